What follows belongs to an exercise in optimizing a design on an open flow for small area, a short achievable clock period and few clock cycles per item; a production flow would make more cautious choices.
RTL that was checked went through simulation tests only; none was proved equivalent to the original.
The runs stand in the order in which they began. Some may have run side by side, so a run need not build on the results above it, and the first need not be the original design.
Not every run is shown, and edits may drop behaviour that the tests do not exercise.
Function not checked in runs 10 to 16, 20, 23, 29, 30, 32, 36, 37 and 40: the RTL went through the layout flow alone.
No activity file was given, so power comes from the tool's default toggle rates.

<file path="design/flow/constraint.sdc">
create_clock -name core_clock -period 10.0 [get_ports {CLK}]
set_input_delay 2.0000 -clock core_clock [delete_from_list [all_inputs] [get_ports {CLK}]]
set_output_delay 2.0000 -clock core_clock [all_outputs]
set_load 0.01 [all_outputs]
</file>
<file path="design/flow/design.v">
module matvecmult(
    CLK,
    RST,
    vector_x,
    vector_b,
    vector_y,
    Q,
    A,
    finish
);
input               CLK;
input               RST;
input       [127:0]	vector_x;
input       [127:0]	vector_b;
output  reg [127:0]	vector_y;
input       [127:0]	Q;
output  reg [3:0]   A;
output  reg         finish;
integer i;
integer j;
reg [7:0] vector_x_w[0:15],vector_x_r[0:15];
reg [7:0] vector_b_w[0:15],vector_b_r[0:15];
reg [7:0] vector_y_w[0:15],vector_y_r[0:15];
reg [7:0] part_matrix_a_w[0:15],part_matrix_a_r[0:15];
reg       finish_w,finish_r;
reg [3:0] counter_w,counter_r;
reg [7:0] temp;
always @(*) begin
    vector_x_w[0] = vector_x[7:0];
    vector_x_w[1] = vector_x[15:8];
    vector_x_w[2] = vector_x[23:16];
    vector_x_w[3] = vector_x[31:24];
    vector_x_w[4] = vector_x[39:32];
    vector_x_w[5] = vector_x[47:40];
    vector_x_w[6] = vector_x[55:48];
    vector_x_w[7] = vector_x[63:56];
    vector_x_w[8] = vector_x[71:64];
    vector_x_w[9] = vector_x[79:72];
    vector_x_w[10] = vector_x[87:80];
    vector_x_w[11] = vector_x[95:88];
    vector_x_w[12] = vector_x[103:96];
    vector_x_w[13] = vector_x[111:104];
    vector_x_w[14] = vector_x[119:112];
    vector_x_w[15] = vector_x[127:120];
    vector_b_w[0] = vector_b[7:0];
    vector_b_w[1] = vector_b[15:8];
    vector_b_w[2] = vector_b[23:16];
    vector_b_w[3] = vector_b[31:24];
    vector_b_w[4] = vector_b[39:32];
    vector_b_w[5] = vector_b[47:40];
    vector_b_w[6] = vector_b[55:48];
    vector_b_w[7] = vector_b[63:56];
    vector_b_w[8] = vector_b[71:64];
    vector_b_w[9] = vector_b[79:72];
    vector_b_w[10] = vector_b[87:80];
    vector_b_w[11] = vector_b[95:88];
    vector_b_w[12] = vector_b[103:96];
    vector_b_w[13] = vector_b[111:104];
    vector_b_w[14] = vector_b[119:112];
    vector_b_w[15] = vector_b[127:120];
    part_matrix_a_w[0] = Q[7:0];
    part_matrix_a_w[1] = Q[15:8];
    part_matrix_a_w[2] = Q[23:16];
    part_matrix_a_w[3] = Q[31:24];
    part_matrix_a_w[4] = Q[39:32];
    part_matrix_a_w[5] = Q[47:40];
    part_matrix_a_w[6] = Q[55:48];
    part_matrix_a_w[7] = Q[63:56];
    part_matrix_a_w[8] = Q[71:64];
    part_matrix_a_w[9] = Q[79:72];
    part_matrix_a_w[10] = Q[87:80];
    part_matrix_a_w[11] = Q[95:88];
    part_matrix_a_w[12] = Q[103:96];
    part_matrix_a_w[13] = Q[111:104];
    part_matrix_a_w[14] = Q[119:112];
    part_matrix_a_w[15] = Q[127:120];
    for(i=0;i<=15;i=i+1) begin
        vector_y_w[i] = vector_y_r[i];
    end
    temp =  2*part_matrix_a_w[15]*vector_x_w[0]+
            2*part_matrix_a_w[14]*vector_x_w[1]+
            2*part_matrix_a_w[13]*vector_x_w[2]+
            2*part_matrix_a_w[12]*vector_x_w[3]+
            2*part_matrix_a_w[11]*vector_x_w[4]+
            2*part_matrix_a_w[10]*vector_x_w[5]+
            2*part_matrix_a_w[9]*vector_x_w[6]+
            2*part_matrix_a_w[8]*vector_x_w[7]+
            2*part_matrix_a_w[7]*vector_x_w[8]+
            2*part_matrix_a_w[6]*vector_x_w[9]+
            2*part_matrix_a_w[5]*vector_x_w[10]+
            2*part_matrix_a_w[4]*vector_x_w[11]+
            2*part_matrix_a_w[3]*vector_x_w[12]+
            2*part_matrix_a_w[2]*vector_x_w[13]+
            2*part_matrix_a_w[1]*vector_x_w[14]+
            2*part_matrix_a_w[0]*vector_x_w[15];
    finish_w = 1'b0;
    counter_w = counter_r;
    if(RST)
        counter_w = 1'b0;
    else if(counter_r<4'b1111) begin
        i = counter_r;
        vector_y_w[i] = vector_y_r[i]+temp+vector_b_w[i];
        counter_w = counter_r+1'b1;
    end
    else begin
        finish_w = 1'b1;
        if(finish_r==1'b0)
            vector_y_w[15] = vector_y_r[15]+temp+vector_b_w[15];
        else
            vector_y_w[15] = vector_y_r[15];
    end
    finish = finish_r;
    A = counter_w;
    vector_y = {vector_y_r[15],vector_y_r[14],vector_y_r[13],vector_y_r[12],vector_y_r[11],vector_y_r[10],vector_y_r[9],vector_y_r[8],vector_y_r[7],vector_y_r[6],vector_y_r[5],vector_y_r[4],vector_y_r[3],vector_y_r[2],vector_y_r[1],vector_y_r[0]};
end
always @(posedge CLK or posedge RST) begin
    if (RST) begin
        counter_r <= 1'b0;
        finish_r <= 1'b0;
        for(i=0;i<=15;i=i+1) begin
            part_matrix_a_r[i]<=1'b0;
            vector_y_r[i]<=1'b0;
        end
    end
    else begin
        counter_r <= counter_w;
        finish_r <= finish_w;
        for(i=0;i<=15;i=i+1) begin
            part_matrix_a_r[i]<=part_matrix_a_w[i];
            vector_y_r[i]<=vector_y_w[i];
        end
    end
end
endmodule
</file>
<file path="design/flow/run.sh">
#!/bin/bash
# synth_recipe.tcl (not shown) runs the flow's synth.tcl, then flattens the netlist and writes it again
# the make line also repeats each setting of config.mk as NAME=value (left out here)
make -C /OpenROAD-flow-scripts/flow DESIGN_CONFIG=/design/flow/config.mk WORK_HOME=/design/flow/orfs CLKGATE_MAP_FILE= SYNTH_SCRIPT=/design/flow/synth_recipe.tcl finish
</file>
<file path="design/flow/config.mk">
export PLATFORM = sky130hd
export DESIGN_NAME = matvecmult
export DESIGN_NICKNAME = matvecmult
export VERILOG_FILES = /design/flow/design.v
export SDC_FILE = /design/flow/constraint.sdc
export NUM_CORES = 4
export LEC_CHECK = 0
export CAP_MARGIN = 20
export CORE_MARGIN = 2
export CORE_UTILIZATION = 40
export SLEW_MARGIN = 20
</file>
==> out/results.tsv, run 1 <==
stage	metric	value	unit
run	max-capacitance violation count	0	
synthesis	Synth area leaders	fa_1 (20%), dfrtp_1 (17%), ha_1 (15%)	
drt	Avg Vias per Cell	5.29	
critical_path	WP data required	10.31	ns
sta	Worst Tran Pin Value	1.14	ns
synthesis	sequential fraction of the synthesis area	16.7	%
clocking	Clk Latency, worst-skew pair	0.42	ns
sta	Setup-failing EPs final	0	
hold_path	hold crit path type	flop to flop	
global_route	initial antenna violation count	2	
synthesis	synthesized area	0.0199	mm2
drt	DRT Pass-1 Iters	7	
synthesis	top-count cell post-synth	and2_1	
drt	via count	18400	
critical_path	max incr delay on CP	0.55	ns
floorplan	starting density of the core	40.6	%
critical_path	Critical Path AT	10.13	ns
critical_path	critical path's slowest cell	fa_1	
global_route	first-pass GRT wire length	118000	um
synthesis	cell taking the most area after synthesis	fa_1	
place	port bufs	486	
drt	drt drc	0	
critical_path	R2R Setup Slk	4.32	ns
critical_path	critical path peak fanout	7	
clocking	H-tree levels	4	
drt	post-route antenna net violation count	0	
floorplan	io pins	519	
cells_and_area	P&R area growth vs syn	46.5	%
drt	drt initial violations	1506	
clocking	clock root buffer	clkbuf_16	
cells_and_area	filler cell count	4312	
global_route	largest net degree at the start of global routing	83	
drt	Avg WL per Cell	23.9	um
sta	Min Clock Period, post-route	9.82	ns
floorplan	core region area	0.0491	mm2
sta	Tcrit/Tclk final	98.2	%
cells_and_area	Storage cell area	0.00333	mm2
clocking	Sink Count	133	
clocking	CTS tree	built	
synthesis	Cells after Synth	2124	
floorplan	row cnt	81	
outcome	outcome	timing/DRC/antenna clean	
floorplan	Die Span X	227	um
global_route	total track usage	31.4	%
critical_path	critical path's top delay family	adder cells	
floorplan	Die ar.	0.0516	mm2
synthesis	ys flop type	dfrtp_1	
critical_path	WS Path Type	primary input to flop	
clocking	CTS Hold Bufs	0	
synthesis	Yosys cell types	48	
sta	fmax	102	MHz
critical_path	Critical Path Most Common Cell	fa_1	
sta	Final Hold Viols	0	
cells_and_area	post-layout util	59.5	%
sta	Max-slew headroom	23.7	%
place	gpl congestion	0.973	
clocking	Clock Path Buffers	2	
drt	DRT Wirelength	83300	um
floorplan	Die H	227	um
synthesis	Post-synth ARST share	100	%
cells_and_area	area of the multi-input gates	0.0168	mm2
synthesis	synth cell count leaders	and2_1 (257), inv_1 (251), ha_1 (238), nand2_1 (232), fa_1 (199)	
clocking	CTS Buf Count	17	
sta	skew final	0.0122	ns
cells_and_area	fin nets	3627	
critical_path	CP endpoint kind	flop	
global_route	GR Overflow Total	0	
global_route	vias in the first global route	18700	
synthesis	Ys Warns	7	
clocking	clock-pin slew on the worst setup and hold paths	0.06	ns
critical_path	Startpoint Class	primary input	
cells_and_area	fraction of layout cells with a size suffix above 1	20.5	%
synthesis	number of synthesized flops with an enable pin	0	
sta	final max-slew violation count	0	
synthesis	post-synth top area share	20.0	%
critical_path	WP buf/inv	8	
place	DP Wirelength	70400	um
synthesis	Syn Area/Cell	9.38	um2
synthesis	Synth Register Bits	133	
sta	RSZ-0062 raised after global routing	no	
## flip-flops by register name, summed over array words and instances (netlist names)
signal	count
counter_r	4
vector_y_r	128
finish_r	1
## area by class of cell
class | count | share of cell area [%]
Multi-Input combinational cell | 1680 | 57.5
Timing Repair Buffer | 721 | 23.1
Sequential cell | 133 | 11.4
Inverter | 251 | 3.24
Tap cell | 664 | 2.85
Clock buffer | 19 | 1.55
Clock inverter | 12 | 0.360
Antenna cell | 2 | 0.0171
## cells by family (layout without fill, tap and decap cells)
family	count (synthesis)	in the layout	share of synthesized area, %
adders and majority gates	437	437	35.0
other	0	2	0
DFF	133	133	16.7
buffers and inverters	311	1003	5.91
xor gates and xnor gates	267	267	12.3
muxes	96	96	5.43
AOI/OAI and AO/OA	263	263	8.94
and+or+nand+nor	617	617	15.7
## path summary, 6_finish.rpt
| path | cells past startpoint | endpoint | from |
|---|---|---|---|
| worst min register to register | 2 | vector_y_r[1][3] | vector_y_r[1][3] |
| worst max register to register | 21 | vector_y_r[14][7] | counter_r[3] |
| min in group asynchronous | 2 | finish_r | RST |
| max in group asynchronous | 3 | vector_y_r[14][3] | RST |
| worst max-delay path | 30 | vector_y_r[14][7] | Q[60] |
| worst min-delay path | 2 | vector_y_r[1][3] | vector_y_r[1][3] |
## placed cells by master, fill, tap and decap left out, types with 7 or more instances in the layout
cell type / instances
ha_1: 173
a22o_1: 14
xnor2_2: 10
buf_4: 231
fa_2: 12
nand2b_1: 7
nand2_1: 221
xnor2_1: 185
a22oi_1: 67
mux2_2: 93
a222oi_1: 15
clkbuf_16: 18
and2_1: 231
nand3_1: 25
dfrtp_1: 133
inv_2: 17
a21oi_1: 60
nor2_1: 52
a221oi_1: 11
a21o_1: 38
clkdlybuf4s50_1: 349
dlymetal6s2s_1: 95
ha_4: 65
xor2_4: 8
o21ai_0: 33
xor2_1: 48
nand4_1: 9
and2_4: 26
inv_1: 233
clkbuf_2: 34
fa_1: 187
nand2_2: 11
## timing repair
| item | CTS | global route |
|---|---|---|
| gates cloned | 0 | 1 |
| pin swaps | 51 | 99 |
| gates resized for setup | 95 | 310 |
| buffers inserted | 2 | 0 |
| endpoints found under the setup margin | 48 | 44 |
## metal layers
| metal | vias up | GRT usage [%] | share of wire (%) | wire length (um) |
|---|---|---|---|---|
| li1 | 8312 | - | - | - |
| met1 | 9241 | 46.2 | 45 | 37800 |
| met2 | 743 | 49.8 | 46 | 38000 |
| met3 | 137 | 3.78 | 6.3 | 5220 |
| met4 | 2 | 6.51 | 2.8 | 2330 |
| met5 | - | 0 | 0.016 | 13 |
## stage by stage
| step | setup slack, ns | cell area (um2) | hold WS [ns] | TNS [ns] | instances |
|---|---|---|---|---|---|
| after floorplan | 0.0912 | 19900 | 0.533 | 0 | 2124 |
| after global placement | -1.06 | 27200 | 0.489 | -38.01 | 3449 |
| after detailed placement | -1.12 | 27200 | 0.501 | -41.28 | 3449 |
| after CTS | -0.130 | 28200 | 0.515 | -1.87 | 3482 |
| after global routing | 0.00233 | 29200 | 0.540 | 0 | 3481 |
| final | 0.180 | 29200 | 0.513 | 0 | 3482 |
## worst reg2reg max path, delay by kind of cell (launching register included)
| kind | cells | cell delay, ns |
|---|---|---|
| and+or+nand+nor | 4 | 1.09 |
| DFF | 1 | 0.98 |
| muxes | 1 | 0.26 |
| xor gates and xnor gates | 3 | 0.51 |
| buffers and inverters | 4 | 0.64 |
| adders and majority gates | 3 | 1.25 |
| AOI/OAI and AO/OA | 6 | 0.85 |
Testbench counts, summed over its fixed seeds: cycles 40,800, items 2,400.
Power of run 1 is left out: the tool's default activity adds up to more than one toggle a clock period on the data nets, which glitch-free logic cannot reach.
==> run 2: changes to the inputs <==
==> design/flow/design.v (replaced) <==
module matvecmult(
    CLK,
    RST,
    vector_x,
    vector_b,
    vector_y,
    Q,
    A,
    finish
);
input               CLK;
input               RST;
input       [127:0] vector_x;
input       [127:0] vector_b;
output      [127:0] vector_y;
input       [127:0] Q;
output      [3:0]   A;
output              finish;
reg  [4:0] cnt;
reg        rs;
reg        slow;
reg  [3:0] tag1;      
reg  [3:0] tag2;      
reg        done1;
reg        fin;
reg  [7:0] y_r [0:15];
reg  [7:0] bsel;
integer    i;
wire [3:0] a_w = {cnt[3:1], cnt[0] | rs};
wire       fetched = cnt[4] & (cnt[0] == slow);    
assign A = a_w;
assign finish = fin;
always @(posedge CLK) begin
    rs   <= RST;
    if (RST)
        slow <= rs;
    tag1 <= a_w;
    tag2 <= tag1;
end
always @(posedge CLK or posedge RST) begin
    if (RST) begin
        cnt   <= 5'd0;
        done1 <= 1'b0;
        fin   <= 1'b0;
    end else begin
        if (!fetched)
            cnt <= cnt + (rs ? 5'd2 : 5'd1);
        done1 <= fetched;
        fin   <= fetched;
    end
end
always @(*) begin
    bsel = 8'd0;
    for (i = 0; i < 16; i = i + 1)
        if (tag1 == i)
            bsel = vector_b[8*i +: 8];
end
wire p1;
wire p2;
wire p3;
wire p4;
wire p5;
wire p6;
wire p7;
wire p8;
wire p9;
wire p10;
wire p11;
wire p12;
wire p13;
wire p14;
wire p15;
wire p16;
wire p17;
wire p18;
wire p19;
wire p20;
wire p21;
wire p22;
wire p23;
wire p24;
wire p25;
wire p26;
wire p27;
wire p28;
wire p29;
wire p30;
wire p31;
wire p32;
wire p33;
wire p34;
wire p35;
wire p36;
wire p37;
wire p38;
wire p39;
wire p40;
wire p41;
wire p42;
wire p43;
wire p44;
wire p45;
wire p46;
wire p47;
wire p48;
wire p49;
wire p50;
wire p51;
wire p52;
wire p53;
wire p54;
wire p55;
wire p56;
wire p57;
wire p58;
wire p59;
wire p60;
wire p61;
wire p62;
wire p63;
wire p64;
wire p65;
wire p66;
wire p67;
wire p68;
wire p69;
wire p70;
wire p71;
wire p72;
wire p73;
wire p74;
wire p75;
wire p76;
wire p77;
wire p78;
wire p79;
wire p80;
wire p81;
wire p82;
wire p83;
wire p84;
wire p85;
wire p86;
wire p87;
wire p88;
wire p89;
wire p90;
wire p91;
wire p92;
wire p93;
wire p94;
wire p95;
wire p96;
wire p97;
wire p98;
wire p99;
wire p100;
wire p101;
wire p102;
wire p103;
wire p104;
wire p105;
wire p106;
wire p107;
wire p108;
wire p109;
wire p110;
wire p111;
wire p112;
wire p113;
wire p114;
wire p115;
wire p116;
wire p117;
wire p118;
wire p119;
wire p120;
wire p121;
wire p122;
wire p123;
wire p124;
wire p125;
wire p126;
wire p127;
wire p128;
wire p129;
wire p130;
wire p131;
wire p132;
wire p133;
wire p134;
wire p135;
wire p136;
wire p137;
wire p138;
wire p139;
wire p140;
wire p141;
wire p142;
wire p143;
wire p144;
wire p145;
wire p146;
wire p147;
wire p148;
wire p149;
wire p150;
wire p151;
wire p152;
wire p153;
wire p154;
wire p155;
wire p156;
wire p157;
wire p158;
wire p159;
wire p160;
wire p161;
wire p162;
wire p163;
wire p164;
wire p165;
wire p166;
wire p167;
wire p168;
wire p169;
wire p170;
wire p171;
wire p172;
wire p173;
wire p174;
wire p175;
wire p176;
wire p177;
wire p178;
wire p179;
wire p180;
wire p181;
wire p182;
wire p183;
wire p184;
wire p185;
wire p186;
wire p187;
wire p188;
wire p189;
wire p190;
wire p191;
wire p192;
wire p193;
wire p194;
wire p195;
wire p196;
wire p197;
wire p198;
wire p199;
wire p200;
wire p201;
wire p202;
wire p203;
wire p204;
wire p205;
wire p206;
wire p207;
wire p208;
wire p209;
wire p210;
wire p211;
wire p212;
wire p213;
wire p214;
wire p215;
wire p216;
wire p217;
wire p218;
wire p219;
wire p220;
wire p221;
wire p222;
wire p223;
wire p224;
wire p225;
wire p226;
wire p227;
wire p228;
wire p229;
wire p230;
wire p231;
wire p232;
wire p233;
wire p234;
wire p235;
wire p236;
wire p237;
wire p238;
wire p239;
wire p240;
wire p241;
wire p242;
wire p243;
wire p244;
wire p245;
wire p246;
wire p247;
wire p248;
wire p249;
wire p250;
wire p251;
wire p252;
wire p253;
wire p254;
wire p255;
wire p256;
wire p257;
wire p258;
wire p259;
wire p260;
wire p261;
wire p262;
wire p263;
wire p264;
wire p265;
wire p266;
wire p267;
wire p268;
wire p269;
wire p270;
wire p271;
wire p272;
wire p273;
wire p274;
wire p275;
wire p276;
wire p277;
wire p278;
wire p279;
wire p280;
wire p281;
wire p282;
wire p283;
wire p284;
wire p285;
wire p286;
wire p287;
wire p288;
wire p289;
wire p290;
wire p291;
wire p292;
wire p293;
wire p294;
wire p295;
wire p296;
wire p297;
wire p298;
wire p299;
wire p300;
wire p301;
wire p302;
wire p303;
wire p304;
wire p305;
wire p306;
wire p307;
wire p308;
wire p309;
wire p310;
wire p311;
wire p312;
wire p313;
wire p314;
wire p315;
wire p316;
wire p317;
wire p318;
wire p319;
wire p320;
wire p321;
wire p322;
wire p323;
wire p324;
wire p325;
wire p326;
wire p327;
wire p328;
wire p329;
wire p330;
wire p331;
wire p332;
wire p333;
wire p334;
wire p335;
wire p336;
wire p337;
wire p338;
wire p339;
wire p340;
wire p341;
wire p342;
wire p343;
wire p344;
wire p345;
wire p346;
wire p347;
wire p348;
wire p349;
wire p350;
wire p351;
wire p352;
wire p353;
wire p354;
wire p355;
wire p356;
wire p357;
wire p358;
wire p359;
wire p360;
wire p361;
wire p362;
wire p363;
wire p364;
wire p365;
wire p366;
wire p367;
wire p368;
wire p369;
wire p370;
wire p371;
wire p372;
wire p373;
wire p374;
wire p375;
wire p376;
wire p377;
wire p378;
wire p379;
wire p380;
wire p381;
wire p382;
wire p383;
wire p384;
wire p385;
wire p386;
wire p387;
wire p388;
wire p389;
wire p390;
wire p391;
wire p392;
wire p393;
wire p394;
wire p395;
wire p396;
wire p397;
wire p398;
wire p399;
wire p400;
wire p401;
wire p402;
wire p403;
wire p404;
wire p405;
wire p406;
wire p407;
wire p408;
wire p409;
wire p410;
wire p411;
wire p412;
wire p413;
wire p414;
wire p415;
wire p416;
wire p417;
wire p418;
wire p419;
wire p420;
wire p421;
wire p422;
wire p423;
wire p424;
wire p425;
wire p426;
wire p427;
wire p428;
wire p429;
wire p430;
wire p431;
wire p432;
wire p433;
wire p434;
wire p435;
wire p436;
wire p437;
wire p438;
wire p439;
wire p440;
wire p441;
wire p442;
wire p443;
wire p444;
wire p445;
wire p446;
wire p447;
wire p448;
wire bb449;
wire bb450;
wire bb451;
wire bb452;
wire bb453;
wire bb454;
wire bb455;
wire s456;
wire c457;
wire s458;
wire c459;
wire s460;
wire c461;
wire s462;
wire c463;
wire s464;
wire c465;
wire s466;
wire c467;
wire s468;
wire c469;
wire s470;
wire c471;
wire s472;
wire c473;
wire s474;
wire c475;
wire s476;
wire c477;
wire s478;
wire c479;
wire s480;
wire c481;
wire s482;
wire c483;
wire s484;
wire c485;
wire s486;
wire c487;
wire s488;
wire c489;
wire s490;
wire c491;
wire s492;
wire c493;
wire s494;
wire c495;
wire s496;
wire c497;
wire s498;
wire c499;
wire s500;
wire c501;
wire s502;
wire c503;
wire s504;
wire c505;
wire s506;
wire c507;
wire s508;
wire c509;
wire s510;
wire c511;
wire s512;
wire c513;
wire s514;
wire c515;
wire s516;
wire c517;
wire s518;
wire c519;
wire s520;
wire c521;
wire s522;
wire c523;
wire s524;
wire c525;
wire s526;
wire c527;
wire s528;
wire c529;
wire s530;
wire c531;
wire s532;
wire c533;
wire s534;
wire c535;
wire s536;
wire c537;
wire s538;
wire c539;
wire s540;
wire c541;
wire s542;
wire c543;
wire s544;
wire c545;
wire s546;
wire c547;
wire s548;
wire c549;
wire s550;
wire c551;
wire s552;
wire c553;
wire s554;
wire c555;
wire s556;
wire c557;
wire s558;
wire c559;
wire s560;
wire c561;
wire s562;
wire c563;
wire s564;
wire c565;
wire s566;
wire c567;
wire s568;
wire c569;
wire s570;
wire c571;
wire s572;
wire c573;
wire s574;
wire c575;
wire s576;
wire c577;
wire s578;
wire c579;
wire s580;
wire c581;
wire s582;
wire c583;
wire s584;
wire c585;
wire s586;
wire c587;
wire s588;
wire c589;
wire s590;
wire c591;
wire s592;
wire c593;
wire s594;
wire c595;
wire s596;
wire c597;
wire s598;
wire c599;
wire s600;
wire c601;
wire s602;
wire c603;
wire s604;
wire c605;
wire s606;
wire c607;
wire s608;
wire c609;
wire s610;
wire c611;
wire s612;
wire c613;
wire s614;
wire c615;
wire s616;
wire c617;
wire s618;
wire c619;
wire s620;
wire c621;
wire s622;
wire c623;
wire s624;
wire c625;
wire s626;
wire c627;
wire s628;
wire c629;
wire s630;
wire c631;
wire s632;
wire c633;
wire s634;
wire c635;
wire s636;
wire c637;
wire s638;
wire c639;
wire s640;
wire c641;
wire s642;
wire c643;
wire s644;
wire c645;
wire s646;
wire c647;
wire s648;
wire c649;
wire s650;
wire c651;
wire s652;
wire c653;
wire s654;
wire c655;
wire s656;
wire c657;
wire s658;
wire c659;
wire s660;
wire c661;
wire s662;
wire c663;
wire s664;
wire c665;
wire s666;
wire c667;
wire s668;
wire c669;
wire s670;
wire c671;
wire s672;
wire c673;
wire s674;
wire c675;
wire s676;
wire c677;
wire s678;
wire c679;
wire s680;
wire c681;
wire s682;
wire c683;
wire s684;
wire c685;
wire s686;
wire c687;
wire s688;
wire c689;
wire s690;
wire c691;
wire s692;
wire c693;
wire s694;
wire c695;
wire s696;
wire c697;
wire s698;
wire c699;
wire s700;
wire c701;
wire s702;
wire c703;
wire s704;
wire c705;
wire s706;
wire c707;
wire s708;
wire c709;
wire s710;
wire c711;
wire s712;
wire c713;
wire s714;
wire c715;
wire s716;
wire c717;
wire s718;
wire c719;
wire s720;
wire c721;
wire s722;
wire c723;
wire s724;
wire c725;
wire s726;
wire c727;
wire s728;
wire c729;
wire s730;
wire c731;
wire s732;
wire c733;
wire s734;
wire c735;
wire s736;
wire c737;
wire s738;
wire c739;
wire s740;
wire c741;
wire s742;
wire c743;
wire s744;
wire c745;
wire s746;
wire c747;
wire s748;
wire c749;
wire s750;
wire c751;
wire s752;
wire c753;
wire s754;
wire c755;
wire s756;
wire c757;
wire s758;
wire c759;
wire s760;
wire c761;
wire s762;
wire c763;
wire s764;
wire c765;
wire s766;
wire c767;
wire s768;
wire c769;
wire s770;
wire c771;
wire s772;
wire c773;
wire s774;
wire c775;
wire s776;
wire c777;
wire s778;
wire c779;
wire s780;
wire c781;
wire s782;
wire c783;
wire s784;
wire c785;
wire s786;
wire c787;
wire s788;
wire c789;
wire s790;
wire c791;
wire s792;
wire c793;
wire s794;
wire c795;
wire s796;
wire c797;
wire s798;
wire c799;
wire s800;
wire c801;
wire s802;
wire c803;
wire s804;
wire c805;
wire s806;
wire c807;
wire s808;
wire c809;
wire s810;
wire c811;
wire s812;
wire c813;
wire s814;
wire c815;
wire s816;
wire c817;
wire s818;
wire c819;
wire s820;
wire c821;
wire s822;
wire c823;
wire s824;
wire c825;
wire s826;
wire c827;
wire s828;
wire c829;
wire s830;
wire c831;
wire s832;
wire c833;
wire s834;
wire c835;
wire s836;
wire c837;
wire s838;
wire c839;
wire s840;
wire c841;
wire s842;
wire c843;
wire s844;
wire c845;
wire s846;
wire c847;
wire s848;
wire c849;
wire s850;
wire c851;
wire s852;
wire c853;
wire s854;
wire c855;
wire s856;
wire c857;
wire s858;
wire c859;
wire s860;
wire c861;
wire s862;
wire c863;
wire s864;
wire c865;
wire s866;
wire c867;
wire s868;
wire c869;
wire s870;
wire c871;
wire s872;
wire c873;
wire s874;
wire c875;
wire s876;
wire c877;
wire s878;
wire c879;
wire s880;
wire c881;
wire s882;
wire c883;
wire s884;
wire c885;
wire s886;
wire c887;
wire s888;
wire c889;
wire s890;
wire c891;
wire s892;
wire c893;
wire s894;
wire c895;
wire s896;
wire c897;
wire s898;
wire c899;
wire s900;
wire c901;
wire s902;
wire c903;
wire s904;
wire c905;
wire s906;
wire c907;
wire s908;
wire c909;
wire s910;
wire c911;
wire s912;
wire c913;
wire s914;
wire c915;
wire s916;
wire c917;
wire s918;
wire c919;
wire s920;
wire c921;
wire s922;
wire c923;
wire s924;
wire c925;
wire s926;
wire c927;
wire s928;
wire c929;
wire s930;
wire c931;
wire s932;
wire c933;
wire s934;
wire c935;
wire s936;
wire c937;
wire s938;
wire c939;
wire s940;
wire c941;
wire s942;
wire c943;
wire s944;
wire c945;
wire s946;
wire c947;
wire s948;
wire c949;
wire s950;
wire c951;
wire s952;
wire c953;
wire s954;
wire c955;
wire s956;
wire c957;
wire s958;
wire c959;
wire s960;
wire c961;
wire s962;
wire c963;
wire s964;
wire c965;
wire s966;
wire c967;
wire s968;
wire c969;
wire s970;
wire s971;
wire s972;
wire s973;
wire s974;
wire s975;
wire s976;
wire s977;
wire s978;
wire s979;
wire s980;
wire s981;
wire s982;
wire s983;
wire s984;
wire s985;
wire s986;
wire s987;
wire s988;
wire s989;
wire s990;
wire s991;
wire s992;
wire s993;
wire s994;
wire s995;
wire s996;
wire s997;
wire s998;
wire s999;
wire s1000;
wire s1001;
wire s1002;
wire s1003;
wire s1004;
wire s1005;
wire s1006;
wire s1007;
wire s1008;
wire s1009;
wire s1010;
wire s1011;
wire s1012;
wire s1013;
wire s1014;
wire s1015;
wire s1016;
wire s1017;
wire s1018;
wire s1019;
wire s1020;
wire s1021;
wire s1022;
wire s1023;
wire s1024;
wire s1025;
wire s1026;
wire s1027;
wire s1028;
wire s1029;
wire s1030;
wire s1031;
wire s1032;
wire s1033;
wire s1034;
wire s1035;
wire s1036;
wire s1037;
wire s1038;
wire s1039;
wire s1040;
wire s1041;
wire s1042;
wire s1043;
wire s1044;
wire s1045;
wire s1046;
wire s1047;
wire s1048;
wire s1049;
wire s1050;
wire s1051;
wire s1052;
wire s1053;
wire s1054;
wire s1055;
wire s1056;
wire s1057;
wire s1058;
wire s1059;
wire s1060;
wire s1061;
wire s1062;
wire s1063;
wire s1064;
wire s1065;
wire s1066;
assign p1 = Q[0] & vector_x[120];
assign p2 = Q[0] & vector_x[121];
assign p3 = Q[0] & vector_x[122];
assign p4 = Q[0] & vector_x[123];
assign p5 = Q[0] & vector_x[124];
assign p6 = Q[0] & vector_x[125];
assign p7 = Q[0] & vector_x[126];
assign p8 = Q[1] & vector_x[120];
assign p9 = Q[1] & vector_x[121];
assign p10 = Q[1] & vector_x[122];
assign p11 = Q[1] & vector_x[123];
assign p12 = Q[1] & vector_x[124];
assign p13 = Q[1] & vector_x[125];
assign p14 = Q[2] & vector_x[120];
assign p15 = Q[2] & vector_x[121];
assign p16 = Q[2] & vector_x[122];
assign p17 = Q[2] & vector_x[123];
assign p18 = Q[2] & vector_x[124];
assign p19 = Q[3] & vector_x[120];
assign p20 = Q[3] & vector_x[121];
assign p21 = Q[3] & vector_x[122];
assign p22 = Q[3] & vector_x[123];
assign p23 = Q[4] & vector_x[120];
assign p24 = Q[4] & vector_x[121];
assign p25 = Q[4] & vector_x[122];
assign p26 = Q[5] & vector_x[120];
assign p27 = Q[5] & vector_x[121];
assign p28 = Q[6] & vector_x[120];
assign p29 = Q[8] & vector_x[112];
assign p30 = Q[8] & vector_x[113];
assign p31 = Q[8] & vector_x[114];
assign p32 = Q[8] & vector_x[115];
assign p33 = Q[8] & vector_x[116];
assign p34 = Q[8] & vector_x[117];
assign p35 = Q[8] & vector_x[118];
assign p36 = Q[9] & vector_x[112];
assign p37 = Q[9] & vector_x[113];
assign p38 = Q[9] & vector_x[114];
assign p39 = Q[9] & vector_x[115];
assign p40 = Q[9] & vector_x[116];
assign p41 = Q[9] & vector_x[117];
assign p42 = Q[10] & vector_x[112];
assign p43 = Q[10] & vector_x[113];
assign p44 = Q[10] & vector_x[114];
assign p45 = Q[10] & vector_x[115];
assign p46 = Q[10] & vector_x[116];
assign p47 = Q[11] & vector_x[112];
assign p48 = Q[11] & vector_x[113];
assign p49 = Q[11] & vector_x[114];
assign p50 = Q[11] & vector_x[115];
assign p51 = Q[12] & vector_x[112];
assign p52 = Q[12] & vector_x[113];
assign p53 = Q[12] & vector_x[114];
assign p54 = Q[13] & vector_x[112];
assign p55 = Q[13] & vector_x[113];
assign p56 = Q[14] & vector_x[112];
assign p57 = Q[16] & vector_x[104];
assign p58 = Q[16] & vector_x[105];
assign p59 = Q[16] & vector_x[106];
assign p60 = Q[16] & vector_x[107];
assign p61 = Q[16] & vector_x[108];
assign p62 = Q[16] & vector_x[109];
assign p63 = Q[16] & vector_x[110];
assign p64 = Q[17] & vector_x[104];
assign p65 = Q[17] & vector_x[105];
assign p66 = Q[17] & vector_x[106];
assign p67 = Q[17] & vector_x[107];
assign p68 = Q[17] & vector_x[108];
assign p69 = Q[17] & vector_x[109];
assign p70 = Q[18] & vector_x[104];
assign p71 = Q[18] & vector_x[105];
assign p72 = Q[18] & vector_x[106];
assign p73 = Q[18] & vector_x[107];
assign p74 = Q[18] & vector_x[108];
assign p75 = Q[19] & vector_x[104];
assign p76 = Q[19] & vector_x[105];
assign p77 = Q[19] & vector_x[106];
assign p78 = Q[19] & vector_x[107];
assign p79 = Q[20] & vector_x[104];
assign p80 = Q[20] & vector_x[105];
assign p81 = Q[20] & vector_x[106];
assign p82 = Q[21] & vector_x[104];
assign p83 = Q[21] & vector_x[105];
assign p84 = Q[22] & vector_x[104];
assign p85 = Q[24] & vector_x[96];
assign p86 = Q[24] & vector_x[97];
assign p87 = Q[24] & vector_x[98];
assign p88 = Q[24] & vector_x[99];
assign p89 = Q[24] & vector_x[100];
assign p90 = Q[24] & vector_x[101];
assign p91 = Q[24] & vector_x[102];
assign p92 = Q[25] & vector_x[96];
assign p93 = Q[25] & vector_x[97];
assign p94 = Q[25] & vector_x[98];
assign p95 = Q[25] & vector_x[99];
assign p96 = Q[25] & vector_x[100];
assign p97 = Q[25] & vector_x[101];
assign p98 = Q[26] & vector_x[96];
assign p99 = Q[26] & vector_x[97];
assign p100 = Q[26] & vector_x[98];
assign p101 = Q[26] & vector_x[99];
assign p102 = Q[26] & vector_x[100];
assign p103 = Q[27] & vector_x[96];
assign p104 = Q[27] & vector_x[97];
assign p105 = Q[27] & vector_x[98];
assign p106 = Q[27] & vector_x[99];
assign p107 = Q[28] & vector_x[96];
assign p108 = Q[28] & vector_x[97];
assign p109 = Q[28] & vector_x[98];
assign p110 = Q[29] & vector_x[96];
assign p111 = Q[29] & vector_x[97];
assign p112 = Q[30] & vector_x[96];
assign p113 = Q[32] & vector_x[88];
assign p114 = Q[32] & vector_x[89];
assign p115 = Q[32] & vector_x[90];
assign p116 = Q[32] & vector_x[91];
assign p117 = Q[32] & vector_x[92];
assign p118 = Q[32] & vector_x[93];
assign p119 = Q[32] & vector_x[94];
assign p120 = Q[33] & vector_x[88];
assign p121 = Q[33] & vector_x[89];
assign p122 = Q[33] & vector_x[90];
assign p123 = Q[33] & vector_x[91];
assign p124 = Q[33] & vector_x[92];
assign p125 = Q[33] & vector_x[93];
assign p126 = Q[34] & vector_x[88];
assign p127 = Q[34] & vector_x[89];
assign p128 = Q[34] & vector_x[90];
assign p129 = Q[34] & vector_x[91];
assign p130 = Q[34] & vector_x[92];
assign p131 = Q[35] & vector_x[88];
assign p132 = Q[35] & vector_x[89];
assign p133 = Q[35] & vector_x[90];
assign p134 = Q[35] & vector_x[91];
assign p135 = Q[36] & vector_x[88];
assign p136 = Q[36] & vector_x[89];
assign p137 = Q[36] & vector_x[90];
assign p138 = Q[37] & vector_x[88];
assign p139 = Q[37] & vector_x[89];
assign p140 = Q[38] & vector_x[88];
assign p141 = Q[40] & vector_x[80];
assign p142 = Q[40] & vector_x[81];
assign p143 = Q[40] & vector_x[82];
assign p144 = Q[40] & vector_x[83];
assign p145 = Q[40] & vector_x[84];
assign p146 = Q[40] & vector_x[85];
assign p147 = Q[40] & vector_x[86];
assign p148 = Q[41] & vector_x[80];
assign p149 = Q[41] & vector_x[81];
assign p150 = Q[41] & vector_x[82];
assign p151 = Q[41] & vector_x[83];
assign p152 = Q[41] & vector_x[84];
assign p153 = Q[41] & vector_x[85];
assign p154 = Q[42] & vector_x[80];
assign p155 = Q[42] & vector_x[81];
assign p156 = Q[42] & vector_x[82];
assign p157 = Q[42] & vector_x[83];
assign p158 = Q[42] & vector_x[84];
assign p159 = Q[43] & vector_x[80];
assign p160 = Q[43] & vector_x[81];
assign p161 = Q[43] & vector_x[82];
assign p162 = Q[43] & vector_x[83];
assign p163 = Q[44] & vector_x[80];
assign p164 = Q[44] & vector_x[81];
assign p165 = Q[44] & vector_x[82];
assign p166 = Q[45] & vector_x[80];
assign p167 = Q[45] & vector_x[81];
assign p168 = Q[46] & vector_x[80];
assign p169 = Q[48] & vector_x[72];
assign p170 = Q[48] & vector_x[73];
assign p171 = Q[48] & vector_x[74];
assign p172 = Q[48] & vector_x[75];
assign p173 = Q[48] & vector_x[76];
assign p174 = Q[48] & vector_x[77];
assign p175 = Q[48] & vector_x[78];
assign p176 = Q[49] & vector_x[72];
assign p177 = Q[49] & vector_x[73];
assign p178 = Q[49] & vector_x[74];
assign p179 = Q[49] & vector_x[75];
assign p180 = Q[49] & vector_x[76];
assign p181 = Q[49] & vector_x[77];
assign p182 = Q[50] & vector_x[72];
assign p183 = Q[50] & vector_x[73];
assign p184 = Q[50] & vector_x[74];
assign p185 = Q[50] & vector_x[75];
assign p186 = Q[50] & vector_x[76];
assign p187 = Q[51] & vector_x[72];
assign p188 = Q[51] & vector_x[73];
assign p189 = Q[51] & vector_x[74];
assign p190 = Q[51] & vector_x[75];
assign p191 = Q[52] & vector_x[72];
assign p192 = Q[52] & vector_x[73];
assign p193 = Q[52] & vector_x[74];
assign p194 = Q[53] & vector_x[72];
assign p195 = Q[53] & vector_x[73];
assign p196 = Q[54] & vector_x[72];
assign p197 = Q[56] & vector_x[64];
assign p198 = Q[56] & vector_x[65];
assign p199 = Q[56] & vector_x[66];
assign p200 = Q[56] & vector_x[67];
assign p201 = Q[56] & vector_x[68];
assign p202 = Q[56] & vector_x[69];
assign p203 = Q[56] & vector_x[70];
assign p204 = Q[57] & vector_x[64];
assign p205 = Q[57] & vector_x[65];
assign p206 = Q[57] & vector_x[66];
assign p207 = Q[57] & vector_x[67];
assign p208 = Q[57] & vector_x[68];
assign p209 = Q[57] & vector_x[69];
assign p210 = Q[58] & vector_x[64];
assign p211 = Q[58] & vector_x[65];
assign p212 = Q[58] & vector_x[66];
assign p213 = Q[58] & vector_x[67];
assign p214 = Q[58] & vector_x[68];
assign p215 = Q[59] & vector_x[64];
assign p216 = Q[59] & vector_x[65];
assign p217 = Q[59] & vector_x[66];
assign p218 = Q[59] & vector_x[67];
assign p219 = Q[60] & vector_x[64];
assign p220 = Q[60] & vector_x[65];
assign p221 = Q[60] & vector_x[66];
assign p222 = Q[61] & vector_x[64];
assign p223 = Q[61] & vector_x[65];
assign p224 = Q[62] & vector_x[64];
assign p225 = Q[64] & vector_x[56];
assign p226 = Q[64] & vector_x[57];
assign p227 = Q[64] & vector_x[58];
assign p228 = Q[64] & vector_x[59];
assign p229 = Q[64] & vector_x[60];
assign p230 = Q[64] & vector_x[61];
assign p231 = Q[64] & vector_x[62];
assign p232 = Q[65] & vector_x[56];
assign p233 = Q[65] & vector_x[57];
assign p234 = Q[65] & vector_x[58];
assign p235 = Q[65] & vector_x[59];
assign p236 = Q[65] & vector_x[60];
assign p237 = Q[65] & vector_x[61];
assign p238 = Q[66] & vector_x[56];
assign p239 = Q[66] & vector_x[57];
assign p240 = Q[66] & vector_x[58];
assign p241 = Q[66] & vector_x[59];
assign p242 = Q[66] & vector_x[60];
assign p243 = Q[67] & vector_x[56];
assign p244 = Q[67] & vector_x[57];
assign p245 = Q[67] & vector_x[58];
assign p246 = Q[67] & vector_x[59];
assign p247 = Q[68] & vector_x[56];
assign p248 = Q[68] & vector_x[57];
assign p249 = Q[68] & vector_x[58];
assign p250 = Q[69] & vector_x[56];
assign p251 = Q[69] & vector_x[57];
assign p252 = Q[70] & vector_x[56];
assign p253 = Q[72] & vector_x[48];
assign p254 = Q[72] & vector_x[49];
assign p255 = Q[72] & vector_x[50];
assign p256 = Q[72] & vector_x[51];
assign p257 = Q[72] & vector_x[52];
assign p258 = Q[72] & vector_x[53];
assign p259 = Q[72] & vector_x[54];
assign p260 = Q[73] & vector_x[48];
assign p261 = Q[73] & vector_x[49];
assign p262 = Q[73] & vector_x[50];
assign p263 = Q[73] & vector_x[51];
assign p264 = Q[73] & vector_x[52];
assign p265 = Q[73] & vector_x[53];
assign p266 = Q[74] & vector_x[48];
assign p267 = Q[74] & vector_x[49];
assign p268 = Q[74] & vector_x[50];
assign p269 = Q[74] & vector_x[51];
assign p270 = Q[74] & vector_x[52];
assign p271 = Q[75] & vector_x[48];
assign p272 = Q[75] & vector_x[49];
assign p273 = Q[75] & vector_x[50];
assign p274 = Q[75] & vector_x[51];
assign p275 = Q[76] & vector_x[48];
assign p276 = Q[76] & vector_x[49];
assign p277 = Q[76] & vector_x[50];
assign p278 = Q[77] & vector_x[48];
assign p279 = Q[77] & vector_x[49];
assign p280 = Q[78] & vector_x[48];
assign p281 = Q[80] & vector_x[40];
assign p282 = Q[80] & vector_x[41];
assign p283 = Q[80] & vector_x[42];
assign p284 = Q[80] & vector_x[43];
assign p285 = Q[80] & vector_x[44];
assign p286 = Q[80] & vector_x[45];
assign p287 = Q[80] & vector_x[46];
assign p288 = Q[81] & vector_x[40];
assign p289 = Q[81] & vector_x[41];
assign p290 = Q[81] & vector_x[42];
assign p291 = Q[81] & vector_x[43];
assign p292 = Q[81] & vector_x[44];
assign p293 = Q[81] & vector_x[45];
assign p294 = Q[82] & vector_x[40];
assign p295 = Q[82] & vector_x[41];
assign p296 = Q[82] & vector_x[42];
assign p297 = Q[82] & vector_x[43];
assign p298 = Q[82] & vector_x[44];
assign p299 = Q[83] & vector_x[40];
assign p300 = Q[83] & vector_x[41];
assign p301 = Q[83] & vector_x[42];
assign p302 = Q[83] & vector_x[43];
assign p303 = Q[84] & vector_x[40];
assign p304 = Q[84] & vector_x[41];
assign p305 = Q[84] & vector_x[42];
assign p306 = Q[85] & vector_x[40];
assign p307 = Q[85] & vector_x[41];
assign p308 = Q[86] & vector_x[40];
assign p309 = Q[88] & vector_x[32];
assign p310 = Q[88] & vector_x[33];
assign p311 = Q[88] & vector_x[34];
assign p312 = Q[88] & vector_x[35];
assign p313 = Q[88] & vector_x[36];
assign p314 = Q[88] & vector_x[37];
assign p315 = Q[88] & vector_x[38];
assign p316 = Q[89] & vector_x[32];
assign p317 = Q[89] & vector_x[33];
assign p318 = Q[89] & vector_x[34];
assign p319 = Q[89] & vector_x[35];
assign p320 = Q[89] & vector_x[36];
assign p321 = Q[89] & vector_x[37];
assign p322 = Q[90] & vector_x[32];
assign p323 = Q[90] & vector_x[33];
assign p324 = Q[90] & vector_x[34];
assign p325 = Q[90] & vector_x[35];
assign p326 = Q[90] & vector_x[36];
assign p327 = Q[91] & vector_x[32];
assign p328 = Q[91] & vector_x[33];
assign p329 = Q[91] & vector_x[34];
assign p330 = Q[91] & vector_x[35];
assign p331 = Q[92] & vector_x[32];
assign p332 = Q[92] & vector_x[33];
assign p333 = Q[92] & vector_x[34];
assign p334 = Q[93] & vector_x[32];
assign p335 = Q[93] & vector_x[33];
assign p336 = Q[94] & vector_x[32];
assign p337 = Q[96] & vector_x[24];
assign p338 = Q[96] & vector_x[25];
assign p339 = Q[96] & vector_x[26];
assign p340 = Q[96] & vector_x[27];
assign p341 = Q[96] & vector_x[28];
assign p342 = Q[96] & vector_x[29];
assign p343 = Q[96] & vector_x[30];
assign p344 = Q[97] & vector_x[24];
assign p345 = Q[97] & vector_x[25];
assign p346 = Q[97] & vector_x[26];
assign p347 = Q[97] & vector_x[27];
assign p348 = Q[97] & vector_x[28];
assign p349 = Q[97] & vector_x[29];
assign p350 = Q[98] & vector_x[24];
assign p351 = Q[98] & vector_x[25];
assign p352 = Q[98] & vector_x[26];
assign p353 = Q[98] & vector_x[27];
assign p354 = Q[98] & vector_x[28];
assign p355 = Q[99] & vector_x[24];
assign p356 = Q[99] & vector_x[25];
assign p357 = Q[99] & vector_x[26];
assign p358 = Q[99] & vector_x[27];
assign p359 = Q[100] & vector_x[24];
assign p360 = Q[100] & vector_x[25];
assign p361 = Q[100] & vector_x[26];
assign p362 = Q[101] & vector_x[24];
assign p363 = Q[101] & vector_x[25];
assign p364 = Q[102] & vector_x[24];
assign p365 = Q[104] & vector_x[16];
assign p366 = Q[104] & vector_x[17];
assign p367 = Q[104] & vector_x[18];
assign p368 = Q[104] & vector_x[19];
assign p369 = Q[104] & vector_x[20];
assign p370 = Q[104] & vector_x[21];
assign p371 = Q[104] & vector_x[22];
assign p372 = Q[105] & vector_x[16];
assign p373 = Q[105] & vector_x[17];
assign p374 = Q[105] & vector_x[18];
assign p375 = Q[105] & vector_x[19];
assign p376 = Q[105] & vector_x[20];
assign p377 = Q[105] & vector_x[21];
assign p378 = Q[106] & vector_x[16];
assign p379 = Q[106] & vector_x[17];
assign p380 = Q[106] & vector_x[18];
assign p381 = Q[106] & vector_x[19];
assign p382 = Q[106] & vector_x[20];
assign p383 = Q[107] & vector_x[16];
assign p384 = Q[107] & vector_x[17];
assign p385 = Q[107] & vector_x[18];
assign p386 = Q[107] & vector_x[19];
assign p387 = Q[108] & vector_x[16];
assign p388 = Q[108] & vector_x[17];
assign p389 = Q[108] & vector_x[18];
assign p390 = Q[109] & vector_x[16];
assign p391 = Q[109] & vector_x[17];
assign p392 = Q[110] & vector_x[16];
assign p393 = Q[112] & vector_x[8];
assign p394 = Q[112] & vector_x[9];
assign p395 = Q[112] & vector_x[10];
assign p396 = Q[112] & vector_x[11];
assign p397 = Q[112] & vector_x[12];
assign p398 = Q[112] & vector_x[13];
assign p399 = Q[112] & vector_x[14];
assign p400 = Q[113] & vector_x[8];
assign p401 = Q[113] & vector_x[9];
assign p402 = Q[113] & vector_x[10];
assign p403 = Q[113] & vector_x[11];
assign p404 = Q[113] & vector_x[12];
assign p405 = Q[113] & vector_x[13];
assign p406 = Q[114] & vector_x[8];
assign p407 = Q[114] & vector_x[9];
assign p408 = Q[114] & vector_x[10];
assign p409 = Q[114] & vector_x[11];
assign p410 = Q[114] & vector_x[12];
assign p411 = Q[115] & vector_x[8];
assign p412 = Q[115] & vector_x[9];
assign p413 = Q[115] & vector_x[10];
assign p414 = Q[115] & vector_x[11];
assign p415 = Q[116] & vector_x[8];
assign p416 = Q[116] & vector_x[9];
assign p417 = Q[116] & vector_x[10];
assign p418 = Q[117] & vector_x[8];
assign p419 = Q[117] & vector_x[9];
assign p420 = Q[118] & vector_x[8];
assign p421 = Q[120] & vector_x[0];
assign p422 = Q[120] & vector_x[1];
assign p423 = Q[120] & vector_x[2];
assign p424 = Q[120] & vector_x[3];
assign p425 = Q[120] & vector_x[4];
assign p426 = Q[120] & vector_x[5];
assign p427 = Q[120] & vector_x[6];
assign p428 = Q[121] & vector_x[0];
assign p429 = Q[121] & vector_x[1];
assign p430 = Q[121] & vector_x[2];
assign p431 = Q[121] & vector_x[3];
assign p432 = Q[121] & vector_x[4];
assign p433 = Q[121] & vector_x[5];
assign p434 = Q[122] & vector_x[0];
assign p435 = Q[122] & vector_x[1];
assign p436 = Q[122] & vector_x[2];
assign p437 = Q[122] & vector_x[3];
assign p438 = Q[122] & vector_x[4];
assign p439 = Q[123] & vector_x[0];
assign p440 = Q[123] & vector_x[1];
assign p441 = Q[123] & vector_x[2];
assign p442 = Q[123] & vector_x[3];
assign p443 = Q[124] & vector_x[0];
assign p444 = Q[124] & vector_x[1];
assign p445 = Q[124] & vector_x[2];
assign p446 = Q[125] & vector_x[0];
assign p447 = Q[125] & vector_x[1];
assign p448 = Q[126] & vector_x[0];
assign bb449 = bsel[1];
assign bb450 = bsel[2];
assign bb451 = bsel[3];
assign bb452 = bsel[4];
assign bb453 = bsel[5];
assign bb454 = bsel[6];
assign bb455 = bsel[7];
assign s456 = p1 ^ p113 ^ p141;
assign c457 = (p1 & p113) | (p1 & p141) | (p113 & p141);
assign s458 = p169 ^ p197 ^ p225;
assign c459 = (p169 & p197) | (p169 & p225) | (p197 & p225);
assign s460 = p253 ^ p281 ^ p29;
assign c461 = (p253 & p281) | (p253 & p29) | (p281 & p29);
assign s462 = p309 ^ p337 ^ p365;
assign c463 = (p309 & p337) | (p309 & p365) | (p337 & p365);
assign s464 = p393 ^ p421 ^ p57;
assign c465 = (p393 & p421) | (p393 & p57) | (p421 & p57);
assign s466 = p85 ^ bb449 ^ s456;
assign c467 = (p85 & bb449) | (p85 & s456) | (bb449 & s456);
assign s468 = s458 ^ s460 ^ s462;
assign c469 = (s458 & s460) | (s458 & s462) | (s460 & s462);
assign s470 = s464 ^ s466 ^ s468;
assign c471 = (s464 & s466) | (s464 & s468) | (s466 & s468);
assign s472 = p114 ^ p120 ^ p142;
assign c473 = (p114 & p120) | (p114 & p142) | (p120 & p142);
assign s474 = p148 ^ p170 ^ p176;
assign c475 = (p148 & p170) | (p148 & p176) | (p170 & p176);
assign s476 = p198 ^ p2 ^ p204;
assign c477 = (p198 & p2) | (p198 & p204) | (p2 & p204);
assign s478 = p226 ^ p232 ^ p254;
assign c479 = (p226 & p232) | (p226 & p254) | (p232 & p254);
assign s480 = p260 ^ p282 ^ p288;
assign c481 = (p260 & p282) | (p260 & p288) | (p282 & p288);
assign s482 = p30 ^ p310 ^ p316;
assign c483 = (p30 & p310) | (p30 & p316) | (p310 & p316);
assign s484 = p338 ^ p344 ^ p36;
assign c485 = (p338 & p344) | (p338 & p36) | (p344 & p36);
assign s486 = p366 ^ p372 ^ p394;
assign c487 = (p366 & p372) | (p366 & p394) | (p372 & p394);
assign s488 = p400 ^ p422 ^ p428;
assign c489 = (p400 & p422) | (p400 & p428) | (p422 & p428);
assign s490 = p58 ^ p64 ^ p8;
assign c491 = (p58 & p64) | (p58 & p8) | (p64 & p8);
assign s492 = p86 ^ p92 ^ c457;
assign c493 = (p86 & p92) | (p86 & c457) | (p92 & c457);
assign s494 = c459 ^ c461 ^ c463;
assign c495 = (c459 & c461) | (c459 & c463) | (c461 & c463);
assign s496 = c465 ^ bb450 ^ s472;
assign c497 = (c465 & bb450) | (c465 & s472) | (bb450 & s472);
assign s498 = s474 ^ s476 ^ s478;
assign c499 = (s474 & s476) | (s474 & s478) | (s476 & s478);
assign s500 = s480 ^ s482 ^ s484;
assign c501 = (s480 & s482) | (s480 & s484) | (s482 & s484);
assign s502 = s486 ^ s488 ^ s490;
assign c503 = (s486 & s488) | (s486 & s490) | (s488 & s490);
assign s504 = c467 ^ c469 ^ s492;
assign c505 = (c467 & c469) | (c467 & s492) | (c469 & s492);
assign s506 = s494 ^ s496 ^ s498;
assign c507 = (s494 & s496) | (s494 & s498) | (s496 & s498);
assign s508 = s500 ^ s502 ^ s504;
assign c509 = (s500 & s502) | (s500 & s504) | (s502 & s504);
assign s510 = c471 ^ s506 ^ s508;
assign c511 = (c471 & s506) | (c471 & s508) | (s506 & s508);
assign s512 = p115 ^ p121 ^ p126;
assign c513 = (p115 & p121) | (p115 & p126) | (p121 & p126);
assign s514 = p14 ^ p143 ^ p149;
assign c515 = (p14 & p143) | (p14 & p149) | (p143 & p149);
assign s516 = p154 ^ p171 ^ p177;
assign c517 = (p154 & p171) | (p154 & p177) | (p171 & p177);
assign s518 = p182 ^ p199 ^ p205;
assign c519 = (p182 & p199) | (p182 & p205) | (p199 & p205);
assign s520 = p210 ^ p227 ^ p233;
assign c521 = (p210 & p227) | (p210 & p233) | (p227 & p233);
assign s522 = p238 ^ p255 ^ p261;
assign c523 = (p238 & p255) | (p238 & p261) | (p255 & p261);
assign s524 = p266 ^ p283 ^ p289;
assign c525 = (p266 & p283) | (p266 & p289) | (p283 & p289);
assign s526 = p294 ^ p3 ^ p31;
assign c527 = (p294 & p3) | (p294 & p31) | (p3 & p31);
assign s528 = p311 ^ p317 ^ p322;
assign c529 = (p311 & p317) | (p311 & p322) | (p317 & p322);
assign s530 = p339 ^ p345 ^ p350;
assign c531 = (p339 & p345) | (p339 & p350) | (p345 & p350);
assign s532 = p367 ^ p37 ^ p373;
assign c533 = (p367 & p37) | (p367 & p373) | (p37 & p373);
assign s534 = p378 ^ p395 ^ p401;
assign c535 = (p378 & p395) | (p378 & p401) | (p395 & p401);
assign s536 = p406 ^ p42 ^ p423;
assign c537 = (p406 & p42) | (p406 & p423) | (p42 & p423);
assign s538 = p429 ^ p434 ^ p59;
assign c539 = (p429 & p434) | (p429 & p59) | (p434 & p59);
assign s540 = p65 ^ p70 ^ p87;
assign c541 = (p65 & p70) | (p65 & p87) | (p70 & p87);
assign s542 = p9 ^ p93 ^ p98;
assign c543 = (p9 & p93) | (p9 & p98) | (p93 & p98);
assign s544 = c473 ^ c475 ^ c477;
assign c545 = (c473 & c475) | (c473 & c477) | (c475 & c477);
assign s546 = c479 ^ c481 ^ c483;
assign c547 = (c479 & c481) | (c479 & c483) | (c481 & c483);
assign s548 = c485 ^ c487 ^ c489;
assign c549 = (c485 & c487) | (c485 & c489) | (c487 & c489);
assign s550 = c491 ^ bb451 ^ s512;
assign c551 = (c491 & bb451) | (c491 & s512) | (bb451 & s512);
assign s552 = s514 ^ s516 ^ s518;
assign c553 = (s514 & s516) | (s514 & s518) | (s516 & s518);
assign s554 = s520 ^ s522 ^ s524;
assign c555 = (s520 & s522) | (s520 & s524) | (s522 & s524);
assign s556 = s526 ^ s528 ^ s530;
assign c557 = (s526 & s528) | (s526 & s530) | (s528 & s530);
assign s558 = s532 ^ s534 ^ s536;
assign c559 = (s532 & s534) | (s532 & s536) | (s534 & s536);
assign s560 = s538 ^ s540 ^ s542;
assign c561 = (s538 & s540) | (s538 & s542) | (s540 & s542);
assign s562 = c493 ^ c495 ^ c497;
assign c563 = (c493 & c495) | (c493 & c497) | (c495 & c497);
assign s564 = c499 ^ c501 ^ c503;
assign c565 = (c499 & c501) | (c499 & c503) | (c501 & c503);
assign s566 = s544 ^ s546 ^ s548;
assign c567 = (s544 & s546) | (s544 & s548) | (s546 & s548);
assign s568 = s550 ^ s552 ^ s554;
assign c569 = (s550 & s552) | (s550 & s554) | (s552 & s554);
assign s570 = s556 ^ s558 ^ s560;
assign c571 = (s556 & s558) | (s556 & s560) | (s558 & s560);
assign s572 = c505 ^ s562 ^ s564;
assign c573 = (c505 & s562) | (c505 & s564) | (s562 & s564);
assign s574 = s566 ^ c507 ^ s568;
assign c575 = (s566 & c507) | (s566 & s568) | (c507 & s568);
assign s576 = s570 ^ c509 ^ s572;
assign c577 = (s570 & c509) | (s570 & s572) | (c509 & s572);
assign s578 = s574 ^ c511 ^ s576;
assign c579 = (s574 & c511) | (s574 & s576) | (c511 & s576);
assign s580 = p10 ^ p103 ^ p116;
assign c581 = (p10 & p103) | (p10 & p116) | (p103 & p116);
assign s582 = p122 ^ p127 ^ p131;
assign c583 = (p122 & p127) | (p122 & p131) | (p127 & p131);
assign s584 = p144 ^ p15 ^ p150;
assign c585 = (p144 & p15) | (p144 & p150) | (p15 & p150);
assign s586 = p155 ^ p159 ^ p172;
assign c587 = (p155 & p159) | (p155 & p172) | (p159 & p172);
assign s588 = p178 ^ p183 ^ p187;
assign c589 = (p178 & p183) | (p178 & p187) | (p183 & p187);
assign s590 = p19 ^ p200 ^ p206;
assign c591 = (p19 & p200) | (p19 & p206) | (p200 & p206);
assign s592 = p211 ^ p215 ^ p228;
assign c593 = (p211 & p215) | (p211 & p228) | (p215 & p228);
assign s594 = p234 ^ p239 ^ p243;
assign c595 = (p234 & p239) | (p234 & p243) | (p239 & p243);
assign s596 = p256 ^ p262 ^ p267;
assign c597 = (p256 & p262) | (p256 & p267) | (p262 & p267);
assign s598 = p271 ^ p284 ^ p290;
assign c599 = (p271 & p284) | (p271 & p290) | (p284 & p290);
assign s600 = p295 ^ p299 ^ p312;
assign c601 = (p295 & p299) | (p295 & p312) | (p299 & p312);
assign s602 = p318 ^ p32 ^ p323;
assign c603 = (p318 & p32) | (p318 & p323) | (p32 & p323);
assign s604 = p327 ^ p340 ^ p346;
assign c605 = (p327 & p340) | (p327 & p346) | (p340 & p346);
assign s606 = p351 ^ p355 ^ p368;
assign c607 = (p351 & p355) | (p351 & p368) | (p355 & p368);
assign s608 = p374 ^ p379 ^ p38;
assign c609 = (p374 & p379) | (p374 & p38) | (p379 & p38);
assign s610 = p383 ^ p396 ^ p4;
assign c611 = (p383 & p396) | (p383 & p4) | (p396 & p4);
assign s612 = p402 ^ p407 ^ p411;
assign c613 = (p402 & p407) | (p402 & p411) | (p407 & p411);
assign s614 = p424 ^ p43 ^ p430;
assign c615 = (p424 & p43) | (p424 & p430) | (p43 & p430);
assign s616 = p435 ^ p439 ^ p47;
assign c617 = (p435 & p439) | (p435 & p47) | (p439 & p47);
assign s618 = p60 ^ p66 ^ p71;
assign c619 = (p60 & p66) | (p60 & p71) | (p66 & p71);
assign s620 = p75 ^ p88 ^ p94;
assign c621 = (p75 & p88) | (p75 & p94) | (p88 & p94);
assign s622 = p99 ^ c513 ^ c515;
assign c623 = (p99 & c513) | (p99 & c515) | (c513 & c515);
assign s624 = c517 ^ c519 ^ c521;
assign c625 = (c517 & c519) | (c517 & c521) | (c519 & c521);
assign s626 = c523 ^ c525 ^ c527;
assign c627 = (c523 & c525) | (c523 & c527) | (c525 & c527);
assign s628 = c529 ^ c531 ^ c533;
assign c629 = (c529 & c531) | (c529 & c533) | (c531 & c533);
assign s630 = c535 ^ c537 ^ c539;
assign c631 = (c535 & c537) | (c535 & c539) | (c537 & c539);
assign s632 = c541 ^ c543 ^ bb452;
assign c633 = (c541 & c543) | (c541 & bb452) | (c543 & bb452);
assign s634 = s580 ^ s582 ^ s584;
assign c635 = (s580 & s582) | (s580 & s584) | (s582 & s584);
assign s636 = s586 ^ s588 ^ s590;
assign c637 = (s586 & s588) | (s586 & s590) | (s588 & s590);
assign s638 = s592 ^ s594 ^ s596;
assign c639 = (s592 & s594) | (s592 & s596) | (s594 & s596);
assign s640 = s598 ^ s600 ^ s602;
assign c641 = (s598 & s600) | (s598 & s602) | (s600 & s602);
assign s642 = s604 ^ s606 ^ s608;
assign c643 = (s604 & s606) | (s604 & s608) | (s606 & s608);
assign s644 = s610 ^ s612 ^ s614;
assign c645 = (s610 & s612) | (s610 & s614) | (s612 & s614);
assign s646 = s616 ^ s618 ^ s620;
assign c647 = (s616 & s618) | (s616 & s620) | (s618 & s620);
assign s648 = c545 ^ c547 ^ c549;
assign c649 = (c545 & c547) | (c545 & c549) | (c547 & c549);
assign s650 = c551 ^ c553 ^ c555;
assign c651 = (c551 & c553) | (c551 & c555) | (c553 & c555);
assign s652 = c557 ^ c559 ^ c561;
assign c653 = (c557 & c559) | (c557 & c561) | (c559 & c561);
assign s654 = s622 ^ s624 ^ s626;
assign c655 = (s622 & s624) | (s622 & s626) | (s624 & s626);
assign s656 = s628 ^ s630 ^ s632;
assign c657 = (s628 & s630) | (s628 & s632) | (s630 & s632);
assign s658 = s634 ^ s636 ^ s638;
assign c659 = (s634 & s636) | (s634 & s638) | (s636 & s638);
assign s660 = s640 ^ s642 ^ s644;
assign c661 = (s640 & s642) | (s640 & s644) | (s642 & s644);
assign s662 = s646 ^ c563 ^ c565;
assign c663 = (s646 & c563) | (s646 & c565) | (c563 & c565);
assign s664 = c567 ^ s648 ^ s650;
assign c665 = (c567 & s648) | (c567 & s650) | (s648 & s650);
assign s666 = s652 ^ s654 ^ c569;
assign c667 = (s652 & s654) | (s652 & c569) | (s654 & c569);
assign s668 = c571 ^ s656 ^ s658;
assign c669 = (c571 & s656) | (c571 & s658) | (s656 & s658);
assign s670 = s660 ^ s662 ^ c573;
assign c671 = (s660 & s662) | (s660 & c573) | (s662 & c573);
assign s672 = c575 ^ s664 ^ s666;
assign c673 = (c575 & s664) | (c575 & s666) | (s664 & s666);
assign s674 = s668 ^ c577 ^ s670;
assign c675 = (s668 & c577) | (s668 & s670) | (c577 & s670);
assign s676 = s672 ^ c579 ^ s674;
assign c677 = (s672 & c579) | (s672 & s674) | (c579 & s674);
assign s678 = p100 ^ p104 ^ p107;
assign c679 = (p100 & p104) | (p100 & p107) | (p104 & p107);
assign s680 = p11 ^ p117 ^ p123;
assign c681 = (p11 & p117) | (p11 & p123) | (p117 & p123);
assign s682 = p128 ^ p132 ^ p135;
assign c683 = (p128 & p132) | (p128 & p135) | (p132 & p135);
assign s684 = p145 ^ p151 ^ p156;
assign c685 = (p145 & p151) | (p145 & p156) | (p151 & p156);
assign s686 = p16 ^ p160 ^ p163;
assign c687 = (p16 & p160) | (p16 & p163) | (p160 & p163);
assign s688 = p173 ^ p179 ^ p184;
assign c689 = (p173 & p179) | (p173 & p184) | (p179 & p184);
assign s690 = p188 ^ p191 ^ p20;
assign c691 = (p188 & p191) | (p188 & p20) | (p191 & p20);
assign s692 = p201 ^ p207 ^ p212;
assign c693 = (p201 & p207) | (p201 & p212) | (p207 & p212);
assign s694 = p216 ^ p219 ^ p229;
assign c695 = (p216 & p219) | (p216 & p229) | (p219 & p229);
assign s696 = p23 ^ p235 ^ p240;
assign c697 = (p23 & p235) | (p23 & p240) | (p235 & p240);
assign s698 = p244 ^ p247 ^ p257;
assign c699 = (p244 & p247) | (p244 & p257) | (p247 & p257);
assign s700 = p263 ^ p268 ^ p272;
assign c701 = (p263 & p268) | (p263 & p272) | (p268 & p272);
assign s702 = p275 ^ p285 ^ p291;
assign c703 = (p275 & p285) | (p275 & p291) | (p285 & p291);
assign s704 = p296 ^ p300 ^ p303;
assign c705 = (p296 & p300) | (p296 & p303) | (p300 & p303);
assign s706 = p313 ^ p319 ^ p324;
assign c707 = (p313 & p319) | (p313 & p324) | (p319 & p324);
assign s708 = p328 ^ p33 ^ p331;
assign c709 = (p328 & p33) | (p328 & p331) | (p33 & p331);
assign s710 = p341 ^ p347 ^ p352;
assign c711 = (p341 & p347) | (p341 & p352) | (p347 & p352);
assign s712 = p356 ^ p359 ^ p369;
assign c713 = (p356 & p359) | (p356 & p369) | (p359 & p369);
assign s714 = p375 ^ p380 ^ p384;
assign c715 = (p375 & p380) | (p375 & p384) | (p380 & p384);
assign s716 = p387 ^ p39 ^ p397;
assign c717 = (p387 & p39) | (p387 & p397) | (p39 & p397);
assign s718 = p403 ^ p408 ^ p412;
assign c719 = (p403 & p408) | (p403 & p412) | (p408 & p412);
assign s720 = p415 ^ p425 ^ p431;
assign c721 = (p415 & p425) | (p415 & p431) | (p425 & p431);
assign s722 = p436 ^ p44 ^ p440;
assign c723 = (p436 & p44) | (p436 & p440) | (p44 & p440);
assign s724 = p443 ^ p48 ^ p5;
assign c725 = (p443 & p48) | (p443 & p5) | (p48 & p5);
assign s726 = p51 ^ p61 ^ p67;
assign c727 = (p51 & p61) | (p51 & p67) | (p61 & p67);
assign s728 = p72 ^ p76 ^ p79;
assign c729 = (p72 & p76) | (p72 & p79) | (p76 & p79);
assign s730 = p89 ^ p95 ^ c581;
assign c731 = (p89 & p95) | (p89 & c581) | (p95 & c581);
assign s732 = c583 ^ c585 ^ c587;
assign c733 = (c583 & c585) | (c583 & c587) | (c585 & c587);
assign s734 = c589 ^ c591 ^ c593;
assign c735 = (c589 & c591) | (c589 & c593) | (c591 & c593);
assign s736 = c595 ^ c597 ^ c599;
assign c737 = (c595 & c597) | (c595 & c599) | (c597 & c599);
assign s738 = c601 ^ c603 ^ c605;
assign c739 = (c601 & c603) | (c601 & c605) | (c603 & c605);
assign s740 = c607 ^ c609 ^ c611;
assign c741 = (c607 & c609) | (c607 & c611) | (c609 & c611);
assign s742 = c613 ^ c615 ^ c617;
assign c743 = (c613 & c615) | (c613 & c617) | (c615 & c617);
assign s744 = c619 ^ c621 ^ bb453;
assign c745 = (c619 & c621) | (c619 & bb453) | (c621 & bb453);
assign s746 = s678 ^ s680 ^ s682;
assign c747 = (s678 & s680) | (s678 & s682) | (s680 & s682);
assign s748 = s684 ^ s686 ^ s688;
assign c749 = (s684 & s686) | (s684 & s688) | (s686 & s688);
assign s750 = s690 ^ s692 ^ s694;
assign c751 = (s690 & s692) | (s690 & s694) | (s692 & s694);
assign s752 = s696 ^ s698 ^ s700;
assign c753 = (s696 & s698) | (s696 & s700) | (s698 & s700);
assign s754 = s702 ^ s704 ^ s706;
assign c755 = (s702 & s704) | (s702 & s706) | (s704 & s706);
assign s756 = s708 ^ s710 ^ s712;
assign c757 = (s708 & s710) | (s708 & s712) | (s710 & s712);
assign s758 = s714 ^ s716 ^ s718;
assign c759 = (s714 & s716) | (s714 & s718) | (s716 & s718);
assign s760 = s720 ^ s722 ^ s724;
assign c761 = (s720 & s722) | (s720 & s724) | (s722 & s724);
assign s762 = s726 ^ s728 ^ c623;
assign c763 = (s726 & s728) | (s726 & c623) | (s728 & c623);
assign s764 = c625 ^ c627 ^ c629;
assign c765 = (c625 & c627) | (c625 & c629) | (c627 & c629);
assign s766 = c631 ^ c633 ^ c635;
assign c767 = (c631 & c633) | (c631 & c635) | (c633 & c635);
assign s768 = c637 ^ c639 ^ c641;
assign c769 = (c637 & c639) | (c637 & c641) | (c639 & c641);
assign s770 = c643 ^ c645 ^ c647;
assign c771 = (c643 & c645) | (c643 & c647) | (c645 & c647);
assign s772 = s730 ^ s732 ^ s734;
assign c773 = (s730 & s732) | (s730 & s734) | (s732 & s734);
assign s774 = s736 ^ s738 ^ s740;
assign c775 = (s736 & s738) | (s736 & s740) | (s738 & s740);
assign s776 = s742 ^ s744 ^ s746;
assign c777 = (s742 & s744) | (s742 & s746) | (s744 & s746);
assign s778 = s748 ^ s750 ^ s752;
assign c779 = (s748 & s750) | (s748 & s752) | (s750 & s752);
assign s780 = s754 ^ s756 ^ s758;
assign c781 = (s754 & s756) | (s754 & s758) | (s756 & s758);
assign s782 = s760 ^ c649 ^ c651;
assign c783 = (s760 & c649) | (s760 & c651) | (c649 & c651);
assign s784 = c653 ^ c655 ^ s762;
assign c785 = (c653 & c655) | (c653 & s762) | (c655 & s762);
assign s786 = s764 ^ s766 ^ s768;
assign c787 = (s764 & s766) | (s764 & s768) | (s766 & s768);
assign s788 = s770 ^ s772 ^ s774;
assign c789 = (s770 & s772) | (s770 & s774) | (s772 & s774);
assign s790 = c657 ^ c659 ^ c661;
assign c791 = (c657 & c659) | (c657 & c661) | (c659 & c661);
assign s792 = s776 ^ s778 ^ s780;
assign c793 = (s776 & s778) | (s776 & s780) | (s778 & s780);
assign s794 = c663 ^ s782 ^ c665;
assign c795 = (c663 & s782) | (c663 & c665) | (s782 & c665);
assign s796 = c667 ^ s784 ^ c669;
assign c797 = (c667 & s784) | (c667 & c669) | (s784 & c669);
assign s798 = s786 ^ s788 ^ s790;
assign c799 = (s786 & s788) | (s786 & s790) | (s788 & s790);
assign s800 = s792 ^ c671 ^ c673;
assign c801 = (s792 & c671) | (s792 & c673) | (c671 & c673);
assign s802 = s794 ^ s796 ^ s798;
assign c803 = (s794 & s796) | (s794 & s798) | (s796 & s798);
assign s804 = c675 ^ s800 ^ s802;
assign c805 = (c675 & s800) | (c675 & s802) | (s800 & s802);
assign s806 = c677 ^ s804;
assign c807 = c677 & s804;
assign s808 = p101 ^ p105 ^ p108;
assign c809 = (p101 & p105) | (p101 & p108) | (p105 & p108);
assign s810 = p110 ^ p118 ^ p12;
assign c811 = (p110 & p118) | (p110 & p12) | (p118 & p12);
assign s812 = p124 ^ p129 ^ p133;
assign c813 = (p124 & p129) | (p124 & p133) | (p129 & p133);
assign s814 = p136 ^ p138 ^ p146;
assign c815 = (p136 & p138) | (p136 & p146) | (p138 & p146);
assign s816 = p152 ^ p157 ^ p161;
assign c817 = (p152 & p157) | (p152 & p161) | (p157 & p161);
assign s818 = p164 ^ p166 ^ p17;
assign c819 = (p164 & p166) | (p164 & p17) | (p166 & p17);
assign s820 = p174 ^ p180 ^ p185;
assign c821 = (p174 & p180) | (p174 & p185) | (p180 & p185);
assign s822 = p189 ^ p192 ^ p194;
assign c823 = (p189 & p192) | (p189 & p194) | (p192 & p194);
assign s824 = p202 ^ p208 ^ p21;
assign c825 = (p202 & p208) | (p202 & p21) | (p208 & p21);
assign s826 = p213 ^ p217 ^ p220;
assign c827 = (p213 & p217) | (p213 & p220) | (p217 & p220);
assign s828 = p222 ^ p230 ^ p236;
assign c829 = (p222 & p230) | (p222 & p236) | (p230 & p236);
assign s830 = p24 ^ p241 ^ p245;
assign c831 = (p24 & p241) | (p24 & p245) | (p241 & p245);
assign s832 = p248 ^ p250 ^ p258;
assign c833 = (p248 & p250) | (p248 & p258) | (p250 & p258);
assign s834 = p26 ^ p264 ^ p269;
assign c835 = (p26 & p264) | (p26 & p269) | (p264 & p269);
assign s836 = p273 ^ p276 ^ p278;
assign c837 = (p273 & p276) | (p273 & p278) | (p276 & p278);
assign s838 = p286 ^ p292 ^ p297;
assign c839 = (p286 & p292) | (p286 & p297) | (p292 & p297);
assign s840 = p301 ^ p304 ^ p306;
assign c841 = (p301 & p304) | (p301 & p306) | (p304 & p306);
assign s842 = p314 ^ p320 ^ p325;
assign c843 = (p314 & p320) | (p314 & p325) | (p320 & p325);
assign s844 = p329 ^ p332 ^ p334;
assign c845 = (p329 & p332) | (p329 & p334) | (p332 & p334);
assign s846 = p34 ^ p342 ^ p348;
assign c847 = (p34 & p342) | (p34 & p348) | (p342 & p348);
assign s848 = p353 ^ p357 ^ p360;
assign c849 = (p353 & p357) | (p353 & p360) | (p357 & p360);
assign s850 = p362 ^ p370 ^ p376;
assign c851 = (p362 & p370) | (p362 & p376) | (p370 & p376);
assign s852 = p381 ^ p385 ^ p388;
assign c853 = (p381 & p385) | (p381 & p388) | (p385 & p388);
assign s854 = p390 ^ p398 ^ p40;
assign c855 = (p390 & p398) | (p390 & p40) | (p398 & p40);
assign s856 = p404 ^ p409 ^ p413;
assign c857 = (p404 & p409) | (p404 & p413) | (p409 & p413);
assign s858 = p416 ^ p418 ^ p426;
assign c859 = (p416 & p418) | (p416 & p426) | (p418 & p426);
assign s860 = p432 ^ p437 ^ p441;
assign c861 = (p432 & p437) | (p432 & p441) | (p437 & p441);
assign s862 = p444 ^ p446 ^ p45;
assign c863 = (p444 & p446) | (p444 & p45) | (p446 & p45);
assign s864 = p49 ^ p52 ^ p54;
assign c865 = (p49 & p52) | (p49 & p54) | (p52 & p54);
assign s866 = p6 ^ p62 ^ p68;
assign c867 = (p6 & p62) | (p6 & p68) | (p62 & p68);
assign s868 = p73 ^ p77 ^ p80;
assign c869 = (p73 & p77) | (p73 & p80) | (p77 & p80);
assign s870 = p82 ^ p90 ^ p96;
assign c871 = (p82 & p90) | (p82 & p96) | (p90 & p96);
assign s872 = c679 ^ c681 ^ c683;
assign c873 = (c679 & c681) | (c679 & c683) | (c681 & c683);
assign s874 = c685 ^ c687 ^ c689;
assign c875 = (c685 & c687) | (c685 & c689) | (c687 & c689);
assign s876 = c691 ^ c693 ^ c695;
assign c877 = (c691 & c693) | (c691 & c695) | (c693 & c695);
assign s878 = c697 ^ c699 ^ c701;
assign c879 = (c697 & c699) | (c697 & c701) | (c699 & c701);
assign s880 = c703 ^ c705 ^ c707;
assign c881 = (c703 & c705) | (c703 & c707) | (c705 & c707);
assign s882 = c709 ^ c711 ^ c713;
assign c883 = (c709 & c711) | (c709 & c713) | (c711 & c713);
assign s884 = c715 ^ c717 ^ c719;
assign c885 = (c715 & c717) | (c715 & c719) | (c717 & c719);
assign s886 = c721 ^ c723 ^ c725;
assign c887 = (c721 & c723) | (c721 & c725) | (c723 & c725);
assign s888 = c727 ^ c729 ^ bb454;
assign c889 = (c727 & c729) | (c727 & bb454) | (c729 & bb454);
assign s890 = s808 ^ s810 ^ s812;
assign c891 = (s808 & s810) | (s808 & s812) | (s810 & s812);
assign s892 = s814 ^ s816 ^ s818;
assign c893 = (s814 & s816) | (s814 & s818) | (s816 & s818);
assign s894 = s820 ^ s822 ^ s824;
assign c895 = (s820 & s822) | (s820 & s824) | (s822 & s824);
assign s896 = s826 ^ s828 ^ s830;
assign c897 = (s826 & s828) | (s826 & s830) | (s828 & s830);
assign s898 = s832 ^ s834 ^ s836;
assign c899 = (s832 & s834) | (s832 & s836) | (s834 & s836);
assign s900 = s838 ^ s840 ^ s842;
assign c901 = (s838 & s840) | (s838 & s842) | (s840 & s842);
assign s902 = s844 ^ s846 ^ s848;
assign c903 = (s844 & s846) | (s844 & s848) | (s846 & s848);
assign s904 = s850 ^ s852 ^ s854;
assign c905 = (s850 & s852) | (s850 & s854) | (s852 & s854);
assign s906 = s856 ^ s858 ^ s860;
assign c907 = (s856 & s858) | (s856 & s860) | (s858 & s860);
assign s908 = s862 ^ s864 ^ s866;
assign c909 = (s862 & s864) | (s862 & s866) | (s864 & s866);
assign s910 = s868 ^ s870 ^ c731;
assign c911 = (s868 & s870) | (s868 & c731) | (s870 & c731);
assign s912 = c733 ^ c735 ^ c737;
assign c913 = (c733 & c735) | (c733 & c737) | (c735 & c737);
assign s914 = c739 ^ c741 ^ c743;
assign c915 = (c739 & c741) | (c739 & c743) | (c741 & c743);
assign s916 = c745 ^ c747 ^ c749;
assign c917 = (c745 & c747) | (c745 & c749) | (c747 & c749);
assign s918 = c751 ^ c753 ^ c755;
assign c919 = (c751 & c753) | (c751 & c755) | (c753 & c755);
assign s920 = c757 ^ c759 ^ c761;
assign c921 = (c757 & c759) | (c757 & c761) | (c759 & c761);
assign s922 = s872 ^ s874 ^ s876;
assign c923 = (s872 & s874) | (s872 & s876) | (s874 & s876);
assign s924 = s878 ^ s880 ^ s882;
assign c925 = (s878 & s880) | (s878 & s882) | (s880 & s882);
assign s926 = s884 ^ s886 ^ s888;
assign c927 = (s884 & s886) | (s884 & s888) | (s886 & s888);
assign s928 = s890 ^ s892 ^ s894;
assign c929 = (s890 & s892) | (s890 & s894) | (s892 & s894);
assign s930 = s896 ^ s898 ^ s900;
assign c931 = (s896 & s898) | (s896 & s900) | (s898 & s900);
assign s932 = s902 ^ s904 ^ s906;
assign c933 = (s902 & s904) | (s902 & s906) | (s904 & s906);
assign s934 = s908 ^ c763 ^ c765;
assign c935 = (s908 & c763) | (s908 & c765) | (c763 & c765);
assign s936 = c767 ^ c769 ^ c771;
assign c937 = (c767 & c769) | (c767 & c771) | (c769 & c771);
assign s938 = c773 ^ c775 ^ s910;
assign c939 = (c773 & c775) | (c773 & s910) | (c775 & s910);
assign s940 = s912 ^ s914 ^ s916;
assign c941 = (s912 & s914) | (s912 & s916) | (s914 & s916);
assign s942 = s918 ^ s920 ^ s922;
assign c943 = (s918 & s920) | (s918 & s922) | (s920 & s922);
assign s944 = s924 ^ c777 ^ c779;
assign c945 = (s924 & c777) | (s924 & c779) | (c777 & c779);
assign s946 = c781 ^ s926 ^ s928;
assign c947 = (c781 & s926) | (c781 & s928) | (s926 & s928);
assign s948 = s930 ^ s932 ^ c783;
assign c949 = (s930 & s932) | (s930 & c783) | (s932 & c783);
assign s950 = s934 ^ c785 ^ s936;
assign c951 = (s934 & c785) | (s934 & s936) | (c785 & s936);
assign s952 = c787 ^ c789 ^ c791;
assign c953 = (c787 & c789) | (c787 & c791) | (c789 & c791);
assign s954 = s938 ^ c793 ^ s940;
assign c955 = (s938 & c793) | (s938 & s940) | (c793 & s940);
assign s956 = s942 ^ s944 ^ s946;
assign c957 = (s942 & s944) | (s942 & s946) | (s944 & s946);
assign s958 = c795 ^ s948 ^ c797;
assign c959 = (c795 & s948) | (c795 & c797) | (s948 & c797);
assign s960 = s950 ^ c799 ^ s952;
assign c961 = (s950 & c799) | (s950 & s952) | (c799 & s952);
assign s962 = s954 ^ s956 ^ c801;
assign c963 = (s954 & s956) | (s954 & c801) | (s956 & c801);
assign s964 = c803 ^ s958 ^ s960;
assign c965 = (c803 & s958) | (c803 & s960) | (s958 & s960);
assign s966 = s962 ^ c805 ^ s964;
assign c967 = (s962 & c805) | (s962 & s964) | (c805 & s964);
assign s968 = c807 ^ s966;
assign c969 = c807 & s966;
assign s970 = p102 ^ p106 ^ p109;
assign s971 = p111 ^ p112 ^ p119;
assign s972 = p125 ^ p13 ^ p130;
assign s973 = p134 ^ p137 ^ p139;
assign s974 = p140 ^ p147 ^ p153;
assign s975 = p158 ^ p162 ^ p165;
assign s976 = p167 ^ p168 ^ p175;
assign s977 = p18 ^ p181 ^ p186;
assign s978 = p190 ^ p193 ^ p195;
assign s979 = p196 ^ p203 ^ p209;
assign s980 = p214 ^ p218 ^ p22;
assign s981 = p221 ^ p223 ^ p224;
assign s982 = p231 ^ p237 ^ p242;
assign s983 = p246 ^ p249 ^ p25;
assign s984 = p251 ^ p252 ^ p259;
assign s985 = p265 ^ p27 ^ p270;
assign s986 = p274 ^ p277 ^ p279;
assign s987 = p28 ^ p280 ^ p287;
assign s988 = p293 ^ p298 ^ p302;
assign s989 = p305 ^ p307 ^ p308;
assign s990 = p315 ^ p321 ^ p326;
assign s991 = p330 ^ p333 ^ p335;
assign s992 = p336 ^ p343 ^ p349;
assign s993 = p35 ^ p354 ^ p358;
assign s994 = p361 ^ p363 ^ p364;
assign s995 = p371 ^ p377 ^ p382;
assign s996 = p386 ^ p389 ^ p391;
assign s997 = p392 ^ p399 ^ p405;
assign s998 = p41 ^ p410 ^ p414;
assign s999 = p417 ^ p419 ^ p420;
assign s1000 = p427 ^ p433 ^ p438;
assign s1001 = p442 ^ p445 ^ p447;
assign s1002 = p448 ^ p46 ^ p50;
assign s1003 = p53 ^ p55 ^ p56;
assign s1004 = p63 ^ p69 ^ p7;
assign s1005 = p74 ^ p78 ^ p81;
assign s1006 = p83 ^ p84 ^ p91;
assign s1007 = p97 ^ c809 ^ c811;
assign s1008 = c813 ^ c815 ^ c817;
assign s1009 = c819 ^ c821 ^ c823;
assign s1010 = c825 ^ c827 ^ c829;
assign s1011 = c831 ^ c833 ^ c835;
assign s1012 = c837 ^ c839 ^ c841;
assign s1013 = c843 ^ c845 ^ c847;
assign s1014 = c849 ^ c851 ^ c853;
assign s1015 = c855 ^ c857 ^ c859;
assign s1016 = c861 ^ c863 ^ c865;
assign s1017 = c867 ^ c869 ^ c871;
assign s1018 = bb455 ^ s1000 ^ s1001;
assign s1019 = s1002 ^ s1003 ^ s1004;
assign s1020 = s1005 ^ s1006 ^ s970;
assign s1021 = s971 ^ s972 ^ s973;
assign s1022 = s974 ^ s975 ^ s976;
assign s1023 = s977 ^ s978 ^ s979;
assign s1024 = s980 ^ s981 ^ s982;
assign s1025 = s983 ^ s984 ^ s985;
assign s1026 = s986 ^ s987 ^ s988;
assign s1027 = s989 ^ s990 ^ s991;
assign s1028 = s992 ^ s993 ^ s994;
assign s1029 = s995 ^ s996 ^ s997;
assign s1030 = s998 ^ s999 ^ c873;
assign s1031 = c875 ^ c877 ^ c879;
assign s1032 = c881 ^ c883 ^ c885;
assign s1033 = c887 ^ c889 ^ c891;
assign s1034 = c893 ^ c895 ^ c897;
assign s1035 = c899 ^ c901 ^ c903;
assign s1036 = c905 ^ c907 ^ c909;
assign s1037 = s1007 ^ s1008 ^ s1009;
assign s1038 = s1010 ^ s1011 ^ s1012;
assign s1039 = s1013 ^ s1014 ^ s1015;
assign s1040 = s1016 ^ s1017 ^ s1018;
assign s1041 = s1019 ^ s1020 ^ s1021;
assign s1042 = s1022 ^ s1023 ^ s1024;
assign s1043 = s1025 ^ s1026 ^ s1027;
assign s1044 = s1028 ^ s1029 ^ c911;
assign s1045 = c913 ^ c915 ^ c917;
assign s1046 = c919 ^ c921 ^ c923;
assign s1047 = c925 ^ s1030 ^ s1031;
assign s1048 = s1032 ^ s1033 ^ s1034;
assign s1049 = s1035 ^ s1036 ^ s1037;
assign s1050 = s1038 ^ s1039 ^ c927;
assign s1051 = c929 ^ c931 ^ c933;
assign s1052 = s1040 ^ s1041 ^ s1042;
assign s1053 = s1043 ^ c935 ^ c937;
assign s1054 = s1044 ^ c939 ^ s1045;
assign s1055 = s1046 ^ c941 ^ c943;
assign s1056 = c945 ^ s1047 ^ c947;
assign s1057 = s1048 ^ s1049 ^ s1050;
assign s1058 = s1051 ^ s1052 ^ c949;
assign s1059 = c951 ^ c953 ^ s1053;
assign s1060 = c955 ^ s1054 ^ s1055;
assign s1061 = c957 ^ s1056 ^ s1057;
assign s1062 = s1058 ^ c959 ^ c961;
assign s1063 = s1059 ^ s1060 ^ s1061;
assign s1064 = c963 ^ c965 ^ s1062;
assign s1065 = s1063 ^ c967 ^ s1064;
assign s1066 = c969 ^ s1065;
wire [6:0] sum = {s1066, s968, s806, s676, s578, s510, s470};
always @(posedge CLK) begin
    for (i = 0; i < 16; i = i + 1)
        if (tag1 == i)
            y_r[i] <= {sum, bsel[0]};
end
genvar g;
generate for (g = 0; g < 16; g = g + 1) begin : gy
    assign vector_y[8*g +: 8] = y_r[g];
end endgenerate
endmodule
==> run 2 against run 1 <==
  * Still clean on timing, DRC and antenna
  * Design area down 25%
  * Final cell count shrank 28%
  * Sequential share of layout area up 7.4 points
  * Clock-buffer cell count increased by 1
  * Core utilization decreased by 3.0 points
  * Hold slack worse by 0.070 ns
  * Via count decreased by 32%
  * Critical path type unchanged
  * Critical endpoint is now y_r[1][7]
  * Highest routed layer is now met4
==> out/results.tsv, run 2 <==
stage	metric	value	unit	change
outcome	outcome	timing/DRC/antenna clean		
critical_path	critical path's slowest cell	fa_1		
cells_and_area	commonest non-fill, non-tap cell in the layout	clkdlybuf4s50_1		
sta	Max-slew headroom	36.2	%	+13 points
synthesis	synth cell count leaders	and2_1 (305), fa_1 (256), inv_1 (229), nand2_1 (164), xnor2_1 (142)		
clocking	CTS Buf Count	17		unchanged
hold_path	Hold Crit Start	cnt[3]		
global_route	GR Overflow Total	0		unchanged
critical_path	Reg2Reg Capture Point	y_r[1][7]		
critical_path	R2R Path Start	tag1[2]		
cells_and_area	max reg flops	128		unchanged
synthesis	sequential fraction of the synthesis area	26.1	%	+9.4 points
critical_path	WS Path Type	primary input to flop		
drt	drt drc	0		unchanged
synthesis	Yosys cell types	52		+8.3%
synthesis	ys flop type	edfxtp_1		
place	DP Wirelength	56400	um	-20%
critical_path	max incr delay on CP	0.55	ns	about the same
global_route	vias in the first global route	13500		-28%
synthesis	post-synth top area share	32.5	%	+12 points
synthesis	Syn Area/Cell	10.6	um2	+13%
critical_path	Critical Path AT	9.44	ns	-0.69 ns
cells_and_area	P&R area growth vs syn	39.0	%	
clocking	Sink Count	140		+5.3%
critical_path	WP buf/inv	5		-3
clocking	Clk Latency, worst-skew pair	0.41	ns	about the same
sta	RSZ-0062 raised after global routing	no		
sta	Worst Tran Pin Value	0.956	ns	-0.184 ns
critical_path	CP endpoint kind	flop		
sta	Min Clock Period, post-route	9.32	ns	-0.502 ns
cells_and_area	most frequent cells in the layout	clkdlybuf4s50_1 (486), and2_1 (305), fa_1 (256), inv_1 (229), nand2_1 (164)		
hold_path	hold depth	0		-2
synthesis	cell taking the most area after synthesis	fa_1		
floorplan	row cnt	72		-11%
floorplan	Die Span X	203	um	-11%
place	port bufs	486		unchanged
drt	Avg WL per Cell	25.5	um	+6.4%
drt	Avg Vias per Cell	4.99		-5.7%
sta	Tcrit/Tclk final	93.2	%	-5.0 points
clocking	CTS Hold Bufs	0		unchanged
clocking	Clock Path Buffers	2		unchanged
sta	skew final	0.00965	ns	-0.00257 ns
global_route	total track usage	31.5	%	+0.075 points
floorplan	core region area	0.0388	mm2	-21%
global_route	largest net degree at the start of global routing	32		-61%
clocking	H-tree levels	4		unchanged
place	gpl congestion	0.967		-0.64%
sta	Setup-failing EPs final	0		unchanged
clocking	CTS tree	built		
clocking	post-cts resize count	0		-100%
sta	final max-slew violation count	0		unchanged
clocking	Post-CTS Setup Inserts	0		-2
drt	DRT Wirelength	64100	um	-23%
synthesis	Synth area leaders	fa_1 (32%), edfxtp_1 (25%), and2_1 (12%)		
synthesis	Cells after Synth	1488		-30%
cells_and_area	fraction of layout cells with a size suffix above 1	3.40	%	-17 points
clocking	clock root buffer	clkbuf_16		
cells_and_area	fin nets	2633		-27%
synthesis	Ys Warns	2		-5
critical_path	Startpoint Class	primary input		
floorplan	Die H	203	um	-11%
critical_path	critical path's top delay family	adder cells		
cells_and_area	Largest Register	y_r		
floorplan	Die ar.	0.0410	mm2	-20%
critical_path	critical path peak fanout	16		+9
critical_path	WP data required	10.12	ns	-0.19 ns
run	max-capacitance violation count	0		unchanged
cells_and_area	diode count	0		-2
synthesis	number of synthesized flops with an enable pin	129		+129
clocking	clock-pin slew on the worst setup and hold paths	0.06	ns	about the same
synthesis	Synth Register Bits	140		+5.3%
synthesis	synthesized area	0.0158	mm2	-21%
hold_path	hold crit path type	flop to flop		
global_route	first-pass GRT wire length	92400	um	-22%
place	placed insts	2485		-28%
synthesis	Post-synth ARST share	4.29	%	-96 points
critical_path	R2R Setup Slk	1.35	ns	-2.97 ns
critical_path	R2R depth	27		+29%
cells_and_area	final non-filler cell total	2517		-28%
critical_path	Critical Path Most Common Cell	fa_1		
drt	post-route antenna net violation count	0		unchanged
sta	Setup TNS	0	ns	unchanged
drt	DRT Pass-1 Iters	5		-2
cells_and_area	Top Registers	y_r (128), cnt (5), tag1 (4)		
hold_path	WHS Endpoint	tag1[3]		
sta	fmax	107	MHz	+5.4%
sta	Final Hold Viols	0		unchanged
global_route	initial antenna violation count	0		-2
floorplan	io pins	519		unchanged
synthesis	top-count cell post-synth	and2_1		
floorplan	starting density of the core	40.6	%	about the same
drt	via count	12600		-32%
drt	drt initial violations	791		-47%
==> run 2: changes by cell type in the layout (fill, tap and decap cells not counted), sizes merged, moves of 36 or more <==
cell,previous run,this run
a21o,38,2
a21oi,70,23
a22oi,67,6
and2,261,305
buf,238,15
clkdlybuf4s50,349,486
dfrtp,133,6
dlymetal6s2s,95,0
edfxtp,0,129
fa,199,256
ha,238,5
mux2,94,6
nand2,232,164
xnor2,200,144
==> run 2: cell type report <==
class | count | area [um2]
clock buffer | 20 | 437
clock inverter | 12 | 163
fill | 3501 | 16900
inverter | 232 | 871
multi-input combinational | 1094 | 10700
sequential | 140 | 4130
tap | 518 | 648
timing repair buffer | 501 | 4980
==> run 2: worst max path at each step <==
stage,start,slack [ns],endpoint,cells past startpoint
2_1_floorplan,vector_b[19],1.62,y_r[0][7],25
3_3_place_gp,vector_b[19],0.43,y_r[7][7],27
3_5_place_dp,vector_b[19],0.37,y_r[2][7],27
4_1_cts,vector_b[19],0.74,y_r[1][7],27
5_1_grt,vector_b[19],0.39,y_r[1][7],27
6_report,vector_b[19],0.68,y_r[1][7],27
==> run 2: through the flow <==
step	setup slack [ns]	util, %	instance area (um2)	hold WS [ns]
floorplan	1.62	-	15800	0.407
global placement	0.432	54.9	21300	0.429
detailed placement	0.373	54.9	21300	0.429
CTS	0.744	56.4	21900	0.446
global route	0.386	56.5	21900	0.461
finish	0.681	56.5	21900	0.443
==> run 2: layer usage <==
metal  routed length, um  GRT usage (%)
met1               25100           39.0
met2               33600           57.6
met3                3640           4.04
met4                1780           8.86
met5                   0              0
==> run 2: kinds of logic after synthesis <==
| family | after synthesis | synth area share [%] |
|---|---|---|
| buf+inv | 254 | 6.15 |
| fa+ha+maj | 261 | 32.9 |
| compound gates | 97 | 4.06 |
| xor+xnor | 187 | 11.3 |
| flops | 140 | 26.1 |
| simple gates | 530 | 17.9 |
| mux | 19 | 1.57 |
Testbench counts for the RTL of run 2, summed over its fixed seeds: cycles 40,800, items 2,400.
Power of run 2 is not shown: the default activity estimate is doubtful for this run.
## Run 3: large edit since run 2, in outline
design/flow/design.v: 2200 -> 2298 lines; modules unchanged: 0
  matvecmult: edited, 2200 -> 2298 lines, shown in part
==> module matvecmult, changes in run 3, first 82 of 1496 lines <==
@@ -46,7 +46,7 @@
         if (!fetched)
             cnt <= cnt + (rs ? 5'd2 : 5'd1);
         done1 <= fetched;
-        fin   <= fetched;
+        fin   <= done1;
     end
 end
 always @(*) begin
@@ -937,168 +937,168 @@
 wire s880;
 wire c881;
 wire s882;
-wire c883;
+wire s883;
 wire s884;
-wire c885;
+wire s885;
 wire s886;
-wire c887;
+wire s887;
 wire s888;
-wire c889;
+wire s889;
 wire s890;
-wire c891;
+wire s891;
 wire s892;
-wire c893;
+wire s893;
 wire s894;
-wire c895;
+wire s895;
 wire s896;
-wire c897;
+wire s897;
 wire s898;
-wire c899;
+wire s899;
 wire s900;
-wire c901;
+wire s901;
 wire s902;
-wire c903;
+wire s903;
 wire s904;
-wire c905;
+wire s905;
 wire s906;
-wire c907;
+wire s907;
 wire s908;
-wire c909;
+wire s909;
 wire s910;
-wire c911;
+wire s911;
 wire s912;
-wire c913;
+wire s913;
 wire s914;
-wire c915;
+wire s915;
 wire s916;
-wire c917;
+wire s917;
 wire s918;
-wire c919;
+wire s919;
 wire s920;
-wire c921;
+wire s921;
 wire s922;
-wire c923;
+wire s923;
 wire s924;
-wire c925;
+wire s925;
 wire s926;
-wire c927;
+wire s927;
 wire s928;
==> run 3 against run 2 <==
  * Design area up 9.6%
  * Critical endpoint is now cut[91]
  * Sequential cell count rose by 98
  * Register-to-register slack better by 3.9 ns
  * Sequential share of layout area up 6.5 points
  * Synthesized cell count grew 5.9%
  * Non-clock buffer count is 8 lower
  * Critical path type unchanged
  * Clock-buffer cell count grew 13
  * Via count is 2.4% higher
  * Die area grew 12%
  * Hold slack worse by 0.098 ns
==> out/results.tsv, run 3 <==
stage	metric	value	unit	change
synthesis	Synth Register Bits	238		+70%
sta	RSZ-0062 raised after global routing	no		
sta	Setup-failing EPs final	0		unchanged
drt	Met2 Wirelength	29200	um	-13%
sta	Worst Tran Pin Value	1.06	ns	+0.106 ns
critical_path	WS Path Type	primary input to flop		
sta	skew final	0.00969	ns	+0.0000342 ns
drt	Avg WL per Cell	21.7	um	-15%
synthesis	sequential fraction of the synthesis area	34.4	%	+8.3 points
synthesis	Synth Area in Simple Gates	16.1	%	-1.8 points
cells_and_area	fin nets	2719		+3.3%
global_route	initial antenna violation count	6		+6
clocking	clock-pin slew on the worst setup and hold paths	0.07	ns	about the same
critical_path	CP endpoint kind	flop		
critical_path	critical path's slowest cell	clkdlybuf4s50_1		
critical_path	WP buf/inv	1		-4
critical_path	critical path's top delay family	adder cells		
synthesis	Syn Area/Cell	11.2	um2	+5.8%
clocking	Sink Count	238		+70%
critical_path	R2R depth	15		-44%
critical_path	R2R Setup Slk	5.29	ns	+3.94 ns
floorplan	io pins	519		unchanged
synthesis	ys flop type	edfxtp_1		
clocking	Clk Latency, worst-skew pair	0.51	ns	+0.10 ns
drt	via count	12900		+2.4%
synthesis	post-synth top area share	29.0	%	-3.5 points
drt	DRT Pass-1 Iters	5		unchanged
synthesis	main combinational cell family by area after synthesis	adder cells		
clocking	clock root buffer	clkbuf_16		
floorplan	core region area	0.0439	mm2	+13%
cells_and_area	Largest Register	y_r		
critical_path	critical path cell sequence	clkdlybuf4s50_1 -> and2_1 -> fa_1 -> fa_1 -> fa_1 -> xor2_1 -> xnor2_1 -> xnor2_1 -> xnor2_1 -> xnor2_1		
critical_path	max incr delay on CP	0.60	ns	+0.05 ns
synthesis	synth cell count leaders	and2_1 (284), fa_1 (256), inv_1 (191), nand2_1 (182), xnor2_1 (155)		
floorplan	Die ar.	0.0459	mm2	+12%
clocking	CTS Buf Count	24		+7
critical_path	WP depth	10		-63%
sta	Min Clock Period, post-route	4.83	ns	-4.48 ns
sta	Final Hold Viols	0		unchanged
critical_path	Critical Path Most Common Cell	xnor2_1		
clocking	CTS Hold Bufs	0		unchanged
critical_path	Startpoint Class	primary input		
synthesis	Cells after Synth	1576		+5.9%
drt	Top Metal Used	met5		
synthesis	top-count cell post-synth	and2_1		
floorplan	row cnt	77		+6.9%
synthesis	synthesized area	0.0177	mm2	+12%
hold_path	hold crit path type	flop to flop		
critical_path	Setup crit end	cut[91]		
floorplan	starting density of the core	40.3	%	-0.38 points
clocking	CTS tree	built		
drt	drt drc	0		unchanged
floorplan	Die Span X	214	um	+5.8%
synthesis	Yosys cell types	55		+5.8%
clocking	Post-CTS Setup Inserts	0		unchanged
floorplan	Die H	214	um	+5.8%
critical_path	WP data required	10.43	ns	+0.31 ns
clocking	post-cts resize count	0		unchanged
drt	met3 routed WL	3100	um	-15%
synthesis	Ys Warns	2		unchanged
global_route	total track usage	25.2	%	-6.3 points
synthesis	cell taking the most area after synthesis	fa_1		
synthesis	number of synthesized flops with an enable pin	129		unchanged
drt	DRT Wirelength	58200	um	-9.2%
place	port bufs	486		unchanged
drt	wire length on met1	24700	um	-1.7%
drt	Avg Vias per Cell	4.79		-4.1%
sta	Tcrit/Tclk final	48.3	%	-45 points
sta	final max-slew violation count	0		unchanged
synthesis	Post-synth ARST share	2.94	%	-1.3 points
sta	Setup TNS	0	ns	unchanged
run	max-capacitance violation count	0		unchanged
critical_path	critical path peak fanout	7		-9
global_route	GR Overflow Total	0		unchanged
global_route	largest net degree at the start of global routing	54		+69%
cells_and_area	max reg flops	128		unchanged
critical_path	crit path from	vector_x[96]		
cells_and_area	commonest non-fill, non-tap cell in the layout	clkdlybuf4s50_1		
clocking	Clock Path Buffers	3		+1
global_route	vias in the first global route	13900		+3.3%
cells_and_area	Top Registers	y_r (128), cut (92), cnt (5)		
outcome	outcome	timing/DRC/antenna clean		
place	gpl congestion	0.883		-8.7%
cells_and_area	fraction of layout cells with a size suffix above 1	2.87	%	-0.53 points
cells_and_area	filler cell count	3932		+12%
critical_path	Critical Path AT	5.27	ns	-4.17 ns
synthesis	Synth Area in Compound Gates	3.28	%	-0.78 points
cells_and_area	most frequent cells in the layout	clkdlybuf4s50_1 (486), and2_1 (284), fa_1 (256), inv_1 (191), nand2_1 (182)		
synthesis	post-synthesis adder-cell area fraction	29.3	%	-3.5 points
place	DP Wirelength	49800	um	-12%
synthesis	Synth area leaders	fa_1 (29%), edfxtp_1 (22%), dfxtp_1 (12%)		
synthesis	mux cell area share after synthesis	2.19	%	+0.62 points
sta	Max-slew headroom	28.7	%	-7.6 points
critical_path	Reg2Reg Capture Point	y_r[10][7]		
clocking	H-tree levels	1		-3
drt	post-route antenna net violation count	0		unchanged
synthesis	Synth Area in XOR/XNOR	9.71	%	-1.6 points
critical_path	R2R Path Start	cut[32]		
sta	fmax	207	MHz	+93%
cells_and_area	P&R area growth vs syn	35.9	%	
drt	drt initial violations	617		-22%
global_route	first-pass GRT wire length	86600	um	-6.2%
==> run 3: changes by cell type in the layout (fill, tap and decap cells not counted), sizes merged, moves of 6 or more <==
cell	before	now
o21ai	23	17
buf	15	7
nand2	164	182
clkbuf	20	33
inv	235	193
nor2	30	44
and2	305	284
xor2	34	41
xnor2	144	155
dfxtp	5	102
xnor3	9	0
==> run 3: area by class of cell <==
type	instances	area [um2]	area share [%]
inverter	193	724	3.01
tap	592	741	3.08
antenna	5	12.5	0.0521
clock buffer	33	687	2.86
clock inverter	11	119	0.495
sequential	238	6090	25.4
timing repair buffer	493	4920	20.5
multi-input combinational	1122	10700	44.7
==> run 3: how the worst min path moves through the flow <==
stage,startpoint,endpoint,slack [ns],cells after the start
3_5_place_dp,done1,fin,0.34,0
3_3_place_gp,done1,fin,0.33,0
6_report,done1,fin,0.34,0
5_1_grt,done1,fin,0.36,0
2_1_floorplan,tag1[3],tag2[3],0.33,0
4_1_cts,tag1[0],tag2[0],0.36,0
==> run 3: per-layer routing <==
metal	up-vias	track usage, %
met5	-	0
met1	6461	33.0
li1	5903	-
met4	2	5.88
met3	63	3.76
met2	442	44.1
==> run 3: logic make-up (layout without fill, tap and decap cells) <==
kind of cell / after synthesis / after routing
simple gates: 549 / 549
buf+inv: 216 / 730
mux: 26 / 26
xor+xnor: 196 / 196
compound gates: 90 / 90
fa+ha+maj: 261 / 261
flops: 238 / 238
other cells: 0 / 5
==> run 3: through the flow <==
step	instance area (um2)	hold slack (ns)	std cells	setup slack (ns)	util, %
6_report	24000	0.345	2687	5.17	54.7
5_1_grt	24000	0.359	2687	5.08	54.7
4_1_cts	24000	0.364	2682	5.20	54.6
3_5_place_dp	23200	0.336	2638	4.70	52.8
3_3_place_gp	23200	0.333	2638	4.72	52.8
2_1_floorplan	17700	0.329	1576	5.47	-
Testbench counts for the RTL of run 3, summed over its fixed seeds: cycles 43,200, items 2,400.
Power of run 3 is not shown: the default activity estimate is doubtful for this run.
==> run 4: changes to the inputs <==
--- a/design/flow/config.mk
+++ b/design/flow/config.mk
@@ -5,6 +5,7 @@
 export SDC_FILE = /design/flow/constraint.sdc
 export NUM_CORES = 4
 export LEC_CHECK = 0
+export ABC_CLOCK_PERIOD_IN_PS = 3000
 export CAP_MARGIN = 20
 export CORE_MARGIN = 2
 export CORE_UTILIZATION = 40
==> run 4 against run 3 <==
  * Critical endpoint unchanged
  * Die area unchanged
  * Clock-buffer cell count unchanged
  * Clock skew stayed put
==> out/results.tsv, run 4 <==
stage	metric	value	unit	change
global_route	total track usage	25.2	%	unchanged
critical_path	critical path cell sequence	clkdlybuf4s50_1 -> and2_1 -> fa_1 -> fa_1 -> fa_1 -> xor2_1 -> xnor2_1 -> xnor2_1 -> xnor2_1 -> xnor2_1		
floorplan	starting density of the core	40.3	%	unchanged
cells_and_area	Largest Register	y_r		
sta	Min Clock Period, post-route	4.83	ns	unchanged
drt	via count	12900		unchanged
drt	DRT Pass-1 Iters	5		unchanged
sta	fmax	207	MHz	unchanged
sta	Setup TNS	0	ns	unchanged
drt	post-route antenna net violation count	0		unchanged
cells_and_area	most frequent cells in the layout	clkdlybuf4s50_1 (486), and2_1 (284), fa_1 (256), inv_1 (191), nand2_1 (182)		
place	cell area after placement	0.0232	mm2	unchanged
clocking	CTS tree	built		
drt	drt drc	0		unchanged
drt	Avg Vias per Cell	4.79		unchanged
cells_and_area	filler cell count	3932		unchanged
clocking	Clock Path Buffers	3		unchanged
clocking	Post-CTS Setup Inserts	0		unchanged
cells_and_area	max reg flops	128		unchanged
sta	Tcrit/Tclk final	48.3	%	unchanged
drt	drt initial violations	617		unchanged
cells_and_area	area of the multi-input gates	0.0107	mm2	unchanged
place	gpl congestion	0.883		unchanged
floorplan	io pins	519		unchanged
synthesis	cell taking the most area after synthesis	fa_1		
critical_path	critical path's slowest cell	clkdlybuf4s50_1		
clocking	clock-pin slew on the worst setup and hold paths	0.07	ns	about the same
synthesis	Post-synth ARST share	2.94	%	unchanged
synthesis	Synth area leaders	fa_1 (29%), edfxtp_1 (22%), dfxtp_1 (12%)		
synthesis	Ys Warns	2		unchanged
drt	Avg WL per Cell	21.7	um	unchanged
critical_path	CP endpoint kind	flop		
clocking	Sink Count	238		unchanged
sta	Setup-failing EPs final	0		unchanged
sta	RSZ-0062 raised after global routing	no		
cells_and_area	commonest non-fill, non-tap cell in the layout	clkdlybuf4s50_1		
critical_path	WP data required	10.43	ns	about the same
synthesis	synth cell count leaders	and2_1 (284), fa_1 (256), inv_1 (191), nand2_1 (182), xnor2_1 (155)		
floorplan	core region area	0.0439	mm2	unchanged
synthesis	number of synthesized flops with an enable pin	129		unchanged
critical_path	max incr delay on CP	0.60	ns	about the same
synthesis	Synth Register Bits	238		unchanged
hold_path	hold crit path type	flop to flop		
floorplan	Die ar.	0.0459	mm2	unchanged
clocking	post-cts resize count	0		unchanged
critical_path	Startpoint Class	primary input		
critical_path	Critical Path AT	5.27	ns	about the same
cells_and_area	fraction of layout cells with a size suffix above 1	2.87	%	unchanged
sta	worst hold slack	0.345	ns	unchanged
place	DP Wirelength	49800	um	unchanged
place	placed insts	2638		unchanged
global_route	largest net degree at the start of global routing	54		unchanged
cells_and_area	fin nets	2719		unchanged
run	max-capacitance violation count	0		unchanged
global_route	GR Overflow Total	0		unchanged
clocking	CTS Buf Count	24		unchanged
synthesis	ys flop type	edfxtp_1		
critical_path	critical path peak fanout	7		unchanged
cells_and_area	fin area	0.0240	mm2	unchanged
critical_path	Critical Path Most Common Cell	xnor2_1		
sta	Worst Tran Pin Value	1.06	ns	unchanged
outcome	outcome	timing/DRC/antenna clean		
synthesis	Yosys cell types	55		unchanged
place	port bufs	486		unchanged
floorplan	Die H	214	um	unchanged
critical_path	WS Path Type	primary input to flop		
synthesis	Syn Area/Cell	11.2	um2	unchanged
critical_path	R2R Setup Slk	5.29	ns	about the same
clocking	H-tree levels	1		unchanged
synthesis	synthesized area	0.0177	mm2	unchanged
cells_and_area	final non-filler cell total	2687		unchanged
synthesis	top-count cell post-synth	and2_1		
global_route	initial antenna violation count	6		unchanged
clocking	CTS Hold Bufs	0		unchanged
global_route	first-pass GRT wire length	86600	um	unchanged
sta	Final Hold Viols	0		unchanged
sta	skew final	0.00969	ns	unchanged
clocking	clock root buffer	clkbuf_16		
global_route	vias in the first global route	13900		unchanged
floorplan	Die Span X	214	um	unchanged
synthesis	post-synth top area share	29.0	%	unchanged
drt	DRT Wirelength	58200	um	unchanged
cells_and_area	Storage cell area	0.00609	mm2	unchanged
synthesis	Cells after Synth	1576		unchanged
sta	Max-slew headroom	28.7	%	unchanged
cells_and_area	Top Registers	y_r (128), cut (92), cnt (5)		
floorplan	row cnt	77		unchanged
sta	final max-slew violation count	0		unchanged
cells_and_area	P&R area growth vs syn	35.9	%	unchanged
clocking	Clk Latency, worst-skew pair	0.51	ns	about the same
synthesis	sequential fraction of the synthesis area	34.4	%	unchanged
## run 4: cell counts in the layout (fill, tap and decap cells not counted)
Identical to the previous run, type by type.
## run 4: final cells by class
class	instances	area share, %
antenna	5	0.0521
clock buffer	33	2.86
clock inverter	11	0.495
inverter	193	3.01
multi-input combinational	1122	44.7
sequential	238	25.4
tap	592	3.08
timing repair buffer	493	20.5
## run 4: worst paths after layout
check | from | endpoint | depth (start not counted)
max | vector_x[96] | cut[91] | 10
min | done1 | fin | 0
max reg2reg | cut[32] | y_r[10][7] | 15
min reg2reg | done1 | fin | 0
max in group asynchronous | RST | cnt[2] | 2
min in group asynchronous | RST | cnt[1] | 2
## run 4: stage by stage
step / utilization [%] / setup WS [ns]
3_3_place_gp: 52.8 / 4.72
2_1_floorplan: - / 5.47
5_1_grt: 54.7 / 5.08
3_5_place_dp: 52.8 / 4.70
6_report: 54.7 / 5.17
4_1_cts: 54.6 / 5.20
## run 4: kinds of logic (layout without fill, tap and decap cells)
group,after synthesis,in the layout,synth area share [%]
flops,238,238,34.4
xor+xnor,196,196,9.71
buf+inv,216,730,4.96
compound gates,90,90,3.28
other cells,0,5,0
mux,26,26,2.19
simple gates,549,549,16.1
fa+ha+maj,261,261,29.3
## run 4: critical path: cells and delay by family
family | cells | cell delay [ns]
XOR/XNOR | 5 | 0.86
adder cells (fa/ha/maj) | 3 | 1.50
buffers and inverters | 1 | 0.60
AND/OR/NAND/NOR | 1 | 0.28
## run 4: routing by layer
layer / part of all wire (%) / track usage, % / vias to the layer above
met4: 2.0 / 5.88 / 2
met1: 42 / 33.0 / 6461
met5: 0.021 / 0 / -
met2: 50 / 44.1 / 442
met3: 5.3 / 3.76 / 63
li1: - / - / 5903
Power of run 4 is not shown: the default activity estimate is doubtful for this run.
==> run 5: changes to the inputs <==
==> design/flow/flow/run.sh (new file) <==
#!/bin/bash
set -euo pipefail
export BUFFER_PORTS_ARGS="-buffer_cell sky130_fd_sc_hd__buf_1"
bash standard.sh > standard_make.log 2>&1
==> design/flow/standard.sh (new file) <==
#!/bin/bash
# synth_recipe.tcl (not shown) runs the flow's synth.tcl, then flattens the netlist and writes it again
# the make line also repeats each setting of config.mk as NAME=value (left out here)
make -C /OpenROAD-flow-scripts/flow DESIGN_CONFIG=/design/flow/config.mk WORK_HOME=/design/flow/orfs CLKGATE_MAP_FILE= SYNTH_SCRIPT=/design/flow/synth_recipe.tcl "${@:-finish}"
removed: design/flow/run.sh
==> run 5 against run 4 <==
  * Still clean
  * Design area decreased by 12%
  * Sequential cell count is the same
  * Core utilization down 6.8 points
  * Hold slack improved by 0.012 ns
  * Via count is 0.17% lower
  * Clock skew increased by 0.0032 ns
  * Setup slack improved by 0.21 ns
  * Synthesized area is the same
  * Critical endpoint is now y_r[13][7]
  * Highest routed layer unchanged
==> out/results.tsv, run 5 <==
stage	metric	value	unit	change
cells_and_area	fin area	0.0211	mm2	-12%
outcome	outcome	timing/DRC/antenna clean		
synthesis	ys flop type	edfxtp_1		
synthesis	Post-synth ARST share	2.94	%	unchanged
clocking	Clock Path Buffers	3		unchanged
place	DP Wirelength	47700	um	-4.3%
cells_and_area	Top Registers	y_r (128), cut (92), cnt (5)		
hold_path	hold depth	0		unchanged
floorplan	Die Span X	214	um	unchanged
global_route	initial antenna violation count	12		+6
critical_path	CP endpoint kind	flop		
floorplan	core region area	0.0439	mm2	unchanged
synthesis	Yosys cell types	55		unchanged
place	port bufs	486		unchanged
sta	Tcrit/Tclk final	46.2	%	-2.1 points
cells_and_area	max reg flops	128		unchanged
sta	skew final	0.0129	ns	+0.00322 ns
global_route	largest net degree at the start of global routing	32		-41%
floorplan	starting density of the core	40.3	%	unchanged
synthesis	synthesized area	0.0177	mm2	unchanged
sta	fmax	216	MHz	+4.6%
clocking	post-cts resize count	0		unchanged
floorplan	Die ar.	0.0459	mm2	unchanged
run	max-capacitance violation count	0		unchanged
clocking	CTS Buf Count	25		+4.2%
sta	Setup TNS	0	ns	unchanged
synthesis	sequential fraction of the synthesis area	34.4	%	unchanged
critical_path	Critical Path AT	4.97	ns	-0.30 ns
cells_and_area	area of the multi-input gates	0.0107	mm2	about the same
critical_path	R2R Setup Slk	5.38	ns	+0.09 ns
sta	Worst Tran Pin Value	0.983	ns	-0.0790 ns
clocking	CTS tree	built		
clocking	clock root buffer	clkbuf_16		
global_route	first-pass GRT wire length	83500	um	-3.7%
synthesis	top-count cell post-synth	and2_1		
drt	DRT Pass-1 Iters	5		unchanged
sta	Max-slew headroom	34.2	%	+5.6 points
floorplan	row cnt	77		unchanged
synthesis	cell taking the most area after synthesis	fa_1		
critical_path	Startpoint Class	flop		
clocking	Clk Latency, worst-skew pair	0.54	ns	+0.03 ns
drt	post-route antenna net violation count	0		unchanged
critical_path	WS Path Type	flop to flop		
synthesis	Syn Area/Cell	11.2	um2	unchanged
clocking	clock-pin slew on the worst setup and hold paths	0.07	ns	about the same
place	cell area after placement	0.0202	mm2	-13%
clocking	Sink Count	238		unchanged
sta	Setup-failing EPs final	0		unchanged
cells_and_area	fraction of layout cells with a size suffix above 1	3.30	%	+0.43 points
drt	drt drc	0		unchanged
global_route	total track usage	24.2	%	-0.95 points
synthesis	post-synth top area share	29.0	%	unchanged
cells_and_area	most frequent cells in the layout	buf_1 (486), and2_1 (284), fa_1 (256), inv_1 (191), nand2_1 (182)		
critical_path	R2R Path Start	cut[32]		
drt	drt initial violations	602		-2.4%
place	Place WS	5.11	ns	+0.411 ns
hold_path	WHS Endpoint	fin		
cells_and_area	filler cell count	4169		+6.0%
cells_and_area	Largest Register	y_r		
critical_path	Reg2Reg Capture Point	y_r[13][7]		
floorplan	Die H	214	um	unchanged
sta	final max-slew violation count	0		unchanged
cells_and_area	Storage cell area	0.00609	mm2	unchanged
clocking	Post-CTS Setup Inserts	0		unchanged
global_route	GR Overflow Total	0		unchanged
clocking	H-tree levels	1		unchanged
drt	via count	12800		-0.17%
synthesis	Ys Warns	2		unchanged
synthesis	Synth Register Bits	238		unchanged
critical_path	WP data required	10.35	ns	-0.08 ns
cells_and_area	P&R area growth vs syn	19.1	%	
critical_path	critical path peak fanout	16		+9
drt	Avg Vias per Cell	4.77		-0.36%
drt	DRT Wirelength	55100	um	-5.3%
sta	RSZ-0062 raised after global routing	no		
global_route	vias in the first global route	13600		-1.9%
hold_path	hold crit path type	flop to flop		
sta	Final Hold Viols	0		unchanged
cells_and_area	post-layout util	47.9	%	-6.8 points
synthesis	number of synthesized flops with an enable pin	129		unchanged
cells_and_area	commonest non-fill, non-tap cell in the layout	buf_1		
sta	final setup margin	5.38	ns	+0.214 ns
synthesis	Synth area leaders	fa_1 (29%), edfxtp_1 (22%), dfxtp_1 (12%)		
hold_path	Hold Crit Start	done1		
sta	Min Clock Period, post-route	4.62	ns	-0.214 ns
synthesis	synth cell count leaders	and2_1 (284), fa_1 (256), inv_1 (191), nand2_1 (182), xnor2_1 (155)		
drt	Avg WL per Cell	20.5	um	-5.5%
clocking	CTS Hold Bufs	0		unchanged
synthesis	Cells after Synth	1576		unchanged
cells_and_area	fin nets	2720		+0.037%
floorplan	io pins	519		unchanged
critical_path	R2R depth	15		unchanged
place	gpl congestion	0.893		+1.1%
run 5: cell types whose count changed in the layout (fill, tap and decap cells not counted), moves of 3 or more:
cell	previous run	this run
inv_6	1	4
buf_1	0	486
clkbuf_1	6	0
clkinvlp_4	2	5
clkdlybuf4s50_1	486	0
diode_2	5	8
run 5: worst max-delay path by stage:
| stage | start | to | slack (ns) |
|---|---|---|---|
| final | cut[32] | y_r[13][7] | 5.38 |
| after global routing | cut[32] | y_r[15][7] | 5.14 |
| after CTS | cut[32] | y_r[13][7] | 5.34 |
| after detailed placement | vector_x[96] | cut[91] | 5.11 |
| after global placement | vector_x[96] | cut[91] | 5.10 |
| after floorplan | cut[32] | y_r[0][7] | 5.47 |
run 5: final cells by class:
type	instances	share of cell area, %
Inverter	193	3.44
Timing Repair Buffer	493	8.91
Clock buffer	25	2.97
Tap cell	592	3.52
Multi-Input combinational cell	1122	51.0
Sequential cell	238	28.9
Antenna cell	8	0.0951
Clock inverter	21	1.13
run 5: per-layer routing:
| metal | part of all wire [%] | up-vias | global-route usage, % |
|---|---|---|---|
| met5 | 0.083 | - | 0 |
| met4 | 3.3 | 8 | 8.15 |
| met3 | 6.9 | 93 | 5.01 |
| met2 | 49 | 498 | 41.2 |
| met1 | 41 | 6338 | 30.9 |
| li1 | - | 5912 | - |
run 5: logic make-up (layout without fill, tap and decap cells):
group / Yosys count / count (layout) / synth area share, %
fa+ha+maj: 261 / 261 / 29.3
flops: 238 / 238 / 34.4
mux: 26 / 26 / 2.19
compound gates: 90 / 90 / 3.28
simple gates: 549 / 549 / 16.1
xor+xnor: 196 / 196 / 9.71
other cells: 0 / 8 / 0
buf+inv: 216 / 732 / 4.96
run 5: critical path, stage by stage (launching register included):
cell	delay, ns
dfxtp_1	0.33
fa_1	0.55
inv_1	0.06
fa_1	0.45
fa_1	0.58
fa_1	0.44
fa_1	0.50
inv_1	0.04
ha_1	0.21
xnor2_1	0.15
xnor2_1	0.22
xnor2_1	0.17
xnor2_1	0.16
xnor2_1	0.15
xnor2_1	0.14
buf_4	0.28
run 5: per-stage QoR:
stage          instances  hold WS (ns)
2_1_floorplan       1576         0.329
3_3_place_gp        2638         0.336
3_5_place_dp        2638         0.340
4_1_cts             2684         0.363
5_1_grt             2686         0.374
6_report            2692         0.356
Power of run 5 is not shown: the default activity estimate is doubtful for this run.
## Run 6: large edit since run 5, in outline
design/flow/design.v: 2298 -> 2233 lines; modules unchanged: 0
  matvecmult: edited, 2298 -> 2220 lines, shown in part
  mv_fa: new, 4 lines, not shown
  mv_xor3: new, 3 lines
  mv_xor2: new, 3 lines
  mv_xnor2: new, 3 lines
==> module matvecmult, changes in run 6, first 25 of 2271 lines <==
@@ -1012,1182 +1012,1119 @@
 wire s955;
 wire s956;
 wire s957;
-wire c958;
+wire s958;
 wire s959;
-wire c960;
+wire s960;
 wire s961;
-wire c962;
+wire s962;
 wire s963;
-wire c964;
+wire s964;
 wire s965;
-wire c966;
+wire s966;
 wire s967;
-wire c968;
+wire s968;
 wire s969;
-wire c970;
+wire s970;
 wire s971;
==> module mv_xor3 as of run 6 <==
module mv_xor3(input a, input b, input c, output s);
assign s = a ^ b ^ c;
endmodule
==> module mv_xor2 as of run 6 <==
module mv_xor2(input a, input b, output s);
assign s = a ^ b;
endmodule
==> module mv_xnor2 as of run 6 <==
module mv_xnor2(input a, input b, output s);
assign s = ~(a ^ b);
endmodule
--- a/design/flow/config.mk
+++ b/design/flow/config.mk
@@ -5,8 +5,9 @@
 export SDC_FILE = /design/flow/constraint.sdc
 export NUM_CORES = 4
 export LEC_CHECK = 0
-export ABC_CLOCK_PERIOD_IN_PS = 3000
 export CAP_MARGIN = 20
 export CORE_MARGIN = 2
 export CORE_UTILIZATION = 40
 export SLEW_MARGIN = 20
+export SYNTH_HIERARCHICAL = 1
+export SYNTH_MINIMUM_KEEP_SIZE = 0
==> run 6 against run 5 <==
  * Design area is 8.5% lower
  * Maximum frequency is 14% higher
  * Via count shrank 5.8%
  * Routed wire length shrank 7.7%
  * Synthesized area down 8.9%
  * Critical path type unchanged
  * Largest cell class unchanged
==> out/results.tsv, run 6 <==
stage	metric	value	unit	change
outcome	outcome	timing/DRC/antenna clean		
drt	Avg WL per Cell	20.9	um	+2.3%
critical_path	critical path's top delay family	adder cells		
synthesis	post-synth top area share	31.8	%	+2.8 points
cells_and_area	P&R area growth vs syn	19.6	%	
global_route	first-pass GRT wire length	75400	um	-9.6%
cells_and_area	most frequent cells in the layout	buf_1 (486), nand2_1 (468), fa_1 (256), xnor2_1 (197), edfxtp_1 (129)		
cells_and_area	Top Registers	y_r (128), cut (77), cnt (5)		
cells_and_area	post-layout util	48.5	%	+0.55 points
cells_and_area	fin nets	2531		-6.9%
drt	post-route antenna net violation count	0		unchanged
clocking	Sink Count	223		-6.3%
sta	fmax	246	MHz	+14%
cells_and_area	Storage cell area	0.00579	mm2	-4.9%
hold_path	hold crit path type	flop to flop		
global_route	GR Overflow Total	0		unchanged
cells_and_area	max reg flops	128		unchanged
synthesis	synth cell count leaders	nand2_1 (468), fa_1 (256), xnor2_1 (197), edfxtp_1 (129), dfxtp_1 (87)		
drt	drt initial violations	615		+2.2%
place	Place WS	5.48	ns	+0.371 ns
clocking	H-tree levels	1		unchanged
critical_path	CP endpoint kind	flop		
global_route	initial antenna violation count	5		-7
place	port bufs	486		unchanged
critical_path	WP data required	10.21	ns	-0.14 ns
cells_and_area	filler cell count	3713		-11%
critical_path	critical path cell sequence	fa_1 -> fa_1 -> fa_1 -> fa_1 -> fa_1 -> or3_1 -> xnor2_1 -> inv_1		
sta	Final Hold Viols	0		unchanged
clocking	clock-pin slew on the worst setup and hold paths	0.07	ns	about the same
place	gpl congestion	0.942		+5.5%
clocking	post-cts resize count	0		unchanged
hold_path	WHS Endpoint	fin		
drt	drt drc	0		unchanged
sta	Worst Tran Pin Value	0.899	ns	-0.0843 ns
critical_path	max incr delay on CP	0.58	ns	about the same
floorplan	Die H	205	um	-4.5%
floorplan	starting density of the core	40.5	%	+0.29 points
global_route	largest net degree at the start of global routing	49		+53%
synthesis	number of synthesized flops with an enable pin	129		unchanged
critical_path	Reg2Reg Capture Point	y_r[0][7]		
critical_path	Startpoint Class	flop		
synthesis	ys flop type	edfxtp_1		
clocking	CTS Buf Count	23		-8.0%
clocking	Clock Path Buffers	3		unchanged
sta	final setup margin	5.94	ns	+0.557 ns
sta	Min Clock Period, post-route	4.06	ns	-0.557 ns
global_route	vias in the first global route	12500		-8.3%
critical_path	WP buf/inv	1		-2
drt	DRT Pass-1 Iters	5		unchanged
critical_path	R2R Path Start	cut[26]		
run	max-capacitance violation count	0		unchanged
floorplan	Die Span X	205	um	-4.5%
clocking	clock root buffer	clkbuf_16		
synthesis	synthesized area	0.0161	mm2	-8.9%
cells_and_area	area of the multi-input gates	0.0101	mm2	-6.1%
sta	final max-slew violation count	0		unchanged
sta	skew final	0.0110	ns	-0.00194 ns
synthesis	Yosys cell types	62		+13%
global_route	total track usage	24.3	%	+0.068 points
synthesis	Syn Area/Cell	11.6	um2	+3.2%
synthesis	Post-synth ARST share	3.14	%	+0.20 points
cells_and_area	Largest Register	y_r		
cells_and_area	commonest non-fill, non-tap cell in the layout	buf_1		
drt	DRT Wirelength	50900	um	-7.7%
critical_path	critical path peak fanout	16		unchanged
synthesis	Ys Warns	8		+6
drt	Avg Vias per Cell	4.98		+4.4%
critical_path	R2R depth	8		-7
clocking	CTS tree	built		
floorplan	io pins	519		unchanged
synthesis	Cells after Synth	1391		-12%
clocking	CTS Hold Bufs	0		unchanged
synthesis	sequential fraction of the synthesis area	35.9	%	+1.5 points
sta	Setup-failing EPs final	0		unchanged
place	DP Wirelength	43900	um	-7.9%
sta	Setup TNS	0	ns	unchanged
sta	Max-slew headroom	39.9	%	+5.6 points
floorplan	Die ar.	0.0419	mm2	-8.7%
critical_path	Critical Path AT	4.27	ns	-0.70 ns
critical_path	WS Path Type	flop to flop		
synthesis	Synth Register Bits	223		-6.3%
synthesis	top-count cell post-synth	nand2_1		
critical_path	Critical Path Most Common Cell	fa_1		
hold_path	Hold Crit Start	done1		
floorplan	row cnt	73		-5.2%
clocking	Clk Latency, worst-skew pair	0.50	ns	-0.04 ns
clocking	Post-CTS Setup Inserts	0		unchanged
synthesis	cell taking the most area after synthesis	fa_1		
critical_path	R2R Setup Slk	5.94	ns	+0.56 ns
hold_path	hold depth	0		unchanged
critical_path	critical path's slowest cell	fa_1		
cells_and_area	fraction of layout cells with a size suffix above 1	3.73	%	+0.44 points
drt	via count	12100		-5.8%
sta	RSZ-0062 raised after global routing	no		
synthesis	Synth area leaders	fa_1 (32%), edfxtp_1 (24%), nand2_1 (11%)		
sta	Tcrit/Tclk final	40.6	%	-5.6 points
floorplan	core region area	0.0397	mm2	-9.6%
-- run 6: changes by cell type after synthesis, moves of 5 or more --
cell,previous run,this run
xnor2_1,155,197
o21ai_0,15,22
buf_4,5,13
o22ai_1,11,4
nand2_1,182,468
and2_1,284,1
nand2b_1,7,12
a21oi_1,27,21
nor2_1,44,26
dfxtp_1,102,87
xor2_1,41,1
inv_1,191,18
-- run 6: through the flow --
stage / instances / hold WS (ns) / area [um2]
2_1_floorplan: 1391 / 0.331 / 16100
3_3_place_gp: 2385 / 0.337 / 18500
3_5_place_dp: 2386 / 0.336 / 18500
4_1_cts: 2426 / 0.358 / 19200
5_1_grt: 2429 / 0.361 / 19300
6_report: 2429 / 0.355 / 19300
-- run 6: cell families (layout without fill, tap and decap cells) --
kind of cell,Yosys count,after routing,share of synthesized area [%]
AOI/OAI and AO/OA,92,92,3.78
xor gates and xnor gates,198,198,10.8
adders and majority gates,259,259,32.0
buffers and inverters,43,553,1.55
DFF,223,223,35.9
muxes,29,29,2.35
other,0,3,0
and+or+nand+nor,547,547,13.5
-- run 6: worst max-delay path by stage --
| stage | startpoint | end | slack (ns) | depth (start not counted) |
|---|---|---|---|---|
| floorplan | vector_b[27] | cut[11] | 6.03 | 6 |
| global placement | vector_x[120] | cut[64] | 5.53 | 6 |
| detailed placement | vector_x[120] | cut[64] | 5.48 | 6 |
| CTS | cut[26] | y_r[11][7] | 5.90 | 8 |
| global route | cut[26] | y_r[4][7] | 5.75 | 8 |
| finish | cut[26] | y_r[0][7] | 5.94 | 8 |
-- run 6: cell type report --
| cell class | count | share of cell area, % |
|---|---|---|
| clock buffer | 24 | 3.01 |
| clock inverter | 16 | 1.00 |
| antenna | 3 | 0.0390 |
| inverter | 20 | 0.390 |
| multi-input combinational | 1125 | 52.4 |
| sequential | 223 | 30.1 |
| timing repair buffer | 493 | 9.73 |
| tap | 525 | 3.41 |
-- run 6: routing by layer --
metal  up-vias  global-route usage (%)  routed length [um]
met5         -                       0                  26
met4         4                    7.51                1750
met3        88                    3.04                2770
met2       480                    42.4               25500
met1      6013                    31.5               20900
li1       5520                       -                   -
-- run 6: Yosys stat by module, one instance, submodules excluded --
module	flops+latches	cell area (um2)	cells inside
mv_xnor2	0	8.76	1
matvecmult	223	9300	941
mv_fa	0	20.0	1
Testbench counts for the RTL of run 6, summed over its fixed seeds: cycles 43,200, items 2,400.
Power of run 6 is not shown: the default activity estimate is doubtful for this run.
==> run 7: changes to the inputs <==
==> design/flow/run.sh (new file) <==
#!/bin/bash
# synth_recipe.tcl (not shown) runs the flow's synth.tcl, then flattens the netlist and writes it again
# the make line also repeats each setting of config.mk as NAME=value (left out here)
make -C /OpenROAD-flow-scripts/flow DESIGN_CONFIG=/design/flow/config.mk WORK_HOME=/design/flow/orfs CLKGATE_MAP_FILE= SYNTH_SCRIPT=/design/flow/synth_recipe.tcl finish
removed: design/flow/flow/run.sh
removed: design/flow/standard.sh
==> run 7 against run 6 <==
  * Critical path depth fell by 2
  * Critical path type is now primary input to flop
  * Largest cell class unchanged
  * Critical endpoint is now cut[64]
  * Via count is 0.31% higher
  * Register-to-register slack got worse by 0.04 ns
==> out/results.tsv, run 7 <==
stage	metric	value	unit	change
clocking	Clock Path Buffers	3		unchanged
drt	post-route antenna net violation count	0		unchanged
outcome	outcome	timing/DRC/antenna clean		
hold_path	hold crit path type	flop to flop		
critical_path	WP depth	6		-2
critical_path	Critical Path AT	4.75	ns	+0.48 ns
clocking	H-tree levels	1		unchanged
drt	via count	12100		+0.31%
sta	Worst Tran Pin Value	0.959	ns	+0.0606 ns
critical_path	WP data required	10.38	ns	+0.17 ns
global_route	vias in the first global route	12900		+3.1%
floorplan	core region area	0.0397	mm2	unchanged
clocking	CTS tree	built		
floorplan	Die ar.	0.0419	mm2	unchanged
critical_path	R2R Path Start	cut[26]		
floorplan	row cnt	73		unchanged
critical_path	R2R Setup Slk	5.90	ns	-0.04 ns
place	DP Wirelength	46600	um	+6.1%
hold_path	WHS Endpoint	fin		
synthesis	Synth area leaders	fa_1 (32%), edfxtp_1 (24%), nand2_1 (11%)		
cells_and_area	fin nets	2531		unchanged
drt	DRT Wirelength	53900	um	+5.9%
cells_and_area	diode count	0		-3
cells_and_area	fin area	0.0223	mm2	+16%
drt	Avg WL per Cell	22.2	um	+6.1%
critical_path	critical path's slowest cell	clkdlybuf4s50_1		
synthesis	post-synth top area share	31.8	%	unchanged
cells_and_area	Largest Register	y_r		
clocking	post-cts resize count	0		unchanged
clocking	clock-pin slew on the worst setup and hold paths	0.06	ns	about the same
drt	Avg Vias per Cell	5.00		+0.43%
sta	fmax	229	MHz	-6.9%
clocking	CTS Buf Count	22		-4.3%
synthesis	number of synthesized flops with an enable pin	129		unchanged
critical_path	R2R depth	8		unchanged
synthesis	synthesized area	0.0161	mm2	unchanged
critical_path	Startpoint Class	primary input		
sta	Tcrit/Tclk final	43.7	%	+3.0 points
critical_path	CP endpoint kind	flop		
global_route	initial antenna violation count	1		-4
clocking	Clk Latency, worst-skew pair	0.51	ns	about the same
clocking	Sink Count	223		unchanged
run	max-capacitance violation count	0		unchanged
sta	Setup TNS	0	ns	unchanged
drt	drt drc	0		unchanged
cells_and_area	Top Registers	y_r (128), cut (77), cnt (5)		
synthesis	cell taking the most area after synthesis	fa_1		
synthesis	Post-synth ARST share	3.14	%	unchanged
cells_and_area	max reg flops	128		unchanged
sta	Max-slew headroom	35.8	%	-4.1 points
sta	final setup margin	5.63	ns	-0.301 ns
synthesis	synth cell count leaders	nand2_1 (468), fa_1 (256), xnor2_1 (197), edfxtp_1 (129), dfxtp_1 (87)		
drt	DRT Pass-1 Iters	7		+2
cells_and_area	fraction of layout cells with a size suffix above 1	3.52	%	-0.21 points
clocking	clock root buffer	clkbuf_16		
global_route	GR Overflow Total	0		unchanged
sta	final max-slew violation count	0		unchanged
critical_path	critical path peak fanout	7		-9
drt	drt initial violations	701		+14%
floorplan	Die Span X	205	um	unchanged
synthesis	Cells after Synth	1391		unchanged
floorplan	Die H	205	um	unchanged
cells_and_area	commonest non-fill, non-tap cell in the layout	clkdlybuf4s50_1		
hold_path	Hold Crit Start	done1		
global_route	total track usage	25.7	%	+1.4 points
critical_path	max incr delay on CP	0.72	ns	+0.14 ns
critical_path	critical path cell sequence	clkdlybuf4s50_1 -> nand2_1 -> fa_1 -> fa_1 -> fa_1 -> fa_1		
synthesis	Synth Register Bits	223		unchanged
clocking	CTS Hold Bufs	0		unchanged
cells_and_area	P&R area growth vs syn	38.2	%	
synthesis	ys flop type	edfxtp_1		
cells_and_area	filler cell count	3487		-6.1%
place	cell area after placement	0.0215	mm2	+16%
critical_path	WS Path Type	primary input to flop		
synthesis	top-count cell post-synth	nand2_1		
sta	Final Hold Viols	0		unchanged
hold_path	hold depth	0		unchanged
critical_path	critical path's top delay family	adder cells		
floorplan	io pins	519		unchanged
place	gpl congestion	0.935		-0.75%
sta	Setup-failing EPs final	0		unchanged
synthesis	sequential fraction of the synthesis area	35.9	%	unchanged
synthesis	Syn Area/Cell	11.6	um2	unchanged
sta	skew final	0.0215	ns	+0.0105 ns
sta	Min Clock Period, post-route	4.37	ns	+0.301 ns
global_route	largest net degree at the start of global routing	48		-2.0%
critical_path	Critical Path Most Common Cell	fa_1		
sta	RSZ-0062 raised after global routing	no		
critical_path	WP buf/inv	1		unchanged
place	Place WS	5.14	ns	-0.338 ns
cells_and_area	most frequent cells in the layout	clkdlybuf4s50_1 (486), nand2_1 (468), fa_1 (256), xnor2_1 (197), edfxtp_1 (129)		
global_route	first-pass GRT wire length	79700	um	+5.7%
synthesis	Ys Warns	8		unchanged
place	port bufs	486		unchanged
critical_path	Reg2Reg Capture Point	y_r[12][7]		
clocking	Post-CTS Setup Inserts	0		unchanged
synthesis	Yosys cell types	62		unchanged
floorplan	starting density of the core	40.5	%	unchanged
==> run 7: modules after synthesis (local to each module, per instance) <==
module	area, um2	cells	flops+latches	times used
matvecmult	9300	941	223	1
mv_fa	20.0	1	0	255
mv_xnor2	8.76	1	0	195
==> run 7: worst max-delay path by stage <==
stage / from / end / slack [ns]
floorplan: vector_b[27] / cut[11] / 6.03
global placement: vector_x[120] / cut[64] / 5.16
detailed placement: vector_x[120] / cut[64] / 5.14
CTS: vector_x[120] / cut[64] / 5.68
global route: vector_x[120] / cut[64] / 5.62
finish: vector_x[120] / cut[64] / 5.63
==> run 7: worst reg2reg max path: stages, from the launching register on <==
cell and delay [ns]:
dfxtp_1 0.35, fa_1 0.46, fa_1 0.57, fa_1 0.44, fa_1 0.55, fa_1 0.46, or3_1 0.34, xnor2_1 0.13
inv_1 0.48
==> run 7: per-stage QoR <==
| step | util, % | hold WS (ns) | cells |
|---|---|---|---|
| after global placement | 54.2 | 0.336 | 2387 |
| final | 56.0 | 0.348 | 2426 |
| after floorplan | - | 0.331 | 1391 |
| after detailed placement | 54.2 | 0.335 | 2387 |
| after CTS | 56.0 | 0.349 | 2426 |
| after global routing | 56.0 | 0.370 | 2426 |
==> run 7: cells by family after synthesis <==
kind of cell               after synthesis  synth area share (%)
and+or+nand+nor                        547                  13.5
adders and majority gates              259                  32.0
muxes                                   29                  2.35
AOI/OAI and AO/OA                       92                  3.78
DFF                                    223                  35.9
xor gates and xnor gates               198                  10.8
buffers and inverters                   43                  1.55
==> run 7: per-layer routing <==
metal | GRT usage, % | wire length [um]
met2 | 46.6 | 28000
met1 | 34.0 | 22600
met4 | 3.70 | 612
met5 | 0 | 11
met3 | 2.48 | 2730
==> run 7: area by class of cell <==
type | count | area (um2) | share of cell area, %
multi-input combinational | 1125 | 10100 | 45.3
tap | 525 | 657 | 2.95
clock buffer | 29 | 619 | 2.78
sequential | 223 | 5790 | 26.0
timing repair buffer | 494 | 4920 | 22.1
clock inverter | 10 | 115 | 0.517
inverter | 20 | 75.1 | 0.337
Power of run 7 is not shown: the default activity estimate is doubtful for this run.
==> run 8: changes to the inputs <==
==> design/flow/flow/run.sh (new file) <==
#!/bin/bash
set -euo pipefail
export BUFFER_PORTS_ARGS="-buffer_cell sky130_fd_sc_hd__buf_1"
export SETUP_SLACK_MARGIN=6.5
bash standard.sh > standard_make.log 2>&1
==> design/flow/standard.sh (new file) <==
#!/bin/bash
# synth_recipe.tcl (not shown) runs the flow's synth.tcl, then flattens the netlist and writes it again
# the make line also repeats each setting of config.mk as NAME=value (left out here)
make -C /OpenROAD-flow-scripts/flow DESIGN_CONFIG=/design/flow/config.mk WORK_HOME=/design/flow/orfs CLKGATE_MAP_FILE= SYNTH_SCRIPT=/design/flow/synth_recipe.tcl "${@:-finish}"
removed: design/flow/run.sh
==> run 8 against run 7 <==
  * Critical endpoint is now y_r[6][7]
  * Critical path type is now flop to flop
  * Non-clock buffer count up 1
  * Hold slack worse by 0.0011 ns
  * Setup slack improved by 0.47 ns
  * Sequential cell count stayed put
==> out/results.tsv, run 8 <==
stage	metric	value	unit	change
outcome	outcome	timing/DRC/antenna clean		
synthesis	ys flop type	edfxtp_1		
critical_path	R2R Path Start	cut[26]		
run	max-capacitance violation count	0		unchanged
critical_path	WS Path Type	flop to flop		
cells_and_area	P&R area growth vs syn	30.0	%	
cells_and_area	Storage cell area	0.00580	mm2	about the same
cells_and_area	final non-filler cell total	2435		+0.37%
sta	Tcrit/Tclk final	38.9	%	-4.7 points
floorplan	Die H	205	um	unchanged
floorplan	Die Span X	205	um	unchanged
sta	final max-slew violation count	0		unchanged
critical_path	Reg2Reg Capture Point	y_r[6][7]		
cells_and_area	Largest Register	y_r		
clocking	clock root buffer	clkbuf_16		
global_route	total track usage	25.4	%	-0.30 points
synthesis	post-synth top area share	31.8	%	unchanged
sta	Setup TNS	0	ns	unchanged
drt	Avg Vias per Cell	5.06		+1.0%
drt	DRT Wirelength	53700	um	-0.43%
synthesis	Cells after Synth	1391		unchanged
floorplan	Die ar.	0.0419	mm2	unchanged
cells_and_area	fraction of layout cells with a size suffix above 1	23.8	%	+20 points
hold_path	hold crit path type	flop to flop		
place	gpl congestion	0.887		-5.1%
sta	Final Hold Viols	0		unchanged
floorplan	row cnt	73		unchanged
clocking	Clk Latency, worst-skew pair	0.51	ns	about the same
hold_path	WHS Endpoint	fin		
cells_and_area	area of the multi-input gates	0.0111	mm2	+11%
clocking	CTS Buf Count	24		+9.1%
sta	skew final	0.00820	ns	-0.0133 ns
critical_path	R2R Setup Slk	6.11	ns	+0.21 ns
place	cell area after placement	0.0193	mm2	-10%
cells_and_area	Top Registers	y_r (128), cut (77), cnt (5)		
drt	drt drc	0		unchanged
synthesis	Syn Area/Cell	11.6	um2	unchanged
sta	Min Clock Period, post-route	3.89	ns	-0.470 ns
cells_and_area	fin area	0.0209	mm2	-5.9%
synthesis	Post-synth ARST share	3.14	%	unchanged
cells_and_area	commonest non-fill, non-tap cell in the layout	nand2_1		
sta	RSZ-0062 raised after global routing	yes		
floorplan	io pins	519		unchanged
critical_path	WP data required	10.21	ns	-0.17 ns
drt	post-route antenna net violation count	0		unchanged
critical_path	CP endpoint kind	flop		
drt	DRT Pass-1 Iters	5		-2
drt	Avg WL per Cell	22.0	um	-0.79%
place	port bufs	486		unchanged
global_route	first-pass GRT wire length	78800	um	-1.2%
cells_and_area	filler cell count	3512		+0.72%
synthesis	Ys Warns	8		unchanged
cells_and_area	most frequent cells in the layout	nand2_1 (377), buf_1 (357), xnor2_1 (188), fa_2 (129), edfxtp_1 (129)		
clocking	Clock Path Buffers	3		unchanged
hold_path	Hold Crit Start	done1		
critical_path	critical path peak fanout	8		+1
synthesis	top-count cell post-synth	nand2_1		
place	DP Wirelength	45700	um	-1.8%
place	placed insts	2385		-0.084%
sta	fmax	257	MHz	+12%
sta	Setup-failing EPs final	0		unchanged
critical_path	Critical Path AT	4.10	ns	-0.65 ns
clocking	clock-pin slew on the worst setup and hold paths	0.06	ns	about the same
global_route	initial antenna violation count	5		+4
cells_and_area	fin nets	2535		+0.16%
critical_path	Startpoint Class	flop		
synthesis	Yosys cell types	62		unchanged
drt	drt initial violations	588		-16%
synthesis	Synth Register Bits	223		unchanged
clocking	Sink Count	223		unchanged
synthesis	number of synthesized flops with an enable pin	129		unchanged
global_route	vias in the first global route	12900		+0.22%
hold_path	hold depth	0		unchanged
global_route	largest net degree at the start of global routing	51		+6.3%
synthesis	cell taking the most area after synthesis	fa_1		
synthesis	synth cell count leaders	nand2_1 (468), fa_1 (256), xnor2_1 (197), edfxtp_1 (129), dfxtp_1 (87)		
synthesis	Synth area leaders	fa_1 (32%), edfxtp_1 (24%), nand2_1 (11%)		
floorplan	core region area	0.0397	mm2	unchanged
synthesis	sequential fraction of the synthesis area	35.9	%	unchanged
clocking	H-tree levels	1		unchanged
cells_and_area	max reg flops	128		unchanged
critical_path	R2R depth	8		unchanged
floorplan	starting density of the core	40.5	%	unchanged
sta	Max-slew headroom	48.1	%	+12 points
global_route	GR Overflow Total	0		unchanged
clocking	CTS tree	built		
drt	via count	12300		+1.4%
sta	Worst Tran Pin Value	0.776	ns	-0.183 ns
synthesis	synthesized area	0.0161	mm2	unchanged
clocking	CTS Hold Bufs	0		unchanged
run 8: cell counts after synthesis:
No cell type changed its count.
run 8: cell type report:
cell class	count	share of cell area, %
Clock inverter	16	1.03
Clock buffer	28	3.04
Sequential cell	223	27.7
Multi-Input combinational cell	1125	53.2
Inverter	20	0.376
Tap cell	525	3.14
Antenna cell	2	0.0239
Timing Repair Buffer	495	11.5
Timing Repair inverter	1	0.0358
run 8: cell families (layout without fill, tap and decap cells):
logic type / after synthesis / in the layout / share of synthesized area, %
multiplexers: 29 / 29 / 2.35
flip-flops: 223 / 223 / 35.9
XOR/XNOR: 198 / 198 / 10.8
AND/OR/NAND/NOR: 547 / 547 / 13.5
adder cells (fa/ha/maj): 259 / 259 / 32.0
other: 0 / 2 / 0
AO/OA/AOI/OAI: 92 / 92 / 3.78
buffers and inverters: 43 / 560 / 1.55
run 8: how the worst max path moves through the flow:
stage                  from         end  slack (ns)
2_1_floorplan  vector_b[27]     cut[11]        6.11
3_3_place_gp           Q[0]     cut[64]        5.42
3_5_place_dp   vector_x[49]     cut[64]        5.41
4_1_cts             cut[26]  y_r[12][7]        6.06
5_1_grt             cut[26]   y_r[6][7]        6.02
6_report            cut[26]   y_r[6][7]        6.11
run 8: critical path: stages (launching register included):
cell        delay (ns)
dfxtp_2           0.34
fa_2              0.58
fa_2              0.45
fa_2              0.38
fa_1              0.54
fa_1              0.44
or3_4             0.37
xnor2_4           0.25
clkinvlp_4        0.24
run 8: modules after synthesis (local to each module, per instance):
module / cell area, um2 / flops+latches
matvecmult: 9300 / 223
mv_xnor2: 8.76 / 0
mv_fa: 20.0 / 0
run 8: layer usage:
metal	part of all wire, %	vias to the layer above	GRT usage (%)
li1	-	5537	-
met1	42	6281	34.0
met2	51	425	44.9
met3	5.0	61	2.47
met4	1.8	6	5.15
met5	0.078	-	0
run 8: what timing repair did:
action / 4_1_cts / 5_1_grt
endpoints found under the setup margin: 106 / 56
setup buffers: 2 / 1
resized for setup: 148 / 201
pin swaps: 12 / 31
cloned: 1 / 0
run 8: stage by stage:
| stage | hold WS [ns] | util [%] | worst slack [ns] |
|---|---|---|---|
| 3_3_place_gp | 0.334 | 48.6 | 5.42 |
| 4_1_cts | 0.347 | 51.5 | 6.06 |
| 5_1_grt | 0.358 | 52.7 | 6.02 |
| 3_5_place_dp | 0.339 | 48.6 | 5.41 |
| 6_report | 0.347 | 52.7 | 6.11 |
| 2_1_floorplan | 0.331 | - | 6.11 |
Power of run 8 is left out: the tool's default activity adds up to more than one toggle a clock period on the data nets, which glitch-free logic cannot reach.
==> run 9: changes to the inputs <==
==> design/flow/flow/run.sh (replaced) <==
#!/bin/bash
set -euo pipefail
export BUFFER_PORTS_ARGS="-buffer_cell sky130_fd_sc_hd__buf_1"
export SETUP_SLACK_MARGIN=7.0
bash standard.sh > standard_make.log 2>&1
--- a/design/flow/config.mk
+++ b/design/flow/config.mk
@@ -7,7 +7,7 @@
 export LEC_CHECK = 0
 export CAP_MARGIN = 20
 export CORE_MARGIN = 2
-export CORE_UTILIZATION = 40
+export CORE_UTILIZATION = 55
 export SLEW_MARGIN = 20
 export SYNTH_HIERARCHICAL = 1
 export SYNTH_MINIMUM_KEEP_SIZE = 0
==> run 9 against run 8 <==
  * Clock-buffer cell count is 1 higher
  * Critical path depth is 1 higher
  * Final cell count shrank 3.4%
  * Synthesized cell count unchanged
  * Sequential cell count unchanged
  * Still clean on timing, DRC and antenna
  * Hold slack better by 0.019 ns
  * Setup slack gained 0.16 ns
  * Design area increased by 16%
  * First-iteration DRC count is 86% higher
  * Clock skew rose by 0.0052 ns
  * Routed wire length grew 9.3%
  * Synthesized area unchanged
==> out/results.tsv, run 9 <==
stage	metric	value	unit	change
drt	post-route antenna net violation count	0		unchanged
sta	Tcrit/Tclk final	37.4	%	-1.6 points
sta	final setup margin	6.26	ns	+0.156 ns
cells_and_area	most frequent cells in the layout	nand2_1 (217), fa_2 (197), buf_1 (186), nand2_2 (147), xnor2_1 (141)		
synthesis	cell taking the most area after synthesis	fa_1		
critical_path	WS Path Type	flop to flop		
floorplan	starting density of the core	56.0	%	+15 points
hold_path	hold depth	0		unchanged
critical_path	critical path peak fanout	8		unchanged
cells_and_area	fin nets	2591		+2.2%
synthesis	Synth Register Bits	223		unchanged
clocking	clock-pin slew on the worst setup and hold paths	0.06	ns	about the same
synthesis	number of synthesized flops with an enable pin	129		unchanged
hold_path	WHS Endpoint	fin		
outcome	outcome	timing/DRC/antenna clean		
drt	DRT Pass-1 Iters	5		unchanged
critical_path	WP data required	10.22	ns	about the same
clocking	Sink Count	223		unchanged
hold_path	hold crit path type	flop to flop		
global_route	vias in the first global route	13600		+5.2%
sta	RSZ-0062 raised after global routing	yes		
hold_path	Hold Crit Start	done1		
cells_and_area	Largest Register	y_r		
critical_path	WP buf/inv	3		+2
global_route	first-pass GRT wire length	80800	um	+2.6%
drt	Avg Vias per Cell	5.69		+12%
critical_path	critical path's slowest cell	fa_1		
floorplan	Die Span X	175	um	-14%
synthesis	Cells after Synth	1391		unchanged
sta	Setup TNS	0	ns	unchanged
sta	Setup-failing EPs final	0		unchanged
place	gpl congestion	0.932		+5.0%
run	max-capacitance violation count	0		unchanged
drt	drt initial violations	1095		+86%
critical_path	CP endpoint kind	flop		
synthesis	ys flop type	edfxtp_1		
place	port bufs	486		unchanged
clocking	CTS Hold Bufs	0		unchanged
clocking	CTS Buf Count	23		-4.2%
synthesis	Ys Warns	8		unchanged
synthesis	sequential fraction of the synthesis area	35.9	%	unchanged
synthesis	synth cell count leaders	nand2_1 (468), fa_1 (256), xnor2_1 (197), edfxtp_1 (129), dfxtp_1 (87)		
critical_path	critical path's top delay family	adder cells		
floorplan	Die H	175	um	-14%
global_route	GR Overflow Total	0		unchanged
sta	Max-slew headroom	32.1	%	-16 points
critical_path	Startpoint Class	flop		
global_route	total track usage	35.6	%	+10 points
drt	Avg WL per Cell	24.9	um	+13%
clocking	Clock Path Buffers	3		unchanged
clocking	Clk Latency, worst-skew pair	0.52	ns	about the same
synthesis	Yosys cell types	62		unchanged
sta	skew final	0.0134	ns	+0.00516 ns
floorplan	io pins	519		unchanged
sta	Min Clock Period, post-route	3.74	ns	-0.156 ns
sta	worst hold slack	0.366	ns	+0.0190 ns
synthesis	Synth area leaders	fa_1 (32%), edfxtp_1 (24%), nand2_1 (11%)		
critical_path	Critical Path AT	3.96	ns	-0.14 ns
critical_path	critical path cell sequence	fa_2 -> fa_1 -> fa_1 -> fa_1 -> fa_2 -> buf_6 -> buf_6 -> xnor2_4 -> clkinvlp_4		
clocking	clock root buffer	clkbuf_16		
sta	fmax	267	MHz	+4.2%
place	DP Wirelength	42200	um	-7.7%
clocking	H-tree levels	1		unchanged
cells_and_area	post-layout util	84.2	%	+31 points
drt	DRT Wirelength	58600	um	+9.3%
critical_path	R2R Path Start	cut[30]		
floorplan	core region area	0.0288	mm2	-28%
cells_and_area	fraction of layout cells with a size suffix above 1	49.7	%	+26 points
cells_and_area	Top Registers	y_r (128), cut (77), cnt (5)		
cells_and_area	commonest non-fill, non-tap cell in the layout	nand2_1		
floorplan	row cnt	62		-15%
place	Place WS	5.39	ns	-0.0127 ns
sta	Final Hold Viols	0		unchanged
global_route	initial antenna violation count	4		-1
drt	via count	13400		+8.6%
clocking	CTS tree	built		
cells_and_area	P&R area growth vs syn	50.5	%	
sta	final max-slew violation count	0		unchanged
floorplan	Die ar.	0.0307	mm2	-27%
critical_path	R2R Setup Slk	6.26	ns	+0.16 ns
synthesis	Syn Area/Cell	11.6	um2	unchanged
synthesis	Post-synth ARST share	3.14	%	unchanged
critical_path	R2R depth	9		+1
sta	Worst Tran Pin Value	1.01	ns	+0.234 ns
critical_path	Critical Path Most Common Cell	fa_1		
cells_and_area	max reg flops	128		unchanged
drt	drt drc	0		unchanged
synthesis	post-synth top area share	31.8	%	unchanged
critical_path	Reg2Reg Capture Point	y_r[13][6]		
synthesis	top-count cell post-synth	nand2_1		
synthesis	synthesized area	0.0161	mm2	unchanged
critical_path	max incr delay on CP	0.52	ns	-0.06 ns
global_route	largest net degree at the start of global routing	36		-29%
run 9: worst reg2reg max path, cell delays in order (launching register included):
cell	delay (ns)
dfxtp_2	0.33
fa_2	0.41
fa_1	0.51
fa_1	0.52
fa_1	0.51
fa_2	0.46
buf_6	0.13
buf_6	0.11
xnor2_4	0.21
clkinvlp_4	0.24
run 9: metrics by stage:
| step | instance area (um2) | instances |
|---|---|---|
| 2_1_floorplan | 17500 | 1391 |
| 3_3_place_gp | 19600 | 2244 |
| 3_5_place_dp | 19600 | 2244 |
| 4_1_cts | 23100 | 2324 |
| 5_1_grt | 24200 | 2351 |
| 6_report | 24200 | 2351 |
run 9: final cells by class:
class	count	area, um2
inverters	20	83.8
multi-input cells	1125	12700
repair buffers	551	4380
fillers	1521	4540
well taps	384	480
clock buffers	29	639
flip-flops and latches	223	5810
diodes	4	10.0
repair inverters	2	15.0
clock inverters	13	154
run 9: how the worst max path moves through the flow:
stage                 startpoint  cells after the start         end  slack [ns]
global route             cut[30]                      8   y_r[1][7]        6.18
floorplan           vector_b[27]                      6     cut[11]        6.11
detailed placement  vector_x[49]                      5     cut[62]        5.39
finish                   cut[30]                      9  y_r[13][6]        6.26
CTS                      cut[32]                      8   y_r[1][7]        6.20
global placement            Q[0]                      8     cut[76]        5.41
run 9: layer usage:
metal,GRT usage [%],share of wire (%)
met3,4.35,6.5
met1,46.4,36
met2,61.6,52
met5,0,0
met4,13.1,5.1
run 9: logic make-up (layout without fill, tap and decap cells):
| family | after synthesis | after routing | share of synthesized area, % |
|---|---|---|---|
| XOR/XNOR | 198 | 198 | 10.8 |
| flip-flops | 223 | 223 | 35.9 |
| multiplexers | 29 | 29 | 2.35 |
| adder cells (fa/ha/maj) | 259 | 259 | 32.0 |
| buffers and inverters | 43 | 615 | 1.55 |
| AND/OR/NAND/NOR | 547 | 547 | 13.5 |
| other | 0 | 4 | 0 |
| AO/OA/AOI/OAI | 92 | 92 | 3.78 |
run 9: per-module statistics from Yosys (local to each module, per instance):
module      cell area, um2  flops+latches  cells  times used
mv_fa                 20.0              0      1         255
matvecmult            9300            223    941           1
mv_xnor2              8.76              0      1         195
run 9: what timing repair did:
item,4_1_cts,5_1_grt
setup endpoints to repair,274,254
buffers inserted,36,21
gates cloned,2,0
pin swaps,204,147
resized for setup,799,280
Power of run 9 is left out for the same reason.
--- run 10: outline of the changes from run 9 ---
design/flow/design.v: 2233 -> 2230 lines; modules unchanged: 2
  matvecmult: edited, 2220 -> 2223 lines, shown in part
  removed: mv_xor3, mv_xor2
==> module matvecmult, changes in run 10, first 25 of 1000 lines <==
@@ -19,34 +19,35 @@
 reg  [4:0] cnt;
 reg        rs;
 reg        slow;
-reg  [3:0] tag1;      
-reg  [3:0] tag2;      
-reg        done1;
+reg  [3:0] tag1;            
+reg  [2:1] val;          
+reg  [2:1] done;         
 reg        fin;
 reg  [7:0] y_r [0:15];
 reg  [7:0] bsel;
 integer    i;
-wire [3:0] a_w = {cnt[3:1], cnt[0] | rs};
-wire       fetched = cnt[4] & (cnt[0] == slow);    
+wire       skip = rs & ~slow;           
+wire [3:0] a_w = {cnt[3:1], cnt[0] | skip};
+wire       fetched = cnt[4];            
 assign A = a_w;
 assign finish = fin;
 always @(posedge CLK) begin
-    rs   <= RST;
+    rs <= RST;
     if (RST)
==> design/flow/flow/run.sh (replaced) <==
#!/bin/bash
set -euo pipefail
export BUFFER_PORTS_ARGS="-buffer_cell sky130_fd_sc_hd__buf_1"
bash standard.sh > standard_make.log 2>&1
--- a/design/flow/config.mk
+++ b/design/flow/config.mk
@@ -7,7 +7,7 @@
 export LEC_CHECK = 0
 export CAP_MARGIN = 20
 export CORE_MARGIN = 2
-export CORE_UTILIZATION = 55
+export CORE_UTILIZATION = 40
 export SLEW_MARGIN = 20
 export SYNTH_HIERARCHICAL = 1
 export SYNTH_MINIMUM_KEEP_SIZE = 0
==> run 10 against run 9 <==
  * Largest cell class unchanged
  * Critical path depth rose by 1
  * Sequential share of layout area rose by 6.2 points
  * Clock skew fell by 0.0038 ns
  * Sequential cell count fell by 2
==> out/results.tsv, run 10 <==
stage	metric	value	unit	change
outcome	outcome	timing/DRC/antenna clean		
drt	drt initial violations	712		-35%
drt	Avg WL per Cell	20.6	um	-17%
sta	Max-slew headroom	35.6	%	+3.5 points
power_and_ir_drop	P_int	0.00415	W	
synthesis	Syn Area/Cell	11.7	um2	+1.2%
synthesis	sequential fraction of the synthesis area	36.1	%	+0.12 points
floorplan	io pins	519		unchanged
cells_and_area	max reg flops	128		unchanged
clocking	Sink Count	221		-0.90%
drt	via count	12000		-10%
critical_path	WS Path Type	primary input to flop		
clocking	post-cts resize count	0		-100%
cells_and_area	post-layout util	48.3	%	-36 points
clocking	H-tree levels	1		unchanged
sta	skew final	0.00958	ns	-0.00378 ns
place	DP Wirelength	42500	um	+0.57%
clocking	CTS tree	built		
global_route	initial antenna violation count	1		-3
drt	Avg Vias per Cell	4.99		-12%
synthesis	synthesized area	0.0159	mm2	-1.0%
synthesis	post-synth top area share	32.1	%	+0.33 points
sta	Setup TNS	0	ns	unchanged
clocking	CTS Hold Bufs	0		unchanged
drt	post-route antenna net violation count	0		unchanged
drt	wire length on met1	19900	um	-6.9%
place	cell area after placement	0.0183	mm2	-6.7%
critical_path	Startpoint Class	primary input		
sta	Final Hold Viols	0		unchanged
floorplan	Die H	204	um	+16%
drt	drt drc	0		unchanged
synthesis	Synth area leaders	fa_1 (32%), edfxtp_1 (24%), nand2_1 (11%)		
sta	final max-slew violation count	0		unchanged
critical_path	CP endpoint kind	flop		
synthesis	Ys Warns	8		unchanged
synthesis	synth cell count leaders	nand2_1 (475), fa_1 (256), xnor2_1 (195), edfxtp_1 (129), dfxtp_1 (85)		
clocking	Post-CTS Setup Inserts	0		-100%
synthesis	Synth Register Bits	221		-0.90%
power_and_ir_drop	Comb power frac	63.2	%	
floorplan	starting density of the core	40.3	%	-16 points
clocking	Clock Path Buffers	3		unchanged
critical_path	R2R Setup Slk	6.40	ns	+0.14 ns
floorplan	row cnt	73		+18%
critical_path	critical path peak fanout	6		-2
place	port bufs	486		unchanged
synthesis	top-count cell post-synth	nand2_1		
cells_and_area	commonest non-fill, non-tap cell in the layout	buf_1		
sta	RSZ-0062 raised after global routing	no		
power_and_ir_drop	Reg power frac	24.5	%	
sta	Worst Tran Pin Value	0.959	ns	-0.0515 ns
cells_and_area	Top Registers	y_r (128), cut1 (77), cnt (5)		
floorplan	Die ar.	0.0415	mm2	+35%
power_and_ir_drop	PD cells	365	mW/mm2	
synthesis	Yosys cell types	60		-3.2%
cells_and_area	diode count	0		-4
sta	Tcrit/Tclk final	43.8	%	+6.4 points
global_route	vias in the first global route	12600		-7.3%
power_and_ir_drop	Pleak	6.49	nW	
cells_and_area	fin area	0.0191	mm2	-21%
cells_and_area	most frequent cells in the layout	buf_1 (486), nand2_1 (475), fa_1 (256), xnor2_1 (195), edfxtp_1 (129)		
critical_path	WP data required	10.43	ns	+0.21 ns
run	max-capacitance violation count	0		unchanged
drt	Met2 Wirelength	24600	um	-19%
place	gpl congestion	0.947		+1.6%
drt	met3 routed WL	3300	um	-14%
sta	Min Clock Period, post-route	4.38	ns	+0.640 ns
cells_and_area	fin nets	2499		-3.6%
cells_and_area	fraction of layout cells with a size suffix above 1	3.31	%	-46 points
clocking	Clk Latency, worst-skew pair	0.50	ns	-0.02 ns
sta	fmax	228	MHz	-15%
power_and_ir_drop	P_sw	0.00283	W	
global_route	total track usage	23.8	%	-12 points
drt	Top Metal Used	met5		
power_and_ir_drop	sw frac	40.5	%	
synthesis	Post-synth ARST share	3.17	%	+0.028 points
synthesis	number of synthesized flops with an enable pin	129		unchanged
power_and_ir_drop	Max IR drop VDD	1010	uV	
floorplan	Die Span X	204	um	+16%
global_route	first-pass GRT wire length	74100	um	-8.3%
power_and_ir_drop	clock power share	12.4	%	
cells_and_area	filler cell count	3724		+140%
drt	DRT Wirelength	49400	um	-16%
global_route	largest net degree at the start of global routing	94		+160%
sta	Setup-failing EPs final	0		unchanged
hold_path	hold crit path type	flop to flop		
clocking	clock root buffer	clkbuf_16		
floorplan	core region area	0.0395	mm2	+37%
global_route	GR Overflow Total	0		unchanged
clocking	clock-pin slew on the worst setup and hold paths	0.06	ns	about the same
cells_and_area	Largest Register	y_r		
cells_and_area	P&R area growth vs syn	19.8	%	
clocking	CTS Buf Count	24		+4.3%
critical_path	Critical Path AT	4.81	ns	+0.85 ns
drt	DRT Pass-1 Iters	5		unchanged
synthesis	Cells after Synth	1361		-2.2%
synthesis	cell taking the most area after synthesis	fa_1		
synthesis	ys flop type	edfxtp_1		
[run 10: final cells by class]
class	count	area (um2)	share of cell area, %
clock buffer	26	629	3.29
clock inverter	18	155	0.812
inverter	20	75.1	0.393
multi-input combinational	1096	9960	52.2
sequential	221	5760	30.1
tap	525	657	3.44
timing repair buffer	491	1870	9.77
[run 10: Yosys stat by module (local to each module, per instance)]
module	area, um2	cells	flip-flops and latches	copies in the design
matvecmult	9130	911	221	1
mv_fa	20.0	1	0	255
mv_xnor2	8.76	1	0	195
[run 10: path summary, 6_finish.rpt]
kind / startpoint / to / cells past startpoint
max in group asynchronous: RST / done / 2
min in group asynchronous: RST / cnt[3] / 2
worst min register to register: val[1] / val[2] / 0
worst max register to register: cut1[26] / y_r[15][7] / 8
worst max-delay path: Q[17] / cut1[72] / 10
worst min-delay path: val[1] / val[2] / 0
[run 10: cell families (layout without fill, tap and decap cells)]
logic type,Yosys count,in the layout,share of synthesized area [%]
simple gates,525,525,13.0
fa+ha+maj,259,259,32.4
mux,30,30,2.57
flops,221,221,36.1
buf+inv,44,555,1.44
compound gates,85,85,3.72
xor+xnor,197,197,10.8
[run 10: through the flow]
step           power, W  std cells  worst slack (ns)  hold slack (ns)
2_1_floorplan   0.00511       1361              6.01            0.310
3_3_place_gp    0.00609       2353              5.27            0.310
3_5_place_dp    0.00618       2353              5.24            0.314
4_1_cts         0.00706       2397              5.75            0.327
5_1_grt         0.00763       2397              5.63            0.329
6_report        0.00698       2397              5.62            0.325
[run 10: power by group through the flow]
stage | sequential [W] | clock [W] | combinational [W]
2_1_floorplan | 0.00177 | 0 | 0.00334
3_3_place_gp | 0.00173 | 0 | 0.00436
3_5_place_dp | 0.00174 | 0 | 0.00445
4_1_cts | 0.00172 | 0.000889 | 0.00445
5_1_grt | 0.00174 | 0.000925 | 0.00496
6_report | 0.00171 | 0.000863 | 0.00441
[run 10: routing by layer]
layer  up-vias  track usage, %
li1       5415               -
met4         2            7.61
met3        80            3.69
met1      5976            30.7
met5         -               0
met2       497            41.3
[run 10: critical path: stages]
cell and delay (ns):
buf_1 0.36, nand2_1 0.12, xnor2_1 0.78, xnor2_1 0.19, xnor2_1 0.18, xnor2_1 0.40
xnor2_1 0.15, xnor2_1 0.31, xnor2_1 0.17, xnor2_1 0.13
==> run 11: too many edits to list; what changed since run 10 <==
design/flow/design.v: 2230 -> 2311 lines; modules unchanged: 2
  matvecmult: edited, 2223 -> 2304 lines, shown in part
==> module matvecmult, changes in run 11, first 63 of 1377 lines <==
@@ -20,8 +20,8 @@
 reg        rs;
 reg        slow;
 reg  [3:0] tag1;            
-reg  [2:1] val;          
-reg  [2:1] done;         
+reg  [3:1] val;          
+reg  [3:1] done;         
 reg        fin;
 reg  [7:0] y_r [0:15];
 reg  [7:0] bsel;
@@ -41,13 +41,13 @@
 always @(posedge CLK or posedge RST) begin
     if (RST) begin
         cnt  <= 5'd0;
-        done <= {2{1'b0}};
+        done <= {3{1'b0}};
         fin  <= 1'b0;
     end else begin
         if (!fetched)
             cnt <= cnt + (skip ? 5'd2 : 5'd1);
         done <= {done, fetched};
-        fin  <= done[1];
+        fin  <= done[2];
     end
 end
 always @(*) begin
@@ -862,79 +862,79 @@
 wire s804;
 wire c805;
 wire s806;
-wire c807;
+wire s807;
 wire s808;
-wire c809;
+wire s809;
 wire s810;
-wire c811;
+wire s811;
 wire s812;
-wire c813;
+wire s813;
 wire s814;
-wire c815;
+wire s815;
 wire s816;
-wire c817;
+wire s817;
 wire s818;
-wire c819;
+wire s819;
 wire s820;
-wire c821;
+wire s821;
 wire s822;
-wire c823;
+wire s823;
 wire s824;
-wire c825;
+wire s825;
 wire s826;
-wire c827;
+wire s827;
==> run 11 against run 10 <==
  * Via count up 3.2%
  * Critical path depth down 6
  * Design area up 9.6%
  * Critical path type is now flop to primary output
  * Clock power up 27%
  * Clock skew up 0.011 ns
  * Synthesized area up 10%
  * Critical endpoint is now A[0]
  * Largest cell class unchanged
==> out/results.tsv, run 11 <==
stage	metric	value	unit	change
sta	Setup TNS	0	ns	unchanged
global_route	GR met1 Demand/Resource	30.7	%	about the same
sta	Tcrit/Tclk final	36.0	%	-7.8 points
synthesis	synthesized area	0.0175	mm2	+10%
sta	Max-slew headroom	36.0	%	+0.40 points
floorplan	core region area	0.0432	mm2	+9.2%
drt	via count	12400		+3.2%
critical_path	critical path peak fanout	4		-2
synthesis	number of synthesized flops with an enable pin	129		unchanged
power_and_ir_drop	Reg power frac	32.8	%	+8.3 points
synthesis	Ys Warns	8		unchanged
synthesis	Syn Area/Cell	12.2	um2	+3.9%
critical_path	Critical Path AT	1.60	ns	-3.21 ns
clocking	CTS Buf Count	31		+29%
sta	final max-slew violation count	0		unchanged
clocking	clock-pin slew on the worst setup and hold paths	0.06	ns	about the same
synthesis	Post-synth ARST share	2.68	%	-0.49 points
clocking	clock root buffer	clkbuf_16		
cells_and_area	Largest Register	cut1		
floorplan	Die Span X	213	um	+4.8%
floorplan	Die ar.	0.0455	mm2	+9.8%
cells_and_area	final non-filler cell total	2547		+6.3%
critical_path	R2R depth	8		unchanged
power_and_ir_drop	clock power share	17.8	%	+5.4 points
power_and_ir_drop	Pleak	7.24	nW	+11%
cells_and_area	P&R area growth vs syn	19.4	%	
place	gpl congestion	0.874		-7.7%
synthesis	Cells after Synth	1441		+5.9%
synthesis	ys flop type	dfxtp_1		
cells_and_area	Top Registers	cut1 (134), y_r (128), cut2 (18)		
sta	Final Hold Viols	0		unchanged
floorplan	Die H	213	um	+4.8%
cells_and_area	commonest non-fill, non-tap cell in the layout	buf_1		
power_and_ir_drop	sw frac	38.3	%	-2.3 points
cells_and_area	fin area	0.0209	mm2	+9.6%
power_and_ir_drop	P_sw	0.00237	W	-16%
sta	Setup-failing EPs final	0		unchanged
clocking	H-tree levels	1		unchanged
clocking	post-cts resize count	0		unchanged
global_route	first-pass GRT wire length	75300	um	+1.6%
sta	Worst Tran Pin Value	0.960	ns	+0.000825 ns
synthesis	post-synth top area share	29.2	%	-2.9 points
clocking	Clock Path Buffers	3		unchanged
synthesis	Synth Area in Compound Gates	3.94	%	+0.22 points
drt	drt drc	0		unchanged
synthesis	Synth Register Bits	299		+35%
place	placed insts	2489		+5.8%
floorplan	io pins	519		unchanged
global_route	initial antenna violation count	6		+5
synthesis	sequential fraction of the synthesis area	41.7	%	+5.7 points
cells_and_area	fin nets	2582		+3.3%
global_route	grt peak-use layer	met2		
sta	fmax	278	MHz	+22%
critical_path	WS Path Type	flop to primary output		
critical_path	R2R Setup Slk	6.98	ns	+0.58 ns
global_route	largest net degree at the start of global routing	81		-14%
synthesis	mux cell area share after synthesis	2.02	%	-0.55 points
synthesis	Yosys cell types	57		-5.0%
place	port bufs	486		unchanged
drt	Avg WL per Cell	20.2	um	-2.1%
synthesis	cell taking the most area after synthesis	fa_1		
power_and_ir_drop	total power	0.00619	W	-11%
clocking	Clk Latency, worst-skew pair	0.57	ns	+0.07 ns
global_route	vias in the first global route	13000		+3.0%
clocking	CTS Hold Bufs	0		unchanged
power_and_ir_drop	Comb power frac	49.4	%	-14 points
drt	post-route antenna net violation count	0		unchanged
synthesis	main combinational cell family by area after synthesis	adder cells		
synthesis	top-count cell post-synth	nand2_1		
synthesis	Synth Area in XOR/XNOR	9.84	%	-0.98 points
sta	Min Clock Period, post-route	3.60	ns	-0.779 ns
drt	DRT Pass-1 Iters	5		unchanged
cells_and_area	filler cell count	4031		+8.2%
power_and_ir_drop	PD cells	296	mW/mm2	-19%
clocking	CTS tree	built		
synthesis	synth cell count leaders	nand2_1 (458), fa_1 (256), xnor2_1 (195), dfxtp_1 (162), edfxtp_1 (129)		
place	cell area after placement	0.0199	mm2	+8.9%
global_route	total track usage	22.3	%	-1.5 points
critical_path	WP data required	8.00	ns	-2.43 ns
outcome	outcome	timing/DRC/antenna clean		
hold_path	hold depth	0		unchanged
critical_path	Startpoint Class	flop		
sta	skew final	0.0211	ns	+0.0115 ns
power_and_ir_drop	P_int	0.00382	W	-7.9%
synthesis	Synth area leaders	fa_1 (29%), edfxtp_1 (22%), dfxtp_1 (18%)		
clocking	Sink Count	299		+35%
hold_path	hold crit path type	flop to flop		
cells_and_area	most frequent cells in the layout	buf_1 (486), nand2_1 (458), fa_1 (256), xnor2_1 (195), dfxtp_1 (160)		
power_and_ir_drop	Max IR drop VDD	242	uV	-76%
global_route	M3 GR Usage	4.96	%	+1.3 points
floorplan	starting density of the core	40.6	%	+0.30 points
global_route	GR Overflow Total	0		unchanged
place	DP Wirelength	43600	um	+2.6%
clocking	Post-CTS Setup Inserts	0		unchanged
synthesis	Synth Area in Simple Gates	11.6	%	-1.4 points
cells_and_area	fraction of layout cells with a size suffix above 1	3.58	%	+0.26 points
global_route	met2 track demand over resource	36.1	%	-5.2 points
run	max-capacitance violation count	0		unchanged
floorplan	row cnt	76		+4.1%
sta	RSZ-0062 raised after global routing	no		
critical_path	CP endpoint kind	primary output		
drt	Avg Vias per Cell	4.85		-2.9%
cells_and_area	max reg flops	134		+4.7%
synthesis	post-synthesis adder-cell area fraction	29.4	%	-2.9 points
drt	DRT Wirelength	51400	um	+4.1%
drt	drt initial violations	743		+4.4%
## run 11: changes by cell type after synthesis, sizes merged, moves of 5 or more
cell    delta
mux2       +5
nand2     -17
mux4       -6
a31oi      +6
nand2b     -7
nor2       +6
dfxtp     +77
## run 11: worst paths after layout
| kind | from | to |
|---|---|---|
| min | val[1] | val[2] |
| max | slow | A[0] |
| min reg2reg | val[1] | val[2] |
| min in group asynchronous | RST | cnt[3] |
| max in group asynchronous | RST | cnt[1] |
| max reg2reg | tag1[1] | cut1[125] |
## run 11: metrics by stage
step / setup WS, ns / util [%] / hold WS (ns)
2_1_floorplan: 6.43 / - / 0.310
4_1_cts: 6.34 / 48.5 / 0.327
3_5_place_dp: 6.07 / 46.2 / 0.315
3_3_place_gp: 6.07 / 46.2 / 0.311
6_report: 6.40 / 48.5 / 0.326
5_1_grt: 6.28 / 48.5 / 0.334
## run 11: kinds of logic (layout without fill, tap and decap cells)
group | Yosys count | count (layout)
adders and majority gates | 259 | 259
AOI/OAI and AO/OA | 98 | 98
muxes | 32 | 32
other | 0 | 4
buffers and inverters | 45 | 562
and+or+nand+nor | 511 | 511
xor gates and xnor gates | 197 | 197
DFF | 299 | 299
## run 11: critical path: stages (launching register included)
cell      delay [ns]
edfxtp_1        0.36
nand2b_1        0.24
ha_1            0.23
inv_1           0.07
buf_1           0.16
## run 11: layout make-up
cell class	instances	area (um2)	share of cell area [%]
multi-input combinational	1097	9970	47.6
tap	585	732	3.50
timing repair buffer	491	1860	8.90
sequential	299	7320	35.0
antenna	4	10.0	0.0478
inverter	17	63.8	0.305
clock buffer	44	906	4.33
clock inverter	10	65.1	0.311
## run 11: power by group through the flow
stage | Clock, W | Combinational, W | Sequential, W
2_1_floorplan | 0 | 0.00213 | 0.00205
3_3_place_gp | 0 | 0.00308 | 0.00205
3_5_place_dp | 0 | 0.00311 | 0.00206
4_1_cts | 0.00113 | 0.00312 | 0.00204
5_1_grt | 0.00118 | 0.00345 | 0.00207
6_report | 0.00110 | 0.00306 | 0.00203
## run 11: metal layers
layer	routed length (um)	vias to the layer above
li1	-	5686
met1	22600	6125
met2	24100	475
met3	3740	62
met4	892	4
met5	31	-
## run 11: Yosys stat by module, one instance, submodules excluded
module,cells inside,times used,flip-flops and latches,area [um2]
mv_xnor2,1,195,0,8.76
mv_fa,1,255,0,20.0
matvecmult,991,1,299,10700
## Run 12: large edit since run 11, in outline
design/flow/design.v: 2311 -> 2239 lines; modules unchanged: 2
  matvecmult: edited, 2304 -> 2232 lines, shown in part
==> module matvecmult, changes in run 12, first 44 of 1478 lines <==
@@ -18,36 +18,34 @@
 output              finish;
 reg  [4:0] cnt;
 reg        rs;
-reg        slow;
 reg  [3:0] tag1;            
-reg  [3:1] val;          
-reg  [3:1] done;         
+reg  [2:1] val;          
+reg  [2:1] done;         
 reg        fin;
 reg  [7:0] y_r [0:15];
 reg  [7:0] bsel;
 integer    i;
-wire       skip = rs & ~slow;           
+reg        skip;                        
 wire [3:0] a_w = {cnt[3:1], cnt[0] | skip};
 wire       fetched = cnt[4];            
 assign A = a_w;
 assign finish = fin;
 always @(posedge CLK) begin
-    rs <= RST;
-    if (RST)
-        slow <= rs;
+    rs   <= RST;
+    skip <= RST & ~rs;
     tag1 <= a_w;
     val  <= {val, RST ? ~rs : ~fetched};
 end
 always @(posedge CLK or posedge RST) begin
     if (RST) begin
         cnt  <= 5'd0;
-        done <= {3{1'b0}};
+        done <= {2{1'b0}};
         fin  <= 1'b0;
     end else begin
         if (!fetched)
             cnt <= cnt + (skip ? 5'd2 : 5'd1);
         done <= {done, fetched};
-        fin  <= done[2];
+        fin  <= done[1];
     end
 end
 always @(*) begin
==> run 12 against run 11 <==
  * Design area fell by 8.4%
  * Still clean on timing, DRC and antenna
  * Sequential share of layout area shrank 3.9 points
  * Synthesized cell count shrank 6.9%
  * Critical path depth is 4 higher
  * Register-to-register slack lost 0.57 ns
  * Via count fell by 4.2%
  * Hold slack better by 0.0018 ns
  * Clock-buffer cell count decreased by 10
  * Die area down 8.7%
  * Final cell count is 6.5% lower
  * Critical path type is now primary input to flop
==> out/results.tsv, run 12 <==
stage	metric	value	unit	change
outcome	outcome	timing/DRC/antenna clean		
clocking	CTS tree	built		
hold_path	hold crit path type	flop to flop		
power_and_ir_drop	Comb power frac	61.2	%	+12 points
synthesis	post-synthesis adder-cell area fraction	32.3	%	+2.9 points
global_route	initial antenna violation count	1		-5
power_and_ir_drop	P_sw	0.00277	W	+17%
cells_and_area	P&R area growth vs syn	19.9	%	
power_and_ir_drop	PD cells	364	mW/mm2	+23%
floorplan	Die Span X	204	um	-4.4%
synthesis	cell taking the most area after synthesis	fa_1		
critical_path	crit path from	vector_b[36]		
floorplan	row cnt	73		-3.9%
global_route	largest net degree at the start of global routing	89		+9.9%
drt	Avg WL per Cell	20.2	um	-0.13%
floorplan	io pins	519		unchanged
global_route	GR Overflow Total	0		unchanged
run	max-capacitance violation count	0		unchanged
clocking	clock root buffer	clkbuf_16		
synthesis	Synth area leaders	fa_1 (32%), edfxtp_1 (24%), dfxtp_1 (12%)		
clocking	Sink Count	232		-22%
sta	Setup TNS	0	ns	unchanged
sta	final max-slew violation count	0		unchanged
clocking	Clk Latency, worst-skew pair	0.52	ns	-0.05 ns
global_route	vias in the first global route	12500		-3.9%
sta	Final Hold Viols	0		unchanged
floorplan	Die H	204	um	-4.4%
sta	Setup-failing EPs final	0		unchanged
place	Place WS	5.48	ns	-0.595 ns
synthesis	Yosys cell types	55		-3.5%
place	gpl congestion	0.982		+12%
clocking	clock-pin slew on the worst setup and hold paths	0.06	ns	about the same
critical_path	Startpoint Class	primary input		
drt	Avg Vias per Cell	4.97		+2.5%
power_and_ir_drop	sw frac	39.7	%	+1.5 points
synthesis	Synth Area in XOR/XNOR	10.8	%	+0.95 points
clocking	Clock Path Buffers	3		unchanged
global_route	first-pass GRT wire length	72000	um	-4.4%
power_and_ir_drop	Pleak	6.56	nW	-9.3%
sta	RSZ-0062 raised after global routing	no		
floorplan	starting density of the core	40.4	%	-0.20 points
synthesis	Cells after Synth	1341		-6.9%
global_route	total track usage	23.0	%	+0.75 points
critical_path	WP data required	10.39	ns	+2.39 ns
synthesis	Synth Area in Simple Gates	12.4	%	+0.76 points
synthesis	sequential fraction of the synthesis area	37.3	%	-4.4 points
power_and_ir_drop	P_int	0.00420	W	+10%
sta	Tcrit/Tclk final	40.3	%	+4.3 points
synthesis	number of synthesized flops with an enable pin	128		-0.78%
place	port bufs	486		unchanged
synthesis	Post-synth ARST share	3.02	%	+0.34 points
synthesis	synthesized area	0.0160	mm2	-8.8%
sta	Min Clock Period, post-route	4.03	ns	+0.431 ns
sta	final setup margin	5.97	ns	-0.431 ns
sta	Worst Tran Pin Value	1.06	ns	+0.104 ns
synthesis	main combinational cell family by area after synthesis	adder cells		
clocking	CTS Hold Bufs	0		unchanged
cells_and_area	most frequent cells in the layout	buf_1 (486), nand2_1 (462), fa_1 (256), xnor2_1 (195), edfxtp_1 (128)		
critical_path	critical path peak fanout	2		-2
synthesis	Synth Register Bits	232		-22%
floorplan	core region area	0.0395	mm2	-8.4%
synthesis	mux cell area share after synthesis	2.73	%	+0.71 points
synthesis	synth cell count leaders	nand2_1 (462), fa_1 (256), xnor2_1 (195), edfxtp_1 (128), dfxtp_1 (97)		
drt	post-route antenna net violation count	0		unchanged
power_and_ir_drop	total power	0.00698	W	+13%
drt	drt drc	0		unchanged
synthesis	Synth Area in Compound Gates	3.09	%	-0.85 points
synthesis	Ys Warns	8		unchanged
critical_path	R2R Path Start	tag1[0]		
sta	fmax	248	MHz	-11%
critical_path	CP endpoint kind	flop		
power_and_ir_drop	clock power share	12.9	%	-4.9 points
global_route	GR met1 Demand/Resource	29.5	%	-1.2 points
drt	DRT Pass-1 Iters	5		unchanged
hold_path	Hold Crit Start	val[1]		
cells_and_area	Largest Register	y_r		
drt	DRT Wirelength	48000	um	-6.6%
cells_and_area	Top Registers	y_r (128), cut1 (88), cnt (5)		
power_and_ir_drop	Max IR drop VDD	816	uV	+240%
drt	drt initial violations	666		-10%
synthesis	post-synth top area share	32.1	%	+2.8 points
cells_and_area	max reg flops	128		-4.5%
place	DP Wirelength	41100	um	-5.7%
critical_path	Critical Path AT	4.42	ns	+2.82 ns
clocking	CTS Buf Count	26		-16%
cells_and_area	fin nets	2481		-3.9%
global_route	M3 GR Usage	3.00	%	-2.0 points
synthesis	Syn Area/Cell	11.9	um2	-2.0%
floorplan	Die ar.	0.0416	mm2	-8.7%
sta	skew final	0.0100	ns	-0.0110 ns
cells_and_area	commonest non-fill, non-tap cell in the layout	buf_1		
global_route	met2 track demand over resource	40.5	%	+4.4 points
clocking	Post-CTS Setup Inserts	0		unchanged
drt	via count	11800		-4.2%
power_and_ir_drop	Reg power frac	25.9	%	-6.9 points
synthesis	top-count cell post-synth	nand2_1		
clocking	H-tree levels	1		unchanged
clocking	post-cts resize count	0		unchanged
critical_path	WS Path Type	primary input to flop		
sta	Max-slew headroom	29.1	%	-7.0 points
synthesis	ys flop type	edfxtp_1		
global_route	grt peak-use layer	met2		
cells_and_area	fraction of layout cells with a size suffix above 1	2.64	%	-0.93 points
[run 12: logic make-up (layout without fill, tap and decap cells)]
family          after synthesis  count (layout)
simple gates                504             504
fa+ha+maj                   259             259
flops                       232             232
xor+xnor                    197             197
compound gates               76              76
buf+inv                      44             558
mux                          29              29
other cells                   0               1
[run 12: path summary, 6_finish.rpt]
kind                            end  slack (ns)  depth (start not counted)
min in group asynchronous       fin        1.47                          2
min reg2reg                  val[2]        0.33                          0
max in group asynchronous      done        8.30                          2
max reg2reg                cut1[61]        6.41                          8
min                          val[2]        0.33                          0
max                        cut1[22]        5.97                          8
[run 12: metrics by stage]
step	instance area [um2]	util, %	hold slack (ns)	std cells
final	19200	48.5	0.328	2381
after global routing	19200	48.5	0.343	2380
after CTS	19200	48.5	0.332	2380
after detailed placement	18400	46.4	0.322	2333
after global placement	18400	46.4	0.312	2333
after floorplan	16000	-	0.310	1341
[run 12: final cells by class]
| type | count | area (um2) |
|---|---|---|
| clock inverters | 13 | 114 |
| repair buffers | 490 | 1850 |
| multi-input cells | 1065 | 9800 |
| inverters | 21 | 78.8 |
| clock buffers | 34 | 702 |
| well taps | 525 | 657 |
| diodes | 1 | 2.50 |
| flip-flops and latches | 232 | 5970 |
| fillers | 3705 | 20400 |
[run 12: metal layers]
metal / share of wire [%] / wire [um]
met2: 50 / 24000
met4: 3.3 / 1600
met3: 6.3 / 3020
met1: 40 / 19400
met5: 0 / 0
[run 12: worst max-delay path, cell delays in order]
cell	delay [ns]
buf_1	0.07
or3b_1	0.15
a21oi_1	0.07
a311oi_1	0.66
nor3b_1	0.26
o22a_1	0.22
fa_1	0.49
fa_1	0.49
[run 12: power groups by stage]
stage	sequential, W	clock [W]	combinational (W)
floorplan	0.00184	0	0.00327
global placement	0.00182	0	0.00420
detailed placement	0.00183	0	0.00429
CTS	0.00182	0.000928	0.00431
global route	0.00184	0.000966	0.00474
finish	0.00180	0.000903	0.00427
[run 12: Yosys stat by module (local to each module, per instance)]
module      cells  flip-flops and latches  cell area [um2]  times used
matvecmult    891                     232             9170           1
mv_fa           1                       0             20.0         255
mv_xnor2        1                       0             8.76         195
--- run 13: outline of the changes from run 12 ---
design/flow/design.v: 2239 -> 2326 lines; modules unchanged: 2
  matvecmult: edited, 2232 -> 2319 lines, shown in part
==> module matvecmult, changes in run 13, first 63 of 1494 lines <==
@@ -19,8 +19,8 @@
 reg  [4:0] cnt;
 reg        rs;
 reg  [3:0] tag1;            
-reg  [2:1] val;          
-reg  [2:1] done;         
+reg  [3:1] val;          
+reg  [3:1] done;         
 reg        fin;
 reg  [7:0] y_r [0:15];
 reg  [7:0] bsel;
@@ -39,13 +39,13 @@
 always @(posedge CLK or posedge RST) begin
     if (RST) begin
         cnt  <= 5'd0;
-        done <= {2{1'b0}};
+        done <= {3{1'b0}};
         fin  <= 1'b0;
     end else begin
         if (!fetched)
             cnt <= cnt + (skip ? 5'd2 : 5'd1);
         done <= {done, fetched};
-        fin  <= done[1];
+        fin  <= done[2];
     end
 end
 always @(*) begin
@@ -860,79 +860,79 @@
 wire s804;
 wire c805;
 wire s806;
-wire c807;
+wire s807;
 wire s808;
-wire c809;
+wire s809;
 wire s810;
-wire c811;
+wire s811;
 wire s812;
-wire c813;
+wire s813;
 wire s814;
-wire c815;
+wire s815;
 wire s816;
-wire c817;
+wire s817;
 wire s818;
-wire c819;
+wire s819;
 wire s820;
-wire c821;
+wire s821;
 wire s822;
-wire c823;
+wire s823;
 wire s824;
-wire c825;
+wire s825;
 wire s826;
-wire c827;
+wire s827;
==> run 13 against run 12 <==
  * First-iteration DRC count shrank 5.0%
  * Critical path depth shrank 4
  * Critical path type is now flop to primary output
  * Clock-buffer cell count grew 16
  * Setup slack gained 0.62 ns
  * Still clean on timing, DRC and antenna
==> out/results.tsv, run 13 <==
stage	metric	value	unit	change
critical_path	R2R Path Start	cut1[51]		
floorplan	Die Span X	214	um	+5.1%
critical_path	WS Path Type	flop to primary output		
sta	RSZ-0062 raised after global routing	no		
critical_path	critical path peak fanout	3		+1
cells_and_area	max reg flops	158		+23%
cells_and_area	fin nets	2573		+3.7%
critical_path	R2R Setup Slk	7.00	ns	+0.59 ns
clocking	Sink Count	316		+36%
drt	drt drc	0		unchanged
synthesis	Synth Register Bits	316		+36%
drt	drt initial violations	633		-5.0%
synthesis	number of synthesized flops with an enable pin	128		unchanged
cells_and_area	fraction of layout cells with a size suffix above 1	4.15	%	+1.5 points
power_and_ir_drop	PD cells	329	mW/mm2	-9.5%
cells_and_area	most frequent cells in the layout	buf_1 (486), nand2_1 (459), fa_1 (256), xnor2_1 (195), dfxtp_1 (178)		
place	port bufs	486		unchanged
clocking	clock-pin slew on the worst setup and hold paths	0.05	ns	about the same
cells_and_area	P&R area growth vs syn	20.6	%	
critical_path	critical path's slowest cell	dfxtp_1		
critical_path	critical path's top delay family	buffers and inverters		
global_route	largest net degree at the start of global routing	86		-3.4%
global_route	GR Overflow Total	0		unchanged
critical_path	critical path cell sequence	inv_1 -> ha_1 -> inv_1 -> buf_1		
clocking	Clock Path Buffers	3		unchanged
sta	skew final	0.0140	ns	+0.00393 ns
power_and_ir_drop	Pleak	7.44	nW	+13%
critical_path	Critical Path Most Common Cell	inv_1		
sta	Setup TNS	0	ns	unchanged
clocking	clock root buffer	clkbuf_16		
synthesis	sequential fraction of the synthesis area	43.2	%	+5.9 points
floorplan	Die ar.	0.0459	mm2	+10%
place	DP Wirelength	45400	um	+10%
power_and_ir_drop	Max IR drop VDD	314	uV	-62%
cells_and_area	commonest non-fill, non-tap cell in the layout	buf_1		
synthesis	synth cell count leaders	nand2_1 (459), fa_1 (256), xnor2_1 (195), dfxtp_1 (180), edfxtp_1 (128)		
clocking	Post-CTS Setup Inserts	0		unchanged
synthesis	Cells after Synth	1420		+5.9%
synthesis	post-synth top area share	29.0	%	-3.1 points
global_route	vias in the first global route	13100		+4.9%
sta	Worst Tran Pin Value	1.04	ns	-0.0230 ns
sta	Min Clock Period, post-route	3.41	ns	-0.619 ns
critical_path	Critical Path AT	1.41	ns	-3.01 ns
cells_and_area	Top Registers	cut1 (158), y_r (128), cut2 (11)		
critical_path	Setup crit end	A[0]		
global_route	initial antenna violation count	4		+3
run	max-capacitance violation count	0		unchanged
synthesis	ys flop type	dfxtp_1		
cells_and_area	Largest Register	cut1		
hold_path	hold crit path type	flop to flop		
floorplan	core region area	0.0439	mm2	+11%
floorplan	io pins	519		unchanged
clocking	Clk Latency, worst-skew pair	0.54	ns	+0.02 ns
critical_path	CP endpoint kind	primary output		
synthesis	synthesized area	0.0177	mm2	+11%
floorplan	Die H	214	um	+5.1%
sta	Final Hold Viols	0		unchanged
critical_path	WP depth	4		-4
drt	Avg WL per Cell	21.1	um	+4.7%
sta	Max-slew headroom	30.6	%	+1.5 points
synthesis	Syn Area/Cell	12.5	um2	+4.5%
global_route	first-pass GRT wire length	80000	um	+11%
sta	Tcrit/Tclk final	34.1	%	-6.2 points
clocking	CTS Hold Bufs	0		unchanged
synthesis	Yosys cell types	62		+13%
critical_path	Reg2Reg Capture Point	cut2[10]		
critical_path	WP data required	8.00	ns	-2.39 ns
synthesis	Post-synth ARST share	2.53	%	-0.49 points
outcome	outcome	timing/DRC/antenna clean		
synthesis	Synth area leaders	fa_1 (29%), edfxtp_1 (22%), dfxtp_1 (20%)		
drt	via count	12400		+4.8%
drt	post-route antenna net violation count	0		unchanged
drt	DRT Pass-1 Iters	5		unchanged
synthesis	Ys Warns	8		unchanged
critical_path	crit path from	skip		
synthesis	cell taking the most area after synthesis	fa_1		
floorplan	starting density of the core	40.3	%	-0.14 points
critical_path	WP buf/inv	3		+2
cells_and_area	filler cell count	4045		+9.2%
sta	fmax	293	MHz	+18%
critical_path	Startpoint Class	flop		
sta	final max-slew violation count	0		unchanged
clocking	CTS tree	built		
clocking	H-tree levels	2		+1
clocking	post-cts resize count	0		unchanged
sta	worst hold slack	0.326	ns	-0.00170 ns
clocking	CTS Buf Count	37		+42%
synthesis	top-count cell post-synth	nand2_1		
floorplan	row cnt	77		+5.5%
critical_path	R2R depth	6		-2
global_route	total track usage	23.5	%	+0.42 points
drt	DRT Wirelength	53900	um	+12%
place	gpl congestion	0.924		-5.9%
sta	Setup-failing EPs final	0		unchanged
critical_path	max incr delay on CP	0.33	ns	-0.33 ns
drt	Avg Vias per Cell	4.86		-2.2%
## run 13: modules after synthesis (local to each module, per instance)
| module | area, um2 | flip-flops and latches | times used |
|---|---|---|---|
| mv_xnor2 | 8.76 | 0 | 195 |
| matvecmult | 10900 | 316 | 1 |
| mv_fa | 20.0 | 0 | 255 |
## run 13: layer usage
metal	track usage, %	routed length [um]
met3	4.62	3530
met2	37.6	25400
met4	6.30	1210
met1	32.7	23700
met5	0	0
## run 13: area by class of cell
| type | count | area [um2] | share of cell area [%] |
|---|---|---|---|
| Antenna cell | 4 | 10.0 | 0.0469 |
| Timing Repair Buffer | 491 | 1860 | 8.72 |
| Clock buffer | 50 | 1020 | 4.80 |
| Multi-Input combinational cell | 1064 | 9860 | 46.2 |
| Sequential cell | 316 | 7650 | 35.9 |
| Tap cell | 592 | 741 | 3.47 |
| Clock inverter | 15 | 124 | 0.580 |
| Inverter | 18 | 67.6 | 0.317 |
## run 13: worst min-delay path by stage
| stage | startpoint | to | slack (ns) | depth (start not counted) |
|---|---|---|---|---|
| after floorplan | b0_1 | b0_2 | 0.31 | 0 |
| after global placement | b0_1 | b0_2 | 0.31 | 0 |
| after detailed placement | val[2] | val[3] | 0.31 | 0 |
| after CTS | val[2] | val[3] | 0.33 | 0 |
| after global routing | val[2] | val[3] | 0.34 | 0 |
| final | val[2] | val[3] | 0.33 | 0 |
## run 13: through the flow
step / total power [W] / instances / setup WS [ns] / instance area [um2] / util (%)
floorplan: 0.00465 / 1420 / 6.37 / 17700 / -
global placement: 0.00578 / 2481 / 6.10 / 20200 / 45.9
detailed placement: 0.00582 / 2481 / 6.08 / 20200 / 45.9
CTS: 0.00712 / 2546 / 6.54 / 21300 / 48.6
global route: 0.00758 / 2550 / 6.52 / 21300 / 48.6
finish: 0.00703 / 2550 / 6.59 / 21300 / 48.6
## run 13: logic make-up after synthesis
kind of cell             synth area share (%)
buffers and inverters                    1.07
AO/OA/AOI/OAI                            2.68
AND/OR/NAND/NOR                          11.2
multiplexers                             2.89
XOR/XNOR                                 9.75
adder cells (fa/ha/maj)                  29.2
flip-flops                               43.2
## run 13: power breakdown
part           total, W  leakage (nW)  internal, W  switching (W)
registers       0.00209          2.81      0.00185       0.000243
logic           0.00366          4.07      0.00173        0.00193
clock network   0.00128         0.566     0.000747       0.000532
total           0.00703          7.44      0.00432        0.00271
## Run 14: large edit since run 13, in outline
design/flow/design.v: 2326 -> 2326 lines; modules unchanged: 2
  matvecmult: edited, 2319 -> 2316 lines, shown in part
  mv_or2: new, 3 lines
==> module matvecmult, changes in run 14, first 39 of 922 lines <==
@@ -18,7 +18,6 @@
 output              finish;
 reg  [4:0] cnt;
 reg        rs;
-reg  [3:0] tag1;            
 reg  [3:1] val;          
 reg  [3:1] done;         
 reg        fin;
@@ -26,14 +25,15 @@
 reg  [7:0] bsel;
 integer    i;
 reg        skip;                        
-wire [3:0] a_w = {cnt[3:1], cnt[0] | skip};
+wire [3:0] a_w;
+mv_or2 ua0 (.a(cnt[0]), .b(skip), .y(a_w[0]));
+assign a_w[3:1] = cnt[3:1];
 wire       fetched = cnt[4];            
 assign A = a_w;
 assign finish = fin;
 always @(posedge CLK) begin
     rs   <= RST;
     skip <= RST & ~rs;
-    tag1 <= a_w;
     val  <= {val, RST ? ~rs : ~fetched};
 end
 always @(posedge CLK or posedge RST) begin
@@ -48,11 +48,10 @@
         fin  <= done[2];
     end
 end
-always @(*) begin
-    bsel = 8'd0;
+always @(posedge CLK) begin
     for (i = 0; i < 16; i = i + 1)
-        if (tag1 == i)
-            bsel = vector_b[8*i +: 8];
+        if (a_w == i)
+            bsel <= vector_b[8*i +: 8];
 end
==> module mv_or2 as of run 14 <==
module mv_or2(input a, input b, output y);
assign y = a | b;
endmodule
==> run 14 against run 13 <==
  * First-iteration DRC count rose by 22%
  * Clock-buffer cell count rose by 4
  * Routed wire length fell by 1.0%
  * Clock skew rose by 0.013 ns
  * Final cell count rose by 3.5%
  * Die area rose by 3.1%
  * Highest routed layer is now met5
==> out/results.tsv, run 14 <==
stage	metric	value	unit	change
critical_path	R2R Setup Slk	7.00	ns	about the same
sta	worst hold slack	0.326	ns	+0.000154 ns
sta	Max-slew headroom	35.1	%	+4.5 points
floorplan	Die ar.	0.0474	mm2	+3.1%
global_route	largest net degree at the start of global routing	87		+1.2%
sta	Setup-failing EPs final	0		unchanged
global_route	GR met1 Demand/Resource	31.4	%	-1.3 points
synthesis	sequential fraction of the synthesis area	42.5	%	-0.68 points
sta	final max-slew violation count	0		unchanged
synthesis	Ys Warns	8		unchanged
drt	drt drc	0		unchanged
floorplan	core region area	0.0452	mm2	+2.9%
cells_and_area	filler cell count	4225		+4.4%
clocking	H-tree levels	2		unchanged
cells_and_area	commonest non-fill, non-tap cell in the layout	buf_1		
synthesis	Synth Register Bits	318		+0.63%
global_route	first-pass GRT wire length	79400	um	-0.76%
floorplan	Die Span X	218	um	+1.6%
hold_path	hold depth	0		unchanged
floorplan	io pins	519		unchanged
critical_path	R2R Path Start	cut1[74]		
hold_path	hold crit path type	flop to flop		
synthesis	number of synthesized flops with an enable pin	136		+6.3%
place	gpl congestion	0.920		-0.44%
drt	via count	13000		+4.8%
synthesis	top-count cell post-synth	nand2_1		
cells_and_area	area of the multi-input gates	0.0102	mm2	+3.5%
clocking	CTS Hold Bufs	0		unchanged
synthesis	Cells after Synth	1497		+5.4%
sta	Setup TNS	0	ns	unchanged
sta	Final Hold Viols	0		unchanged
place	port bufs	486		unchanged
synthesis	synth cell count leaders	nand2_1 (470), fa_1 (256), xnor2_1 (197), dfxtp_1 (174), edfxtp_1 (136)		
clocking	CTS tree	built		
sta	skew final	0.0271	ns	+0.0132 ns
sta	RSZ-0062 raised after global routing	no		
critical_path	max incr delay on CP	0.70	ns	+0.37 ns
cells_and_area	Largest Register	cut1		
power_and_ir_drop	Max IR drop VDD	523	uV	+67%
power_and_ir_drop	PD cells	331	mW/mm2	+0.61%
sta	fmax	250	MHz	-15%
sta	Min Clock Period, post-route	4.00	ns	+0.591 ns
critical_path	Startpoint Class	flop		
cells_and_area	Storage cell area	0.00777	mm2	+1.6%
cells_and_area	fin nets	2650		+3.0%
critical_path	WS Path Type	flop to primary output		
drt	Avg WL per Cell	20.2	um	-4.4%
cells_and_area	P&R area growth vs syn	20.3	%	
clocking	Sink Count	318		+0.63%
critical_path	Reg2Reg Capture Point	cut2[10]		
synthesis	Synth area leaders	fa_1 (28%), edfxtp_1 (22%), dfxtp_1 (19%)		
power_and_ir_drop	total power	0.00728	W	+3.6%
synthesis	Post-synth ARST share	2.52	%	-0.016 points
clocking	Post-CTS Setup Inserts	0		unchanged
floorplan	row cnt	78		+1.3%
cells_and_area	fraction of layout cells with a size suffix above 1	4.72	%	+0.57 points
global_route	total track usage	22.6	%	-0.85 points
clocking	clock root buffer	clkbuf_16		
synthesis	Syn Area/Cell	12.2	um2	-2.1%
global_route	met2 track demand over resource	35.4	%	-2.2 points
outcome	outcome	timing/DRC/antenna clean		
drt	drt initial violations	771		+22%
global_route	M3 GR Usage	5.47	%	+0.84 points
global_route	GR Overflow Total	0		unchanged
critical_path	Critical Path AT	2.00	ns	+0.59 ns
critical_path	critical path's slowest cell	buf_4		
global_route	initial antenna violation count	9		+5
critical_path	WP data required	8.00	ns	about the same
drt	DRT Wirelength	53300	um	-1.0%
clocking	CTS Buf Count	38		+2.7%
clocking	Clk Latency, worst-skew pair	0.55	ns	about the same
hold_path	Hold Crit Start	val[1]		
sta	Worst Tran Pin Value	0.973	ns	-0.0678 ns
floorplan	Die H	218	um	+1.6%
global_route	vias in the first global route	13500		+3.4%
power_and_ir_drop	Pleak	7.66	nW	+2.9%
synthesis	post-synth top area share	28.1	%	-0.90 points
synthesis	cell taking the most area after synthesis	fa_1		
drt	Avg Vias per Cell	4.92		+1.3%
cells_and_area	most frequent cells in the layout	buf_1 (486), nand2_1 (470), fa_1 (256), xnor2_1 (197), dfxtp_1 (173)		
drt	DRT Pass-1 Iters	6		+1
clocking	clock-pin slew on the worst setup and hold paths	0.06	ns	about the same
drt	post-route antenna net violation count	0		unchanged
global_route	grt peak-use layer	met2		
synthesis	ys flop type	dfxtp_1		
place	DP Wirelength	43800	um	-3.6%
critical_path	R2R depth	6		unchanged
synthesis	Yosys cell types	62		unchanged
sta	Tcrit/Tclk final	40.0	%	+5.9 points
hold_path	WHS Endpoint	val[2]		
clocking	post-cts resize count	0		unchanged
synthesis	synthesized area	0.0183	mm2	+3.2%
critical_path	CP endpoint kind	primary output		
run	max-capacitance violation count	0		unchanged
critical_path	critical path cell sequence	or2_2 -> buf_4 -> buf_1		
clocking	Clock Path Buffers	3		unchanged
critical_path	critical path peak fanout	86		+83
cells_and_area	max reg flops	156		-1.3%
cells_and_area	Top Registers	cut1 (156), y_r (128), cut2 (11)		
floorplan	starting density of the core	40.4	%	+0.14 points
run 14: modules after synthesis, one instance, submodules excluded:
module      copies in the design  cells
mv_xnor2                     195      1
matvecmult                     1   1046
mv_or2                         1      1
mv_fa                        255      1
run 14: worst max path at each step:
stage / from / end / cells after the start
2_1_floorplan: val[3] / y_r[0][0] / 0
3_3_place_gp: Q[0] / cut1[46] / 4
3_5_place_dp: Q[0] / cut1[46] / 4
4_1_cts: skip / A[0] / 3
5_1_grt: cnt[0] / A[0] / 3
6_report: cnt[0] / A[0] / 3
run 14: report_power, final:
part           leakage, nW  switching [W]  total (W)  internal (W)
sequential            2.84       0.000247    0.00212       0.00188
combinational         4.20        0.00201    0.00375       0.00174
clock                0.619       0.000548    0.00140      0.000857
run 14: critical path, delay by kind of cell (launching register included):
kind,cells,cell delay (ns)
DFF,1,0.36
buffers and inverters,2,0.92
and+or+nand+nor,1,0.11
run 14: logic make-up (layout without fill, tap and decap cells):
logic type / after synthesis / after routing / share of synthesized area [%]
AND/OR/NAND/NOR: 530 / 530 / 11.7
flip-flops: 318 / 318 / 42.5
adder cells (fa/ha/maj): 258 / 258 / 28.2
XOR/XNOR: 197 / 197 / 9.45
AO/OA/AOI/OAI: 106 / 106 / 4.01
buffers and inverters: 53 / 583 / 1.71
multiplexers: 34 / 34 / 2.38
other: 1 / 13 / 0.0205
run 14: area by class of cell:
cell class | instances | share of cell area (%)
multi-input cells | 1133 | 46.5
flip-flops and latches | 318 | 35.4
repair buffers | 491 | 8.47
clock buffers | 54 | 5.07
well taps | 600 | 3.42
clock inverters | 14 | 0.746
inverters | 24 | 0.410
diodes | 5 | 0.0569
run 14: metrics by stage:
stage	cell area (um2)	utilization (%)	setup WS, ns	instances
finish	22000	48.6	6.00	2639
global route	22000	48.6	5.86	2637
CTS	22000	48.6	5.98	2634
detailed placement	20700	45.8	6.10	2566
global placement	20700	45.8	6.12	2566
floorplan	18300	-	6.43	1504
run 14: metal layers:
metal,share of wire [%],vias up
met4,1.8,8
met5,0.10,-
met3,8.0,64
met2,46,541
met1,44,6478
li1,-,5906
==> run 15: too many edits to list; what changed since run 14 <==
design/flow/design.v: 2326 -> 2240 lines; modules unchanged: 3
  matvecmult: edited, 2316 -> 2230 lines, shown in part
==> module matvecmult, changes in run 15, first 62 of 1483 lines <==
@@ -18,8 +18,8 @@
 output              finish;
 reg  [4:0] cnt;
 reg        rs;
-reg  [3:1] val;          
-reg  [3:1] done;         
+reg  [2:1] val;          
+reg  [2:1] done;         
 reg        fin;
 reg  [7:0] y_r [0:15];
 reg  [7:0] bsel;
@@ -39,13 +39,13 @@
 always @(posedge CLK or posedge RST) begin
     if (RST) begin
         cnt  <= 5'd0;
-        done <= {3{1'b0}};
+        done <= {2{1'b0}};
         fin  <= 1'b0;
     end else begin
         if (!fetched)
             cnt <= cnt + (skip ? 5'd2 : 5'd1);
         done <= {done, fetched};
-        fin  <= done[2];
+        fin  <= done[1];
     end
 end
 always @(posedge CLK) begin
@@ -863,77 +863,77 @@
 wire s808;
 wire c809;
 wire s810;
-wire s811;
+wire c811;
 wire s812;
-wire s813;
+wire c813;
 wire s814;
-wire s815;
+wire c815;
 wire s816;
-wire s817;
+wire c817;
 wire s818;
-wire s819;
+wire c819;
 wire s820;
-wire s821;
+wire c821;
 wire s822;
-wire s823;
+wire c823;
 wire s824;
-wire s825;
+wire c825;
 wire s826;
-wire s827;
+wire c827;
 wire s828;
-wire s829;
+wire c829;
 wire s830;
-wire s831;
==> run 15 against run 14 <==
  * Synthesized area decreased by 9.9%
  * Via count decreased by 6.3%
  * Non-clock buffer count unchanged
  * Synthesized cell count decreased by 5.5%
  * Register-to-register slack got worse by 0.67 ns
  * Global-route usage increased by 0.86 points
  * Critical endpoint is now cut1[41]
  * Combinational power increased by 18%
==> out/results.tsv, run 15 <==
stage	metric	value	unit	change
place	gpl congestion	0.886		-3.7%
global_route	vias in the first global route	12600		-7.2%
floorplan	starting density of the core	40.4	%	about the same
floorplan	Die ar.	0.0428	mm2	-9.7%
clocking	Sink Count	235		-26%
sta	Final Hold Viols	0		unchanged
critical_path	Startpoint Class	primary input		
drt	DRT Pass-1 Iters	5		-1
clocking	post-cts resize count	0		unchanged
hold_path	hold depth	0		unchanged
synthesis	cell taking the most area after synthesis	fa_1		
cells_and_area	fraction of layout cells with a size suffix above 1	3.68	%	-1.0 points
synthesis	Post-synth ARST share	2.98	%	+0.46 points
power_and_ir_drop	Pleak	6.75	nW	-12%
power_and_ir_drop	PD cells	364	mW/mm2	+9.8%
clocking	Clock Path Buffers	3		unchanged
cells_and_area	commonest non-fill, non-tap cell in the layout	buf_1		
cells_and_area	most frequent cells in the layout	buf_1 (486), nand2_1 (465), fa_1 (256), xnor2_1 (197), edfxtp_1 (136)		
sta	fmax	258	MHz	+3.5%
drt	drt drc	0		unchanged
clocking	CTS Hold Bufs	0		unchanged
critical_path	R2R depth	8		+2
clocking	CTS Buf Count	26		-32%
clocking	clock root buffer	clkbuf_16		
synthesis	synthesized area	0.0165	mm2	-9.9%
synthesis	Syn Area/Cell	11.6	um2	-4.6%
hold_path	Hold Crit Start	val[1]		
floorplan	io pins	519		unchanged
sta	Max-slew headroom	35.4	%	+0.24 points
floorplan	row cnt	74		-5.1%
sta	Setup-failing EPs final	0		unchanged
drt	Avg Vias per Cell	4.93		about the same
clocking	clock-pin slew on the worst setup and hold paths	0.06	ns	about the same
synthesis	top-count cell post-synth	nand2_1		
critical_path	R2R Path Start	cut1[26]		
cells_and_area	Largest Register	y_r		
synthesis	post-synth top area share	31.2	%	+3.1 points
drt	via count	12200		-6.3%
outcome	outcome	timing/DRC/antenna clean		
synthesis	Synth area leaders	fa_1 (31%), edfxtp_1 (25%), dfxtp_1 (11%)		
synthesis	number of synthesized flops with an enable pin	136		unchanged
global_route	first-pass GRT wire length	74200	um	-6.6%
critical_path	Critical Path AT	4.28	ns	+2.28 ns
power_and_ir_drop	Max IR drop VDD	908	uV	+74%
synthesis	ys flop type	edfxtp_1		
synthesis	Yosys cell types	59		-4.8%
sta	Min Clock Period, post-route	3.87	ns	-0.134 ns
drt	DRT Wirelength	50800	um	-4.6%
synthesis	Ys Warns	8		unchanged
clocking	CTS tree	built		
floorplan	core region area	0.0407	mm2	-9.8%
global_route	GR Overflow Total	0		unchanged
floorplan	Die Span X	207	um	-5.0%
critical_path	WP data required	10.41	ns	+2.41 ns
critical_path	CP endpoint kind	flop		
cells_and_area	post-layout util	48.4	%	-0.25 points
cells_and_area	P&R area growth vs syn	19.8	%	
drt	Avg WL per Cell	20.6	um	+1.9%
global_route	total track usage	23.5	%	+0.86 points
synthesis	sequential fraction of the synthesis area	37.1	%	-5.4 points
cells_and_area	Top Registers	y_r (128), cut1 (87), bsel (8)		
clocking	H-tree levels	1		-1
cells_and_area	max reg flops	128		-18%
sta	Worst Tran Pin Value	0.967	ns	-0.00564 ns
critical_path	crit path from	Q[0]		
critical_path	WS Path Type	primary input to flop		
synthesis	Synth Register Bits	235		-26%
global_route	largest net degree at the start of global routing	90		+3.4%
sta	final max-slew violation count	0		unchanged
sta	Tcrit/Tclk final	38.7	%	-1.3 points
place	port bufs	486		unchanged
hold_path	hold crit path type	flop to flop		
clocking	Clk Latency, worst-skew pair	0.52	ns	-0.03 ns
drt	post-route antenna net violation count	0		unchanged
clocking	Post-CTS Setup Inserts	0		unchanged
place	DP Wirelength	43100	um	-1.5%
cells_and_area	fin nets	2555		-3.6%
run	max-capacitance violation count	0		unchanged
sta	skew final	0.0171	ns	-0.00998 ns
drt	drt initial violations	749		-2.9%
global_route	initial antenna violation count	8		-1
critical_path	critical path peak fanout	7		-92%
synthesis	Cells after Synth	1414		-5.5%
sta	RSZ-0062 raised after global routing	no		
floorplan	Die H	207	um	-5.0%
sta	Setup TNS	0	ns	unchanged
synthesis	synth cell count leaders	nand2_1 (465), fa_1 (256), xnor2_1 (197), edfxtp_1 (136), dfxtp_1 (92)		
-- run 15: logic make-up (layout without fill, tap and decap cells) --
logic type | after synthesis | count (layout) | synth area share, %
xor gates and xnor gates | 197 | 197 | 10.5
AOI/OAI and AO/OA | 97 | 97 | 3.84
DFF | 235 | 235 | 37.1
and+or+nand+nor | 533 | 533 | 12.9
muxes | 38 | 38 | 2.86
adders and majority gates | 258 | 258 | 31.3
other | 1 | 15 | 0.0228
buffers and inverters | 55 | 565 | 1.54
-- run 15: worst paths after layout --
kind                               to  slack (ns)
setup / recovery             cut1[41]        6.13
hold / removal                 val[2]        0.33
setup reg to reg           y_r[15][7]        6.33
hold reg to reg                val[2]        0.33
max in group asynchronous      cnt[1]        8.28
min in group asynchronous      cnt[0]        1.46
-- run 15: worst max-delay path: stages --
cell     delay, ns
buf_1         0.41
nand2_1       0.28
fa_1          0.51
fa_1          0.57
fa_1          0.50
-- run 15: layer usage --
layer | track usage (%) | vias up | wire length (um)
li1 | - | 5595 | -
met1 | 33.7 | 6090 | 22300
met2 | 37.3 | 443 | 23800
met3 | 4.35 | 48 | 3880
met4 | 5.14 | 0 | 833
met5 | 0 | - | 0
-- run 15: through the flow --
step / hold slack, ns / total power [W] / cells / area [um2] / setup slack, ns
2_1_floorplan: 0.310 / 0.00511 / 1421 / 16500 / 6.34
3_3_place_gp: 0.311 / 0.00623 / 2415 / 18900 / 5.52
3_5_place_dp: 0.320 / 0.00631 / 2415 / 18900 / 5.54
4_1_cts: 0.333 / 0.00726 / 2463 / 19700 / 6.09
5_1_grt: 0.338 / 0.00776 / 2468 / 19700 / 6.01
6_report: 0.332 / 0.00717 / 2470 / 19700 / 6.13
-- run 15: cell type report --
class                   count  area [um2]
clock inverters            17         103
repair buffers            491        1870
flip-flops and latches    235        6110
clock buffers              31         731
diodes                      7        17.5
well taps                 532         666
fillers                  3861       21000
inverters                  26        97.6
multi-input cells        1131       10100
-- run 15: report_power, final --
| group | internal (W) | leakage [nW] | switching (W) | total (W) |
|---|---|---|---|---|
| clock | 0.000524 | 0.424 | 0.000394 | 0.000917 |
| sequential | 0.00161 | 2.14 | 0.000206 | 0.00182 |
| combinational | 0.00208 | 4.19 | 0.00236 | 0.00443 |
| total | 0.00421 | 6.75 | 0.00296 | 0.00717 |
-- run 15: per-module statistics from Yosys, one instance, submodules excluded --
module      times used  cells
matvecmult           1    963
mv_fa              255      1
mv_xnor2           195      1
mv_or2               1      1
## Run 16: large edit since run 15, in outline
design/flow/design.v: 2240 -> 2328 lines; modules unchanged: 3
  matvecmult: edited, 2230 -> 2318 lines, shown in part
==> module matvecmult, changes in run 16, first 39 of 1512 lines <==
@@ -18,18 +18,20 @@
 output              finish;
 reg  [4:0] cnt;
 reg        rs;
-reg  [2:1] val;          
-reg  [2:1] done;         
+reg  [3:1] val;          
+reg  [3:1] done;         
 reg        fin;
 reg  [7:0] y_r [0:15];
 reg  [7:0] bsel;
 integer    i;
 reg        skip;                        
-wire [3:0] a_w;
-mv_or2 ua0 (.a(cnt[0]), .b(skip), .y(a_w[0]));
-assign a_w[3:1] = cnt[3:1];
+reg  [3:0] ar;                          
+wire [3:0] a_w = {cnt[3:1], cnt[0] ^ skip};    
+wire [3:0] a_o;
+mv_or2 ua0 (.a(ar[0]), .b(skip), .y(a_o[0]));
+assign a_o[3:1] = ar[3:1];
 wire       fetched = cnt[4];            
-assign A = a_w;
+assign A = a_o;
 assign finish = fin;
 always @(posedge CLK) begin
     rs   <= RST;
@@ -39,20 +41,20 @@
 always @(posedge CLK or posedge RST) begin
     if (RST) begin
         cnt  <= 5'd0;
-        done <= {2{1'b0}};
+        ar   <= 4'd0;
+        done <= {3{1'b0}};
         fin  <= 1'b0;
     end else begin
-        if (!fetched)
+        if (!fetched) begin
             cnt <= cnt + (skip ? 5'd2 : 5'd1);
==> run 16 against run 15 <==
  * Synthesized area rose by 7.9%
  * Setup slack gained 0.48 ns
  * Sequential share of layout area up 5.5 points
  * Design area is 8.5% higher
  * Combinational power down about 20%
  * Clock skew is 0.0061 ns lower
==> out/results.tsv, run 16 <==
stage	metric	value	unit	change
critical_path	critical path cell sequence	buf_1 -> nand2_1 -> fa_1 -> fa_1		
clocking	H-tree levels	2		+1
critical_path	critical path peak fanout	7		unchanged
drt	DRT Wirelength	49200	um	-3.1%
floorplan	Die ar.	0.0461	mm2	+7.7%
synthesis	Syn Area/Cell	12.9	um2	+11%
critical_path	critical path's slowest cell	fa_1		
critical_path	WS Path Type	primary input to flop		
power_and_ir_drop	Pleak	7.51	nW	+11%
floorplan	Die H	215	um	+3.8%
sta	Final Hold Viols	0		unchanged
synthesis	Ys Warns	8		unchanged
synthesis	cell taking the most area after synthesis	fa_1		
cells_and_area	max reg flops	156		+22%
clocking	clock-pin slew on the worst setup and hold paths	0.06	ns	about the same
hold_path	hold crit path type	flop to flop		
critical_path	CP endpoint kind	flop		
run	max-capacitance violation count	0		unchanged
drt	drt drc	0		unchanged
sta	Tcrit/Tclk final	33.9	%	-4.8 points
cells_and_area	Storage cell area	0.00779	mm2	+28%
sta	Min Clock Period, post-route	3.39	ns	-0.479 ns
power_and_ir_drop	Max IR drop VDD	373	uV	-59%
drt	Avg WL per Cell	19.6	um	-4.6%
cells_and_area	fin nets	2531		-0.94%
global_route	GR Overflow Total	0		unchanged
critical_path	Critical Path Most Common Cell	fa_1		
synthesis	Post-synth ARST share	3.73	%	+0.75 points
critical_path	Startpoint Class	primary input		
clocking	Clock Path Buffers	3		unchanged
drt	post-route antenna net violation count	0		unchanged
synthesis	Yosys cell types	37		-37%
critical_path	WP data required	10.40	ns	about the same
place	gpl congestion	0.899		+1.5%
place	DP Wirelength	41300	um	-4.2%
drt	drt initial violations	644		-14%
clocking	CTS Buf Count	36		+38%
clocking	Post-CTS Setup Inserts	0		unchanged
synthesis	top-count cell post-synth	nand2_1		
synthesis	ys flop type	dfxtp_1		
clocking	post-cts resize count	0		unchanged
drt	via count	11900		-2.0%
cells_and_area	P&R area growth vs syn	20.4	%	
global_route	largest net degree at the start of global routing	70		-22%
cells_and_area	filler cell count	4050		+4.9%
cells_and_area	most frequent cells in the layout	buf_1 (486), nand2_1 (457), fa_1 (256), xnor2_1 (197), dfxtp_1 (181)		
clocking	CTS Hold Bufs	0		unchanged
floorplan	starting density of the core	40.3	%	-0.064 points
synthesis	Synth Register Bits	322		+37%
synthesis	synth cell count leaders	nand2_1 (457), fa_1 (256), xnor2_1 (197), dfxtp_1 (182), edfxtp_1 (128)		
cells_and_area	Top Registers	cut1 (156), y_r (128), cut2 (11)		
cells_and_area	Largest Register	cut1		
cells_and_area	post-layout util	48.6	%	+0.18 points
sta	final max-slew violation count	0		unchanged
floorplan	Die Span X	215	um	+3.8%
power_and_ir_drop	PD cells	329	mW/mm2	-9.4%
cells_and_area	fraction of layout cells with a size suffix above 1	4.13	%	+0.46 points
floorplan	core region area	0.0440	mm2	+8.1%
synthesis	Synth area leaders	fa_1 (29%), edfxtp_1 (22%), dfxtp_1 (21%)		
sta	skew final	0.0110	ns	-0.00614 ns
critical_path	max incr delay on CP	0.56	ns	about the same
floorplan	row cnt	77		+4.1%
cells_and_area	area of the multi-input gates	0.00974	mm2	-3.8%
sta	Max-slew headroom	43.7	%	+8.4 points
clocking	CTS tree	built		
outcome	outcome	timing/DRC/antenna clean		
drt	DRT Pass-1 Iters	5		unchanged
critical_path	Critical Path AT	3.79	ns	-0.49 ns
clocking	Clk Latency, worst-skew pair	0.54	ns	+0.02 ns
global_route	vias in the first global route	12700		+0.83%
global_route	total track usage	21.5	%	-2.0 points
synthesis	number of synthesized flops with an enable pin	128		-5.9%
sta	Setup TNS	0	ns	unchanged
global_route	initial antenna violation count	6		-2
clocking	clock root buffer	clkbuf_16		
sta	fmax	295	MHz	+14%
synthesis	post-synth top area share	28.9	%	-2.3 points
drt	Avg Vias per Cell	4.76		-3.4%
sta	Worst Tran Pin Value	0.844	ns	-0.124 ns
sta	Setup-failing EPs final	0		unchanged
global_route	first-pass GRT wire length	74000	um	-0.20%
place	port bufs	486		unchanged
floorplan	io pins	519		unchanged
clocking	Sink Count	322		+37%
synthesis	sequential fraction of the synthesis area	43.9	%	+6.8 points
synthesis	Cells after Synth	1377		-2.6%
synthesis	synthesized area	0.0178	mm2	+7.9%
sta	RSZ-0062 raised after global routing	no		
cells_and_area	commonest non-fill, non-tap cell in the layout	buf_1		
==> run 16: cell types whose count changed after synthesis, moves of 8 or more <==
cell      before  now
buf_2         17    3
mux2i_1       20   33
edfxtp_1     136  128
a21oi_1       26    1
nand3_1       12    1
o21ai_0       21    1
nor2_1        19    2
dfxtp_1       92  182
nand2_1      465  457
==> run 16: final timing paths <==
path                               start         to  slack, ns  cells after the start
worst max register to register  cut1[48]    cut2[5]       6.98                      5
min in group asynchronous            RST     cnt[3]       1.51                      2
worst min-delay path              val[2]     val[3]       0.32                      0
worst min register to register    val[2]     val[3]       0.32                      0
max in group asynchronous            RST     cnt[0]       8.15                      2
worst max-delay path                Q[0]  cut1[112]       6.61                      4
==> run 16: critical path: cells and delay by family <==
kind / cells / cell delay [ns]
fa+ha+maj: 2 / 1.08
buf+inv: 1 / 0.41
simple gates: 1 / 0.29
==> run 16: layout make-up <==
class | instances | share of cell area, %
Timing Repair Buffer | 488 | 8.60
Clock buffer | 45 | 4.56
Antenna cell | 4 | 0.0468
Inverter | 17 | 0.298
Sequential cell | 322 | 36.4
Clock inverter | 21 | 1.03
Multi-Input combinational cell | 1018 | 45.5
Tap cell | 592 | 3.46
==> run 16: cells by family after synthesis <==
| group | Yosys count | share of synthesized area [%] |
|---|---|---|
| XOR/XNOR | 200 | 9.87 |
| adder cells (fa/ha/maj) | 262 | 29.3 |
| flip-flops | 322 | 43.9 |
| AND/OR/NAND/NOR | 468 | 10.0 |
| multiplexers | 53 | 4.23 |
| AO/OA/AOI/OAI | 35 | 1.43 |
| buffers and inverters | 37 | 1.29 |
==> run 16: power by group <==
part / internal, W / switching (W)
clock: 0.000800 / 0.000541
sequential: 0.00188 / 0.000287
combinational: 0.00173 / 0.00181
==> run 16: layer usage <==
metal	track usage, %	vias to the layer above	part of all wire [%]
li1	-	5454	-
met1	29.6	6005	44
met2	34.4	415	48
met3	4.82	58	6.5
met4	5.42	4	1.7
met5	0	-	0.055
==> run 16: per-stage QoR <==
step           hold slack (ns)  total power (W)  cell area [um2]  setup WS, ns  cells
2_1_floorplan            0.310          0.00466            17800          6.43   1377
3_3_place_gp             0.311          0.00582            20200          6.03   2437
3_5_place_dp             0.312          0.00581            20200          6.08   2437
4_1_cts                  0.325          0.00721            21400          6.65   2503
5_1_grt                  0.329          0.00760            21400          6.59   2507
6_report                 0.324          0.00704            21400          6.61   2507
==> run 16: Yosys stat by module (local to each module, per instance) <==
| module | flops+latches | times used | cells inside | cell area [um2] |
|---|---|---|---|---|
| mv_fa | 0 | 255 | 1 | 20.0 |
| mv_or2 | 0 | 1 | 1 | 6.26 |
| matvecmult | 322 | 1 | 926 | 10900 |
| mv_xnor2 | 0 | 195 | 1 | 8.76 |
--- run 17: outline of the changes from run 16 ---
design/flow/design.v: 2328 -> 2242 lines; modules unchanged: 3
  matvecmult: edited, 2318 -> 2232 lines, shown in part
==> module matvecmult, changes in run 17, first 61 of 1485 lines <==
@@ -18,8 +18,8 @@
 output              finish;
 reg  [4:0] cnt;
 reg        rs;
-reg  [3:1] val;          
-reg  [3:1] done;         
+reg  [2:1] val;          
+reg  [2:1] done;         
 reg        fin;
 reg  [7:0] y_r [0:15];
 reg  [7:0] bsel;
@@ -42,7 +42,7 @@
     if (RST) begin
         cnt  <= 5'd0;
         ar   <= 4'd0;
-        done <= {3{1'b0}};
+        done <= {2{1'b0}};
         fin  <= 1'b0;
     end else begin
         if (!fetched) begin
@@ -50,7 +50,7 @@
             ar  <= {ar[3:1] + {2'b0, ar[0]}, ~ar[0]} + {3'b0, skip};
         end
         done <= {done, fetched};
-        fin  <= done[2];
+        fin  <= done[1];
     end
 end
 always @(posedge CLK)
@@ -865,77 +865,77 @@
 wire s808;
 wire c809;
 wire s810;
-wire s811;
+wire c811;
 wire s812;
-wire s813;
+wire c813;
 wire s814;
-wire s815;
+wire c815;
 wire s816;
-wire s817;
+wire c817;
 wire s818;
-wire s819;
+wire c819;
 wire s820;
-wire s821;
+wire c821;
 wire s822;
-wire s823;
+wire c823;
 wire s824;
-wire s825;
+wire c825;
 wire s826;
-wire s827;
+wire c827;
 wire s828;
-wire s829;
==> run 17 against run 16 <==
  * Still clean on timing, DRC and antenna
  * Clock power shrank 31%
  * Synthesized area shrank 9.8%
  * Non-clock buffer count is the same
  * Power grew 0.18%
  * Clock-buffer cell count shrank 6
  * Synthesized cell count shrank 8.6%
  * Design area shrank 10%
  * Critical path depth grew 1
  * Maximum frequency shrank 13%
  * Largest power group unchanged
==> out/results.tsv, run 17 <==
stage	metric	value	unit	change
outcome	outcome	timing/DRC/antenna clean		
sta	Worst Tran Pin Value	0.979	ns	+0.136 ns
drt	DRT Pass-1 Iters	5		unchanged
clocking	Clock Path Buffers	3		unchanged
floorplan	starting density of the core	40.4	%	+0.057 points
global_route	initial antenna violation count	4		-2
cells_and_area	P&R area growth vs syn	20.2	%	
clocking	post-cts resize count	0		unchanged
floorplan	Die ar.	0.0416	mm2	-9.7%
cells_and_area	Largest Register	y_r		
cells_and_area	fin nets	2407		-4.9%
synthesis	Cells after Synth	1258		-8.6%
critical_path	WP data required	10.40	ns	about the same
power_and_ir_drop	Max IR drop VDD	1020	uV	+170%
clocking	Post-CTS Setup Inserts	0		unchanged
power_and_ir_drop	total power	0.00706	W	+0.18%
global_route	largest net degree at the start of global routing	73		+4.3%
drt	DRT Wirelength	46800	um	-4.9%
cells_and_area	Top Registers	y_r (128), cut1 (87), bsel (8)		
drt	Avg Vias per Cell	4.88		+2.5%
global_route	GR Overflow Total	0		unchanged
synthesis	cell taking the most area after synthesis	fa_1		
sta	Setup-failing EPs final	0		unchanged
clocking	CTS Buf Count	26		-28%
hold_path	hold crit path type	flop to flop		
floorplan	Die Span X	204	um	-5.0%
critical_path	CP endpoint kind	flop		
power_and_ir_drop	PD cells	367	mW/mm2	+11%
synthesis	Yosys cell types	33		-11%
critical_path	Critical Path AT	4.28	ns	+0.49 ns
place	DP Wirelength	40600	um	-1.7%
synthesis	Post-synth ARST share	4.60	%	+0.88 points
sta	Max-slew headroom	34.7	%	-9.0 points
run	max-capacitance violation count	0		unchanged
cells_and_area	filler cell count	3707		-8.5%
sta	fmax	258	MHz	-13%
global_route	first-pass GRT wire length	70200	um	-5.1%
cells_and_area	fin area	0.0192	mm2	-10%
drt	post-route antenna net violation count	0		unchanged
clocking	CTS tree	built		
cells_and_area	most frequent cells in the layout	buf_1 (486), nand2_1 (457), fa_1 (256), xnor2_1 (197), edfxtp_1 (128)		
drt	drt initial violations	509		-21%
clocking	Sink Count	239		-26%
floorplan	row cnt	73		-5.2%
sta	worst hold slack	0.333	ns	+0.00918 ns
floorplan	Die H	204	um	-5.0%
synthesis	post-synth top area share	32.0	%	+3.2 points
cells_and_area	area of the multi-input gates	0.00971	mm2	-0.31%
place	gpl congestion	0.902		+0.30%
synthesis	Syn Area/Cell	12.7	um2	-1.3%
clocking	H-tree levels	1		-1
synthesis	synth cell count leaders	nand2_1 (457), fa_1 (256), xnor2_1 (197), edfxtp_1 (128), dfxtp_1 (100)		
sta	Final Hold Viols	0		unchanged
clocking	Clk Latency, worst-skew pair	0.53	ns	about the same
cells_and_area	Storage cell area	0.00612	mm2	-21%
cells_and_area	post-layout util	48.5	%	about the same
clocking	CTS Hold Bufs	0		unchanged
synthesis	ys flop type	edfxtp_1		
sta	skew final	0.0134	ns	+0.00240 ns
sta	RSZ-0062 raised after global routing	no		
drt	Avg WL per Cell	20.3	um	+3.4%
floorplan	core region area	0.0396	mm2	-10%
critical_path	WS Path Type	primary input to flop		
synthesis	Synth area leaders	fa_1 (32%), edfxtp_1 (24%), dfxtp_1 (13%)		
sta	Min Clock Period, post-route	3.88	ns	+0.491 ns
sta	Setup TNS	0	ns	unchanged
cells_and_area	commonest non-fill, non-tap cell in the layout	buf_1		
drt	drt drc	0		unchanged
floorplan	io pins	519		unchanged
synthesis	Synth Register Bits	239		-26%
critical_path	critical path peak fanout	7		unchanged
place	cell area after placement	0.0184	mm2	-8.8%
clocking	clock root buffer	clkbuf_16		
synthesis	sequential fraction of the synthesis area	38.2	%	-5.6 points
synthesis	Ys Warns	8		unchanged
sta	final max-slew violation count	0		unchanged
critical_path	Startpoint Class	primary input		
sta	Tcrit/Tclk final	38.8	%	+4.9 points
clocking	clock-pin slew on the worst setup and hold paths	0.06	ns	about the same
global_route	total track usage	22.6	%	+1.1 points
power_and_ir_drop	Pleak	6.57	nW	-12%
synthesis	top-count cell post-synth	nand2_1		
cells_and_area	max reg flops	128		-18%
place	port bufs	486		unchanged
global_route	vias in the first global route	12000		-5.3%
drt	via count	11300		-5.7%
cells_and_area	fraction of layout cells with a size suffix above 1	3.71	%	-0.42 points
synthesis	synthesized area	0.0160	mm2	-9.8%
synthesis	number of synthesized flops with an enable pin	128		unchanged
==> run 17: cell count changes after synthesis, sizes merged, moves of 2 or more <==
cell and change:
a22oi +8, buf -4, dfxtp -82, o211ai -8, clkbuf -2, a221oi -8, o21ai -8, mux2i -32
mux4 +16
==> run 17: area by class of cell <==
| type | count | share of cell area [%] |
|---|---|---|
| inverters | 17 | 0.332 |
| diodes | 2 | 0.0260 |
| multi-input cells | 987 | 50.5 |
| well taps | 525 | 3.41 |
| flip-flops and latches | 239 | 31.8 |
| repair buffers | 488 | 9.56 |
| clock buffers | 39 | 3.97 |
| clock inverters | 9 | 0.397 |
==> run 17: final timing paths <==
path | depth (start not counted) | startpoint | slack (ns) | endpoint
setup / recovery | 5 | Q[0] | 6.12 | cut1[41]
hold / removal | 0 | val[1] | 0.33 | val[2]
setup reg to reg | 8 | cut1[26] | 6.34 | y_r[15][7]
hold reg to reg | 0 | val[1] | 0.33 | val[2]
max in group asynchronous | 2 | RST | 8.17 | ar[3]
min in group asynchronous | 2 | RST | 1.51 | cnt[1]
==> run 17: cell families (layout without fill, tap and decap cells) <==
family	count (synthesis)	in the layout	synth area share, %
and+or+nand+nor	469	469	11.1
adders and majority gates	262	262	32.5
DFF	239	239	38.2
xor gates and xnor gates	200	200	10.9
muxes	37	37	5.20
buffers and inverters	32	553	1.12
AOI/OAI and AO/OA	19	19	0.860
other	0	2	0
==> run 17: metrics by stage <==
stage / setup WS [ns] / std cells
6_report: 6.12 / 2306
5_1_grt: 6.06 / 2304
4_1_cts: 6.10 / 2304
3_5_place_dp: 5.55 / 2256
3_3_place_gp: 5.56 / 2256
2_1_floorplan: 6.34 / 1258
==> run 17: layer usage <==
metal  part of all wire [%]  GRT usage (%)
met5                  0.058              0
met2                     50           39.4
met1                     41           29.4
met4                    2.0           4.92
met3                    6.8           4.11
==> run 17: per-module statistics from Yosys, one instance, submodules excluded <==
module	cells inside	copies in the design	area (um2)
matvecmult	807	1	9190
mv_fa	1	255	20.0
mv_xnor2	1	195	8.76
mv_or2	1	1	6.26
==> run 17: critical path, stage by stage <==
cell     delay, ns
buf_1         0.45
nand2_1       0.25
fa_1          0.49
fa_1          0.58
fa_1          0.49
==> run 17: report_power, final <==
part	switching, W	total (W)	internal [W]
Clock	0.000378	0.000930	0.000552
Sequential	0.000224	0.00184	0.00161
Combinational	0.00225	0.00429	0.00204
Testbench counts for the RTL of run 17, summed over its fixed seeds: cycles 43,200, items 2,400.
==> run 18: changes to the inputs <==
--- a/design/flow/config.mk
+++ b/design/flow/config.mk
@@ -7,7 +7,8 @@
 export LEC_CHECK = 0
 export CAP_MARGIN = 20
 export CORE_MARGIN = 2
-export CORE_UTILIZATION = 40
+export CORE_UTILIZATION = 55
+export CTS_BUF_LIST = sky130_fd_sc_hd__clkbuf_8
 export SLEW_MARGIN = 20
 export SYNTH_HIERARCHICAL = 1
 export SYNTH_MINIMUM_KEEP_SIZE = 0
==> run 18 against run 17 <==
  * Final cell count fell by 4.9%
  * Combinational power hardly changed
  * Critical path type unchanged
  * Still clean on timing, DRC and antenna
  * Sequential power is essentially flat
  * Setup slack got worse by 0.011 ns
  * Die area down 27%
  * Core utilization grew 18 points
  * Largest power group unchanged
  * Clock power is 7.2% lower
==> out/results.tsv, run 18 <==
stage	metric	value	unit	change
clocking	post-cts resize count	0		unchanged
cells_and_area	filler cell count	2340		-37%
synthesis	Yosys cell types	33		unchanged
cells_and_area	most frequent cells in the layout	buf_1 (486), nand2_1 (457), fa_1 (256), xnor2_1 (197), edfxtp_1 (128)		
cells_and_area	commonest non-fill, non-tap cell in the layout	buf_1		
clocking	Sink Count	239		unchanged
critical_path	Critical Path AT	4.32	ns	+0.04 ns
floorplan	Die H	175	um	-14%
synthesis	sequential fraction of the synthesis area	38.2	%	unchanged
critical_path	Startpoint Class	primary input		
sta	skew final	0.0335	ns	+0.0201 ns
floorplan	starting density of the core	55.8	%	+15 points
drt	via count	11300		+0.48%
synthesis	post-synth top area share	32.0	%	unchanged
cells_and_area	Top Registers	y_r (128), cut1 (87), bsel (8)		
synthesis	Post-synth ARST share	4.60	%	unchanged
floorplan	row cnt	62		-15%
global_route	total track usage	30.3	%	+7.7 points
synthesis	ys flop type	edfxtp_1		
critical_path	WS Path Type	primary input to flop		
cells_and_area	fraction of layout cells with a size suffix above 1	4.49	%	+0.78 points
floorplan	Die ar.	0.0305	mm2	-27%
sta	Setup-failing EPs final	0		unchanged
floorplan	io pins	519		unchanged
cells_and_area	post-layout util	66.3	%	+18 points
cells_and_area	fin nets	2421		+0.58%
cells_and_area	max reg flops	128		unchanged
clocking	H-tree levels	2		+1
critical_path	R2R Path Start	cut1[26]		
clocking	clock-pin slew on the worst setup and hold paths	0.06	ns	about the same
drt	drt initial violations	557		+9.4%
synthesis	top-count cell post-synth	nand2_1		
synthesis	Synth area leaders	fa_1 (32%), edfxtp_1 (24%), dfxtp_1 (13%)		
sta	RSZ-0062 raised after global routing	no		
sta	Final Hold Viols	0		unchanged
clocking	CTS Hold Bufs	0		unchanged
drt	post-route antenna net violation count	0		unchanged
sta	Tcrit/Tclk final	38.9	%	+0.11 points
sta	Max-slew headroom	35.0	%	+0.26 points
global_route	first-pass GRT wire length	68100	um	-3.0%
synthesis	Ys Warns	8		unchanged
critical_path	critical path peak fanout	7		unchanged
drt	DRT Wirelength	45400	um	-3.0%
hold_path	Hold Crit Start	val[1]		
cells_and_area	Largest Register	y_r		
clocking	Post-CTS Setup Inserts	0		unchanged
clocking	clock root buffer	clkbuf_8		
synthesis	Synth Register Bits	239		unchanged
place	DP Wirelength	38900	um	-4.2%
sta	Worst Tran Pin Value	0.975	ns	-0.00386 ns
sta	Setup TNS	0	ns	unchanged
floorplan	core region area	0.0287	mm2	-28%
sta	Min Clock Period, post-route	3.89	ns	+0.0111 ns
clocking	Clock Path Buffers	3		unchanged
place	gpl congestion	0.951		+5.4%
sta	fmax	257	MHz	-0.28%
cells_and_area	P&R area growth vs syn	18.8	%	
global_route	initial antenna violation count	4		unchanged
synthesis	synth cell count leaders	nand2_1 (457), fa_1 (256), xnor2_1 (197), edfxtp_1 (128), dfxtp_1 (100)		
power_and_ir_drop	Pleak	6.60	nW	+0.44%
drt	DRT Pass-1 Iters	4		-1
global_route	vias in the first global route	11800		-1.7%
global_route	GR Overflow Total	0		unchanged
synthesis	Cells after Synth	1258		unchanged
power_and_ir_drop	PD cells	366	mW/mm2	-0.31%
run	max-capacitance violation count	0		unchanged
drt	Avg Vias per Cell	5.16		+5.7%
sta	final max-slew violation count	0		unchanged
critical_path	WP data required	10.42	ns	+0.02 ns
drt	drt drc	0		unchanged
hold_path	hold crit path type	flop to flop		
power_and_ir_drop	Max IR drop VDD	747	uV	-26%
clocking	CTS Buf Count	40		+54%
global_route	largest net degree at the start of global routing	67		-8.2%
drt	Avg WL per Cell	20.7	um	+2.0%
outcome	outcome	timing/DRC/antenna clean		
clocking	Clk Latency, worst-skew pair	0.58	ns	+0.05 ns
synthesis	synthesized area	0.0160	mm2	unchanged
critical_path	CP endpoint kind	flop		
synthesis	cell taking the most area after synthesis	fa_1		
floorplan	Die Span X	175	um	-14%
synthesis	Syn Area/Cell	12.7	um2	unchanged
clocking	CTS tree	built		
critical_path	crit path from	Q[0]		
synthesis	number of synthesized flops with an enable pin	128		unchanged
place	port bufs	486		unchanged
-- run 18: per-module statistics from Yosys (local to each module, per instance) --
module      flops+latches  cell area (um2)  times used  cells inside
matvecmult            239             9190           1           807
mv_fa                   0             20.0         255             1
mv_or2                  0             6.26           1             1
mv_xnor2                0             8.76         195             1
-- run 18: logic make-up (layout without fill, tap and decap cells) --
kind of cell               after synthesis  in the layout  synth area share, %
AOI/OAI and AO/OA                       19             19                0.860
xor gates and xnor gates               200            200                 10.9
adders and majority gates              262            262                 32.5
buffers and inverters                   32            577                 1.12
DFF                                    239            239                 38.2
muxes                                   37             37                 5.20
other                                    0              6                    0
and+or+nand+nor                        469            469                 11.1
-- run 18: final timing paths --
| path | end | slack [ns] | cells past startpoint |
|---|---|---|---|
| max | cut1[64] | 6.11 | 5 |
| min reg2reg | val[2] | 0.33 | 0 |
| max in group asynchronous | cnt[0] | 8.20 | 2 |
| min | val[2] | 0.33 | 0 |
| max reg2reg | y_r[15][7] | 6.32 | 8 |
| min in group asynchronous | done | 1.46 | 2 |
-- run 18: power by group --
part	total [W]	switching [W]	leakage (nW)	internal, W
Combinational	0.00427	0.00223	3.98	0.00204
Clock	0.000863	0.000411	0.439	0.000452
Sequential	0.00182	0.000215	2.18	0.00161
Total	0.00695	0.00286	6.60	0.00410
-- run 18: metrics by stage --
step                cell area [um2]  hold slack [ns]  std cells  total power, W  worst slack (ns)
floorplan                     16000            0.310       1258         0.00499              6.34
global placement              18200            0.311       2115         0.00612              5.53
detailed placement            18200            0.313       2115         0.00619              5.57
CTS                           19000            0.326       2187         0.00706              6.12
global route                  19000            0.335       2191         0.00744              6.11
finish                        19000            0.326       2193         0.00695              6.11
-- run 18: cell type report --
class	instances	area (um2)	share of cell area, %
multi-input cells	987	9710	51.0
clock buffers	42	578	3.04
inverters	17	63.8	0.335
repair buffers	488	1840	9.67
well taps	384	480	2.53
clock inverters	30	211	1.11
diodes	6	15.0	0.0789
flip-flops and latches	239	6120	32.2
-- run 18: routing by layer --
| layer | wire (um) | global-route usage (%) | vias to the layer above |
|---|---|---|---|
| li1 | - | - | 5110 |
| met5 | 0 | 0 | - |
| met2 | 23400 | 53.3 | 489 |
| met3 | 3060 | 5.33 | 77 |
| met1 | 17700 | 38.8 | 5635 |
| met4 | 1230 | 8.92 | 0 |
-- run 18: worst max-delay path, cell delays in order --
cell	delay (ns)
buf_1	0.47
nand2_1	0.20
fa_1	0.53
fa_1	0.66
fa_1	0.44
==> run 19: changes to the inputs <==
==> design/flow/flow/run.sh (replaced) <==
#!/bin/bash
set -euo pipefail
export BUFFER_PORTS_ARGS="-buffer_cell sky130_fd_sc_hd__buf_2"
bash standard.sh > standard_make.log 2>&1
--- a/design/flow/config.mk
+++ b/design/flow/config.mk
@@ -7,8 +7,7 @@
 export LEC_CHECK = 0
 export CAP_MARGIN = 20
 export CORE_MARGIN = 2
-export CORE_UTILIZATION = 55
-export CTS_BUF_LIST = sky130_fd_sc_hd__clkbuf_8
+export CORE_UTILIZATION = 40
 export SLEW_MARGIN = 20
 export SYNTH_HIERARCHICAL = 1
 export SYNTH_MINIMUM_KEEP_SIZE = 0
==> run 19 against run 18 <==
  * Synthesized cell count unchanged
  * Sequential share of layout area down 1.2 points
  * Via count down 0.95%
  * Design area up 3.9%
  * Die area up 37%
  * Power up 0.12%
  * Final cell count up 5.0%
  * Combinational power about the same
  * Critical path depth up 3
  * Critical path type is now flop to flop
  * Critical endpoint is now y_r[15][7]
  * Largest power group unchanged
==> out/results.tsv, run 19 <==
stage	metric	value	unit	change
sta	Tcrit/Tclk final	36.6	%	-2.3 points
clocking	Clk Latency, worst-skew pair	0.51	ns	-0.07 ns
cells_and_area	Largest Register	y_r		
synthesis	sequential fraction of the synthesis area	38.2	%	unchanged
run	max-capacitance violation count	0		unchanged
clocking	Sink Count	239		unchanged
cells_and_area	post-layout util	49.8	%	-16 points
place	gpl congestion	0.919		-3.3%
critical_path	WP data required	10.26	ns	-0.16 ns
critical_path	Startpoint Class	flop		
synthesis	synth cell count leaders	nand2_1 (457), fa_1 (256), xnor2_1 (197), edfxtp_1 (128), dfxtp_1 (100)		
floorplan	io pins	519		unchanged
clocking	post-cts resize count	0		unchanged
cells_and_area	fin area	0.0198	mm2	+3.9%
drt	post-route antenna net violation count	0		unchanged
place	cell area after placement	0.0190	mm2	+4.3%
global_route	largest net degree at the start of global routing	85		+27%
synthesis	post-synth top area share	32.0	%	unchanged
drt	Avg Vias per Cell	4.86		-5.7%
sta	Min Clock Period, post-route	3.66	ns	-0.233 ns
synthesis	Synth Register Bits	239		unchanged
cells_and_area	commonest non-fill, non-tap cell in the layout	buf_2		
synthesis	Yosys cell types	33		unchanged
global_route	vias in the first global route	12100		+2.4%
cells_and_area	fraction of layout cells with a size suffix above 1	31.1	%	+27 points
drt	drt initial violations	522		-6.3%
place	Place WS	5.84	ns	+0.272 ns
place	port bufs	486		unchanged
sta	Setup-failing EPs final	0		unchanged
clocking	CTS tree	built		
outcome	outcome	timing/DRC/antenna clean		
sta	Setup TNS	0	ns	unchanged
critical_path	R2R Setup Slk	6.34	ns	+0.02 ns
sta	Final Hold Viols	0		unchanged
drt	Avg WL per Cell	20.5	um	-1.2%
cells_and_area	P&R area growth vs syn	23.5	%	
drt	DRT Wirelength	47100	um	+3.8%
global_route	first-pass GRT wire length	70700	um	+3.8%
floorplan	starting density of the core	40.4	%	-15 points
clocking	CTS Buf Count	25		-38%
global_route	initial antenna violation count	10		+6
critical_path	critical path peak fanout	2		-5
critical_path	Reg2Reg Capture Point	y_r[15][7]		
sta	Worst Tran Pin Value	1.01	ns	+0.0364 ns
clocking	clock-pin slew on the worst setup and hold paths	0.07	ns	about the same
synthesis	number of synthesized flops with an enable pin	128		unchanged
sta	fmax	273	MHz	+6.4%
floorplan	Die ar.	0.0416	mm2	+37%
sta	final setup margin	6.34	ns	+0.233 ns
synthesis	cell taking the most area after synthesis	fa_1		
critical_path	R2R depth	8		unchanged
synthesis	top-count cell post-synth	nand2_1		
cells_and_area	filler cell count	3615		+54%
floorplan	row cnt	73		+18%
cells_and_area	most frequent cells in the layout	buf_2 (486), nand2_1 (457), fa_1 (256), xnor2_1 (197), edfxtp_1 (128)		
power_and_ir_drop	Max IR drop VDD	664	uV	-11%
drt	DRT Pass-1 Iters	5		+1
synthesis	Cells after Synth	1258		unchanged
sta	final max-slew violation count	0		unchanged
cells_and_area	fin nets	2405		-0.66%
hold_path	hold crit path type	flop to flop		
place	DP Wirelength	41000	um	+5.4%
clocking	Post-CTS Setup Inserts	0		unchanged
synthesis	Post-synth ARST share	4.60	%	unchanged
global_route	total track usage	22.8	%	-7.5 points
power_and_ir_drop	Pleak	7.87	nW	+19%
sta	Max-slew headroom	32.5	%	-2.4 points
synthesis	ys flop type	edfxtp_1		
critical_path	CP endpoint kind	flop		
clocking	H-tree levels	1		-1
floorplan	Die H	204	um	+17%
synthesis	Syn Area/Cell	12.7	um2	unchanged
drt	drt drc	0		unchanged
critical_path	Critical Path AT	3.92	ns	-0.40 ns
clocking	clock root buffer	clkbuf_16		
cells_and_area	max reg flops	128		unchanged
hold_path	hold depth	0		unchanged
critical_path	WS Path Type	flop to flop		
clocking	Clock Path Buffers	3		unchanged
hold_path	Hold Crit Start	val[1]		
floorplan	Die Span X	204	um	+17%
clocking	CTS Hold Bufs	0		unchanged
global_route	GR Overflow Total	0		unchanged
synthesis	Ys Warns	8		unchanged
floorplan	core region area	0.0396	mm2	+38%
power_and_ir_drop	total power	0.00696	W	+0.12%
hold_path	WHS Endpoint	val[2]		
synthesis	Synth area leaders	fa_1 (32%), edfxtp_1 (24%), dfxtp_1 (13%)		
sta	RSZ-0062 raised after global routing	no		
drt	via count	11200		-0.95%
cells_and_area	Top Registers	y_r (128), cut1 (87), bsel (8)		
critical_path	R2R Path Start	cut1[26]		
synthesis	synthesized area	0.0160	mm2	unchanged
sta	skew final	0.00819	ns	-0.0253 ns
power_and_ir_drop	PD cells	352	mW/mm2	-3.6%
-- run 19: cell types whose count changed in the layout (fill, tap and decap cells not counted), moves of 3 or more --
cell       previous run  this run
clkbuf_2              0         5
clkbuf_16             0        26
clkinv_1              9         0
clkinv_2              7         4
clkbuf_1              0         3
buf_2                 0       486
buf_1               486         0
inv_1                25        17
clkbuf_8             42         1
-- run 19: cell type report --
class	instances	area (um2)	share of cell area (%)
clock buffers	35	701	3.55
flip-flops and latches	239	6130	31.0
multi-input cells	987	9710	49.1
diodes	5	12.5	0.0633
repair buffers	487	2440	12.3
well taps	525	657	3.32
clock inverters	8	51.3	0.260
inverters	17	63.8	0.323
-- run 19: Yosys stat by module (local to each module, per instance) --
module / cells / times used
mv_or2: 1 / 1
matvecmult: 807 / 1
mv_xnor2: 1 / 195
mv_fa: 1 / 255
-- run 19: per-stage QoR --
| step | hold WS (ns) | std cells |
|---|---|---|
| 2_1_floorplan | 0.310 | 1258 |
| 3_3_place_gp | 0.311 | 2255 |
| 3_5_place_dp | 0.314 | 2255 |
| 4_1_cts | 0.336 | 2298 |
| 5_1_grt | 0.336 | 2301 |
| 6_report | 0.332 | 2303 |
-- run 19: per-layer routing --
metal | wire, um | share of wire (%) | GRT usage, %
met4 | 1110 | 2.4 | 5.82
met3 | 3170 | 6.7 | 3.92
met1 | 19200 | 41 | 29.5
met2 | 23600 | 50 | 39.7
met5 | 56 | 0.12 | 0
-- run 19: where the power goes --
group | internal (W) | switching [W] | leakage, nW
registers | 0.00161 | 0.000241 | 2.18
clock network | 0.000490 | 0.000373 | 0.381
logic | 0.00210 | 0.00215 | 5.32
total | 0.00420 | 0.00276 | 7.87
-- run 19: kinds of logic after synthesis --
| family | Yosys count | share of synthesized area (%) |
|---|---|---|
| AO/OA/AOI/OAI | 19 | 0.860 |
| buffers and inverters | 32 | 1.12 |
| XOR/XNOR | 200 | 10.9 |
| flip-flops | 239 | 38.2 |
| adder cells (fa/ha/maj) | 262 | 32.5 |
| multiplexers | 37 | 5.20 |
| AND/OR/NAND/NOR | 469 | 11.1 |
-- run 19: how the worst max path moves through the flow --
stage               startpoint    endpoint  slack [ns]
CTS                   cut1[26]  y_r[15][7]        6.31
detailed placement        Q[0]    cut1[25]        5.84
global placement          Q[0]    cut1[25]        5.84
finish                cut1[26]  y_r[15][7]        6.34
floorplan                Q[73]    cut1[12]        6.34
global route          cut1[26]  y_r[15][7]        6.23
-- run 19: worst max-delay path, cell delays in order (launching register included) --
cell and delay (ns):
dfxtp_1 0.34, fa_1 0.57, fa_1 0.44, fa_1 0.45, fa_1 0.59, fa_1 0.45, or3_1 0.34, xnor2_1 0.16
inv_1 0.07
==> run 20: too many edits to list; what changed since run 19 <==
design/flow/design.v: 2242 -> 2331 lines; modules unchanged: 3
  matvecmult: edited, 2232 -> 2318 lines, shown in part
  mv_add7: new, 3 lines
==> module matvecmult, changes in run 20, first 33 of 1503 lines <==
@@ -18,15 +18,15 @@
 output              finish;
 reg  [4:0] cnt;
 reg        rs;
-reg  [2:1] val;          
-reg  [2:1] done;         
+reg  [3:1] val;          
+reg  [3:1] done;         
 reg        fin;
 reg  [7:0] y_r [0:15];
 reg  [7:0] bsel;
 integer    i;
 reg        skip;                        
 reg  [3:0] ar;                          
-wire [3:0] a_w = {cnt[3:1], cnt[0] ^ skip};    
+wire [3:0] a_w = {cnt[3:1], cnt[0] ^ skip} | {4{cnt[4]}};
 wire [3:0] a_o;
 mv_or2 ua0 (.a(ar[0]), .b(skip), .y(a_o[0]));
 assign a_o[3:1] = ar[3:1];
@@ -36,21 +36,22 @@
 always @(posedge CLK) begin
     rs   <= RST;
     skip <= RST & ~rs;
-    val  <= {val, RST ? ~rs : ~fetched};
+    val  <= {val, ~RST & ~fetched & (a_w != 4'd0)};
 end
 always @(posedge CLK or posedge RST) begin
     if (RST) begin
         cnt  <= 5'd0;
         ar   <= 4'd0;
-        done <= {2{1'b0}};
+        done <= {3{1'b0}};
         fin  <= 1'b0;
==> module mv_add7 as of run 20 <==
module mv_add7(input [6:0] a, input [6:0] b, output [6:0] s);
assign s = ~a + ~b;
endmodule
==> run 20 against run 19 <==
  * Largest power group unchanged
  * Highest routed layer unchanged
  * Critical endpoint is now A[0]
  * Largest cell class unchanged
  * Die area up 11%
  * Non-clock buffer count up 3
  * Combinational power down 15%
  * Critical path type is now flop to primary output
  * First-iteration DRC count up 25%
  * Still clean on timing, DRC and antenna
  * Final cell count up 11%
  * Sequential power up 12%
==> out/results.tsv, run 20 <==
stage	metric	value	unit	change
sta	final max-slew violation count	0		unchanged
sta	skew final	0.0149	ns	+0.00673 ns
floorplan	core region area	0.0441	mm2	+11%
clocking	CTS Buf Count	37		+48%
cells_and_area	fraction of layout cells with a size suffix above 1	28.9	%	-2.2 points
sta	Setup-failing EPs final	0		unchanged
run	max-capacitance violation count	0		unchanged
drt	post-route antenna net violation count	0		unchanged
critical_path	CP endpoint kind	primary output		
drt	DRT Wirelength	51100	um	+8.5%
sta	Max-slew headroom	29.7	%	-2.8 points
floorplan	io pins	519		unchanged
clocking	CTS tree	built		
drt	drt drc	0		unchanged
synthesis	Cells after Synth	1440		+14%
cells_and_area	Top Registers	cut1 (156), y_r (128), cut2 (11)		
synthesis	Yosys cell types	48		+45%
synthesis	post-synth top area share	28.7	%	-3.3 points
global_route	largest net degree at the start of global routing	84		-1.2%
critical_path	Startpoint Class	flop		
floorplan	Die H	215	um	+5.5%
cells_and_area	most frequent cells in the layout	buf_2 (486), nand2_1 (476), fa_1 (256), xnor2_1 (199), dfxtp_1 (189)		
sta	final setup margin	6.70	ns	+0.359 ns
place	cell area after placement	0.0209	mm2	+10%
sta	fmax	303	MHz	+11%
global_route	initial antenna violation count	7		-3
global_route	GR Overflow Total	0		unchanged
synthesis	Synth Register Bits	322		+35%
power_and_ir_drop	Max IR drop VDD	358	uV	-46%
sta	Min Clock Period, post-route	3.30	ns	-0.359 ns
synthesis	Synth Area in Simple Gates	11.1	%	-0.085 points
global_route	total track usage	22.1	%	-0.72 points
place	port bufs	486		unchanged
synthesis	top-count cell post-synth	nand2_1		
drt	via count	12400		+11%
clocking	clock-pin slew on the worst setup and hold paths	0.06	ns	about the same
critical_path	WS Path Type	flop to primary output		
synthesis	ys flop type	dfxtp_1		
drt	DRT Pass-1 Iters	5		unchanged
drt	drt initial violations	652		+25%
synthesis	post-synthesis adder-cell area fraction	29.1	%	-3.4 points
global_route	vias in the first global route	13200		+9.5%
synthesis	cell taking the most area after synthesis	fa_1		
clocking	Clk Latency, worst-skew pair	0.54	ns	+0.03 ns
cells_and_area	Storage cell area	0.00771	mm2	+26%
place	Place WS	6.37	ns	+0.535 ns
global_route	first-pass GRT wire length	76800	um	+8.7%
synthesis	Post-synth ARST share	3.73	%	-0.88 points
cells_and_area	filler cell count	4013		+11%
floorplan	starting density of the core	40.5	%	+0.096 points
sta	Tcrit/Tclk final	33.0	%	-3.6 points
synthesis	sequential fraction of the synthesis area	43.2	%	+4.9 points
drt	Avg Vias per Cell	4.85		-0.39%
cells_and_area	max reg flops	156		+22%
outcome	outcome	timing/DRC/antenna clean		
hold_path	hold crit path type	flop to flop		
cells_and_area	P&R area growth vs syn	23.8	%	
sta	Worst Tran Pin Value	1.04	ns	+0.0286 ns
floorplan	row cnt	77		+5.5%
sta	RSZ-0062 raised after global routing	no		
synthesis	Synth Area in Compound Gates	2.75	%	+1.9 points
cells_and_area	area of the multi-input gates	0.00994	mm2	+2.4%
clocking	Clock Path Buffers	3		unchanged
place	gpl congestion	0.916		-0.40%
synthesis	Synth area leaders	fa_1 (29%), dfxtp_1 (21%), edfxtp_1 (20%)		
clocking	Sink Count	322		+35%
synthesis	mux cell area share after synthesis	2.92	%	-2.3 points
floorplan	Die Span X	215	um	+5.5%
sta	worst hold slack	0.328	ns	-0.00331 ns
critical_path	Critical Path AT	1.30	ns	-2.62 ns
clocking	post-cts resize count	0		unchanged
cells_and_area	fin nets	2592		+7.8%
synthesis	main combinational cell family by area after synthesis	adder cells		
synthesis	synthesized area	0.0179	mm2	+12%
floorplan	Die ar.	0.0464	mm2	+11%
critical_path	critical path peak fanout	5		+3
clocking	clock root buffer	clkbuf_16		
drt	Avg WL per Cell	19.9	um	-2.7%
cells_and_area	fin area	0.0221	mm2	+12%
clocking	H-tree levels	2		+1
power_and_ir_drop	PD cells	316	mW/mm2	-10%
clocking	Post-CTS Setup Inserts	0		unchanged
sta	Setup TNS	0	ns	unchanged
cells_and_area	commonest non-fill, non-tap cell in the layout	buf_2		
synthesis	Syn Area/Cell	12.4	um2	-2.5%
sta	Final Hold Viols	0		unchanged
synthesis	Synth Area in XOR/XNOR	9.81	%	-1.1 points
synthesis	synth cell count leaders	nand2_1 (476), fa_1 (256), xnor2_1 (199), dfxtp_1 (190), edfxtp_1 (120)		
power_and_ir_drop	Pleak	8.83	nW	+12%
critical_path	WP data required	8.00	ns	-2.26 ns
cells_and_area	Largest Register	cut1		
synthesis	number of synthesized flops with an enable pin	120		-6.3%
clocking	CTS Hold Bufs	0		unchanged
synthesis	Ys Warns	8		unchanged
place	DP Wirelength	42800	um	+4.4%
-- run 20: cell count changes after synthesis, moves of 15 or more --
cell,previous run,this run
mux2i_1,1,33
nand2_1,457,476
mux4_1,15,0
dfxtp_1,100,190
a22oi_1,16,0
mux4_2,17,0
-- run 20: kinds of logic (layout without fill, tap and decap cells) --
kind of cell	count (synthesis)	in the layout
AOI/OAI and AO/OA	57	57
xor gates and xnor gates	200	200
adders and majority gates	262	262
buffers and inverters	44	576
DFF	322	322
muxes	50	50
other	0	3
and+or+nand+nor	505	505
-- run 20: final cells by class --
type,count,area share [%]
Multi-Input combinational cell,1074,45.0
Sequential cell,322,34.9
Timing Repair Buffer,490,11.1
Clock buffer,53,4.88
Tap cell,592,3.35
Clock inverter,14,0.430
Inverter,19,0.323
Antenna cell,3,0.0340
-- run 20: worst max-delay path, cell delays in order, from the launching register on --
cell and delay (ns):
dfxtp_1 0.38, or2_1 0.24, buf_2 0.14
-- run 20: path summary, 6_finish.rpt --
| check | start | slack [ns] | end | cells past startpoint |
|---|---|---|---|---|
| setup / recovery | skip | 6.70 | A[0] | 2 |
| hold / removal | b0_2 | 0.33 | y_r[15][0] | 0 |
| setup reg to reg | cut1[35] | 6.96 | cut2[10] | 6 |
| hold reg to reg | b0_2 | 0.33 | y_r[15][0] | 0 |
| max in group asynchronous | RST | 8.17 | ar[3] | 2 |
| min in group asynchronous | RST | 1.49 | done[0] | 2 |
-- run 20: power breakdown --
part	total, W	switching [W]	leakage (nW)	internal, W
Sequential	0.00208	0.000252	2.82	0.00183
Combinational	0.00360	0.00187	5.43	0.00173
Clock	0.00131	0.000533	0.586	0.000776
Total	0.00699	0.00266	8.83	0.00434
-- run 20: metal layers --
layer	global-route usage (%)	part of all wire, %	vias to the layer above
met5	0	0.092	-
met4	6.09	1.9	8
met3	4.87	7.2	68
met2	35.8	48	483
met1	30.0	43	6218
li1	-	-	5662
-- run 20: modules after synthesis, one instance, submodules excluded --
module,area [um2],copies in the design
matvecmult,11000,1
mv_fa,20.0,255
mv_or2,6.26,1
mv_xnor2,8.76,195
-- run 20: through the flow --
| stage | instances | total power [W] | util [%] |
|---|---|---|---|
| 2_1_floorplan | 1440 | 0.00454 | - |
| 3_3_place_gp | 2497 | 0.00575 | 47.4 |
| 3_5_place_dp | 2497 | 0.00580 | 47.4 |
| 4_1_cts | 2564 | 0.00715 | 50.1 |
| 5_1_grt | 2567 | 0.00754 | 50.1 |
| 6_report | 2567 | 0.00699 | 50.1 |
## Run 21: large edit since run 20, in outline
design/flow/design.v: 2331 -> 2245 lines; modules unchanged: 4
  matvecmult: edited, 2318 -> 2232 lines, shown in part
==> module matvecmult, changes in run 21, first 61 of 1485 lines <==
@@ -18,8 +18,8 @@
 output              finish;
 reg  [4:0] cnt;
 reg        rs;
-reg  [3:1] val;          
-reg  [3:1] done;         
+reg  [2:1] val;          
+reg  [2:1] done;         
 reg        fin;
 reg  [7:0] y_r [0:15];
 reg  [7:0] bsel;
@@ -42,7 +42,7 @@
     if (RST) begin
         cnt  <= 5'd0;
         ar   <= 4'd0;
-        done <= {3{1'b0}};
+        done <= {2{1'b0}};
         fin  <= 1'b0;
     end else begin
         if (!fetched) begin
@@ -51,7 +51,7 @@
                 ar <= {ar[3:1] + {2'b0, ar[0]}, ~ar[0]} + {3'b0, skip};
         end
         done <= {done, fetched};
-        fin  <= done[2];
+        fin  <= done[1];
     end
 end
 always @(posedge CLK)
@@ -866,77 +866,77 @@
 wire s808;
 wire c809;
 wire s810;
-wire s811;
+wire c811;
 wire s812;
-wire s813;
+wire c813;
 wire s814;
-wire s815;
+wire c815;
 wire s816;
-wire s817;
+wire c817;
 wire s818;
-wire s819;
+wire c819;
 wire s820;
-wire s821;
+wire c821;
 wire s822;
-wire s823;
+wire c823;
 wire s824;
-wire s825;
+wire c825;
 wire s826;
-wire s827;
+wire c827;
 wire s828;
-wire s829;
==> run 21 against run 20 <==
  * Core utilization is 0.11 points higher
  * Sequential share of layout area fell by 4.6 points
  * Synthesized area down 9.4%
  * Clock power shrank 27%
  * Non-clock buffer count decreased by 1
  * Maximum frequency fell by 9.4%
  * Routed wire length decreased by 1.9%
  * Power barely moved
==> out/results.tsv, run 21 <==
stage	metric	value	unit	change
sta	fmax	274	MHz	-9.4%
floorplan	core region area	0.0398	mm2	-9.7%
sta	Tcrit/Tclk final	36.4	%	+3.4 points
cells_and_area	max reg flops	128		-18%
sta	RSZ-0062 raised after global routing	no		
global_route	first-pass GRT wire length	74100	um	-3.5%
clocking	CTS tree	built		
cells_and_area	Largest Register	y_r		
sta	Min Clock Period, post-route	3.64	ns	+0.341 ns
sta	Final Hold Viols	0		unchanged
clocking	Sink Count	239		-26%
power_and_ir_drop	Max IR drop VDD	837	uV	+130%
critical_path	WS Path Type	primary input to flop		
hold_path	hold crit path type	flop to flop		
clocking	CTS Buf Count	26		-30%
clocking	clock-pin slew on the worst setup and hold paths	0.06	ns	about the same
synthesis	Syn Area/Cell	11.8	um2	-4.5%
drt	DRT Wirelength	50200	um	-1.9%
synthesis	number of synthesized flops with an enable pin	120		unchanged
drt	DRT Pass-1 Iters	5		unchanged
synthesis	Post-synth ARST share	4.60	%	+0.88 points
critical_path	critical path cell sequence	buf_2 -> nand2_1 -> fa_1 -> fa_1 -> fa_1		
synthesis	Synth Register Bits	239		-26%
place	DP Wirelength	43200	um	+0.93%
critical_path	Critical Path AT	4.05	ns	+2.75 ns
synthesis	Cells after Synth	1367		-5.1%
synthesis	Ys Warns	8		unchanged
place	cell area after placement	0.0191	mm2	-8.6%
sta	Max-slew headroom	37.8	%	+8.2 points
run	max-capacitance violation count	0		unchanged
floorplan	starting density of the core	40.6	%	+0.16 points
global_route	vias in the first global route	12500		-5.7%
drt	drt drc	0		unchanged
synthesis	sequential fraction of the synthesis area	37.3	%	-5.8 points
floorplan	Die ar.	0.0421	mm2	-9.2%
cells_and_area	fin area	0.0200	mm2	-9.6%
drt	post-route antenna net violation count	0		unchanged
synthesis	Yosys cell types	44		-8.3%
outcome	outcome	timing/DRC/antenna clean		
floorplan	Die H	205	um	-4.7%
synthesis	synthesized area	0.0162	mm2	-9.4%
synthesis	cell taking the most area after synthesis	fa_1		
synthesis	synth cell count leaders	nand2_1 (470), fa_1 (256), xnor2_1 (199), edfxtp_1 (120), dfxtp_1 (108)		
floorplan	io pins	519		unchanged
clocking	CTS Hold Bufs	0		unchanged
synthesis	post-synth top area share	31.7	%	+3.0 points
drt	via count	11800		-5.1%
floorplan	row cnt	73		-5.2%
power_and_ir_drop	PD cells	350	mW/mm2	+11%
critical_path	Startpoint Class	primary input		
critical_path	critical path peak fanout	7		+2
cells_and_area	commonest non-fill, non-tap cell in the layout	buf_2		
cells_and_area	fin nets	2507		-3.3%
clocking	clock root buffer	clkbuf_16		
clocking	post-cts resize count	0		unchanged
floorplan	Die Span X	205	um	-4.7%
clocking	Clk Latency, worst-skew pair	0.54	ns	about the same
critical_path	critical path's top delay family	adder cells		
sta	Worst Tran Pin Value	0.932	ns	-0.108 ns
power_and_ir_drop	Pleak	7.96	nW	-9.8%
sta	worst hold slack	0.323	ns	-0.00553 ns
drt	drt initial violations	730		+12%
cells_and_area	fraction of layout cells with a size suffix above 1	29.2	%	+0.29 points
sta	final max-slew violation count	0		unchanged
place	gpl congestion	0.897		-2.0%
sta	Setup-failing EPs final	0		unchanged
global_route	GR Overflow Total	0		unchanged
clocking	H-tree levels	1		-1
power_and_ir_drop	total power	0.00699	W	about the same
drt	Avg WL per Cell	20.8	um	+4.5%
synthesis	top-count cell post-synth	nand2_1		
cells_and_area	P&R area growth vs syn	23.6	%	
clocking	Clock Path Buffers	3		unchanged
critical_path	CP endpoint kind	flop		
critical_path	Critical Path Most Common Cell	fa_1		
cells_and_area	filler cell count	3743		-6.7%
critical_path	WP data required	10.41	ns	+2.41 ns
global_route	total track usage	23.8	%	+1.8 points
sta	skew final	0.0197	ns	+0.00479 ns
cells_and_area	Top Registers	y_r (128), cut1 (87), bsel (8)		
synthesis	ys flop type	edfxtp_1		
critical_path	WP buf/inv	1		unchanged
sta	Setup TNS	0	ns	unchanged
clocking	Post-CTS Setup Inserts	0		unchanged
cells_and_area	post-layout util	50.2	%	+0.11 points
global_route	largest net degree at the start of global routing	80		-4.8%
drt	Avg Vias per Cell	4.90		+1.1%
critical_path	max incr delay on CP	0.67	ns	+0.29 ns
place	port bufs	486		unchanged
critical_path	critical path's slowest cell	fa_1		
global_route	initial antenna violation count	9		+2
cells_and_area	most frequent cells in the layout	buf_2 (486), nand2_1 (470), fa_1 (256), xnor2_1 (199), edfxtp_1 (120)		
synthesis	Synth area leaders	fa_1 (32%), edfxtp_1 (22%), dfxtp_1 (13%)		
[run 21: cell types whose count changed in the layout (fill, tap and decap cells not counted), sizes merged, moves of 14 or more]
cell,before,now
clkbuf,53,32
dfxtp,190,108
nor2,3,19
o22ai,0,24
o221ai,0,14
[run 21: cell families after synthesis]
group	after synthesis	synth area share, %
simple gates	504	12.0
fa+ha+maj	262	32.1
flops	239	37.3
xor+xnor	200	10.8
compound gates	76	3.46
buf+inv	44	1.55
mux	42	2.70
[run 21: per-module statistics from Yosys (local to each module, per instance)]
module | times used | cell area (um2) | flip-flops and latches
mv_or2 | 1 | 6.26 | 0
matvecmult | 1 | 9360 | 239
mv_fa | 255 | 20.0 | 0
mv_xnor2 | 195 | 8.76 | 0
[run 21: where the power goes]
group	internal, W	total [W]	switching, W
clock	0.000565	0.000953	0.000387
sequential	0.00144	0.00166	0.000218
combinational	0.00208	0.00438	0.00230
[run 21: metrics by stage]
step	instances	setup WS (ns)
floorplan	1367	6.34
global placement	2356	5.85
detailed placement	2356	5.85
CTS	2402	6.40
global route	2410	6.31
finish	2411	6.36
[run 21: layer usage]
layer	GRT usage (%)	vias up	share of wire [%]
met3	3.88	53	7.0
met1	32.9	5874	43
li1	-	5431	-
met5	0	-	0.024
met4	6.01	2	2.0
met2	39.3	449	48
[run 21: cell type report]
cell class                      count  area (um2)  share of cell area [%]
Multi-Input combinational cell   1084        9890                    49.5
Sequential cell                   239        6040                    30.2
Timing Repair Buffer              489        2450                    12.3
Clock buffer                       32         726                    3.63
Tap cell                          525         657                    3.29
Clock inverter                     14         126                   0.632
Inverter                           19        71.3                   0.357
Antenna cell                        9        22.5                   0.113
[run 21: final timing paths]
kind                       startpoint         end  slack, ns  depth (start not counted)
min in group asynchronous         RST       ar[0]       1.50                          2
max in group asynchronous         RST         fin       8.18                          2
setup reg to reg             cut1[36]  y_r[15][7]       6.41                          8
setup / recovery                 Q[0]    cut1[41]       6.36                          5
hold reg to reg                val[1]      val[2]       0.32                          0
hold / removal                 val[1]      val[2]       0.32                          0
[run 21: worst register-to-register path, delay by kind of cell (launching register included)]
kind / cells / cell delay, ns
adder cells (fa/ha/maj): 5 / 2.47
flip-flops: 1 / 0.39
AND/OR/NAND/NOR: 1 / 0.36
XOR/XNOR: 1 / 0.20
buffers and inverters: 1 / 0.07
Testbench counts for the RTL of run 21, summed over its fixed seeds: cycles 43,200, items 2,400.
==> run 22: changes to the inputs <==
--- a/design/flow/design.v
+++ b/design/flow/design.v
@@ -26,7 +26,7 @@
 integer    i;
 reg        skip;                        
 reg  [3:0] ar;                          
-wire [3:0] a_w = {cnt[3:1], cnt[0] ^ skip} | {4{cnt[4]}};
+wire [3:0] a_w = {cnt[3:1], cnt[0] ^ skip};    
 wire [3:0] a_o;
 mv_or2 ua0 (.a(ar[0]), .b(skip), .y(a_o[0]));
 assign a_o[3:1] = ar[3:1];
@@ -36,7 +36,7 @@
 always @(posedge CLK) begin
     rs   <= RST;
     skip <= RST & ~rs;
-    val  <= {val, ~RST & ~fetched & (a_w != 4'd0)};
+    val  <= {val, RST ? ~rs : ~fetched};
 end
 always @(posedge CLK or posedge RST) begin
     if (RST) begin
@@ -47,8 +47,7 @@
     end else begin
         if (!fetched) begin
             cnt <= cnt + (skip ? 5'd2 : 5'd1);
-            if (ar != 4'd15)
-                ar <= {ar[3:1] + {2'b0, ar[0]}, ~ar[0]} + {3'b0, skip};
+            ar  <= {ar[3:1] + {2'b0, ar[0]}, ~ar[0]} + {3'b0, skip};
         end
         done <= {done, fetched};
         fin  <= done[1];
@@ -2220,10 +2219,11 @@
     b0_1 <= bsel[0];
 wire [6:0] sum = ~{s1162, s1123, s1089, s1063, s1047, s1039, k1_0};
 always @(posedge CLK) begin
-    if (val[2])
+    if (val[2]) begin
         for (i = 0; i < 15; i = i + 1)
             y_r[i] <= y_r[i + 1];
-    y_r[15] <= {sum, b0_1};
+        y_r[15] <= {sum, b0_1};
+    end
 end
 genvar g;
 generate for (g = 0; g < 16; g = g + 1) begin : gy
@@ -2234,9 +2234,6 @@
 assign s  = a ^ b ^ c;
 assign co = (a & b) | (a & c) | (b & c);
 endmodule
-module mv_add7(input [6:0] a, input [6:0] b, output [6:0] s);
-assign s = ~a + ~b;
-endmodule
 module mv_or2(input a, input b, output y);
 assign y = a | b;
 endmodule
==> run 22 against run 21 <==
  * Still clean on timing, DRC and antenna
  * Clock power down 9.4%
  * Via count down 5.1%
  * Setup slack worse by 0.018 ns
  * Non-clock buffer count down 2
  * Synthesized cell count down 8.0%
  * Critical path depth up 3
  * Global-route usage down 1.1 points
  * Maximum frequency down 0.49%
  * Routed wire length down 6.1%
  * Sequential share of layout area up 0.77 points
  * Sequential power up 11%
  * Clock-buffer cell count up 3
  * Largest power group unchanged
==> out/results.tsv, run 22 <==
stage	metric	value	unit	change
clocking	CTS Hold Bufs	0		unchanged
cells_and_area	fraction of layout cells with a size suffix above 1	31.1	%	+1.9 points
cells_and_area	commonest non-fill, non-tap cell in the layout	buf_2		
clocking	clock root buffer	clkbuf_16		
synthesis	number of synthesized flops with an enable pin	128		+6.7%
critical_path	Critical Path AT	3.92	ns	-0.13 ns
power_and_ir_drop	Pleak	7.87	nW	-1.1%
critical_path	R2R Setup Slk	6.34	ns	-0.07 ns
synthesis	synthesized area	0.0160	mm2	-1.1%
drt	drt drc	0		unchanged
synthesis	cell taking the most area after synthesis	fa_1		
critical_path	crit path from	cut1[26]		
sta	RSZ-0062 raised after global routing	no		
critical_path	R2R depth	8		unchanged
drt	Avg WL per Cell	20.5	um	-1.7%
hold_path	Hold Crit Start	val[1]		
clocking	Post-CTS Setup Inserts	0		unchanged
sta	fmax	273	MHz	-0.49%
clocking	Sink Count	239		unchanged
critical_path	Critical Path Most Common Cell	fa_1		
synthesis	top-count cell post-synth	nand2_1		
cells_and_area	most frequent cells in the layout	buf_2 (486), nand2_1 (457), fa_1 (256), xnor2_1 (197), edfxtp_1 (128)		
critical_path	Startpoint Class	flop		
clocking	post-cts resize count	0		unchanged
global_route	first-pass GRT wire length	70700	um	-4.6%
floorplan	Die Span X	204	um	-0.53%
global_route	total track usage	22.8	%	-1.1 points
global_route	GR Overflow Total	0		unchanged
global_route	initial antenna violation count	10		+1
critical_path	WP buf/inv	1		unchanged
sta	Min Clock Period, post-route	3.66	ns	+0.0179 ns
cells_and_area	Top Registers	y_r (128), cut1 (87), bsel (8)		
place	gpl congestion	0.919		+2.5%
critical_path	WS Path Type	flop to flop		
sta	Worst Tran Pin Value	1.01	ns	+0.0796 ns
synthesis	Yosys cell types	33		-25%
critical_path	WP data required	10.26	ns	-0.15 ns
sta	Setup-failing EPs final	0		unchanged
floorplan	io pins	519		unchanged
sta	Tcrit/Tclk final	36.6	%	+0.18 points
cells_and_area	P&R area growth vs syn	23.5	%	about the same
run	max-capacitance violation count	0		unchanged
place	DP Wirelength	41000	um	-5.1%
cells_and_area	fin nets	2405		-4.1%
synthesis	Cells after Synth	1258		-8.0%
floorplan	Die H	204	um	-0.53%
floorplan	starting density of the core	40.4	%	-0.26 points
drt	via count	11200		-5.1%
hold_path	hold crit path type	flop to flop		
critical_path	CP endpoint kind	flop		
sta	final setup margin	6.34	ns	-0.0179 ns
synthesis	Post-synth ARST share	4.60	%	unchanged
sta	skew final	0.00819	ns	-0.0115 ns
clocking	Clock Path Buffers	3		unchanged
global_route	largest net degree at the start of global routing	85		+6.3%
sta	Setup TNS	0	ns	unchanged
critical_path	R2R Path Start	cut1[26]		
floorplan	core region area	0.0396	mm2	-0.46%
critical_path	Reg2Reg Capture Point	y_r[15][7]		
synthesis	Synth Register Bits	239		unchanged
clocking	H-tree levels	1		unchanged
critical_path	WP depth	8		+3
sta	Max-slew headroom	32.5	%	-5.3 points
clocking	CTS tree	built		
cells_and_area	Largest Register	y_r		
cells_and_area	max reg flops	128		unchanged
clocking	clock-pin slew on the worst setup and hold paths	0.07	ns	about the same
synthesis	post-synth top area share	32.0	%	+0.35 points
synthesis	ys flop type	edfxtp_1		
critical_path	max incr delay on CP	0.59	ns	-0.08 ns
cells_and_area	final non-filler cell total	2303		-4.5%
synthesis	Synth area leaders	fa_1 (32%), edfxtp_1 (24%), dfxtp_1 (13%)		
sta	Final Hold Viols	0		unchanged
power_and_ir_drop	Max IR drop VDD	664	uV	-21%
outcome	outcome	timing/DRC/antenna clean		
critical_path	critical path's top delay family	adder cells		
critical_path	critical path peak fanout	2		-5
synthesis	Syn Area/Cell	12.7	um2	+7.5%
synthesis	sequential fraction of the synthesis area	38.2	%	+0.91 points
power_and_ir_drop	total power	0.00696	W	-0.44%
global_route	vias in the first global route	12100		-3.2%
floorplan	Die ar.	0.0416	mm2	-1.1%
floorplan	row cnt	73		unchanged
synthesis	Ys Warns	8		unchanged
power_and_ir_drop	PD cells	352	mW/mm2	+0.76%
sta	final max-slew violation count	0		unchanged
place	placed insts	2255		-4.3%
synthesis	synth cell count leaders	nand2_1 (457), fa_1 (256), xnor2_1 (197), edfxtp_1 (128), dfxtp_1 (100)		
critical_path	critical path cell sequence	fa_1 -> fa_1 -> fa_1 -> fa_1 -> fa_1 -> or3_1 -> xnor2_1 -> inv_1		
critical_path	critical path's slowest cell	fa_1		
drt	DRT Wirelength	47100	um	-6.1%
drt	drt initial violations	522		-28%
drt	Avg Vias per Cell	4.86		-0.68%
drt	DRT Pass-1 Iters	5		unchanged
place	Place WS	5.84	ns	-0.00972 ns
clocking	CTS Buf Count	25		-3.8%
clocking	Clk Latency, worst-skew pair	0.51	ns	-0.03 ns
drt	post-route antenna net violation count	0		unchanged
critical_path	Setup crit end	y_r[15][7]		
place	port bufs	486		unchanged
[run 22: per-module statistics from Yosys (local to each module, per instance)]
module	times used	cell area, um2	flip-flops and latches
mv_fa	255	20.0	0
mv_or2	1	6.26	0
mv_xnor2	195	8.76	0
matvecmult	1	9190	239
[run 22: routing by layer]
metal	wire, um	GRT usage [%]	vias up
met5	56	0	-
met4	1110	5.82	8
met3	3170	3.92	70
met2	23600	39.7	410
met1	19200	29.5	5648
li1	-	-	5067
[run 22: kinds of logic after synthesis]
| family | synth area share, % |
|---|---|
| simple gates | 11.1 |
| buf+inv | 1.12 |
| flops | 38.2 |
| fa+ha+maj | 32.5 |
| compound gates | 0.860 |
| xor+xnor | 10.9 |
| mux | 5.20 |
[run 22: worst min path at each step]
stage	cells after the start	endpoint	slack, ns
detailed placement	0	val[2]	0.31
global placement	0	val[2]	0.31
CTS	0	val[2]	0.34
floorplan	0	b0_1	0.31
finish	0	val[2]	0.33
global route	0	val[2]	0.34
[run 22: power breakdown]
part	switching (W)	total (W)	internal, W	leakage [nW]
clock network	0.000373	0.000863	0.000490	0.381
registers	0.000241	0.00185	0.00161	2.18
logic	0.00215	0.00425	0.00210	5.32
[run 22: final cells by class]
class	instances	area, um2
inverters	17	63.8
flip-flops and latches	239	6130
clock buffers	35	701
well taps	525	657
clock inverters	8	51.3
fillers	3615	19900
multi-input cells	987	9710
diodes	5	12.5
repair buffers	487	2440
[run 22: per-stage QoR]
step | hold WS (ns) | area (um2) | util, %
final | 0.332 | 19800 | 49.8
after global routing | 0.336 | 19800 | 49.8
after detailed placement | 0.314 | 19000 | 47.9
after CTS | 0.336 | 19700 | 49.8
after global placement | 0.311 | 19000 | 47.9
after floorplan | 0.310 | 16000 | -
Testbench counts for the RTL of run 22, summed over its fixed seeds: cycles 43,200, items 2,400.
==> run 23: changes to the inputs <==
--- a/design/flow/design.v
+++ b/design/flow/design.v
@@ -26,7 +26,7 @@
 integer    i;
 reg        skip;                        
 reg  [3:0] ar;                          
-wire [3:0] a_w = {cnt[3:1], cnt[0] ^ skip};    
+wire [3:0] a_w = {cnt[3:1], cnt[0] ^ skip} | {4{cnt[4]}};
 wire [3:0] a_o;
 mv_or2 ua0 (.a(ar[0]), .b(skip), .y(a_o[0]));
 assign a_o[3:1] = ar[3:1];
@@ -36,7 +36,7 @@
 always @(posedge CLK) begin
     rs   <= RST;
     skip <= RST & ~rs;
-    val  <= {val, RST ? ~rs : ~fetched};
+    val  <= {val, ~RST & ~fetched & (a_w != 4'd0)};
 end
 always @(posedge CLK or posedge RST) begin
     if (RST) begin
@@ -47,7 +47,8 @@
     end else begin
         if (!fetched) begin
             cnt <= cnt + (skip ? 5'd2 : 5'd1);
-            ar  <= {ar[3:1] + {2'b0, ar[0]}, ~ar[0]} + {3'b0, skip};
+            if (ar != 4'd15)
+                ar <= {ar[3:1] + {2'b0, ar[0]}, ~ar[0]} + {3'b0, skip};
         end
         done <= {done, fetched};
         fin  <= done[1];
@@ -2066,7 +2067,7 @@
 mv_fa us1083 (.a(s1075), .b(c1058), .c(c1060), .s(s1083), .co(c1084));
 mv_fa us1085 (.a(s1077), .b(s1079), .c(s1081), .s(s1085), .co(c1086));
 mv_fa us1087 (.a(c1062), .b(s1083), .c(s1085), .s(s1087), .co(c1088));
-mv_xnor2 us1089 (.a(c1064), .b(s1087), .s(s1089));
+mv_xor2 us1089 (.a(c1064), .b(s1087), .s(s1089));
 assign c1090 = c1064 | s1087;
 mv_fa us1091 (.a(k1_44), .b(k1_45), .c(k1_46), .s(s1091), .co(c1092));
 mv_fa us1093 (.a(k1_47), .b(k1_48), .c(k1_49), .s(s1093), .co(c1094));
@@ -2084,7 +2085,7 @@
 mv_fa us1117 (.a(s1109), .b(s1111), .c(c1084), .s(s1117), .co(c1118));
 mv_fa us1119 (.a(c1086), .b(s1113), .c(s1115), .s(s1119), .co(c1120));
 mv_fa us1121 (.a(s1117), .b(c1088), .c(s1119), .s(s1121), .co(c1122));
-mv_xnor2 us1123 (.a(c1090), .b(s1121), .s(s1123));
+mv_xor2 us1123 (.a(c1090), .b(s1121), .s(s1123));
 assign c1124 = c1090 | s1121;
 mv_xnor2 us1125 (.a(k1_65), .b(k1_66), .s(s1125));
 mv_xnor2 us1126 (.a(k1_67), .b(k1_68), .s(s1126));
@@ -2123,7 +2124,7 @@
 mv_xnor2 us1159 (.a(c1120), .b(s1157), .s(s1159));
 mv_xnor2 us1160 (.a(s1158), .b(s1159), .s(s1160));
 mv_xnor2 us1161 (.a(c1122), .b(s1160), .s(s1161));
-mv_xnor2 us1162 (.a(c1124), .b(s1161), .s(s1162));
+mv_xor2 us1162 (.a(c1124), .b(s1161), .s(s1162));
 reg [86:0] cut1;
 wire k1_0 = cut1[0];
 wire k1_1 = cut1[1];
@@ -2217,13 +2218,12 @@
 reg b0_1;
 always @(posedge CLK)
     b0_1 <= bsel[0];
-wire [6:0] sum = ~{s1162, s1123, s1089, s1063, s1047, s1039, k1_0};
+wire [6:0] sum = {s1162, s1123, s1089, ~s1063, ~s1047, ~s1039, ~k1_0};
 always @(posedge CLK) begin
-    if (val[2]) begin
+    if (val[2])
         for (i = 0; i < 15; i = i + 1)
             y_r[i] <= y_r[i + 1];
-        y_r[15] <= {sum, b0_1};
-    end
+    y_r[15] <= {sum, b0_1};
 end
 genvar g;
 generate for (g = 0; g < 16; g = g + 1) begin : gy
@@ -2234,9 +2234,15 @@
 assign s  = a ^ b ^ c;
 assign co = (a & b) | (a & c) | (b & c);
 endmodule
+module mv_add7(input [6:0] a, input [6:0] b, output [6:0] s);
+assign s = ~a + ~b;
+endmodule
 module mv_or2(input a, input b, output y);
 assign y = a | b;
 endmodule
+module mv_xor2(input a, input b, output s);
+assign s = a ^ b;
+endmodule
 module mv_xnor2(input a, input b, output s);
 assign s = ~(a ^ b);
 endmodule
==> design/flow/flow/run.sh (replaced) <==
#!/bin/bash
set -euo pipefail
export PRE_GLOBAL_PLACE_TCL="$PWD/flow/buffer_ports.tcl"
bash standard.sh > standard_make.log 2>&1
==> design/flow/flow/buffer_ports.tcl (new file) <==
# Port buffers: buf_2 on the inputs (they fan out to several gates), buf_1 on
# the outputs.  Replaces the single buffer_ports call of global_place.tcl.
rename buffer_ports my_orig_buffer_ports
proc buffer_ports {args} {
  my_orig_buffer_ports -inputs -buffer_cell sky130_fd_sc_hd__buf_2
  my_orig_buffer_ports -outputs -buffer_cell sky130_fd_sc_hd__buf_1
}
==> run 23 against run 22 <==
  * Via count grew 5.3%
  * Design area up 0.63%
  * Critical path type is now primary input to flop
  * Synthesized area up 1.0%
==> out/results.tsv, run 23 <==
stage	metric	value	unit	change
clocking	CTS Buf Count	27		+8.0%
critical_path	critical path's slowest cell	fa_1		
drt	Avg Vias per Cell	4.89		+0.52%
critical_path	R2R Path Start	cut1[26]		
floorplan	Die ar.	0.0420	mm2	+1.0%
clocking	Post-CTS Setup Inserts	0		unchanged
power_and_ir_drop	P_int	0.00393	W	-6.5%
clocking	clock-pin slew on the worst setup and hold paths	0.06	ns	about the same
drt	post-route antenna net violation count	0		unchanged
sta	Min Clock Period, post-route	3.62	ns	-0.0400 ns
drt	Avg WL per Cell	20.9	um	+2.1%
critical_path	Critical Path Most Common Cell	fa_1		
synthesis	sequential fraction of the synthesis area	37.4	%	-0.89 points
sta	skew final	0.0152	ns	+0.00698 ns
cells_and_area	max reg flops	128		unchanged
drt	drt initial violations	650		+25%
synthesis	post-synth top area share	31.7	%	-0.33 points
power_and_ir_drop	sw frac	41.0	%	+1.3 points
place	DP Wirelength	43400	um	+5.9%
global_route	largest net degree at the start of global routing	88		+3.5%
hold_path	Hold Crit Start	val[1]		
cells_and_area	Largest Register	y_r		
drt	DRT Wirelength	50400	um	+7.0%
drt	DRT Pass-1 Iters	7		+2
power_and_ir_drop	Pleak	7.61	nW	-3.4%
drt	drt drc	0		unchanged
sta	RSZ-0062 raised after global routing	no		
cells_and_area	fin nets	2505		+4.2%
synthesis	ys flop type	edfxtp_1		
power_and_ir_drop	Comb power frac	59.9	%	-1.1 points
clocking	CTS tree	built		
cells_and_area	fin area	0.0199	mm2	+0.63%
critical_path	R2R Setup Slk	6.53	ns	+0.19 ns
global_route	vias in the first global route	12300		+1.6%
floorplan	core region area	0.0398	mm2	+0.46%
power_and_ir_drop	clock power share	15.1	%	+2.7 points
sta	Setup TNS	0	ns	unchanged
global_route	first-pass GRT wire length	74100	um	+4.9%
place	port bufs	486		unchanged
cells_and_area	fraction of layout cells with a size suffix above 1	22.3	%	-8.8 points
clocking	Clock Path Buffers	3		unchanged
global_route	GR Overflow Total	0		unchanged
floorplan	row cnt	73		unchanged
clocking	H-tree levels	1		unchanged
global_route	initial antenna violation count	10		unchanged
power_and_ir_drop	P_sw	0.00273	W	-1.2%
synthesis	Syn Area/Cell	11.9	um2	-6.8%
synthesis	synth cell count leaders	nand2_1 (470), fa_1 (256), xnor2_1 (196), edfxtp_1 (120), dfxtp_1 (108)		
clocking	clock root buffer	clkbuf_16		
clocking	post-cts resize count	0		unchanged
sta	Setup-failing EPs final	0		unchanged
run	max-capacitance violation count	0		unchanged
floorplan	io pins	519		unchanged
place	placed insts	2353		+4.3%
place	cell area after placement	0.0189	mm2	-0.27%
sta	Final Hold Viols	0		unchanged
synthesis	number of synthesized flops with an enable pin	120		-6.3%
synthesis	Synth area leaders	fa_1 (32%), edfxtp_1 (22%), dfxtp_1 (13%)		
floorplan	Die H	205	um	+0.50%
floorplan	starting density of the core	40.6	%	+0.23 points
hold_path	hold crit path type	flop to flop		
cells_and_area	final non-filler cell total	2413		+4.8%
critical_path	critical path cell sequence	buf_2 -> nand2_1 -> fa_1 -> fa_1 -> fa_1		
synthesis	Yosys cell types	44		+33%
critical_path	WS Path Type	primary input to flop		
outcome	outcome	timing/DRC/antenna clean		
cells_and_area	Top Registers	y_r (128), cut1 (87), bsel (8)		
power_and_ir_drop	Reg power frac	25.0	%	-1.6 points
place	gpl congestion	0.898		-2.3%
clocking	Sink Count	239		unchanged
synthesis	top-count cell post-synth	nand2_1		
critical_path	critical path peak fanout	7		+5
critical_path	CP endpoint kind	flop		
clocking	Clk Latency, worst-skew pair	0.53	ns	+0.02 ns
global_route	total track usage	23.8	%	+1.1 points
critical_path	WP data required	10.40	ns	+0.14 ns
power_and_ir_drop	total power	0.00666	W	-4.4%
synthesis	Post-synth ARST share	4.60	%	unchanged
sta	Tcrit/Tclk final	36.2	%	-0.40 points
cells_and_area	most frequent cells in the layout	nand2_1 (470), buf_2 (353), fa_1 (256), xnor2_1 (196), buf_1 (133)		
floorplan	Die Span X	205	um	+0.50%
drt	via count	11800		+5.3%
power_and_ir_drop	PD cells	335	mW/mm2	-5.0%
cells_and_area	commonest non-fill, non-tap cell in the layout	nand2_1		
sta	Max-slew headroom	31.2	%	-1.3 points
critical_path	crit path from	Q[0]		
critical_path	WP buf/inv	1		unchanged
sta	Worst Tran Pin Value	1.03	ns	+0.0196 ns
critical_path	Startpoint Class	primary input		
cells_and_area	filler cell count	3725		+3.0%
power_and_ir_drop	Max IR drop VDD	859	uV	+29%
critical_path	Critical Path AT	4.02	ns	+0.10 ns
sta	final max-slew violation count	0		unchanged
synthesis	synthesized area	0.0162	mm2	+1.0%
critical_path	max incr delay on CP	0.64	ns	+0.05 ns
sta	fmax	276	MHz	+1.1%
critical_path	critical path's top delay family	adder cells		
cells_and_area	post-layout util	49.9	%	+0.082 points
synthesis	Ys Warns	8		unchanged
clocking	CTS Hold Bufs	0		unchanged
cells_and_area	P&R area growth vs syn	23.0	%	
synthesis	Cells after Synth	1364		+8.4%
synthesis	Synth Register Bits	239		unchanged
synthesis	cell taking the most area after synthesis	fa_1		
[run 23: changes by cell type in the layout (fill, tap and decap cells not counted), moves of 14 or more]
| cell | before | now |
|---|---|---|
| o22ai_1 | 0 | 24 |
| nor2_1 | 3 | 19 |
| a22oi_1 | 16 | 0 |
| mux4_1 | 15 | 0 |
| buf_1 | 0 | 133 |
| mux2i_1 | 1 | 32 |
| o221ai_1 | 0 | 14 |
| buf_2 | 486 | 353 |
| mux4_2 | 17 | 0 |
[run 23: layout make-up]
| cell class | count | area, um2 | share of cell area [%] |
|---|---|---|---|
| Antenna cell | 11 | 27.5 | 0.138 |
| Clock buffer | 31 | 722 | 3.63 |
| Clock inverter | 18 | 190 | 0.957 |
| Inverter | 16 | 60.1 | 0.302 |
| Multi-Input combinational cell | 1084 | 9890 | 49.8 |
| Sequential cell | 239 | 6040 | 30.4 |
| Tap cell | 525 | 657 | 3.30 |
| Timing Repair Buffer | 489 | 2290 | 11.5 |
[run 23: cell families (layout without fill, tap and decap cells)]
group	after synthesis	after routing	synth area share, %
buf+inv	41	554	1.48
xor+xnor	200	200	10.8
simple gates	504	504	12.0
flops	239	239	37.4
other cells	0	11	0
mux	42	42	2.70
fa+ha+maj	262	262	32.2
compound gates	76	76	3.46
[run 23: routing by layer]
layer / share of wire (%) / GRT usage (%) / vias up
met2: 49 / 40.2 / 450
met4: 1.5 / 5.24 / 0
li1: - / - / 5429
met1: 42 / 32.4 / 5878
met3: 6.8 / 3.98 / 42
met5: 0 / 0 / -
[run 23: metrics by stage]
step                      worst slack [ns]  hold WS (ns)
after floorplan                       6.34         0.310
after global placement                5.87         0.310
after detailed placement              5.87         0.313
after CTS                             6.41         0.326
after global routing                  6.37         0.332
final                                 6.38         0.324
[run 23: Yosys stat by module (local to each module, per instance)]
module      area (um2)  flip-flops and latches  cells inside
mv_or2            6.26                       0             1
mv_xnor2          8.76                       0             1
mv_fa             20.0                       0             1
matvecmult        9350                     239           913
mv_xor2           8.76                       0             1
[run 23: final timing paths]
path | to | cells past startpoint
worst min-delay path | val[2] | 0
worst min register to register | val[2] | 0
worst max register to register | y_r[15][7] | 7
max in group asynchronous | cnt[1] | 2
min in group asynchronous | done | 2
worst max-delay path | cut1[64] | 5
[run 23: power groups by stage]
stage / clock network [W] / logic, W / registers, W
final: 0.00100 / 0.00399 / 0.00166
after global routing: 0.00107 / 0.00438 / 0.00170
after CTS: 0.00103 / 0.00406 / 0.00167
after detailed placement: 0 / 0.00405 / 0.00169
after global placement: 0 / 0.00396 / 0.00168
after floorplan: 0 / 0.00291 / 0.00167
==> run 24: changes to the inputs <==
--- a/design/flow/design.v
+++ b/design/flow/design.v
@@ -2067,7 +2067,7 @@
 mv_fa us1083 (.a(s1075), .b(c1058), .c(c1060), .s(s1083), .co(c1084));
 mv_fa us1085 (.a(s1077), .b(s1079), .c(s1081), .s(s1085), .co(c1086));
 mv_fa us1087 (.a(c1062), .b(s1083), .c(s1085), .s(s1087), .co(c1088));
-mv_xor2 us1089 (.a(c1064), .b(s1087), .s(s1089));
+mv_xnor2 us1089 (.a(c1064), .b(s1087), .s(s1089));
 assign c1090 = c1064 | s1087;
 mv_fa us1091 (.a(k1_44), .b(k1_45), .c(k1_46), .s(s1091), .co(c1092));
 mv_fa us1093 (.a(k1_47), .b(k1_48), .c(k1_49), .s(s1093), .co(c1094));
@@ -2085,7 +2085,7 @@
 mv_fa us1117 (.a(s1109), .b(s1111), .c(c1084), .s(s1117), .co(c1118));
 mv_fa us1119 (.a(c1086), .b(s1113), .c(s1115), .s(s1119), .co(c1120));
 mv_fa us1121 (.a(s1117), .b(c1088), .c(s1119), .s(s1121), .co(c1122));
-mv_xor2 us1123 (.a(c1090), .b(s1121), .s(s1123));
+mv_xnor2 us1123 (.a(c1090), .b(s1121), .s(s1123));
 assign c1124 = c1090 | s1121;
 mv_xnor2 us1125 (.a(k1_65), .b(k1_66), .s(s1125));
 mv_xnor2 us1126 (.a(k1_67), .b(k1_68), .s(s1126));
@@ -2124,7 +2124,7 @@
 mv_xnor2 us1159 (.a(c1120), .b(s1157), .s(s1159));
 mv_xnor2 us1160 (.a(s1158), .b(s1159), .s(s1160));
 mv_xnor2 us1161 (.a(c1122), .b(s1160), .s(s1161));
-mv_xor2 us1162 (.a(c1124), .b(s1161), .s(s1162));
+mv_xnor2 us1162 (.a(c1124), .b(s1161), .s(s1162));
 reg [86:0] cut1;
 wire k1_0 = cut1[0];
 wire k1_1 = cut1[1];
@@ -2218,7 +2218,7 @@
 reg b0_1;
 always @(posedge CLK)
     b0_1 <= bsel[0];
-wire [6:0] sum = {s1162, s1123, s1089, ~s1063, ~s1047, ~s1039, ~k1_0};
+wire [6:0] sum = ~{s1162, s1123, s1089, s1063, s1047, s1039, k1_0};
 always @(posedge CLK) begin
     if (val[2])
         for (i = 0; i < 15; i = i + 1)
@@ -2240,9 +2240,6 @@
 module mv_or2(input a, input b, output y);
 assign y = a | b;
 endmodule
-module mv_xor2(input a, input b, output s);
-assign s = a ^ b;
-endmodule
 module mv_xnor2(input a, input b, output s);
 assign s = ~(a ^ b);
 endmodule
==> design/flow/flow/buffer_ports.tcl (replaced) <==
# Port buffers: buf_2 on the inputs that feed the partial products (Q and
# vector_x fan out to several gates), buf_1 on the other inputs and on the
# outputs.  Replaces the single buffer_ports call of global_place.tcl.
rename buffer_ports my_orig_buffer_ports
proc buffer_ports {args} {
  my_orig_buffer_ports -inputs -buffer_cell sky130_fd_sc_hd__buf_2
  my_orig_buffer_ports -outputs -buffer_cell sky130_fd_sc_hd__buf_1
  set small [get_lib_cells sky130_fd_sc_hd__buf_1]
  set n 0
  foreach port [get_ports {vector_b* RST}] {
    foreach pin [get_pins -of_objects [get_nets -of_objects $port]] {
      set inst [get_cells -of_objects $pin]
      if {[get_property [get_property $inst liberty_cell] name] eq "sky130_fd_sc_hd__buf_2"} {
        replace_cell $inst $small
        incr n
      }
    }
  }
  puts "buffer_ports.tcl: $n input buffers set to buf_1"
}
==> run 24 against run 23 <==
  * The flow now stops in global placement
  * Synthesized area is essentially flat
  * Synthesized cell count is 0.22% higher
==> out/results.tsv, run 24 <==
stage	metric	value	unit	change
synthesis	sequential fraction of the synthesis area	37.3	%	about the same
synthesis	Syn Area/Cell	11.8	um2	-0.15%
synthesis	ys flop type	edfxtp_1		
synthesis	synthesized area	0.0162	mm2	about the same
floorplan	row cnt	73		unchanged
synthesis	Yosys cell types	44		unchanged
synthesis	cell taking the most area after synthesis	fa_1		
synthesis	Synth Register Bits	239		unchanged
floorplan	Die Span X	205	um	about the same
synthesis	Post-synth ARST share	4.60	%	unchanged
synthesis	number of synthesized flops with an enable pin	120		unchanged
synthesis	top-count cell post-synth	nand2_1		
outcome	outcome	did not finish		
synthesis	Cells after Synth	1367		+0.22%
outcome	Err	[ERROR STA-0100] unsupported object type Port.		
outcome	failing step	global placement		
synthesis	Ys Warns	8		unchanged
place	port bufs	486		unchanged
synthesis	post-synth top area share	31.7	%	about the same
synthesis	Synth area leaders	fa_1 (32%), edfxtp_1 (22%), dfxtp_1 (13%)		
floorplan	starting density of the core	40.6	%	about the same
synthesis	synth cell count leaders	nand2_1 (470), fa_1 (256), xnor2_1 (199), edfxtp_1 (120), dfxtp_1 (108)		
floorplan	Die H	205	um	about the same
floorplan	io pins	519		unchanged
## run 24: cell count changes after synthesis
cell	before	now
xnor2_1	196	199
inv_1	15	18
xor2_1	4	1
## run 24: Yosys stat by module (local to each module, per instance)
module / flops+latches / times used / area (um2) / cells
matvecmult: 239 / 1 / 9360 / 916
mv_fa: 0 / 255 / 20.0 / 1
mv_or2: 0 / 1 / 6.26 / 1
mv_xnor2: 0 / 195 / 8.76 / 1
## run 24: logic make-up after synthesis
family,after synthesis,synth area share (%)
and+or+nand+nor,504,12.0
adders and majority gates,262,32.1
DFF,239,37.3
xor gates and xnor gates,200,10.8
AOI/OAI and AO/OA,76,3.46
buffers and inverters,44,1.55
muxes,42,2.70
Testbench counts for the RTL of run 24, summed over its fixed seeds: cycles 43,200, items 2,400.
==> run 25: changes to the inputs <==
--- a/design/flow/config.mk
+++ b/design/flow/config.mk
@@ -7,7 +7,7 @@
 export LEC_CHECK = 0
 export CAP_MARGIN = 20
 export CORE_MARGIN = 2
-export CORE_UTILIZATION = 40
+export CORE_UTILIZATION = 50
 export SLEW_MARGIN = 20
 export SYNTH_HIERARCHICAL = 1
 export SYNTH_MINIMUM_KEEP_SIZE = 0
==> run 25 against run 24 <==
  * The run again fails in global placement
  * Synthesized cell count did not move
  * Synthesized area did not move
==> out/results.tsv, run 25 <==
stage	metric	value	unit	change
outcome	outcome	did not finish		
outcome	failing step	global placement		
outcome	Err	[ERROR STA-0100] unsupported object type Port.		
synthesis	Yosys cell types	44		unchanged
floorplan	Die H	184	um	-10%
synthesis	synthesized area	0.0162	mm2	unchanged
synthesis	Synth area leaders	fa_1 (32%), edfxtp_1 (22%), dfxtp_1 (13%)		
floorplan	row cnt	65		-11%
synthesis	number of synthesized flops with an enable pin	120		unchanged
synthesis	cell taking the most area after synthesis	fa_1		
floorplan	starting density of the core	51.0	%	+10 points
synthesis	post-synth top area share	31.7	%	unchanged
synthesis	Post-synth ARST share	4.60	%	unchanged
floorplan	io pins	519		unchanged
synthesis	Synth Register Bits	239		unchanged
synthesis	ys flop type	edfxtp_1		
synthesis	top-count cell post-synth	nand2_1		
synthesis	Syn Area/Cell	11.8	um2	unchanged
synthesis	synth cell count leaders	nand2_1 (470), fa_1 (256), xnor2_1 (199), edfxtp_1 (120), dfxtp_1 (108)		
synthesis	Cells after Synth	1367		unchanged
floorplan	Die Span X	184	um	-10%
place	port bufs	486		unchanged
synthesis	Ys Warns	8		unchanged
synthesis	sequential fraction of the synthesis area	37.3	%	unchanged
## run 25: cell counts after synthesis
Identical to the previous run, type by type.
## run 25: kinds of logic after synthesis
family | count (synthesis) | share of synthesized area (%)
buf+inv | 44 | 1.55
mux | 42 | 2.70
compound gates | 76 | 3.46
xor+xnor | 200 | 10.8
simple gates | 504 | 12.0
flops | 239 | 37.3
fa+ha+maj | 262 | 32.1
## run 25: modules after synthesis (local to each module, per instance)
module      flops+latches  cells  cell area (um2)  copies in the design
mv_xnor2                0      1             8.76                   195
mv_fa                   0      1             20.0                   255
matvecmult            239    916             9360                     1
mv_or2                  0      1             6.26                     1
==> run 26: changes to the inputs <==
--- a/design/flow/flow/buffer_ports.tcl
+++ b/design/flow/flow/buffer_ports.tcl
@@ -7,11 +7,13 @@
   my_orig_buffer_ports -outputs -buffer_cell sky130_fd_sc_hd__buf_1
   set small [get_lib_cells sky130_fd_sc_hd__buf_1]
   set n 0
-  foreach port [get_ports {vector_b* RST}] {
-    foreach pin [get_pins -of_objects [get_nets -of_objects $port]] {
-      set inst [get_cells -of_objects $pin]
-      if {[get_property [get_property $inst liberty_cell] name] eq "sky130_fd_sc_hd__buf_2"} {
-        replace_cell $inst $small
+  foreach bterm [[ord::get_db_block] getBTerms] {
+    set name [$bterm getName]
+    if {![string match {vector_b*} $name] && $name ne "RST"} { continue }
+    foreach iterm [[$bterm getNet] getITerms] {
+      set inst [$iterm getInst]
+      if {[[$inst getMaster] getName] eq "sky130_fd_sc_hd__buf_2"} {
+        replace_cell [get_cells [$inst getName]] $small
         incr n
       }
     }
--- a/design/flow/config.mk
+++ b/design/flow/config.mk
@@ -7,7 +7,7 @@
 export LEC_CHECK = 0
 export CAP_MARGIN = 20
 export CORE_MARGIN = 2
-export CORE_UTILIZATION = 50
+export CORE_UTILIZATION = 40
 export SLEW_MARGIN = 20
 export SYNTH_HIERARCHICAL = 1
 export SYNTH_MINIMUM_KEEP_SIZE = 0
==> run 26 against run 25 <==
  * The run now finishes clean
  * Synthesized area is the same
  * Synthesized cell count stayed put
==> out/results.tsv, run 26 <==
stage	metric	value	unit	change
floorplan	Die Span X	205	um	+12%
synthesis	cell taking the most area after synthesis	fa_1		
place	cell area after placement	0.0188	mm2	
floorplan	io pins	519		unchanged
run	max-capacitance violation count	0		
sta	Tcrit/Tclk final	36.1	%	
critical_path	R2R depth	8		
synthesis	number of synthesized flops with an enable pin	120		unchanged
cells_and_area	fin nets	2507		
floorplan	Die H	205	um	+12%
clocking	CTS tree	built		
synthesis	Yosys cell types	44		unchanged
synthesis	top-count cell post-synth	nand2_1		
sta	worst hold slack	0.327	ns	
sta	Min Clock Period, post-route	3.61	ns	
hold_path	hold depth	0		
synthesis	Synth Register Bits	239		unchanged
cells_and_area	P&R area growth vs syn	21.5	%	
floorplan	starting density of the core	40.6	%	-10 points
drt	DRT Pass-1 Iters	5		
power_and_ir_drop	clock power share	13.8	%	
sta	Final Hold Viols	0		
cells_and_area	most frequent cells in the layout	nand2_1 (470), buf_1 (262), fa_1 (256), buf_2 (224), xnor2_1 (199)		
global_route	initial antenna violation count	6		
synthesis	Ys Warns	8		unchanged
place	gpl congestion	0.908		
global_route	largest net degree at the start of global routing	74		
critical_path	critical path peak fanout	2		
place	DP Wirelength	43300	um	
clocking	H-tree levels	1		
cells_and_area	filler cell count	3781		
clocking	Post-CTS Setup Inserts	0		
hold_path	hold crit path type	flop to flop		
synthesis	ys flop type	edfxtp_1		
sta	fmax	277	MHz	
clocking	clock-pin slew on the worst setup and hold paths	0.06	ns	
power_and_ir_drop	Pleak	7.23	nW	
cells_and_area	fraction of layout cells with a size suffix above 1	14.8	%	
synthesis	synthesized area	0.0162	mm2	unchanged
power_and_ir_drop	Reg power frac	24.0	%	
synthesis	Cells after Synth	1367		unchanged
cells_and_area	post-layout util	49.4	%	
critical_path	WP data required	10.41	ns	
power_and_ir_drop	P_int	0.00407	W	
cells_and_area	Top Registers	y_r (128), cut1 (87), bsel (8)		
critical_path	Startpoint Class	flop		
clocking	post-cts resize count	0		
power_and_ir_drop	sw frac	41.3	%	
clocking	Clk Latency, worst-skew pair	0.53	ns	
power_and_ir_drop	PD cells	353	mW/mm2	
cells_and_area	Largest Register	y_r		
global_route	first-pass GRT wire length	74100	um	
drt	drt initial violations	673		
outcome	outcome	timing/DRC/antenna clean		
drt	via count	11900		
sta	Setup-failing EPs final	0		
cells_and_area	fin area	0.0197	mm2	
synthesis	sequential fraction of the synthesis area	37.3	%	unchanged
cells_and_area	commonest non-fill, non-tap cell in the layout	nand2_1		
hold_path	Hold Crit Start	bsel[0]		
drt	Met2 Wirelength	24200	um	
drt	DRT Wirelength	50200	um	
synthesis	synth cell count leaders	nand2_1 (470), fa_1 (256), xnor2_1 (199), edfxtp_1 (120), dfxtp_1 (108)		
critical_path	R2R Setup Slk	6.39	ns	
drt	post-route antenna net violation count	0		
critical_path	Critical Path AT	4.02	ns	
clocking	clock root buffer	clkbuf_16		
clocking	Sink Count	239		
synthesis	Synth area leaders	fa_1 (32%), edfxtp_1 (22%), dfxtp_1 (13%)		
synthesis	Syn Area/Cell	11.8	um2	unchanged
clocking	CTS Hold Bufs	0		
global_route	vias in the first global route	12800		
hold_path	WHS Endpoint	b0_1		
clocking	CTS Buf Count	26		
sta	final max-slew violation count	0		
floorplan	core region area	0.0398	mm2	
power_and_ir_drop	Comb power frac	62.1	%	
power_and_ir_drop	P_sw	0.00287	W	
sta	Max-slew headroom	41.6	%	
drt	met3 routed WL	3400	um	
cells_and_area	max reg flops	128		
sta	RSZ-0062 raised after global routing	no		
critical_path	R2R Path Start	cut1[26]		
floorplan	Die ar.	0.0421	mm2	
drt	drt drc	0		
synthesis	post-synth top area share	31.7	%	unchanged
sta	Worst Tran Pin Value	0.875	ns	
sta	Setup TNS	0	ns	
sta	final setup margin	6.39	ns	
global_route	GR Overflow Total	0		
drt	Avg Vias per Cell	4.93		
place	Place WS	5.87	ns	
drt	Top Metal Used	met5		
critical_path	CP endpoint kind	flop		
floorplan	row cnt	73		+12%
global_route	total track usage	23.8	%	
clocking	Clock Path Buffers	3		
place	port bufs	486		unchanged
synthesis	Post-synth ARST share	4.60	%	unchanged
power_and_ir_drop	Max IR drop VDD	732	uV	
drt	wire length on met1	21500	um	
critical_path	Reg2Reg Capture Point	y_r[15][7]		
sta	skew final	0.0157	ns	
drt	Avg WL per Cell	20.8	um	
critical_path	WS Path Type	flop to flop		
run 26: cell counts after synthesis:
Identical to the previous run, type by type.
run 26: power by group through the flow:
stage / registers [W] / logic, W / clock network [W]
finish: 0.00167 / 0.00431 / 0.000960
detailed placement: 0.00169 / 0.00433 / 0
global placement: 0.00168 / 0.00425 / 0
floorplan: 0.00167 / 0.00317 / 0
global route: 0.00170 / 0.00470 / 0.00102
CTS: 0.00168 / 0.00434 / 0.000986
run 26: cells by family (layout without fill, tap and decap cells):
logic type | Yosys count | in the layout | synth area share [%]
fa+ha+maj | 262 | 262 | 32.1
mux | 42 | 42 | 2.70
xor+xnor | 200 | 200 | 10.8
simple gates | 504 | 504 | 12.0
flops | 239 | 239 | 37.3
buf+inv | 44 | 556 | 1.55
compound gates | 76 | 76 | 3.46
other cells | 0 | 5 | 0
run 26: layout make-up:
class                           instances  area [um2]  area share (%)
Antenna cell                            5        12.5          0.0636
Clock buffer                           35         706            3.59
Clock inverter                         13         150           0.764
Inverter                               19        71.3           0.363
Multi-Input combinational cell       1084        9890            50.3
Sequential cell                       239        6040            30.7
Tap cell                              525         657            3.34
Timing Repair Buffer                  489        2130            10.8
run 26: critical path: stages, from the launching register on:
cell and delay [ns]:
dfxtp_1 0.36, fa_1 0.57, fa_1 0.44, fa_1 0.43, fa_1 0.58, fa_1 0.48
or3_1 0.36, xnor2_1 0.21, inv_1 0.06
run 26: Yosys stat by module, one instance, submodules excluded:
module	copies in the design	flip-flops and latches	cells inside
mv_fa	255	0	1
mv_xnor2	195	0	1
mv_or2	1	0	1
matvecmult	1	239	916
run 26: worst max path at each step:
stage | endpoint | from | slack, ns
after CTS | y_r[15][7] | cut1[26] | 6.42
final | y_r[15][7] | cut1[26] | 6.39
after floorplan | cut1[12] | Q[73] | 6.34
after global placement | cut1[41] | Q[0] | 5.85
after detailed placement | cut1[41] | Q[0] | 5.87
after global routing | y_r[15][7] | cut1[26] | 6.33
run 26: per-layer routing:
metal / global-route usage (%) / vias to the layer above
met4: 5.76 / 2
met1: 32.7 / 5905
met5: 0 / -
met3: 3.82 / 69
met2: 39.6 / 472
li1: - / 5428
run 26: stage by stage:
step | std cells | total power, W
2_1_floorplan | 1367 | 0.00484
3_3_place_gp | 2356 | 0.00594
3_5_place_dp | 2356 | 0.00602
4_1_cts | 2404 | 0.00700
5_1_grt | 2409 | 0.00742
6_report | 2409 | 0.00693
==> run 27: changes to the inputs <==
--- a/design/flow/config.mk
+++ b/design/flow/config.mk
@@ -7,7 +7,7 @@
 export LEC_CHECK = 0
 export CAP_MARGIN = 20
 export CORE_MARGIN = 2
-export CORE_UTILIZATION = 40
+export CORE_UTILIZATION = 50
 export SLEW_MARGIN = 20
 export SYNTH_HIERARCHICAL = 1
 export SYNTH_MINIMUM_KEEP_SIZE = 0
==> run 27 against run 26 <==
  * Power is 0.11% lower
  * Clock-buffer cell count is 3 higher
  * Design area shrank 0.56%
  * Combinational power decreased by 1%
  * Clock power rose by 2.7%
  * Sequential share of layout area up 0.18 points
  * Final cell count decreased by 5.0%
  * Via count is 0.38% lower
  * Setup slack improved by 0.014 ns
  * Routed wire length decreased by 4.4%
  * Critical path type is now primary input to flop
==> out/results.tsv, run 27 <==
stage	metric	value	unit	change
sta	Tcrit/Tclk final	35.9	%	-0.14 points
cells_and_area	commonest non-fill, non-tap cell in the layout	nand2_1		
sta	Setup-failing EPs final	0		unchanged
sta	Min Clock Period, post-route	3.59	ns	-0.0138 ns
power_and_ir_drop	Max IR drop VDD	832	uV	+14%
global_route	total track usage	28.5	%	+4.7 points
critical_path	critical path cell sequence	buf_2 -> nand2_1 -> fa_1 -> fa_1 -> fa_1		
sta	Max-slew headroom	40.3	%	-1.3 points
sta	final max-slew violation count	0		unchanged
place	DP Wirelength	41200	um	-4.9%
global_route	first-pass GRT wire length	71300	um	-3.8%
sta	Final Hold Viols	0		unchanged
clocking	Clk Latency, worst-skew pair	0.55	ns	+0.02 ns
critical_path	max incr delay on CP	0.56	ns	-0.02 ns
drt	drt drc	0		unchanged
floorplan	Die ar.	0.0338	mm2	-20%
sta	fmax	278	MHz	+0.38%
drt	post-route antenna net violation count	0		unchanged
synthesis	cell taking the most area after synthesis	fa_1		
critical_path	Critical Path Most Common Cell	fa_1		
synthesis	Yosys cell types	44		unchanged
synthesis	Synth area leaders	fa_1 (32%), edfxtp_1 (22%), dfxtp_1 (13%)		
hold_path	hold crit path type	flop to flop		
floorplan	row cnt	65		-11%
synthesis	synth cell count leaders	nand2_1 (470), fa_1 (256), xnor2_1 (199), edfxtp_1 (120), dfxtp_1 (108)		
clocking	clock-pin slew on the worst setup and hold paths	0.06	ns	about the same
critical_path	WS Path Type	primary input to flop		
synthesis	synthesized area	0.0162	mm2	unchanged
critical_path	CP endpoint kind	flop		
power_and_ir_drop	Pleak	7.25	nW	+0.32%
synthesis	Cells after Synth	1367		unchanged
cells_and_area	fin nets	2506		-0.040%
global_route	GR Overflow Total	0		unchanged
critical_path	critical path's slowest cell	fa_1		
synthesis	ys flop type	edfxtp_1		
drt	DRT Wirelength	48000	um	-4.4%
critical_path	WP data required	10.40	ns	about the same
synthesis	Syn Area/Cell	11.8	um2	unchanged
sta	skew final	0.0219	ns	+0.00612 ns
outcome	outcome	timing/DRC/antenna clean		
cells_and_area	post-layout util	61.6	%	+12 points
synthesis	number of synthesized flops with an enable pin	120		unchanged
clocking	Clock Path Buffers	3		unchanged
sta	RSZ-0062 raised after global routing	no		
clocking	CTS Buf Count	26		unchanged
critical_path	Critical Path AT	3.99	ns	-0.03 ns
clocking	Post-CTS Setup Inserts	0		unchanged
run	max-capacitance violation count	0		unchanged
drt	Met2 Wirelength	24300	um	+0.35%
floorplan	io pins	519		unchanged
place	gpl congestion	0.913		+0.64%
place	port bufs	486		unchanged
cells_and_area	fraction of layout cells with a size suffix above 1	15.2	%	+0.33 points
synthesis	Synth Register Bits	239		unchanged
drt	wire length on met1	18700	um	-13%
synthesis	top-count cell post-synth	nand2_1		
floorplan	starting density of the core	51.0	%	+10 points
sta	Worst Tran Pin Value	0.895	ns	+0.0197 ns
clocking	Sink Count	239		unchanged
critical_path	critical path peak fanout	7		+5
global_route	largest net degree at the start of global routing	71		-4.1%
drt	DRT Pass-1 Iters	5		unchanged
drt	Avg Vias per Cell	5.17		+4.8%
critical_path	WP buf/inv	1		unchanged
cells_and_area	Top Registers	y_r (128), cut1 (87), bsel (8)		
floorplan	Die Span X	184	um	-10%
drt	Top Metal Used	met4		
clocking	post-cts resize count	0		unchanged
drt	via count	11800		-0.38%
synthesis	sequential fraction of the synthesis area	37.3	%	unchanged
critical_path	critical path's top delay family	adder cells		
clocking	CTS Hold Bufs	0		unchanged
synthesis	Post-synth ARST share	4.60	%	unchanged
floorplan	core region area	0.0317	mm2	-20%
drt	Avg WL per Cell	21.0	um	+0.64%
drt	drt initial violations	680		+1.0%
cells_and_area	P&R area growth vs syn	20.8	%	
drt	met3 routed WL	3550	um	+4.5%
global_route	initial antenna violation count	8		+2
cells_and_area	most frequent cells in the layout	nand2_1 (470), buf_1 (262), fa_1 (256), buf_2 (224), xnor2_1 (199)		
global_route	vias in the first global route	12300		-3.4%
synthesis	post-synth top area share	31.7	%	unchanged
power_and_ir_drop	PD cells	354	mW/mm2	+0.46%
cells_and_area	max reg flops	128		unchanged
critical_path	Startpoint Class	primary input		
cells_and_area	Largest Register	y_r		
floorplan	Die H	184	um	-10%
synthesis	Ys Warns	8		unchanged
clocking	CTS tree	built		
clocking	clock root buffer	clkbuf_16		
sta	Setup TNS	0	ns	unchanged
clocking	H-tree levels	1		unchanged
## run 27: logic make-up (layout without fill, tap and decap cells)
family	Yosys count	in the layout	synth area share (%)
AOI/OAI and AO/OA	76	76	3.46
other	0	9	0
muxes	42	42	2.70
DFF	239	239	37.3
and+or+nand+nor	504	504	12.0
adders and majority gates	262	262	32.1
xor gates and xnor gates	200	200	10.8
buffers and inverters	44	555	1.55
## run 27: cell type report
type,instances,area [um2]
antenna,9,22.5
clock buffer,38,766
clock inverter,10,130
fill,2752,12200
inverter,19,71.3
multi-input combinational,1084,9890
sequential,239,6050
tap,402,503
timing repair buffer,488,2120
## run 27: worst register-to-register path, delay by kind of cell, from the launching register on
kind | cells | cell delay, ns
flip-flops | 1 | 0.38
XOR/XNOR | 1 | 0.18
buffers and inverters | 1 | 0.07
AND/OR/NAND/NOR | 1 | 0.35
adder cells (fa/ha/maj) | 5 | 2.48
## run 27: where the power goes
part,switching (W),leakage [nW],internal [W],total (W)
sequential,0.000239,2.12,0.00144,0.00168
combinational,0.00220,4.69,0.00205,0.00426
clock,0.000401,0.440,0.000586,0.000986
total,0.00284,7.25,0.00408,0.00693
## run 27: metrics by stage
| stage | total power, W | instance area, um2 | hold WS [ns] | worst slack, ns | cells |
|---|---|---|---|---|---|
| 2_1_floorplan | 0.00484 | 16200 | 0.310 | 6.34 | 1367 |
| 3_3_place_gp | 0.00595 | 18600 | 0.312 | 5.88 | 2232 |
| 3_5_place_dp | 0.00599 | 18600 | 0.315 | 5.87 | 2232 |
| 4_1_cts | 0.00702 | 19500 | 0.326 | 6.42 | 2280 |
| 5_1_grt | 0.00754 | 19500 | 0.324 | 6.33 | 2288 |
| 6_report | 0.00693 | 19600 | 0.322 | 6.41 | 2289 |
## run 27: final timing paths
check | startpoint | end | slack [ns] | cells after the start
worst max-delay path | Q[0] | cut1[25] | 6.41 | 5
worst min-delay path | val[1] | val[2] | 0.32 | 0
worst max register to register | cut1[33] | y_r[15][7] | 6.45 | 8
worst min register to register | val[1] | val[2] | 0.32 | 0
max in group asynchronous | RST | cnt[1] | 8.20 | 2
min in group asynchronous | RST | done | 1.46 | 2
## run 27: Yosys stat by module, one instance, submodules excluded
module	cells	area, um2	times used	flops+latches
mv_xnor2	1	8.76	195	0
mv_or2	1	6.26	1	0
mv_fa	1	20.0	255	0
matvecmult	916	9360	1	239
## run 27: layer usage
metal / track usage (%) / vias to the layer above
met1: 36.1 / 5809
met3: 4.56 / 69
met2: 50.2 / 525
li1: - / 5428
met4: 8.93 / 0
met5: 0 / -
==> run 28: changes to the inputs <==
==> design/flow/flow/buffer_ports.tcl (replaced) <==
# Port buffers: buf_2 on the inputs (they fan out to several gates), buf_1 on
# the outputs.  Replaces the single buffer_ports call of global_place.tcl.
rename buffer_ports my_orig_buffer_ports
proc buffer_ports {args} {
  my_orig_buffer_ports -inputs -buffer_cell sky130_fd_sc_hd__buf_2
  my_orig_buffer_ports -outputs -buffer_cell sky130_fd_sc_hd__buf_1
}
--- a/design/flow/config.mk
+++ b/design/flow/config.mk
@@ -7,7 +7,7 @@
 export LEC_CHECK = 0
 export CAP_MARGIN = 20
 export CORE_MARGIN = 2
-export CORE_UTILIZATION = 50
+export CORE_UTILIZATION = 40
 export SLEW_MARGIN = 20
 export SYNTH_HIERARCHICAL = 1
 export SYNTH_MINIMUM_KEEP_SIZE = 0
==> run 28 against run 27 <==
  * Global-route usage decreased by 4.8 points
  * Setup slack got worse by 0.0078 ns
  * Critical path depth unchanged
  * Design area increased by 1.0%
  * First-iteration DRC count decreased by 5.7%
  * Clock power decreased by about 10%
  * Sequential cell count unchanged
  * Via count decreased by 0.22%
  * Core utilization decreased by 12 points
  * Non-clock buffer count increased by 1
  * Final cell count increased by 5.2%
  * Largest power group unchanged
  * Highest routed layer is now met5
==> out/results.tsv, run 28 <==
stage	metric	value	unit	change
clocking	Clk Latency, worst-skew pair	0.53	ns	-0.02 ns
global_route	largest net degree at the start of global routing	78		+9.9%
power_and_ir_drop	Pleak	7.55	nW	+4.2%
power_and_ir_drop	total power	0.00687	W	-0.74%
synthesis	ys flop type	edfxtp_1		
drt	drt drc	0		unchanged
place	cell area after placement	0.0190	mm2	+1.7%
cells_and_area	Largest Register	y_r		
global_route	GR Overflow Total	0		unchanged
outcome	outcome	timing/DRC/antenna clean		
cells_and_area	Top Registers	y_r (128), cut1 (87), bsel (8)		
cells_and_area	fin area	0.0197	mm2	+1.0%
critical_path	WP buf/inv	1		unchanged
cells_and_area	max reg flops	128		unchanged
synthesis	Syn Area/Cell	11.8	um2	unchanged
synthesis	top-count cell post-synth	nand2_1		
floorplan	row cnt	73		+12%
sta	fmax	278	MHz	-0.22%
sta	final setup margin	6.40	ns	-0.00780 ns
hold_path	hold crit path type	flop to flop		
critical_path	Reg2Reg Capture Point	y_r[15][7]		
sta	Min Clock Period, post-route	3.60	ns	+0.00780 ns
place	DP Wirelength	43000	um	+4.5%
drt	Avg WL per Cell	20.8	um	-1.0%
floorplan	Die ar.	0.0421	mm2	+24%
cells_and_area	most frequent cells in the layout	nand2_1 (470), buf_2 (353), fa_1 (256), xnor2_1 (199), buf_1 (133)		
global_route	first-pass GRT wire length	73900	um	+3.6%
critical_path	CP endpoint kind	flop		
drt	DRT Wirelength	50000	um	+4.1%
sta	Setup-failing EPs final	0		unchanged
drt	Met2 Wirelength	24400	um	+0.45%
critical_path	WS Path Type	primary input to flop		
clocking	CTS tree	built		
hold_path	WHS Endpoint	val[2]		
sta	skew final	0.0172	ns	-0.00466 ns
global_route	total track usage	23.7	%	-4.8 points
drt	Top Metal Used	met5		
cells_and_area	P&R area growth vs syn	22.0	%	
sta	Tcrit/Tclk final	36.0	%	+0.078 points
floorplan	io pins	519		unchanged
critical_path	Critical Path Most Common Cell	fa_1		
sta	Worst Tran Pin Value	0.928	ns	+0.0331 ns
sta	RSZ-0062 raised after global routing	no		
synthesis	post-synth top area share	31.7	%	unchanged
synthesis	Post-synth ARST share	4.60	%	unchanged
synthesis	cell taking the most area after synthesis	fa_1		
synthesis	Ys Warns	8		unchanged
clocking	H-tree levels	1		unchanged
sta	worst hold slack	0.331	ns	+0.00875 ns
critical_path	critical path's top delay family	adder cells		
synthesis	sequential fraction of the synthesis area	37.3	%	unchanged
clocking	CTS Buf Count	25		-3.8%
sta	Setup TNS	0	ns	unchanged
global_route	vias in the first global route	12500		+1.2%
place	Place WS	5.84	ns	-0.0246 ns
run	max-capacitance violation count	0		unchanged
synthesis	synth cell count leaders	nand2_1 (470), fa_1 (256), xnor2_1 (199), edfxtp_1 (120), dfxtp_1 (108)		
clocking	clock-pin slew on the worst setup and hold paths	0.06	ns	about the same
drt	Avg Vias per Cell	4.90		-5.2%
clocking	clock root buffer	clkbuf_16		
clocking	Clock Path Buffers	3		unchanged
sta	Max-slew headroom	38.1	%	-2.2 points
critical_path	critical path cell sequence	buf_2 -> nand2_1 -> fa_1 -> fa_1 -> fa_1		
synthesis	Cells after Synth	1367		unchanged
floorplan	Die Span X	205	um	+12%
place	gpl congestion	0.882		-3.4%
drt	drt initial violations	641		-5.7%
critical_path	Startpoint Class	primary input		
drt	via count	11800		-0.22%
place	port bufs	486		unchanged
power_and_ir_drop	Max IR drop VDD	913	uV	+9.7%
critical_path	max incr delay on CP	0.65	ns	+0.09 ns
critical_path	Critical Path AT	4.00	ns	about the same
floorplan	Die H	205	um	+12%
floorplan	starting density of the core	40.6	%	-10 points
hold_path	hold depth	0		unchanged
critical_path	R2R Setup Slk	6.43	ns	-0.02 ns
critical_path	critical path peak fanout	7		unchanged
drt	wire length on met1	21900	um	+17%
synthesis	number of synthesized flops with an enable pin	120		unchanged
synthesis	Synth area leaders	fa_1 (32%), edfxtp_1 (22%), dfxtp_1 (13%)		
clocking	Post-CTS Setup Inserts	0		unchanged
global_route	initial antenna violation count	7		-1
power_and_ir_drop	PD cells	348	mW/mm2	-1.7%
drt	DRT Pass-1 Iters	5		unchanged
critical_path	critical path's slowest cell	fa_1		
cells_and_area	commonest non-fill, non-tap cell in the layout	nand2_1		
cells_and_area	fraction of layout cells with a size suffix above 1	22.1	%	+6.9 points
clocking	post-cts resize count	0		unchanged
critical_path	WP data required	10.40	ns	about the same
floorplan	core region area	0.0398	mm2	+26%
cells_and_area	fin nets	2506		unchanged
drt	met3 routed WL	3010	um	-15%
critical_path	R2R Path Start	cut1[26]		
drt	post-route antenna net violation count	0		unchanged
synthesis	synthesized area	0.0162	mm2	unchanged
critical_path	R2R depth	8		unchanged
synthesis	Synth Register Bits	239		unchanged
sta	Final Hold Viols	0		unchanged
sta	final max-slew violation count	0		unchanged
synthesis	Yosys cell types	44		unchanged
hold_path	Hold Crit Start	val[1]		
clocking	CTS Hold Bufs	0		unchanged
clocking	Sink Count	239		unchanged
run 28: cell counts after synthesis:
Identical to the previous run, type by type.
run 28: worst max-delay path by stage:
stage	start	end	slack [ns]	cells past startpoint
after CTS	Q[0]	cut1[64]	6.39	5
final	Q[0]	cut1[64]	6.40	5
after global routing	cut1[26]	y_r[15][7]	6.33	8
after detailed placement	Q[0]	cut1[64]	5.84	5
after floorplan	Q[73]	cut1[12]	6.34	4
after global placement	Q[0]	cut1[41]	5.85	5
run 28: cells by family after synthesis:
group / count (synthesis) / share of synthesized area (%)
adders and majority gates: 262 / 32.1
DFF: 239 / 37.3
and+or+nand+nor: 504 / 12.0
muxes: 42 / 2.70
xor gates and xnor gates: 200 / 10.8
buffers and inverters: 44 / 1.55
AOI/OAI and AO/OA: 76 / 3.46
run 28: per-layer routing:
layer | up-vias | GRT usage (%)
met5 | - | 0
met4 | 2 | 4.32
met3 | 42 | 3.13
met2 | 412 | 39.8
met1 | 5929 | 33.1
li1 | 5420 | -
run 28: layout make-up:
type | count | area (um2)
Clock inverter | 13 | 90.1
Fill cell | 3794 | 20100
Antenna cell | 6 | 15.0
Tap cell | 525 | 657
Sequential cell | 239 | 6040
Multi-Input combinational cell | 1084 | 9890
Clock buffer | 33 | 687
Timing Repair Buffer | 489 | 2290
Inverter | 19 | 71.3
run 28: where the power goes:
part	switching (W)	internal, W	leakage [nW]
combinational	0.00228	0.00205	5.05
clock	0.000395	0.000490	0.380
sequential	0.000220	0.00144	2.12
total	0.00289	0.00398	7.55
run 28: metrics by stage:
stage | cells | util, %
2_1_floorplan | 1367 | -
6_report | 2408 | 49.6
5_1_grt | 2408 | 49.6
3_3_place_gp | 2356 | 47.6
4_1_cts | 2402 | 49.5
3_5_place_dp | 2356 | 47.6
run 28: Yosys stat by module, one instance, submodules excluded:
module      cells  times used  area [um2]
mv_fa           1         255        20.0
mv_or2          1           1        6.26
mv_xnor2        1         195        8.76
matvecmult    916           1        9360
==> run 29: changes to the inputs <==
--- a/design/flow/design.v
+++ b/design/flow/design.v
@@ -1092,94 +1092,94 @@
 wire s1034;
 wire s1035;
 wire s1036;
-wire s1037;
-wire c1038;
-wire s1039;
-wire c1040;
-wire s1041;
-wire c1042;
-wire s1043;
-wire c1044;
-wire s1045;
-wire c1046;
-wire s1047;
-wire c1048;
-wire s1049;
-wire c1050;
-wire s1051;
-wire c1052;
-wire s1053;
-wire c1054;
-wire s1055;
-wire c1056;
-wire s1057;
-wire c1058;
-wire s1059;
-wire c1060;
-wire s1061;
-wire c1062;
-wire s1063;
-wire c1064;
-wire s1065;
-wire c1066;
-wire s1067;
-wire c1068;
-wire s1069;
-wire c1070;
-wire s1071;
-wire c1072;
-wire s1073;
-wire c1074;
-wire s1075;
-wire c1076;
-wire s1077;
-wire c1078;
-wire s1079;
-wire c1080;
-wire s1081;
-wire c1082;
-wire s1083;
-wire c1084;
-wire s1085;
-wire c1086;
-wire s1087;
-wire c1088;
-wire s1089;
-wire c1090;
-wire s1091;
-wire c1092;
-wire s1093;
-wire c1094;
-wire s1095;
-wire c1096;
-wire s1097;
-wire c1098;
-wire s1099;
-wire c1100;
-wire s1101;
-wire c1102;
-wire s1103;
-wire c1104;
-wire s1105;
-wire c1106;
-wire s1107;
-wire c1108;
-wire s1109;
-wire c1110;
-wire s1111;
-wire c1112;
-wire s1113;
-wire c1114;
-wire s1115;
-wire c1116;
-wire s1117;
-wire c1118;
-wire s1119;
-wire c1120;
-wire s1121;
-wire c1122;
-wire s1123;
-wire c1124;
+wire c1037;
+wire s1038;
+wire c1039;
+wire s1040;
+wire c1041;
+wire s1042;
+wire c1043;
+wire s1044;
+wire c1045;
+wire s1046;
+wire c1047;
+wire s1048;
+wire c1049;
+wire s1050;
+wire c1051;
+wire s1052;
+wire c1053;
+wire s1054;
+wire c1055;
+wire s1056;
+wire c1057;
+wire s1058;
+wire c1059;
+wire s1060;
+wire c1061;
+wire s1062;
+wire c1063;
+wire s1064;
+wire c1065;
+wire s1066;
+wire c1067;
+wire s1068;
+wire c1069;
+wire s1070;
+wire c1071;
+wire s1072;
+wire c1073;
+wire s1074;
+wire c1075;
+wire s1076;
+wire c1077;
+wire s1078;
+wire c1079;
+wire s1080;
+wire c1081;
+wire s1082;
+wire c1083;
+wire s1084;
+wire c1085;
+wire s1086;
+wire c1087;
+wire s1088;
+wire c1089;
+wire s1090;
+wire c1091;
+wire s1092;
+wire c1093;
+wire s1094;
+wire c1095;
+wire s1096;
+wire c1097;
+wire s1098;
+wire c1099;
+wire s1100;
+wire c1101;
+wire s1102;
+wire c1103;
+wire s1104;
+wire c1105;
+wire s1106;
+wire c1107;
+wire s1108;
+wire c1109;
+wire s1110;
+wire c1111;
+wire s1112;
+wire c1113;
+wire s1114;
+wire c1115;
+wire s1116;
+wire c1117;
+wire s1118;
+wire c1119;
+wire s1120;
+wire c1121;
+wire s1122;
+wire c1123;
+wire s1124;
 wire s1125;
 wire s1126;
 wire s1127;
@@ -2040,92 +2040,92 @@
 mv_xnor2 us1033 (.a(s1019), .b(s1020), .s(s1033));
 mv_xnor2 us1034 (.a(s1021), .b(s1022), .s(s1034));
 mv_xnor2 us1035 (.a(s1023), .b(s1024), .s(s1035));
-mv_xnor2 us1036 (.a(c859), .b(c861), .s(s1036));
-mv_fa us1037 (.a(k1_1), .b(k1_2), .c(k1_3), .s(s1037), .co(c1038));
-mv_fa us1039 (.a(k1_4), .b(k1_5), .c(s1037), .s(s1039), .co(c1040));
-mv_fa us1041 (.a(k1_10), .b(k1_11), .c(k1_12), .s(s1041), .co(c1042));
-mv_fa us1043 (.a(k1_6), .b(k1_7), .c(k1_8), .s(s1043), .co(c1044));
-mv_fa us1045 (.a(k1_9), .b(c1038), .c(s1041), .s(s1045), .co(c1046));
-mv_fa us1047 (.a(s1043), .b(c1040), .c(s1045), .s(s1047), .co(c1048));
-mv_fa us1049 (.a(k1_13), .b(k1_14), .c(k1_15), .s(s1049), .co(c1050));
-mv_fa us1051 (.a(k1_16), .b(k1_17), .c(k1_18), .s(s1051), .co(c1052));
-mv_fa us1053 (.a(k1_19), .b(k1_20), .c(k1_21), .s(s1053), .co(c1054));
-mv_fa us1055 (.a(k1_22), .b(k1_23), .c(k1_24), .s(s1055), .co(c1056));
-mv_fa us1057 (.a(k1_25), .b(c1042), .c(c1044), .s(s1057), .co(c1058));
-mv_fa us1059 (.a(s1049), .b(s1051), .c(s1053), .s(s1059), .co(c1060));
-mv_fa us1061 (.a(s1055), .b(c1046), .c(s1057), .s(s1061), .co(c1062));
-mv_fa us1063 (.a(s1059), .b(c1048), .c(s1061), .s(s1063), .co(c1064));
-mv_fa us1065 (.a(k1_26), .b(k1_27), .c(k1_28), .s(s1065), .co(c1066));
-mv_fa us1067 (.a(k1_29), .b(k1_30), .c(k1_31), .s(s1067), .co(c1068));
-mv_fa us1069 (.a(k1_32), .b(k1_33), .c(k1_34), .s(s1069), .co(c1070));
-mv_fa us1071 (.a(k1_35), .b(k1_36), .c(k1_37), .s(s1071), .co(c1072));
-mv_fa us1073 (.a(k1_38), .b(k1_39), .c(k1_40), .s(s1073), .co(c1074));
-mv_fa us1075 (.a(k1_41), .b(k1_42), .c(k1_43), .s(s1075), .co(c1076));
-mv_fa us1077 (.a(c1050), .b(c1052), .c(c1054), .s(s1077), .co(c1078));
-mv_fa us1079 (.a(c1056), .b(s1065), .c(s1067), .s(s1079), .co(c1080));
-mv_fa us1081 (.a(s1069), .b(s1071), .c(s1073), .s(s1081), .co(c1082));
-mv_fa us1083 (.a(s1075), .b(c1058), .c(c1060), .s(s1083), .co(c1084));
-mv_fa us1085 (.a(s1077), .b(s1079), .c(s1081), .s(s1085), .co(c1086));
-mv_fa us1087 (.a(c1062), .b(s1083), .c(s1085), .s(s1087), .co(c1088));
-mv_xnor2 us1089 (.a(c1064), .b(s1087), .s(s1089));
-assign c1090 = c1064 | s1087;
-mv_fa us1091 (.a(k1_44), .b(k1_45), .c(k1_46), .s(s1091), .co(c1092));
-mv_fa us1093 (.a(k1_47), .b(k1_48), .c(k1_49), .s(s1093), .co(c1094));
-mv_fa us1095 (.a(k1_50), .b(k1_51), .c(k1_52), .s(s1095), .co(c1096));
-mv_fa us1097 (.a(k1_53), .b(k1_54), .c(k1_55), .s(s1097), .co(c1098));
-mv_fa us1099 (.a(k1_56), .b(k1_57), .c(k1_58), .s(s1099), .co(c1100));
-mv_fa us1101 (.a(k1_59), .b(k1_60), .c(k1_61), .s(s1101), .co(c1102));
-mv_fa us1103 (.a(k1_62), .b(k1_63), .c(k1_64), .s(s1103), .co(c1104));
-mv_fa us1105 (.a(c1066), .b(c1068), .c(c1070), .s(s1105), .co(c1106));
-mv_fa us1107 (.a(c1072), .b(c1074), .c(c1076), .s(s1107), .co(c1108));
-mv_fa us1109 (.a(s1091), .b(s1093), .c(s1095), .s(s1109), .co(c1110));
-mv_fa us1111 (.a(s1097), .b(s1099), .c(s1101), .s(s1111), .co(c1112));
-mv_fa us1113 (.a(s1103), .b(c1078), .c(c1080), .s(s1113), .co(c1114));
-mv_fa us1115 (.a(c1082), .b(s1105), .c(s1107), .s(s1115), .co(c1116));
-mv_fa us1117 (.a(s1109), .b(s1111), .c(c1084), .s(s1117), .co(c1118));
-mv_fa us1119 (.a(c1086), .b(s1113), .c(s1115), .s(s1119), .co(c1120));
-mv_fa us1121 (.a(s1117), .b(c1088), .c(s1119), .s(s1121), .co(c1122));
-mv_xnor2 us1123 (.a(c1090), .b(s1121), .s(s1123));
-assign c1124 = c1090 | s1121;
-mv_xnor2 us1125 (.a(k1_65), .b(k1_66), .s(s1125));
-mv_xnor2 us1126 (.a(k1_67), .b(k1_68), .s(s1126));
-mv_xnor2 us1127 (.a(k1_69), .b(k1_70), .s(s1127));
-mv_xnor2 us1128 (.a(k1_71), .b(k1_72), .s(s1128));
-mv_xnor2 us1129 (.a(k1_73), .b(k1_74), .s(s1129));
-mv_xnor2 us1130 (.a(k1_75), .b(k1_76), .s(s1130));
-mv_xnor2 us1131 (.a(k1_77), .b(k1_78), .s(s1131));
-mv_xnor2 us1132 (.a(k1_79), .b(k1_80), .s(s1132));
-mv_xnor2 us1133 (.a(k1_81), .b(k1_82), .s(s1133));
-mv_xnor2 us1134 (.a(k1_83), .b(k1_84), .s(s1134));
-mv_xnor2 us1135 (.a(k1_85), .b(k1_86), .s(s1135));
+mv_fa us1036 (.a(k1_1), .b(k1_2), .c(k1_3), .s(s1036), .co(c1037));
+mv_fa us1038 (.a(k1_4), .b(k1_5), .c(s1036), .s(s1038), .co(c1039));
+mv_fa us1040 (.a(k1_10), .b(k1_11), .c(k1_12), .s(s1040), .co(c1041));
+mv_fa us1042 (.a(k1_6), .b(k1_7), .c(k1_8), .s(s1042), .co(c1043));
+mv_fa us1044 (.a(k1_9), .b(c1037), .c(s1040), .s(s1044), .co(c1045));
+mv_fa us1046 (.a(s1042), .b(c1039), .c(s1044), .s(s1046), .co(c1047));
+mv_fa us1048 (.a(k1_13), .b(k1_14), .c(k1_15), .s(s1048), .co(c1049));
+mv_fa us1050 (.a(k1_16), .b(k1_17), .c(k1_18), .s(s1050), .co(c1051));
+mv_fa us1052 (.a(k1_19), .b(k1_20), .c(k1_21), .s(s1052), .co(c1053));
+mv_fa us1054 (.a(k1_22), .b(k1_23), .c(k1_24), .s(s1054), .co(c1055));
+mv_fa us1056 (.a(k1_25), .b(c1041), .c(c1043), .s(s1056), .co(c1057));
+mv_fa us1058 (.a(s1048), .b(s1050), .c(s1052), .s(s1058), .co(c1059));
+mv_fa us1060 (.a(s1054), .b(c1045), .c(s1056), .s(s1060), .co(c1061));
+mv_fa us1062 (.a(s1058), .b(c1047), .c(s1060), .s(s1062), .co(c1063));
+mv_fa us1064 (.a(k1_26), .b(k1_27), .c(k1_28), .s(s1064), .co(c1065));
+mv_fa us1066 (.a(k1_29), .b(k1_30), .c(k1_31), .s(s1066), .co(c1067));
+mv_fa us1068 (.a(k1_32), .b(k1_33), .c(k1_34), .s(s1068), .co(c1069));
+mv_fa us1070 (.a(k1_35), .b(k1_36), .c(k1_37), .s(s1070), .co(c1071));
+mv_fa us1072 (.a(k1_38), .b(k1_39), .c(k1_40), .s(s1072), .co(c1073));
+mv_fa us1074 (.a(k1_41), .b(k1_42), .c(k1_43), .s(s1074), .co(c1075));
+mv_fa us1076 (.a(c1049), .b(c1051), .c(c1053), .s(s1076), .co(c1077));
+mv_fa us1078 (.a(c1055), .b(s1064), .c(s1066), .s(s1078), .co(c1079));
+mv_fa us1080 (.a(s1068), .b(s1070), .c(s1072), .s(s1080), .co(c1081));
+mv_fa us1082 (.a(s1074), .b(c1057), .c(c1059), .s(s1082), .co(c1083));
+mv_fa us1084 (.a(s1076), .b(s1078), .c(s1080), .s(s1084), .co(c1085));
+mv_fa us1086 (.a(c1061), .b(s1082), .c(s1084), .s(s1086), .co(c1087));
+mv_xor2 us1088 (.a(c1063), .b(s1086), .s(s1088));
+assign c1089 = c1063 | s1086;
+mv_fa us1090 (.a(k1_44), .b(k1_45), .c(k1_46), .s(s1090), .co(c1091));
+mv_fa us1092 (.a(k1_47), .b(k1_48), .c(k1_49), .s(s1092), .co(c1093));
+mv_fa us1094 (.a(k1_50), .b(k1_51), .c(k1_52), .s(s1094), .co(c1095));
+mv_fa us1096 (.a(k1_53), .b(k1_54), .c(k1_55), .s(s1096), .co(c1097));
+mv_fa us1098 (.a(k1_56), .b(k1_57), .c(k1_58), .s(s1098), .co(c1099));
+mv_fa us1100 (.a(k1_59), .b(k1_60), .c(k1_61), .s(s1100), .co(c1101));
+mv_fa us1102 (.a(k1_62), .b(k1_63), .c(k1_64), .s(s1102), .co(c1103));
+mv_fa us1104 (.a(c1065), .b(c1067), .c(c1069), .s(s1104), .co(c1105));
+mv_fa us1106 (.a(c1071), .b(c1073), .c(c1075), .s(s1106), .co(c1107));
+mv_fa us1108 (.a(s1090), .b(s1092), .c(s1094), .s(s1108), .co(c1109));
+mv_fa us1110 (.a(s1096), .b(s1098), .c(s1100), .s(s1110), .co(c1111));
+mv_fa us1112 (.a(s1102), .b(c1077), .c(c1079), .s(s1112), .co(c1113));
+mv_fa us1114 (.a(c1081), .b(s1104), .c(s1106), .s(s1114), .co(c1115));
+mv_fa us1116 (.a(s1108), .b(s1110), .c(c1083), .s(s1116), .co(c1117));
+mv_fa us1118 (.a(c1085), .b(s1112), .c(s1114), .s(s1118), .co(c1119));
+mv_fa us1120 (.a(s1116), .b(c1087), .c(s1118), .s(s1120), .co(c1121));
+mv_xor2 us1122 (.a(c1089), .b(s1120), .s(s1122));
+assign c1123 = c1089 | s1120;
+mv_xnor2 us1124 (.a(k1_65), .b(k1_66), .s(s1124));
+mv_xnor2 us1125 (.a(k1_67), .b(k1_68), .s(s1125));
+mv_xnor2 us1126 (.a(k1_69), .b(k1_70), .s(s1126));
+mv_xnor2 us1127 (.a(k1_71), .b(k1_72), .s(s1127));
+mv_xnor2 us1128 (.a(k1_73), .b(k1_74), .s(s1128));
+mv_xnor2 us1129 (.a(k1_75), .b(k1_76), .s(s1129));
+mv_xnor2 us1130 (.a(k1_77), .b(k1_78), .s(s1130));
+mv_xnor2 us1131 (.a(k1_79), .b(k1_80), .s(s1131));
+mv_xnor2 us1132 (.a(k1_81), .b(k1_82), .s(s1132));
+mv_xnor2 us1133 (.a(k1_83), .b(k1_84), .s(s1133));
+mv_xnor2 us1134 (.a(k1_85), .b(k1_86), .s(s1134));
+mv_xnor2 us1135 (.a(k1_87), .b(s1124), .s(s1135));
 mv_xnor2 us1136 (.a(s1125), .b(s1126), .s(s1136));
 mv_xnor2 us1137 (.a(s1127), .b(s1128), .s(s1137));
 mv_xnor2 us1138 (.a(s1129), .b(s1130), .s(s1138));
 mv_xnor2 us1139 (.a(s1131), .b(s1132), .s(s1139));
 mv_xnor2 us1140 (.a(s1133), .b(s1134), .s(s1140));
-mv_xnor2 us1141 (.a(s1135), .b(c1092), .s(s1141));
-mv_xnor2 us1142 (.a(c1094), .b(c1096), .s(s1142));
-mv_xnor2 us1143 (.a(c1098), .b(c1100), .s(s1143));
-mv_xnor2 us1144 (.a(c1102), .b(c1104), .s(s1144));
+mv_xnor2 us1141 (.a(c1091), .b(c1093), .s(s1141));
+mv_xnor2 us1142 (.a(c1095), .b(c1097), .s(s1142));
+mv_xnor2 us1143 (.a(c1099), .b(c1101), .s(s1143));
+mv_xnor2 us1144 (.a(c1103), .b(s1135), .s(s1144));
 mv_xnor2 us1145 (.a(s1136), .b(s1137), .s(s1145));
 mv_xnor2 us1146 (.a(s1138), .b(s1139), .s(s1146));
 mv_xnor2 us1147 (.a(s1140), .b(s1141), .s(s1147));
 mv_xnor2 us1148 (.a(s1142), .b(s1143), .s(s1148));
 mv_xnor2 us1149 (.a(s1144), .b(s1145), .s(s1149));
-mv_xnor2 us1150 (.a(s1146), .b(c1106), .s(s1150));
-mv_xnor2 us1151 (.a(c1108), .b(c1110), .s(s1151));
-mv_xnor2 us1152 (.a(c1112), .b(s1147), .s(s1152));
+mv_xnor2 us1150 (.a(s1146), .b(c1105), .s(s1150));
+mv_xnor2 us1151 (.a(c1107), .b(c1109), .s(s1151));
+mv_xnor2 us1152 (.a(c1111), .b(s1147), .s(s1152));
 mv_xnor2 us1153 (.a(s1148), .b(s1149), .s(s1153));
 mv_xnor2 us1154 (.a(s1150), .b(s1151), .s(s1154));
-mv_xnor2 us1155 (.a(s1152), .b(c1114), .s(s1155));
-mv_xnor2 us1156 (.a(c1116), .b(s1153), .s(s1156));
+mv_xnor2 us1155 (.a(s1152), .b(c1113), .s(s1155));
+mv_xnor2 us1156 (.a(c1115), .b(s1153), .s(s1156));
 mv_xnor2 us1157 (.a(s1154), .b(s1155), .s(s1157));
-mv_xnor2 us1158 (.a(s1156), .b(c1118), .s(s1158));
-mv_xnor2 us1159 (.a(c1120), .b(s1157), .s(s1159));
+mv_xnor2 us1158 (.a(s1156), .b(c1117), .s(s1158));
+mv_xnor2 us1159 (.a(c1119), .b(s1157), .s(s1159));
 mv_xnor2 us1160 (.a(s1158), .b(s1159), .s(s1160));
-mv_xnor2 us1161 (.a(c1122), .b(s1160), .s(s1161));
-mv_xnor2 us1162 (.a(c1124), .b(s1161), .s(s1162));
-reg [86:0] cut1;
+mv_xnor2 us1161 (.a(c1121), .b(s1160), .s(s1161));
+mv_xor2 us1162 (.a(c1123), .b(s1161), .s(s1162));
+reg [87:0] cut1;
 wire k1_0 = cut1[0];
 wire k1_1 = cut1[1];
 wire k1_2 = cut1[2];
@@ -2213,12 +2213,13 @@
 wire k1_84 = cut1[84];
 wire k1_85 = cut1[85];
 wire k1_86 = cut1[86];
+wire k1_87 = cut1[87];
 always @(posedge CLK)
-    cut1 <= {s1036, s1035, s1034, s1033, s1032, s1031, c881, c879, c877, c875, s1030, s1029, s1028, s1027, s1026, s1025, c873, c871, c869, c867, c865, c863, s880, s878, s876, s874, s872, s870, s868, s866, s864, s862, c753, c751, c749, s860, s858, c747, c745, c743, c741, c739, c737, s752, s750, s748, s746, s744, s742, s740, c649, c647, s738, s736, c645, c643, c641, c639, c637, s734, s732, s648, s646, s644, s642, s640, s638, c567, c565, s636, c563, c561, c559, s634, s566, s564, s562, s560, s558, c507, c505, s506, s504, c471, s502, s500, s470};
+    cut1 <= {s1035, s1034, s1033, s1032, s1031, c881, c879, c877, c875, s1030, s1029, s1028, s1027, s1026, s1025, c873, c871, c869, c867, c865, c863, c861, c859, s880, s878, s876, s874, s872, s870, s868, s866, s864, s862, c753, c751, c749, s860, s858, c747, c745, c743, c741, c739, c737, s752, s750, s748, s746, s744, s742, s740, c649, c647, s738, s736, c645, c643, c641, c639, c637, s734, s732, s648, s646, s644, s642, s640, s638, c567, c565, s636, c563, c561, c559, s634, s566, s564, s562, s560, s558, c507, c505, s506, s504, c471, s502, s500, s470};
 reg b0_1;
 always @(posedge CLK)
     b0_1 <= bsel[0];
-wire [6:0] sum = ~{s1162, s1123, s1089, s1063, s1047, s1039, k1_0};
+wire [6:0] sum = {s1162, s1122, s1088, ~s1062, ~s1046, ~s1038, ~k1_0};
 always @(posedge CLK) begin
     if (val[2])
         for (i = 0; i < 15; i = i + 1)
@@ -2240,6 +2241,9 @@
 module mv_or2(input a, input b, output y);
 assign y = a | b;
 endmodule
+module mv_xor2(input a, input b, output s);
+assign s = a ^ b;
+endmodule
 module mv_xnor2(input a, input b, output s);
 assign s = ~(a ^ b);
 endmodule
==> run 29 against run 28 <==
  * Combinational power shrank 8.3%
  * Clock skew shrank 0.0054 ns
  * Synthesized cell count shrank 0.15%
  * Critical path type unchanged
  * Largest cell class unchanged
==> out/results.tsv, run 29 <==
stage	metric	value	unit	change
synthesis	synth cell count leaders	nand2_1 (470), fa_1 (256), xnor2_1 (196), edfxtp_1 (120), dfxtp_1 (109)		
critical_path	Critical Path AT	4.00	ns	about the same
clocking	H-tree levels	1		unchanged
synthesis	number of synthesized flops with an enable pin	120		unchanged
place	gpl congestion	0.899		+1.9%
floorplan	row cnt	73		unchanged
cells_and_area	final non-filler cell total	2406		-0.083%
sta	Max-slew headroom	32.4	%	-5.7 points
drt	Avg Vias per Cell	4.91		+0.24%
floorplan	starting density of the core	40.7	%	about the same
power_and_ir_drop	Reg power frac	25.3	%	+1.1 points
critical_path	R2R depth	7		-1
sta	RSZ-0062 raised after global routing	no		
drt	drt initial violations	634		-1.1%
cells_and_area	Storage cell area	0.00606	mm2	+0.33%
place	DP Wirelength	42800	um	-0.52%
critical_path	CP endpoint kind	flop		
synthesis	sequential fraction of the synthesis area	37.4	%	+0.10 points
global_route	first-pass GRT wire length	74000	um	+0.16%
cells_and_area	Largest Register	y_r		
cells_and_area	P&R area growth vs syn	22.1	%	about the same
clocking	CTS Hold Bufs	0		unchanged
sta	Worst Tran Pin Value	1.01	ns	+0.0853 ns
sta	Setup TNS	0	ns	unchanged
sta	Min Clock Period, post-route	3.60	ns	+0.00278 ns
power_and_ir_drop	P_sw	0.00273	W	-5.5%
synthesis	Synth Register Bits	240		+0.42%
hold_path	hold crit path type	flop to flop		
clocking	CTS tree	built		
power_and_ir_drop	Comb power frac	60.8	%	-2.1 points
synthesis	post-synth top area share	31.7	%	about the same
floorplan	core region area	0.0398	mm2	unchanged
cells_and_area	fraction of layout cells with a size suffix above 1	22.1	%	+0.024 points
power_and_ir_drop	Pleak	7.55	nW	about the same
clocking	Clk Latency, worst-skew pair	0.52	ns	about the same
power_and_ir_drop	Max IR drop VDD	805	uV	-12%
critical_path	R2R Path Start	cut1[26]		
global_route	initial antenna violation count	6		-1
cells_and_area	fin nets	2505		-0.040%
floorplan	Die ar.	0.0421	mm2	about the same
outcome	outcome	timing/DRC/antenna clean		
critical_path	crit path from	Q[0]		
synthesis	synthesized area	0.0162	mm2	about the same
critical_path	critical path peak fanout	7		unchanged
synthesis	Cells after Synth	1365		-0.15%
critical_path	WS Path Type	primary input to flop		
cells_and_area	filler cell count	3754		-1.1%
synthesis	cell taking the most area after synthesis	fa_1		
critical_path	Setup crit end	cut1[41]		
drt	Avg WL per Cell	20.6	um	-0.85%
run	max-capacitance violation count	0		unchanged
global_route	GR Overflow Total	0		unchanged
critical_path	Startpoint Class	primary input		
power_and_ir_drop	PD cells	330	mW/mm2	-5.3%
synthesis	ys flop type	edfxtp_1		
place	placed insts	2354		-0.085%
critical_path	Reg2Reg Capture Point	y_r[15][7]		
clocking	clock-pin slew on the worst setup and hold paths	0.06	ns	about the same
cells_and_area	commonest non-fill, non-tap cell in the layout	nand2_1		
cells_and_area	max reg flops	128		unchanged
drt	via count	11800		+0.15%
clocking	CTS Buf Count	26		+4.0%
place	port bufs	486		unchanged
synthesis	Syn Area/Cell	11.9	um2	+0.20%
sta	Final Hold Viols	0		unchanged
cells_and_area	Top Registers	y_r (128), cut1 (88), bsel (8)		
power_and_ir_drop	P_int	0.00379	W	-4.9%
synthesis	Yosys cell types	44		unchanged
global_route	vias in the first global route	12400		-0.11%
floorplan	io pins	519		unchanged
sta	Setup-failing EPs final	0		unchanged
sta	Tcrit/Tclk final	36.0	%	about the same
floorplan	Die H	205	um	about the same
cells_and_area	most frequent cells in the layout	nand2_1 (470), buf_2 (353), fa_1 (256), xnor2_1 (196), buf_1 (133)		
power_and_ir_drop	clock power share	13.9	%	+1.0 points
drt	DRT Wirelength	49500	um	-0.93%
clocking	Clock Path Buffers	3		unchanged
global_route	largest net degree at the start of global routing	87		+12%
global_route	total track usage	23.5	%	-0.17 points
clocking	clock root buffer	clkbuf_16		
clocking	Post-CTS Setup Inserts	0		unchanged
critical_path	WP data required	10.40	ns	about the same
floorplan	Die Span X	205	um	about the same
synthesis	top-count cell post-synth	nand2_1		
drt	DRT Pass-1 Iters	5		unchanged
sta	fmax	278	MHz	about the same
synthesis	Synth area leaders	fa_1 (32%), edfxtp_1 (22%), dfxtp_1 (13%)		
sta	skew final	0.0118	ns	-0.00541 ns
critical_path	R2R Setup Slk	6.48	ns	+0.05 ns
clocking	post-cts resize count	0		unchanged
sta	worst hold slack	0.328	ns	-0.00354 ns
cells_and_area	area of the multi-input gates	0.00989	mm2	unchanged
synthesis	Ys Warns	8		unchanged
drt	post-route antenna net violation count	0		unchanged
drt	drt drc	0		unchanged
clocking	Sink Count	240		+0.42%
sta	final max-slew violation count	0		unchanged
power_and_ir_drop	sw frac	41.9	%	-0.16 points
synthesis	Post-synth ARST share	4.58	%	-0.019 points
run 29: cell types whose count changed after synthesis, sizes merged:
cell   previous run  this run
inv              19        16
xnor2           199       196
xor2              1         4
dfxtp           108       109
run 29: metrics by stage:
stage | setup WS [ns] | power (W) | util [%] | cell area (um2)
after detailed placement | 5.85 | 0.00570 | 47.6 | 19000
after floorplan | 6.34 | 0.00458 | - | 16200
after global routing | 6.36 | 0.00706 | 49.6 | 19800
after CTS | 6.39 | 0.00662 | 49.6 | 19800
final | 6.40 | 0.00652 | 49.7 | 19800
after global placement | 5.86 | 0.00562 | 47.6 | 19000
run 29: worst max-delay path, cell delays in order:
cell and delay (ns):
buf_2 0.26, nand2_1 0.16, fa_1 0.47, fa_1 0.68, fa_1 0.43
run 29: logic make-up (layout without fill, tap and decap cells):
group | after synthesis | in the layout | synth area share (%)
compound gates | 76 | 76 | 3.45
mux | 42 | 42 | 2.70
buf+inv | 41 | 551 | 1.48
simple gates | 504 | 504 | 12.0
fa+ha+maj | 262 | 262 | 32.1
xor+xnor | 200 | 200 | 10.8
other cells | 0 | 6 | 0
flops | 240 | 240 | 37.4
run 29: worst min-delay path by stage:
| stage | start | endpoint | depth (start not counted) |
|---|---|---|---|
| global route | val[1] | val[2] | 0 |
| CTS | val[1] | val[2] | 0 |
| detailed placement | val[1] | val[2] | 0 |
| global placement | bsel[0] | b0_1 | 0 |
| floorplan | bsel[0] | b0_1 | 0 |
| finish | val[1] | val[2] | 0 |
run 29: power groups by stage:
stage / clock network (W) / registers (W) / logic, W
5_1_grt: 0.000971 / 0.00169 / 0.00440
6_report: 0.000904 / 0.00165 / 0.00397
2_1_floorplan: 0 / 0.00167 / 0.00291
3_3_place_gp: 0 / 0.00167 / 0.00395
3_5_place_dp: 0 / 0.00168 / 0.00402
4_1_cts: 0.000928 / 0.00166 / 0.00403
run 29: per-module statistics from Yosys (local to each module, per instance):
module      area (um2)  copies in the design
matvecmult        9370                     1
mv_fa             20.0                   255
mv_xnor2          8.76                   192
mv_xor2           8.76                     3
mv_or2            6.26                     1
run 29: routing by layer:
layer | routed length (um) | track usage (%)
met1 | 21500 | 33.0
met2 | 24100 | 39.4
met3 | 3280 | 3.25
met4 | 631 | 4.14
met5 | 0 | 0
run 29: area by class of cell:
class,instances,share of cell area [%]
Sequential cell,240,30.7
Clock inverter,11,0.361
Antenna cell,6,0.0759
Multi-Input combinational cell,1084,50.0
Timing Repair Buffer,489,11.6
Tap cell,525,3.32
Clock buffer,35,3.68
Inverter,16,0.304
## Run 30: large edit since run 29, in outline
design/flow/design.v: 2249 -> 2248 lines; modules unchanged: 5
  matvecmult: edited, 2233 -> 2232 lines, shown in part
==> module matvecmult, changes in run 30, first 81 of 2040 lines <==
@@ -54,8 +54,11 @@
         fin  <= done[1];
     end
 end
-always @(posedge CLK)
-    bsel <= vector_b[8*a_w +: 8];
+reg  [3:0] tag1;      
+always @(posedge CLK) begin
+    tag1 <= a_w;
+    bsel <= vector_b[8*tag1 +: 8];
+end
 wire p1;
 wire p2;
 wire p3;
@@ -504,439 +507,439 @@
 wire p446;
 wire p447;
 wire p448;
-wire bb449;
-wire bb450;
-wire bb451;
-wire bb452;
-wire bb453;
-wire bb454;
-wire bb455;
-wire s456;
-wire c457;
-wire s458;
-wire c459;
-wire s460;
-wire c461;
-wire s462;
-wire c463;
-wire s464;
-wire c465;
-wire s466;
-wire c467;
-wire s468;
-wire c469;
-wire s470;
-wire c471;
-wire s472;
-wire c473;
-wire s474;
-wire c475;
-wire s476;
-wire c477;
-wire s478;
-wire c479;
-wire s480;
-wire c481;
-wire s482;
-wire c483;
-wire s484;
-wire c485;
-wire s486;
-wire c487;
-wire s488;
-wire c489;
-wire s490;
-wire c491;
-wire s492;
-wire c493;
-wire s494;
-wire c495;
-wire s496;
-wire c497;
-wire s498;
-wire c499;
-wire s500;
-wire c501;
-wire s502;
-wire c503;
-wire s504;
-wire c505;
-wire s506;
-wire c507;
-wire s508;
-wire c509;
-wire s510;
-wire c511;
==> run 30 against run 29 <==
  * Clock power rose by 7.3%
  * Critical endpoint is now y_r[15][7]
  * Still clean
  * Power fell by 0.45%
  * Maximum frequency fell by 1.4%
==> out/results.tsv, run 30 <==
stage	metric	value	unit	change
clocking	CTS Buf Count	27		+3.8%
critical_path	crit path from	bsel[3]		
cells_and_area	fraction of layout cells with a size suffix above 1	24.3	%	+2.2 points
synthesis	Syn Area/Cell	12.6	um2	+6.5%
power_and_ir_drop	Max IR drop VDD	910	uV	+13%
cells_and_area	final non-filler cell total	2320		-3.6%
drt	DRT Wirelength	47400	um	-4.2%
clocking	CTS tree	built		
synthesis	synthesized area	0.0160	mm2	-1.3%
cells_and_area	commonest non-fill, non-tap cell in the layout	nand2_1		
global_route	vias in the first global route	12200		-2.2%
sta	Final Hold Viols	0		unchanged
sta	Setup TNS	0	ns	unchanged
floorplan	core region area	0.0395	mm2	-0.69%
synthesis	post-synth top area share	32.1	%	+0.43 points
sta	Tcrit/Tclk final	36.5	%	+0.51 points
synthesis	cell taking the most area after synthesis	fa_1		
synthesis	number of synthesized flops with an enable pin	120		unchanged
synthesis	top-count cell post-synth	nand2_1		
place	DP Wirelength	41200	um	-3.8%
clocking	CTS Hold Bufs	0		unchanged
clocking	clock-pin slew on the worst setup and hold paths	0.06	ns	about the same
critical_path	CP endpoint kind	flop		
clocking	H-tree levels	1		unchanged
sta	worst hold slack	0.329	ns	+0.00120 ns
drt	Avg WL per Cell	20.4	um	-0.69%
drt	drt initial violations	561		-12%
cells_and_area	fin nets	2416		-3.6%
sta	Worst Tran Pin Value	0.898	ns	-0.116 ns
clocking	Sink Count	242		+0.83%
floorplan	row cnt	73		unchanged
drt	Avg Vias per Cell	4.89		-0.42%
clocking	clock root buffer	clkbuf_16		
floorplan	Die Span X	204	um	-0.66%
place	gpl congestion	0.923		+2.6%
cells_and_area	filler cell count	3626		-3.4%
clocking	Clk Latency, worst-skew pair	0.53	ns	about the same
critical_path	R2R Path Start	bsel[3]		
critical_path	Startpoint Class	flop		
critical_path	WS Path Type	flop to flop		
synthesis	Post-synth ARST share	4.55	%	-0.038 points
synthesis	ys flop type	edfxtp_1		
global_route	GR Overflow Total	0		unchanged
drt	DRT Pass-1 Iters	4		-1
critical_path	critical path peak fanout	2		-5
cells_and_area	Top Registers	y_r (128), cut1 (87), bsel (8)		
clocking	Post-CTS Setup Inserts	0		unchanged
sta	skew final	0.0162	ns	+0.00442 ns
synthesis	Synth Register Bits	242		+0.83%
clocking	Clock Path Buffers	3		unchanged
global_route	total track usage	22.9	%	-0.61 points
sta	final setup margin	6.35	ns	-0.0514 ns
floorplan	starting density of the core	40.4	%	-0.27 points
synthesis	Cells after Synth	1265		-7.3%
synthesis	Yosys cell types	35		-20%
synthesis	Ys Warns	8		unchanged
clocking	post-cts resize count	0		unchanged
sta	Max-slew headroom	40.1	%	+7.7 points
sta	Setup-failing EPs final	0		unchanged
place	port bufs	486		unchanged
sta	final max-slew violation count	0		unchanged
synthesis	synth cell count leaders	nand2_1 (460), fa_1 (256), xnor2_1 (196), edfxtp_1 (120), dfxtp_1 (111)		
outcome	outcome	timing/DRC/antenna clean		
run	max-capacitance violation count	0		unchanged
global_route	initial antenna violation count	10		+4
floorplan	Die H	204	um	-0.66%
sta	fmax	274	MHz	-1.4%
power_and_ir_drop	Pleak	7.56	nW	+0.10%
cells_and_area	P&R area growth vs syn	23.4	%	
cells_and_area	Largest Register	y_r		
place	placed insts	2264		-3.8%
drt	post-route antenna net violation count	0		unchanged
hold_path	Hold Crit Start	bsel[0]		
power_and_ir_drop	PD cells	329	mW/mm2	-0.13%
global_route	first-pass GRT wire length	71000	um	-4.1%
critical_path	WP data required	10.40	ns	about the same
sta	RSZ-0062 raised after global routing	no		
global_route	largest net degree at the start of global routing	76		-13%
hold_path	hold crit path type	flop to flop		
cells_and_area	max reg flops	128		unchanged
drt	drt drc	0		unchanged
cells_and_area	most frequent cells in the layout	nand2_1 (460), buf_2 (353), fa_1 (256), xnor2_1 (196), buf_1 (133)		
place	Place WS	5.86	ns	+0.00984 ns
drt	via count	11400		-4.0%
synthesis	Synth area leaders	fa_1 (32%), edfxtp_1 (23%), dfxtp_1 (14%)		
sta	Min Clock Period, post-route	3.65	ns	+0.0514 ns
floorplan	Die ar.	0.0415	mm2	-1.3%
synthesis	sequential fraction of the synthesis area	38.2	%	+0.76 points
critical_path	Critical Path AT	4.05	ns	+0.05 ns
floorplan	io pins	519		unchanged
[run 30: changes by cell type after synthesis, sizes merged, moves of 14 or more]
cell,previous run,this run
mux2i,32,0
a22oi,0,16
o22ai,24,0
nor2,19,3
mux4,0,32
o221ai,14,0
[run 30: worst max-delay path, cell delays in order, from the launching register on]
cell and delay, ns:
dfxtp_1 0.31, inv_1 0.05, fa_1 0.43, fa_1 0.39, fa_1 0.51, fa_1 0.43
fa_1 0.40, fa_1 0.50, or3_1 0.33, xor2_1 0.17
[run 30: cell families after synthesis]
logic type,Yosys count,synth area share [%]
AO/OA/AOI/OAI,21,0.940
flip-flops,242,38.2
AND/OR/NAND/NOR,478,11.5
multiplexers,34,4.84
adder cells (fa/ha/maj),262,32.6
XOR/XNOR,200,11.0
buffers and inverters,28,1.03
[run 30: where the power goes]
part | switching [W] | internal (W) | leakage, nW
registers | 0.000209 | 0.00145 | 2.14
clock network | 0.000388 | 0.000582 | 0.445
logic | 0.00196 | 0.00191 | 4.97
[run 30: final cells by class]
| cell class | count | area (um2) | share of cell area, % |
|---|---|---|---|
| flip-flops and latches | 242 | 6110 | 31.0 |
| repair buffers | 488 | 2280 | 11.6 |
| inverters | 14 | 52.6 | 0.267 |
| multi-input cells | 995 | 9710 | 49.3 |
| clock buffers | 40 | 801 | 4.06 |
| clock inverters | 10 | 90.1 | 0.457 |
| diodes | 6 | 15.0 | 0.0762 |
| well taps | 525 | 657 | 3.33 |
[run 30: path summary, 6_finish.rpt]
| check | end | slack, ns | cells past startpoint |
|---|---|---|---|
| worst max-delay path | y_r[15][7] | 6.35 | 9 |
| worst min-delay path | y_r[15][0] | 0.33 | 0 |
| worst max register to register | y_r[15][7] | 6.35 | 9 |
| worst min register to register | y_r[15][0] | 0.33 | 0 |
| max in group asynchronous | cnt[2] | 8.15 | 2 |
| min in group asynchronous | cnt[0] | 1.52 | 2 |
[run 30: metrics by stage]
stage | instance area, um2 | power (W) | util (%)
2_1_floorplan | 16000 | 0.00459 | -
3_3_place_gp | 18800 | 0.00554 | 47.5
3_5_place_dp | 18800 | 0.00562 | 47.5
4_1_cts | 19700 | 0.00660 | 49.8
5_1_grt | 19700 | 0.00706 | 49.8
6_report | 19700 | 0.00649 | 49.8
[run 30: metal layers]
metal  GRT usage, %  wire length, um  vias to the layer above
met5              0               47                        -
met4           6.60             1370                        8
met3           3.91             3370                       79
met2           40.0            23900                      457
met1           29.2            18800                     5715
li1               -                -                     5093
[run 30: per-module statistics from Yosys, one instance, submodules excluded]
module,cells inside,flops+latches
mv_or2,1,0
mv_fa,1,0
mv_xnor2,1,0
mv_xor2,1,0
matvecmult,814,242
==> run 31: changes to the inputs <==
==> design/flow/design.v: back to that of run 21 <==
--- a/design/flow/config.mk
+++ b/design/flow/config.mk
@@ -8,6 +8,7 @@
 export CAP_MARGIN = 20
 export CORE_MARGIN = 2
 export CORE_UTILIZATION = 40
+export CTS_BUF_LIST = sky130_fd_sc_hd__clkbuf_4 sky130_fd_sc_hd__clkbuf_8
 export SLEW_MARGIN = 20
 export SYNTH_HIERARCHICAL = 1
 export SYNTH_MINIMUM_KEEP_SIZE = 0
==> run 31 against run 30 <==
  * Still clean on timing, DRC and antenna
  * Die area increased by 1.3%
  * Non-clock buffer count increased by 1
  * Setup slack gained 0.091 ns
  * Critical path type is now primary input to flop
==> out/results.tsv, run 31 <==
stage	metric	value	unit	change
synthesis	synth cell count leaders	nand2_1 (470), fa_1 (256), xnor2_1 (199), edfxtp_1 (120), dfxtp_1 (108)		
place	DP Wirelength	43000	um	+4.5%
sta	skew final	0.0526	ns	+0.0364 ns
cells_and_area	max reg flops	128		unchanged
critical_path	critical path's top delay family	adder cells		
synthesis	cell taking the most area after synthesis	fa_1		
place	gpl congestion	0.882		-4.4%
power_and_ir_drop	Comb power frac	61.9	%	+2.4 points
power_and_ir_drop	P_sw	0.00290	W	+13%
power_and_ir_drop	Max IR drop VDD	913	uV	+0.37%
critical_path	critical path peak fanout	7		+5
synthesis	Syn Area/Cell	11.8	um2	-6.3%
global_route	total track usage	23.8	%	+0.95 points
power_and_ir_drop	sw frac	41.5	%	+2.2 points
synthesis	top-count cell post-synth	nand2_1		
floorplan	Die H	205	um	+0.64%
cells_and_area	filler cell count	3765		+3.8%
power_and_ir_drop	Pleak	7.67	nW	+1.4%
synthesis	Yosys cell types	44		+26%
drt	via count	11900		+4.9%
global_route	initial antenna violation count	6		-4
power_and_ir_drop	Reg power frac	23.8	%	-1.8 points
clocking	CTS Buf Count	41		+52%
drt	DRT Wirelength	50100	um	+5.8%
cells_and_area	post-layout util	50.0	%	+0.14 points
cells_and_area	Top Registers	y_r (128), cut1 (87), bsel (8)		
synthesis	Synth Register Bits	239		-1.2%
critical_path	Critical Path AT	4.00	ns	-0.05 ns
drt	Avg Vias per Cell	4.89		about the same
synthesis	Synth area leaders	fa_1 (32%), edfxtp_1 (22%), dfxtp_1 (13%)		
clocking	CTS tree	built		
cells_and_area	Storage cell area	0.00604	mm2	-1.0%
hold_path	hold crit path type	flop to flop		
sta	worst hold slack	0.323	ns	-0.00579 ns
sta	RSZ-0062 raised after global routing	no		
outcome	outcome	timing/DRC/antenna clean		
clocking	Clock Path Buffers	3		unchanged
floorplan	core region area	0.0398	mm2	+0.69%
sta	Setup TNS	0	ns	unchanged
critical_path	R2R Setup Slk	6.44	ns	+0.09 ns
clocking	post-cts resize count	0		unchanged
cells_and_area	fin nets	2522		+4.4%
drt	Avg WL per Cell	20.6	um	+0.73%
drt	DRT Pass-1 Iters	7		+3
critical_path	WP buf/inv	1		unchanged
power_and_ir_drop	P_int	0.00409	W	+3.7%
clocking	Post-CTS Setup Inserts	0		unchanged
sta	final max-slew violation count	0		unchanged
sta	Tcrit/Tclk final	35.6	%	-0.91 points
power_and_ir_drop	PD cells	351	mW/mm2	+6.5%
cells_and_area	commonest non-fill, non-tap cell in the layout	nand2_1		
sta	Max-slew headroom	38.4	%	-1.7 points
clocking	Clk Latency, worst-skew pair	0.56	ns	+0.03 ns
drt	post-route antenna net violation count	0		unchanged
critical_path	max incr delay on CP	0.64	ns	+0.13 ns
drt	drt initial violations	641		+14%
clocking	Sink Count	239		-1.2%
drt	drt drc	0		unchanged
critical_path	WS Path Type	primary input to flop		
run	max-capacitance violation count	0		unchanged
floorplan	Die Span X	205	um	+0.64%
cells_and_area	fin area	0.0199	mm2	+0.98%
sta	Min Clock Period, post-route	3.56	ns	-0.0910 ns
sta	fmax	281	MHz	+2.6%
critical_path	critical path cell sequence	buf_2 -> nand2_1 -> fa_1 -> fa_1 -> fa_1		
place	cell area after placement	0.0190	mm2	+0.79%
critical_path	Critical Path Most Common Cell	fa_1		
synthesis	Ys Warns	8		unchanged
floorplan	Die ar.	0.0421	mm2	+1.3%
global_route	largest net degree at the start of global routing	78		+2.6%
floorplan	io pins	519		unchanged
clocking	clock-pin slew on the worst setup and hold paths	0.07	ns	about the same
floorplan	starting density of the core	40.6	%	+0.24 points
sta	Worst Tran Pin Value	0.924	ns	+0.0261 ns
global_route	GR Overflow Total	0		unchanged
place	port bufs	486		unchanged
synthesis	synthesized area	0.0162	mm2	+1.3%
cells_and_area	area of the multi-input gates	0.00989	mm2	+1.9%
critical_path	CP endpoint kind	flop		
synthesis	sequential fraction of the synthesis area	37.3	%	-0.86 points
clocking	CTS Hold Bufs	0		unchanged
power_and_ir_drop	clock power share	14.2	%	-0.7 points
critical_path	WP data required	10.43	ns	+0.03 ns
cells_and_area	fraction of layout cells with a size suffix above 1	23.5	%	-0.86 points
sta	Setup-failing EPs final	0		unchanged
global_route	vias in the first global route	12600		+3.5%
clocking	clock root buffer	clkbuf_8		
synthesis	post-synth top area share	31.7	%	-0.41 points
sta	Final Hold Viols	0		unchanged
critical_path	Startpoint Class	primary input		
synthesis	Post-synth ARST share	4.60	%	+0.057 points
clocking	H-tree levels	2		+1
synthesis	number of synthesized flops with an enable pin	120		unchanged
cells_and_area	most frequent cells in the layout	nand2_1 (470), buf_2 (353), fa_1 (256), xnor2_1 (199), buf_1 (133)		
synthesis	ys flop type	edfxtp_1		
critical_path	critical path's slowest cell	fa_1		
global_route	first-pass GRT wire length	74100	um	+4.5%
floorplan	row cnt	73		unchanged
synthesis	Cells after Synth	1367		+8.1%
cells_and_area	P&R area growth vs syn	23.0	%	
cells_and_area	Largest Register	y_r		
-- run 31: cells by family after synthesis --
group                      share of synthesized area, %
and+or+nand+nor                                    12.0
adders and majority gates                          32.1
DFF                                                37.3
xor gates and xnor gates                           10.8
AOI/OAI and AO/OA                                  3.46
buffers and inverters                              1.55
muxes                                              2.70
-- run 31: modules after synthesis (local to each module, per instance) --
module | copies in the design | flip-flops and latches | cells inside
mv_or2 | 1 | 0 | 1
mv_xnor2 | 195 | 0 | 1
mv_fa | 255 | 0 | 1
matvecmult | 1 | 239 | 916
-- run 31: metal layers --
metal  part of all wire [%]  routed length, um  track usage, %  up-vias
met1                     43              21800            32.7     5986
met2                     49              24500            39.8      416
li1                       -                  -               -     5458
met3                    6.3               3150            4.04       51
met4                    1.4                710            5.16        2
met5                  0.026                 13               0        -
-- run 31: area by class of cell --
| class | count | share of cell area, % |
|---|---|---|
| multi-input combinational | 1084 | 49.7 |
| tap | 525 | 3.30 |
| clock inverter | 13 | 0.911 |
| timing repair buffer | 489 | 11.5 |
| inverter | 19 | 0.358 |
| clock buffer | 62 | 3.81 |
| antenna | 5 | 0.0628 |
| sequential | 239 | 30.4 |
-- run 31: worst paths after layout --
path	start	endpoint	cells past startpoint
setup / recovery	Q[0]	cut1[64]	5
hold / removal	cut1[0]	y_r[15][1]	1
setup reg to reg	cut1[32]	y_r[15][7]	8
hold reg to reg	cut1[0]	y_r[15][1]	1
max in group asynchronous	RST	cnt[2]	2
min in group asynchronous	RST	ar[3]	2
-- run 31: through the flow --
step / power, W / worst slack [ns] / std cells
floorplan: 0.00484 / 6.34 / 1367
global placement: 0.00599 / 5.85 / 2356
detailed placement: 0.00602 / 5.84 / 2356
CTS: 0.00704 / 6.43 / 2431
global route: 0.00749 / 6.37 / 2436
finish: 0.00698 / 6.44 / 2436
-- run 31: power groups by stage --
| stage | Sequential (W) | Combinational, W | Clock (W) |
|---|---|---|---|
| after global routing | 0.00169 | 0.00473 | 0.00106 |
| after floorplan | 0.00167 | 0.00317 | 0 |
| after detailed placement | 0.00169 | 0.00433 | 0 |
| after CTS | 0.00167 | 0.00435 | 0.00102 |
| final | 0.00166 | 0.00432 | 0.000994 |
| after global placement | 0.00168 | 0.00431 | 0 |
Testbench counts for the RTL of run 31, summed over its fixed seeds: cycles 43,200, items 2,400.
==> run 32: changes to the inputs <==
--- a/design/flow/design.v
+++ b/design/flow/design.v
@@ -1093,11 +1093,11 @@
 wire s1035;
 wire s1036;
 wire s1037;
-wire c1038;
+wire s1038;
 wire s1039;
-wire c1040;
+wire s1040;
 wire s1041;
-wire c1042;
+wire s1042;
 wire s1043;
 wire c1044;
 wire s1045;
@@ -1181,11 +1181,11 @@
 wire s1123;
 wire c1124;
 wire s1125;
-wire s1126;
+wire c1126;
 wire s1127;
-wire s1128;
+wire c1128;
 wire s1129;
-wire s1130;
+wire c1130;
 wire s1131;
 wire s1132;
 wire s1133;
@@ -2041,91 +2041,91 @@
 mv_xnor2 us1034 (.a(s1021), .b(s1022), .s(s1034));
 mv_xnor2 us1035 (.a(s1023), .b(s1024), .s(s1035));
 mv_xnor2 us1036 (.a(c859), .b(c861), .s(s1036));
-mv_fa us1037 (.a(k1_1), .b(k1_2), .c(k1_3), .s(s1037), .co(c1038));
-mv_fa us1039 (.a(k1_4), .b(k1_5), .c(s1037), .s(s1039), .co(c1040));
-mv_fa us1041 (.a(k1_10), .b(k1_11), .c(k1_12), .s(s1041), .co(c1042));
-mv_fa us1043 (.a(k1_6), .b(k1_7), .c(k1_8), .s(s1043), .co(c1044));
-mv_fa us1045 (.a(k1_9), .b(c1038), .c(s1041), .s(s1045), .co(c1046));
-mv_fa us1047 (.a(s1043), .b(c1040), .c(s1045), .s(s1047), .co(c1048));
-mv_fa us1049 (.a(k1_13), .b(k1_14), .c(k1_15), .s(s1049), .co(c1050));
-mv_fa us1051 (.a(k1_16), .b(k1_17), .c(k1_18), .s(s1051), .co(c1052));
-mv_fa us1053 (.a(k1_19), .b(k1_20), .c(k1_21), .s(s1053), .co(c1054));
-mv_fa us1055 (.a(k1_22), .b(k1_23), .c(k1_24), .s(s1055), .co(c1056));
-mv_fa us1057 (.a(k1_25), .b(c1042), .c(c1044), .s(s1057), .co(c1058));
-mv_fa us1059 (.a(s1049), .b(s1051), .c(s1053), .s(s1059), .co(c1060));
-mv_fa us1061 (.a(s1055), .b(c1046), .c(s1057), .s(s1061), .co(c1062));
-mv_fa us1063 (.a(s1059), .b(c1048), .c(s1061), .s(s1063), .co(c1064));
-mv_fa us1065 (.a(k1_26), .b(k1_27), .c(k1_28), .s(s1065), .co(c1066));
-mv_fa us1067 (.a(k1_29), .b(k1_30), .c(k1_31), .s(s1067), .co(c1068));
-mv_fa us1069 (.a(k1_32), .b(k1_33), .c(k1_34), .s(s1069), .co(c1070));
-mv_fa us1071 (.a(k1_35), .b(k1_36), .c(k1_37), .s(s1071), .co(c1072));
-mv_fa us1073 (.a(k1_38), .b(k1_39), .c(k1_40), .s(s1073), .co(c1074));
-mv_fa us1075 (.a(k1_41), .b(k1_42), .c(k1_43), .s(s1075), .co(c1076));
-mv_fa us1077 (.a(c1050), .b(c1052), .c(c1054), .s(s1077), .co(c1078));
-mv_fa us1079 (.a(c1056), .b(s1065), .c(s1067), .s(s1079), .co(c1080));
-mv_fa us1081 (.a(s1069), .b(s1071), .c(s1073), .s(s1081), .co(c1082));
-mv_fa us1083 (.a(s1075), .b(c1058), .c(c1060), .s(s1083), .co(c1084));
-mv_fa us1085 (.a(s1077), .b(s1079), .c(s1081), .s(s1085), .co(c1086));
-mv_fa us1087 (.a(c1062), .b(s1083), .c(s1085), .s(s1087), .co(c1088));
-mv_xnor2 us1089 (.a(c1064), .b(s1087), .s(s1089));
-assign c1090 = c1064 | s1087;
-mv_fa us1091 (.a(k1_44), .b(k1_45), .c(k1_46), .s(s1091), .co(c1092));
-mv_fa us1093 (.a(k1_47), .b(k1_48), .c(k1_49), .s(s1093), .co(c1094));
-mv_fa us1095 (.a(k1_50), .b(k1_51), .c(k1_52), .s(s1095), .co(c1096));
-mv_fa us1097 (.a(k1_53), .b(k1_54), .c(k1_55), .s(s1097), .co(c1098));
-mv_fa us1099 (.a(k1_56), .b(k1_57), .c(k1_58), .s(s1099), .co(c1100));
-mv_fa us1101 (.a(k1_59), .b(k1_60), .c(k1_61), .s(s1101), .co(c1102));
-mv_fa us1103 (.a(k1_62), .b(k1_63), .c(k1_64), .s(s1103), .co(c1104));
-mv_fa us1105 (.a(c1066), .b(c1068), .c(c1070), .s(s1105), .co(c1106));
-mv_fa us1107 (.a(c1072), .b(c1074), .c(c1076), .s(s1107), .co(c1108));
-mv_fa us1109 (.a(s1091), .b(s1093), .c(s1095), .s(s1109), .co(c1110));
-mv_fa us1111 (.a(s1097), .b(s1099), .c(s1101), .s(s1111), .co(c1112));
-mv_fa us1113 (.a(s1103), .b(c1078), .c(c1080), .s(s1113), .co(c1114));
-mv_fa us1115 (.a(c1082), .b(s1105), .c(s1107), .s(s1115), .co(c1116));
-mv_fa us1117 (.a(s1109), .b(s1111), .c(c1084), .s(s1117), .co(c1118));
-mv_fa us1119 (.a(c1086), .b(s1113), .c(s1115), .s(s1119), .co(c1120));
-mv_fa us1121 (.a(s1117), .b(c1088), .c(s1119), .s(s1121), .co(c1122));
-mv_xnor2 us1123 (.a(c1090), .b(s1121), .s(s1123));
-assign c1124 = c1090 | s1121;
-mv_xnor2 us1125 (.a(k1_65), .b(k1_66), .s(s1125));
-mv_xnor2 us1126 (.a(k1_67), .b(k1_68), .s(s1126));
-mv_xnor2 us1127 (.a(k1_69), .b(k1_70), .s(s1127));
-mv_xnor2 us1128 (.a(k1_71), .b(k1_72), .s(s1128));
-mv_xnor2 us1129 (.a(k1_73), .b(k1_74), .s(s1129));
-mv_xnor2 us1130 (.a(k1_75), .b(k1_76), .s(s1130));
-mv_xnor2 us1131 (.a(k1_77), .b(k1_78), .s(s1131));
-mv_xnor2 us1132 (.a(k1_79), .b(k1_80), .s(s1132));
-mv_xnor2 us1133 (.a(k1_81), .b(k1_82), .s(s1133));
-mv_xnor2 us1134 (.a(k1_83), .b(k1_84), .s(s1134));
-mv_xnor2 us1135 (.a(k1_85), .b(k1_86), .s(s1135));
-mv_xnor2 us1136 (.a(s1125), .b(s1126), .s(s1136));
-mv_xnor2 us1137 (.a(s1127), .b(s1128), .s(s1137));
-mv_xnor2 us1138 (.a(s1129), .b(s1130), .s(s1138));
+mv_xnor2 us1037 (.a(c863), .b(c865), .s(s1037));
+mv_xnor2 us1038 (.a(c867), .b(c869), .s(s1038));
+mv_xnor2 us1039 (.a(c871), .b(c873), .s(s1039));
+mv_xnor2 us1040 (.a(s1025), .b(s1026), .s(s1040));
+mv_xnor2 us1041 (.a(s1027), .b(s1028), .s(s1041));
+mv_xnor2 us1042 (.a(s1029), .b(s1030), .s(s1042));
+mv_fa us1043 (.a(k1_1), .b(k1_2), .c(k1_3), .s(s1043), .co(c1044));
+mv_fa us1045 (.a(k1_4), .b(k1_5), .c(s1043), .s(s1045), .co(c1046));
+mv_fa us1047 (.a(k1_10), .b(k1_11), .c(k1_12), .s(s1047), .co(c1048));
+mv_fa us1049 (.a(k1_6), .b(k1_7), .c(k1_8), .s(s1049), .co(c1050));
+mv_fa us1051 (.a(k1_9), .b(c1044), .c(s1047), .s(s1051), .co(c1052));
+mv_fa us1053 (.a(s1049), .b(c1046), .c(s1051), .s(s1053), .co(c1054));
+mv_fa us1055 (.a(k1_13), .b(k1_14), .c(k1_15), .s(s1055), .co(c1056));
+mv_fa us1057 (.a(k1_16), .b(k1_17), .c(k1_18), .s(s1057), .co(c1058));
+mv_fa us1059 (.a(k1_19), .b(k1_20), .c(k1_21), .s(s1059), .co(c1060));
+mv_fa us1061 (.a(k1_22), .b(k1_23), .c(k1_24), .s(s1061), .co(c1062));
+mv_fa us1063 (.a(k1_25), .b(c1048), .c(c1050), .s(s1063), .co(c1064));
+mv_fa us1065 (.a(s1055), .b(s1057), .c(s1059), .s(s1065), .co(c1066));
+mv_fa us1067 (.a(s1061), .b(c1052), .c(s1063), .s(s1067), .co(c1068));
+mv_fa us1069 (.a(s1065), .b(c1054), .c(s1067), .s(s1069), .co(c1070));
+mv_fa us1071 (.a(k1_26), .b(k1_27), .c(k1_28), .s(s1071), .co(c1072));
+mv_fa us1073 (.a(k1_29), .b(k1_30), .c(k1_31), .s(s1073), .co(c1074));
+mv_fa us1075 (.a(k1_32), .b(k1_33), .c(k1_34), .s(s1075), .co(c1076));
+mv_fa us1077 (.a(k1_35), .b(k1_36), .c(k1_37), .s(s1077), .co(c1078));
+mv_fa us1079 (.a(k1_38), .b(k1_39), .c(k1_40), .s(s1079), .co(c1080));
+mv_fa us1081 (.a(k1_41), .b(k1_42), .c(k1_43), .s(s1081), .co(c1082));
+mv_fa us1083 (.a(c1056), .b(c1058), .c(c1060), .s(s1083), .co(c1084));
+mv_fa us1085 (.a(c1062), .b(s1071), .c(s1073), .s(s1085), .co(c1086));
+mv_fa us1087 (.a(s1075), .b(s1077), .c(s1079), .s(s1087), .co(c1088));
+mv_fa us1089 (.a(s1081), .b(c1064), .c(c1066), .s(s1089), .co(c1090));
+mv_fa us1091 (.a(s1083), .b(s1085), .c(s1087), .s(s1091), .co(c1092));
+mv_fa us1093 (.a(c1068), .b(s1089), .c(s1091), .s(s1093), .co(c1094));
+mv_xnor2 us1095 (.a(c1070), .b(s1093), .s(s1095));
+assign c1096 = c1070 | s1093;
+mv_fa us1097 (.a(k1_44), .b(k1_45), .c(k1_46), .s(s1097), .co(c1098));
+mv_fa us1099 (.a(k1_47), .b(k1_48), .c(k1_49), .s(s1099), .co(c1100));
+mv_fa us1101 (.a(k1_50), .b(k1_51), .c(k1_52), .s(s1101), .co(c1102));
+mv_fa us1103 (.a(k1_53), .b(k1_54), .c(k1_55), .s(s1103), .co(c1104));
+mv_fa us1105 (.a(k1_56), .b(k1_57), .c(k1_58), .s(s1105), .co(c1106));
+mv_fa us1107 (.a(k1_59), .b(k1_60), .c(k1_61), .s(s1107), .co(c1108));
+mv_fa us1109 (.a(k1_62), .b(k1_63), .c(k1_64), .s(s1109), .co(c1110));
+mv_fa us1111 (.a(c1072), .b(c1074), .c(c1076), .s(s1111), .co(c1112));
+mv_fa us1113 (.a(c1078), .b(c1080), .c(c1082), .s(s1113), .co(c1114));
+mv_fa us1115 (.a(s1097), .b(s1099), .c(s1101), .s(s1115), .co(c1116));
+mv_fa us1117 (.a(s1103), .b(s1105), .c(s1107), .s(s1117), .co(c1118));
+mv_fa us1119 (.a(s1109), .b(c1084), .c(c1086), .s(s1119), .co(c1120));
+mv_fa us1121 (.a(c1088), .b(s1111), .c(s1113), .s(s1121), .co(c1122));
+mv_fa us1123 (.a(s1115), .b(s1117), .c(c1090), .s(s1123), .co(c1124));
+mv_fa us1125 (.a(c1092), .b(s1119), .c(s1121), .s(s1125), .co(c1126));
+mv_fa us1127 (.a(s1123), .b(c1094), .c(s1125), .s(s1127), .co(c1128));
+mv_xnor2 us1129 (.a(c1096), .b(s1127), .s(s1129));
+assign c1130 = c1096 | s1127;
+mv_xnor2 us1131 (.a(k1_65), .b(k1_66), .s(s1131));
+mv_xnor2 us1132 (.a(k1_67), .b(k1_68), .s(s1132));
+mv_xnor2 us1133 (.a(k1_69), .b(k1_70), .s(s1133));
+mv_xnor2 us1134 (.a(k1_71), .b(k1_72), .s(s1134));
+mv_xnor2 us1135 (.a(k1_73), .b(k1_74), .s(s1135));
+mv_xnor2 us1136 (.a(k1_75), .b(k1_76), .s(s1136));
+mv_xnor2 us1137 (.a(k1_77), .b(k1_78), .s(s1137));
+mv_xnor2 us1138 (.a(k1_79), .b(k1_80), .s(s1138));
 mv_xnor2 us1139 (.a(s1131), .b(s1132), .s(s1139));
 mv_xnor2 us1140 (.a(s1133), .b(s1134), .s(s1140));
-mv_xnor2 us1141 (.a(s1135), .b(c1092), .s(s1141));
-mv_xnor2 us1142 (.a(c1094), .b(c1096), .s(s1142));
+mv_xnor2 us1141 (.a(s1135), .b(s1136), .s(s1141));
+mv_xnor2 us1142 (.a(s1137), .b(s1138), .s(s1142));
 mv_xnor2 us1143 (.a(c1098), .b(c1100), .s(s1143));
 mv_xnor2 us1144 (.a(c1102), .b(c1104), .s(s1144));
-mv_xnor2 us1145 (.a(s1136), .b(s1137), .s(s1145));
-mv_xnor2 us1146 (.a(s1138), .b(s1139), .s(s1146));
+mv_xnor2 us1145 (.a(c1106), .b(c1108), .s(s1145));
+mv_xnor2 us1146 (.a(c1110), .b(s1139), .s(s1146));
 mv_xnor2 us1147 (.a(s1140), .b(s1141), .s(s1147));
 mv_xnor2 us1148 (.a(s1142), .b(s1143), .s(s1148));
 mv_xnor2 us1149 (.a(s1144), .b(s1145), .s(s1149));
-mv_xnor2 us1150 (.a(s1146), .b(c1106), .s(s1150));
-mv_xnor2 us1151 (.a(c1108), .b(c1110), .s(s1151));
-mv_xnor2 us1152 (.a(c1112), .b(s1147), .s(s1152));
+mv_xnor2 us1150 (.a(s1146), .b(s1147), .s(s1150));
+mv_xnor2 us1151 (.a(c1112), .b(c1114), .s(s1151));
+mv_xnor2 us1152 (.a(c1116), .b(c1118), .s(s1152));
 mv_xnor2 us1153 (.a(s1148), .b(s1149), .s(s1153));
 mv_xnor2 us1154 (.a(s1150), .b(s1151), .s(s1154));
-mv_xnor2 us1155 (.a(s1152), .b(c1114), .s(s1155));
-mv_xnor2 us1156 (.a(c1116), .b(s1153), .s(s1156));
+mv_xnor2 us1155 (.a(s1152), .b(s1153), .s(s1155));
+mv_xnor2 us1156 (.a(c1120), .b(c1122), .s(s1156));
 mv_xnor2 us1157 (.a(s1154), .b(s1155), .s(s1157));
-mv_xnor2 us1158 (.a(s1156), .b(c1118), .s(s1158));
-mv_xnor2 us1159 (.a(c1120), .b(s1157), .s(s1159));
+mv_xnor2 us1158 (.a(s1156), .b(c1124), .s(s1158));
+mv_xnor2 us1159 (.a(s1157), .b(c1126), .s(s1159));
 mv_xnor2 us1160 (.a(s1158), .b(s1159), .s(s1160));
-mv_xnor2 us1161 (.a(c1122), .b(s1160), .s(s1161));
-mv_xnor2 us1162 (.a(c1124), .b(s1161), .s(s1162));
-reg [86:0] cut1;
+mv_xnor2 us1161 (.a(c1128), .b(s1160), .s(s1161));
+mv_xnor2 us1162 (.a(s1161), .b(c1130), .s(s1162));
+reg [80:0] cut1;
 wire k1_0 = cut1[0];
 wire k1_1 = cut1[1];
 wire k1_2 = cut1[2];
@@ -2207,18 +2207,12 @@
 wire k1_78 = cut1[78];
 wire k1_79 = cut1[79];
 wire k1_80 = cut1[80];
-wire k1_81 = cut1[81];
-wire k1_82 = cut1[82];
-wire k1_83 = cut1[83];
-wire k1_84 = cut1[84];
-wire k1_85 = cut1[85];
-wire k1_86 = cut1[86];
 always @(posedge CLK)
-    cut1 <= {s1036, s1035, s1034, s1033, s1032, s1031, c881, c879, c877, c875, s1030, s1029, s1028, s1027, s1026, s1025, c873, c871, c869, c867, c865, c863, s880, s878, s876, s874, s872, s870, s868, s866, s864, s862, c753, c751, c749, s860, s858, c747, c745, c743, c741, c739, c737, s752, s750, s748, s746, s744, s742, s740, c649, c647, s738, s736, c645, c643, c641, c639, c637, s734, s732, s648, s646, s644, s642, s640, s638, c567, c565, s636, c563, c561, c559, s634, s566, s564, s562, s560, s558, c507, c505, s506, s504, c471, s502, s500, s470};
+    cut1 <= {s1042, s1041, s1040, s1039, s1038, s1037, s1036, s1035, s1034, s1033, s1032, s1031, c881, c879, c877, c875, s880, s878, s876, s874, s872, s870, s868, s866, s864, s862, c753, c751, c749, s860, s858, c747, c745, c743, c741, c739, c737, s752, s750, s748, s746, s744, s742, s740, c649, c647, s738, s736, c645, c643, c641, c639, c637, s734, s732, s648, s646, s644, s642, s640, s638, c567, c565, s636, c563, c561, c559, s634, s566, s564, s562, s560, s558, c507, c505, s506, s504, c471, s502, s500, s470};
 reg b0_1;
 always @(posedge CLK)
     b0_1 <= bsel[0];
-wire [6:0] sum = ~{s1162, s1123, s1089, s1063, s1047, s1039, k1_0};
+wire [6:0] sum = ~{s1162, s1129, s1095, s1069, s1053, s1045, k1_0};
 always @(posedge CLK) begin
     if (val[2])
         for (i = 0; i < 15; i = i + 1)
--- a/design/flow/config.mk
+++ b/design/flow/config.mk
@@ -8,7 +8,6 @@
 export CAP_MARGIN = 20
 export CORE_MARGIN = 2
 export CORE_UTILIZATION = 40
-export CTS_BUF_LIST = sky130_fd_sc_hd__clkbuf_4 sky130_fd_sc_hd__clkbuf_8
 export SLEW_MARGIN = 20
 export SYNTH_HIERARCHICAL = 1
 export SYNTH_MINIMUM_KEEP_SIZE = 0
==> run 32 against run 31 <==
  * Final cell count down 1.3%
  * Routed wire length down 1.2%
  * Non-clock buffer count unchanged
  * First-iteration DRC count down 13%
  * Global-route usage down 0.22 points
  * Largest power group unchanged
==> out/results.tsv, run 32 <==
stage	metric	value	unit	change
outcome	outcome	timing/DRC/antenna clean		
synthesis	synth cell count leaders	nand2_1 (470), fa_1 (256), xnor2_1 (199), edfxtp_1 (120), dfxtp_1 (102)		
critical_path	WP data required	10.39	ns	-0.04 ns
synthesis	cell taking the most area after synthesis	fa_1		
synthesis	Yosys cell types	44		unchanged
floorplan	io pins	519		unchanged
critical_path	Reg2Reg Capture Point	y_r[15][7]		
floorplan	Die Span X	204	um	-0.36%
drt	DRT Pass-1 Iters	4		-3
critical_path	CP endpoint kind	flop		
hold_path	hold crit path type	flop to flop		
synthesis	Synth area leaders	fa_1 (32%), edfxtp_1 (22%), dfxtp_1 (13%)		
sta	skew final	0.0119	ns	-0.0407 ns
sta	final setup margin	6.34	ns	-0.101 ns
clocking	clock-pin slew on the worst setup and hold paths	0.06	ns	about the same
clocking	CTS Hold Bufs	0		unchanged
floorplan	starting density of the core	40.5	%	-0.12 points
critical_path	R2R depth	8		unchanged
critical_path	WS Path Type	primary input to flop		
synthesis	post-synth top area share	31.9	%	+0.24 points
global_route	vias in the first global route	12300		-2.5%
clocking	Clock Path Buffers	3		unchanged
synthesis	Synth Register Bits	233		-2.5%
clocking	H-tree levels	1		-1
place	gpl congestion	0.885		+0.28%
floorplan	Die ar.	0.0418	mm2	-0.73%
floorplan	row cnt	73		unchanged
floorplan	Die H	204	um	-0.36%
sta	fmax	273	MHz	-2.8%
drt	via count	11900		-0.28%
critical_path	Critical Path AT	4.06	ns	+0.06 ns
global_route	initial antenna violation count	10		+4
power_and_ir_drop	total power	0.00691	W	-1.0%
place	DP Wirelength	42800	um	-0.45%
clocking	post-cts resize count	0		unchanged
clocking	CTS Buf Count	25		-39%
drt	Avg WL per Cell	20.6	um	+0.11%
global_route	GR Overflow Total	0		unchanged
drt	DRT Wirelength	49500	um	-1.2%
synthesis	number of synthesized flops with an enable pin	120		unchanged
synthesis	sequential fraction of the synthesis area	36.9	%	-0.47 points
cells_and_area	most frequent cells in the layout	nand2_1 (470), buf_2 (353), fa_1 (256), xnor2_1 (199), buf_1 (133)		
critical_path	R2R Path Start	cut1[26]		
sta	Max-slew headroom	38.1	%	-0.31 points
global_route	largest net degree at the start of global routing	75		-3.8%
cells_and_area	Largest Register	y_r		
hold_path	WHS Endpoint	y_r[15][0]		
synthesis	top-count cell post-synth	nand2_1		
run	max-capacitance violation count	0		unchanged
critical_path	Startpoint Class	primary input		
clocking	Clk Latency, worst-skew pair	0.52	ns	-0.04 ns
hold_path	Hold Crit Start	b0_1		
cells_and_area	P&R area growth vs syn	23.0	%	about the same
power_and_ir_drop	PD cells	350	mW/mm2	-0.27%
sta	Setup TNS	0	ns	unchanged
cells_and_area	commonest non-fill, non-tap cell in the layout	nand2_1		
clocking	clock root buffer	clkbuf_16		
sta	Tcrit/Tclk final	36.6	%	+1.0 points
critical_path	R2R Setup Slk	6.52	ns	+0.08 ns
drt	post-route antenna net violation count	0		unchanged
global_route	first-pass GRT wire length	73200	um	-1.2%
sta	Setup-failing EPs final	0		unchanged
cells_and_area	Top Registers	y_r (128), cut1 (81), bsel (8)		
clocking	Sink Count	233		-2.5%
drt	drt drc	0		unchanged
clocking	Post-CTS Setup Inserts	0		unchanged
hold_path	hold depth	0		-1
critical_path	critical path peak fanout	7		unchanged
power_and_ir_drop	Pleak	7.56	nW	-1.4%
sta	final max-slew violation count	0		unchanged
sta	RSZ-0062 raised after global routing	no		
sta	Final Hold Viols	0		unchanged
synthesis	synthesized area	0.0161	mm2	-0.74%
sta	Min Clock Period, post-route	3.66	ns	+0.101 ns
synthesis	Post-synth ARST share	4.72	%	+0.12 points
drt	Avg Vias per Cell	4.94		+1.1%
global_route	total track usage	23.6	%	-0.22 points
power_and_ir_drop	Max IR drop VDD	705	uV	-23%
place	port bufs	486		unchanged
cells_and_area	fin nets	2500		-0.87%
synthesis	Ys Warns	8		unchanged
clocking	CTS tree	built		
cells_and_area	max reg flops	128		unchanged
synthesis	Cells after Synth	1361		-0.44%
synthesis	Syn Area/Cell	11.8	um2	-0.30%
place	Place WS	5.80	ns	-0.0417 ns
sta	Worst Tran Pin Value	0.929	ns	+0.00465 ns
floorplan	core region area	0.0396	mm2	-0.46%
drt	drt initial violations	560		-13%
synthesis	ys flop type	edfxtp_1		
cells_and_area	fraction of layout cells with a size suffix above 1	22.2	%	-1.3 points
-- run 32: logic make-up after synthesis --
logic type      count (synthesis)  share of synthesized area [%]
simple gates                  504                           12.1
fa+ha+maj                     262                           32.4
flops                         233                           36.9
xor+xnor                      200                           10.9
compound gates                 76                           3.48
buf+inv                        44                           1.56
mux                            42                           2.72
-- run 32: per-layer routing --
metal	routed length, um	vias to the layer above	share of wire, %	global-route usage, %
li1	-	5412	-	-
met1	21100	5964	43	32.4
met2	24100	451	49	39.1
met3	3490	51	7.0	4.02
met4	841	2	1.7	5.67
met5	13	-	0.026	0
-- run 32: how the worst max path moves through the flow --
stage / endpoint / cells after the start / slack (ns) / startpoint
floorplan: cut1[77] / 5 / 6.31 / Q[84]
global placement: cut1[64] / 5 / 5.82 / Q[0]
detailed placement: cut1[64] / 5 / 5.80 / Q[0]
CTS: cut1[64] / 5 / 6.34 / Q[0]
global route: cut1[76] / 6 / 6.34 / Q[0]
finish: cut1[64] / 5 / 6.34 / Q[0]
-- run 32: modules after synthesis (local to each module, per instance) --
module | cells inside | copies in the design | flops+latches | cell area [um2]
matvecmult | 910 | 1 | 233 | 9240
mv_fa | 1 | 255 | 0 | 20.0
mv_or2 | 1 | 1 | 0 | 6.26
mv_xnor2 | 1 | 195 | 0 | 8.76
-- run 32: worst max-delay path: stages --
cell,delay [ns]
buf_2,0.24
nand2_1,0.21
fa_1,0.53
fa_1,0.63
fa_1,0.44
-- run 32: report_power, final --
| part | total (W) | leakage, nW | internal [W] | switching [W] |
|---|---|---|---|---|
| logic | 0.00429 | 5.05 | 0.00203 | 0.00226 |
| clock network | 0.00100 | 0.442 | 0.000625 | 0.000379 |
| registers | 0.00162 | 2.07 | 0.00141 | 0.000205 |
| total | 0.00691 | 7.56 | 0.00407 | 0.00284 |
-- run 32: cell type report --
cell class                 count  area, um2
clock buffer                  30        656
fill                        3667      19900
multi-input combinational   1084       9890
sequential                   233       5920
inverter                      19       71.3
timing repair buffer         489       2290
antenna                       10       25.0
clock inverter                14        239
tap                          525        657
-- run 32: stage by stage --
step                      util [%]  cells  area (um2)  hold slack [ns]
after floorplan                  -   1361       16100            0.310
after global placement        47.5   2350       18800            0.311
after detailed placement      47.5   2350       18800            0.312
after CTS                     49.8   2394       19700            0.325
after global routing          49.8   2403       19800            0.328
final                         49.8   2404       19800            0.324
==> run 33: changes to the inputs <==
==> design/flow/design.v: back to that of run 21 <==
==> design/flow/flow/run.sh (replaced) <==
#!/bin/bash
set -euo pipefail
export PRE_GLOBAL_PLACE_TCL="$PWD/flow/buffer_ports.tcl"
export SETUP_SLACK_MARGIN=6.5
bash standard.sh > standard_make.log 2>&1
==> run 33 against run 32 <==
  * Combinational power up 11%
  * Global-route usage up 0.10 points
  * Design area up 3.1%
  * Largest cell class unchanged
  * Synthesized cell count up 0.44%
  * Die area up 0.73%
  * Clock skew up 0.0030 ns
  * Critical path type unchanged
  * Sequential cell count up 6
  * Clock-buffer cell count up 6
  * Critical endpoint is now cut1[5]
==> out/results.tsv, run 33 <==
stage	metric	value	unit	change
clocking	H-tree levels	1		unchanged
global_route	vias in the first global route	12400		+0.95%
synthesis	post-synth top area share	31.7	%	-0.24 points
sta	Final Hold Viols	0		unchanged
clocking	Clk Latency, worst-skew pair	0.53	ns	about the same
sta	fmax	286	MHz	+4.9%
run	max-capacitance violation count	0		unchanged
critical_path	critical path cell sequence	clkbuf_4 -> nand2_1 -> fa_1 -> fa_1 -> fa_1		
floorplan	Die ar.	0.0421	mm2	+0.73%
power_and_ir_drop	Max IR drop VDD	1070	uV	+52%
critical_path	Critical Path Most Common Cell	fa_1		
drt	post-route antenna net violation count	0		unchanged
global_route	total track usage	23.7	%	+0.10 points
drt	drt initial violations	686		+23%
cells_and_area	max reg flops	128		unchanged
floorplan	Die H	205	um	+0.36%
cells_and_area	most frequent cells in the layout	nand2_1 (412), buf_2 (338), fa_1 (213), xnor2_1 (198), buf_1 (133)		
critical_path	R2R Setup Slk	6.57	ns	+0.05 ns
hold_path	hold crit path type	flop to flop		
synthesis	mux cell area share after synthesis	2.70	%	-0.020 points
synthesis	Ys Warns	8		unchanged
cells_and_area	final non-filler cell total	2415		+0.46%
drt	DRT Pass-1 Iters	5		+1
floorplan	row cnt	73		unchanged
sta	Tcrit/Tclk final	34.9	%	-1.7 points
synthesis	Synth Area in Compound Gates	3.46	%	-0.026 points
clocking	Clock Path Buffers	3		unchanged
critical_path	critical path's slowest cell	fa_1		
sta	final max-slew violation count	0		unchanged
cells_and_area	Largest Register	y_r		
critical_path	WP buf/inv	1		unchanged
critical_path	Critical Path AT	3.89	ns	-0.17 ns
sta	Setup-failing EPs final	0		unchanged
synthesis	cell taking the most area after synthesis	fa_1		
clocking	clock-pin slew on the worst setup and hold paths	0.06	ns	about the same
synthesis	Synth Area in XOR/XNOR	10.8	%	-0.081 points
synthesis	sequential fraction of the synthesis area	37.3	%	+0.47 points
clocking	CTS Buf Count	26		+4.0%
clocking	clock root buffer	clkbuf_16		
synthesis	top-count cell post-synth	nand2_1		
drt	DRT Wirelength	49900	um	+0.69%
critical_path	Setup crit end	cut1[5]		
critical_path	critical path peak fanout	7		unchanged
place	gpl congestion	0.883		-0.18%
critical_path	Reg2Reg Capture Point	y_r[15][7]		
global_route	first-pass GRT wire length	74000	um	+0.99%
critical_path	WP data required	10.40	ns	about the same
place	DP Wirelength	43200	um	+0.78%
cells_and_area	filler cell count	3639		-0.76%
cells_and_area	fraction of layout cells with a size suffix above 1	27.7	%	+5.6 points
drt	via count	11800		-0.85%
synthesis	ys flop type	edfxtp_1		
clocking	Sink Count	239		+2.6%
sta	Worst Tran Pin Value	1.04	ns	+0.116 ns
place	port bufs	486		unchanged
critical_path	WP depth	5		unchanged
synthesis	synth cell count leaders	nand2_1 (470), fa_1 (256), xnor2_1 (199), edfxtp_1 (120), dfxtp_1 (108)		
drt	drt drc	0		unchanged
synthesis	Synth Area in Simple Gates	12.0	%	-0.090 points
floorplan	core region area	0.0398	mm2	+0.46%
sta	Min Clock Period, post-route	3.49	ns	-0.170 ns
synthesis	Cells after Synth	1367		+0.44%
cells_and_area	P&R area growth vs syn	25.8	%	
critical_path	R2R depth	8		unchanged
sta	RSZ-0062 raised after global routing	yes		
cells_and_area	Top Registers	y_r (128), cut1 (87), bsel (8)		
power_and_ir_drop	PD cells	360	mW/mm2	+2.9%
place	placed insts	2356		+0.26%
sta	Max-slew headroom	30.4	%	-7.7 points
cells_and_area	commonest non-fill, non-tap cell in the layout	nand2_1		
synthesis	Synth area leaders	fa_1 (32%), edfxtp_1 (22%), dfxtp_1 (13%)		
synthesis	Post-synth ARST share	4.60	%	-0.12 points
global_route	initial antenna violation count	9		-1
outcome	outcome	timing/DRC/antenna clean		
drt	Avg Vias per Cell	4.88		-1.3%
synthesis	Yosys cell types	44		unchanged
critical_path	max incr delay on CP	0.62	ns	about the same
floorplan	io pins	519		unchanged
clocking	CTS tree	built		
cells_and_area	post-layout util	51.1	%	+1.3 points
synthesis	number of synthesized flops with an enable pin	120		unchanged
synthesis	main combinational cell family by area after synthesis	adder cells		
synthesis	synthesized area	0.0162	mm2	+0.75%
floorplan	Die Span X	205	um	+0.36%
global_route	GR Overflow Total	0		unchanged
synthesis	Synth Register Bits	239		+2.6%
global_route	largest net degree at the start of global routing	90		+20%
critical_path	R2R Path Start	cut1[35]		
critical_path	crit path from	Q[40]		
drt	Avg WL per Cell	20.7	um	+0.23%
sta	skew final	0.0149	ns	+0.00297 ns
clocking	CTS Hold Bufs	0		unchanged
floorplan	starting density of the core	40.6	%	+0.12 points
sta	Setup TNS	0	ns	unchanged
critical_path	Startpoint Class	primary input		
critical_path	WS Path Type	primary input to flop		
synthesis	post-synthesis adder-cell area fraction	32.1	%	-0.24 points
cells_and_area	fin nets	2508		+0.32%
power_and_ir_drop	Pleak	7.68	nW	+1.6%
critical_path	CP endpoint kind	flop		
critical_path	critical path's top delay family	adder cells		
synthesis	Syn Area/Cell	11.8	um2	+0.31%
run 33: cell count changes in the layout (fill, tap and decap cells not counted), sizes merged:
| cell | change |
|---|---|
| clkinvlp | +3 |
| buf | -8 |
| bufinv | -6 |
| clkbuf | +15 |
| clkinv | +1 |
| dfxtp | +6 |
run 33: cell families after synthesis:
family | after synthesis
buf+inv | 44
fa+ha+maj | 262
mux | 42
flops | 239
compound gates | 76
xor+xnor | 200
simple gates | 504
run 33: worst min-delay path by stage:
| stage | startpoint | end | slack [ns] | cells after the start |
|---|---|---|---|---|
| detailed placement | bsel[0] | b0_1 | 0.31 | 0 |
| floorplan | bsel[0] | b0_1 | 0.31 | 0 |
| global route | bsel[0] | b0_1 | 0.33 | 0 |
| CTS | bsel[0] | b0_1 | 0.33 | 0 |
| finish | bsel[0] | b0_1 | 0.33 | 0 |
| global placement | val[1] | val[2] | 0.31 | 0 |
run 33: power breakdown:
| group | total, W | switching, W | internal [W] | leakage (nW) |
|---|---|---|---|---|
| Clock | 0.000927 | 0.000395 | 0.000531 | 0.406 |
| Combinational | 0.00475 | 0.00239 | 0.00235 | 5.15 |
| Sequential | 0.00165 | 0.000213 | 0.00144 | 2.12 |
| Total | 0.00733 | 0.00300 | 0.00432 | 7.68 |
run 33: worst register-to-register path, stage by stage, from the launching register on:
cell and delay (ns):
dfxtp_1 0.33, fa_2 0.59, fa_2 0.46, fa_2 0.38, fa_1 0.57, fa_1 0.44, or3_4 0.36, xnor2_2 0.15
inv_2 0.06
run 33: cell type report:
class | count | area [um2] | share of cell area, %
Antenna cell | 10 | 25.0 | 0.123
Clock buffer | 36 | 753 | 3.70
Clock inverter | 12 | 81.3 | 0.399
Inverter | 19 | 71.3 | 0.350
Multi-Input combinational cell | 1084 | 10400 | 51.0
Sequential cell | 239 | 6050 | 29.7
Tap cell | 525 | 657 | 3.23
Timing Repair Buffer | 490 | 2340 | 11.5
run 33: stage by stage:
| stage | cell area [um2] | power, W | worst slack (ns) | hold slack, ns |
|---|---|---|---|---|
| final | 20400 | 0.00733 | 6.51 | 0.328 |
| after CTS | 20300 | 0.00719 | 6.48 | 0.327 |
| after global placement | 19400 | 0.00605 | 5.84 | 0.311 |
| after floorplan | 16600 | 0.00485 | 6.37 | 0.310 |
| after global routing | 20400 | 0.00797 | 6.46 | 0.330 |
| after detailed placement | 19400 | 0.00609 | 5.82 | 0.313 |
run 33: what timing repair did:
| action | 4_1_cts | 5_1_grt |
|---|---|---|
| gates resized for setup | 10 | 23 |
| endpoints found under the setup margin | 11 | 13 |
| pin swaps | 4 | 11 |
| buffers inserted | 1 | 0 |
run 33: modules after synthesis (local to each module, per instance):
module	cells inside	times used	area, um2	flops+latches
matvecmult	916	1	9360	239
mv_fa	1	255	20.0	0
mv_xnor2	1	195	8.76	0
mv_or2	1	1	6.26	0
run 33: layer usage:
layer	routed length (um)	GRT usage, %	vias up
met5	0	0	-
met3	3180	3.72	48
met1	21800	32.8	5904
met4	850	5.60	0
met2	24000	39.2	397
li1	-	-	5430
Testbench counts for the RTL of run 33, summed over its fixed seeds: cycles 43,200, items 2,400.
==> run 34: changes to the inputs <==
==> design/flow/flow/run.sh (replaced) <==
#!/bin/bash
set -euo pipefail
export PRE_GLOBAL_PLACE_TCL="$PWD/flow/buffer_ports.tcl"
export SETUP_SLACK_MARGIN=6.7
bash standard.sh > standard_make.log 2>&1
==> run 34 against run 33 <==
  * Design area is 9.3% higher
  * Non-clock buffer count increased by 5
  * Sequential cell count stayed put
  * Clock skew rose by 0.0063 ns
  * Sequential power about the same
  * Critical path depth grew 3
  * Synthesized area is the same
  * Hold slack worse by 0.0010 ns
  * Clock-buffer cell count shrank 5
  * Setup slack improved by 0.10 ns
  * Via count increased by 1.6%
==> out/results.tsv, run 34 <==
stage	metric	value	unit	change
outcome	outcome	timing/DRC/antenna clean		
power_and_ir_drop	Max IR drop VDD	745	uV	-30%
power_and_ir_drop	P_sw	0.00288	W	-4.0%
cells_and_area	max reg flops	128		unchanged
cells_and_area	fin nets	2513		+0.20%
cells_and_area	post-layout util	55.9	%	+4.8 points
cells_and_area	final non-filler cell total	2415		unchanged
floorplan	Die ar.	0.0421	mm2	unchanged
sta	skew final	0.0212	ns	+0.00626 ns
floorplan	core region area	0.0398	mm2	unchanged
sta	Max-slew headroom	32.9	%	+2.5 points
hold_path	hold crit path type	flop to flop		
sta	final max-slew violation count	0		unchanged
drt	DRT Pass-1 Iters	5		unchanged
synthesis	number of synthesized flops with an enable pin	120		unchanged
synthesis	sequential fraction of the synthesis area	37.3	%	unchanged
power_and_ir_drop	Reg power frac	22.8	%	+0.2 points
global_route	GR met1 Demand/Resource	33.2	%	+0.40 points
synthesis	post-synth top area share	31.7	%	unchanged
synthesis	Cells after Synth	1367		unchanged
sta	Worst Tran Pin Value	1.01	ns	-0.0377 ns
floorplan	starting density of the core	40.6	%	unchanged
drt	DRT Wirelength	51700	um	+3.6%
cells_and_area	commonest non-fill, non-tap cell in the layout	nand2_1		
cells_and_area	fraction of layout cells with a size suffix above 1	37.9	%	+10 points
sta	Setup-failing EPs final	0		unchanged
floorplan	Die H	205	um	unchanged
synthesis	synth cell count leaders	nand2_1 (470), fa_1 (256), xnor2_1 (199), edfxtp_1 (120), dfxtp_1 (108)		
critical_path	Critical Path AT	3.81	ns	-0.08 ns
drt	via count	12000		+1.6%
global_route	vias in the first global route	12500		+0.97%
sta	RSZ-0062 raised after global routing	yes		
sta	Tcrit/Tclk final	33.9	%	-1.0 points
drt	drt initial violations	606		-12%
global_route	GR Overflow Total	0		unchanged
clocking	Sink Count	239		unchanged
drt	Avg Vias per Cell	4.96		+1.6%
power_and_ir_drop	sw frac	39.7	%	-1.3 points
cells_and_area	Top Registers	y_r (128), cut1 (87), bsel (8)		
drt	drt drc	0		unchanged
sta	Min Clock Period, post-route	3.39	ns	-0.102 ns
synthesis	Ys Warns	8		unchanged
sta	Final Hold Viols	0		unchanged
global_route	met2 track demand over resource	40.2	%	+0.90 points
synthesis	Yosys cell types	44		unchanged
power_and_ir_drop	clock power share	13.4	%	+0.8 points
global_route	initial antenna violation count	6		-3
global_route	total track usage	24.3	%	+0.56 points
place	DP Wirelength	43500	um	+0.66%
drt	Avg WL per Cell	21.4	um	+3.6%
critical_path	Startpoint Class	flop		
critical_path	WP data required	10.42	ns	+0.02 ns
floorplan	Die Span X	205	um	unchanged
clocking	CTS tree	built		
clocking	clock root buffer	clkbuf_16		
floorplan	io pins	519		unchanged
place	port bufs	486		unchanged
power_and_ir_drop	total power	0.00726	W	-0.95%
cells_and_area	filler cell count	3413		-6.2%
clocking	clock-pin slew on the worst setup and hold paths	0.06	ns	about the same
floorplan	row cnt	73		unchanged
power_and_ir_drop	P_int	0.00437	W	+1.2%
critical_path	WS Path Type	flop to flop		
clocking	CTS Buf Count	26		unchanged
global_route	grt peak-use layer	met2		
drt	post-route antenna net violation count	0		unchanged
global_route	largest net degree at the start of global routing	84		-6.7%
critical_path	CP endpoint kind	flop		
global_route	first-pass GRT wire length	75300	um	+1.8%
place	placed insts	2356		unchanged
cells_and_area	Largest Register	y_r		
sta	Setup TNS	0	ns	unchanged
clocking	CTS Hold Bufs	0		unchanged
cells_and_area	most frequent cells in the layout	nand2_1 (277), buf_2 (211), xnor2_1 (198), fa_1 (161), buf_1 (132)		
global_route	M3 GR Usage	3.93	%	+0.21 points
run	max-capacitance violation count	0		unchanged
clocking	H-tree levels	1		unchanged
power_and_ir_drop	PD cells	326	mW/mm2	-9.4%
synthesis	cell taking the most area after synthesis	fa_1		
synthesis	Syn Area/Cell	11.8	um2	unchanged
sta	worst hold slack	0.327	ns	-0.00102 ns
power_and_ir_drop	Pleak	8.35	nW	+8.7%
synthesis	Synth area leaders	fa_1 (32%), edfxtp_1 (22%), dfxtp_1 (13%)		
synthesis	synthesized area	0.0162	mm2	unchanged
synthesis	top-count cell post-synth	nand2_1		
place	gpl congestion	0.859		-2.8%
synthesis	ys flop type	edfxtp_1		
power_and_ir_drop	Comb power frac	63.8	%	-1.0 points
synthesis	Post-synth ARST share	4.60	%	unchanged
cells_and_area	P&R area growth vs syn	37.6	%	
sta	fmax	295	MHz	+3.0%
clocking	Clock Path Buffers	3		unchanged
synthesis	Synth Register Bits	239		unchanged
critical_path	critical path peak fanout	2		-5
clocking	Clk Latency, worst-skew pair	0.54	ns	about the same
==> run 34: per-stage QoR <==
step | worst slack, ns | cell area [um2]
final | 6.61 | 22300
after global routing | 6.47 | 22300
after CTS | 6.59 | 21300
after detailed placement | 5.80 | 19600
after global placement | 5.82 | 19600
after floorplan | 6.37 | 16900
==> run 34: worst paths after layout <==
kind	from	endpoint	slack, ns	cells past startpoint
min reg2reg	bsel[0]	b0_1	0.33	0
min	bsel[0]	b0_1	0.33	0
max in group asynchronous	RST	ar[3]	8.14	2
min in group asynchronous	RST	cnt[3]	1.51	2
max reg2reg	cut1[35]	y_r[15][7]	6.61	8
max	cut1[35]	y_r[15][7]	6.61	8
==> run 34: cell type report <==
cell class	count	area, um2	share of cell area, %
antenna	5	12.5	0.0562
clock buffer	31	712	3.20
clock inverter	17	158	0.708
inverter	19	71.3	0.320
multi-input combinational	1084	11100	49.9
sequential	239	6050	27.2
tap	525	657	2.95
timing repair buffer	495	3490	15.7
==> run 34: cells by family after synthesis <==
group	count (synthesis)	synth area share, %
XOR/XNOR	200	10.8
adder cells (fa/ha/maj)	262	32.1
buffers and inverters	44	1.55
AND/OR/NAND/NOR	504	12.0
AO/OA/AOI/OAI	76	3.46
multiplexers	42	2.70
flip-flops	239	37.3
==> run 34: what timing repair did <==
item	in CTS	in global routing
buffers inserted	4	2
setup endpoints to repair	57	24
resized for setup	255	278
pin swaps	75	116
==> run 34: critical path, stage by stage (launching register included) <==
cell	delay [ns]
dfxtp_1	0.33
fa_2	0.59
fa_2	0.46
fa_2	0.36
fa_1	0.57
fa_1	0.44
or3_1	0.33
xnor2_1	0.14
inv_1	0.05
==> run 34: layer usage <==
| metal | vias to the layer above | wire length (um) |
|---|---|---|
| met1 | 6015 | 22100 |
| met3 | 72 | 3100 |
| met4 | 2 | 1250 |
| li1 | 5461 | - |
| met5 | - | 13 |
| met2 | 422 | 25200 |
==> run 34: modules after synthesis, one instance, submodules excluded <==
module	cells inside	times used	flops+latches	area (um2)
matvecmult	916	1	239	9360
mv_xnor2	1	195	0	8.76
mv_or2	1	1	0	6.26
mv_fa	1	255	0	20.0
==> run 34: power groups by stage <==
stage / Sequential, W / Combinational (W) / Clock [W]
floorplan: 0.00166 / 0.00321 / 0
global placement: 0.00167 / 0.00420 / 0
detailed placement: 0.00168 / 0.00426 / 0
CTS: 0.00167 / 0.00447 / 0.000992
global route: 0.00169 / 0.00512 / 0.00103
finish: 0.00166 / 0.00463 / 0.000970
==> run 35: changes to the inputs <==
==> design/flow/flow/run.sh (replaced) <==
#!/bin/bash
set -euo pipefail
export PRE_GLOBAL_PLACE_TCL="$PWD/flow/buffer_ports.tcl"
bash standard.sh > standard_make.log 2>&1
--- a/design/flow/config.mk
+++ b/design/flow/config.mk
@@ -8,6 +8,7 @@
 export CAP_MARGIN = 20
 export CORE_MARGIN = 2
 export CORE_UTILIZATION = 40
+export PLACE_DENSITY = 0.8
 export SLEW_MARGIN = 20
 export SYNTH_HIERARCHICAL = 1
 export SYNTH_MINIMUM_KEEP_SIZE = 0
==> run 35 against run 34 <==
  * Register-to-register slack got worse by 0.24 ns
  * Clock power fell by 2%
  * Largest power group unchanged
  * Sequential cell count did not move
  * Clock skew rose by 0.0055 ns
  * Hold slack got worse by 0.0024 ns
  * Routed wire length fell by 4.7%
==> out/results.tsv, run 35 <==
stage	metric	value	unit	change
synthesis	Syn Area/Cell	11.8	um2	unchanged
place	gpl congestion	0.934		+8.8%
drt	DRT Pass-1 Iters	7		+2
synthesis	Synth Area in Compound Gates	3.46	%	unchanged
critical_path	Critical Path AT	4.03	ns	+0.22 ns
synthesis	main combinational cell family by area after synthesis	adder cells		
cells_and_area	Top Registers	y_r (128), cut1 (87), bsel (8)		
synthesis	post-synth top area share	31.7	%	unchanged
critical_path	Startpoint Class	flop		
place	cell area after placement	0.0190	mm2	-3.5%
place	DP Wirelength	42500	um	-2.3%
synthesis	post-synthesis adder-cell area fraction	32.1	%	unchanged
critical_path	WS Path Type	flop to flop		
cells_and_area	commonest non-fill, non-tap cell in the layout	nand2_1		
critical_path	WP data required	10.40	ns	-0.02 ns
critical_path	CP endpoint kind	flop		
synthesis	Synth Area in XOR/XNOR	10.8	%	unchanged
drt	drt drc	0		unchanged
sta	fmax	275	MHz	-6.6%
cells_and_area	fraction of layout cells with a size suffix above 1	22.0	%	-16 points
critical_path	R2R Setup Slk	6.37	ns	-0.24 ns
sta	Tcrit/Tclk final	36.3	%	+2.4 points
global_route	M3 GR Usage	3.44	%	-0.49 points
sta	skew final	0.0266	ns	+0.00548 ns
synthesis	sequential fraction of the synthesis area	37.3	%	unchanged
place	port bufs	486		unchanged
synthesis	Synth area leaders	fa_1 (32%), edfxtp_1 (22%), dfxtp_1 (13%)		
sta	final max-slew violation count	0		unchanged
drt	DRT Wirelength	49300	um	-4.7%
drt	post-route antenna net violation count	0		unchanged
sta	Max-slew headroom	37.2	%	+4.3 points
hold_path	hold crit path type	flop to flop		
sta	Min Clock Period, post-route	3.63	ns	+0.239 ns
global_route	total track usage	23.3	%	-0.99 points
floorplan	Die Span X	205	um	unchanged
clocking	clock root buffer	clkbuf_16		
power_and_ir_drop	Pleak	7.58	nW	-9.2%
synthesis	Synth Register Bits	239		unchanged
cells_and_area	fin nets	2506		-0.28%
synthesis	synth cell count leaders	nand2_1 (470), fa_1 (256), xnor2_1 (199), edfxtp_1 (120), dfxtp_1 (108)		
synthesis	cell taking the most area after synthesis	fa_1		
synthesis	number of synthesized flops with an enable pin	120		unchanged
synthesis	Ys Warns	8		unchanged
synthesis	Yosys cell types	44		unchanged
drt	Avg Vias per Cell	5.04		+1.6%
synthesis	top-count cell post-synth	nand2_1		
floorplan	Die H	205	um	unchanged
clocking	CTS Buf Count	25		-3.8%
global_route	vias in the first global route	12800		+2.3%
critical_path	critical path peak fanout	2		unchanged
drt	drt initial violations	760		+25%
floorplan	core region area	0.0398	mm2	unchanged
sta	worst hold slack	0.325	ns	-0.00240 ns
clocking	post-cts resize count	0		-100%
floorplan	starting density of the core	40.6	%	unchanged
cells_and_area	fin area	0.0198	mm2	-11%
drt	Avg WL per Cell	20.5	um	-4.4%
sta	Final Hold Viols	0		unchanged
cells_and_area	max reg flops	128		unchanged
synthesis	Post-synth ARST share	4.60	%	unchanged
synthesis	Synth Area in Simple Gates	12.0	%	unchanged
synthesis	synthesized area	0.0162	mm2	unchanged
clocking	CTS tree	built		
clocking	CTS Hold Bufs	0		unchanged
synthesis	mux cell area share after synthesis	2.70	%	unchanged
global_route	met2 track demand over resource	40.8	%	+0.69 points
sta	RSZ-0062 raised after global routing	no		
clocking	clock-pin slew on the worst setup and hold paths	0.06	ns	about the same
global_route	largest net degree at the start of global routing	82		-2.4%
cells_and_area	Largest Register	y_r		
global_route	grt peak-use layer	met2		
clocking	H-tree levels	1		unchanged
cells_and_area	P&R area growth vs syn	22.4	%	
clocking	Clk Latency, worst-skew pair	0.53	ns	about the same
power_and_ir_drop	PD cells	352	mW/mm2	+8.1%
cells_and_area	filler cell count	3531		+3.5%
floorplan	io pins	519		unchanged
floorplan	Die ar.	0.0421	mm2	unchanged
outcome	outcome	timing/DRC/antenna clean		
sta	Setup TNS	0	ns	unchanged
global_route	initial antenna violation count	7		+1
run	max-capacitance violation count	0		unchanged
global_route	GR Overflow Total	0		unchanged
sta	Setup-failing EPs final	0		unchanged
drt	via count	12100		+1.3%
clocking	Clock Path Buffers	3		unchanged
floorplan	row cnt	73		unchanged
synthesis	Cells after Synth	1367		unchanged
synthesis	ys flop type	edfxtp_1		
global_route	first-pass GRT wire length	73600	um	-2.3%
power_and_ir_drop	Max IR drop VDD	590	uV	-21%
sta	Worst Tran Pin Value	0.943	ns	-0.0640 ns
global_route	GR met1 Demand/Resource	30.5	%	-2.7 points
cells_and_area	most frequent cells in the layout	nand2_1 (470), buf_2 (353), fa_1 (256), xnor2_1 (199), buf_1 (133)		
clocking	Sink Count	239		unchanged
clocking	Post-CTS Setup Inserts	0		-4
==> run 35: cell types whose count changed in the layout (fill, tap and decap cells not counted), moves of 47 or more <==
cell     previous run  this run
fa_2               95         0
buf_2             211       353
nand2_2           127         0
fa_1              161       256
nand2_4            47         0
nand2_1           277       470
buf_6              57         0
==> run 35: power breakdown <==
part / leakage, nW / internal (W) / switching, W / total [W]
clock: 0.411 / 0.000551 / 0.000400 / 0.000951
combinational: 5.05 / 0.00202 / 0.00234 / 0.00437
sequential: 2.12 / 0.00144 / 0.000217 / 0.00166
total: 7.58 / 0.00401 / 0.00296 / 0.00698
==> run 35: kinds of logic (layout without fill, tap and decap cells) <==
family,Yosys count,count (layout)
simple gates,504,504
fa+ha+maj,262,262
flops,239,239
xor+xnor,200,200
compound gates,76,76
buf+inv,44,553
mux,42,42
other cells,0,6
==> run 35: layer usage <==
layer  routed length [um]  vias up  part of all wire [%]
li1                     -     5425                     -
met1                19900     6058                    40
met2                24900      575                    51
met3                 3520       69                   7.2
met4                  851        2                   1.7
met5                   13        -                 0.026
==> run 35: final cells by class <==
class                           instances  area, um2  area share, %
Multi-Input combinational cell       1084       9890           49.9
Clock inverter                         15        194          0.979
Inverter                               19       71.3          0.360
Antenna cell                            6       15.0         0.0758
Timing Repair Buffer                  489       2290           11.6
Sequential cell                       239       6040           30.5
Clock buffer                           30        644           3.25
Tap cell                              525        657           3.32
==> run 35: Yosys stat by module (local to each module, per instance) <==
module      copies in the design  flops+latches  area [um2]
mv_fa                        255              0        20.0
mv_xnor2                     195              0        8.76
mv_or2                         1              0        6.26
matvecmult                     1            239        9360
==> run 35: metrics by stage <==
step	total power [W]	std cells	utilization, %	setup WS, ns
floorplan	0.00484	1367	-	6.34
global placement	0.00587	2356	47.6	5.87
detailed placement	0.00597	2356	47.6	5.84
CTS	0.00698	2401	49.7	6.27
global route	0.00752	2405	49.7	6.20
finish	0.00698	2407	49.7	6.37
==> run 35: worst max-delay path, stage by stage, from the launching register on <==
cell and delay [ns]:
dfxtp_1 0.35, fa_1 0.57, fa_1 0.46, fa_1 0.44
fa_1 0.59, fa_1 0.45, or3_1 0.34, xnor2_1 0.25
inv_1 0.07
==> run 35: final timing paths <==
check                      depth (start not counted)         end     start
max                                                8  y_r[15][7]  cut1[26]
min                                                0  y_r[15][0]      b0_1
max in group asynchronous                          2       ar[3]       RST
min reg2reg                                        0  y_r[15][0]      b0_1
max reg2reg                                        8  y_r[15][7]  cut1[26]
min in group asynchronous                          2      cnt[4]       RST
==> run 36: too many edits to list; what changed since run 35 <==
design/flow/design.v: 2245 -> 2261 lines; modules unchanged: 4
  matvecmult: edited, 2232 -> 2248 lines, shown in part
==> module matvecmult, changes in run 36, first 59 of 1199 lines <==
@@ -912,31 +912,31 @@
 wire s854;
 wire c855;
 wire s856;
-wire c857;
+wire s857;
 wire s858;
-wire c859;
+wire s859;
 wire s860;
-wire c861;
+wire s861;
 wire s862;
-wire c863;
+wire s863;
 wire s864;
-wire c865;
+wire s865;
 wire s866;
-wire c867;
+wire s867;
 wire s868;
-wire c869;
+wire s869;
 wire s870;
-wire c871;
+wire s871;
 wire s872;
-wire c873;
+wire s873;
 wire s874;
-wire c875;
+wire s875;
 wire s876;
-wire c877;
+wire s877;
 wire s878;
-wire c879;
+wire s879;
 wire s880;
-wire c881;
+wire s881;
 wire s882;
 wire s883;
 wire s884;
@@ -1064,122 +1064,122 @@
 wire s1006;
 wire s1007;
 wire s1008;
-wire s1009;
+wire c1009;
 wire s1010;
-wire s1011;
+wire c1011;
 wire s1012;
-wire s1013;
+wire c1013;
 wire s1014;
-wire s1015;
--- a/design/flow/config.mk
+++ b/design/flow/config.mk
@@ -7,8 +7,8 @@
 export LEC_CHECK = 0
 export CAP_MARGIN = 20
 export CORE_MARGIN = 2
-export CORE_UTILIZATION = 40
-export PLACE_DENSITY = 0.8
+export CORE_UTILIZATION = 55
+export PLACE_DENSITY = 0.7
 export SLEW_MARGIN = 20
 export SYNTH_HIERARCHICAL = 1
 export SYNTH_MINIMUM_KEEP_SIZE = 0
==> run 36 against run 35 <==
  * Hold slack lost 0.0023 ns
  * Power grew 11%
  * Core utilization grew 18 points
  * Clock skew shrank 0.010 ns
  * Largest cell class unchanged
  * Routed wire length shrank 3.3%
  * Critical path depth grew 1
  * Final cell count shrank 5.1%
  * Synthesized cell count grew 0.44%
  * Sequential share of layout area grew 1.2 points
  * Still clean on timing, DRC and antenna
  * Clock power grew 3.8%
  * Setup slack lost 0.54 ns
  * Die area shrank 25%
==> out/results.tsv, run 36 <==
stage	metric	value	unit	change
power_and_ir_drop	P_sw	0.00327	W	+10%
sta	skew final	0.0166	ns	-0.0100 ns
clocking	clock-pin slew on the worst setup and hold paths	0.06	ns	about the same
drt	drt initial violations	849		+12%
clocking	CTS Buf Count	26		+4.0%
floorplan	row cnt	63		-14%
power_and_ir_drop	Max IR drop VDD	926	uV	+57%
cells_and_area	P&R area growth vs syn	21.5	%	
clocking	Post-CTS Setup Inserts	0		unchanged
drt	DRT Pass-1 Iters	5		-2
synthesis	post-synth top area share	31.0	%	-0.63 points
sta	Final Hold Viols	0		unchanged
clocking	H-tree levels	1		unchanged
power_and_ir_drop	Reg power frac	22.9	%	-0.8 points
synthesis	Cells after Synth	1373		+0.44%
run	max-capacitance violation count	0		unchanged
critical_path	Startpoint Class	flop		
critical_path	max incr delay on CP	0.60	ns	about the same
clocking	Clock Path Buffers	3		unchanged
cells_and_area	Top Registers	y_r (128), cut1 (103), bsel (8)		
clocking	CTS Hold Bufs	0		unchanged
synthesis	Post-synth ARST share	4.31	%	-0.29 points
cells_and_area	fraction of layout cells with a size suffix above 1	22.5	%	+0.47 points
floorplan	io pins	519		unchanged
power_and_ir_drop	Pleak	7.75	nW	+2.2%
drt	Top Metal Used	met4		
sta	fmax	240	MHz	-13%
sta	Setup-failing EPs final	0		unchanged
drt	Avg WL per Cell	20.9	um	+1.9%
cells_and_area	fin nets	2515		+0.36%
clocking	Sink Count	255		+6.7%
sta	RSZ-0062 raised after global routing	no		
synthesis	Synth area leaders	fa_1 (31%), edfxtp_1 (22%), dfxtp_1 (15%)		
synthesis	synthesized area	0.0165	mm2	+2.0%
clocking	post-cts resize count	0		unchanged
sta	worst hold slack	0.322	ns	-0.00227 ns
critical_path	critical path cell sequence	fa_1 -> fa_1 -> fa_1 -> fa_1 -> fa_1 -> fa_1 -> or3_1 -> xnor2_1 -> inv_1		
critical_path	critical path's top delay family	adder cells		
cells_and_area	commonest non-fill, non-tap cell in the layout	nand2_1		
critical_path	WP buf/inv	1		unchanged
critical_path	R2R depth	9		+1
floorplan	Die H	177	um	-14%
synthesis	Synth Register Bits	255		+6.7%
synthesis	Ys Warns	8		unchanged
synthesis	Syn Area/Cell	12.0	um2	+1.6%
synthesis	number of synthesized flops with an enable pin	120		unchanged
critical_path	WP depth	9		+1
drt	Avg Vias per Cell	5.25		+4.1%
synthesis	sequential fraction of the synthesis area	38.5	%	+1.2 points
place	gpl congestion	0.888		-5.0%
drt	via count	12000		-1.2%
synthesis	cell taking the most area after synthesis	fa_1		
drt	DRT Wirelength	47600	um	-3.3%
synthesis	top-count cell post-synth	nand2_1		
sta	Setup TNS	0	ns	unchanged
place	DP Wirelength	40500	um	-4.6%
power_and_ir_drop	PD cells	386	mW/mm2	+9.5%
power_and_ir_drop	P_int	0.00447	W	+11%
critical_path	WS Path Type	flop to flop		
clocking	CTS tree	built		
floorplan	Die Span X	177	um	-14%
critical_path	Critical Path Most Common Cell	fa_1		
hold_path	hold depth	0		unchanged
floorplan	starting density of the core	55.7	%	+15 points
drt	met3 routed WL	3440	um	-2.3%
sta	Worst Tran Pin Value	0.951	ns	+0.00809 ns
critical_path	critical path's slowest cell	fa_1		
cells_and_area	filler cell count	2324		-34%
outcome	outcome	timing/DRC/antenna clean		
cells_and_area	Largest Register	y_r		
drt	wire length on met1	19300	um	-3.4%
global_route	total track usage	30.5	%	+7.2 points
floorplan	core region area	0.0296	mm2	-26%
power_and_ir_drop	clock power share	12.8	%	-0.8 points
critical_path	Critical Path AT	4.60	ns	+0.57 ns
sta	Tcrit/Tclk final	41.7	%	+5.4 points
floorplan	Die ar.	0.0314	mm2	-25%
drt	post-route antenna net violation count	0		unchanged
critical_path	WP data required	10.43	ns	+0.03 ns
cells_and_area	Storage cell area	0.00636	mm2	+5.3%
critical_path	critical path peak fanout	2		unchanged
synthesis	Yosys cell types	48		+9.1%
power_and_ir_drop	sw frac	42.3	%	-0.17 points
global_route	GR Overflow Total	0		unchanged
critical_path	CP endpoint kind	flop		
hold_path	hold crit path type	flop to flop		
clocking	clock root buffer	clkbuf_16		
sta	final max-slew violation count	0		unchanged
sta	Min Clock Period, post-route	4.17	ns	+0.539 ns
drt	drt drc	0		unchanged
clocking	Clk Latency, worst-skew pair	0.55	ns	+0.02 ns
global_route	initial antenna violation count	8		+1
synthesis	synth cell count leaders	nand2_1 (476), fa_1 (256), xnor2_1 (199), dfxtp_1 (124), edfxtp_1 (120)		
sta	Max-slew headroom	35.8	%	-1.4 points
power_and_ir_drop	Comb power frac	64.3	%	+1.7 points
synthesis	ys flop type	dfxtp_1		
cells_and_area	most frequent cells in the layout	nand2_1 (476), buf_2 (353), fa_1 (256), xnor2_1 (199), buf_1 (133)		
cells_and_area	area of the multi-input gates	0.00994	mm2	+0.49%
global_route	largest net degree at the start of global routing	80		-2.4%
global_route	first-pass GRT wire length	71200	um	-3.3%
place	port bufs	486		unchanged
cells_and_area	max reg flops	128		unchanged
global_route	vias in the first global route	12400		-3.3%
drt	Met2 Wirelength	24100	um	-3.2%
## run 36: power groups by stage
| stage | Clock [W] | Sequential (W) | Combinational, W |
|---|---|---|---|
| after CTS | 0.00100 | 0.00178 | 0.00503 |
| after global placement | 0 | 0.00178 | 0.00489 |
| after floorplan | 0 | 0.00177 | 0.00383 |
| after global routing | 0.00105 | 0.00181 | 0.00544 |
| final | 0.000987 | 0.00177 | 0.00498 |
| after detailed placement | 0 | 0.00179 | 0.00501 |
## run 36: logic make-up (layout without fill, tap and decap cells)
group           count (synthesis)  in the layout  synth area share [%]
flops                         255            255                  38.5
xor+xnor                      200            200                  10.6
fa+ha+maj                     262            262                  31.5
mux                            50             50                  3.16
compound gates                 57             57                  2.97
buf+inv                        44            557                  1.28
simple gates                  505            505                  12.0
other cells                     0              8                     0
## run 36: modules after synthesis (local to each module, per instance)
module / cells / flip-flops and latches / times used
mv_xnor2: 1 / 0 / 195
mv_fa: 1 / 0 / 255
mv_or2: 1 / 0 / 1
matvecmult: 922 / 255 / 1
## run 36: metal layers
metal | up-vias | GRT usage [%]
met5 | - | 0
met4 | 0 | 6.73
met3 | 55 | 4.45
met2 | 522 | 53.0
met1 | 5969 | 41.0
li1 | 5435 | -
## run 36: worst paths after layout
kind | start | to | slack [ns]
setup / recovery | cut1[19] | y_r[15][7] | 5.83
hold / removal | val[1] | val[2] | 0.32
setup reg to reg | cut1[19] | y_r[15][7] | 5.83
hold reg to reg | val[1] | val[2] | 0.32
max in group asynchronous | RST | done | 8.19
min in group asynchronous | RST | cnt[1] | 1.48
## run 36: cell type report
| class | count | area share (%) |
|---|---|---|
| diodes | 8 | 0.0998 |
| clock inverters | 14 | 0.842 |
| multi-input cells | 1074 | 49.6 |
| flip-flops and latches | 255 | 31.7 |
| inverters | 19 | 0.356 |
| clock buffers | 33 | 3.47 |
| repair buffers | 491 | 11.5 |
| well taps | 390 | 2.43 |
## run 36: through the flow
step / power [W] / area, um2 / setup slack [ns] / std cells / util (%)
CTS: 0.00781 / 20000 / 5.84 / 2276 / 67.6
global placement: 0.00668 / 19200 / 5.93 / 2229 / 64.7
global route: 0.00829 / 20100 / 5.80 / 2283 / 67.7
floorplan: 0.00560 / 16500 / 6.34 / 1373 / -
finish: 0.00774 / 20100 / 5.83 / 2284 / 67.7
detailed placement: 0.00680 / 19200 / 5.86 / 2229 / 64.7
## run 36: worst register-to-register path: stages (launching register included)
cell	delay, ns
dfxtp_1	0.33
fa_1	0.56
fa_1	0.60
fa_1	0.44
fa_1	0.42
fa_1	0.41
fa_1	0.50
or3_1	0.36
xnor2_1	0.34
inv_1	0.09
==> run 37: changes to the inputs <==
--- a/design/flow/design.v
+++ b/design/flow/design.v
@@ -2060,7 +2060,7 @@
 mv_fa us1072 (.a(s1062), .b(s1064), .c(s1066), .s(s1072), .co(c1073));
 mv_fa us1074 (.a(s1068), .b(c1043), .c(c1045), .s(s1074), .co(c1075));
 mv_fa us1076 (.a(s1070), .b(s1072), .c(c1047), .s(s1076), .co(c1077));
-mv_xnor2 us1078 (.a(s1074), .b(s1076), .s(s1078));
+mv_xor2 us1078 (.a(s1074), .b(s1076), .s(s1078));
 assign c1079 = s1074 | s1076;
 mv_fa us1080 (.a(k1_56), .b(k1_57), .c(k1_58), .s(s1080), .co(c1081));
 mv_fa us1082 (.a(k1_59), .b(k1_60), .c(k1_61), .s(s1082), .co(c1083));
@@ -2082,7 +2082,7 @@
 mv_fa us1114 (.a(s1106), .b(c1073), .c(s1108), .s(s1114), .co(c1115));
 mv_fa us1116 (.a(s1110), .b(c1075), .c(s1112), .s(s1116), .co(c1117));
 mv_fa us1118 (.a(s1114), .b(c1077), .c(s1116), .s(s1118), .co(c1119));
-mv_xnor2 us1120 (.a(c1079), .b(s1118), .s(s1120));
+mv_xor2 us1120 (.a(c1079), .b(s1118), .s(s1120));
 assign c1121 = c1079 | s1118;
 mv_xnor2 us1122 (.a(k1_100), .b(k1_101), .s(s1122));
 mv_xnor2 us1123 (.a(k1_102), .b(k1_82), .s(s1123));
@@ -2124,7 +2124,7 @@
 mv_xnor2 us1159 (.a(s1157), .b(s1158), .s(s1159));
 mv_xnor2 us1160 (.a(c1117), .b(s1159), .s(s1160));
 mv_xnor2 us1161 (.a(s1160), .b(c1119), .s(s1161));
-mv_xnor2 us1162 (.a(s1161), .b(c1121), .s(s1162));
+mv_xor2 us1162 (.a(s1161), .b(c1121), .s(s1162));
 reg [102:0] cut1;
 wire k1_0 = cut1[0];
 wire k1_1 = cut1[1];
@@ -2234,7 +2234,7 @@
 reg b0_1;
 always @(posedge CLK)
     b0_1 <= bsel[0];
-wire [6:0] sum = ~{s1162, s1120, s1078, s1046, s1026, s1014, s1008};
+wire [6:0] sum = {s1162, s1120, s1078, ~s1046, ~s1026, ~s1014, ~s1008};
 always @(posedge CLK) begin
     if (val[2])
         for (i = 0; i < 15; i = i + 1)
@@ -2256,6 +2256,9 @@
 module mv_or2(input a, input b, output y);
 assign y = a | b;
 endmodule
+module mv_xor2(input a, input b, output s);
+assign s = a ^ b;
+endmodule
 module mv_xnor2(input a, input b, output s);
 assign s = ~(a ^ b);
 endmodule
==> run 37 against run 36 <==
  * Non-clock buffer count fell by 2
  * Sequential power barely moved
  * Highest routed layer unchanged
  * Synthesized area fell by 0.20%
  * Clock skew fell by 0.0080 ns
  * Via count barely moved
  * Largest power group unchanged
  * Register-to-register slack improved by 0.29 ns
  * Maximum frequency rose by 7.4%
==> out/results.tsv, run 37 <==
stage	metric	value	unit	change
sta	Min Clock Period, post-route	3.89	ns	-0.286 ns
clocking	Post-CTS Setup Inserts	0		unchanged
clocking	Clk Latency, worst-skew pair	0.54	ns	about the same
sta	Setup TNS	0	ns	unchanged
synthesis	top-count cell post-synth	nand2_1		
sta	skew final	0.00863	ns	-0.00800 ns
floorplan	io pins	519		unchanged
global_route	GR Overflow Total	0		unchanged
place	port bufs	486		unchanged
floorplan	Die ar.	0.0314	mm2	-0.20%
global_route	total track usage	31.2	%	+0.66 points
power_and_ir_drop	PD cells	371	mW/mm2	-3.7%
global_route	largest net degree at the start of global routing	66		-18%
cells_and_area	fin nets	2506		-0.36%
drt	drt initial violations	837		-1.4%
sta	Worst Tran Pin Value	1.01	ns	+0.0571 ns
sta	Final Hold Viols	0		unchanged
run	max-capacitance violation count	0		unchanged
global_route	first-pass GRT wire length	72000	um	+1.1%
floorplan	core region area	0.0296	mm2	-0.27%
place	gpl congestion	0.920		+3.6%
synthesis	Synth Area in Compound Gates	2.95	%	-0.017 points
place	placed insts	2218		-0.49%
cells_and_area	Top Registers	y_r (128), cut1 (103), bsel (8)		
power_and_ir_drop	Max IR drop VDD	1090	uV	+18%
floorplan	Die H	177	um	-0.10%
sta	final setup margin	6.11	ns	+0.286 ns
synthesis	Synth area leaders	fa_1 (31%), edfxtp_1 (22%), dfxtp_1 (15%)		
global_route	vias in the first global route	12500		+0.61%
floorplan	row cnt	63		unchanged
clocking	CTS Buf Count	28		+7.7%
critical_path	WP data required	10.44	ns	about the same
sta	fmax	257	MHz	+7.4%
cells_and_area	fraction of layout cells with a size suffix above 1	23.0	%	+0.51 points
synthesis	Synth Area in Simple Gates	11.9	%	-0.089 points
critical_path	critical path peak fanout	2		unchanged
synthesis	synth cell count leaders	nand2_1 (476), fa_1 (256), xnor2_1 (196), dfxtp_1 (124), edfxtp_1 (120)		
clocking	clock-pin slew on the worst setup and hold paths	0.06	ns	about the same
cells_and_area	commonest non-fill, non-tap cell in the layout	nand2_1		
sta	Max-slew headroom	32.7	%	-3.0 points
drt	drt drc	0		unchanged
cells_and_area	max reg flops	128		unchanged
sta	Tcrit/Tclk final	38.9	%	-2.9 points
drt	post-route antenna net violation count	0		unchanged
drt	via count	12000		+0.067%
hold_path	Hold Crit Start	b0_1		
synthesis	Synth Register Bits	255		unchanged
critical_path	R2R Path Start	cut1[19]		
cells_and_area	post-layout util	68.0	%	+0.33 points
synthesis	ys flop type	dfxtp_1		
sta	final max-slew violation count	0		unchanged
clocking	Clock Path Buffers	3		unchanged
place	cell area after placement	0.0191	mm2	-0.23%
global_route	initial antenna violation count	3		-5
synthesis	cell taking the most area after synthesis	fa_1		
drt	DRT Pass-1 Iters	8		+3
synthesis	Cells after Synth	1361		-0.87%
cells_and_area	fin area	0.0201	mm2	+0.22%
clocking	CTS tree	built		
critical_path	Critical Path AT	4.33	ns	-0.27 ns
synthesis	Ys Warns	8		unchanged
drt	Avg WL per Cell	21.4	um	+2.7%
synthesis	Yosys cell types	43		-10%
sta	Setup-failing EPs final	0		unchanged
critical_path	WS Path Type	flop to flop		
critical_path	Startpoint Class	flop		
synthesis	sequential fraction of the synthesis area	38.6	%	+0.079 points
synthesis	Post-synth ARST share	4.31	%	unchanged
clocking	H-tree levels	1		unchanged
outcome	outcome	timing/DRC/antenna clean		
clocking	Sink Count	255		unchanged
synthesis	mux cell area share after synthesis	3.22	%	+0.060 points
clocking	clock root buffer	clkbuf_16		
power_and_ir_drop	Pleak	7.76	nW	+0.16%
cells_and_area	Largest Register	y_r		
place	DP Wirelength	40900	um	+1.1%
hold_path	hold crit path type	flop to flop		
drt	DRT Wirelength	48700	um	+2.2%
cells_and_area	final non-filler cell total	2272		-0.53%
drt	Avg Vias per Cell	5.28		+0.60%
cells_and_area	P&R area growth vs syn	22.0	%	
synthesis	Syn Area/Cell	12.1	um2	+0.68%
synthesis	number of synthesized flops with an enable pin	120		unchanged
floorplan	starting density of the core	55.7	%	about the same
synthesis	main combinational cell family by area after synthesis	adder cells		
synthesis	Synth Area in XOR/XNOR	10.6	%	+0.022 points
synthesis	synthesized area	0.0165	mm2	-0.20%
place	Place WS	5.92	ns	+0.0659 ns
sta	RSZ-0062 raised after global routing	no		
critical_path	crit path from	cut1[19]		
synthesis	post-synth top area share	31.1	%	+0.064 points
critical_path	CP endpoint kind	flop		
clocking	post-cts resize count	0		unchanged
clocking	CTS Hold Bufs	0		unchanged
synthesis	post-synthesis adder-cell area fraction	31.6	%	+0.065 points
floorplan	Die Span X	177	um	-0.10%
cells_and_area	most frequent cells in the layout	nand2_1 (476), buf_2 (353), fa_1 (256), xnor2_1 (196), buf_1 (133)		
-- run 37: stage by stage --
stage | hold WS (ns) | total power, W
after detailed placement | 0.312 | 0.00643
final | 0.325 | 0.00746
after CTS | 0.325 | 0.00750
after global placement | 0.311 | 0.00634
after floorplan | 0.310 | 0.00523
after global routing | 0.337 | 0.00798
-- run 37: kinds of logic (layout without fill, tap and decap cells) --
logic type                 count (synthesis)  count (layout)
other                                      0               3
buffers and inverters                     37             555
AOI/OAI and AO/OA                         54              54
xor gates and xnor gates                 200             200
adders and majority gates                262             262
and+or+nand+nor                          503             503
muxes                                     50              50
DFF                                      255             255
-- run 37: cell type report --
cell class / count / area, um2
Sequential cell: 255 / 6360
Clock inverter: 14 / 183
Inverter: 15 / 56.3
Clock buffer: 37 / 785
Tap cell: 390 / 488
Timing Repair Buffer: 489 / 2290
Antenna cell: 3 / 7.51
Fill cell: 2276 / 9460
Multi-Input combinational cell: 1069 / 9930
-- run 37: worst paths after layout --
path	endpoint	slack, ns	cells past startpoint
setup / recovery	y_r[15][7]	6.11	8
hold / removal	y_r[15][0]	0.33	0
min in group asynchronous	cnt[2]	1.48	2
setup reg to reg	y_r[15][7]	6.11	8
max in group asynchronous	cnt[4]	8.21	2
hold reg to reg	y_r[15][0]	0.33	0
-- run 37: Yosys stat by module, one instance, submodules excluded --
module      copies in the design  cells inside  area (um2)
matvecmult                     1           910        9660
mv_fa                        255             1        20.0
mv_xnor2                     192             1        8.76
mv_xor2                        3             1        8.76
mv_or2                         1             1        6.26
-- run 37: layer usage --
| metal | global-route usage (%) | share of wire (%) | wire length (um) |
|---|---|---|---|
| met1 | 43.2 | 42 | 20200 |
| met5 | 0 | 0 | 0 |
| met3 | 4.79 | 7.4 | 3590 |
| met2 | 50.4 | 47 | 23100 |
| met4 | 11.1 | 3.6 | 1730 |
-- run 37: worst max-delay path: stages, from the launching register on --
cell	delay, ns
dfxtp_1	0.33
fa_1	0.54
fa_1	0.58
fa_1	0.44
fa_1	0.40
fa_1	0.40
fa_1	0.50
or3_1	0.34
xor2_1	0.26
-- run 37: where the power goes --
part           leakage, nW  internal, W  total, W  switching [W]
logic                 5.03      0.00218   0.00462        0.00244
clock network        0.471     0.000653   0.00107       0.000416
registers             2.25      0.00152   0.00178       0.000264
==> run 38: changes to the inputs <==
==> design/flow/design.v: back to that of run 21 <==
==> run 38 against run 37 <==
  * Still clean
  * Core utilization grew 0.063 points
  * Clock power shrank 13%
  * Synthesized area shrank 1.8%
  * Sequential power shrank 7%
  * Power shrank 7.5%
  * Die area shrank 1.8%
  * Design area shrank 2.3%
  * Sequential share of layout area shrank 0.89 points
  * Synthesized cell count grew 0.44%
  * Clock skew grew 0.0058 ns
  * Setup slack gained 0.33 ns
  * First-iteration DRC count shrank 3.7%
  * Critical endpoint is now cut1[86]
==> out/results.tsv, run 38 <==
stage	metric	value	unit	change
critical_path	critical path's slowest cell	fa_1		
sta	final setup margin	6.45	ns	+0.334 ns
critical_path	WS Path Type	primary input to flop		
cells_and_area	area of the multi-input gates	0.00989	mm2	-0.35%
sta	Setup-failing EPs final	0		unchanged
global_route	initial antenna violation count	10		+7
hold_path	WHS Endpoint	y_r[15][0]		
sta	Final Hold Viols	0		unchanged
critical_path	Reg2Reg Capture Point	y_r[15][7]		
floorplan	row cnt	62		-1.6%
cells_and_area	commonest non-fill, non-tap cell in the layout	nand2_1		
critical_path	CP endpoint kind	flop		
hold_path	hold depth	0		unchanged
synthesis	number of synthesized flops with an enable pin	120		unchanged
critical_path	critical path peak fanout	7		+5
sta	skew final	0.0145	ns	+0.00583 ns
place	Place WS	5.90	ns	-0.0224 ns
clocking	CTS Hold Bufs	0		unchanged
floorplan	Die Span X	176	um	-0.88%
synthesis	top-count cell post-synth	nand2_1		
hold_path	hold crit path type	flop to flop		
cells_and_area	Largest Register	y_r		
critical_path	max incr delay on CP	0.48	ns	-0.10 ns
synthesis	cell taking the most area after synthesis	fa_1		
cells_and_area	Top Registers	y_r (128), cut1 (87), bsel (8)		
synthesis	Synth area leaders	fa_1 (32%), edfxtp_1 (22%), dfxtp_1 (13%)		
cells_and_area	Storage cell area	0.00604	mm2	-5.0%
clocking	clock root buffer	clkbuf_16		
global_route	total track usage	31.0	%	-0.19 points
critical_path	critical path cell sequence	buf_2 -> nand2_1 -> fa_1 -> fa_1 -> fa_1 -> xnor2_1		
sta	RSZ-0062 raised after global routing	no		
floorplan	io pins	519		unchanged
hold_path	Hold Crit Start	b0_1		
critical_path	R2R Setup Slk	6.50	ns	+0.39 ns
drt	Avg Vias per Cell	5.28		+0.15%
floorplan	core region area	0.0289	mm2	-2.4%
sta	Min Clock Period, post-route	3.55	ns	-0.334 ns
critical_path	Critical Path Most Common Cell	fa_1		
place	port bufs	486		unchanged
cells_and_area	fin nets	2506		unchanged
place	DP Wirelength	39900	um	-2.4%
cells_and_area	most frequent cells in the layout	nand2_1 (470), buf_2 (353), fa_1 (256), xnor2_1 (199), buf_1 (133)		
synthesis	sequential fraction of the synthesis area	37.3	%	-1.3 points
critical_path	R2R depth	8		unchanged
critical_path	WP data required	10.42	ns	-0.02 ns
critical_path	R2R Path Start	cut1[26]		
global_route	first-pass GRT wire length	70900	um	-1.5%
synthesis	Ys Warns	8		unchanged
clocking	Clock Path Buffers	3		unchanged
synthesis	Synth Register Bits	239		-6.3%
cells_and_area	P&R area growth vs syn	21.4	%	
drt	Avg WL per Cell	20.9	um	-2.4%
global_route	GR Overflow Total	0		unchanged
cells_and_area	fraction of layout cells with a size suffix above 1	22.1	%	-0.88 points
outcome	outcome	timing/DRC/antenna clean		
synthesis	synthesized area	0.0162	mm2	-1.8%
drt	drt initial violations	806		-3.7%
synthesis	Syn Area/Cell	11.8	um2	-2.2%
floorplan	Die ar.	0.0308	mm2	-1.8%
floorplan	starting density of the core	56.1	%	+0.33 points
synthesis	post-synth top area share	31.7	%	+0.57 points
power_and_ir_drop	PD cells	352	mW/mm2	-5.3%
drt	DRT Pass-1 Iters	8		unchanged
clocking	post-cts resize count	0		unchanged
sta	Tcrit/Tclk final	35.5	%	-3.3 points
critical_path	critical path's top delay family	adder cells		
sta	final max-slew violation count	0		unchanged
power_and_ir_drop	Pleak	7.59	nW	-2.1%
global_route	vias in the first global route	12700		+1.5%
synthesis	Cells after Synth	1367		+0.44%
floorplan	Die H	176	um	-0.88%
global_route	largest net degree at the start of global routing	69		+4.5%
sta	Worst Tran Pin Value	0.878	ns	-0.130 ns
power_and_ir_drop	total power	0.00691	W	-7.5%
clocking	CTS tree	built		
run	max-capacitance violation count	0		unchanged
synthesis	Yosys cell types	44		+2.3%
drt	via count	12000		+0.058%
clocking	clock-pin slew on the worst setup and hold paths	0.06	ns	about the same
drt	post-route antenna net violation count	0		unchanged
clocking	Clk Latency, worst-skew pair	0.54	ns	about the same
synthesis	Post-synth ARST share	4.60	%	+0.29 points
clocking	Post-CTS Setup Inserts	0		unchanged
clocking	Sink Count	239		-6.3%
synthesis	synth cell count leaders	nand2_1 (470), fa_1 (256), xnor2_1 (199), edfxtp_1 (120), dfxtp_1 (108)		
sta	fmax	282	MHz	+9.4%
critical_path	Critical Path AT	3.97	ns	-0.36 ns
synthesis	ys flop type	edfxtp_1		
place	gpl congestion	0.906		-1.5%
cells_and_area	filler cell count	2289		+0.57%
sta	Max-slew headroom	41.5	%	+8.7 points
power_and_ir_drop	Max IR drop VDD	507	uV	-54%
cells_and_area	max reg flops	128		unchanged
critical_path	Startpoint Class	primary input		
clocking	H-tree levels	1		unchanged
clocking	CTS Buf Count	25		-11%
drt	DRT Wirelength	47500	um	-2.5%
critical_path	WP buf/inv	1		+1
drt	drt drc	0		unchanged
sta	Setup TNS	0	ns	unchanged
run 38: cell types whose count changed after synthesis, sizes merged, moves of 9 or more:
cell and change:
o21ai +9, nor2 +15, o22ai +24, dfxtp -16, o221ai +14
run 38: modules after synthesis, one instance, submodules excluded:
module,cells,copies in the design
matvecmult,916,1
mv_or2,1,1
mv_fa,1,255
mv_xnor2,1,195
run 38: worst max path at each step:
stage                     startpoint  cells after the start  slack [ns]         end
after floorplan                Q[73]                      4        6.34    cut1[12]
after global placement          Q[0]                      5        5.93    cut1[41]
after detailed placement        Q[0]                      5        5.90    cut1[64]
after CTS                       Q[0]                      5        6.46    cut1[64]
after global routing        cut1[26]                      8        6.38  y_r[15][7]
final                           Q[0]                      6        6.45    cut1[86]
run 38: cell type report:
class	instances	share of cell area [%]
Antenna cell	9	0.115
Clock inverter	11	0.541
Clock buffer	35	3.74
Inverter	19	0.363
Timing Repair Buffer	489	11.7
Tap cell	384	2.45
Sequential cell	239	30.8
Multi-Input combinational cell	1084	50.4
run 38: logic make-up (layout without fill, tap and decap cells):
group	after synthesis	count (layout)	share of synthesized area [%]
DFF	239	239	37.3
other	0	9	0
adders and majority gates	262	262	32.1
xor gates and xnor gates	200	200	10.8
buffers and inverters	44	554	1.55
and+or+nand+nor	504	504	12.0
muxes	42	42	2.70
AOI/OAI and AO/OA	76	76	3.46
run 38: power by group:
part	internal [W]	switching, W	leakage (nW)
clock network	0.000544	0.000391	0.422
registers	0.00144	0.000219	2.12
logic	0.00205	0.00226	5.05
run 38: per-stage QoR:
stage / hold WS (ns) / area, um2 / std cells / util (%)
after global placement: 0.311 / 18800 / 2215 / 65.1
after floorplan: 0.310 / 16200 / 1367 / -
after detailed placement: 0.313 / 18800 / 2215 / 65.1
final: 0.327 / 19600 / 2270 / 68.1
after global routing: 0.331 / 19600 / 2270 / 68.1
after CTS: 0.328 / 19600 / 2261 / 68.0
run 38: worst register-to-register path, stage by stage (launching register included):
cell	delay [ns]
dfxtp_1	0.35
fa_1	0.58
fa_1	0.44
fa_1	0.43
fa_1	0.56
fa_1	0.46
or3_1	0.36
xnor2_1	0.17
inv_1	0.06
run 38: metal layers:
metal / wire [um] / global-route usage, % / part of all wire [%] / vias up
met1: 18200 / 38.9 / 38 / 5968
met4: 1240 / 9.50 / 2.6 / 0
met5: 0 / 0 / 0 / -
li1: - / - / - / 5418
met2: 24100 / 53.9 / 51 / 540
met3: 4000 / 6.97 / 8.4 / 70
Testbench counts for the RTL of run 38, summed over its fixed seeds: cycles 43,200, items 2,400.
==> run 39: changes to the inputs <==
--- a/design/flow/config.mk
+++ b/design/flow/config.mk
@@ -7,8 +7,8 @@
 export LEC_CHECK = 0
 export CAP_MARGIN = 20
 export CORE_MARGIN = 2
-export CORE_UTILIZATION = 55
-export PLACE_DENSITY = 0.7
+export CORE_UTILIZATION = 62
+export PLACE_DENSITY = 0.75
 export SLEW_MARGIN = 20
 export SYNTH_HIERARCHICAL = 1
 export SYNTH_MINIMUM_KEEP_SIZE = 0
==> run 39 against run 38 <==
  * Clock power fell by 2.9%
  * Routed wire length fell by 0.86%
  * Clock skew rose by 0.0033 ns
  * Synthesized area did not move
  * Via count rose by 1.4%
  * Final cell count fell by 2.1%
  * Critical endpoint is now cut1[64]
==> out/results.tsv, run 39 <==
stage	metric	value	unit	change
outcome	outcome	timing/DRC/antenna clean		
critical_path	critical path peak fanout	7		unchanged
power_and_ir_drop	PD cells	356	mW/mm2	+1.2%
critical_path	Reg2Reg Capture Point	y_r[15][7]		
power_and_ir_drop	sw frac	42.1	%	+0.60 points
hold_path	hold crit path type	flop to flop		
cells_and_area	Top Registers	y_r (128), cut1 (87), bsel (8)		
clocking	Sink Count	239		unchanged
synthesis	synth cell count leaders	nand2_1 (470), fa_1 (256), xnor2_1 (199), edfxtp_1 (120), dfxtp_1 (108)		
synthesis	synthesized area	0.0162	mm2	unchanged
synthesis	post-synth top area share	31.7	%	unchanged
power_and_ir_drop	clock power share	13.1	%	-0.5 points
sta	Tcrit/Tclk final	36.1	%	+0.62 points
floorplan	Die ar.	0.0274	mm2	-11%
global_route	initial antenna violation count	14		+4
cells_and_area	P&R area growth vs syn	20.8	%	
global_route	GR Overflow Total	0		unchanged
drt	Avg Vias per Cell	5.47		+3.5%
critical_path	WS Path Type	primary input to flop		
power_and_ir_drop	P_sw	0.00293	W	+2.2%
synthesis	Cells after Synth	1367		unchanged
power_and_ir_drop	Reg power frac	23.7	%	-0.4 points
critical_path	R2R depth	8		unchanged
global_route	vias in the first global route	12200		-3.4%
cells_and_area	max reg flops	128		unchanged
clocking	post-cts resize count	0		unchanged
synthesis	Syn Area/Cell	11.8	um2	unchanged
critical_path	Critical Path AT	4.01	ns	+0.04 ns
synthesis	cell taking the most area after synthesis	fa_1		
synthesis	sequential fraction of the synthesis area	37.3	%	unchanged
clocking	H-tree levels	1		unchanged
sta	fmax	277	MHz	-1.7%
floorplan	core region area	0.0258	mm2	-10%
place	DP Wirelength	39500	um	-1.2%
cells_and_area	most frequent cells in the layout	nand2_1 (470), buf_2 (353), fa_1 (256), xnor2_1 (199), buf_1 (133)		
place	gpl congestion	0.977		+7.8%
drt	drt drc	0		unchanged
clocking	Post-CTS Setup Inserts	0		unchanged
synthesis	Yosys cell types	44		unchanged
floorplan	Die H	166	um	-5.7%
synthesis	Post-synth ARST share	4.60	%	unchanged
sta	final setup margin	6.39	ns	-0.0620 ns
critical_path	R2R Path Start	cut1[26]		
synthesis	top-count cell post-synth	nand2_1		
sta	Min Clock Period, post-route	3.61	ns	+0.0620 ns
sta	Setup-failing EPs final	0		unchanged
floorplan	Die Span X	166	um	-5.7%
clocking	CTS tree	built		
synthesis	Synth Register Bits	239		unchanged
clocking	clock-pin slew on the worst setup and hold paths	0.06	ns	about the same
floorplan	io pins	519		unchanged
place	Place WS	5.90	ns	-0.00162 ns
cells_and_area	fin area	0.0196	mm2	-0.46%
sta	RSZ-0062 raised after global routing	no		
synthesis	Ys Warns	8		unchanged
sta	skew final	0.0177	ns	+0.00325 ns
place	cell area after placement	0.0187	mm2	-0.33%
drt	via count	12200		+1.4%
power_and_ir_drop	P_int	0.00403	W	-0.29%
floorplan	row cnt	59		-4.8%
drt	drt initial violations	1032		+28%
cells_and_area	fraction of layout cells with a size suffix above 1	21.8	%	-0.35 points
drt	DRT Pass-1 Iters	7		-1
power_and_ir_drop	Comb power frac	63.2	%	+0.8 points
power_and_ir_drop	Pleak	7.56	nW	-0.43%
cells_and_area	Largest Register	y_r		
hold_path	Hold Crit Start	val[1]		
floorplan	starting density of the core	62.6	%	+6.6 points
cells_and_area	commonest non-fill, non-tap cell in the layout	nand2_1		
drt	post-route antenna net violation count	0		unchanged
sta	Final Hold Viols	0		unchanged
global_route	largest net degree at the start of global routing	78		+13%
cells_and_area	fin nets	2505		-0.040%
sta	Setup TNS	0	ns	unchanged
critical_path	WP data required	10.40	ns	-0.02 ns
sta	Max-slew headroom	38.2	%	-3.3 points
global_route	first-pass GRT wire length	68600	um	-3.3%
critical_path	Startpoint Class	primary input		
critical_path	Setup crit end	cut1[64]		
synthesis	number of synthesized flops with an enable pin	120		unchanged
clocking	clock root buffer	clkbuf_16		
power_and_ir_drop	Max IR drop VDD	557	uV	+9.9%
drt	Avg WL per Cell	21.2	um	+1.2%
critical_path	R2R Setup Slk	6.42	ns	-0.08 ns
sta	Worst Tran Pin Value	0.927	ns	+0.0494 ns
synthesis	ys flop type	edfxtp_1		
synthesis	Synth area leaders	fa_1 (32%), edfxtp_1 (22%), dfxtp_1 (13%)		
sta	final max-slew violation count	0		unchanged
clocking	Clk Latency, worst-skew pair	0.53	ns	about the same
clocking	CTS Buf Count	24		-4.0%
drt	DRT Wirelength	47100	um	-0.86%
place	port bufs	486		unchanged
global_route	total track usage	34.3	%	+3.3 points
clocking	CTS Hold Bufs	0		unchanged
clocking	Clock Path Buffers	3		unchanged
critical_path	CP endpoint kind	flop		
critical_path	crit path from	vector_x[112]		
run	max-capacitance violation count	0		unchanged
run 39: stage by stage:
stage	cells	util [%]	total power, W	hold WS (ns)
2_1_floorplan	1367	-	0.00484	0.310
3_3_place_gp	2166	72.4	0.00597	0.312
3_5_place_dp	2166	72.4	0.00605	0.313
4_1_cts	2210	75.5	0.00704	0.326
5_1_grt	2223	75.7	0.00748	0.329
6_report	2223	75.7	0.00696	0.325
run 39: layout make-up:
class | instances | area, um2
Clock inverter | 14 | 168
Tap cell | 335 | 419
Clock buffer | 30 | 633
Multi-Input combinational cell | 1084 | 9890
Fill cell | 1856 | 6290
Inverter | 19 | 71.3
Sequential cell | 239 | 6040
Antenna cell | 13 | 32.5
Timing Repair Buffer | 489 | 2290
run 39: worst min path at each step:
| stage | endpoint | slack (ns) | cells past startpoint |
|---|---|---|---|
| 2_1_floorplan | b0_1 | 0.31 | 0 |
| 3_3_place_gp | val[2] | 0.31 | 0 |
| 3_5_place_dp | b0_1 | 0.31 | 0 |
| 4_1_cts | val[2] | 0.33 | 0 |
| 5_1_grt | val[2] | 0.33 | 0 |
| 6_report | val[2] | 0.32 | 0 |
run 39: kinds of logic after synthesis:
kind of cell	after synthesis	share of synthesized area, %
fa+ha+maj	262	32.1
buf+inv	44	1.55
flops	239	37.3
mux	42	2.70
simple gates	504	12.0
xor+xnor	200	10.8
compound gates	76	3.46
run 39: critical path: stages:
cell and delay, ns:
buf_2 0.20, nand2_1 0.16, fa_1 0.53, fa_1 0.67
fa_1 0.44
run 39: Yosys stat by module (local to each module, per instance):
| module | cells | flip-flops and latches |
|---|---|---|
| matvecmult | 916 | 239 |
| mv_fa | 1 | 0 |
| mv_or2 | 1 | 0 |
| mv_xnor2 | 1 | 0 |
run 39: power groups by stage:
stage | sequential, W | combinational [W] | clock, W
after floorplan | 0.00167 | 0.00317 | 0
after global placement | 0.00166 | 0.00431 | 0
after detailed placement | 0.00166 | 0.00439 | 0
after CTS | 0.00165 | 0.00447 | 0.000919
after global routing | 0.00168 | 0.00484 | 0.000958
final | 0.00165 | 0.00440 | 0.000909
run 39: metal layers:
| layer | track usage [%] | vias to the layer above | part of all wire, % |
|---|---|---|---|
| li1 | - | 5425 | - |
| met1 | 43.7 | 5976 | 36 |
| met2 | 59.6 | 657 | 52 |
| met3 | 4.27 | 103 | 7.9 |
| met4 | 14.5 | 0 | 4.0 |
| met5 | 0 | - | 0 |
==> run 40: changes to the inputs <==
--- a/design/flow/design.v
+++ b/design/flow/design.v
@@ -2067,7 +2067,7 @@
 mv_fa us1083 (.a(s1075), .b(c1058), .c(c1060), .s(s1083), .co(c1084));
 mv_fa us1085 (.a(s1077), .b(s1079), .c(s1081), .s(s1085), .co(c1086));
 mv_fa us1087 (.a(c1062), .b(s1083), .c(s1085), .s(s1087), .co(c1088));
-mv_xnor2 us1089 (.a(c1064), .b(s1087), .s(s1089));
+mv_xor2 us1089 (.a(c1064), .b(s1087), .s(s1089));
 assign c1090 = c1064 | s1087;
 mv_fa us1091 (.a(k1_44), .b(k1_45), .c(k1_46), .s(s1091), .co(c1092));
 mv_fa us1093 (.a(k1_47), .b(k1_48), .c(k1_49), .s(s1093), .co(c1094));
@@ -2085,7 +2085,7 @@
 mv_fa us1117 (.a(s1109), .b(s1111), .c(c1084), .s(s1117), .co(c1118));
 mv_fa us1119 (.a(c1086), .b(s1113), .c(s1115), .s(s1119), .co(c1120));
 mv_fa us1121 (.a(s1117), .b(c1088), .c(s1119), .s(s1121), .co(c1122));
-mv_xnor2 us1123 (.a(c1090), .b(s1121), .s(s1123));
+mv_xor2 us1123 (.a(c1090), .b(s1121), .s(s1123));
 assign c1124 = c1090 | s1121;
 mv_xnor2 us1125 (.a(k1_65), .b(k1_66), .s(s1125));
 mv_xnor2 us1126 (.a(k1_67), .b(k1_68), .s(s1126));
@@ -2124,7 +2124,7 @@
 mv_xnor2 us1159 (.a(c1120), .b(s1157), .s(s1159));
 mv_xnor2 us1160 (.a(s1158), .b(s1159), .s(s1160));
 mv_xnor2 us1161 (.a(c1122), .b(s1160), .s(s1161));
-mv_xnor2 us1162 (.a(c1124), .b(s1161), .s(s1162));
+mv_xor2 us1162 (.a(c1124), .b(s1161), .s(s1162));
 reg [86:0] cut1;
 wire k1_0 = cut1[0];
 wire k1_1 = cut1[1];
@@ -2218,7 +2218,7 @@
 reg b0_1;
 always @(posedge CLK)
     b0_1 <= bsel[0];
-wire [6:0] sum = ~{s1162, s1123, s1089, s1063, s1047, s1039, k1_0};
+wire [6:0] sum = {s1162, s1123, s1089, ~s1063, ~s1047, ~s1039, ~k1_0};
 always @(posedge CLK) begin
     if (val[2])
         for (i = 0; i < 15; i = i + 1)
@@ -2240,6 +2240,9 @@
 module mv_or2(input a, input b, output y);
 assign y = a | b;
 endmodule
+module mv_xor2(input a, input b, output s);
+assign s = a ^ b;
+endmodule
 module mv_xnor2(input a, input b, output s);
 assign s = ~(a ^ b);
 endmodule
--- a/design/flow/config.mk
+++ b/design/flow/config.mk
@@ -7,8 +7,8 @@
 export LEC_CHECK = 0
 export CAP_MARGIN = 20
 export CORE_MARGIN = 2
-export CORE_UTILIZATION = 62
-export PLACE_DENSITY = 0.75
+export CORE_UTILIZATION = 55
+export PLACE_DENSITY = 0.7
 export SLEW_MARGIN = 20
 export SYNTH_HIERARCHICAL = 1
 export SYNTH_MINIMUM_KEEP_SIZE = 0
==> run 40 against run 39 <==
  * Critical endpoint is now cut1[41]
  * Synthesized cell count fell by 0.22%
  * Largest cell class unchanged
  * Die area increased by 12%
  * Power is 6.9% lower
==> out/results.tsv, run 40 <==
stage	metric	value	unit	change
clocking	CTS Hold Bufs	0		unchanged
cells_and_area	Largest Register	y_r		
cells_and_area	fin nets	2503		-0.080%
critical_path	critical path peak fanout	7		unchanged
global_route	total track usage	30.7	%	-3.6 points
clocking	clock root buffer	clkbuf_16		
clocking	Clk Latency, worst-skew pair	0.53	ns	about the same
clocking	Clock Path Buffers	3		unchanged
critical_path	max incr delay on CP	0.55	ns	-0.12 ns
synthesis	Synth Register Bits	239		unchanged
critical_path	critical path's top delay family	adder cells		
synthesis	number of synthesized flops with an enable pin	120		unchanged
critical_path	WP buf/inv	1		unchanged
clocking	CTS Buf Count	25		+4.2%
outcome	outcome	timing/DRC/antenna clean		
cells_and_area	fin area	0.0196	mm2	+0.13%
synthesis	synthesized area	0.0162	mm2	about the same
synthesis	Yosys cell types	44		unchanged
critical_path	critical path cell sequence	buf_2 -> nand2_1 -> fa_1 -> fa_1 -> fa_1		
cells_and_area	fraction of layout cells with a size suffix above 1	21.9	%	+0.18 points
synthesis	sequential fraction of the synthesis area	37.4	%	about the same
drt	post-route antenna net violation count	0		unchanged
clocking	clock-pin slew on the worst setup and hold paths	0.06	ns	about the same
drt	Avg WL per Cell	20.8	um	-1.6%
power_and_ir_drop	Max IR drop VDD	586	uV	+5.2%
global_route	vias in the first global route	12700		+3.5%
clocking	CTS tree	built		
drt	drt initial violations	857		-17%
synthesis	Syn Area/Cell	11.9	um2	+0.15%
sta	Min Clock Period, post-route	3.59	ns	-0.0196 ns
floorplan	Die ar.	0.0308	mm2	+12%
drt	Avg Vias per Cell	5.33		-2.6%
sta	Tcrit/Tclk final	35.9	%	-0.20 points
synthesis	cell taking the most area after synthesis	fa_1		
drt	via count	12100		-0.80%
critical_path	Critical Path AT	4.00	ns	about the same
synthesis	post-synth top area share	31.7	%	about the same
global_route	largest net degree at the start of global routing	80		+2.6%
place	gpl congestion	0.930		-4.8%
critical_path	WP data required	10.40	ns	about the same
sta	Final Hold Viols	0		unchanged
place	DP Wirelength	40000	um	+1.4%
sta	Max-slew headroom	36.6	%	-1.5 points
synthesis	Ys Warns	8		unchanged
clocking	Post-CTS Setup Inserts	0		unchanged
drt	DRT Pass-1 Iters	5		-2
global_route	first-pass GRT wire length	70900	um	+3.4%
cells_and_area	post-layout util	67.8	%	-7.8 points
sta	final max-slew violation count	0		unchanged
synthesis	Synth area leaders	fa_1 (32%), edfxtp_1 (22%), dfxtp_1 (13%)		
global_route	GR Overflow Total	0		unchanged
sta	Worst Tran Pin Value	0.950	ns	+0.0231 ns
sta	Setup TNS	0	ns	unchanged
power_and_ir_drop	Pleak	7.55	nW	-0.16%
floorplan	core region area	0.0289	mm2	+12%
floorplan	row cnt	62		+5.1%
synthesis	Post-synth ARST share	4.60	%	unchanged
floorplan	starting density of the core	56.0	%	-6.6 points
critical_path	Startpoint Class	primary input		
cells_and_area	filler cell count	2301		+24%
cells_and_area	commonest non-fill, non-tap cell in the layout	nand2_1		
sta	fmax	278	MHz	+0.55%
hold_path	hold crit path type	flop to flop		
clocking	H-tree levels	1		unchanged
critical_path	critical path's slowest cell	fa_1		
floorplan	io pins	519		unchanged
sta	RSZ-0062 raised after global routing	no		
cells_and_area	P&R area growth vs syn	21.1	%	
sta	worst hold slack	0.327	ns	+0.00259 ns
drt	DRT Wirelength	47200	um	+0.22%
sta	final setup margin	6.41	ns	+0.0196 ns
floorplan	Die Span X	175	um	+6.0%
cells_and_area	Top Registers	y_r (128), cut1 (87), bsel (8)		
power_and_ir_drop	PD cells	331	mW/mm2	-7.0%
run	max-capacitance violation count	0		unchanged
cells_and_area	most frequent cells in the layout	nand2_1 (470), buf_2 (353), fa_1 (256), xnor2_1 (196), buf_1 (133)		
synthesis	Cells after Synth	1364		-0.22%
critical_path	CP endpoint kind	flop		
critical_path	WS Path Type	primary input to flop		
sta	skew final	0.00975	ns	-0.00797 ns
clocking	post-cts resize count	0		unchanged
critical_path	crit path from	Q[0]		
synthesis	top-count cell post-synth	nand2_1		
floorplan	Die H	175	um	+6.0%
cells_and_area	max reg flops	128		unchanged
clocking	Sink Count	239		unchanged
synthesis	synth cell count leaders	nand2_1 (470), fa_1 (256), xnor2_1 (196), edfxtp_1 (120), dfxtp_1 (108)		
synthesis	ys flop type	edfxtp_1		
place	cell area after placement	0.0188	mm2	+0.27%
place	Place WS	5.90	ns	-0.00365 ns
critical_path	Critical Path Most Common Cell	fa_1		
global_route	initial antenna violation count	9		-5
place	port bufs	486		unchanged
sta	Setup-failing EPs final	0		unchanged
drt	drt drc	0		unchanged
critical_path	R2R Path Start	cut1[26]		
hold_path	Hold Crit Start	bsel[0]		
-- run 40: final cells by class --
class                           instances  area [um2]  share of cell area, %
Tap cell                              384         480                   2.45
Sequential cell                       239        6040                   30.9
Multi-Input combinational cell       1084        9890                   50.5
Timing Repair Buffer                  489        2290                   11.7
Clock buffer                           31         689                   3.52
Antenna cell                            7        17.5                 0.0895
Inverter                               16        60.1                  0.307
Clock inverter                         14         103                  0.524
-- run 40: metal layers --
layer	GRT usage [%]	routed length [um]	vias to the layer above
met2	55.1	24500	518
met1	40.1	18600	6071
met3	4.35	3370	52
met4	5.99	716	4
li1	-	-	5419
met5	0	21	-
-- run 40: final timing paths --
| kind | cells after the start | slack, ns | end |
|---|---|---|---|
| max | 5 | 6.41 | cut1[41] |
| min | 0 | 0.33 | b0_1 |
| max reg2reg | 7 | 6.54 | y_r[15][7] |
| min reg2reg | 0 | 0.33 | b0_1 |
| max in group asynchronous | 2 | 8.16 | cnt[2] |
| min in group asynchronous | 2 | 1.50 | ar[2] |
-- run 40: cell families (layout without fill, tap and decap cells) --
group | count (synthesis) | after routing | synth area share (%)
and+or+nand+nor | 504 | 504 | 12.0
AOI/OAI and AO/OA | 76 | 76 | 3.46
adders and majority gates | 262 | 262 | 32.2
xor gates and xnor gates | 200 | 200 | 10.8
buffers and inverters | 41 | 550 | 1.48
muxes | 42 | 42 | 2.70
other | 0 | 7 | 0
DFF | 239 | 239 | 37.4
-- run 40: stage by stage --
step                instances  power [W]
floorplan                1364    0.00458
global placement         2212    0.00557
detailed placement       2212    0.00563
CTS                      2257    0.00653
global route             2262    0.00690
finish                   2264    0.00648
-- run 40: worst reg2reg max path, delay by kind of cell (launching register included) --
family	cells	cell delay [ns]
xor gates and xnor gates	1	0.21
and+or+nand+nor	1	0.34
DFF	1	0.36
adders and majority gates	5	2.46
-- run 40: where the power goes --
group	internal (W)	switching, W
Sequential	0.00143	0.000217
Combinational	0.00185	0.00208
Clock	0.000497	0.000395
-- run 40: Yosys stat by module (local to each module, per instance) --
module	copies in the design	cells	flip-flops and latches
matvecmult	1	913	239
mv_xnor2	192	1	0
mv_fa	255	1	0
mv_or2	1	1	0
mv_xor2	3	1	0

-- port drivers added, routing unchanged --
The flow's constraints put no driver on any port. The routed layouts listed below were extracted and timed again, unchanged, in two steps.
Step 1 sets driving cells, clkbuf_16 on the clock port and buf_2 on the other inputs (assumed; they add their load-dependent delay and slew).
Step 2 also shifts input and output timing later by t, the mid clock arrival at the registers, as if the neighbouring blocks saw the same clock.
Three values: ideal, step 1, step 2; two values: the first two.
| run | t, ns | setup slack, ns | worst setup path after step 2 | latest minus earliest clock arrival (ns) | worst register clock-pin slew, ns |
|---|---|---|---|---|---|
| run 1 | 0.470 | 0.180 / 0.191 / -0.279 | input to register | 0.012 / 0.012 | 0.06 / 0.06 |
| run 2 | 0.458 | 0.681 / 0.698 / 0.240 | input to register | 0.012 / 0.012 | 0.06 / 0.06 |
| run 3 | 0.560 | 5.165 / 5.166 / 4.605 | input to register | 0.011 / 0.011 | 0.07 / 0.07 |
| run 4 | 0.560 | 5.165 / 5.166 / 4.605 | input to register | 0.011 / 0.011 | 0.07 / 0.07 |
| run 5 | 0.591 | 5.379 / 5.379 / 5.087 | input to register | 0.014 / 0.015 | 0.07 / 0.07 |
| run 6 | 0.547 | 5.936 / 5.936 / 5.465 | input to register | 0.012 / 0.012 | 0.07 / 0.07 |
| run 7 | 0.548 | 5.635 / 5.658 / 5.109 | input to register | 0.023 / 0.023 | 0.07 / 0.07 |
| run 8 | 0.562 | 6.105 / 6.105 / 5.798 | input to register | 0.008 / 0.009 | 0.06 / 0.06 |
| run 9 | 0.563 | 6.261 / 6.261 / 5.791 | input to register | 0.014 / 0.014 | 0.07 / 0.07 |
| run 10 | 0.546 | 5.621 / 5.642 / 5.096 | input to register | 0.012 / 0.012 | 0.06 / 0.06 |
| run 11 | 0.613 | 6.400 / 6.347 / 6.059 | input to register | 0.022 / 0.023 | 0.07 / 0.07 |
| run 12 | 0.556 | 5.969 / 5.996 / 5.439 | input to register | 0.012 / 0.013 | 0.06 / 0.06 |
| run 13 | 0.595 | 6.587 / 6.530 / 6.096 | input to register | 0.015 / 0.015 | 0.06 / 0.06 |
| run 14 | 0.589 | 5.996 / 5.940 / 6.072 | input to register | 0.030 / 0.029 | 0.06 / 0.06 |
| run 15 | 0.569 | 6.130 / 6.158 / 5.589 | input to register | 0.024 / 0.023 | 0.06 / 0.06 |
| run 16 | 0.584 | 6.609 / 6.635 / 6.051 | input to register | 0.012 / 0.012 | 0.07 / 0.07 |
| run 17 | 0.569 | 6.117 / 6.141 / 5.572 | input to register | 0.014 / 0.014 | 0.07 / 0.07 |
| run 18 | 0.605 | 6.106 / 6.118 / 5.512 | input to register | 0.035 / 0.035 | 0.07 / 0.07 |
| run 19 | 0.556 | 6.339 / 6.339 / 5.816 | input to register | 0.011 / 0.011 | 0.07 / 0.07 |
| run 20 | 0.587 | 6.698 / 6.645 / 6.365 | input to register | 0.017 / 0.017 | 0.06 / 0.06 |
| run 21 | 0.580 | 6.357 / 6.387 / 5.807 | input to register | 0.025 / 0.024 | 0.07 / 0.07 |
| run 22 | 0.556 | 6.339 / 6.339 / 5.816 | input to register | 0.011 / 0.011 | 0.07 / 0.07 |
| run 23 | 0.571 | 6.379 / 6.405 / 5.833 | input to register | 0.016 / 0.015 | 0.07 / 0.07 |
| run 26 | 0.570 | 6.394 / 6.394 / 5.856 | input to register | 0.018 / 0.018 | 0.07 / 0.07 |
| run 27 | 0.573 | 6.408 / 6.419 / 5.846 | input to register | 0.024 / 0.025 | 0.06 / 0.06 |
| run 28 | 0.569 | 6.400 / 6.427 / 5.858 | input to register | 0.020 / 0.019 | 0.07 / 0.07 |
| run 29 | 0.555 | 6.397 / 6.414 / 5.859 | input to register | 0.012 / 0.012 | 0.07 / 0.07 |
| run 30 | 0.570 | 6.346 / 6.346 / 5.864 | input to register | 0.020 / 0.020 | 0.07 / 0.07 |
| run 31 | 0.578 | 6.437 / 6.442 / 5.885 | input to register | 0.053 / 0.053 | 0.07 / 0.07 |
| run 32 | 0.572 | 6.336 / 6.368 / 5.796 | input to register | 0.014 / 0.014 | 0.07 / 0.07 |
| run 33 | 0.575 | 6.505 / 6.527 / 5.952 | input to register | 0.016 / 0.016 | 0.06 / 0.06 |
| run 34 | 0.583 | 6.607 / 6.607 / 6.046 | input to register | 0.022 / 0.022 | 0.07 / 0.07 |
| run 35 | 0.569 | 6.368 / 6.368 / 5.841 | input to register | 0.029 / 0.029 | 0.07 / 0.07 |
| run 36 | 0.589 | 5.829 / 5.829 / 5.829 | register to register | 0.018 / 0.017 | 0.06 / 0.06 |
| run 37 | 0.595 | 6.115 / 6.115 / 5.900 | input to register | 0.011 / 0.010 | 0.06 / 0.06 |
| run 38 | 0.585 | 6.448 / 6.477 / 5.893 | input to register | 0.018 / 0.019 | 0.07 / 0.07 |
| run 39 | 0.571 | 6.386 / 6.414 / 5.843 | input to register | 0.018 / 0.017 | 0.07 / 0.07 |
| run 40 | 0.577 | 6.406 / 6.434 / 5.858 | input to register | 0.010 / 0.009 | 0.07 / 0.07 |
Met with ideal ports but missed after step 2: setup timing in run 1. The setup slack of run 18, which loses most, moves by +0.012 ns with the drivers and by -0.594 ns with both steps.
